Background: an optimization exercise with open tools, aiming at small area, a short achievable clock period and few clock cycles. Do not read the settings as production practice.
Where RTL was checked, it was by simulation tests only, not by an equivalence proof against the original.
Order is by start time. A run may have started before the one above it ended, and the first run may already hold edits.
Some runs may be left out. An edit can pass the tests and still lose a function that they never use.
Function not checked in runs 2 to 4: the RTL went through the layout flow alone.

$ cat run.sh
#!/bin/bash
# synth_recipe.tcl (not shown) runs the flow's synth.tcl, then flattens the netlist and writes it again
# the make line also repeats each setting of config.mk as NAME=value (left out here)
make -C /OpenROAD-flow-scripts/flow DESIGN_CONFIG=/design/flow/config.mk WORK_HOME=/design/flow/orfs CLKGATE_MAP_FILE= SYNTH_SCRIPT=/design/flow/synth_recipe.tcl finish
$ cat config.mk
export PLATFORM = sky130hd
export DESIGN_NAME = conv_acc
export DESIGN_NICKNAME = conv_acc
export VERILOG_FILES = /design/flow/design.v
export SDC_FILE = /design/flow/constraint.sdc
export NUM_CORES = 4
export LEC_CHECK = 0
export CAP_MARGIN = 20
export CORE_MARGIN = 2
export CORE_UTILIZATION = 40
export SLEW_MARGIN = 20
$ cat constraint.sdc
create_clock -name core_clock -period 9.0 [get_ports {clk}]
set_input_delay 1.8000 -clock core_clock [delete_from_list [all_inputs] [get_ports {clk}]]
set_output_delay 1.8000 -clock core_clock [all_outputs]
set_load 0.01 [all_outputs]
$ cat design.v
`timescale 1ns / 1ns
module conv_acc(
    input         clk,
    input         rst_n,
    input         in_valid,
    input  [31:0] in_data,
    output        in_ready,
    output        out_valid,
    output [19:0] out_data
);
localparam W = 20;
localparam M_W = 2'd0, M_ING = 2'd1, M_FL = 2'd2;
reg [1:0] mode;
reg [1:0] widx;
reg [1:0] phase;
reg [4:0] col;
reg [4:0] row;
reg [4:0] rot;
reg       rdy;
wire at_start = (row == 5'd0) && (col == 5'd0);
wire can_adv  = (rot == 5'd0) || at_start;
wire adv_ing  = (mode == M_ING) && in_valid && can_adv;
wire adv      = adv_ing || (mode == M_FL);
wire last_col = (col == 5'd27);
reg [1:0] mode_n;
reg [1:0] widx_n;
reg [1:0] phase_n;
reg [4:0] col_n;
reg [4:0] row_n;
reg [4:0] rot_n;
always @(*) begin
    mode_n  = mode;
    widx_n  = widx;
    phase_n = phase;
    col_n   = col;
    row_n   = row;
    rot_n   = rot;
    if (adv) begin
        rot_n = 5'd0;
        col_n = last_col ? 5'd0 : col + 5'd1;
        row_n = last_col ? row + 5'd1 : row;
    end else if (rot != 5'd0 || (mode == M_ING && !at_start)) begin
        rot_n = (rot == 5'd27) ? 5'd0 : rot + 5'd1;
    end
    if (adv_ing)
        phase_n = phase + 2'd1;
    case (mode)
        M_W: if (in_valid) begin
            widx_n = (widx == 2'd2) ? 2'd0 : widx + 2'd1;
            if (widx == 2'd2) mode_n = M_ING;
        end
        M_ING: if (adv && row == 5'd27 && last_col) mode_n = M_FL;
        default: if (row == 5'd29) begin
            mode_n = M_W;
            row_n  = 5'd0;
            col_n  = 5'd0;
        end
    endcase
end
wire at_start_n = (row_n == 5'd0) && (col_n == 5'd0);
wire rdy_n = (mode_n == M_W) ||
             ((mode_n == M_ING) && (phase_n == 2'd3) && ((rot_n == 5'd0) || at_start_n));
always @(posedge clk or negedge rst_n) begin
    if (!rst_n) begin
        mode  <= M_W;
        widx  <= 2'd0;
        phase <= 2'd0;
        col   <= 5'd0;
        row   <= 5'd0;
        rot   <= 5'd0;
        rdy   <= 1'b0;
    end else begin
        mode  <= mode_n;
        widx  <= widx_n;
        phase <= phase_n;
        col   <= col_n;
        row   <= row_n;
        rot   <= rot_n;
        rdy   <= rdy_n;
    end
end
assign in_ready = rdy;
reg [7:0] k0, k1, k2, k3, k4, k5, k6, k7, k8;
always @(posedge clk) begin
    if (mode == M_W && in_valid) begin
        if (widx == 2'd0) {k0, k1, k2, k3} <= in_data;
        if (widx == 2'd1) {k4, k5, k6, k7} <= in_data;
        if (widx == 2'd2) k8 <= in_data[7:0];
    end
end
wire [7:0] byte_in = in_data[8*phase +: 8];
reg  [7:0] ry [0:27];
reg  [7:0] rx [0:27];
reg  [7:0] t1, t2;
integer q;
always @(posedge clk) begin
    ry[0] <= adv ? byte_in : ry[27];
    rx[0] <= adv ? ry[27]  : rx[27];
    for (q = 1; q < 28; q = q + 1) begin
        ry[q] <= ry[q-1];
        rx[q] <= rx[q-1];
    end
    t1 <= rx[27];
    t2 <= t1;
end
reg v1, top1, bot1, cm0_1, cm2_1, ov1;
always @(posedge clk or negedge rst_n) begin
    if (!rst_n) begin
        v1 <= 1'b0;
        ov1 <= 1'b0;
    end else begin
        v1  <= adv;
        ov1 <= adv && ((col != 5'd0) ? (row >= 5'd1 && row <= 5'd28)
                                     : (row >= 5'd2 && row <= 5'd29));
    end
end
always @(posedge clk) begin
    top1  <= (row <= 5'd1);
    bot1  <= (row >= 5'd28);
    cm0_1 <= last_col;
    cm2_1 <= (col == 5'd0);
end
reg [9:0] p3_0, p3_1, p3_2;      
reg v2, top2, bot2, cm0_2, cm2_2, ov2;
always @(posedge clk) begin
    p3_0 <= {2'b0, t1}    + {1'b0, t1, 1'b0};
    p3_1 <= {2'b0, rx[0]} + {1'b0, rx[0], 1'b0};
    p3_2 <= {2'b0, ry[0]} + {1'b0, ry[0], 1'b0};
    top2  <= top1;
    bot2  <= bot1;
    cm0_2 <= cm0_1;
    cm2_2 <= cm2_1;
end
always @(posedge clk or negedge rst_n) begin
    if (!rst_n) begin
        v2 <= 1'b0;
        ov2 <= 1'b0;
    end else begin
        v2  <= v1;
        ov2 <= ov1;
    end
end
wire [7:0] px0 = t2;        
wire [7:0] px1 = rx[1];     
wire [7:0] px2 = ry[1];     
wire [71:0] kk = {k0, k1, k2, k3, k4, k5, k6, k7, k8};
wire [2:0] rmask = {~bot2, 1'b1, ~top2};    
wire [2:0] cmask = {~cm2_2, 1'b1, ~cm0_2};  
function [39:0] pp;    
    input [7:0] k;
    input       en;
    input [7:0] p;
    input [9:0] p3;
    integer m;
    reg [1:0] d;
    begin
        for (m = 0; m < 4; m = m + 1) begin
            d = k[2*m +: 2] & {2{en}};
            pp[10*m +: 10] = ({10{d == 2'd1}} & {2'b0, p})
                           | ({10{d == 2'd2}} & {1'b0, p, 1'b0})
                           | ({10{d == 2'd3}} & p3);
        end
    end
endfunction
wire [39:0] pp_0_0 = pp(k0, rmask[0] & cmask[0], px0, p3_0);
wire [39:0] pp_0_1 = pp(k1, rmask[0] & cmask[1], px0, p3_0);
wire [39:0] pp_0_2 = pp(k2, rmask[0] & cmask[2], px0, p3_0);
wire [39:0] pp_1_0 = pp(k3, rmask[1] & cmask[0], px1, p3_1);
wire [39:0] pp_1_1 = pp(k4, rmask[1] & cmask[1], px1, p3_1);
wire [39:0] pp_1_2 = pp(k5, rmask[1] & cmask[2], px1, p3_1);
wire [39:0] pp_2_0 = pp(k6, rmask[2] & cmask[0], px2, p3_2);
wire [39:0] pp_2_1 = pp(k7, rmask[2] & cmask[1], px2, p3_2);
wire [39:0] pp_2_2 = pp(k8, rmask[2] & cmask[2], px2, p3_2);
reg [W-1:0] r1_s, r1_c, r2_s, r2_c, o_s, o_c;
always @(posedge clk) begin
    if (v2) begin
        r1_s <= n0_s; r1_c <= n0_c;
        r2_s <= n1_s; r2_c <= n1_c;
    end
    o_s <= n2_s; o_c <= n2_c;
end
reg        ov3, ov4;
reg [W-1:0] res;
always @(posedge clk or negedge rst_n) begin
    if (!rst_n) begin
        ov3 <= 1'b0;
        ov4 <= 1'b0;
    end else begin
        ov3 <= ov2;
        ov4 <= ov3;
    end
end
always @(posedge clk) res <= o_s + o_c;
assign out_valid = ov4;
assign out_data  = res;
wire t0_w1;
wire t0_w2;
wire t0_w3;
wire t0_w4;
wire t0_w5;
wire t0_w6;
wire t0_w7;
wire t0_w8;
wire t0_w9;
wire t0_w10;
wire t0_w11;
wire t0_w12;
wire t0_w13;
wire t0_w14;
wire t0_w15;
wire t0_w16;
wire t0_w17;
wire t0_w18;
wire t0_w19;
wire t0_w20;
wire t0_w21;
wire t0_w22;
wire t0_w23;
wire t0_w24;
wire t0_w25;
wire t0_w26;
wire t0_w27;
wire t0_w28;
wire t0_w29;
wire t0_w30;
wire t0_w31;
wire t0_w32;
wire t0_w33;
wire t0_w34;
wire t0_w35;
wire t0_w36;
wire t0_w37;
wire t0_w38;
wire t0_w39;
wire t0_w40;
wire t0_w41;
wire t0_w42;
wire t0_w43;
wire t0_w44;
wire t0_w45;
wire t0_w46;
wire t0_w47;
wire t0_w48;
wire t0_w49;
wire t0_w50;
wire t0_w51;
wire t0_w52;
wire t0_w53;
wire t0_w54;
wire t0_w55;
wire t0_w56;
wire t0_w57;
wire t0_w58;
wire t0_w59;
wire t0_w60;
wire t0_w61;
wire t0_w62;
wire t0_w63;
wire t0_w64;
wire t0_w65;
wire t0_w66;
wire t0_w67;
wire t0_w68;
wire t0_w69;
wire t0_w70;
wire t0_w71;
wire t0_w72;
wire t0_w73;
wire t0_w74;
wire t0_w75;
wire t0_w76;
wire t0_w77;
wire t0_w78;
wire t0_w79;
wire t0_w80;
wire t0_w81;
wire t0_w82;
wire t0_w83;
wire t0_w84;
wire t0_w85;
wire t0_w86;
wire t0_w87;
wire t0_w88;
wire t0_w89;
wire t0_w90;
wire t0_w91;
wire t0_w92;
wire t0_w93;
wire t0_w94;
wire t0_w95;
wire t0_w96;
wire t0_w97;
wire t0_w98;
wire t0_w99;
wire t0_w100;
wire t0_w101;
wire t0_w102;
wire t0_w103;
wire t0_w104;
wire t0_w105;
wire t0_w106;
wire t0_w107;
wire t0_w108;
wire t0_w109;
wire t0_w110;
wire t0_w111;
wire t0_w112;
wire t0_w113;
wire t0_w114;
wire t0_w115;
wire t0_w116;
wire t0_w117;
wire t0_w118;
wire t0_w119;
wire t0_w120;
wire t0_w121;
wire t0_w122;
wire t0_w123;
wire t0_w124;
wire t0_w125;
wire t0_w126;
wire t0_w127;
wire t0_w128;
wire t0_w129;
wire t0_w130;
wire t0_w131;
wire t0_w132;
wire t0_w133;
wire t0_w134;
wire t0_w135;
wire t0_w136;
wire t0_w137;
wire t0_w138;
wire t0_w139;
wire t0_w140;
wire t0_w141;
wire t0_w142;
wire t0_w143;
wire t0_w144;
wire t0_w145;
wire t0_w146;
wire t0_w147;
wire t0_w148;
wire t0_w149;
wire t0_w150;
wire t0_w151;
wire t0_w152;
wire t0_w153;
wire t0_w154;
wire t0_w155;
wire t0_w156;
wire t0_w157;
wire t0_w158;
wire t0_w159;
wire t0_w160;
wire t0_w161;
wire t0_w162;
wire t0_w163;
wire t0_w164;
wire t0_w165;
wire t0_w166;
wire t0_w167;
wire t0_w168;
wire t0_w169;
wire t0_w170;
wire t0_w171;
wire t0_w172;
wire t0_w173;
wire t0_w174;
wire t0_w175;
wire t0_w176;
wire t0_w177;
wire t0_w178;
wire t0_w179;
wire t0_w180;
wire t0_w181;
wire t0_w182;
wire t0_w183;
wire t0_w184;
wire t0_w185;
wire t0_w186;
wire t0_w187;
wire t0_w188;
wire [W-1:0] n0_s, n0_c;
assign t0_w1 = pp_0_0[6] ^ pp_0_0[14] ^ pp_0_0[22];
assign t0_w2 = (pp_0_0[6] & pp_0_0[14]) | (pp_0_0[6] & pp_0_0[22]) | (pp_0_0[14] & pp_0_0[22]);
assign t0_w3 = pp_0_0[30] ^ pp_1_0[6];
assign t0_w4 = pp_0_0[30] & pp_1_0[6];
assign t0_w5 = pp_0_0[7] ^ pp_0_0[15] ^ pp_0_0[23];
assign t0_w6 = (pp_0_0[7] & pp_0_0[15]) | (pp_0_0[7] & pp_0_0[23]) | (pp_0_0[15] & pp_0_0[23]);
assign t0_w7 = pp_0_0[31] ^ pp_1_0[7] ^ pp_1_0[15];
assign t0_w8 = (pp_0_0[31] & pp_1_0[7]) | (pp_0_0[31] & pp_1_0[15]) | (pp_1_0[7] & pp_1_0[15]);
assign t0_w9 = pp_1_0[23] ^ pp_1_0[31];
assign t0_w10 = pp_1_0[23] & pp_1_0[31];
assign t0_w11 = pp_0_0[8] ^ pp_0_0[16] ^ pp_0_0[24];
assign t0_w12 = (pp_0_0[8] & pp_0_0[16]) | (pp_0_0[8] & pp_0_0[24]) | (pp_0_0[16] & pp_0_0[24]);
assign t0_w13 = pp_0_0[32] ^ pp_1_0[8] ^ pp_1_0[16];
assign t0_w14 = (pp_0_0[32] & pp_1_0[8]) | (pp_0_0[32] & pp_1_0[16]) | (pp_1_0[8] & pp_1_0[16]);
assign t0_w15 = pp_1_0[24] ^ pp_1_0[32] ^ pp_2_0[8];
assign t0_w16 = (pp_1_0[24] & pp_1_0[32]) | (pp_1_0[24] & pp_2_0[8]) | (pp_1_0[32] & pp_2_0[8]);
assign t0_w17 = pp_0_0[9] ^ pp_0_0[17] ^ pp_0_0[25];
assign t0_w18 = (pp_0_0[9] & pp_0_0[17]) | (pp_0_0[9] & pp_0_0[25]) | (pp_0_0[17] & pp_0_0[25]);
assign t0_w19 = pp_0_0[33] ^ pp_1_0[9] ^ pp_1_0[17];
assign t0_w20 = (pp_0_0[33] & pp_1_0[9]) | (pp_0_0[33] & pp_1_0[17]) | (pp_1_0[9] & pp_1_0[17]);
assign t0_w21 = pp_1_0[25] ^ pp_1_0[33] ^ pp_2_0[9];
assign t0_w22 = (pp_1_0[25] & pp_1_0[33]) | (pp_1_0[25] & pp_2_0[9]) | (pp_1_0[33] & pp_2_0[9]);
assign t0_w23 = pp_0_0[18] ^ pp_0_0[26] ^ pp_0_0[34];
assign t0_w24 = (pp_0_0[18] & pp_0_0[26]) | (pp_0_0[18] & pp_0_0[34]) | (pp_0_0[26] & pp_0_0[34]);
assign t0_w25 = pp_1_0[18] ^ pp_1_0[26];
assign t0_w26 = pp_1_0[18] & pp_1_0[26];
assign t0_w27 = pp_0_0[19] ^ pp_0_0[27] ^ pp_0_0[35];
assign t0_w28 = (pp_0_0[19] & pp_0_0[27]) | (pp_0_0[19] & pp_0_0[35]) | (pp_0_0[27] & pp_0_0[35]);
assign t0_w29 = pp_0_0[4] ^ pp_0_0[12] ^ pp_0_0[20];
assign t0_w30 = (pp_0_0[4] & pp_0_0[12]) | (pp_0_0[4] & pp_0_0[20]) | (pp_0_0[12] & pp_0_0[20]);
assign t0_w31 = pp_1_0[4] ^ pp_1_0[12];
assign t0_w32 = pp_1_0[4] & pp_1_0[12];
assign t0_w33 = pp_0_0[5] ^ pp_0_0[13] ^ pp_0_0[21];
assign t0_w34 = (pp_0_0[5] & pp_0_0[13]) | (pp_0_0[5] & pp_0_0[21]) | (pp_0_0[13] & pp_0_0[21]);
assign t0_w35 = pp_1_0[5] ^ pp_1_0[13] ^ pp_1_0[21];
assign t0_w36 = (pp_1_0[5] & pp_1_0[13]) | (pp_1_0[5] & pp_1_0[21]) | (pp_1_0[13] & pp_1_0[21]);
assign t0_w37 = pp_2_0[5] ^ pp_2_0[13];
assign t0_w38 = pp_2_0[5] & pp_2_0[13];
assign t0_w39 = t0_w1 ^ t0_w3 ^ pp_1_0[14];
assign t0_w40 = (t0_w1 & t0_w3) | (t0_w1 & pp_1_0[14]) | (t0_w3 & pp_1_0[14]);
assign t0_w41 = pp_1_0[22] ^ pp_1_0[30] ^ pp_2_0[6];
assign t0_w42 = (pp_1_0[22] & pp_1_0[30]) | (pp_1_0[22] & pp_2_0[6]) | (pp_1_0[30] & pp_2_0[6]);
assign t0_w43 = pp_2_0[14] ^ pp_2_0[22] ^ pp_2_0[30];
assign t0_w44 = (pp_2_0[14] & pp_2_0[22]) | (pp_2_0[14] & pp_2_0[30]) | (pp_2_0[22] & pp_2_0[30]);
assign t0_w45 = t0_w2 ^ t0_w4 ^ t0_w5;
assign t0_w46 = (t0_w2 & t0_w4) | (t0_w2 & t0_w5) | (t0_w4 & t0_w5);
assign t0_w47 = t0_w7 ^ t0_w9 ^ pp_2_0[7];
assign t0_w48 = (t0_w7 & t0_w9) | (t0_w7 & pp_2_0[7]) | (t0_w9 & pp_2_0[7]);
assign t0_w49 = pp_2_0[15] ^ pp_2_0[23] ^ pp_2_0[31];
assign t0_w50 = (pp_2_0[15] & pp_2_0[23]) | (pp_2_0[15] & pp_2_0[31]) | (pp_2_0[23] & pp_2_0[31]);
assign t0_w51 = t0_w6 ^ t0_w8 ^ t0_w10;
assign t0_w52 = (t0_w6 & t0_w8) | (t0_w6 & t0_w10) | (t0_w8 & t0_w10);
assign t0_w53 = t0_w11 ^ t0_w13 ^ t0_w15;
assign t0_w54 = (t0_w11 & t0_w13) | (t0_w11 & t0_w15) | (t0_w13 & t0_w15);
assign t0_w55 = pp_2_0[16] ^ pp_2_0[24] ^ pp_2_0[32];
assign t0_w56 = (pp_2_0[16] & pp_2_0[24]) | (pp_2_0[16] & pp_2_0[32]) | (pp_2_0[24] & pp_2_0[32]);
assign t0_w57 = t0_w12 ^ t0_w14 ^ t0_w16;
assign t0_w58 = (t0_w12 & t0_w14) | (t0_w12 & t0_w16) | (t0_w14 & t0_w16);
assign t0_w59 = t0_w17 ^ t0_w19 ^ t0_w21;
assign t0_w60 = (t0_w17 & t0_w19) | (t0_w17 & t0_w21) | (t0_w19 & t0_w21);
assign t0_w61 = pp_2_0[17] ^ pp_2_0[25] ^ pp_2_0[33];
assign t0_w62 = (pp_2_0[17] & pp_2_0[25]) | (pp_2_0[17] & pp_2_0[33]) | (pp_2_0[25] & pp_2_0[33]);
assign t0_w63 = t0_w18 ^ t0_w20 ^ t0_w22;
assign t0_w64 = (t0_w18 & t0_w20) | (t0_w18 & t0_w22) | (t0_w20 & t0_w22);
assign t0_w65 = t0_w23 ^ t0_w25 ^ pp_1_0[34];
assign t0_w66 = (t0_w23 & t0_w25) | (t0_w23 & pp_1_0[34]) | (t0_w25 & pp_1_0[34]);
assign t0_w67 = pp_2_0[18] ^ pp_2_0[26] ^ pp_2_0[34];
assign t0_w68 = (pp_2_0[18] & pp_2_0[26]) | (pp_2_0[18] & pp_2_0[34]) | (pp_2_0[26] & pp_2_0[34]);
assign t0_w69 = t0_w24 ^ t0_w26 ^ t0_w27;
assign t0_w70 = (t0_w24 & t0_w26) | (t0_w24 & t0_w27) | (t0_w26 & t0_w27);
assign t0_w71 = pp_1_0[19] ^ pp_1_0[27] ^ pp_1_0[35];
assign t0_w72 = (pp_1_0[19] & pp_1_0[27]) | (pp_1_0[19] & pp_1_0[35]) | (pp_1_0[27] & pp_1_0[35]);
assign t0_w73 = pp_2_0[19] ^ pp_2_0[27] ^ pp_2_0[35];
assign t0_w74 = (pp_2_0[19] & pp_2_0[27]) | (pp_2_0[19] & pp_2_0[35]) | (pp_2_0[27] & pp_2_0[35]);
assign t0_w75 = t0_w28 ^ pp_0_0[28] ^ pp_0_0[36];
assign t0_w76 = (t0_w28 & pp_0_0[28]) | (t0_w28 & pp_0_0[36]) | (pp_0_0[28] & pp_0_0[36]);
assign t0_w77 = pp_1_0[28] ^ pp_1_0[36] ^ pp_2_0[28];
assign t0_w78 = (pp_1_0[28] & pp_1_0[36]) | (pp_1_0[28] & pp_2_0[28]) | (pp_1_0[36] & pp_2_0[28]);
assign t0_w79 = pp_0_0[29] ^ pp_0_0[37] ^ pp_1_0[29];
assign t0_w80 = (pp_0_0[29] & pp_0_0[37]) | (pp_0_0[29] & pp_1_0[29]) | (pp_0_0[37] & pp_1_0[29]);
assign t0_w81 = pp_0_0[2] ^ pp_0_0[10] ^ pp_1_0[2];
assign t0_w82 = (pp_0_0[2] & pp_0_0[10]) | (pp_0_0[2] & pp_1_0[2]) | (pp_0_0[10] & pp_1_0[2]);
assign t0_w83 = pp_0_0[3] ^ pp_0_0[11] ^ pp_1_0[3];
assign t0_w84 = (pp_0_0[3] & pp_0_0[11]) | (pp_0_0[3] & pp_1_0[3]) | (pp_0_0[11] & pp_1_0[3]);
assign t0_w85 = pp_1_0[11] ^ pp_2_0[3];
assign t0_w86 = pp_1_0[11] & pp_2_0[3];
assign t0_w87 = t0_w29 ^ t0_w31 ^ pp_1_0[20];
assign t0_w88 = (t0_w29 & t0_w31) | (t0_w29 & pp_1_0[20]) | (t0_w31 & pp_1_0[20]);
assign t0_w89 = pp_2_0[4] ^ pp_2_0[12] ^ pp_2_0[20];
assign t0_w90 = (pp_2_0[4] & pp_2_0[12]) | (pp_2_0[4] & pp_2_0[20]) | (pp_2_0[12] & pp_2_0[20]);
assign t0_w91 = t0_w30 ^ t0_w32 ^ t0_w33;
assign t0_w92 = (t0_w30 & t0_w32) | (t0_w30 & t0_w33) | (t0_w32 & t0_w33);
assign t0_w93 = t0_w35 ^ t0_w37 ^ pp_2_0[21];
assign t0_w94 = (t0_w35 & t0_w37) | (t0_w35 & pp_2_0[21]) | (t0_w37 & pp_2_0[21]);
assign t0_w95 = t0_w34 ^ t0_w36 ^ t0_w38;
assign t0_w96 = (t0_w34 & t0_w36) | (t0_w34 & t0_w38) | (t0_w36 & t0_w38);
assign t0_w97 = t0_w39 ^ t0_w41 ^ t0_w43;
assign t0_w98 = (t0_w39 & t0_w41) | (t0_w39 & t0_w43) | (t0_w41 & t0_w43);
assign t0_w99 = t0_w40 ^ t0_w42 ^ t0_w44;
assign t0_w100 = (t0_w40 & t0_w42) | (t0_w40 & t0_w44) | (t0_w42 & t0_w44);
assign t0_w101 = t0_w45 ^ t0_w47 ^ t0_w49;
assign t0_w102 = (t0_w45 & t0_w47) | (t0_w45 & t0_w49) | (t0_w47 & t0_w49);
assign t0_w103 = t0_w46 ^ t0_w48 ^ t0_w50;
assign t0_w104 = (t0_w46 & t0_w48) | (t0_w46 & t0_w50) | (t0_w48 & t0_w50);
assign t0_w105 = t0_w51 ^ t0_w53 ^ t0_w55;
assign t0_w106 = (t0_w51 & t0_w53) | (t0_w51 & t0_w55) | (t0_w53 & t0_w55);
assign t0_w107 = t0_w52 ^ t0_w54 ^ t0_w56;
assign t0_w108 = (t0_w52 & t0_w54) | (t0_w52 & t0_w56) | (t0_w54 & t0_w56);
assign t0_w109 = t0_w57 ^ t0_w59 ^ t0_w61;
assign t0_w110 = (t0_w57 & t0_w59) | (t0_w57 & t0_w61) | (t0_w59 & t0_w61);
assign t0_w111 = t0_w58 ^ t0_w60 ^ t0_w62;
assign t0_w112 = (t0_w58 & t0_w60) | (t0_w58 & t0_w62) | (t0_w60 & t0_w62);
assign t0_w113 = t0_w63 ^ t0_w65 ^ t0_w67;
assign t0_w114 = (t0_w63 & t0_w65) | (t0_w63 & t0_w67) | (t0_w65 & t0_w67);
assign t0_w115 = t0_w64 ^ t0_w66 ^ t0_w68;
assign t0_w116 = (t0_w64 & t0_w66) | (t0_w64 & t0_w68) | (t0_w66 & t0_w68);
assign t0_w117 = t0_w69 ^ t0_w71 ^ t0_w73;
assign t0_w118 = (t0_w69 & t0_w71) | (t0_w69 & t0_w73) | (t0_w71 & t0_w73);
assign t0_w119 = t0_w70 ^ t0_w72 ^ t0_w74;
assign t0_w120 = (t0_w70 & t0_w72) | (t0_w70 & t0_w74) | (t0_w72 & t0_w74);
assign t0_w121 = t0_w75 ^ t0_w77 ^ pp_2_0[36];
assign t0_w122 = (t0_w75 & t0_w77) | (t0_w75 & pp_2_0[36]) | (t0_w77 & pp_2_0[36]);
assign t0_w123 = t0_w76 ^ t0_w78 ^ t0_w79;
assign t0_w124 = (t0_w76 & t0_w78) | (t0_w76 & t0_w79) | (t0_w78 & t0_w79);
assign t0_w125 = pp_1_0[37] ^ pp_2_0[29] ^ pp_2_0[37];
assign t0_w126 = (pp_1_0[37] & pp_2_0[29]) | (pp_1_0[37] & pp_2_0[37]) | (pp_2_0[29] & pp_2_0[37]);
assign t0_w127 = t0_w80 ^ pp_0_0[38] ^ pp_1_0[38];
assign t0_w128 = (t0_w80 & pp_0_0[38]) | (t0_w80 & pp_1_0[38]) | (pp_0_0[38] & pp_1_0[38]);
assign t0_w129 = t0_w81 ^ pp_1_0[10];
assign t0_w130 = t0_w81 & pp_1_0[10];
assign t0_w131 = t0_w82 ^ t0_w83 ^ t0_w85;
assign t0_w132 = (t0_w82 & t0_w83) | (t0_w82 & t0_w85) | (t0_w83 & t0_w85);
assign t0_w133 = t0_w84 ^ t0_w86 ^ t0_w87;
assign t0_w134 = (t0_w84 & t0_w86) | (t0_w84 & t0_w87) | (t0_w86 & t0_w87);
assign t0_w135 = t0_w88 ^ t0_w90 ^ t0_w91;
assign t0_w136 = (t0_w88 & t0_w90) | (t0_w88 & t0_w91) | (t0_w90 & t0_w91);
assign t0_w137 = t0_w92 ^ t0_w94 ^ t0_w95;
assign t0_w138 = (t0_w92 & t0_w94) | (t0_w92 & t0_w95) | (t0_w94 & t0_w95);
assign t0_w139 = t0_w96 ^ t0_w98 ^ t0_w99;
assign t0_w140 = (t0_w96 & t0_w98) | (t0_w96 & t0_w99) | (t0_w98 & t0_w99);
assign t0_w141 = t0_w100 ^ t0_w102 ^ t0_w103;
assign t0_w142 = (t0_w100 & t0_w102) | (t0_w100 & t0_w103) | (t0_w102 & t0_w103);
assign t0_w143 = t0_w104 ^ t0_w106 ^ t0_w107;
assign t0_w144 = (t0_w104 & t0_w106) | (t0_w104 & t0_w107) | (t0_w106 & t0_w107);
assign t0_w145 = t0_w108 ^ t0_w110 ^ t0_w111;
assign t0_w146 = (t0_w108 & t0_w110) | (t0_w108 & t0_w111) | (t0_w110 & t0_w111);
assign t0_w147 = t0_w112 ^ t0_w114 ^ t0_w115;
assign t0_w148 = (t0_w112 & t0_w114) | (t0_w112 & t0_w115) | (t0_w114 & t0_w115);
assign t0_w149 = t0_w116 ^ t0_w118 ^ t0_w119;
assign t0_w150 = (t0_w116 & t0_w118) | (t0_w116 & t0_w119) | (t0_w118 & t0_w119);
assign t0_w151 = t0_w120 ^ t0_w122 ^ t0_w123;
assign t0_w152 = (t0_w120 & t0_w122) | (t0_w120 & t0_w123) | (t0_w122 & t0_w123);
assign t0_w153 = t0_w124 ^ t0_w126 ^ t0_w127;
assign t0_w154 = (t0_w124 & t0_w126) | (t0_w124 & t0_w127) | (t0_w126 & t0_w127);
assign t0_w155 = t0_w128 ^ pp_0_0[39] ^ pp_1_0[39];
assign t0_w156 = (t0_w128 & pp_0_0[39]) | (t0_w128 & pp_1_0[39]) | (pp_0_0[39] & pp_1_0[39]);
assign t0_w157 = pp_0_0[0] ^ pp_1_0[0];
assign t0_w158 = pp_0_0[0] & pp_1_0[0];
assign t0_w159 = pp_0_0[1] ^ pp_1_0[1] ^ pp_2_0[1];
assign t0_w160 = (pp_0_0[1] & pp_1_0[1]) | (pp_0_0[1] & pp_2_0[1]) | (pp_1_0[1] & pp_2_0[1]);
assign t0_w161 = t0_w129 ^ pp_2_0[2] ^ pp_2_0[10];
assign t0_w162 = (t0_w129 & pp_2_0[2]) | (t0_w129 & pp_2_0[10]) | (pp_2_0[2] & pp_2_0[10]);
assign t0_w163 = t0_w130 ^ t0_w131 ^ pp_2_0[11];
assign t0_w164 = (t0_w130 & t0_w131) | (t0_w130 & pp_2_0[11]) | (t0_w131 & pp_2_0[11]);
assign t0_w165 = t0_w132 ^ t0_w133 ^ t0_w89;
assign t0_w166 = (t0_w132 & t0_w133) | (t0_w132 & t0_w89) | (t0_w133 & t0_w89);
assign t0_w167 = t0_w134 ^ t0_w135 ^ t0_w93;
assign t0_w168 = (t0_w134 & t0_w135) | (t0_w134 & t0_w93) | (t0_w135 & t0_w93);
assign t0_w169 = t0_w136 ^ t0_w137 ^ t0_w97;
assign t0_w170 = (t0_w136 & t0_w137) | (t0_w136 & t0_w97) | (t0_w137 & t0_w97);
assign t0_w171 = t0_w138 ^ t0_w139 ^ t0_w101;
assign t0_w172 = (t0_w138 & t0_w139) | (t0_w138 & t0_w101) | (t0_w139 & t0_w101);
assign t0_w173 = t0_w140 ^ t0_w141 ^ t0_w105;
assign t0_w174 = (t0_w140 & t0_w141) | (t0_w140 & t0_w105) | (t0_w141 & t0_w105);
assign t0_w175 = t0_w142 ^ t0_w143 ^ t0_w109;
assign t0_w176 = (t0_w142 & t0_w143) | (t0_w142 & t0_w109) | (t0_w143 & t0_w109);
assign t0_w177 = t0_w144 ^ t0_w145 ^ t0_w113;
assign t0_w178 = (t0_w144 & t0_w145) | (t0_w144 & t0_w113) | (t0_w145 & t0_w113);
assign t0_w179 = t0_w146 ^ t0_w147 ^ t0_w117;
assign t0_w180 = (t0_w146 & t0_w147) | (t0_w146 & t0_w117) | (t0_w147 & t0_w117);
assign t0_w181 = t0_w148 ^ t0_w149 ^ t0_w121;
assign t0_w182 = (t0_w148 & t0_w149) | (t0_w148 & t0_w121) | (t0_w149 & t0_w121);
assign t0_w183 = t0_w150 ^ t0_w151 ^ t0_w125;
assign t0_w184 = (t0_w150 & t0_w151) | (t0_w150 & t0_w125) | (t0_w151 & t0_w125);
assign t0_w185 = t0_w152 ^ t0_w153 ^ pp_2_0[38];
assign t0_w186 = (t0_w152 & t0_w153) | (t0_w152 & pp_2_0[38]) | (t0_w153 & pp_2_0[38]);
assign t0_w187 = t0_w154 ^ t0_w155 ^ pp_2_0[39];
assign t0_w188 = (t0_w154 & t0_w155) | (t0_w154 & pp_2_0[39]) | (t0_w155 & pp_2_0[39]);
assign n0_s = {1'b0, 1'b0, 1'b0, t0_w188, t0_w186, t0_w184, t0_w182, t0_w180, t0_w178, t0_w176, t0_w174, t0_w172, t0_w170, t0_w168, t0_w166, t0_w164, t0_w162, t0_w160, t0_w158, t0_w157};
assign n0_c = {1'b0, 1'b0, 1'b0, t0_w156, t0_w187, t0_w185, t0_w183, t0_w181, t0_w179, t0_w177, t0_w175, t0_w173, t0_w171, t0_w169, t0_w167, t0_w165, t0_w163, t0_w161, t0_w159, pp_2_0[0]};
wire t1_w1;
wire t1_w2;
wire t1_w3;
wire t1_w4;
wire t1_w5;
wire t1_w6;
wire t1_w7;
wire t1_w8;
wire t1_w9;
wire t1_w10;
wire t1_w11;
wire t1_w12;
wire t1_w13;
wire t1_w14;
wire t1_w15;
wire t1_w16;
wire t1_w17;
wire t1_w18;
wire t1_w19;
wire t1_w20;
wire t1_w21;
wire t1_w22;
wire t1_w23;
wire t1_w24;
wire t1_w25;
wire t1_w26;
wire t1_w27;
wire t1_w28;
wire t1_w29;
wire t1_w30;
wire t1_w31;
wire t1_w32;
wire t1_w33;
wire t1_w34;
wire t1_w35;
wire t1_w36;
wire t1_w37;
wire t1_w38;
wire t1_w39;
wire t1_w40;
wire t1_w41;
wire t1_w42;
wire t1_w43;
wire t1_w44;
wire t1_w45;
wire t1_w46;
wire t1_w47;
wire t1_w48;
wire t1_w49;
wire t1_w50;
wire t1_w51;
wire t1_w52;
wire t1_w53;
wire t1_w54;
wire t1_w55;
wire t1_w56;
wire t1_w57;
wire t1_w58;
wire t1_w59;
wire t1_w60;
wire t1_w61;
wire t1_w62;
wire t1_w63;
wire t1_w64;
wire t1_w65;
wire t1_w66;
wire t1_w67;
wire t1_w68;
wire t1_w69;
wire t1_w70;
wire t1_w71;
wire t1_w72;
wire t1_w73;
wire t1_w74;
wire t1_w75;
wire t1_w76;
wire t1_w77;
wire t1_w78;
wire t1_w79;
wire t1_w80;
wire t1_w81;
wire t1_w82;
wire t1_w83;
wire t1_w84;
wire t1_w85;
wire t1_w86;
wire t1_w87;
wire t1_w88;
wire t1_w89;
wire t1_w90;
wire t1_w91;
wire t1_w92;
wire t1_w93;
wire t1_w94;
wire t1_w95;
wire t1_w96;
wire t1_w97;
wire t1_w98;
wire t1_w99;
wire t1_w100;
wire t1_w101;
wire t1_w102;
wire t1_w103;
wire t1_w104;
wire t1_w105;
wire t1_w106;
wire t1_w107;
wire t1_w108;
wire t1_w109;
wire t1_w110;
wire t1_w111;
wire t1_w112;
wire t1_w113;
wire t1_w114;
wire t1_w115;
wire t1_w116;
wire t1_w117;
wire t1_w118;
wire t1_w119;
wire t1_w120;
wire t1_w121;
wire t1_w122;
wire t1_w123;
wire t1_w124;
wire t1_w125;
wire t1_w126;
wire t1_w127;
wire t1_w128;
wire t1_w129;
wire t1_w130;
wire t1_w131;
wire t1_w132;
wire t1_w133;
wire t1_w134;
wire t1_w135;
wire t1_w136;
wire t1_w137;
wire t1_w138;
wire t1_w139;
wire t1_w140;
wire t1_w141;
wire t1_w142;
wire t1_w143;
wire t1_w144;
wire t1_w145;
wire t1_w146;
wire t1_w147;
wire t1_w148;
wire t1_w149;
wire t1_w150;
wire t1_w151;
wire t1_w152;
wire t1_w153;
wire t1_w154;
wire t1_w155;
wire t1_w156;
wire t1_w157;
wire t1_w158;
wire t1_w159;
wire t1_w160;
wire t1_w161;
wire t1_w162;
wire t1_w163;
wire t1_w164;
wire t1_w165;
wire t1_w166;
wire t1_w167;
wire t1_w168;
wire t1_w169;
wire t1_w170;
wire t1_w171;
wire t1_w172;
wire t1_w173;
wire t1_w174;
wire t1_w175;
wire t1_w176;
wire t1_w177;
wire t1_w178;
wire t1_w179;
wire t1_w180;
wire t1_w181;
wire t1_w182;
wire t1_w183;
wire t1_w184;
wire t1_w185;
wire t1_w186;
wire t1_w187;
wire t1_w188;
wire t1_w189;
wire t1_w190;
wire t1_w191;
wire t1_w192;
wire t1_w193;
wire t1_w194;
wire t1_w195;
wire t1_w196;
wire t1_w197;
wire t1_w198;
wire t1_w199;
wire t1_w200;
wire t1_w201;
wire t1_w202;
wire t1_w203;
wire t1_w204;
wire t1_w205;
wire t1_w206;
wire t1_w207;
wire t1_w208;
wire t1_w209;
wire t1_w210;
wire t1_w211;
wire t1_w212;
wire t1_w213;
wire t1_w214;
wire t1_w215;
wire t1_w216;
wire t1_w217;
wire t1_w218;
wire t1_w219;
wire t1_w220;
wire t1_w221;
wire t1_w222;
wire t1_w223;
wire t1_w224;
wire t1_w225;
wire t1_w226;
wire t1_w227;
wire t1_w228;
wire t1_w229;
wire t1_w230;
wire t1_w231;
wire t1_w232;
wire t1_w233;
wire t1_w234;
wire t1_w235;
wire t1_w236;
wire t1_w237;
wire t1_w238;
wire t1_w239;
wire t1_w240;
wire t1_w241;
wire t1_w242;
wire t1_w243;
wire t1_w244;
wire t1_w245;
wire t1_w246;
wire t1_w247;
wire t1_w248;
wire t1_w249;
wire t1_w250;
wire t1_w251;
wire t1_w252;
wire t1_w253;
wire t1_w254;
wire t1_w255;
wire t1_w256;
wire t1_w257;
wire t1_w258;
wire t1_w259;
wire t1_w260;
wire t1_w261;
wire t1_w262;
wire [W-1:0] n1_s, n1_c;
assign t1_w1 = r1_s[6] ^ r1_c[6];
assign t1_w2 = r1_s[6] & r1_c[6];
assign t1_w3 = r1_s[7] ^ r1_c[7] ^ pp_0_1[7];
assign t1_w4 = (r1_s[7] & r1_c[7]) | (r1_s[7] & pp_0_1[7]) | (r1_c[7] & pp_0_1[7]);
assign t1_w5 = r1_s[8] ^ r1_c[8] ^ pp_0_1[8];
assign t1_w6 = (r1_s[8] & r1_c[8]) | (r1_s[8] & pp_0_1[8]) | (r1_c[8] & pp_0_1[8]);
assign t1_w7 = r1_s[9] ^ r1_c[9] ^ pp_0_1[9];
assign t1_w8 = (r1_s[9] & r1_c[9]) | (r1_s[9] & pp_0_1[9]) | (r1_c[9] & pp_0_1[9]);
assign t1_w9 = r1_s[4] ^ r1_c[4] ^ pp_0_1[4];
assign t1_w10 = (r1_s[4] & r1_c[4]) | (r1_s[4] & pp_0_1[4]) | (r1_c[4] & pp_0_1[4]);
assign t1_w11 = r1_s[5] ^ r1_c[5] ^ pp_0_1[5];
assign t1_w12 = (r1_s[5] & r1_c[5]) | (r1_s[5] & pp_0_1[5]) | (r1_c[5] & pp_0_1[5]);
assign t1_w13 = pp_0_1[13] ^ pp_0_1[21];
assign t1_w14 = pp_0_1[13] & pp_0_1[21];
assign t1_w15 = t1_w1 ^ pp_0_1[6] ^ pp_0_1[14];
assign t1_w16 = (t1_w1 & pp_0_1[6]) | (t1_w1 & pp_0_1[14]) | (pp_0_1[6] & pp_0_1[14]);
assign t1_w17 = pp_0_1[22] ^ pp_0_1[30] ^ pp_1_1[6];
assign t1_w18 = (pp_0_1[22] & pp_0_1[30]) | (pp_0_1[22] & pp_1_1[6]) | (pp_0_1[30] & pp_1_1[6]);
assign t1_w19 = pp_1_1[14] ^ pp_1_1[22] ^ pp_1_1[30];
assign t1_w20 = (pp_1_1[14] & pp_1_1[22]) | (pp_1_1[14] & pp_1_1[30]) | (pp_1_1[22] & pp_1_1[30]);
assign t1_w21 = t1_w2 ^ t1_w3 ^ pp_0_1[15];
assign t1_w22 = (t1_w2 & t1_w3) | (t1_w2 & pp_0_1[15]) | (t1_w3 & pp_0_1[15]);
assign t1_w23 = pp_0_1[23] ^ pp_0_1[31] ^ pp_1_1[7];
assign t1_w24 = (pp_0_1[23] & pp_0_1[31]) | (pp_0_1[23] & pp_1_1[7]) | (pp_0_1[31] & pp_1_1[7]);
assign t1_w25 = pp_1_1[15] ^ pp_1_1[23] ^ pp_1_1[31];
assign t1_w26 = (pp_1_1[15] & pp_1_1[23]) | (pp_1_1[15] & pp_1_1[31]) | (pp_1_1[23] & pp_1_1[31]);
assign t1_w27 = pp_2_1[7] ^ pp_2_1[15];
assign t1_w28 = pp_2_1[7] & pp_2_1[15];
assign t1_w29 = t1_w4 ^ t1_w5 ^ pp_0_1[16];
assign t1_w30 = (t1_w4 & t1_w5) | (t1_w4 & pp_0_1[16]) | (t1_w5 & pp_0_1[16]);
assign t1_w31 = pp_0_1[24] ^ pp_0_1[32] ^ pp_1_1[8];
assign t1_w32 = (pp_0_1[24] & pp_0_1[32]) | (pp_0_1[24] & pp_1_1[8]) | (pp_0_1[32] & pp_1_1[8]);
assign t1_w33 = pp_1_1[16] ^ pp_1_1[24] ^ pp_1_1[32];
assign t1_w34 = (pp_1_1[16] & pp_1_1[24]) | (pp_1_1[16] & pp_1_1[32]) | (pp_1_1[24] & pp_1_1[32]);
assign t1_w35 = pp_2_1[8] ^ pp_2_1[16] ^ pp_2_1[24];
assign t1_w36 = (pp_2_1[8] & pp_2_1[16]) | (pp_2_1[8] & pp_2_1[24]) | (pp_2_1[16] & pp_2_1[24]);
assign t1_w37 = t1_w6 ^ t1_w7 ^ pp_0_1[17];
assign t1_w38 = (t1_w6 & t1_w7) | (t1_w6 & pp_0_1[17]) | (t1_w7 & pp_0_1[17]);
assign t1_w39 = pp_0_1[25] ^ pp_0_1[33] ^ pp_1_1[9];
assign t1_w40 = (pp_0_1[25] & pp_0_1[33]) | (pp_0_1[25] & pp_1_1[9]) | (pp_0_1[33] & pp_1_1[9]);
assign t1_w41 = pp_1_1[17] ^ pp_1_1[25] ^ pp_1_1[33];
assign t1_w42 = (pp_1_1[17] & pp_1_1[25]) | (pp_1_1[17] & pp_1_1[33]) | (pp_1_1[25] & pp_1_1[33]);
assign t1_w43 = pp_2_1[9] ^ pp_2_1[17] ^ pp_2_1[25];
assign t1_w44 = (pp_2_1[9] & pp_2_1[17]) | (pp_2_1[9] & pp_2_1[25]) | (pp_2_1[17] & pp_2_1[25]);
assign t1_w45 = t1_w8 ^ r1_s[10] ^ r1_c[10];
assign t1_w46 = (t1_w8 & r1_s[10]) | (t1_w8 & r1_c[10]) | (r1_s[10] & r1_c[10]);
assign t1_w47 = pp_0_1[18] ^ pp_0_1[26] ^ pp_0_1[34];
assign t1_w48 = (pp_0_1[18] & pp_0_1[26]) | (pp_0_1[18] & pp_0_1[34]) | (pp_0_1[26] & pp_0_1[34]);
assign t1_w49 = pp_1_1[18] ^ pp_1_1[26] ^ pp_1_1[34];
assign t1_w50 = (pp_1_1[18] & pp_1_1[26]) | (pp_1_1[18] & pp_1_1[34]) | (pp_1_1[26] & pp_1_1[34]);
assign t1_w51 = pp_2_1[18] ^ pp_2_1[26];
assign t1_w52 = pp_2_1[18] & pp_2_1[26];
assign t1_w53 = r1_s[11] ^ r1_c[11] ^ pp_0_1[19];
assign t1_w54 = (r1_s[11] & r1_c[11]) | (r1_s[11] & pp_0_1[19]) | (r1_c[11] & pp_0_1[19]);
assign t1_w55 = pp_0_1[27] ^ pp_0_1[35] ^ pp_1_1[19];
assign t1_w56 = (pp_0_1[27] & pp_0_1[35]) | (pp_0_1[27] & pp_1_1[19]) | (pp_0_1[35] & pp_1_1[19]);
assign t1_w57 = pp_1_1[27] ^ pp_1_1[35] ^ pp_2_1[19];
assign t1_w58 = (pp_1_1[27] & pp_1_1[35]) | (pp_1_1[27] & pp_2_1[19]) | (pp_1_1[35] & pp_2_1[19]);
assign t1_w59 = r1_s[12] ^ r1_c[12] ^ pp_0_1[28];
assign t1_w60 = (r1_s[12] & r1_c[12]) | (r1_s[12] & pp_0_1[28]) | (r1_c[12] & pp_0_1[28]);
assign t1_w61 = r1_s[2] ^ r1_c[2] ^ pp_0_1[2];
assign t1_w62 = (r1_s[2] & r1_c[2]) | (r1_s[2] & pp_0_1[2]) | (r1_c[2] & pp_0_1[2]);
assign t1_w63 = r1_s[3] ^ r1_c[3] ^ pp_0_1[3];
assign t1_w64 = (r1_s[3] & r1_c[3]) | (r1_s[3] & pp_0_1[3]) | (r1_c[3] & pp_0_1[3]);
assign t1_w65 = pp_0_1[11] ^ pp_1_1[3];
assign t1_w66 = pp_0_1[11] & pp_1_1[3];
assign t1_w67 = t1_w9 ^ pp_0_1[12] ^ pp_0_1[20];
assign t1_w68 = (t1_w9 & pp_0_1[12]) | (t1_w9 & pp_0_1[20]) | (pp_0_1[12] & pp_0_1[20]);
assign t1_w69 = pp_1_1[4] ^ pp_1_1[12] ^ pp_1_1[20];
assign t1_w70 = (pp_1_1[4] & pp_1_1[12]) | (pp_1_1[4] & pp_1_1[20]) | (pp_1_1[12] & pp_1_1[20]);
assign t1_w71 = pp_2_1[4] ^ pp_2_1[12];
assign t1_w72 = pp_2_1[4] & pp_2_1[12];
assign t1_w73 = t1_w10 ^ t1_w11 ^ t1_w13;
assign t1_w74 = (t1_w10 & t1_w11) | (t1_w10 & t1_w13) | (t1_w11 & t1_w13);
assign t1_w75 = pp_1_1[5] ^ pp_1_1[13] ^ pp_1_1[21];
assign t1_w76 = (pp_1_1[5] & pp_1_1[13]) | (pp_1_1[5] & pp_1_1[21]) | (pp_1_1[13] & pp_1_1[21]);
assign t1_w77 = pp_2_1[5] ^ pp_2_1[13] ^ pp_2_1[21];
assign t1_w78 = (pp_2_1[5] & pp_2_1[13]) | (pp_2_1[5] & pp_2_1[21]) | (pp_2_1[13] & pp_2_1[21]);
assign t1_w79 = t1_w12 ^ t1_w14 ^ t1_w15;
assign t1_w80 = (t1_w12 & t1_w14) | (t1_w12 & t1_w15) | (t1_w14 & t1_w15);
assign t1_w81 = t1_w17 ^ t1_w19 ^ pp_2_1[6];
assign t1_w82 = (t1_w17 & t1_w19) | (t1_w17 & pp_2_1[6]) | (t1_w19 & pp_2_1[6]);
assign t1_w83 = pp_2_1[14] ^ pp_2_1[22] ^ pp_2_1[30];
assign t1_w84 = (pp_2_1[14] & pp_2_1[22]) | (pp_2_1[14] & pp_2_1[30]) | (pp_2_1[22] & pp_2_1[30]);
assign t1_w85 = t1_w16 ^ t1_w18 ^ t1_w20;
assign t1_w86 = (t1_w16 & t1_w18) | (t1_w16 & t1_w20) | (t1_w18 & t1_w20);
assign t1_w87 = t1_w21 ^ t1_w23 ^ t1_w25;
assign t1_w88 = (t1_w21 & t1_w23) | (t1_w21 & t1_w25) | (t1_w23 & t1_w25);
assign t1_w89 = t1_w27 ^ pp_2_1[23] ^ pp_2_1[31];
assign t1_w90 = (t1_w27 & pp_2_1[23]) | (t1_w27 & pp_2_1[31]) | (pp_2_1[23] & pp_2_1[31]);
assign t1_w91 = t1_w22 ^ t1_w24 ^ t1_w26;
assign t1_w92 = (t1_w22 & t1_w24) | (t1_w22 & t1_w26) | (t1_w24 & t1_w26);
assign t1_w93 = t1_w28 ^ t1_w29 ^ t1_w31;
assign t1_w94 = (t1_w28 & t1_w29) | (t1_w28 & t1_w31) | (t1_w29 & t1_w31);
assign t1_w95 = t1_w33 ^ t1_w35 ^ pp_2_1[32];
assign t1_w96 = (t1_w33 & t1_w35) | (t1_w33 & pp_2_1[32]) | (t1_w35 & pp_2_1[32]);
assign t1_w97 = t1_w30 ^ t1_w32 ^ t1_w34;
assign t1_w98 = (t1_w30 & t1_w32) | (t1_w30 & t1_w34) | (t1_w32 & t1_w34);
assign t1_w99 = t1_w36 ^ t1_w37 ^ t1_w39;
assign t1_w100 = (t1_w36 & t1_w37) | (t1_w36 & t1_w39) | (t1_w37 & t1_w39);
assign t1_w101 = t1_w41 ^ t1_w43 ^ pp_2_1[33];
assign t1_w102 = (t1_w41 & t1_w43) | (t1_w41 & pp_2_1[33]) | (t1_w43 & pp_2_1[33]);
assign t1_w103 = t1_w38 ^ t1_w40 ^ t1_w42;
assign t1_w104 = (t1_w38 & t1_w40) | (t1_w38 & t1_w42) | (t1_w40 & t1_w42);
assign t1_w105 = t1_w44 ^ t1_w45 ^ t1_w47;
assign t1_w106 = (t1_w44 & t1_w45) | (t1_w44 & t1_w47) | (t1_w45 & t1_w47);
assign t1_w107 = t1_w49 ^ t1_w51 ^ pp_2_1[34];
assign t1_w108 = (t1_w49 & t1_w51) | (t1_w49 & pp_2_1[34]) | (t1_w51 & pp_2_1[34]);
assign t1_w109 = t1_w46 ^ t1_w48 ^ t1_w50;
assign t1_w110 = (t1_w46 & t1_w48) | (t1_w46 & t1_w50) | (t1_w48 & t1_w50);
assign t1_w111 = t1_w52 ^ t1_w53 ^ t1_w55;
assign t1_w112 = (t1_w52 & t1_w53) | (t1_w52 & t1_w55) | (t1_w53 & t1_w55);
assign t1_w113 = t1_w57 ^ pp_2_1[27] ^ pp_2_1[35];
assign t1_w114 = (t1_w57 & pp_2_1[27]) | (t1_w57 & pp_2_1[35]) | (pp_2_1[27] & pp_2_1[35]);
assign t1_w115 = t1_w54 ^ t1_w56 ^ t1_w58;
assign t1_w116 = (t1_w54 & t1_w56) | (t1_w54 & t1_w58) | (t1_w56 & t1_w58);
assign t1_w117 = t1_w59 ^ pp_0_1[36] ^ pp_1_1[28];
assign t1_w118 = (t1_w59 & pp_0_1[36]) | (t1_w59 & pp_1_1[28]) | (pp_0_1[36] & pp_1_1[28]);
assign t1_w119 = pp_1_1[36] ^ pp_2_1[28] ^ pp_2_1[36];
assign t1_w120 = (pp_1_1[36] & pp_2_1[28]) | (pp_1_1[36] & pp_2_1[36]) | (pp_2_1[28] & pp_2_1[36]);
assign t1_w121 = t1_w60 ^ r1_s[13] ^ r1_c[13];
assign t1_w122 = (t1_w60 & r1_s[13]) | (t1_w60 & r1_c[13]) | (r1_s[13] & r1_c[13]);
assign t1_w123 = pp_0_1[29] ^ pp_0_1[37] ^ pp_1_1[29];
assign t1_w124 = (pp_0_1[29] & pp_0_1[37]) | (pp_0_1[29] & pp_1_1[29]) | (pp_0_1[37] & pp_1_1[29]);
assign t1_w125 = pp_1_1[37] ^ pp_2_1[29] ^ pp_2_1[37];
assign t1_w126 = (pp_1_1[37] & pp_2_1[29]) | (pp_1_1[37] & pp_2_1[37]) | (pp_2_1[29] & pp_2_1[37]);
assign t1_w127 = r1_s[14] ^ r1_c[14] ^ pp_0_1[38];
assign t1_w128 = (r1_s[14] & r1_c[14]) | (r1_s[14] & pp_0_1[38]) | (r1_c[14] & pp_0_1[38]);
assign t1_w129 = r1_s[0] ^ r1_c[0];
assign t1_w130 = r1_s[0] & r1_c[0];
assign t1_w131 = r1_s[1] ^ r1_c[1] ^ pp_0_1[1];
assign t1_w132 = (r1_s[1] & r1_c[1]) | (r1_s[1] & pp_0_1[1]) | (r1_c[1] & pp_0_1[1]);
assign t1_w133 = t1_w61 ^ pp_0_1[10] ^ pp_1_1[2];
assign t1_w134 = (t1_w61 & pp_0_1[10]) | (t1_w61 & pp_1_1[2]) | (pp_0_1[10] & pp_1_1[2]);
assign t1_w135 = pp_1_1[10] ^ pp_2_1[2];
assign t1_w136 = pp_1_1[10] & pp_2_1[2];
assign t1_w137 = t1_w62 ^ t1_w63 ^ t1_w65;
assign t1_w138 = (t1_w62 & t1_w63) | (t1_w62 & t1_w65) | (t1_w63 & t1_w65);
assign t1_w139 = pp_1_1[11] ^ pp_2_1[3] ^ pp_2_1[11];
assign t1_w140 = (pp_1_1[11] & pp_2_1[3]) | (pp_1_1[11] & pp_2_1[11]) | (pp_2_1[3] & pp_2_1[11]);
assign t1_w141 = t1_w64 ^ t1_w66 ^ t1_w67;
assign t1_w142 = (t1_w64 & t1_w66) | (t1_w64 & t1_w67) | (t1_w66 & t1_w67);
assign t1_w143 = t1_w69 ^ t1_w71 ^ pp_2_1[20];
assign t1_w144 = (t1_w69 & t1_w71) | (t1_w69 & pp_2_1[20]) | (t1_w71 & pp_2_1[20]);
assign t1_w145 = t1_w68 ^ t1_w70 ^ t1_w72;
assign t1_w146 = (t1_w68 & t1_w70) | (t1_w68 & t1_w72) | (t1_w70 & t1_w72);
assign t1_w147 = t1_w73 ^ t1_w75 ^ t1_w77;
assign t1_w148 = (t1_w73 & t1_w75) | (t1_w73 & t1_w77) | (t1_w75 & t1_w77);
assign t1_w149 = t1_w74 ^ t1_w76 ^ t1_w78;
assign t1_w150 = (t1_w74 & t1_w76) | (t1_w74 & t1_w78) | (t1_w76 & t1_w78);
assign t1_w151 = t1_w79 ^ t1_w81 ^ t1_w83;
assign t1_w152 = (t1_w79 & t1_w81) | (t1_w79 & t1_w83) | (t1_w81 & t1_w83);
assign t1_w153 = t1_w80 ^ t1_w82 ^ t1_w84;
assign t1_w154 = (t1_w80 & t1_w82) | (t1_w80 & t1_w84) | (t1_w82 & t1_w84);
assign t1_w155 = t1_w85 ^ t1_w87 ^ t1_w89;
assign t1_w156 = (t1_w85 & t1_w87) | (t1_w85 & t1_w89) | (t1_w87 & t1_w89);
assign t1_w157 = t1_w86 ^ t1_w88 ^ t1_w90;
assign t1_w158 = (t1_w86 & t1_w88) | (t1_w86 & t1_w90) | (t1_w88 & t1_w90);
assign t1_w159 = t1_w91 ^ t1_w93 ^ t1_w95;
assign t1_w160 = (t1_w91 & t1_w93) | (t1_w91 & t1_w95) | (t1_w93 & t1_w95);
assign t1_w161 = t1_w92 ^ t1_w94 ^ t1_w96;
assign t1_w162 = (t1_w92 & t1_w94) | (t1_w92 & t1_w96) | (t1_w94 & t1_w96);
assign t1_w163 = t1_w97 ^ t1_w99 ^ t1_w101;
assign t1_w164 = (t1_w97 & t1_w99) | (t1_w97 & t1_w101) | (t1_w99 & t1_w101);
assign t1_w165 = t1_w98 ^ t1_w100 ^ t1_w102;
assign t1_w166 = (t1_w98 & t1_w100) | (t1_w98 & t1_w102) | (t1_w100 & t1_w102);
assign t1_w167 = t1_w103 ^ t1_w105 ^ t1_w107;
assign t1_w168 = (t1_w103 & t1_w105) | (t1_w103 & t1_w107) | (t1_w105 & t1_w107);
assign t1_w169 = t1_w104 ^ t1_w106 ^ t1_w108;
assign t1_w170 = (t1_w104 & t1_w106) | (t1_w104 & t1_w108) | (t1_w106 & t1_w108);
assign t1_w171 = t1_w109 ^ t1_w111 ^ t1_w113;
assign t1_w172 = (t1_w109 & t1_w111) | (t1_w109 & t1_w113) | (t1_w111 & t1_w113);
assign t1_w173 = t1_w110 ^ t1_w112 ^ t1_w114;
assign t1_w174 = (t1_w110 & t1_w112) | (t1_w110 & t1_w114) | (t1_w112 & t1_w114);
assign t1_w175 = t1_w115 ^ t1_w117 ^ t1_w119;
assign t1_w176 = (t1_w115 & t1_w117) | (t1_w115 & t1_w119) | (t1_w117 & t1_w119);
assign t1_w177 = t1_w116 ^ t1_w118 ^ t1_w120;
assign t1_w178 = (t1_w116 & t1_w118) | (t1_w116 & t1_w120) | (t1_w118 & t1_w120);
assign t1_w179 = t1_w121 ^ t1_w123 ^ t1_w125;
assign t1_w180 = (t1_w121 & t1_w123) | (t1_w121 & t1_w125) | (t1_w123 & t1_w125);
assign t1_w181 = t1_w122 ^ t1_w124 ^ t1_w126;
assign t1_w182 = (t1_w122 & t1_w124) | (t1_w122 & t1_w126) | (t1_w124 & t1_w126);
assign t1_w183 = t1_w127 ^ pp_1_1[38] ^ pp_2_1[38];
assign t1_w184 = (t1_w127 & pp_1_1[38]) | (t1_w127 & pp_2_1[38]) | (pp_1_1[38] & pp_2_1[38]);
assign t1_w185 = t1_w128 ^ r1_s[15] ^ r1_c[15];
assign t1_w186 = (t1_w128 & r1_s[15]) | (t1_w128 & r1_c[15]) | (r1_s[15] & r1_c[15]);
assign t1_w187 = pp_0_1[39] ^ pp_1_1[39] ^ pp_2_1[39];
assign t1_w188 = (pp_0_1[39] & pp_1_1[39]) | (pp_0_1[39] & pp_2_1[39]) | (pp_1_1[39] & pp_2_1[39]);
assign t1_w189 = t1_w129 ^ pp_0_1[0];
assign t1_w190 = t1_w129 & pp_0_1[0];
assign t1_w191 = t1_w130 ^ t1_w131 ^ pp_1_1[1];
assign t1_w192 = (t1_w130 & t1_w131) | (t1_w130 & pp_1_1[1]) | (t1_w131 & pp_1_1[1]);
assign t1_w193 = t1_w132 ^ t1_w133 ^ t1_w135;
assign t1_w194 = (t1_w132 & t1_w133) | (t1_w132 & t1_w135) | (t1_w133 & t1_w135);
assign t1_w195 = t1_w134 ^ t1_w136 ^ t1_w137;
assign t1_w196 = (t1_w134 & t1_w136) | (t1_w134 & t1_w137) | (t1_w136 & t1_w137);
assign t1_w197 = t1_w138 ^ t1_w140 ^ t1_w141;
assign t1_w198 = (t1_w138 & t1_w140) | (t1_w138 & t1_w141) | (t1_w140 & t1_w141);
assign t1_w199 = t1_w142 ^ t1_w144 ^ t1_w145;
assign t1_w200 = (t1_w142 & t1_w144) | (t1_w142 & t1_w145) | (t1_w144 & t1_w145);
assign t1_w201 = t1_w146 ^ t1_w148 ^ t1_w149;
assign t1_w202 = (t1_w146 & t1_w148) | (t1_w146 & t1_w149) | (t1_w148 & t1_w149);
assign t1_w203 = t1_w150 ^ t1_w152 ^ t1_w153;
assign t1_w204 = (t1_w150 & t1_w152) | (t1_w150 & t1_w153) | (t1_w152 & t1_w153);
assign t1_w205 = t1_w154 ^ t1_w156 ^ t1_w157;
assign t1_w206 = (t1_w154 & t1_w156) | (t1_w154 & t1_w157) | (t1_w156 & t1_w157);
assign t1_w207 = t1_w158 ^ t1_w160 ^ t1_w161;
assign t1_w208 = (t1_w158 & t1_w160) | (t1_w158 & t1_w161) | (t1_w160 & t1_w161);
assign t1_w209 = t1_w162 ^ t1_w164 ^ t1_w165;
assign t1_w210 = (t1_w162 & t1_w164) | (t1_w162 & t1_w165) | (t1_w164 & t1_w165);
assign t1_w211 = t1_w166 ^ t1_w168 ^ t1_w169;
assign t1_w212 = (t1_w166 & t1_w168) | (t1_w166 & t1_w169) | (t1_w168 & t1_w169);
assign t1_w213 = t1_w170 ^ t1_w172 ^ t1_w173;
assign t1_w214 = (t1_w170 & t1_w172) | (t1_w170 & t1_w173) | (t1_w172 & t1_w173);
assign t1_w215 = t1_w174 ^ t1_w176 ^ t1_w177;
assign t1_w216 = (t1_w174 & t1_w176) | (t1_w174 & t1_w177) | (t1_w176 & t1_w177);
assign t1_w217 = t1_w178 ^ t1_w180 ^ t1_w181;
assign t1_w218 = (t1_w178 & t1_w180) | (t1_w178 & t1_w181) | (t1_w180 & t1_w181);
assign t1_w219 = t1_w182 ^ t1_w184 ^ t1_w185;
assign t1_w220 = (t1_w182 & t1_w184) | (t1_w182 & t1_w185) | (t1_w184 & t1_w185);
assign t1_w221 = t1_w186 ^ t1_w188 ^ r1_s[16];
assign t1_w222 = (t1_w186 & t1_w188) | (t1_w186 & r1_s[16]) | (t1_w188 & r1_s[16]);
assign t1_w223 = t1_w189 ^ pp_1_1[0];
assign t1_w224 = t1_w189 & pp_1_1[0];
assign t1_w225 = t1_w190 ^ t1_w191 ^ pp_2_1[1];
assign t1_w226 = (t1_w190 & t1_w191) | (t1_w190 & pp_2_1[1]) | (t1_w191 & pp_2_1[1]);
assign t1_w227 = t1_w192 ^ t1_w193 ^ pp_2_1[10];
assign t1_w228 = (t1_w192 & t1_w193) | (t1_w192 & pp_2_1[10]) | (t1_w193 & pp_2_1[10]);
assign t1_w229 = t1_w194 ^ t1_w195 ^ t1_w139;
assign t1_w230 = (t1_w194 & t1_w195) | (t1_w194 & t1_w139) | (t1_w195 & t1_w139);
assign t1_w231 = t1_w196 ^ t1_w197 ^ t1_w143;
assign t1_w232 = (t1_w196 & t1_w197) | (t1_w196 & t1_w143) | (t1_w197 & t1_w143);
assign t1_w233 = t1_w198 ^ t1_w199 ^ t1_w147;
assign t1_w234 = (t1_w198 & t1_w199) | (t1_w198 & t1_w147) | (t1_w199 & t1_w147);
assign t1_w235 = t1_w200 ^ t1_w201 ^ t1_w151;
assign t1_w236 = (t1_w200 & t1_w201) | (t1_w200 & t1_w151) | (t1_w201 & t1_w151);
assign t1_w237 = t1_w202 ^ t1_w203 ^ t1_w155;
assign t1_w238 = (t1_w202 & t1_w203) | (t1_w202 & t1_w155) | (t1_w203 & t1_w155);
assign t1_w239 = t1_w204 ^ t1_w205 ^ t1_w159;
assign t1_w240 = (t1_w204 & t1_w205) | (t1_w204 & t1_w159) | (t1_w205 & t1_w159);
assign t1_w241 = t1_w206 ^ t1_w207 ^ t1_w163;
assign t1_w242 = (t1_w206 & t1_w207) | (t1_w206 & t1_w163) | (t1_w207 & t1_w163);
assign t1_w243 = t1_w208 ^ t1_w209 ^ t1_w167;
assign t1_w244 = (t1_w208 & t1_w209) | (t1_w208 & t1_w167) | (t1_w209 & t1_w167);
assign t1_w245 = t1_w210 ^ t1_w211 ^ t1_w171;
assign t1_w246 = (t1_w210 & t1_w211) | (t1_w210 & t1_w171) | (t1_w211 & t1_w171);
assign t1_w247 = t1_w212 ^ t1_w213 ^ t1_w175;
assign t1_w248 = (t1_w212 & t1_w213) | (t1_w212 & t1_w175) | (t1_w213 & t1_w175);
assign t1_w249 = t1_w214 ^ t1_w215 ^ t1_w179;
assign t1_w250 = (t1_w214 & t1_w215) | (t1_w214 & t1_w179) | (t1_w215 & t1_w179);
assign t1_w251 = t1_w216 ^ t1_w217 ^ t1_w183;
assign t1_w252 = (t1_w216 & t1_w217) | (t1_w216 & t1_w183) | (t1_w217 & t1_w183);
assign t1_w253 = t1_w218 ^ t1_w219 ^ t1_w187;
assign t1_w254 = (t1_w218 & t1_w219) | (t1_w218 & t1_w187) | (t1_w219 & t1_w187);
assign t1_w255 = t1_w220 ^ t1_w221 ^ r1_c[16];
assign t1_w256 = (t1_w220 & t1_w221) | (t1_w220 & r1_c[16]) | (t1_w221 & r1_c[16]);
assign t1_w257 = t1_w222 ^ r1_s[17] ^ r1_c[17];
assign t1_w258 = (t1_w222 & r1_s[17]) | (t1_w222 & r1_c[17]) | (r1_s[17] & r1_c[17]);
assign t1_w259 = r1_s[18] ^ r1_c[18];
assign t1_w260 = r1_s[18] & r1_c[18];
assign t1_w261 = r1_s[19] ^ r1_c[19];
assign t1_w262 = r1_s[19] & r1_c[19];
assign n1_s = {t1_w260, t1_w258, t1_w256, t1_w254, t1_w252, t1_w250, t1_w248, t1_w246, t1_w244, t1_w242, t1_w240, t1_w238, t1_w236, t1_w234, t1_w232, t1_w230, t1_w228, t1_w226, t1_w224, t1_w223};
assign n1_c = {t1_w261, t1_w259, t1_w257, t1_w255, t1_w253, t1_w251, t1_w249, t1_w247, t1_w245, t1_w243, t1_w241, t1_w239, t1_w237, t1_w235, t1_w233, t1_w231, t1_w229, t1_w227, t1_w225, pp_2_1[0]};
wire t2_w1;
wire t2_w2;
wire t2_w3;
wire t2_w4;
wire t2_w5;
wire t2_w6;
wire t2_w7;
wire t2_w8;
wire t2_w9;
wire t2_w10;
wire t2_w11;
wire t2_w12;
wire t2_w13;
wire t2_w14;
wire t2_w15;
wire t2_w16;
wire t2_w17;
wire t2_w18;
wire t2_w19;
wire t2_w20;
wire t2_w21;
wire t2_w22;
wire t2_w23;
wire t2_w24;
wire t2_w25;
wire t2_w26;
wire t2_w27;
wire t2_w28;
wire t2_w29;
wire t2_w30;
wire t2_w31;
wire t2_w32;
wire t2_w33;
wire t2_w34;
wire t2_w35;
wire t2_w36;
wire t2_w37;
wire t2_w38;
wire t2_w39;
wire t2_w40;
wire t2_w41;
wire t2_w42;
wire t2_w43;
wire t2_w44;
wire t2_w45;
wire t2_w46;
wire t2_w47;
wire t2_w48;
wire t2_w49;
wire t2_w50;
wire t2_w51;
wire t2_w52;
wire t2_w53;
wire t2_w54;
wire t2_w55;
wire t2_w56;
wire t2_w57;
wire t2_w58;
wire t2_w59;
wire t2_w60;
wire t2_w61;
wire t2_w62;
wire t2_w63;
wire t2_w64;
wire t2_w65;
wire t2_w66;
wire t2_w67;
wire t2_w68;
wire t2_w69;
wire t2_w70;
wire t2_w71;
wire t2_w72;
wire t2_w73;
wire t2_w74;
wire t2_w75;
wire t2_w76;
wire t2_w77;
wire t2_w78;
wire t2_w79;
wire t2_w80;
wire t2_w81;
wire t2_w82;
wire t2_w83;
wire t2_w84;
wire t2_w85;
wire t2_w86;
wire t2_w87;
wire t2_w88;
wire t2_w89;
wire t2_w90;
wire t2_w91;
wire t2_w92;
wire t2_w93;
wire t2_w94;
wire t2_w95;
wire t2_w96;
wire t2_w97;
wire t2_w98;
wire t2_w99;
wire t2_w100;
wire t2_w101;
wire t2_w102;
wire t2_w103;
wire t2_w104;
wire t2_w105;
wire t2_w106;
wire t2_w107;
wire t2_w108;
wire t2_w109;
wire t2_w110;
wire t2_w111;
wire t2_w112;
wire t2_w113;
wire t2_w114;
wire t2_w115;
wire t2_w116;
wire t2_w117;
wire t2_w118;
wire t2_w119;
wire t2_w120;
wire t2_w121;
wire t2_w122;
wire t2_w123;
wire t2_w124;
wire t2_w125;
wire t2_w126;
wire t2_w127;
wire t2_w128;
wire t2_w129;
wire t2_w130;
wire t2_w131;
wire t2_w132;
wire t2_w133;
wire t2_w134;
wire t2_w135;
wire t2_w136;
wire t2_w137;
wire t2_w138;
wire t2_w139;
wire t2_w140;
wire t2_w141;
wire t2_w142;
wire t2_w143;
wire t2_w144;
wire t2_w145;
wire t2_w146;
wire t2_w147;
wire t2_w148;
wire t2_w149;
wire t2_w150;
wire t2_w151;
wire t2_w152;
wire t2_w153;
wire t2_w154;
wire t2_w155;
wire t2_w156;
wire t2_w157;
wire t2_w158;
wire t2_w159;
wire t2_w160;
wire t2_w161;
wire t2_w162;
wire t2_w163;
wire t2_w164;
wire t2_w165;
wire t2_w166;
wire t2_w167;
wire t2_w168;
wire t2_w169;
wire t2_w170;
wire t2_w171;
wire t2_w172;
wire t2_w173;
wire t2_w174;
wire t2_w175;
wire t2_w176;
wire t2_w177;
wire t2_w178;
wire t2_w179;
wire t2_w180;
wire t2_w181;
wire t2_w182;
wire t2_w183;
wire t2_w184;
wire t2_w185;
wire t2_w186;
wire t2_w187;
wire t2_w188;
wire t2_w189;
wire t2_w190;
wire t2_w191;
wire t2_w192;
wire t2_w193;
wire t2_w194;
wire t2_w195;
wire t2_w196;
wire t2_w197;
wire t2_w198;
wire t2_w199;
wire t2_w200;
wire t2_w201;
wire t2_w202;
wire t2_w203;
wire t2_w204;
wire t2_w205;
wire t2_w206;
wire t2_w207;
wire t2_w208;
wire t2_w209;
wire t2_w210;
wire t2_w211;
wire t2_w212;
wire t2_w213;
wire t2_w214;
wire t2_w215;
wire t2_w216;
wire t2_w217;
wire t2_w218;
wire t2_w219;
wire t2_w220;
wire t2_w221;
wire t2_w222;
wire t2_w223;
wire t2_w224;
wire t2_w225;
wire t2_w226;
wire t2_w227;
wire t2_w228;
wire t2_w229;
wire t2_w230;
wire t2_w231;
wire t2_w232;
wire t2_w233;
wire t2_w234;
wire t2_w235;
wire t2_w236;
wire t2_w237;
wire t2_w238;
wire t2_w239;
wire t2_w240;
wire t2_w241;
wire t2_w242;
wire t2_w243;
wire t2_w244;
wire t2_w245;
wire t2_w246;
wire t2_w247;
wire t2_w248;
wire t2_w249;
wire t2_w250;
wire t2_w251;
wire t2_w252;
wire t2_w253;
wire t2_w254;
wire t2_w255;
wire t2_w256;
wire t2_w257;
wire t2_w258;
wire t2_w259;
wire t2_w260;
wire t2_w261;
wire t2_w262;
wire [W-1:0] n2_s, n2_c;
assign t2_w1 = r2_s[6] ^ r2_c[6];
assign t2_w2 = r2_s[6] & r2_c[6];
assign t2_w3 = r2_s[7] ^ r2_c[7] ^ pp_0_2[7];
assign t2_w4 = (r2_s[7] & r2_c[7]) | (r2_s[7] & pp_0_2[7]) | (r2_c[7] & pp_0_2[7]);
assign t2_w5 = r2_s[8] ^ r2_c[8] ^ pp_0_2[8];
assign t2_w6 = (r2_s[8] & r2_c[8]) | (r2_s[8] & pp_0_2[8]) | (r2_c[8] & pp_0_2[8]);
assign t2_w7 = r2_s[9] ^ r2_c[9] ^ pp_0_2[9];
assign t2_w8 = (r2_s[9] & r2_c[9]) | (r2_s[9] & pp_0_2[9]) | (r2_c[9] & pp_0_2[9]);
assign t2_w9 = r2_s[4] ^ r2_c[4] ^ pp_0_2[4];
assign t2_w10 = (r2_s[4] & r2_c[4]) | (r2_s[4] & pp_0_2[4]) | (r2_c[4] & pp_0_2[4]);
assign t2_w11 = r2_s[5] ^ r2_c[5] ^ pp_0_2[5];
assign t2_w12 = (r2_s[5] & r2_c[5]) | (r2_s[5] & pp_0_2[5]) | (r2_c[5] & pp_0_2[5]);
assign t2_w13 = pp_0_2[13] ^ pp_0_2[21];
assign t2_w14 = pp_0_2[13] & pp_0_2[21];
assign t2_w15 = t2_w1 ^ pp_0_2[6] ^ pp_0_2[14];
assign t2_w16 = (t2_w1 & pp_0_2[6]) | (t2_w1 & pp_0_2[14]) | (pp_0_2[6] & pp_0_2[14]);
assign t2_w17 = pp_0_2[22] ^ pp_0_2[30] ^ pp_1_2[6];
assign t2_w18 = (pp_0_2[22] & pp_0_2[30]) | (pp_0_2[22] & pp_1_2[6]) | (pp_0_2[30] & pp_1_2[6]);
assign t2_w19 = pp_1_2[14] ^ pp_1_2[22] ^ pp_1_2[30];
assign t2_w20 = (pp_1_2[14] & pp_1_2[22]) | (pp_1_2[14] & pp_1_2[30]) | (pp_1_2[22] & pp_1_2[30]);
assign t2_w21 = t2_w2 ^ t2_w3 ^ pp_0_2[15];
assign t2_w22 = (t2_w2 & t2_w3) | (t2_w2 & pp_0_2[15]) | (t2_w3 & pp_0_2[15]);
assign t2_w23 = pp_0_2[23] ^ pp_0_2[31] ^ pp_1_2[7];
assign t2_w24 = (pp_0_2[23] & pp_0_2[31]) | (pp_0_2[23] & pp_1_2[7]) | (pp_0_2[31] & pp_1_2[7]);
assign t2_w25 = pp_1_2[15] ^ pp_1_2[23] ^ pp_1_2[31];
assign t2_w26 = (pp_1_2[15] & pp_1_2[23]) | (pp_1_2[15] & pp_1_2[31]) | (pp_1_2[23] & pp_1_2[31]);
assign t2_w27 = pp_2_2[7] ^ pp_2_2[15];
assign t2_w28 = pp_2_2[7] & pp_2_2[15];
assign t2_w29 = t2_w4 ^ t2_w5 ^ pp_0_2[16];
assign t2_w30 = (t2_w4 & t2_w5) | (t2_w4 & pp_0_2[16]) | (t2_w5 & pp_0_2[16]);
assign t2_w31 = pp_0_2[24] ^ pp_0_2[32] ^ pp_1_2[8];
assign t2_w32 = (pp_0_2[24] & pp_0_2[32]) | (pp_0_2[24] & pp_1_2[8]) | (pp_0_2[32] & pp_1_2[8]);
assign t2_w33 = pp_1_2[16] ^ pp_1_2[24] ^ pp_1_2[32];
assign t2_w34 = (pp_1_2[16] & pp_1_2[24]) | (pp_1_2[16] & pp_1_2[32]) | (pp_1_2[24] & pp_1_2[32]);
assign t2_w35 = pp_2_2[8] ^ pp_2_2[16] ^ pp_2_2[24];
assign t2_w36 = (pp_2_2[8] & pp_2_2[16]) | (pp_2_2[8] & pp_2_2[24]) | (pp_2_2[16] & pp_2_2[24]);
assign t2_w37 = t2_w6 ^ t2_w7 ^ pp_0_2[17];
assign t2_w38 = (t2_w6 & t2_w7) | (t2_w6 & pp_0_2[17]) | (t2_w7 & pp_0_2[17]);
assign t2_w39 = pp_0_2[25] ^ pp_0_2[33] ^ pp_1_2[9];
assign t2_w40 = (pp_0_2[25] & pp_0_2[33]) | (pp_0_2[25] & pp_1_2[9]) | (pp_0_2[33] & pp_1_2[9]);
assign t2_w41 = pp_1_2[17] ^ pp_1_2[25] ^ pp_1_2[33];
assign t2_w42 = (pp_1_2[17] & pp_1_2[25]) | (pp_1_2[17] & pp_1_2[33]) | (pp_1_2[25] & pp_1_2[33]);
assign t2_w43 = pp_2_2[9] ^ pp_2_2[17] ^ pp_2_2[25];
assign t2_w44 = (pp_2_2[9] & pp_2_2[17]) | (pp_2_2[9] & pp_2_2[25]) | (pp_2_2[17] & pp_2_2[25]);
assign t2_w45 = t2_w8 ^ r2_s[10] ^ r2_c[10];
assign t2_w46 = (t2_w8 & r2_s[10]) | (t2_w8 & r2_c[10]) | (r2_s[10] & r2_c[10]);
assign t2_w47 = pp_0_2[18] ^ pp_0_2[26] ^ pp_0_2[34];
assign t2_w48 = (pp_0_2[18] & pp_0_2[26]) | (pp_0_2[18] & pp_0_2[34]) | (pp_0_2[26] & pp_0_2[34]);
assign t2_w49 = pp_1_2[18] ^ pp_1_2[26] ^ pp_1_2[34];
assign t2_w50 = (pp_1_2[18] & pp_1_2[26]) | (pp_1_2[18] & pp_1_2[34]) | (pp_1_2[26] & pp_1_2[34]);
assign t2_w51 = pp_2_2[18] ^ pp_2_2[26];
assign t2_w52 = pp_2_2[18] & pp_2_2[26];
assign t2_w53 = r2_s[11] ^ r2_c[11] ^ pp_0_2[19];
assign t2_w54 = (r2_s[11] & r2_c[11]) | (r2_s[11] & pp_0_2[19]) | (r2_c[11] & pp_0_2[19]);
assign t2_w55 = pp_0_2[27] ^ pp_0_2[35] ^ pp_1_2[19];
assign t2_w56 = (pp_0_2[27] & pp_0_2[35]) | (pp_0_2[27] & pp_1_2[19]) | (pp_0_2[35] & pp_1_2[19]);
assign t2_w57 = pp_1_2[27] ^ pp_1_2[35] ^ pp_2_2[19];
assign t2_w58 = (pp_1_2[27] & pp_1_2[35]) | (pp_1_2[27] & pp_2_2[19]) | (pp_1_2[35] & pp_2_2[19]);
assign t2_w59 = r2_s[12] ^ r2_c[12] ^ pp_0_2[28];
assign t2_w60 = (r2_s[12] & r2_c[12]) | (r2_s[12] & pp_0_2[28]) | (r2_c[12] & pp_0_2[28]);
assign t2_w61 = r2_s[2] ^ r2_c[2] ^ pp_0_2[2];
assign t2_w62 = (r2_s[2] & r2_c[2]) | (r2_s[2] & pp_0_2[2]) | (r2_c[2] & pp_0_2[2]);
assign t2_w63 = r2_s[3] ^ r2_c[3] ^ pp_0_2[3];
assign t2_w64 = (r2_s[3] & r2_c[3]) | (r2_s[3] & pp_0_2[3]) | (r2_c[3] & pp_0_2[3]);
assign t2_w65 = pp_0_2[11] ^ pp_1_2[3];
assign t2_w66 = pp_0_2[11] & pp_1_2[3];
assign t2_w67 = t2_w9 ^ pp_0_2[12] ^ pp_0_2[20];
assign t2_w68 = (t2_w9 & pp_0_2[12]) | (t2_w9 & pp_0_2[20]) | (pp_0_2[12] & pp_0_2[20]);
assign t2_w69 = pp_1_2[4] ^ pp_1_2[12] ^ pp_1_2[20];
assign t2_w70 = (pp_1_2[4] & pp_1_2[12]) | (pp_1_2[4] & pp_1_2[20]) | (pp_1_2[12] & pp_1_2[20]);
assign t2_w71 = pp_2_2[4] ^ pp_2_2[12];
assign t2_w72 = pp_2_2[4] & pp_2_2[12];
assign t2_w73 = t2_w10 ^ t2_w11 ^ t2_w13;
assign t2_w74 = (t2_w10 & t2_w11) | (t2_w10 & t2_w13) | (t2_w11 & t2_w13);
assign t2_w75 = pp_1_2[5] ^ pp_1_2[13] ^ pp_1_2[21];
assign t2_w76 = (pp_1_2[5] & pp_1_2[13]) | (pp_1_2[5] & pp_1_2[21]) | (pp_1_2[13] & pp_1_2[21]);
assign t2_w77 = pp_2_2[5] ^ pp_2_2[13] ^ pp_2_2[21];
assign t2_w78 = (pp_2_2[5] & pp_2_2[13]) | (pp_2_2[5] & pp_2_2[21]) | (pp_2_2[13] & pp_2_2[21]);
assign t2_w79 = t2_w12 ^ t2_w14 ^ t2_w15;
assign t2_w80 = (t2_w12 & t2_w14) | (t2_w12 & t2_w15) | (t2_w14 & t2_w15);
assign t2_w81 = t2_w17 ^ t2_w19 ^ pp_2_2[6];
assign t2_w82 = (t2_w17 & t2_w19) | (t2_w17 & pp_2_2[6]) | (t2_w19 & pp_2_2[6]);
assign t2_w83 = pp_2_2[14] ^ pp_2_2[22] ^ pp_2_2[30];
assign t2_w84 = (pp_2_2[14] & pp_2_2[22]) | (pp_2_2[14] & pp_2_2[30]) | (pp_2_2[22] & pp_2_2[30]);
assign t2_w85 = t2_w16 ^ t2_w18 ^ t2_w20;
assign t2_w86 = (t2_w16 & t2_w18) | (t2_w16 & t2_w20) | (t2_w18 & t2_w20);
assign t2_w87 = t2_w21 ^ t2_w23 ^ t2_w25;
assign t2_w88 = (t2_w21 & t2_w23) | (t2_w21 & t2_w25) | (t2_w23 & t2_w25);
assign t2_w89 = t2_w27 ^ pp_2_2[23] ^ pp_2_2[31];
assign t2_w90 = (t2_w27 & pp_2_2[23]) | (t2_w27 & pp_2_2[31]) | (pp_2_2[23] & pp_2_2[31]);
assign t2_w91 = t2_w22 ^ t2_w24 ^ t2_w26;
assign t2_w92 = (t2_w22 & t2_w24) | (t2_w22 & t2_w26) | (t2_w24 & t2_w26);
assign t2_w93 = t2_w28 ^ t2_w29 ^ t2_w31;
assign t2_w94 = (t2_w28 & t2_w29) | (t2_w28 & t2_w31) | (t2_w29 & t2_w31);
assign t2_w95 = t2_w33 ^ t2_w35 ^ pp_2_2[32];
assign t2_w96 = (t2_w33 & t2_w35) | (t2_w33 & pp_2_2[32]) | (t2_w35 & pp_2_2[32]);
assign t2_w97 = t2_w30 ^ t2_w32 ^ t2_w34;
assign t2_w98 = (t2_w30 & t2_w32) | (t2_w30 & t2_w34) | (t2_w32 & t2_w34);
assign t2_w99 = t2_w36 ^ t2_w37 ^ t2_w39;
assign t2_w100 = (t2_w36 & t2_w37) | (t2_w36 & t2_w39) | (t2_w37 & t2_w39);
assign t2_w101 = t2_w41 ^ t2_w43 ^ pp_2_2[33];
assign t2_w102 = (t2_w41 & t2_w43) | (t2_w41 & pp_2_2[33]) | (t2_w43 & pp_2_2[33]);
assign t2_w103 = t2_w38 ^ t2_w40 ^ t2_w42;
assign t2_w104 = (t2_w38 & t2_w40) | (t2_w38 & t2_w42) | (t2_w40 & t2_w42);
assign t2_w105 = t2_w44 ^ t2_w45 ^ t2_w47;
assign t2_w106 = (t2_w44 & t2_w45) | (t2_w44 & t2_w47) | (t2_w45 & t2_w47);
assign t2_w107 = t2_w49 ^ t2_w51 ^ pp_2_2[34];
assign t2_w108 = (t2_w49 & t2_w51) | (t2_w49 & pp_2_2[34]) | (t2_w51 & pp_2_2[34]);
assign t2_w109 = t2_w46 ^ t2_w48 ^ t2_w50;
assign t2_w110 = (t2_w46 & t2_w48) | (t2_w46 & t2_w50) | (t2_w48 & t2_w50);
assign t2_w111 = t2_w52 ^ t2_w53 ^ t2_w55;
assign t2_w112 = (t2_w52 & t2_w53) | (t2_w52 & t2_w55) | (t2_w53 & t2_w55);
assign t2_w113 = t2_w57 ^ pp_2_2[27] ^ pp_2_2[35];
assign t2_w114 = (t2_w57 & pp_2_2[27]) | (t2_w57 & pp_2_2[35]) | (pp_2_2[27] & pp_2_2[35]);
assign t2_w115 = t2_w54 ^ t2_w56 ^ t2_w58;
assign t2_w116 = (t2_w54 & t2_w56) | (t2_w54 & t2_w58) | (t2_w56 & t2_w58);
assign t2_w117 = t2_w59 ^ pp_0_2[36] ^ pp_1_2[28];
assign t2_w118 = (t2_w59 & pp_0_2[36]) | (t2_w59 & pp_1_2[28]) | (pp_0_2[36] & pp_1_2[28]);
assign t2_w119 = pp_1_2[36] ^ pp_2_2[28] ^ pp_2_2[36];
assign t2_w120 = (pp_1_2[36] & pp_2_2[28]) | (pp_1_2[36] & pp_2_2[36]) | (pp_2_2[28] & pp_2_2[36]);
assign t2_w121 = t2_w60 ^ r2_s[13] ^ r2_c[13];
assign t2_w122 = (t2_w60 & r2_s[13]) | (t2_w60 & r2_c[13]) | (r2_s[13] & r2_c[13]);
assign t2_w123 = pp_0_2[29] ^ pp_0_2[37] ^ pp_1_2[29];
assign t2_w124 = (pp_0_2[29] & pp_0_2[37]) | (pp_0_2[29] & pp_1_2[29]) | (pp_0_2[37] & pp_1_2[29]);
assign t2_w125 = pp_1_2[37] ^ pp_2_2[29] ^ pp_2_2[37];
assign t2_w126 = (pp_1_2[37] & pp_2_2[29]) | (pp_1_2[37] & pp_2_2[37]) | (pp_2_2[29] & pp_2_2[37]);
assign t2_w127 = r2_s[14] ^ r2_c[14] ^ pp_0_2[38];
assign t2_w128 = (r2_s[14] & r2_c[14]) | (r2_s[14] & pp_0_2[38]) | (r2_c[14] & pp_0_2[38]);
assign t2_w129 = r2_s[0] ^ r2_c[0];
assign t2_w130 = r2_s[0] & r2_c[0];
assign t2_w131 = r2_s[1] ^ r2_c[1] ^ pp_0_2[1];
assign t2_w132 = (r2_s[1] & r2_c[1]) | (r2_s[1] & pp_0_2[1]) | (r2_c[1] & pp_0_2[1]);
assign t2_w133 = t2_w61 ^ pp_0_2[10] ^ pp_1_2[2];
assign t2_w134 = (t2_w61 & pp_0_2[10]) | (t2_w61 & pp_1_2[2]) | (pp_0_2[10] & pp_1_2[2]);
assign t2_w135 = pp_1_2[10] ^ pp_2_2[2];
assign t2_w136 = pp_1_2[10] & pp_2_2[2];
assign t2_w137 = t2_w62 ^ t2_w63 ^ t2_w65;
assign t2_w138 = (t2_w62 & t2_w63) | (t2_w62 & t2_w65) | (t2_w63 & t2_w65);
assign t2_w139 = pp_1_2[11] ^ pp_2_2[3] ^ pp_2_2[11];
assign t2_w140 = (pp_1_2[11] & pp_2_2[3]) | (pp_1_2[11] & pp_2_2[11]) | (pp_2_2[3] & pp_2_2[11]);
assign t2_w141 = t2_w64 ^ t2_w66 ^ t2_w67;
assign t2_w142 = (t2_w64 & t2_w66) | (t2_w64 & t2_w67) | (t2_w66 & t2_w67);
assign t2_w143 = t2_w69 ^ t2_w71 ^ pp_2_2[20];
assign t2_w144 = (t2_w69 & t2_w71) | (t2_w69 & pp_2_2[20]) | (t2_w71 & pp_2_2[20]);
assign t2_w145 = t2_w68 ^ t2_w70 ^ t2_w72;
assign t2_w146 = (t2_w68 & t2_w70) | (t2_w68 & t2_w72) | (t2_w70 & t2_w72);
assign t2_w147 = t2_w73 ^ t2_w75 ^ t2_w77;
assign t2_w148 = (t2_w73 & t2_w75) | (t2_w73 & t2_w77) | (t2_w75 & t2_w77);
assign t2_w149 = t2_w74 ^ t2_w76 ^ t2_w78;
assign t2_w150 = (t2_w74 & t2_w76) | (t2_w74 & t2_w78) | (t2_w76 & t2_w78);
assign t2_w151 = t2_w79 ^ t2_w81 ^ t2_w83;
assign t2_w152 = (t2_w79 & t2_w81) | (t2_w79 & t2_w83) | (t2_w81 & t2_w83);
assign t2_w153 = t2_w80 ^ t2_w82 ^ t2_w84;
assign t2_w154 = (t2_w80 & t2_w82) | (t2_w80 & t2_w84) | (t2_w82 & t2_w84);
assign t2_w155 = t2_w85 ^ t2_w87 ^ t2_w89;
assign t2_w156 = (t2_w85 & t2_w87) | (t2_w85 & t2_w89) | (t2_w87 & t2_w89);
assign t2_w157 = t2_w86 ^ t2_w88 ^ t2_w90;
assign t2_w158 = (t2_w86 & t2_w88) | (t2_w86 & t2_w90) | (t2_w88 & t2_w90);
assign t2_w159 = t2_w91 ^ t2_w93 ^ t2_w95;
assign t2_w160 = (t2_w91 & t2_w93) | (t2_w91 & t2_w95) | (t2_w93 & t2_w95);
assign t2_w161 = t2_w92 ^ t2_w94 ^ t2_w96;
assign t2_w162 = (t2_w92 & t2_w94) | (t2_w92 & t2_w96) | (t2_w94 & t2_w96);
assign t2_w163 = t2_w97 ^ t2_w99 ^ t2_w101;
assign t2_w164 = (t2_w97 & t2_w99) | (t2_w97 & t2_w101) | (t2_w99 & t2_w101);
assign t2_w165 = t2_w98 ^ t2_w100 ^ t2_w102;
assign t2_w166 = (t2_w98 & t2_w100) | (t2_w98 & t2_w102) | (t2_w100 & t2_w102);
assign t2_w167 = t2_w103 ^ t2_w105 ^ t2_w107;
assign t2_w168 = (t2_w103 & t2_w105) | (t2_w103 & t2_w107) | (t2_w105 & t2_w107);
assign t2_w169 = t2_w104 ^ t2_w106 ^ t2_w108;
assign t2_w170 = (t2_w104 & t2_w106) | (t2_w104 & t2_w108) | (t2_w106 & t2_w108);
assign t2_w171 = t2_w109 ^ t2_w111 ^ t2_w113;
assign t2_w172 = (t2_w109 & t2_w111) | (t2_w109 & t2_w113) | (t2_w111 & t2_w113);
assign t2_w173 = t2_w110 ^ t2_w112 ^ t2_w114;
assign t2_w174 = (t2_w110 & t2_w112) | (t2_w110 & t2_w114) | (t2_w112 & t2_w114);
assign t2_w175 = t2_w115 ^ t2_w117 ^ t2_w119;
assign t2_w176 = (t2_w115 & t2_w117) | (t2_w115 & t2_w119) | (t2_w117 & t2_w119);
assign t2_w177 = t2_w116 ^ t2_w118 ^ t2_w120;
assign t2_w178 = (t2_w116 & t2_w118) | (t2_w116 & t2_w120) | (t2_w118 & t2_w120);
assign t2_w179 = t2_w121 ^ t2_w123 ^ t2_w125;
assign t2_w180 = (t2_w121 & t2_w123) | (t2_w121 & t2_w125) | (t2_w123 & t2_w125);
assign t2_w181 = t2_w122 ^ t2_w124 ^ t2_w126;
assign t2_w182 = (t2_w122 & t2_w124) | (t2_w122 & t2_w126) | (t2_w124 & t2_w126);
assign t2_w183 = t2_w127 ^ pp_1_2[38] ^ pp_2_2[38];
assign t2_w184 = (t2_w127 & pp_1_2[38]) | (t2_w127 & pp_2_2[38]) | (pp_1_2[38] & pp_2_2[38]);
assign t2_w185 = t2_w128 ^ r2_s[15] ^ r2_c[15];
assign t2_w186 = (t2_w128 & r2_s[15]) | (t2_w128 & r2_c[15]) | (r2_s[15] & r2_c[15]);
assign t2_w187 = pp_0_2[39] ^ pp_1_2[39] ^ pp_2_2[39];
assign t2_w188 = (pp_0_2[39] & pp_1_2[39]) | (pp_0_2[39] & pp_2_2[39]) | (pp_1_2[39] & pp_2_2[39]);
assign t2_w189 = t2_w129 ^ pp_0_2[0];
assign t2_w190 = t2_w129 & pp_0_2[0];
assign t2_w191 = t2_w130 ^ t2_w131 ^ pp_1_2[1];
assign t2_w192 = (t2_w130 & t2_w131) | (t2_w130 & pp_1_2[1]) | (t2_w131 & pp_1_2[1]);
assign t2_w193 = t2_w132 ^ t2_w133 ^ t2_w135;
assign t2_w194 = (t2_w132 & t2_w133) | (t2_w132 & t2_w135) | (t2_w133 & t2_w135);
assign t2_w195 = t2_w134 ^ t2_w136 ^ t2_w137;
assign t2_w196 = (t2_w134 & t2_w136) | (t2_w134 & t2_w137) | (t2_w136 & t2_w137);
assign t2_w197 = t2_w138 ^ t2_w140 ^ t2_w141;
assign t2_w198 = (t2_w138 & t2_w140) | (t2_w138 & t2_w141) | (t2_w140 & t2_w141);
assign t2_w199 = t2_w142 ^ t2_w144 ^ t2_w145;
assign t2_w200 = (t2_w142 & t2_w144) | (t2_w142 & t2_w145) | (t2_w144 & t2_w145);
assign t2_w201 = t2_w146 ^ t2_w148 ^ t2_w149;
assign t2_w202 = (t2_w146 & t2_w148) | (t2_w146 & t2_w149) | (t2_w148 & t2_w149);
assign t2_w203 = t2_w150 ^ t2_w152 ^ t2_w153;
assign t2_w204 = (t2_w150 & t2_w152) | (t2_w150 & t2_w153) | (t2_w152 & t2_w153);
assign t2_w205 = t2_w154 ^ t2_w156 ^ t2_w157;
assign t2_w206 = (t2_w154 & t2_w156) | (t2_w154 & t2_w157) | (t2_w156 & t2_w157);
assign t2_w207 = t2_w158 ^ t2_w160 ^ t2_w161;
assign t2_w208 = (t2_w158 & t2_w160) | (t2_w158 & t2_w161) | (t2_w160 & t2_w161);
assign t2_w209 = t2_w162 ^ t2_w164 ^ t2_w165;
assign t2_w210 = (t2_w162 & t2_w164) | (t2_w162 & t2_w165) | (t2_w164 & t2_w165);
assign t2_w211 = t2_w166 ^ t2_w168 ^ t2_w169;
assign t2_w212 = (t2_w166 & t2_w168) | (t2_w166 & t2_w169) | (t2_w168 & t2_w169);
assign t2_w213 = t2_w170 ^ t2_w172 ^ t2_w173;
assign t2_w214 = (t2_w170 & t2_w172) | (t2_w170 & t2_w173) | (t2_w172 & t2_w173);
assign t2_w215 = t2_w174 ^ t2_w176 ^ t2_w177;
assign t2_w216 = (t2_w174 & t2_w176) | (t2_w174 & t2_w177) | (t2_w176 & t2_w177);
assign t2_w217 = t2_w178 ^ t2_w180 ^ t2_w181;
assign t2_w218 = (t2_w178 & t2_w180) | (t2_w178 & t2_w181) | (t2_w180 & t2_w181);
assign t2_w219 = t2_w182 ^ t2_w184 ^ t2_w185;
assign t2_w220 = (t2_w182 & t2_w184) | (t2_w182 & t2_w185) | (t2_w184 & t2_w185);
assign t2_w221 = t2_w186 ^ t2_w188 ^ r2_s[16];
assign t2_w222 = (t2_w186 & t2_w188) | (t2_w186 & r2_s[16]) | (t2_w188 & r2_s[16]);
assign t2_w223 = t2_w189 ^ pp_1_2[0];
assign t2_w224 = t2_w189 & pp_1_2[0];
assign t2_w225 = t2_w190 ^ t2_w191 ^ pp_2_2[1];
assign t2_w226 = (t2_w190 & t2_w191) | (t2_w190 & pp_2_2[1]) | (t2_w191 & pp_2_2[1]);
assign t2_w227 = t2_w192 ^ t2_w193 ^ pp_2_2[10];
assign t2_w228 = (t2_w192 & t2_w193) | (t2_w192 & pp_2_2[10]) | (t2_w193 & pp_2_2[10]);
assign t2_w229 = t2_w194 ^ t2_w195 ^ t2_w139;
assign t2_w230 = (t2_w194 & t2_w195) | (t2_w194 & t2_w139) | (t2_w195 & t2_w139);
assign t2_w231 = t2_w196 ^ t2_w197 ^ t2_w143;
assign t2_w232 = (t2_w196 & t2_w197) | (t2_w196 & t2_w143) | (t2_w197 & t2_w143);
assign t2_w233 = t2_w198 ^ t2_w199 ^ t2_w147;
assign t2_w234 = (t2_w198 & t2_w199) | (t2_w198 & t2_w147) | (t2_w199 & t2_w147);
assign t2_w235 = t2_w200 ^ t2_w201 ^ t2_w151;
assign t2_w236 = (t2_w200 & t2_w201) | (t2_w200 & t2_w151) | (t2_w201 & t2_w151);
assign t2_w237 = t2_w202 ^ t2_w203 ^ t2_w155;
assign t2_w238 = (t2_w202 & t2_w203) | (t2_w202 & t2_w155) | (t2_w203 & t2_w155);
assign t2_w239 = t2_w204 ^ t2_w205 ^ t2_w159;
assign t2_w240 = (t2_w204 & t2_w205) | (t2_w204 & t2_w159) | (t2_w205 & t2_w159);
assign t2_w241 = t2_w206 ^ t2_w207 ^ t2_w163;
assign t2_w242 = (t2_w206 & t2_w207) | (t2_w206 & t2_w163) | (t2_w207 & t2_w163);
assign t2_w243 = t2_w208 ^ t2_w209 ^ t2_w167;
assign t2_w244 = (t2_w208 & t2_w209) | (t2_w208 & t2_w167) | (t2_w209 & t2_w167);
assign t2_w245 = t2_w210 ^ t2_w211 ^ t2_w171;
assign t2_w246 = (t2_w210 & t2_w211) | (t2_w210 & t2_w171) | (t2_w211 & t2_w171);
assign t2_w247 = t2_w212 ^ t2_w213 ^ t2_w175;
assign t2_w248 = (t2_w212 & t2_w213) | (t2_w212 & t2_w175) | (t2_w213 & t2_w175);
assign t2_w249 = t2_w214 ^ t2_w215 ^ t2_w179;
assign t2_w250 = (t2_w214 & t2_w215) | (t2_w214 & t2_w179) | (t2_w215 & t2_w179);
assign t2_w251 = t2_w216 ^ t2_w217 ^ t2_w183;
assign t2_w252 = (t2_w216 & t2_w217) | (t2_w216 & t2_w183) | (t2_w217 & t2_w183);
assign t2_w253 = t2_w218 ^ t2_w219 ^ t2_w187;
assign t2_w254 = (t2_w218 & t2_w219) | (t2_w218 & t2_w187) | (t2_w219 & t2_w187);
assign t2_w255 = t2_w220 ^ t2_w221 ^ r2_c[16];
assign t2_w256 = (t2_w220 & t2_w221) | (t2_w220 & r2_c[16]) | (t2_w221 & r2_c[16]);
assign t2_w257 = t2_w222 ^ r2_s[17] ^ r2_c[17];
assign t2_w258 = (t2_w222 & r2_s[17]) | (t2_w222 & r2_c[17]) | (r2_s[17] & r2_c[17]);
assign t2_w259 = r2_s[18] ^ r2_c[18];
assign t2_w260 = r2_s[18] & r2_c[18];
assign t2_w261 = r2_s[19] ^ r2_c[19];
assign t2_w262 = r2_s[19] & r2_c[19];
assign n2_s = {t2_w260, t2_w258, t2_w256, t2_w254, t2_w252, t2_w250, t2_w248, t2_w246, t2_w244, t2_w242, t2_w240, t2_w238, t2_w236, t2_w234, t2_w232, t2_w230, t2_w228, t2_w226, t2_w224, t2_w223};
assign n2_c = {t2_w261, t2_w259, t2_w257, t2_w255, t2_w253, t2_w251, t2_w249, t2_w247, t2_w245, t2_w243, t2_w241, t2_w239, t2_w237, t2_w235, t2_w233, t2_w231, t2_w229, t2_w227, t2_w225, pp_2_2[0]};
endmodule
==> out/metrics.csv, run 1 <==
metric,value,unit
coreArea,88100,µm²
place_area,36900,µm²
finalHoldViolations,0,
cp-end-kind,flop,
critPathMostFrequentCell,fa_1,
first_pass_iters,6,
crit_path_start_kind,flop,
cp_max_fo,24,
hold_path.class,flop to flop,
synth-seq-cells,726,
dieHeight,302,µm
clockBufferDepth,3,
drt-total-wl,95900,µm
syn2layout_area_growth,11.5,%
met2_length,40900,µm
num_rows,109,
crit_arrival,5.06,ns
synth-seq-area-share,0.455,
gp_congestion,0.932,
ys.flop_type,dfxtp_1,
fmax,213,MHz
synth-async-reset-ratio,0.0386,
die_w,302,µm
ant_nets,0,
drtIter0Drc,2184,
worstPathRequired,9.37,ns
fin_nets,3480,
cp_slowest_stage_delay,1.03,ns
post_cts_buffers,0,
grt_pass1_vias,22100,
grt.overflow.total,0,
wl_met1,40400,µm
clockRootBuffer,clkbuf_16,
synth_warnings,3,
grt_usage,0.215,
setup_viol,0,
crit_chain,mux2_2 > a21oi_1 > nor2_1 > fa_1 > fa_1 > fa_1 > inv_1 > fa_1 > fa_1 > inv_1 > fa_1,
cts.sink_count,726,
final_common_cell,dfxtp_1,
cts_hold_buf,0,
relSlewSlack,0.238,
initial_utilization,0.402,
numCtsBuffers,74,
finalCritPeriodShare,0.521,
top_layer_used,met5,
place_hpwl,68800,µm
final_cell_area,39500,µm²
critPathSlowestCell,dfxtp_1,
slew_violations,0,
path_clk_slew,0.06,ns
routed_via_density,5.23,
mappedNetlistArea,35400,µm²
boundaryPins,57,
synth_cell_types,70,
vias,22300,
antenna_found_initial,4,
drive_gt1_frac,0.161,
drc,0,
min_period,4.69,ns
cts-resized-gates,0,
critPathKind,flop to flop,
path_delay_family,adder cells,
tightest_slew,1.14,ns
grt_start_max_net_pins,49,
avgSynthCellArea,11.5,µm²
grt_pass1_wl,143000,µm
htreeDepth,3,
io_buffer_count,56,
cts_tree,done,
route.met3.wl,9790,µm
final.setup.tns,0,ns
syn_inst,3083,
outcome,timing/DRC/antenna clean,
rsz0062_at_grt,false,
clock_latency,0.65,ns
wl_per_cell,22.5,µm
fillers,8227,
synth-edff-count,142,
worst-path-buf-inv,2,
skew,0.0349,ns
die_area,90900,µm²
final_cell_mix,"dfxtp_1, inv_1, fa_1",
maxCapViolCount,0,
==> cell usage after synthesis (25+ instances only) <==
cell type    n  share of area
a22o_1      69          0.017
nor2_1     172          0.018
o21ai_0     40         0.0057
mux2_2     271          0.086
inv_1      376          0.040
or2_2       37         0.0065
nor2b_1     45         0.0080
edfxtp_1   142           0.12
nand2_1    217          0.023
dfxtp_1    556           0.31
a21oi_1     61         0.0086
dfrtp_1     28          0.020
fa_1       327           0.18
xnor2_1     25         0.0062
and3_1      29         0.0051
nand3_1     40         0.0057
a22oi_1    135          0.029
clkbuf_1   212          0.022
ha_1        81          0.029
==> logic make-up (layout without fill, tap and decap cells) <==
logic type,count (synthesis),in the layout,share of synthesized area
other cells,0,1,0
fa+ha+maj,408,408,0.213
buf+inv,604,615,0.0642
simple gates,640,640,0.0868
xor+xnor,35,35,0.00866
compound gates,369,369,0.0747
flops,726,726,0.455
mux,301,301,0.0975
==> sequential cells by signal, indices dropped and copies added, names as in the netlist, 9 cells and up <==
register	cells
rx	224
ry	224
res	20
o_s	19
o_c	18
r2_c	18
r2_s	18
r1_c	17
r1_s	17
p3_0	9
p3_1	9
p3_2	9
==> worst register-to-register path, stage by stage, from the launching register on <==
cell,delay (ns)
dfxtp_1,1.03
mux2_2,0.32
a21oi_1,0.06
nor2_1,0.15
fa_1,0.45
fa_1,0.48
fa_1,0.50
inv_1,0.05
fa_1,0.41
fa_1,0.51
inv_1,0.05
fa_1,0.43
==> through the flow <==
| step | cells | utilization | hold slack, ns | setup slack (ns) |
|---|---|---|---|---|
| after floorplan | 3083 | - | 0.310 | 4.10 |
| after detailed placement | 4126 | 0.419 | 0.312 | 4.34 |
| final | 4260 | 0.448 | 0.314 | 4.31 |
| after global routing | 4259 | 0.448 | 0.318 | 4.15 |
| after global placement | 4126 | 0.419 | 0.310 | 4.38 |
| after CTS | 4259 | 0.448 | 0.304 | 4.32 |
==> cell type report <==
cell class                      count  area [µm²]  share of cell area
Sequential cell                   726       16100               0.408
Clock buffer                       98        2040              0.0518
Inverter                          377        1420              0.0358
Timing Repair Buffer              105         928              0.0235
Multi-Input combinational cell   1753       17100               0.432
Tap cell                         1165        1460              0.0369
Clock inverter                     35         488              0.0124
Antenna cell                        1        2.50           0.0000634
==> metal layers <==
layer  global-route usage  up-vias
li1                     -     9969
met1                0.288    11100
met2                0.317      996
met3               0.0677      206
met4               0.0976        6
met5                    0        -
==> final timing paths <==
check | endpoint | cells past startpoint | slack (ns) | startpoint
max | r2_c[8] | 11 | 4.31 | t2[7]
min | ry[3][0] | 0 | 0.31 | ry[2][0]
max reg2reg | r2_c[8] | 11 | 4.31 | t2[7]
min reg2reg | ry[3][0] | 0 | 0.31 | ry[2][0]
max in group asynchronous | v2 | 2 | 7.16 | rst_n
min in group asynchronous | mode[0] | 2 | 1.55 | rst_n
Testbench counts, summed over its fixed seeds: cycles 19,616.
Power of run 1 is not shown: the default activity estimate is doubtful for this run.
==> run 2, diff against run 1 <==
--- a/design.v
+++ b/design.v
@@ -121,15 +121,21 @@
     cm2_1 <= (col == 5'd0);
 end
 reg [9:0] p3_0, p3_1, p3_2;      
-reg v2, top2, bot2, cm0_2, cm2_2, ov2;
+reg [8:0] en;                    
+reg v2, ov2;
 always @(posedge clk) begin
     p3_0 <= {2'b0, t1}    + {1'b0, t1, 1'b0};
     p3_1 <= {2'b0, rx[0]} + {1'b0, rx[0], 1'b0};
     p3_2 <= {2'b0, ry[0]} + {1'b0, ry[0], 1'b0};
-    top2  <= top1;
-    bot2  <= bot1;
-    cm0_2 <= cm0_1;
-    cm2_2 <= cm2_1;
+    en[0] <= ~top1 & ~cm0_1;
+    en[1] <= ~top1;
+    en[2] <= ~top1 & ~cm2_1;
+    en[3] <= ~cm0_1;
+    en[4] <= 1'b1;
+    en[5] <= ~cm2_1;
+    en[6] <= ~bot1 & ~cm0_1;
+    en[7] <= ~bot1;
+    en[8] <= ~bot1 & ~cm2_1;
 end
 always @(posedge clk or negedge rst_n) begin
     if (!rst_n) begin
@@ -143,9 +149,6 @@
 wire [7:0] px0 = t2;        
 wire [7:0] px1 = rx[1];     
 wire [7:0] px2 = ry[1];     
-wire [71:0] kk = {k0, k1, k2, k3, k4, k5, k6, k7, k8};
-wire [2:0] rmask = {~bot2, 1'b1, ~top2};    
-wire [2:0] cmask = {~cm2_2, 1'b1, ~cm0_2};  
 function [39:0] pp;    
     input [7:0] k;
     input       en;
@@ -162,15 +165,15 @@
         end
     end
 endfunction
-wire [39:0] pp_0_0 = pp(k0, rmask[0] & cmask[0], px0, p3_0);
-wire [39:0] pp_0_1 = pp(k1, rmask[0] & cmask[1], px0, p3_0);
-wire [39:0] pp_0_2 = pp(k2, rmask[0] & cmask[2], px0, p3_0);
-wire [39:0] pp_1_0 = pp(k3, rmask[1] & cmask[0], px1, p3_1);
-wire [39:0] pp_1_1 = pp(k4, rmask[1] & cmask[1], px1, p3_1);
-wire [39:0] pp_1_2 = pp(k5, rmask[1] & cmask[2], px1, p3_1);
-wire [39:0] pp_2_0 = pp(k6, rmask[2] & cmask[0], px2, p3_2);
-wire [39:0] pp_2_1 = pp(k7, rmask[2] & cmask[1], px2, p3_2);
-wire [39:0] pp_2_2 = pp(k8, rmask[2] & cmask[2], px2, p3_2);
+wire [39:0] pp_0_0 = pp(k0, en[0], px0, p3_0);
+wire [39:0] pp_0_1 = pp(k1, en[1], px0, p3_0);
+wire [39:0] pp_0_2 = pp(k2, en[2], px0, p3_0);
+wire [39:0] pp_1_0 = pp(k3, en[3], px1, p3_1);
+wire [39:0] pp_1_1 = pp(k4, en[4], px1, p3_1);
+wire [39:0] pp_1_2 = pp(k5, en[5], px1, p3_1);
+wire [39:0] pp_2_0 = pp(k6, en[6], px2, p3_2);
+wire [39:0] pp_2_1 = pp(k7, en[7], px2, p3_2);
+wire [39:0] pp_2_2 = pp(k8, en[8], px2, p3_2);
 reg [W-1:0] r1_s, r1_c, r2_s, r2_c, o_s, o_c;
 always @(posedge clk) begin
     if (v2) begin
--- a/config.mk
+++ b/config.mk
@@ -5,7 +5,9 @@
 export SDC_FILE = /design/flow/constraint.sdc
 export NUM_CORES = 4
 export LEC_CHECK = 0
+export ABC_CLOCK_PERIOD_IN_PS = 3000
 export CAP_MARGIN = 20
 export CORE_MARGIN = 2
 export CORE_UTILIZATION = 40
+export SETUP_SLACK_MARGIN = 5
 export SLEW_MARGIN = 20
==> run 2 against run 1 <==
Net effect:
- worst setup slack better by 0.45 ns
- synthesized cell count increased by 0.65%
- wire length is 2.7% higher
- die area rose by 0.86%
- critical endpoint unchanged
- highest routed layer unchanged
==> out/metrics.csv, run 2 <==
metric,value,unit
fillers,8102,
synth_most_common_cell,dfxtp_1,
synth_warnings,3,
clock_latency,0.68,ns
mappedNetlistArea,35700,µm²
grt_pass1_vias,22900,
synth-seq-cells,730,
relSlewSlack,0.287,
tightest_slew,1.07,ns
finalCritPeriodShare,0.472,
top_regs,"rx (224), ry (224), res (20)",
synthTopCellsByCount,"dfxtp_1, inv_1, fa_1",
routed_via_density,5.22,
yosysTopAreaCellShare,0.314,
worst-path-buf-inv,4,
cts_tree,done,
path_delay_family,adder cells,
grt.overflow.total,0,
final_cell_area,41500,µm²
regArea,16200,µm²
cp_max_fo,2,
syn2layout_area_growth,16.2,%
synth-async-reset-ratio,0.0384,
grt_start_max_net_pins,71,
slew_violations,0,
drc,0,
rsz0062_at_grt,true,
synth_cell_types,67,
initial_utilization,0.404,
setup_viol,0,
avgSynthCellArea,11.5,µm²
hold_path.class,flop to flop,
critPathKind,flop to flop,
drtIter0Drc,2118,
vias,23000,
path_clk_slew,0.06,ns
gp_congestion,0.907,
finalHoldViolations,0,
critPathSlowestCell,fa_1,
boundaryPins,57,
cts_hold_buf,0,
place_hpwl,69000,µm
fin_nets,3612,
crit_path_start_kind,flop,
dieHeight,303,µm
coreArea,88400,µm²
multi_input_area,17600,µm²
wl_per_cell,22.4,µm
die_area,91700,µm²
worstPathRequired,9.36,ns
htreeDepth,3,
crit_arrival,4.61,ns
grt_pass1_wl,147000,µm
ant_nets,0,
syn_inst,3103,
numCtsBuffers,76,
cp_slowest_stage_delay,0.56,ns
clockBufferDepth,3,
skew,0.0681,ns
die_w,303,µm
final_cell_mix,"dfxtp_1, inv_1, nand2_1",
cp-end-kind,flop,
crit_chain,mux2_4 > nand2_2 > o21ai_1 > and2_4 > fa_1 > inv_1 > fa_1 > inv_2 > fa_2 > inv_2 > fa_2 > fa_1 > inv_2 > fa_2,
drive_gt1_frac,0.233,
maxCapViolCount,0,
synth_area_leader_cell,dfxtp_1,
io_buffer_count,56,
grt_usage,0.217,
place_area,37200,µm²
cts.sink_count,730,
ys_top_cells_by_area,"dfxtp_1, fa_1, edfxtp_1",
final.setup.tns,0,ns
min_period,4.25,ns
synth-seq-area-share,0.453,
num_rows,109,
first_pass_iters,5,
ys.flop_type,dfxtp_1,
synth-edff-count,142,
clockRootBuffer,clkbuf_16,
final_common_cell,dfxtp_1,
antenna_found_initial,9,
fmax,236,MHz
outcome,timing/DRC/antenna clean,
drt-total-wl,98400,µm
## run 2: through the flow
step           setup WS (ns)  utilization  std cells  hold WS, ns
4_1_cts                 4.71        0.461       4344        0.298
3_3_place_gp            4.40        0.421       4133        0.310
2_1_floorplan           4.76            -       3103        0.310
3_5_place_dp            4.37        0.421       4133        0.312
6_report                4.75        0.470       4399        0.298
5_1_grt                 4.67        0.470       4398        0.302
## run 2: path summary, 6_finish.rpt
check / startpoint / endpoint / slack (ns) / depth (start not counted)
max: k1[1] / r2_c[8] / 4.75 / 14
max in group asynchronous: rst_n / col[0] / 7.19 / 2
min: rx[3][7] / rx[4][7] / 0.30 / 0
min in group asynchronous: rst_n / v2 / 1.51 / 2
min reg2reg: rx[3][7] / rx[4][7] / 0.30 / 0
max reg2reg: k1[1] / r2_c[8] / 4.75 / 14
## run 2: logic make-up after synthesis
group | after synthesis | share of synthesized area
compound gates | 376 | 0.0774
mux | 302 | 0.0970
simple gates | 644 | 0.0876
fa+ha+maj | 408 | 0.212
xor+xnor | 35 | 0.00858
buf+inv | 608 | 0.0649
flops | 730 | 0.453
## run 2: worst reg2reg max path, delay by kind of cell, from the launching register on
family | cells | cell delay [ns]
compound gates | 1 | 0.06
fa+ha+maj | 6 | 2.81
buf+inv | 4 | 0.19
flops | 1 | 0.42
mux | 1 | 0.32
simple gates | 2 | 0.20
## run 2: area by class of cell
cell class	instances	area share
Timing Repair Buffer	220	0.0507
Sequential cell	730	0.391
Inverter	376	0.0340
Clock buffer	97	0.0506
Clock inverter	44	0.0141
Tap cell	1165	0.0351
Multi-Input combinational cell	1765	0.424
Antenna cell	2	0.000121
## run 2: repair_timing
action                                  4_1_cts  5_1_grt
gates resized for setup                      81      149
cloned                                        4        1
setup buffers                                66       52
endpoints found under the setup margin       54       48
pin swaps                                    17       71
## run 2: per-layer routing
layer  global-route usage  part of all wire
met1                0.300              0.42
met5                    0           0.00021
met3               0.0436             0.092
met2                0.339              0.45
met4               0.0745             0.040
Power of run 2 is not shown: the default activity estimate is doubtful for this run.
==> run 3, diff against run 2 <==
==> design.v (replaced) <==
`timescale 1ns / 1ns
module conv_acc(
    input         clk,
    input         rst_n,
    input         in_valid,
    input  [31:0] in_data,
    output        in_ready,
    output        out_valid,
    output [19:0] out_data
);
localparam W = 20;
localparam M_W = 2'd0, M_ING = 2'd1, M_FL = 2'd2;
reg [1:0] mode;
reg [1:0] widx;
reg [1:0] phase;
reg [4:0] col;
reg [4:0] row;
reg [4:0] rot;
reg       rdy;       
reg       ingc;      
reg       fl;        
wire adv      = (in_valid & ingc) | fl;
wire last_col = (col == 5'd27);
function [23:0] nxt;
    input       v;
    input [1:0] mode;
    input [1:0] widx;
    input [1:0] phase;
    input [4:0] col;
    input [4:0] row;
    input [4:0] rot;
    input       ingc;
    input       fl;
    reg [1:0] mode_n, widx_n, phase_n;
    reg [4:0] col_n, row_n, rot_n;
    reg at_start, a, lc;
    begin
        at_start = (row == 5'd0) && (col == 5'd0);
        lc       = (col == 5'd27);
        a        = (v & ingc) | fl;
        mode_n  = mode;
        widx_n  = widx;
        phase_n = phase;
        col_n   = col;
        row_n   = row;
        rot_n   = rot;
        if (a) begin
            rot_n = 5'd0;
            col_n = lc ? 5'd0 : col + 5'd1;
            row_n = lc ? row + 5'd1 : row;
        end else if (rot != 5'd0 || (mode == M_ING && !at_start)) begin
            rot_n = (rot == 5'd27) ? 5'd0 : rot + 5'd1;
        end
        if (v & ingc)
            phase_n = phase + 2'd1;
        case (mode)
            M_W: if (v) begin
                widx_n = (widx == 2'd2) ? 2'd0 : widx + 2'd1;
                if (widx == 2'd2) mode_n = M_ING;
            end
            M_ING: if (a && row == 5'd27 && lc) mode_n = M_FL;
            default: if (row == 5'd29) begin
                mode_n = M_W;
                row_n  = 5'd0;
                col_n  = 5'd0;
            end
        endcase
        nxt = {mode_n, widx_n, phase_n, col_n, row_n, rot_n,
               (mode_n == M_W) || ((mode_n == M_ING) && (phase_n == 2'd3) &&
                                   ((rot_n == 5'd0) || (row_n == 5'd0 && col_n == 5'd0))),
               (mode_n == M_ING) && ((rot_n == 5'd0) || (row_n == 5'd0 && col_n == 5'd0)),
               (mode_n == M_FL)};
    end
endfunction
wire [23:0] nx1 = nxt(1'b1, mode, widx, phase, col, row, rot, ingc, fl);
wire [23:0] nx0 = nxt(1'b0, mode, widx, phase, col, row, rot, ingc, fl);
wire [23:0] nx  = in_valid ? nx1 : nx0;
always @(posedge clk or negedge rst_n) begin
    if (!rst_n) begin
        {mode, widx, phase, col, row, rot, rdy, ingc, fl} <= {M_W, 22'd0};
    end else begin
        {mode, widx, phase, col, row, rot, rdy, ingc, fl} <= nx;
    end
end
assign in_ready = rdy;
reg [7:0] k0, k1, k2, k3, k4, k5, k6, k7, k8;
always @(posedge clk) begin
    if (mode == M_W) begin       
        if (widx == 2'd0) {k0, k1, k2, k3} <= in_data;
        if (widx == 2'd1) {k4, k5, k6, k7} <= in_data;
        if (widx == 2'd2) k8 <= in_data[7:0];
    end
end
wire [7:0] byte_in = in_data[8*phase +: 8];
reg  [7:0] ry [0:27];
reg  [7:0] rx [0:27];
reg  [7:0] t1, t2;
integer q;
always @(posedge clk) begin
    ry[0] <= adv ? byte_in : ry[27];
    rx[0] <= adv ? ry[27]  : rx[27];
    for (q = 1; q < 28; q = q + 1) begin
        ry[q] <= ry[q-1];
        rx[q] <= rx[q-1];
    end
    t1 <= rx[27];
    t2 <= t1;
end
reg v1, top1, bot1, cm0_1, cm2_1, ov1;
always @(posedge clk or negedge rst_n) begin
    if (!rst_n) begin
        v1 <= 1'b0;
        ov1 <= 1'b0;
    end else begin
        v1  <= adv;
        ov1 <= adv && ((col != 5'd0) ? (row >= 5'd1 && row <= 5'd28)
                                     : (row >= 5'd2 && row <= 5'd29));
    end
end
always @(posedge clk) begin
    top1  <= (row <= 5'd1);
    bot1  <= (row >= 5'd28);
    cm0_1 <= last_col;
    cm2_1 <= (col == 5'd0);
end
reg [9:0] p3_0, p3_1, p3_2;      
reg [8:0] en;                    
reg v2, ov2;
always @(posedge clk) begin
    p3_0 <= {2'b0, t1}    + {1'b0, t1, 1'b0};
    p3_1 <= {2'b0, rx[0]} + {1'b0, rx[0], 1'b0};
    p3_2 <= {2'b0, ry[0]} + {1'b0, ry[0], 1'b0};
    en[0] <= ~top1 & ~cm0_1;
    en[1] <= ~top1;
    en[2] <= ~top1 & ~cm2_1;
    en[3] <= ~cm0_1;
    en[4] <= 1'b1;
    en[5] <= ~cm2_1;
    en[6] <= ~bot1 & ~cm0_1;
    en[7] <= ~bot1;
    en[8] <= ~bot1 & ~cm2_1;
end
always @(posedge clk or negedge rst_n) begin
    if (!rst_n) begin
        v2 <= 1'b0;
        ov2 <= 1'b0;
    end else begin
        v2  <= v1;
        ov2 <= ov1;
    end
end
wire [7:0] px0 = t2;        
wire [7:0] px1 = rx[1];     
wire [7:0] px2 = ry[1];     
function [39:0] pp;    
    input [7:0] k;
    input       en;
    input [7:0] p;
    input [9:0] p3;
    integer m;
    reg [1:0] d;
    begin
        for (m = 0; m < 4; m = m + 1) begin
            d = k[2*m +: 2] & {2{en}};
            pp[10*m +: 10] = ({10{d == 2'd1}} & {2'b0, p})
                           | ({10{d == 2'd2}} & {1'b0, p, 1'b0})
                           | ({10{d == 2'd3}} & p3);
        end
    end
endfunction
wire [39:0] pp_0_0 = pp(k0, en[0], px0, p3_0);
wire [39:0] pp_0_1 = pp(k1, en[1], px0, p3_0);
wire [39:0] pp_0_2 = pp(k2, en[2], px0, p3_0);
wire [39:0] pp_1_0 = pp(k3, en[3], px1, p3_1);
wire [39:0] pp_1_1 = pp(k4, en[4], px1, p3_1);
wire [39:0] pp_1_2 = pp(k5, en[5], px1, p3_1);
wire [39:0] pp_2_0 = pp(k6, en[6], px2, p3_2);
wire [39:0] pp_2_1 = pp(k7, en[7], px2, p3_2);
wire [39:0] pp_2_2 = pp(k8, en[8], px2, p3_2);
localparam NR = 4;             
reg [NR*W-1:0] r1, r2, o;
always @(posedge clk) begin
    if (v2) begin
        r1 <= n0;
        r2 <= n1;
    end
    o <= n2;
end
reg        ov3, ov4;
reg [W-1:0] res;
always @(posedge clk or negedge rst_n) begin
    if (!rst_n) begin
        ov3 <= 1'b0;
        ov4 <= 1'b0;
    end else begin
        ov3 <= ov2;
        ov4 <= ov3;
    end
end
always @(posedge clk) res <= fin[W-1:0] + fin[2*W-1:W];
assign out_valid = ov4;
assign out_data  = res;
wire [NR*W-1:0] n0;
wire t0_w1;
wire t0_w2;
wire t0_w3;
wire t0_w4;
wire t0_w5;
wire t0_w6;
wire t0_w7;
wire t0_w8;
wire t0_w9;
wire t0_w10;
wire t0_w11;
wire t0_w12;
wire t0_w13;
wire t0_w14;
wire t0_w15;
wire t0_w16;
wire t0_w17;
wire t0_w18;
wire t0_w19;
wire t0_w20;
wire t0_w21;
wire t0_w22;
wire t0_w23;
wire t0_w24;
wire t0_w25;
wire t0_w26;
wire t0_w27;
wire t0_w28;
wire t0_w29;
wire t0_w30;
wire t0_w31;
wire t0_w32;
wire t0_w33;
wire t0_w34;
wire t0_w35;
wire t0_w36;
wire t0_w37;
wire t0_w38;
wire t0_w39;
wire t0_w40;
wire t0_w41;
wire t0_w42;
wire t0_w43;
wire t0_w44;
wire t0_w45;
wire t0_w46;
wire t0_w47;
wire t0_w48;
wire t0_w49;
wire t0_w50;
wire t0_w51;
wire t0_w52;
wire t0_w53;
wire t0_w54;
wire t0_w55;
wire t0_w56;
wire t0_w57;
wire t0_w58;
wire t0_w59;
wire t0_w60;
wire t0_w61;
wire t0_w62;
wire t0_w63;
wire t0_w64;
wire t0_w65;
wire t0_w66;
wire t0_w67;
wire t0_w68;
wire t0_w69;
wire t0_w70;
wire t0_w71;
wire t0_w72;
wire t0_w73;
wire t0_w74;
wire t0_w75;
wire t0_w76;
wire t0_w77;
wire t0_w78;
wire t0_w79;
wire t0_w80;
wire t0_w81;
wire t0_w82;
wire t0_w83;
wire t0_w84;
wire t0_w85;
wire t0_w86;
wire t0_w87;
wire t0_w88;
wire t0_w89;
wire t0_w90;
wire t0_w91;
wire t0_w92;
wire t0_w93;
wire t0_w94;
wire t0_w95;
wire t0_w96;
wire t0_w97;
wire t0_w98;
wire t0_w99;
wire t0_w100;
wire t0_w101;
wire t0_w102;
wire t0_w103;
wire t0_w104;
wire t0_w105;
wire t0_w106;
wire t0_w107;
wire t0_w108;
wire t0_w109;
wire t0_w110;
wire t0_w111;
wire t0_w112;
wire t0_w113;
wire t0_w114;
wire t0_w115;
wire t0_w116;
wire t0_w117;
wire t0_w118;
wire t0_w119;
wire t0_w120;
wire t0_w121;
wire t0_w122;
wire t0_w123;
wire t0_w124;
wire t0_w125;
wire t0_w126;
wire t0_w127;
wire t0_w128;
assign t0_w1 = pp_0_0[6] ^ pp_0_0[14] ^ pp_0_0[22];
assign t0_w2 = (pp_0_0[6] & pp_0_0[14]) | (pp_0_0[6] & pp_0_0[22]) | (pp_0_0[14] & pp_0_0[22]);
assign t0_w3 = pp_0_0[30] ^ pp_1_0[6];
assign t0_w4 = pp_0_0[30] & pp_1_0[6];
assign t0_w5 = pp_0_0[7] ^ pp_0_0[15] ^ pp_0_0[23];
assign t0_w6 = (pp_0_0[7] & pp_0_0[15]) | (pp_0_0[7] & pp_0_0[23]) | (pp_0_0[15] & pp_0_0[23]);
assign t0_w7 = pp_0_0[31] ^ pp_1_0[7] ^ pp_1_0[15];
assign t0_w8 = (pp_0_0[31] & pp_1_0[7]) | (pp_0_0[31] & pp_1_0[15]) | (pp_1_0[7] & pp_1_0[15]);
assign t0_w9 = pp_1_0[23] ^ pp_1_0[31];
assign t0_w10 = pp_1_0[23] & pp_1_0[31];
assign t0_w11 = pp_0_0[8] ^ pp_0_0[16] ^ pp_0_0[24];
assign t0_w12 = (pp_0_0[8] & pp_0_0[16]) | (pp_0_0[8] & pp_0_0[24]) | (pp_0_0[16] & pp_0_0[24]);
assign t0_w13 = pp_0_0[32] ^ pp_1_0[8] ^ pp_1_0[16];
assign t0_w14 = (pp_0_0[32] & pp_1_0[8]) | (pp_0_0[32] & pp_1_0[16]) | (pp_1_0[8] & pp_1_0[16]);
assign t0_w15 = pp_1_0[24] ^ pp_1_0[32] ^ pp_2_0[8];
assign t0_w16 = (pp_1_0[24] & pp_1_0[32]) | (pp_1_0[24] & pp_2_0[8]) | (pp_1_0[32] & pp_2_0[8]);
assign t0_w17 = pp_0_0[9] ^ pp_0_0[17] ^ pp_0_0[25];
assign t0_w18 = (pp_0_0[9] & pp_0_0[17]) | (pp_0_0[9] & pp_0_0[25]) | (pp_0_0[17] & pp_0_0[25]);
assign t0_w19 = pp_0_0[33] ^ pp_1_0[9] ^ pp_1_0[17];
assign t0_w20 = (pp_0_0[33] & pp_1_0[9]) | (pp_0_0[33] & pp_1_0[17]) | (pp_1_0[9] & pp_1_0[17]);
assign t0_w21 = pp_1_0[25] ^ pp_1_0[33] ^ pp_2_0[9];
assign t0_w22 = (pp_1_0[25] & pp_1_0[33]) | (pp_1_0[25] & pp_2_0[9]) | (pp_1_0[33] & pp_2_0[9]);
assign t0_w23 = pp_0_0[18] ^ pp_0_0[26] ^ pp_0_0[34];
assign t0_w24 = (pp_0_0[18] & pp_0_0[26]) | (pp_0_0[18] & pp_0_0[34]) | (pp_0_0[26] & pp_0_0[34]);
assign t0_w25 = pp_1_0[18] ^ pp_1_0[26];
assign t0_w26 = pp_1_0[18] & pp_1_0[26];
assign t0_w27 = pp_0_0[19] ^ pp_0_0[27] ^ pp_0_0[35];
assign t0_w28 = (pp_0_0[19] & pp_0_0[27]) | (pp_0_0[19] & pp_0_0[35]) | (pp_0_0[27] & pp_0_0[35]);
assign t0_w29 = pp_0_0[4] ^ pp_0_0[12] ^ pp_0_0[20];
assign t0_w30 = (pp_0_0[4] & pp_0_0[12]) | (pp_0_0[4] & pp_0_0[20]) | (pp_0_0[12] & pp_0_0[20]);
assign t0_w31 = pp_1_0[4] ^ pp_1_0[12];
assign t0_w32 = pp_1_0[4] & pp_1_0[12];
assign t0_w33 = pp_0_0[5] ^ pp_0_0[13] ^ pp_0_0[21];
assign t0_w34 = (pp_0_0[5] & pp_0_0[13]) | (pp_0_0[5] & pp_0_0[21]) | (pp_0_0[13] & pp_0_0[21]);
assign t0_w35 = pp_1_0[5] ^ pp_1_0[13] ^ pp_1_0[21];
assign t0_w36 = (pp_1_0[5] & pp_1_0[13]) | (pp_1_0[5] & pp_1_0[21]) | (pp_1_0[13] & pp_1_0[21]);
assign t0_w37 = pp_2_0[5] ^ pp_2_0[13];
assign t0_w38 = pp_2_0[5] & pp_2_0[13];
assign t0_w39 = t0_w1 ^ t0_w3 ^ pp_1_0[14];
assign t0_w40 = (t0_w1 & t0_w3) | (t0_w1 & pp_1_0[14]) | (t0_w3 & pp_1_0[14]);
assign t0_w41 = pp_1_0[22] ^ pp_1_0[30] ^ pp_2_0[6];
assign t0_w42 = (pp_1_0[22] & pp_1_0[30]) | (pp_1_0[22] & pp_2_0[6]) | (pp_1_0[30] & pp_2_0[6]);
assign t0_w43 = pp_2_0[14] ^ pp_2_0[22] ^ pp_2_0[30];
assign t0_w44 = (pp_2_0[14] & pp_2_0[22]) | (pp_2_0[14] & pp_2_0[30]) | (pp_2_0[22] & pp_2_0[30]);
assign t0_w45 = t0_w2 ^ t0_w4 ^ t0_w5;
assign t0_w46 = (t0_w2 & t0_w4) | (t0_w2 & t0_w5) | (t0_w4 & t0_w5);
assign t0_w47 = t0_w7 ^ t0_w9 ^ pp_2_0[7];
assign t0_w48 = (t0_w7 & t0_w9) | (t0_w7 & pp_2_0[7]) | (t0_w9 & pp_2_0[7]);
assign t0_w49 = pp_2_0[15] ^ pp_2_0[23] ^ pp_2_0[31];
assign t0_w50 = (pp_2_0[15] & pp_2_0[23]) | (pp_2_0[15] & pp_2_0[31]) | (pp_2_0[23] & pp_2_0[31]);
assign t0_w51 = t0_w6 ^ t0_w8 ^ t0_w10;
assign t0_w52 = (t0_w6 & t0_w8) | (t0_w6 & t0_w10) | (t0_w8 & t0_w10);
assign t0_w53 = t0_w11 ^ t0_w13 ^ t0_w15;
assign t0_w54 = (t0_w11 & t0_w13) | (t0_w11 & t0_w15) | (t0_w13 & t0_w15);
assign t0_w55 = pp_2_0[16] ^ pp_2_0[24] ^ pp_2_0[32];
assign t0_w56 = (pp_2_0[16] & pp_2_0[24]) | (pp_2_0[16] & pp_2_0[32]) | (pp_2_0[24] & pp_2_0[32]);
assign t0_w57 = t0_w12 ^ t0_w14 ^ t0_w16;
assign t0_w58 = (t0_w12 & t0_w14) | (t0_w12 & t0_w16) | (t0_w14 & t0_w16);
assign t0_w59 = t0_w17 ^ t0_w19 ^ t0_w21;
assign t0_w60 = (t0_w17 & t0_w19) | (t0_w17 & t0_w21) | (t0_w19 & t0_w21);
assign t0_w61 = pp_2_0[17] ^ pp_2_0[25] ^ pp_2_0[33];
assign t0_w62 = (pp_2_0[17] & pp_2_0[25]) | (pp_2_0[17] & pp_2_0[33]) | (pp_2_0[25] & pp_2_0[33]);
assign t0_w63 = t0_w18 ^ t0_w20 ^ t0_w22;
assign t0_w64 = (t0_w18 & t0_w20) | (t0_w18 & t0_w22) | (t0_w20 & t0_w22);
assign t0_w65 = t0_w23 ^ t0_w25 ^ pp_1_0[34];
assign t0_w66 = (t0_w23 & t0_w25) | (t0_w23 & pp_1_0[34]) | (t0_w25 & pp_1_0[34]);
assign t0_w67 = pp_2_0[18] ^ pp_2_0[26] ^ pp_2_0[34];
assign t0_w68 = (pp_2_0[18] & pp_2_0[26]) | (pp_2_0[18] & pp_2_0[34]) | (pp_2_0[26] & pp_2_0[34]);
assign t0_w69 = t0_w24 ^ t0_w26 ^ t0_w27;
assign t0_w70 = (t0_w24 & t0_w26) | (t0_w24 & t0_w27) | (t0_w26 & t0_w27);
assign t0_w71 = pp_1_0[19] ^ pp_1_0[27] ^ pp_1_0[35];
assign t0_w72 = (pp_1_0[19] & pp_1_0[27]) | (pp_1_0[19] & pp_1_0[35]) | (pp_1_0[27] & pp_1_0[35]);
assign t0_w73 = pp_2_0[19] ^ pp_2_0[27] ^ pp_2_0[35];
assign t0_w74 = (pp_2_0[19] & pp_2_0[27]) | (pp_2_0[19] & pp_2_0[35]) | (pp_2_0[27] & pp_2_0[35]);
assign t0_w75 = t0_w28 ^ pp_0_0[28] ^ pp_0_0[36];
assign t0_w76 = (t0_w28 & pp_0_0[28]) | (t0_w28 & pp_0_0[36]) | (pp_0_0[28] & pp_0_0[36]);
assign t0_w77 = pp_1_0[28] ^ pp_1_0[36] ^ pp_2_0[28];
assign t0_w78 = (pp_1_0[28] & pp_1_0[36]) | (pp_1_0[28] & pp_2_0[28]) | (pp_1_0[36] & pp_2_0[28]);
assign t0_w79 = pp_0_0[29] ^ pp_0_0[37] ^ pp_1_0[29];
assign t0_w80 = (pp_0_0[29] & pp_0_0[37]) | (pp_0_0[29] & pp_1_0[29]) | (pp_0_0[37] & pp_1_0[29]);
assign t0_w81 = pp_0_0[2] ^ pp_0_0[10] ^ pp_1_0[2];
assign t0_w82 = (pp_0_0[2] & pp_0_0[10]) | (pp_0_0[2] & pp_1_0[2]) | (pp_0_0[10] & pp_1_0[2]);
assign t0_w83 = pp_0_0[3] ^ pp_0_0[11] ^ pp_1_0[3];
assign t0_w84 = (pp_0_0[3] & pp_0_0[11]) | (pp_0_0[3] & pp_1_0[3]) | (pp_0_0[11] & pp_1_0[3]);
assign t0_w85 = pp_1_0[11] ^ pp_2_0[3];
assign t0_w86 = pp_1_0[11] & pp_2_0[3];
assign t0_w87 = t0_w29 ^ t0_w31 ^ pp_1_0[20];
assign t0_w88 = (t0_w29 & t0_w31) | (t0_w29 & pp_1_0[20]) | (t0_w31 & pp_1_0[20]);
assign t0_w89 = pp_2_0[4] ^ pp_2_0[12] ^ pp_2_0[20];
assign t0_w90 = (pp_2_0[4] & pp_2_0[12]) | (pp_2_0[4] & pp_2_0[20]) | (pp_2_0[12] & pp_2_0[20]);
assign t0_w91 = t0_w30 ^ t0_w32 ^ t0_w33;
assign t0_w92 = (t0_w30 & t0_w32) | (t0_w30 & t0_w33) | (t0_w32 & t0_w33);
assign t0_w93 = t0_w35 ^ t0_w37 ^ pp_2_0[21];
assign t0_w94 = (t0_w35 & t0_w37) | (t0_w35 & pp_2_0[21]) | (t0_w37 & pp_2_0[21]);
assign t0_w95 = t0_w34 ^ t0_w36 ^ t0_w38;
assign t0_w96 = (t0_w34 & t0_w36) | (t0_w34 & t0_w38) | (t0_w36 & t0_w38);
assign t0_w97 = t0_w39 ^ t0_w41 ^ t0_w43;
assign t0_w98 = (t0_w39 & t0_w41) | (t0_w39 & t0_w43) | (t0_w41 & t0_w43);
assign t0_w99 = t0_w40 ^ t0_w42 ^ t0_w44;
assign t0_w100 = (t0_w40 & t0_w42) | (t0_w40 & t0_w44) | (t0_w42 & t0_w44);
assign t0_w101 = t0_w45 ^ t0_w47 ^ t0_w49;
assign t0_w102 = (t0_w45 & t0_w47) | (t0_w45 & t0_w49) | (t0_w47 & t0_w49);
assign t0_w103 = t0_w46 ^ t0_w48 ^ t0_w50;
assign t0_w104 = (t0_w46 & t0_w48) | (t0_w46 & t0_w50) | (t0_w48 & t0_w50);
assign t0_w105 = t0_w51 ^ t0_w53 ^ t0_w55;
assign t0_w106 = (t0_w51 & t0_w53) | (t0_w51 & t0_w55) | (t0_w53 & t0_w55);
assign t0_w107 = t0_w52 ^ t0_w54 ^ t0_w56;
assign t0_w108 = (t0_w52 & t0_w54) | (t0_w52 & t0_w56) | (t0_w54 & t0_w56);
assign t0_w109 = t0_w57 ^ t0_w59 ^ t0_w61;
assign t0_w110 = (t0_w57 & t0_w59) | (t0_w57 & t0_w61) | (t0_w59 & t0_w61);
assign t0_w111 = t0_w58 ^ t0_w60 ^ t0_w62;
assign t0_w112 = (t0_w58 & t0_w60) | (t0_w58 & t0_w62) | (t0_w60 & t0_w62);
assign t0_w113 = t0_w63 ^ t0_w65 ^ t0_w67;
assign t0_w114 = (t0_w63 & t0_w65) | (t0_w63 & t0_w67) | (t0_w65 & t0_w67);
assign t0_w115 = t0_w64 ^ t0_w66 ^ t0_w68;
assign t0_w116 = (t0_w64 & t0_w66) | (t0_w64 & t0_w68) | (t0_w66 & t0_w68);
assign t0_w117 = t0_w69 ^ t0_w71 ^ t0_w73;
assign t0_w118 = (t0_w69 & t0_w71) | (t0_w69 & t0_w73) | (t0_w71 & t0_w73);
assign t0_w119 = t0_w70 ^ t0_w72 ^ t0_w74;
assign t0_w120 = (t0_w70 & t0_w72) | (t0_w70 & t0_w74) | (t0_w72 & t0_w74);
assign t0_w121 = t0_w75 ^ t0_w77 ^ pp_2_0[36];
assign t0_w122 = (t0_w75 & t0_w77) | (t0_w75 & pp_2_0[36]) | (t0_w77 & pp_2_0[36]);
assign t0_w123 = t0_w76 ^ t0_w78 ^ t0_w79;
assign t0_w124 = (t0_w76 & t0_w78) | (t0_w76 & t0_w79) | (t0_w78 & t0_w79);
assign t0_w125 = pp_1_0[37] ^ pp_2_0[29] ^ pp_2_0[37];
assign t0_w126 = (pp_1_0[37] & pp_2_0[29]) | (pp_1_0[37] & pp_2_0[37]) | (pp_2_0[29] & pp_2_0[37]);
assign t0_w127 = t0_w80 ^ pp_0_0[38] ^ pp_1_0[38];
assign t0_w128 = (t0_w80 & pp_0_0[38]) | (t0_w80 & pp_1_0[38]) | (pp_0_0[38] & pp_1_0[38]);
assign n0 = {1'b0, 1'b0, 1'b0, 1'b0, pp_2_0[39], pp_2_0[38], t0_w125, t0_w121, t0_w117, t0_w113, t0_w109, t0_w105, t0_w101, t0_w97, t0_w93, t0_w89, pp_2_0[11], pp_2_0[10], 1'b0, 1'b0, 1'b0, 1'b0, 1'b0, 1'b0, pp_1_0[39], t0_w127, t0_w123, t0_w119, t0_w115, t0_w111, t0_w107, t0_w103, t0_w99, t0_w95, t0_w91, t0_w87, t0_w85, pp_2_0[2], pp_2_0[1], pp_2_0[0], 1'b0, 1'b0, 1'b0, 1'b0, pp_0_0[39], t0_w126, t0_w122, t0_w118, t0_w114, t0_w110, t0_w106, t0_w102, t0_w98, t0_w94, t0_w90, t0_w86, t0_w83, pp_1_0[10], pp_1_0[1], pp_1_0[0], 1'b0, 1'b0, 1'b0, 1'b0, t0_w128, t0_w124, t0_w120, t0_w116, t0_w112, t0_w108, t0_w104, t0_w100, t0_w96, t0_w92, t0_w88, t0_w84, t0_w82, t0_w81, pp_0_0[1], pp_0_0[0]};
wire [NR*W-1:0] n1;
wire t1_w1;
wire t1_w2;
wire t1_w3;
wire t1_w4;
wire t1_w5;
wire t1_w6;
wire t1_w7;
wire t1_w8;
wire t1_w9;
wire t1_w10;
wire t1_w11;
wire t1_w12;
wire t1_w13;
wire t1_w14;
wire t1_w15;
wire t1_w16;
wire t1_w17;
wire t1_w18;
wire t1_w19;
wire t1_w20;
wire t1_w21;
wire t1_w22;
wire t1_w23;
wire t1_w24;
wire t1_w25;
wire t1_w26;
wire t1_w27;
wire t1_w28;
wire t1_w29;
wire t1_w30;
wire t1_w31;
wire t1_w32;
wire t1_w33;
wire t1_w34;
wire t1_w35;
wire t1_w36;
wire t1_w37;
wire t1_w38;
wire t1_w39;
wire t1_w40;
wire t1_w41;
wire t1_w42;
wire t1_w43;
wire t1_w44;
wire t1_w45;
wire t1_w46;
wire t1_w47;
wire t1_w48;
wire t1_w49;
wire t1_w50;
wire t1_w51;
wire t1_w52;
wire t1_w53;
wire t1_w54;
wire t1_w55;
wire t1_w56;
wire t1_w57;
wire t1_w58;
wire t1_w59;
wire t1_w60;
wire t1_w61;
wire t1_w62;
wire t1_w63;
wire t1_w64;
wire t1_w65;
wire t1_w66;
wire t1_w67;
wire t1_w68;
wire t1_w69;
wire t1_w70;
wire t1_w71;
wire t1_w72;
wire t1_w73;
wire t1_w74;
wire t1_w75;
wire t1_w76;
wire t1_w77;
wire t1_w78;
wire t1_w79;
wire t1_w80;
wire t1_w81;
wire t1_w82;
wire t1_w83;
wire t1_w84;
wire t1_w85;
wire t1_w86;
wire t1_w87;
wire t1_w88;
wire t1_w89;
wire t1_w90;
wire t1_w91;
wire t1_w92;
wire t1_w93;
wire t1_w94;
wire t1_w95;
wire t1_w96;
wire t1_w97;
wire t1_w98;
wire t1_w99;
wire t1_w100;
wire t1_w101;
wire t1_w102;
wire t1_w103;
wire t1_w104;
wire t1_w105;
wire t1_w106;
wire t1_w107;
wire t1_w108;
wire t1_w109;
wire t1_w110;
wire t1_w111;
wire t1_w112;
wire t1_w113;
wire t1_w114;
wire t1_w115;
wire t1_w116;
wire t1_w117;
wire t1_w118;
wire t1_w119;
wire t1_w120;
wire t1_w121;
wire t1_w122;
wire t1_w123;
wire t1_w124;
wire t1_w125;
wire t1_w126;
wire t1_w127;
wire t1_w128;
wire t1_w129;
wire t1_w130;
wire t1_w131;
wire t1_w132;
wire t1_w133;
wire t1_w134;
wire t1_w135;
wire t1_w136;
wire t1_w137;
wire t1_w138;
wire t1_w139;
wire t1_w140;
wire t1_w141;
wire t1_w142;
wire t1_w143;
wire t1_w144;
wire t1_w145;
wire t1_w146;
wire t1_w147;
wire t1_w148;
wire t1_w149;
wire t1_w150;
wire t1_w151;
wire t1_w152;
wire t1_w153;
wire t1_w154;
wire t1_w155;
wire t1_w156;
wire t1_w157;
wire t1_w158;
wire t1_w159;
wire t1_w160;
wire t1_w161;
wire t1_w162;
wire t1_w163;
wire t1_w164;
wire t1_w165;
wire t1_w166;
wire t1_w167;
wire t1_w168;
wire t1_w169;
wire t1_w170;
wire t1_w171;
wire t1_w172;
wire t1_w173;
wire t1_w174;
wire t1_w175;
wire t1_w176;
wire t1_w177;
wire t1_w178;
wire t1_w179;
wire t1_w180;
wire t1_w181;
wire t1_w182;
wire t1_w183;
wire t1_w184;
wire t1_w185;
wire t1_w186;
wire t1_w187;
wire t1_w188;
wire t1_w189;
wire t1_w190;
wire t1_w191;
wire t1_w192;
wire t1_w193;
wire t1_w194;
wire t1_w195;
wire t1_w196;
wire t1_w197;
wire t1_w198;
wire t1_w199;
wire t1_w200;
wire t1_w201;
wire t1_w202;
wire t1_w203;
wire t1_w204;
wire t1_w205;
wire t1_w206;
wire t1_w207;
wire t1_w208;
wire t1_w209;
wire t1_w210;
wire t1_w211;
wire t1_w212;
wire t1_w213;
wire t1_w214;
wire t1_w215;
wire t1_w216;
wire t1_w217;
wire t1_w218;
wire t1_w219;
wire t1_w220;
wire t1_w221;
wire t1_w222;
wire t1_w223;
wire t1_w224;
wire t1_w225;
wire t1_w226;
wire t1_w227;
wire t1_w228;
wire t1_w229;
wire t1_w230;
wire t1_w231;
wire t1_w232;
wire t1_w233;
wire t1_w234;
wire t1_w235;
wire t1_w236;
wire t1_w237;
wire t1_w238;
wire t1_w239;
wire t1_w240;
wire t1_w241;
wire t1_w242;
wire t1_w243;
wire t1_w244;
wire t1_w245;
wire t1_w246;
wire t1_w247;
wire t1_w248;
wire t1_w249;
wire t1_w250;
wire t1_w251;
wire t1_w252;
wire t1_w253;
wire t1_w254;
wire t1_w255;
wire t1_w256;
wire t1_w257;
wire t1_w258;
wire t1_w259;
wire t1_w260;
assign t1_w1 = r1[6] ^ r1[26] ^ r1[46];
assign t1_w2 = (r1[6] & r1[26]) | (r1[6] & r1[46]) | (r1[26] & r1[46]);
assign t1_w3 = r1[66] ^ pp_0_1[6];
assign t1_w4 = r1[66] & pp_0_1[6];
assign t1_w5 = r1[7] ^ r1[27] ^ r1[47];
assign t1_w6 = (r1[7] & r1[27]) | (r1[7] & r1[47]) | (r1[27] & r1[47]);
assign t1_w7 = r1[67] ^ pp_0_1[7] ^ pp_0_1[15];
assign t1_w8 = (r1[67] & pp_0_1[7]) | (r1[67] & pp_0_1[15]) | (pp_0_1[7] & pp_0_1[15]);
assign t1_w9 = pp_0_1[23] ^ pp_0_1[31];
assign t1_w10 = pp_0_1[23] & pp_0_1[31];
assign t1_w11 = r1[8] ^ r1[28] ^ r1[48];
assign t1_w12 = (r1[8] & r1[28]) | (r1[8] & r1[48]) | (r1[28] & r1[48]);
assign t1_w13 = r1[68] ^ pp_0_1[8] ^ pp_0_1[16];
assign t1_w14 = (r1[68] & pp_0_1[8]) | (r1[68] & pp_0_1[16]) | (pp_0_1[8] & pp_0_1[16]);
assign t1_w15 = pp_0_1[24] ^ pp_0_1[32] ^ pp_1_1[8];
assign t1_w16 = (pp_0_1[24] & pp_0_1[32]) | (pp_0_1[24] & pp_1_1[8]) | (pp_0_1[32] & pp_1_1[8]);
assign t1_w17 = r1[9] ^ r1[29] ^ r1[49];
assign t1_w18 = (r1[9] & r1[29]) | (r1[9] & r1[49]) | (r1[29] & r1[49]);
assign t1_w19 = r1[69] ^ pp_0_1[9] ^ pp_0_1[17];
assign t1_w20 = (r1[69] & pp_0_1[9]) | (r1[69] & pp_0_1[17]) | (pp_0_1[9] & pp_0_1[17]);
assign t1_w21 = pp_0_1[25] ^ pp_0_1[33] ^ pp_1_1[9];
assign t1_w22 = (pp_0_1[25] & pp_0_1[33]) | (pp_0_1[25] & pp_1_1[9]) | (pp_0_1[33] & pp_1_1[9]);
assign t1_w23 = r1[10] ^ r1[30] ^ r1[50];
assign t1_w24 = (r1[10] & r1[30]) | (r1[10] & r1[50]) | (r1[30] & r1[50]);
assign t1_w25 = r1[70] ^ pp_0_1[18];
assign t1_w26 = r1[70] & pp_0_1[18];
assign t1_w27 = r1[11] ^ r1[31] ^ r1[51];
assign t1_w28 = (r1[11] & r1[31]) | (r1[11] & r1[51]) | (r1[31] & r1[51]);
assign t1_w29 = r1[2] ^ r1[22];
assign t1_w30 = r1[2] & r1[22];
assign t1_w31 = r1[3] ^ r1[23] ^ r1[43];
assign t1_w32 = (r1[3] & r1[23]) | (r1[3] & r1[43]) | (r1[23] & r1[43]);
assign t1_w33 = r1[4] ^ r1[24] ^ r1[44];
assign t1_w34 = (r1[4] & r1[24]) | (r1[4] & r1[44]) | (r1[24] & r1[44]);
assign t1_w35 = r1[64] ^ pp_0_1[4] ^ pp_0_1[12];
assign t1_w36 = (r1[64] & pp_0_1[4]) | (r1[64] & pp_0_1[12]) | (pp_0_1[4] & pp_0_1[12]);
assign t1_w37 = pp_0_1[20] ^ pp_1_1[4];
assign t1_w38 = pp_0_1[20] & pp_1_1[4];
assign t1_w39 = r1[5] ^ r1[25] ^ r1[45];
assign t1_w40 = (r1[5] & r1[25]) | (r1[5] & r1[45]) | (r1[25] & r1[45]);
assign t1_w41 = r1[65] ^ pp_0_1[5] ^ pp_0_1[13];
assign t1_w42 = (r1[65] & pp_0_1[5]) | (r1[65] & pp_0_1[13]) | (pp_0_1[5] & pp_0_1[13]);
assign t1_w43 = pp_0_1[21] ^ pp_1_1[5] ^ pp_1_1[13];
assign t1_w44 = (pp_0_1[21] & pp_1_1[5]) | (pp_0_1[21] & pp_1_1[13]) | (pp_1_1[5] & pp_1_1[13]);
assign t1_w45 = pp_1_1[21] ^ pp_2_1[5];
assign t1_w46 = pp_1_1[21] & pp_2_1[5];
assign t1_w47 = t1_w1 ^ t1_w3 ^ pp_0_1[14];
assign t1_w48 = (t1_w1 & t1_w3) | (t1_w1 & pp_0_1[14]) | (t1_w3 & pp_0_1[14]);
assign t1_w49 = pp_0_1[22] ^ pp_0_1[30] ^ pp_1_1[6];
assign t1_w50 = (pp_0_1[22] & pp_0_1[30]) | (pp_0_1[22] & pp_1_1[6]) | (pp_0_1[30] & pp_1_1[6]);
assign t1_w51 = pp_1_1[14] ^ pp_1_1[22] ^ pp_1_1[30];
assign t1_w52 = (pp_1_1[14] & pp_1_1[22]) | (pp_1_1[14] & pp_1_1[30]) | (pp_1_1[22] & pp_1_1[30]);
assign t1_w53 = pp_2_1[6] ^ pp_2_1[14] ^ pp_2_1[22];
assign t1_w54 = (pp_2_1[6] & pp_2_1[14]) | (pp_2_1[6] & pp_2_1[22]) | (pp_2_1[14] & pp_2_1[22]);
assign t1_w55 = t1_w2 ^ t1_w4 ^ t1_w5;
assign t1_w56 = (t1_w2 & t1_w4) | (t1_w2 & t1_w5) | (t1_w4 & t1_w5);
assign t1_w57 = t1_w7 ^ t1_w9 ^ pp_1_1[7];
assign t1_w58 = (t1_w7 & t1_w9) | (t1_w7 & pp_1_1[7]) | (t1_w9 & pp_1_1[7]);
assign t1_w59 = pp_1_1[15] ^ pp_1_1[23] ^ pp_1_1[31];
assign t1_w60 = (pp_1_1[15] & pp_1_1[23]) | (pp_1_1[15] & pp_1_1[31]) | (pp_1_1[23] & pp_1_1[31]);
assign t1_w61 = pp_2_1[7] ^ pp_2_1[15] ^ pp_2_1[23];
assign t1_w62 = (pp_2_1[7] & pp_2_1[15]) | (pp_2_1[7] & pp_2_1[23]) | (pp_2_1[15] & pp_2_1[23]);
assign t1_w63 = t1_w6 ^ t1_w8 ^ t1_w10;
assign t1_w64 = (t1_w6 & t1_w8) | (t1_w6 & t1_w10) | (t1_w8 & t1_w10);
assign t1_w65 = t1_w11 ^ t1_w13 ^ t1_w15;
assign t1_w66 = (t1_w11 & t1_w13) | (t1_w11 & t1_w15) | (t1_w13 & t1_w15);
assign t1_w67 = pp_1_1[16] ^ pp_1_1[24] ^ pp_1_1[32];
assign t1_w68 = (pp_1_1[16] & pp_1_1[24]) | (pp_1_1[16] & pp_1_1[32]) | (pp_1_1[24] & pp_1_1[32]);
assign t1_w69 = pp_2_1[8] ^ pp_2_1[16] ^ pp_2_1[24];
assign t1_w70 = (pp_2_1[8] & pp_2_1[16]) | (pp_2_1[8] & pp_2_1[24]) | (pp_2_1[16] & pp_2_1[24]);
assign t1_w71 = t1_w12 ^ t1_w14 ^ t1_w16;
assign t1_w72 = (t1_w12 & t1_w14) | (t1_w12 & t1_w16) | (t1_w14 & t1_w16);
assign t1_w73 = t1_w17 ^ t1_w19 ^ t1_w21;
assign t1_w74 = (t1_w17 & t1_w19) | (t1_w17 & t1_w21) | (t1_w19 & t1_w21);
assign t1_w75 = pp_1_1[17] ^ pp_1_1[25] ^ pp_1_1[33];
assign t1_w76 = (pp_1_1[17] & pp_1_1[25]) | (pp_1_1[17] & pp_1_1[33]) | (pp_1_1[25] & pp_1_1[33]);
assign t1_w77 = pp_2_1[9] ^ pp_2_1[17] ^ pp_2_1[25];
assign t1_w78 = (pp_2_1[9] & pp_2_1[17]) | (pp_2_1[9] & pp_2_1[25]) | (pp_2_1[17] & pp_2_1[25]);
assign t1_w79 = t1_w18 ^ t1_w20 ^ t1_w22;
assign t1_w80 = (t1_w18 & t1_w20) | (t1_w18 & t1_w22) | (t1_w20 & t1_w22);
assign t1_w81 = t1_w23 ^ t1_w25 ^ pp_0_1[26];
assign t1_w82 = (t1_w23 & t1_w25) | (t1_w23 & pp_0_1[26]) | (t1_w25 & pp_0_1[26]);
assign t1_w83 = pp_0_1[34] ^ pp_1_1[18] ^ pp_1_1[26];
assign t1_w84 = (pp_0_1[34] & pp_1_1[18]) | (pp_0_1[34] & pp_1_1[26]) | (pp_1_1[18] & pp_1_1[26]);
assign t1_w85 = pp_1_1[34] ^ pp_2_1[18] ^ pp_2_1[26];
assign t1_w86 = (pp_1_1[34] & pp_2_1[18]) | (pp_1_1[34] & pp_2_1[26]) | (pp_2_1[18] & pp_2_1[26]);
assign t1_w87 = t1_w24 ^ t1_w26 ^ t1_w27;
assign t1_w88 = (t1_w24 & t1_w26) | (t1_w24 & t1_w27) | (t1_w26 & t1_w27);
assign t1_w89 = r1[71] ^ pp_0_1[19] ^ pp_0_1[27];
assign t1_w90 = (r1[71] & pp_0_1[19]) | (r1[71] & pp_0_1[27]) | (pp_0_1[19] & pp_0_1[27]);
assign t1_w91 = pp_0_1[35] ^ pp_1_1[19] ^ pp_1_1[27];
assign t1_w92 = (pp_0_1[35] & pp_1_1[19]) | (pp_0_1[35] & pp_1_1[27]) | (pp_1_1[19] & pp_1_1[27]);
assign t1_w93 = pp_1_1[35] ^ pp_2_1[19] ^ pp_2_1[27];
assign t1_w94 = (pp_1_1[35] & pp_2_1[19]) | (pp_1_1[35] & pp_2_1[27]) | (pp_2_1[19] & pp_2_1[27]);
assign t1_w95 = t1_w28 ^ r1[12] ^ r1[32];
assign t1_w96 = (t1_w28 & r1[12]) | (t1_w28 & r1[32]) | (r1[12] & r1[32]);
assign t1_w97 = r1[52] ^ r1[72] ^ pp_0_1[28];
assign t1_w98 = (r1[52] & r1[72]) | (r1[52] & pp_0_1[28]) | (r1[72] & pp_0_1[28]);
assign t1_w99 = pp_0_1[36] ^ pp_1_1[28] ^ pp_1_1[36];
assign t1_w100 = (pp_0_1[36] & pp_1_1[28]) | (pp_0_1[36] & pp_1_1[36]) | (pp_1_1[28] & pp_1_1[36]);
assign t1_w101 = r1[13] ^ r1[33] ^ r1[53];
assign t1_w102 = (r1[13] & r1[33]) | (r1[13] & r1[53]) | (r1[33] & r1[53]);
assign t1_w103 = r1[73] ^ pp_0_1[29] ^ pp_0_1[37];
assign t1_w104 = (r1[73] & pp_0_1[29]) | (r1[73] & pp_0_1[37]) | (pp_0_1[29] & pp_0_1[37]);
assign t1_w105 = r1[0] ^ r1[20];
assign t1_w106 = r1[0] & r1[20];
assign t1_w107 = r1[1] ^ r1[21] ^ r1[41];
assign t1_w108 = (r1[1] & r1[21]) | (r1[1] & r1[41]) | (r1[21] & r1[41]);
assign t1_w109 = t1_w29 ^ r1[42] ^ r1[62];
assign t1_w110 = (t1_w29 & r1[42]) | (t1_w29 & r1[62]) | (r1[42] & r1[62]);
assign t1_w111 = pp_0_1[2] ^ pp_0_1[10] ^ pp_1_1[2];
assign t1_w112 = (pp_0_1[2] & pp_0_1[10]) | (pp_0_1[2] & pp_1_1[2]) | (pp_0_1[10] & pp_1_1[2]);
assign t1_w113 = t1_w30 ^ t1_w31 ^ r1[63];
assign t1_w114 = (t1_w30 & t1_w31) | (t1_w30 & r1[63]) | (t1_w31 & r1[63]);
assign t1_w115 = pp_0_1[3] ^ pp_0_1[11] ^ pp_1_1[3];
assign t1_w116 = (pp_0_1[3] & pp_0_1[11]) | (pp_0_1[3] & pp_1_1[3]) | (pp_0_1[11] & pp_1_1[3]);
assign t1_w117 = pp_1_1[11] ^ pp_2_1[3];
assign t1_w118 = pp_1_1[11] & pp_2_1[3];
assign t1_w119 = t1_w32 ^ t1_w33 ^ t1_w35;
assign t1_w120 = (t1_w32 & t1_w33) | (t1_w32 & t1_w35) | (t1_w33 & t1_w35);
assign t1_w121 = t1_w37 ^ pp_1_1[12] ^ pp_1_1[20];
assign t1_w122 = (t1_w37 & pp_1_1[12]) | (t1_w37 & pp_1_1[20]) | (pp_1_1[12] & pp_1_1[20]);
assign t1_w123 = pp_2_1[4] ^ pp_2_1[12] ^ pp_2_1[20];
assign t1_w124 = (pp_2_1[4] & pp_2_1[12]) | (pp_2_1[4] & pp_2_1[20]) | (pp_2_1[12] & pp_2_1[20]);
assign t1_w125 = t1_w34 ^ t1_w36 ^ t1_w38;
assign t1_w126 = (t1_w34 & t1_w36) | (t1_w34 & t1_w38) | (t1_w36 & t1_w38);
assign t1_w127 = t1_w39 ^ t1_w41 ^ t1_w43;
assign t1_w128 = (t1_w39 & t1_w41) | (t1_w39 & t1_w43) | (t1_w41 & t1_w43);
assign t1_w129 = t1_w45 ^ pp_2_1[13] ^ pp_2_1[21];
assign t1_w130 = (t1_w45 & pp_2_1[13]) | (t1_w45 & pp_2_1[21]) | (pp_2_1[13] & pp_2_1[21]);
assign t1_w131 = t1_w40 ^ t1_w42 ^ t1_w44;
assign t1_w132 = (t1_w40 & t1_w42) | (t1_w40 & t1_w44) | (t1_w42 & t1_w44);
assign t1_w133 = t1_w46 ^ t1_w47 ^ t1_w49;
assign t1_w134 = (t1_w46 & t1_w47) | (t1_w46 & t1_w49) | (t1_w47 & t1_w49);
assign t1_w135 = t1_w51 ^ t1_w53 ^ pp_2_1[30];
assign t1_w136 = (t1_w51 & t1_w53) | (t1_w51 & pp_2_1[30]) | (t1_w53 & pp_2_1[30]);
assign t1_w137 = t1_w48 ^ t1_w50 ^ t1_w52;
assign t1_w138 = (t1_w48 & t1_w50) | (t1_w48 & t1_w52) | (t1_w50 & t1_w52);
assign t1_w139 = t1_w54 ^ t1_w55 ^ t1_w57;
assign t1_w140 = (t1_w54 & t1_w55) | (t1_w54 & t1_w57) | (t1_w55 & t1_w57);
assign t1_w141 = t1_w59 ^ t1_w61 ^ pp_2_1[31];
assign t1_w142 = (t1_w59 & t1_w61) | (t1_w59 & pp_2_1[31]) | (t1_w61 & pp_2_1[31]);
assign t1_w143 = t1_w56 ^ t1_w58 ^ t1_w60;
assign t1_w144 = (t1_w56 & t1_w58) | (t1_w56 & t1_w60) | (t1_w58 & t1_w60);
assign t1_w145 = t1_w62 ^ t1_w63 ^ t1_w65;
assign t1_w146 = (t1_w62 & t1_w63) | (t1_w62 & t1_w65) | (t1_w63 & t1_w65);
assign t1_w147 = t1_w67 ^ t1_w69 ^ pp_2_1[32];
assign t1_w148 = (t1_w67 & t1_w69) | (t1_w67 & pp_2_1[32]) | (t1_w69 & pp_2_1[32]);
assign t1_w149 = t1_w64 ^ t1_w66 ^ t1_w68;
assign t1_w150 = (t1_w64 & t1_w66) | (t1_w64 & t1_w68) | (t1_w66 & t1_w68);
assign t1_w151 = t1_w70 ^ t1_w71 ^ t1_w73;
assign t1_w152 = (t1_w70 & t1_w71) | (t1_w70 & t1_w73) | (t1_w71 & t1_w73);
assign t1_w153 = t1_w75 ^ t1_w77 ^ pp_2_1[33];
assign t1_w154 = (t1_w75 & t1_w77) | (t1_w75 & pp_2_1[33]) | (t1_w77 & pp_2_1[33]);
assign t1_w155 = t1_w72 ^ t1_w74 ^ t1_w76;
assign t1_w156 = (t1_w72 & t1_w74) | (t1_w72 & t1_w76) | (t1_w74 & t1_w76);
assign t1_w157 = t1_w78 ^ t1_w79 ^ t1_w81;
assign t1_w158 = (t1_w78 & t1_w79) | (t1_w78 & t1_w81) | (t1_w79 & t1_w81);
assign t1_w159 = t1_w83 ^ t1_w85 ^ pp_2_1[34];
assign t1_w160 = (t1_w83 & t1_w85) | (t1_w83 & pp_2_1[34]) | (t1_w85 & pp_2_1[34]);
assign t1_w161 = t1_w80 ^ t1_w82 ^ t1_w84;
assign t1_w162 = (t1_w80 & t1_w82) | (t1_w80 & t1_w84) | (t1_w82 & t1_w84);
assign t1_w163 = t1_w86 ^ t1_w87 ^ t1_w89;
assign t1_w164 = (t1_w86 & t1_w87) | (t1_w86 & t1_w89) | (t1_w87 & t1_w89);
assign t1_w165 = t1_w91 ^ t1_w93 ^ pp_2_1[35];
assign t1_w166 = (t1_w91 & t1_w93) | (t1_w91 & pp_2_1[35]) | (t1_w93 & pp_2_1[35]);
assign t1_w167 = t1_w88 ^ t1_w90 ^ t1_w92;
assign t1_w168 = (t1_w88 & t1_w90) | (t1_w88 & t1_w92) | (t1_w90 & t1_w92);
assign t1_w169 = t1_w94 ^ t1_w95 ^ t1_w97;
assign t1_w170 = (t1_w94 & t1_w95) | (t1_w94 & t1_w97) | (t1_w95 & t1_w97);
assign t1_w171 = t1_w99 ^ pp_2_1[28] ^ pp_2_1[36];
assign t1_w172 = (t1_w99 & pp_2_1[28]) | (t1_w99 & pp_2_1[36]) | (pp_2_1[28] & pp_2_1[36]);
assign t1_w173 = t1_w96 ^ t1_w98 ^ t1_w100;
assign t1_w174 = (t1_w96 & t1_w98) | (t1_w96 & t1_w100) | (t1_w98 & t1_w100);
assign t1_w175 = t1_w101 ^ t1_w103 ^ pp_1_1[29];
assign t1_w176 = (t1_w101 & t1_w103) | (t1_w101 & pp_1_1[29]) | (t1_w103 & pp_1_1[29]);
assign t1_w177 = pp_1_1[37] ^ pp_2_1[29] ^ pp_2_1[37];
assign t1_w178 = (pp_1_1[37] & pp_2_1[29]) | (pp_1_1[37] & pp_2_1[37]) | (pp_2_1[29] & pp_2_1[37]);
assign t1_w179 = t1_w102 ^ t1_w104 ^ r1[14];
assign t1_w180 = (t1_w102 & t1_w104) | (t1_w102 & r1[14]) | (t1_w104 & r1[14]);
assign t1_w181 = r1[34] ^ r1[54] ^ r1[74];
assign t1_w182 = (r1[34] & r1[54]) | (r1[34] & r1[74]) | (r1[54] & r1[74]);
assign t1_w183 = pp_0_1[38] ^ pp_1_1[38] ^ pp_2_1[38];
assign t1_w184 = (pp_0_1[38] & pp_1_1[38]) | (pp_0_1[38] & pp_2_1[38]) | (pp_1_1[38] & pp_2_1[38]);
assign t1_w185 = r1[15] ^ r1[35] ^ r1[55];
assign t1_w186 = (r1[15] & r1[35]) | (r1[15] & r1[55]) | (r1[35] & r1[55]);
assign t1_w187 = r1[75] ^ pp_0_1[39] ^ pp_1_1[39];
assign t1_w188 = (r1[75] & pp_0_1[39]) | (r1[75] & pp_1_1[39]) | (pp_0_1[39] & pp_1_1[39]);
assign t1_w189 = t1_w105 ^ r1[40] ^ r1[60];
assign t1_w190 = (t1_w105 & r1[40]) | (t1_w105 & r1[60]) | (r1[40] & r1[60]);
assign t1_w191 = t1_w106 ^ t1_w107 ^ r1[61];
assign t1_w192 = (t1_w106 & t1_w107) | (t1_w106 & r1[61]) | (t1_w107 & r1[61]);
assign t1_w193 = pp_0_1[1] ^ pp_1_1[1];
assign t1_w194 = pp_0_1[1] & pp_1_1[1];
assign t1_w195 = t1_w108 ^ t1_w109 ^ t1_w111;
assign t1_w196 = (t1_w108 & t1_w109) | (t1_w108 & t1_w111) | (t1_w109 & t1_w111);
assign t1_w197 = pp_1_1[10] ^ pp_2_1[2] ^ pp_2_1[10];
assign t1_w198 = (pp_1_1[10] & pp_2_1[2]) | (pp_1_1[10] & pp_2_1[10]) | (pp_2_1[2] & pp_2_1[10]);
assign t1_w199 = t1_w110 ^ t1_w112 ^ t1_w113;
assign t1_w200 = (t1_w110 & t1_w112) | (t1_w110 & t1_w113) | (t1_w112 & t1_w113);
assign t1_w201 = t1_w115 ^ t1_w117 ^ pp_2_1[11];
assign t1_w202 = (t1_w115 & t1_w117) | (t1_w115 & pp_2_1[11]) | (t1_w117 & pp_2_1[11]);
assign t1_w203 = t1_w114 ^ t1_w116 ^ t1_w118;
assign t1_w204 = (t1_w114 & t1_w116) | (t1_w114 & t1_w118) | (t1_w116 & t1_w118);
assign t1_w205 = t1_w119 ^ t1_w121 ^ t1_w123;
assign t1_w206 = (t1_w119 & t1_w121) | (t1_w119 & t1_w123) | (t1_w121 & t1_w123);
assign t1_w207 = t1_w120 ^ t1_w122 ^ t1_w124;
assign t1_w208 = (t1_w120 & t1_w122) | (t1_w120 & t1_w124) | (t1_w122 & t1_w124);
assign t1_w209 = t1_w125 ^ t1_w127 ^ t1_w129;
assign t1_w210 = (t1_w125 & t1_w127) | (t1_w125 & t1_w129) | (t1_w127 & t1_w129);
assign t1_w211 = t1_w126 ^ t1_w128 ^ t1_w130;
assign t1_w212 = (t1_w126 & t1_w128) | (t1_w126 & t1_w130) | (t1_w128 & t1_w130);
assign t1_w213 = t1_w131 ^ t1_w133 ^ t1_w135;
assign t1_w214 = (t1_w131 & t1_w133) | (t1_w131 & t1_w135) | (t1_w133 & t1_w135);
assign t1_w215 = t1_w132 ^ t1_w134 ^ t1_w136;
assign t1_w216 = (t1_w132 & t1_w134) | (t1_w132 & t1_w136) | (t1_w134 & t1_w136);
assign t1_w217 = t1_w137 ^ t1_w139 ^ t1_w141;
assign t1_w218 = (t1_w137 & t1_w139) | (t1_w137 & t1_w141) | (t1_w139 & t1_w141);
assign t1_w219 = t1_w138 ^ t1_w140 ^ t1_w142;
assign t1_w220 = (t1_w138 & t1_w140) | (t1_w138 & t1_w142) | (t1_w140 & t1_w142);
assign t1_w221 = t1_w143 ^ t1_w145 ^ t1_w147;
assign t1_w222 = (t1_w143 & t1_w145) | (t1_w143 & t1_w147) | (t1_w145 & t1_w147);
assign t1_w223 = t1_w144 ^ t1_w146 ^ t1_w148;
assign t1_w224 = (t1_w144 & t1_w146) | (t1_w144 & t1_w148) | (t1_w146 & t1_w148);
assign t1_w225 = t1_w149 ^ t1_w151 ^ t1_w153;
assign t1_w226 = (t1_w149 & t1_w151) | (t1_w149 & t1_w153) | (t1_w151 & t1_w153);
assign t1_w227 = t1_w150 ^ t1_w152 ^ t1_w154;
assign t1_w228 = (t1_w150 & t1_w152) | (t1_w150 & t1_w154) | (t1_w152 & t1_w154);
assign t1_w229 = t1_w155 ^ t1_w157 ^ t1_w159;
assign t1_w230 = (t1_w155 & t1_w157) | (t1_w155 & t1_w159) | (t1_w157 & t1_w159);
assign t1_w231 = t1_w156 ^ t1_w158 ^ t1_w160;
assign t1_w232 = (t1_w156 & t1_w158) | (t1_w156 & t1_w160) | (t1_w158 & t1_w160);
assign t1_w233 = t1_w161 ^ t1_w163 ^ t1_w165;
assign t1_w234 = (t1_w161 & t1_w163) | (t1_w161 & t1_w165) | (t1_w163 & t1_w165);
assign t1_w235 = t1_w162 ^ t1_w164 ^ t1_w166;
assign t1_w236 = (t1_w162 & t1_w164) | (t1_w162 & t1_w166) | (t1_w164 & t1_w166);
assign t1_w237 = t1_w167 ^ t1_w169 ^ t1_w171;
assign t1_w238 = (t1_w167 & t1_w169) | (t1_w167 & t1_w171) | (t1_w169 & t1_w171);
assign t1_w239 = t1_w168 ^ t1_w170 ^ t1_w172;
assign t1_w240 = (t1_w168 & t1_w170) | (t1_w168 & t1_w172) | (t1_w170 & t1_w172);
assign t1_w241 = t1_w173 ^ t1_w175 ^ t1_w177;
assign t1_w242 = (t1_w173 & t1_w175) | (t1_w173 & t1_w177) | (t1_w175 & t1_w177);
assign t1_w243 = t1_w174 ^ t1_w176 ^ t1_w178;
assign t1_w244 = (t1_w174 & t1_w176) | (t1_w174 & t1_w178) | (t1_w176 & t1_w178);
assign t1_w245 = t1_w179 ^ t1_w181 ^ t1_w183;
assign t1_w246 = (t1_w179 & t1_w181) | (t1_w179 & t1_w183) | (t1_w181 & t1_w183);
assign t1_w247 = t1_w180 ^ t1_w182 ^ t1_w184;
assign t1_w248 = (t1_w180 & t1_w182) | (t1_w180 & t1_w184) | (t1_w182 & t1_w184);
assign t1_w249 = t1_w185 ^ t1_w187 ^ pp_2_1[39];
assign t1_w250 = (t1_w185 & t1_w187) | (t1_w185 & pp_2_1[39]) | (t1_w187 & pp_2_1[39]);
assign t1_w251 = t1_w186 ^ t1_w188 ^ r1[16];
assign t1_w252 = (t1_w186 & t1_w188) | (t1_w186 & r1[16]) | (t1_w188 & r1[16]);
assign t1_w253 = r1[36] ^ r1[56] ^ r1[76];
assign t1_w254 = (r1[36] & r1[56]) | (r1[36] & r1[76]) | (r1[56] & r1[76]);
assign t1_w255 = r1[17] ^ r1[37] ^ r1[57];
assign t1_w256 = (r1[17] & r1[37]) | (r1[17] & r1[57]) | (r1[37] & r1[57]);
assign t1_w257 = r1[18] ^ r1[38];
assign t1_w258 = r1[18] & r1[38];
assign t1_w259 = r1[19] ^ r1[39];
assign t1_w260 = r1[19] & r1[39];
assign n1 = {r1[79], r1[78], r1[77], t1_w253, t1_w249, t1_w245, t1_w241, t1_w237, t1_w233, t1_w229, t1_w225, t1_w221, t1_w217, t1_w213, t1_w209, t1_w205, t1_w201, t1_w197, pp_2_1[1], pp_2_1[0], r1[59], r1[58], t1_w255, t1_w251, t1_w247, t1_w243, t1_w239, t1_w235, t1_w231, t1_w227, t1_w223, t1_w219, t1_w215, t1_w211, t1_w207, t1_w203, t1_w199, t1_w195, t1_w193, pp_1_1[0], t1_w259, t1_w257, t1_w254, t1_w250, t1_w246, t1_w242, t1_w238, t1_w234, t1_w230, t1_w226, t1_w222, t1_w218, t1_w214, t1_w210, t1_w206, t1_w202, t1_w198, t1_w194, t1_w191, pp_0_1[0], t1_w258, t1_w256, t1_w252, t1_w248, t1_w244, t1_w240, t1_w236, t1_w232, t1_w228, t1_w224, t1_w220, t1_w216, t1_w212, t1_w208, t1_w204, t1_w200, t1_w196, t1_w192, t1_w190, t1_w189};
wire [NR*W-1:0] n2;
wire t2_w1;
wire t2_w2;
wire t2_w3;
wire t2_w4;
wire t2_w5;
wire t2_w6;
wire t2_w7;
wire t2_w8;
wire t2_w9;
wire t2_w10;
wire t2_w11;
wire t2_w12;
wire t2_w13;
wire t2_w14;
wire t2_w15;
wire t2_w16;
wire t2_w17;
wire t2_w18;
wire t2_w19;
wire t2_w20;
wire t2_w21;
wire t2_w22;
wire t2_w23;
wire t2_w24;
wire t2_w25;
wire t2_w26;
wire t2_w27;
wire t2_w28;
wire t2_w29;
wire t2_w30;
wire t2_w31;
wire t2_w32;
wire t2_w33;
wire t2_w34;
wire t2_w35;
wire t2_w36;
wire t2_w37;
wire t2_w38;
wire t2_w39;
wire t2_w40;
wire t2_w41;
wire t2_w42;
wire t2_w43;
wire t2_w44;
wire t2_w45;
wire t2_w46;
wire t2_w47;
wire t2_w48;
wire t2_w49;
wire t2_w50;
wire t2_w51;
wire t2_w52;
wire t2_w53;
wire t2_w54;
wire t2_w55;
wire t2_w56;
wire t2_w57;
wire t2_w58;
wire t2_w59;
wire t2_w60;
wire t2_w61;
wire t2_w62;
wire t2_w63;
wire t2_w64;
wire t2_w65;
wire t2_w66;
wire t2_w67;
wire t2_w68;
wire t2_w69;
wire t2_w70;
wire t2_w71;
wire t2_w72;
wire t2_w73;
wire t2_w74;
wire t2_w75;
wire t2_w76;
wire t2_w77;
wire t2_w78;
wire t2_w79;
wire t2_w80;
wire t2_w81;
wire t2_w82;
wire t2_w83;
wire t2_w84;
wire t2_w85;
wire t2_w86;
wire t2_w87;
wire t2_w88;
wire t2_w89;
wire t2_w90;
wire t2_w91;
wire t2_w92;
wire t2_w93;
wire t2_w94;
wire t2_w95;
wire t2_w96;
wire t2_w97;
wire t2_w98;
wire t2_w99;
wire t2_w100;
wire t2_w101;
wire t2_w102;
wire t2_w103;
wire t2_w104;
wire t2_w105;
wire t2_w106;
wire t2_w107;
wire t2_w108;
wire t2_w109;
wire t2_w110;
wire t2_w111;
wire t2_w112;
wire t2_w113;
wire t2_w114;
wire t2_w115;
wire t2_w116;
wire t2_w117;
wire t2_w118;
wire t2_w119;
wire t2_w120;
wire t2_w121;
wire t2_w122;
wire t2_w123;
wire t2_w124;
wire t2_w125;
wire t2_w126;
wire t2_w127;
wire t2_w128;
wire t2_w129;
wire t2_w130;
wire t2_w131;
wire t2_w132;
wire t2_w133;
wire t2_w134;
wire t2_w135;
wire t2_w136;
wire t2_w137;
wire t2_w138;
wire t2_w139;
wire t2_w140;
wire t2_w141;
wire t2_w142;
wire t2_w143;
wire t2_w144;
wire t2_w145;
wire t2_w146;
wire t2_w147;
wire t2_w148;
wire t2_w149;
wire t2_w150;
wire t2_w151;
wire t2_w152;
wire t2_w153;
wire t2_w154;
wire t2_w155;
wire t2_w156;
wire t2_w157;
wire t2_w158;
wire t2_w159;
wire t2_w160;
wire t2_w161;
wire t2_w162;
wire t2_w163;
wire t2_w164;
wire t2_w165;
wire t2_w166;
wire t2_w167;
wire t2_w168;
wire t2_w169;
wire t2_w170;
wire t2_w171;
wire t2_w172;
wire t2_w173;
wire t2_w174;
wire t2_w175;
wire t2_w176;
wire t2_w177;
wire t2_w178;
wire t2_w179;
wire t2_w180;
wire t2_w181;
wire t2_w182;
wire t2_w183;
wire t2_w184;
wire t2_w185;
wire t2_w186;
wire t2_w187;
wire t2_w188;
wire t2_w189;
wire t2_w190;
wire t2_w191;
wire t2_w192;
wire t2_w193;
wire t2_w194;
wire t2_w195;
wire t2_w196;
wire t2_w197;
wire t2_w198;
wire t2_w199;
wire t2_w200;
wire t2_w201;
wire t2_w202;
wire t2_w203;
wire t2_w204;
wire t2_w205;
wire t2_w206;
wire t2_w207;
wire t2_w208;
wire t2_w209;
wire t2_w210;
wire t2_w211;
wire t2_w212;
wire t2_w213;
wire t2_w214;
wire t2_w215;
wire t2_w216;
wire t2_w217;
wire t2_w218;
wire t2_w219;
wire t2_w220;
wire t2_w221;
wire t2_w222;
wire t2_w223;
wire t2_w224;
wire t2_w225;
wire t2_w226;
wire t2_w227;
wire t2_w228;
wire t2_w229;
wire t2_w230;
wire t2_w231;
wire t2_w232;
wire t2_w233;
wire t2_w234;
wire t2_w235;
wire t2_w236;
wire t2_w237;
wire t2_w238;
wire t2_w239;
wire t2_w240;
wire t2_w241;
wire t2_w242;
wire t2_w243;
wire t2_w244;
wire t2_w245;
wire t2_w246;
wire t2_w247;
wire t2_w248;
wire t2_w249;
wire t2_w250;
wire t2_w251;
wire t2_w252;
wire t2_w253;
wire t2_w254;
wire t2_w255;
wire t2_w256;
wire t2_w257;
wire t2_w258;
wire t2_w259;
wire t2_w260;
assign t2_w1 = r2[6] ^ r2[26] ^ r2[46];
assign t2_w2 = (r2[6] & r2[26]) | (r2[6] & r2[46]) | (r2[26] & r2[46]);
assign t2_w3 = r2[66] ^ pp_0_2[6];
assign t2_w4 = r2[66] & pp_0_2[6];
assign t2_w5 = r2[7] ^ r2[27] ^ r2[47];
assign t2_w6 = (r2[7] & r2[27]) | (r2[7] & r2[47]) | (r2[27] & r2[47]);
assign t2_w7 = r2[67] ^ pp_0_2[7] ^ pp_0_2[15];
assign t2_w8 = (r2[67] & pp_0_2[7]) | (r2[67] & pp_0_2[15]) | (pp_0_2[7] & pp_0_2[15]);
assign t2_w9 = pp_0_2[23] ^ pp_0_2[31];
assign t2_w10 = pp_0_2[23] & pp_0_2[31];
assign t2_w11 = r2[8] ^ r2[28] ^ r2[48];
assign t2_w12 = (r2[8] & r2[28]) | (r2[8] & r2[48]) | (r2[28] & r2[48]);
assign t2_w13 = r2[68] ^ pp_0_2[8] ^ pp_0_2[16];
assign t2_w14 = (r2[68] & pp_0_2[8]) | (r2[68] & pp_0_2[16]) | (pp_0_2[8] & pp_0_2[16]);
assign t2_w15 = pp_0_2[24] ^ pp_0_2[32] ^ pp_1_2[8];
assign t2_w16 = (pp_0_2[24] & pp_0_2[32]) | (pp_0_2[24] & pp_1_2[8]) | (pp_0_2[32] & pp_1_2[8]);
assign t2_w17 = r2[9] ^ r2[29] ^ r2[49];
assign t2_w18 = (r2[9] & r2[29]) | (r2[9] & r2[49]) | (r2[29] & r2[49]);
assign t2_w19 = r2[69] ^ pp_0_2[9] ^ pp_0_2[17];
assign t2_w20 = (r2[69] & pp_0_2[9]) | (r2[69] & pp_0_2[17]) | (pp_0_2[9] & pp_0_2[17]);
assign t2_w21 = pp_0_2[25] ^ pp_0_2[33] ^ pp_1_2[9];
assign t2_w22 = (pp_0_2[25] & pp_0_2[33]) | (pp_0_2[25] & pp_1_2[9]) | (pp_0_2[33] & pp_1_2[9]);
assign t2_w23 = r2[10] ^ r2[30] ^ r2[50];
assign t2_w24 = (r2[10] & r2[30]) | (r2[10] & r2[50]) | (r2[30] & r2[50]);
assign t2_w25 = r2[70] ^ pp_0_2[18];
assign t2_w26 = r2[70] & pp_0_2[18];
assign t2_w27 = r2[11] ^ r2[31] ^ r2[51];
assign t2_w28 = (r2[11] & r2[31]) | (r2[11] & r2[51]) | (r2[31] & r2[51]);
assign t2_w29 = r2[2] ^ r2[22];
assign t2_w30 = r2[2] & r2[22];
assign t2_w31 = r2[3] ^ r2[23] ^ r2[43];
assign t2_w32 = (r2[3] & r2[23]) | (r2[3] & r2[43]) | (r2[23] & r2[43]);
assign t2_w33 = r2[4] ^ r2[24] ^ r2[44];
assign t2_w34 = (r2[4] & r2[24]) | (r2[4] & r2[44]) | (r2[24] & r2[44]);
assign t2_w35 = r2[64] ^ pp_0_2[4] ^ pp_0_2[12];
assign t2_w36 = (r2[64] & pp_0_2[4]) | (r2[64] & pp_0_2[12]) | (pp_0_2[4] & pp_0_2[12]);
assign t2_w37 = pp_0_2[20] ^ pp_1_2[4];
assign t2_w38 = pp_0_2[20] & pp_1_2[4];
assign t2_w39 = r2[5] ^ r2[25] ^ r2[45];
assign t2_w40 = (r2[5] & r2[25]) | (r2[5] & r2[45]) | (r2[25] & r2[45]);
assign t2_w41 = r2[65] ^ pp_0_2[5] ^ pp_0_2[13];
assign t2_w42 = (r2[65] & pp_0_2[5]) | (r2[65] & pp_0_2[13]) | (pp_0_2[5] & pp_0_2[13]);
assign t2_w43 = pp_0_2[21] ^ pp_1_2[5] ^ pp_1_2[13];
assign t2_w44 = (pp_0_2[21] & pp_1_2[5]) | (pp_0_2[21] & pp_1_2[13]) | (pp_1_2[5] & pp_1_2[13]);
assign t2_w45 = pp_1_2[21] ^ pp_2_2[5];
assign t2_w46 = pp_1_2[21] & pp_2_2[5];
assign t2_w47 = t2_w1 ^ t2_w3 ^ pp_0_2[14];
assign t2_w48 = (t2_w1 & t2_w3) | (t2_w1 & pp_0_2[14]) | (t2_w3 & pp_0_2[14]);
assign t2_w49 = pp_0_2[22] ^ pp_0_2[30] ^ pp_1_2[6];
assign t2_w50 = (pp_0_2[22] & pp_0_2[30]) | (pp_0_2[22] & pp_1_2[6]) | (pp_0_2[30] & pp_1_2[6]);
assign t2_w51 = pp_1_2[14] ^ pp_1_2[22] ^ pp_1_2[30];
assign t2_w52 = (pp_1_2[14] & pp_1_2[22]) | (pp_1_2[14] & pp_1_2[30]) | (pp_1_2[22] & pp_1_2[30]);
assign t2_w53 = pp_2_2[6] ^ pp_2_2[14] ^ pp_2_2[22];
assign t2_w54 = (pp_2_2[6] & pp_2_2[14]) | (pp_2_2[6] & pp_2_2[22]) | (pp_2_2[14] & pp_2_2[22]);
assign t2_w55 = t2_w2 ^ t2_w4 ^ t2_w5;
assign t2_w56 = (t2_w2 & t2_w4) | (t2_w2 & t2_w5) | (t2_w4 & t2_w5);
assign t2_w57 = t2_w7 ^ t2_w9 ^ pp_1_2[7];
assign t2_w58 = (t2_w7 & t2_w9) | (t2_w7 & pp_1_2[7]) | (t2_w9 & pp_1_2[7]);
assign t2_w59 = pp_1_2[15] ^ pp_1_2[23] ^ pp_1_2[31];
assign t2_w60 = (pp_1_2[15] & pp_1_2[23]) | (pp_1_2[15] & pp_1_2[31]) | (pp_1_2[23] & pp_1_2[31]);
assign t2_w61 = pp_2_2[7] ^ pp_2_2[15] ^ pp_2_2[23];
assign t2_w62 = (pp_2_2[7] & pp_2_2[15]) | (pp_2_2[7] & pp_2_2[23]) | (pp_2_2[15] & pp_2_2[23]);
assign t2_w63 = t2_w6 ^ t2_w8 ^ t2_w10;
assign t2_w64 = (t2_w6 & t2_w8) | (t2_w6 & t2_w10) | (t2_w8 & t2_w10);
assign t2_w65 = t2_w11 ^ t2_w13 ^ t2_w15;
assign t2_w66 = (t2_w11 & t2_w13) | (t2_w11 & t2_w15) | (t2_w13 & t2_w15);
assign t2_w67 = pp_1_2[16] ^ pp_1_2[24] ^ pp_1_2[32];
assign t2_w68 = (pp_1_2[16] & pp_1_2[24]) | (pp_1_2[16] & pp_1_2[32]) | (pp_1_2[24] & pp_1_2[32]);
assign t2_w69 = pp_2_2[8] ^ pp_2_2[16] ^ pp_2_2[24];
assign t2_w70 = (pp_2_2[8] & pp_2_2[16]) | (pp_2_2[8] & pp_2_2[24]) | (pp_2_2[16] & pp_2_2[24]);
assign t2_w71 = t2_w12 ^ t2_w14 ^ t2_w16;
assign t2_w72 = (t2_w12 & t2_w14) | (t2_w12 & t2_w16) | (t2_w14 & t2_w16);
assign t2_w73 = t2_w17 ^ t2_w19 ^ t2_w21;
assign t2_w74 = (t2_w17 & t2_w19) | (t2_w17 & t2_w21) | (t2_w19 & t2_w21);
assign t2_w75 = pp_1_2[17] ^ pp_1_2[25] ^ pp_1_2[33];
assign t2_w76 = (pp_1_2[17] & pp_1_2[25]) | (pp_1_2[17] & pp_1_2[33]) | (pp_1_2[25] & pp_1_2[33]);
assign t2_w77 = pp_2_2[9] ^ pp_2_2[17] ^ pp_2_2[25];
assign t2_w78 = (pp_2_2[9] & pp_2_2[17]) | (pp_2_2[9] & pp_2_2[25]) | (pp_2_2[17] & pp_2_2[25]);
assign t2_w79 = t2_w18 ^ t2_w20 ^ t2_w22;
assign t2_w80 = (t2_w18 & t2_w20) | (t2_w18 & t2_w22) | (t2_w20 & t2_w22);
assign t2_w81 = t2_w23 ^ t2_w25 ^ pp_0_2[26];
assign t2_w82 = (t2_w23 & t2_w25) | (t2_w23 & pp_0_2[26]) | (t2_w25 & pp_0_2[26]);
assign t2_w83 = pp_0_2[34] ^ pp_1_2[18] ^ pp_1_2[26];
assign t2_w84 = (pp_0_2[34] & pp_1_2[18]) | (pp_0_2[34] & pp_1_2[26]) | (pp_1_2[18] & pp_1_2[26]);
assign t2_w85 = pp_1_2[34] ^ pp_2_2[18] ^ pp_2_2[26];
assign t2_w86 = (pp_1_2[34] & pp_2_2[18]) | (pp_1_2[34] & pp_2_2[26]) | (pp_2_2[18] & pp_2_2[26]);
assign t2_w87 = t2_w24 ^ t2_w26 ^ t2_w27;
assign t2_w88 = (t2_w24 & t2_w26) | (t2_w24 & t2_w27) | (t2_w26 & t2_w27);
assign t2_w89 = r2[71] ^ pp_0_2[19] ^ pp_0_2[27];
assign t2_w90 = (r2[71] & pp_0_2[19]) | (r2[71] & pp_0_2[27]) | (pp_0_2[19] & pp_0_2[27]);
assign t2_w91 = pp_0_2[35] ^ pp_1_2[19] ^ pp_1_2[27];
assign t2_w92 = (pp_0_2[35] & pp_1_2[19]) | (pp_0_2[35] & pp_1_2[27]) | (pp_1_2[19] & pp_1_2[27]);
assign t2_w93 = pp_1_2[35] ^ pp_2_2[19] ^ pp_2_2[27];
assign t2_w94 = (pp_1_2[35] & pp_2_2[19]) | (pp_1_2[35] & pp_2_2[27]) | (pp_2_2[19] & pp_2_2[27]);
assign t2_w95 = t2_w28 ^ r2[12] ^ r2[32];
assign t2_w96 = (t2_w28 & r2[12]) | (t2_w28 & r2[32]) | (r2[12] & r2[32]);
assign t2_w97 = r2[52] ^ r2[72] ^ pp_0_2[28];
assign t2_w98 = (r2[52] & r2[72]) | (r2[52] & pp_0_2[28]) | (r2[72] & pp_0_2[28]);
assign t2_w99 = pp_0_2[36] ^ pp_1_2[28] ^ pp_1_2[36];
assign t2_w100 = (pp_0_2[36] & pp_1_2[28]) | (pp_0_2[36] & pp_1_2[36]) | (pp_1_2[28] & pp_1_2[36]);
assign t2_w101 = r2[13] ^ r2[33] ^ r2[53];
assign t2_w102 = (r2[13] & r2[33]) | (r2[13] & r2[53]) | (r2[33] & r2[53]);
assign t2_w103 = r2[73] ^ pp_0_2[29] ^ pp_0_2[37];
assign t2_w104 = (r2[73] & pp_0_2[29]) | (r2[73] & pp_0_2[37]) | (pp_0_2[29] & pp_0_2[37]);
assign t2_w105 = r2[0] ^ r2[20];
assign t2_w106 = r2[0] & r2[20];
assign t2_w107 = r2[1] ^ r2[21] ^ r2[41];
assign t2_w108 = (r2[1] & r2[21]) | (r2[1] & r2[41]) | (r2[21] & r2[41]);
assign t2_w109 = t2_w29 ^ r2[42] ^ r2[62];
assign t2_w110 = (t2_w29 & r2[42]) | (t2_w29 & r2[62]) | (r2[42] & r2[62]);
assign t2_w111 = pp_0_2[2] ^ pp_0_2[10] ^ pp_1_2[2];
assign t2_w112 = (pp_0_2[2] & pp_0_2[10]) | (pp_0_2[2] & pp_1_2[2]) | (pp_0_2[10] & pp_1_2[2]);
assign t2_w113 = t2_w30 ^ t2_w31 ^ r2[63];
assign t2_w114 = (t2_w30 & t2_w31) | (t2_w30 & r2[63]) | (t2_w31 & r2[63]);
assign t2_w115 = pp_0_2[3] ^ pp_0_2[11] ^ pp_1_2[3];
assign t2_w116 = (pp_0_2[3] & pp_0_2[11]) | (pp_0_2[3] & pp_1_2[3]) | (pp_0_2[11] & pp_1_2[3]);
assign t2_w117 = pp_1_2[11] ^ pp_2_2[3];
assign t2_w118 = pp_1_2[11] & pp_2_2[3];
assign t2_w119 = t2_w32 ^ t2_w33 ^ t2_w35;
assign t2_w120 = (t2_w32 & t2_w33) | (t2_w32 & t2_w35) | (t2_w33 & t2_w35);
assign t2_w121 = t2_w37 ^ pp_1_2[12] ^ pp_1_2[20];
assign t2_w122 = (t2_w37 & pp_1_2[12]) | (t2_w37 & pp_1_2[20]) | (pp_1_2[12] & pp_1_2[20]);
assign t2_w123 = pp_2_2[4] ^ pp_2_2[12] ^ pp_2_2[20];
assign t2_w124 = (pp_2_2[4] & pp_2_2[12]) | (pp_2_2[4] & pp_2_2[20]) | (pp_2_2[12] & pp_2_2[20]);
assign t2_w125 = t2_w34 ^ t2_w36 ^ t2_w38;
assign t2_w126 = (t2_w34 & t2_w36) | (t2_w34 & t2_w38) | (t2_w36 & t2_w38);
assign t2_w127 = t2_w39 ^ t2_w41 ^ t2_w43;
assign t2_w128 = (t2_w39 & t2_w41) | (t2_w39 & t2_w43) | (t2_w41 & t2_w43);
assign t2_w129 = t2_w45 ^ pp_2_2[13] ^ pp_2_2[21];
assign t2_w130 = (t2_w45 & pp_2_2[13]) | (t2_w45 & pp_2_2[21]) | (pp_2_2[13] & pp_2_2[21]);
assign t2_w131 = t2_w40 ^ t2_w42 ^ t2_w44;
assign t2_w132 = (t2_w40 & t2_w42) | (t2_w40 & t2_w44) | (t2_w42 & t2_w44);
assign t2_w133 = t2_w46 ^ t2_w47 ^ t2_w49;
assign t2_w134 = (t2_w46 & t2_w47) | (t2_w46 & t2_w49) | (t2_w47 & t2_w49);
assign t2_w135 = t2_w51 ^ t2_w53 ^ pp_2_2[30];
assign t2_w136 = (t2_w51 & t2_w53) | (t2_w51 & pp_2_2[30]) | (t2_w53 & pp_2_2[30]);
assign t2_w137 = t2_w48 ^ t2_w50 ^ t2_w52;
assign t2_w138 = (t2_w48 & t2_w50) | (t2_w48 & t2_w52) | (t2_w50 & t2_w52);
assign t2_w139 = t2_w54 ^ t2_w55 ^ t2_w57;
assign t2_w140 = (t2_w54 & t2_w55) | (t2_w54 & t2_w57) | (t2_w55 & t2_w57);
assign t2_w141 = t2_w59 ^ t2_w61 ^ pp_2_2[31];
assign t2_w142 = (t2_w59 & t2_w61) | (t2_w59 & pp_2_2[31]) | (t2_w61 & pp_2_2[31]);
assign t2_w143 = t2_w56 ^ t2_w58 ^ t2_w60;
assign t2_w144 = (t2_w56 & t2_w58) | (t2_w56 & t2_w60) | (t2_w58 & t2_w60);
assign t2_w145 = t2_w62 ^ t2_w63 ^ t2_w65;
assign t2_w146 = (t2_w62 & t2_w63) | (t2_w62 & t2_w65) | (t2_w63 & t2_w65);
assign t2_w147 = t2_w67 ^ t2_w69 ^ pp_2_2[32];
assign t2_w148 = (t2_w67 & t2_w69) | (t2_w67 & pp_2_2[32]) | (t2_w69 & pp_2_2[32]);
assign t2_w149 = t2_w64 ^ t2_w66 ^ t2_w68;
assign t2_w150 = (t2_w64 & t2_w66) | (t2_w64 & t2_w68) | (t2_w66 & t2_w68);
assign t2_w151 = t2_w70 ^ t2_w71 ^ t2_w73;
assign t2_w152 = (t2_w70 & t2_w71) | (t2_w70 & t2_w73) | (t2_w71 & t2_w73);
assign t2_w153 = t2_w75 ^ t2_w77 ^ pp_2_2[33];
assign t2_w154 = (t2_w75 & t2_w77) | (t2_w75 & pp_2_2[33]) | (t2_w77 & pp_2_2[33]);
assign t2_w155 = t2_w72 ^ t2_w74 ^ t2_w76;
assign t2_w156 = (t2_w72 & t2_w74) | (t2_w72 & t2_w76) | (t2_w74 & t2_w76);
assign t2_w157 = t2_w78 ^ t2_w79 ^ t2_w81;
assign t2_w158 = (t2_w78 & t2_w79) | (t2_w78 & t2_w81) | (t2_w79 & t2_w81);
assign t2_w159 = t2_w83 ^ t2_w85 ^ pp_2_2[34];
assign t2_w160 = (t2_w83 & t2_w85) | (t2_w83 & pp_2_2[34]) | (t2_w85 & pp_2_2[34]);
assign t2_w161 = t2_w80 ^ t2_w82 ^ t2_w84;
assign t2_w162 = (t2_w80 & t2_w82) | (t2_w80 & t2_w84) | (t2_w82 & t2_w84);
assign t2_w163 = t2_w86 ^ t2_w87 ^ t2_w89;
assign t2_w164 = (t2_w86 & t2_w87) | (t2_w86 & t2_w89) | (t2_w87 & t2_w89);
assign t2_w165 = t2_w91 ^ t2_w93 ^ pp_2_2[35];
assign t2_w166 = (t2_w91 & t2_w93) | (t2_w91 & pp_2_2[35]) | (t2_w93 & pp_2_2[35]);
assign t2_w167 = t2_w88 ^ t2_w90 ^ t2_w92;
assign t2_w168 = (t2_w88 & t2_w90) | (t2_w88 & t2_w92) | (t2_w90 & t2_w92);
assign t2_w169 = t2_w94 ^ t2_w95 ^ t2_w97;
assign t2_w170 = (t2_w94 & t2_w95) | (t2_w94 & t2_w97) | (t2_w95 & t2_w97);
assign t2_w171 = t2_w99 ^ pp_2_2[28] ^ pp_2_2[36];
assign t2_w172 = (t2_w99 & pp_2_2[28]) | (t2_w99 & pp_2_2[36]) | (pp_2_2[28] & pp_2_2[36]);
assign t2_w173 = t2_w96 ^ t2_w98 ^ t2_w100;
assign t2_w174 = (t2_w96 & t2_w98) | (t2_w96 & t2_w100) | (t2_w98 & t2_w100);
assign t2_w175 = t2_w101 ^ t2_w103 ^ pp_1_2[29];
assign t2_w176 = (t2_w101 & t2_w103) | (t2_w101 & pp_1_2[29]) | (t2_w103 & pp_1_2[29]);
assign t2_w177 = pp_1_2[37] ^ pp_2_2[29] ^ pp_2_2[37];
assign t2_w178 = (pp_1_2[37] & pp_2_2[29]) | (pp_1_2[37] & pp_2_2[37]) | (pp_2_2[29] & pp_2_2[37]);
assign t2_w179 = t2_w102 ^ t2_w104 ^ r2[14];
assign t2_w180 = (t2_w102 & t2_w104) | (t2_w102 & r2[14]) | (t2_w104 & r2[14]);
assign t2_w181 = r2[34] ^ r2[54] ^ r2[74];
assign t2_w182 = (r2[34] & r2[54]) | (r2[34] & r2[74]) | (r2[54] & r2[74]);
assign t2_w183 = pp_0_2[38] ^ pp_1_2[38] ^ pp_2_2[38];
assign t2_w184 = (pp_0_2[38] & pp_1_2[38]) | (pp_0_2[38] & pp_2_2[38]) | (pp_1_2[38] & pp_2_2[38]);
assign t2_w185 = r2[15] ^ r2[35] ^ r2[55];
assign t2_w186 = (r2[15] & r2[35]) | (r2[15] & r2[55]) | (r2[35] & r2[55]);
assign t2_w187 = r2[75] ^ pp_0_2[39] ^ pp_1_2[39];
assign t2_w188 = (r2[75] & pp_0_2[39]) | (r2[75] & pp_1_2[39]) | (pp_0_2[39] & pp_1_2[39]);
assign t2_w189 = t2_w105 ^ r2[40] ^ r2[60];
assign t2_w190 = (t2_w105 & r2[40]) | (t2_w105 & r2[60]) | (r2[40] & r2[60]);
assign t2_w191 = t2_w106 ^ t2_w107 ^ r2[61];
assign t2_w192 = (t2_w106 & t2_w107) | (t2_w106 & r2[61]) | (t2_w107 & r2[61]);
assign t2_w193 = pp_0_2[1] ^ pp_1_2[1];
assign t2_w194 = pp_0_2[1] & pp_1_2[1];
assign t2_w195 = t2_w108 ^ t2_w109 ^ t2_w111;
assign t2_w196 = (t2_w108 & t2_w109) | (t2_w108 & t2_w111) | (t2_w109 & t2_w111);
assign t2_w197 = pp_1_2[10] ^ pp_2_2[2] ^ pp_2_2[10];
assign t2_w198 = (pp_1_2[10] & pp_2_2[2]) | (pp_1_2[10] & pp_2_2[10]) | (pp_2_2[2] & pp_2_2[10]);
assign t2_w199 = t2_w110 ^ t2_w112 ^ t2_w113;
assign t2_w200 = (t2_w110 & t2_w112) | (t2_w110 & t2_w113) | (t2_w112 & t2_w113);
assign t2_w201 = t2_w115 ^ t2_w117 ^ pp_2_2[11];
assign t2_w202 = (t2_w115 & t2_w117) | (t2_w115 & pp_2_2[11]) | (t2_w117 & pp_2_2[11]);
assign t2_w203 = t2_w114 ^ t2_w116 ^ t2_w118;
assign t2_w204 = (t2_w114 & t2_w116) | (t2_w114 & t2_w118) | (t2_w116 & t2_w118);
assign t2_w205 = t2_w119 ^ t2_w121 ^ t2_w123;
assign t2_w206 = (t2_w119 & t2_w121) | (t2_w119 & t2_w123) | (t2_w121 & t2_w123);
assign t2_w207 = t2_w120 ^ t2_w122 ^ t2_w124;
assign t2_w208 = (t2_w120 & t2_w122) | (t2_w120 & t2_w124) | (t2_w122 & t2_w124);
assign t2_w209 = t2_w125 ^ t2_w127 ^ t2_w129;
assign t2_w210 = (t2_w125 & t2_w127) | (t2_w125 & t2_w129) | (t2_w127 & t2_w129);
assign t2_w211 = t2_w126 ^ t2_w128 ^ t2_w130;
assign t2_w212 = (t2_w126 & t2_w128) | (t2_w126 & t2_w130) | (t2_w128 & t2_w130);
assign t2_w213 = t2_w131 ^ t2_w133 ^ t2_w135;
assign t2_w214 = (t2_w131 & t2_w133) | (t2_w131 & t2_w135) | (t2_w133 & t2_w135);
assign t2_w215 = t2_w132 ^ t2_w134 ^ t2_w136;
assign t2_w216 = (t2_w132 & t2_w134) | (t2_w132 & t2_w136) | (t2_w134 & t2_w136);
assign t2_w217 = t2_w137 ^ t2_w139 ^ t2_w141;
assign t2_w218 = (t2_w137 & t2_w139) | (t2_w137 & t2_w141) | (t2_w139 & t2_w141);
assign t2_w219 = t2_w138 ^ t2_w140 ^ t2_w142;
assign t2_w220 = (t2_w138 & t2_w140) | (t2_w138 & t2_w142) | (t2_w140 & t2_w142);
assign t2_w221 = t2_w143 ^ t2_w145 ^ t2_w147;
assign t2_w222 = (t2_w143 & t2_w145) | (t2_w143 & t2_w147) | (t2_w145 & t2_w147);
assign t2_w223 = t2_w144 ^ t2_w146 ^ t2_w148;
assign t2_w224 = (t2_w144 & t2_w146) | (t2_w144 & t2_w148) | (t2_w146 & t2_w148);
assign t2_w225 = t2_w149 ^ t2_w151 ^ t2_w153;
assign t2_w226 = (t2_w149 & t2_w151) | (t2_w149 & t2_w153) | (t2_w151 & t2_w153);
assign t2_w227 = t2_w150 ^ t2_w152 ^ t2_w154;
assign t2_w228 = (t2_w150 & t2_w152) | (t2_w150 & t2_w154) | (t2_w152 & t2_w154);
assign t2_w229 = t2_w155 ^ t2_w157 ^ t2_w159;
assign t2_w230 = (t2_w155 & t2_w157) | (t2_w155 & t2_w159) | (t2_w157 & t2_w159);
assign t2_w231 = t2_w156 ^ t2_w158 ^ t2_w160;
assign t2_w232 = (t2_w156 & t2_w158) | (t2_w156 & t2_w160) | (t2_w158 & t2_w160);
assign t2_w233 = t2_w161 ^ t2_w163 ^ t2_w165;
assign t2_w234 = (t2_w161 & t2_w163) | (t2_w161 & t2_w165) | (t2_w163 & t2_w165);
assign t2_w235 = t2_w162 ^ t2_w164 ^ t2_w166;
assign t2_w236 = (t2_w162 & t2_w164) | (t2_w162 & t2_w166) | (t2_w164 & t2_w166);
assign t2_w237 = t2_w167 ^ t2_w169 ^ t2_w171;
assign t2_w238 = (t2_w167 & t2_w169) | (t2_w167 & t2_w171) | (t2_w169 & t2_w171);
assign t2_w239 = t2_w168 ^ t2_w170 ^ t2_w172;
assign t2_w240 = (t2_w168 & t2_w170) | (t2_w168 & t2_w172) | (t2_w170 & t2_w172);
assign t2_w241 = t2_w173 ^ t2_w175 ^ t2_w177;
assign t2_w242 = (t2_w173 & t2_w175) | (t2_w173 & t2_w177) | (t2_w175 & t2_w177);
assign t2_w243 = t2_w174 ^ t2_w176 ^ t2_w178;
assign t2_w244 = (t2_w174 & t2_w176) | (t2_w174 & t2_w178) | (t2_w176 & t2_w178);
assign t2_w245 = t2_w179 ^ t2_w181 ^ t2_w183;
assign t2_w246 = (t2_w179 & t2_w181) | (t2_w179 & t2_w183) | (t2_w181 & t2_w183);
assign t2_w247 = t2_w180 ^ t2_w182 ^ t2_w184;
assign t2_w248 = (t2_w180 & t2_w182) | (t2_w180 & t2_w184) | (t2_w182 & t2_w184);
assign t2_w249 = t2_w185 ^ t2_w187 ^ pp_2_2[39];
assign t2_w250 = (t2_w185 & t2_w187) | (t2_w185 & pp_2_2[39]) | (t2_w187 & pp_2_2[39]);
assign t2_w251 = t2_w186 ^ t2_w188 ^ r2[16];
assign t2_w252 = (t2_w186 & t2_w188) | (t2_w186 & r2[16]) | (t2_w188 & r2[16]);
assign t2_w253 = r2[36] ^ r2[56] ^ r2[76];
assign t2_w254 = (r2[36] & r2[56]) | (r2[36] & r2[76]) | (r2[56] & r2[76]);
assign t2_w255 = r2[17] ^ r2[37] ^ r2[57];
assign t2_w256 = (r2[17] & r2[37]) | (r2[17] & r2[57]) | (r2[37] & r2[57]);
assign t2_w257 = r2[18] ^ r2[38];
assign t2_w258 = r2[18] & r2[38];
assign t2_w259 = r2[19] ^ r2[39];
assign t2_w260 = r2[19] & r2[39];
assign n2 = {r2[79], r2[78], r2[77], t2_w253, t2_w249, t2_w245, t2_w241, t2_w237, t2_w233, t2_w229, t2_w225, t2_w221, t2_w217, t2_w213, t2_w209, t2_w205, t2_w201, t2_w197, pp_2_2[1], pp_2_2[0], r2[59], r2[58], t2_w255, t2_w251, t2_w247, t2_w243, t2_w239, t2_w235, t2_w231, t2_w227, t2_w223, t2_w219, t2_w215, t2_w211, t2_w207, t2_w203, t2_w199, t2_w195, t2_w193, pp_1_2[0], t2_w259, t2_w257, t2_w254, t2_w250, t2_w246, t2_w242, t2_w238, t2_w234, t2_w230, t2_w226, t2_w222, t2_w218, t2_w214, t2_w210, t2_w206, t2_w202, t2_w198, t2_w194, t2_w191, pp_0_2[0], t2_w258, t2_w256, t2_w252, t2_w248, t2_w244, t2_w240, t2_w236, t2_w232, t2_w228, t2_w224, t2_w220, t2_w216, t2_w212, t2_w208, t2_w204, t2_w200, t2_w196, t2_w192, t2_w190, t2_w189};
wire [2*W-1:0] fin;
wire t3_w1;
wire t3_w2;
wire t3_w3;
wire t3_w4;
wire t3_w5;
wire t3_w6;
wire t3_w7;
wire t3_w8;
wire t3_w9;
wire t3_w10;
wire t3_w11;
wire t3_w12;
wire t3_w13;
wire t3_w14;
wire t3_w15;
wire t3_w16;
wire t3_w17;
wire t3_w18;
wire t3_w19;
wire t3_w20;
wire t3_w21;
wire t3_w22;
wire t3_w23;
wire t3_w24;
wire t3_w25;
wire t3_w26;
wire t3_w27;
wire t3_w28;
wire t3_w29;
wire t3_w30;
wire t3_w31;
wire t3_w32;
wire t3_w33;
wire t3_w34;
wire t3_w35;
wire t3_w36;
wire t3_w37;
wire t3_w38;
wire t3_w39;
wire t3_w40;
wire t3_w41;
wire t3_w42;
wire t3_w43;
wire t3_w44;
wire t3_w45;
wire t3_w46;
wire t3_w47;
wire t3_w48;
wire t3_w49;
wire t3_w50;
wire t3_w51;
wire t3_w52;
wire t3_w53;
wire t3_w54;
wire t3_w55;
wire t3_w56;
wire t3_w57;
wire t3_w58;
wire t3_w59;
wire t3_w60;
wire t3_w61;
wire t3_w62;
wire t3_w63;
wire t3_w64;
wire t3_w65;
wire t3_w66;
wire t3_w67;
wire t3_w68;
wire t3_w69;
wire t3_w70;
wire t3_w71;
wire t3_w72;
wire t3_w73;
wire t3_w74;
wire t3_w75;
wire t3_w76;
wire t3_w77;
wire t3_w78;
wire t3_w79;
wire t3_w80;
assign t3_w1 = o[0] ^ o[20];
assign t3_w2 = o[0] & o[20];
assign t3_w3 = o[1] ^ o[21] ^ o[41];
assign t3_w4 = (o[1] & o[21]) | (o[1] & o[41]) | (o[21] & o[41]);
assign t3_w5 = o[2] ^ o[22] ^ o[42];
assign t3_w6 = (o[2] & o[22]) | (o[2] & o[42]) | (o[22] & o[42]);
assign t3_w7 = o[3] ^ o[23] ^ o[43];
assign t3_w8 = (o[3] & o[23]) | (o[3] & o[43]) | (o[23] & o[43]);
assign t3_w9 = o[4] ^ o[24] ^ o[44];
assign t3_w10 = (o[4] & o[24]) | (o[4] & o[44]) | (o[24] & o[44]);
assign t3_w11 = o[5] ^ o[25] ^ o[45];
assign t3_w12 = (o[5] & o[25]) | (o[5] & o[45]) | (o[25] & o[45]);
assign t3_w13 = o[6] ^ o[26] ^ o[46];
assign t3_w14 = (o[6] & o[26]) | (o[6] & o[46]) | (o[26] & o[46]);
assign t3_w15 = o[7] ^ o[27] ^ o[47];
assign t3_w16 = (o[7] & o[27]) | (o[7] & o[47]) | (o[27] & o[47]);
assign t3_w17 = o[8] ^ o[28] ^ o[48];
assign t3_w18 = (o[8] & o[28]) | (o[8] & o[48]) | (o[28] & o[48]);
assign t3_w19 = o[9] ^ o[29] ^ o[49];
assign t3_w20 = (o[9] & o[29]) | (o[9] & o[49]) | (o[29] & o[49]);
assign t3_w21 = o[10] ^ o[30] ^ o[50];
assign t3_w22 = (o[10] & o[30]) | (o[10] & o[50]) | (o[30] & o[50]);
assign t3_w23 = o[11] ^ o[31] ^ o[51];
assign t3_w24 = (o[11] & o[31]) | (o[11] & o[51]) | (o[31] & o[51]);
assign t3_w25 = o[12] ^ o[32] ^ o[52];
assign t3_w26 = (o[12] & o[32]) | (o[12] & o[52]) | (o[32] & o[52]);
assign t3_w27 = o[13] ^ o[33] ^ o[53];
assign t3_w28 = (o[13] & o[33]) | (o[13] & o[53]) | (o[33] & o[53]);
assign t3_w29 = o[14] ^ o[34] ^ o[54];
assign t3_w30 = (o[14] & o[34]) | (o[14] & o[54]) | (o[34] & o[54]);
assign t3_w31 = o[15] ^ o[35] ^ o[55];
assign t3_w32 = (o[15] & o[35]) | (o[15] & o[55]) | (o[35] & o[55]);
assign t3_w33 = o[16] ^ o[36] ^ o[56];
assign t3_w34 = (o[16] & o[36]) | (o[16] & o[56]) | (o[36] & o[56]);
assign t3_w35 = o[17] ^ o[37] ^ o[57];
assign t3_w36 = (o[17] & o[37]) | (o[17] & o[57]) | (o[37] & o[57]);
assign t3_w37 = o[18] ^ o[38] ^ o[58];
assign t3_w38 = (o[18] & o[38]) | (o[18] & o[58]) | (o[38] & o[58]);
assign t3_w39 = o[19] ^ o[39] ^ o[59];
assign t3_w40 = (o[19] & o[39]) | (o[19] & o[59]) | (o[39] & o[59]);
assign t3_w41 = t3_w1 ^ o[40];
assign t3_w42 = t3_w1 & o[40];
assign t3_w43 = t3_w2 ^ t3_w3 ^ o[61];
assign t3_w44 = (t3_w2 & t3_w3) | (t3_w2 & o[61]) | (t3_w3 & o[61]);
assign t3_w45 = t3_w4 ^ t3_w5 ^ o[62];
assign t3_w46 = (t3_w4 & t3_w5) | (t3_w4 & o[62]) | (t3_w5 & o[62]);
assign t3_w47 = t3_w6 ^ t3_w7 ^ o[63];
assign t3_w48 = (t3_w6 & t3_w7) | (t3_w6 & o[63]) | (t3_w7 & o[63]);
assign t3_w49 = t3_w8 ^ t3_w9 ^ o[64];
assign t3_w50 = (t3_w8 & t3_w9) | (t3_w8 & o[64]) | (t3_w9 & o[64]);
assign t3_w51 = t3_w10 ^ t3_w11 ^ o[65];
assign t3_w52 = (t3_w10 & t3_w11) | (t3_w10 & o[65]) | (t3_w11 & o[65]);
assign t3_w53 = t3_w12 ^ t3_w13 ^ o[66];
assign t3_w54 = (t3_w12 & t3_w13) | (t3_w12 & o[66]) | (t3_w13 & o[66]);
assign t3_w55 = t3_w14 ^ t3_w15 ^ o[67];
assign t3_w56 = (t3_w14 & t3_w15) | (t3_w14 & o[67]) | (t3_w15 & o[67]);
assign t3_w57 = t3_w16 ^ t3_w17 ^ o[68];
assign t3_w58 = (t3_w16 & t3_w17) | (t3_w16 & o[68]) | (t3_w17 & o[68]);
assign t3_w59 = t3_w18 ^ t3_w19 ^ o[69];
assign t3_w60 = (t3_w18 & t3_w19) | (t3_w18 & o[69]) | (t3_w19 & o[69]);
assign t3_w61 = t3_w20 ^ t3_w21 ^ o[70];
assign t3_w62 = (t3_w20 & t3_w21) | (t3_w20 & o[70]) | (t3_w21 & o[70]);
assign t3_w63 = t3_w22 ^ t3_w23 ^ o[71];
assign t3_w64 = (t3_w22 & t3_w23) | (t3_w22 & o[71]) | (t3_w23 & o[71]);
assign t3_w65 = t3_w24 ^ t3_w25 ^ o[72];
assign t3_w66 = (t3_w24 & t3_w25) | (t3_w24 & o[72]) | (t3_w25 & o[72]);
assign t3_w67 = t3_w26 ^ t3_w27 ^ o[73];
assign t3_w68 = (t3_w26 & t3_w27) | (t3_w26 & o[73]) | (t3_w27 & o[73]);
assign t3_w69 = t3_w28 ^ t3_w29 ^ o[74];
assign t3_w70 = (t3_w28 & t3_w29) | (t3_w28 & o[74]) | (t3_w29 & o[74]);
assign t3_w71 = t3_w30 ^ t3_w31 ^ o[75];
assign t3_w72 = (t3_w30 & t3_w31) | (t3_w30 & o[75]) | (t3_w31 & o[75]);
assign t3_w73 = t3_w32 ^ t3_w33 ^ o[76];
assign t3_w74 = (t3_w32 & t3_w33) | (t3_w32 & o[76]) | (t3_w33 & o[76]);
assign t3_w75 = t3_w34 ^ t3_w35 ^ o[77];
assign t3_w76 = (t3_w34 & t3_w35) | (t3_w34 & o[77]) | (t3_w35 & o[77]);
assign t3_w77 = t3_w36 ^ t3_w37 ^ o[78];
assign t3_w78 = (t3_w36 & t3_w37) | (t3_w36 & o[78]) | (t3_w37 & o[78]);
assign t3_w79 = t3_w38 ^ t3_w39 ^ o[79];
assign t3_w80 = (t3_w38 & t3_w39) | (t3_w38 & o[79]) | (t3_w39 & o[79]);
assign fin = {t3_w79, t3_w77, t3_w75, t3_w73, t3_w71, t3_w69, t3_w67, t3_w65, t3_w63, t3_w61, t3_w59, t3_w57, t3_w55, t3_w53, t3_w51, t3_w49, t3_w47, t3_w45, t3_w43, o[60], t3_w78, t3_w76, t3_w74, t3_w72, t3_w70, t3_w68, t3_w66, t3_w64, t3_w62, t3_w60, t3_w58, t3_w56, t3_w54, t3_w52, t3_w50, t3_w48, t3_w46, t3_w44, t3_w42, t3_w41};
endmodule
--- a/config.mk
+++ b/config.mk
@@ -5,9 +5,9 @@
 export SDC_FILE = /design/flow/constraint.sdc
 export NUM_CORES = 4
 export LEC_CHECK = 0
-export ABC_CLOCK_PERIOD_IN_PS = 3000
 export CAP_MARGIN = 20
 export CORE_MARGIN = 2
-export CORE_UTILIZATION = 40
+export CORE_UTILIZATION = 65
+export PLACE_DENSITY = 0.72
 export SETUP_SLACK_MARGIN = 5
 export SLEW_MARGIN = 20
==> run 3 against run 2 <==
Net effect:
- count of clock-buffer cells in the layout rose by 6
- via count rose by 4.7%
- critical path type unchanged
- still clean on timing, DRC and antenna
- critical path depth fell by 6
==> out/metrics.csv, run 3 <==
metric,value,unit
routed_via_density,6.11,
avgSynthCellArea,12.1,µm²
io_buffer_count,56,
rsz0062_at_grt,false,
grt_usage,0.368,
maxCapViolCount,0,
min_period,3.81,ns
hold_path.class,flop to flop,
outcome,timing/DRC/antenna clean,
finalHoldViolations,0,
synth-async-reset-ratio,0.0363,
cp_max_fo,11,
r2r-start,k1[2],
cts_tree,done,
boundaryPins,57,
path_clk_slew,0.07,ns
post_cts_buffers,0,
initial_utilization,0.658,
ant_nets,0,
wl_per_cell,27.1,µm
synth-seq-area-share,0.493,
ys.flop_type,dfxtp_1,
first_pass_iters,6,
drt-total-wl,107000,µm
fmax,263,MHz
worstPathRequired,9.36,ns
mappedNetlistArea,38000,µm²
clockRootBuffer,clkbuf_16,
tightest_slew,1.20,ns
syn2layout_area_growth,10.1,%
final.setup.tns,0,ns
slew_violations,0,
crit_arrival,4.17,ns
ff2ff_setup_slack,5.19,ns
drtIter0Drc,2554,
critPathKind,flop to flop,
place_hpwl,75200,µm
grt_pass1_vias,25100,
setup_viol,0,
gp_congestion,0.988,
numCtsBuffers,80,
skew,0.0528,ns
final_cell_mix,"dfxtp_1, nand2_1, fa_1",
top_regs,"rx (224), ry (224), o (70)",
synth_most_common_cell,dfxtp_1,
antenna_found_initial,9,
fin_nets,3552,
finalCritPeriodShare,0.423,
synth_warnings,3,
die_area,60300,µm²
synth_cell_types,65,
worstHoldStart,ry[15][5],
cp-end-kind,flop,
drc,0,
grt_start_max_net_pins,72,
cts_hold_buf,0,
coreArea,57700,µm²
relSlewSlack,0.199,
critPathLaunch,k1[2],
synth-seq-cells,826,
clockBufferDepth,3,
cts.sink_count,826,
synth-edff-count,202,
num_rows,88,
htreeDepth,3,
dieHeight,246,µm
grt_pass1_wl,160000,µm
final_common_cell,dfxtp_1,
synthTopCellsByCount,"dfxtp_1, nand2_1, fa_1",
die_w,246,µm
grt.overflow.total,0,
yosysTopAreaCellShare,0.313,
clock_latency,0.67,ns
cts-resized-gates,0,
synth_area_leader_cell,dfxtp_1,
syn_inst,3141,
vias,24100,
drive_gt1_frac,0.152,
ys_top_cells_by_area,"dfxtp_1, fa_1, edfxtp_1",
crit_path_start_kind,flop,
## run 3: cell count changes in the layout (fill, tap and decap cells not counted), sizes merged, moves of 18 or more
cell,before,now
nand2,302,351
o21ai,58,83
inv,389,317
and2,24,42
edfxtp,142,202
dfxtp,560,594
buf,158,38
## run 3: area by class of cell
cell class / instances / area (µm²)
Clock buffer: 103 / 2290
Clock inverter: 46 / 480
Sequential cell: 826 / 18700
Fill cell: 3931 / 15900
Timing Repair Buffer: 94 / 846
Multi-Input combinational cell: 1798 / 17300
Antenna cell: 5 / 12.5
Tap cell: 765 / 957
Inverter: 305 / 1140
## run 3: path summary, 6_finish.rpt
kind / depth (start not counted) / to
hold / removal: 0 / ry[16][5]
min in group asynchronous: 2 / ov2
hold reg to reg: 0 / ry[16][5]
setup reg to reg: 8 / r2[50]
max in group asynchronous: 2 / v2
setup / recovery: 8 / r2[50]
## run 3: worst max-delay path, stage by stage, from the launching register on
cell      delay (ns)
edfxtp_1        0.62
nor2b_1         0.48
a22o_1          0.24
nand2_1         0.08
fa_1            0.51
fa_1            0.54
inv_1           0.07
fa_1            0.45
fa_1            0.50
## run 3: cell families (layout without fill, tap and decap cells)
logic type,count (synthesis),after routing,share of synthesized area
DFF,826,826,0.493
and+or+nand+nor,691,691,0.0881
buffers and inverters,517,548,0.0512
adders and majority gates,412,412,0.200
AOI/OAI and AO/OA,354,354,0.0671
muxes,301,301,0.0911
xor gates and xnor gates,40,40,0.00923
other,0,5,0
## run 3: through the flow
step	utilization	hold WS, ns	area (µm²)	setup WS, ns	cells
detailed placement	0.676	0.312	39000	5.13	3788
CTS	0.724	0.323	41800	5.09	3937
floorplan	-	0.310	38000	5.48	3141
global placement	0.676	0.309	39000	5.18	3788
finish	0.724	0.322	41800	5.19	3942
global route	0.724	0.325	41800	5.03	3937
## run 3: per-layer routing
| layer | vias up | track usage | part of all wire |
|---|---|---|---|
| li1 | 10300 | - | - |
| met5 | - | 0 | 0.000094 |
| met4 | 2 | 0.202 | 0.059 |
| met3 | 326 | 0.0982 | 0.11 |
| met2 | 1416 | 0.559 | 0.45 |
| met1 | 12000 | 0.484 | 0.38 |
Power of run 3 is not shown: the default activity estimate is doubtful for this run.
==> run 4, diff against run 3 <==
--- a/config.mk
+++ b/config.mk
@@ -7,7 +7,6 @@
 export LEC_CHECK = 0
 export CAP_MARGIN = 20
 export CORE_MARGIN = 2
-export CORE_UTILIZATION = 65
-export PLACE_DENSITY = 0.72
+export CORE_UTILIZATION = 40
 export SETUP_SLACK_MARGIN = 5
 export SLEW_MARGIN = 20
==> run 4 against run 3 <==
Net effect:
- largest cell class unchanged
- final cell count is 13% higher
- cell area grew 2.7%
- critical endpoint is now r2[68]
- count of clock-buffer cells in the layout increased by 12
- worst setup slack better by 0.058 ns
==> out/metrics.csv, run 4 <==
metric,value,unit
outcome,timing/DRC/antenna clean,
critPathKind,flop to flop,
syn2layout_area_growth,13.0,%
drtIter0Drc,2229,
fmax,267,MHz
top_regs,"rx (224), ry (224), o (70)",
hold_path.class,flop to flop,
synth_cell_types,65,
ant_nets,0,
initial_utilization,0.405,
crit_arrival,4.14,ns
grt_start_max_net_pins,68,
numCtsBuffers,86,
die_area,97400,µm²
vias,23400,
grt_pass1_vias,23100,
finalCritPeriodShare,0.416,
post_cts_buffers,0,
fillers,8514,
final.setup.tns,0,ns
grt_usage,0.217,
synth-seq-area-share,0.493,
coreArea,93700,µm²
gp_congestion,0.901,
synth-async-reset-ratio,0.0363,
critPathMostFrequentCell,fa_1,
first_pass_iters,6,
cp_slowest_stage_delay,0.61,ns
grt_pass1_wl,155000,µm
grt.overflow.total,0,
cp_max_fo,11,
synthTopCellsByCount,"dfxtp_1, nand2_1, fa_1",
relSlewSlack,0.162,
crit_path_start_kind,flop,
cts.sink_count,826,
num_rows,112,
ys.flop_type,dfxtp_1,
mappedNetlistArea,38000,µm²
multi_input_area,17300,µm²
ys_top_cells_by_area,"dfxtp_1, fa_1, edfxtp_1",
clockBufferDepth,3,
final_cell_mix,"dfxtp_1, nand2_1, fa_1",
drive_gt1_frac,0.158,
clockRootBuffer,clkbuf_16,
synth-edff-count,202,
skew,0.0606,ns
crit_chain,nor2b_1 > a22o_1 > nand2_1 > fa_1 > fa_1 > inv_1 > fa_1 > fa_1,
htreeDepth,3,
cts_hold_buf,0,
io_buffer_count,56,
boundaryPins,57,
dieHeight,312,µm
slew_violations,0,
rsz0062_at_grt,false,
synth_area_leader_cell,dfxtp_1,
final_common_cell,dfxtp_1,
worstPathRequired,9.39,ns
yosysTopAreaCellShare,0.313,
synth_warnings,3,
routed_via_density,5.25,
cts_tree,done,
antenna_found_initial,10,
maxCapViolCount,0,
synth-seq-cells,826,
place_hpwl,75000,µm
clock_latency,0.70,ns
setup_viol,0,
finalHoldViolations,0,
drc,0,
synth_most_common_cell,dfxtp_1,
die_w,312,µm
regArea,18700,µm²
cts-resized-gates,0,
drt-total-wl,106000,µm
cp-end-kind,flop,
wl_per_cell,23.7,µm
min_period,3.75,ns
critPathSlowestCell,edfxtp_1,
path_clk_slew,0.07,ns
tightest_slew,1.25,ns
avgSynthCellArea,12.1,µm²
syn_inst,3141,
fin_nets,3569,
run 4: critical path, delay by kind of cell (launching register included):
kind | cells | cell delay [ns]
adders and majority gates | 4 | 2.02
DFF | 1 | 0.61
and+or+nand+nor | 2 | 0.55
AOI/OAI and AO/OA | 1 | 0.22
buffers and inverters | 1 | 0.06
run 4: per-layer routing:
layer / track usage / vias to the layer above / wire [µm]
li1: - / 10400 / -
met1: 0.294 / 11700 / 44800
met2: 0.332 / 1043 / 46600
met4: 0.0948 / 4 / 4720
met5: 0 / - / 31
met3: 0.0525 / 264 / 9590
run 4: final cells by class:
cell class | count | area share
Clock buffer | 115 | 0.0600
Timing Repair Buffer | 105 | 0.0216
Multi-Input combinational cell | 1798 | 0.404
Sequential cell | 826 | 0.436
Tap cell | 1254 | 0.0366
Clock inverter | 44 | 0.0143
Antenna cell | 4 | 0.000233
Inverter | 305 | 0.0267
run 4: cells by family (layout without fill, tap and decap cells):
family          count (synthesis)  after routing  synth area share
simple gates                  691            691            0.0881
compound gates                354            354            0.0671
mux                           301            301            0.0911
other cells                     0              4                 0
xor+xnor                       40             40           0.00923
fa+ha+maj                     412            412             0.200
flops                         826            826             0.493
buf+inv                       517            569            0.0512
run 4: final timing paths:
kind                              to      start  cells past startpoint  slack [ns]
hold reg to reg            rx[26][2]  rx[25][2]                      0        0.31
min in group asynchronous   phase[1]      rst_n                      2        1.50
setup reg to reg              r2[68]      k1[6]                      8        5.25
setup / recovery              r2[68]      k1[6]                      8        5.25
max in group asynchronous         v2      rst_n                      2        7.18
hold / removal             rx[26][2]  rx[25][2]                      0        0.31
run 4: through the flow:
stage / hold WS (ns) / instances / setup slack (ns) / instance area [µm²] / util
floorplan: 0.310 / 3141 / 5.48 / 38000 / -
global placement: 0.310 / 4288 / 5.32 / 39700 / 0.423
detailed placement: 0.312 / 4288 / 5.30 / 39700 / 0.423
CTS: 0.303 / 4447 / 5.26 / 42900 / 0.457
global route: 0.317 / 4447 / 5.05 / 42900 / 0.457
finish: 0.313 / 4451 / 5.25 / 42900 / 0.458
Power of run 4 is not shown: the default activity estimate is doubtful for this run.
--- run 5: outline of the changes from run 4 ---
design.v: 1667 -> 1337 lines; modules unchanged: 0
  conv_acc: edited, 1666 -> 1332 lines, shown in part
  csa_fa: new, 4 lines
==> module conv_acc as of run 5, first 63 of 1332 lines <==
module conv_acc(
    input         clk,
    input         rst_n,
    input         in_valid,
    input  [31:0] in_data,
    output        in_ready,
    output        out_valid,
    output [19:0] out_data
);
localparam W = 20;
localparam M_W = 2'd0, M_ING = 2'd1, M_FL = 2'd2;
reg [1:0] mode;
reg [1:0] widx;
reg [1:0] phase;
reg [4:0] col;
reg [4:0] row;
reg [4:0] rot;
reg       rdy;       
reg       ingc;      
reg       fl;        
wire adv      = (in_valid & ingc) | fl;
wire last_col = (col == 5'd27);
function [23:0] nxt;
    input       v;
    input [1:0] mode;
    input [1:0] widx;
    input [1:0] phase;
    input [4:0] col;
    input [4:0] row;
    input [4:0] rot;
    input       ingc;
    input       fl;
    reg [1:0] mode_n, widx_n, phase_n;
    reg [4:0] col_n, row_n, rot_n;
    reg at_start, a, lc;
    begin
        at_start = (row == 5'd0) && (col == 5'd0);
        lc       = (col == 5'd27);
        a        = (v & ingc) | fl;
        mode_n  = mode;
        widx_n  = widx;
        phase_n = phase;
        col_n   = col;
        row_n   = row;
        rot_n   = rot;
        if (a) begin
            rot_n = 5'd0;
            col_n = lc ? 5'd0 : col + 5'd1;
            row_n = lc ? row + 5'd1 : row;
        end else if (rot != 5'd0 || (mode == M_ING && !at_start)) begin
            rot_n = (rot == 5'd27) ? 5'd0 : rot + 5'd1;
        end
        if (v & ingc)
            phase_n = phase + 2'd1;
        case (mode)
            M_W: if (v) begin
                widx_n = (widx == 2'd2) ? 2'd0 : widx + 2'd1;
                if (widx == 2'd2) mode_n = M_ING;
            end
            M_ING: if (a && row == 5'd27 && lc) mode_n = M_FL;
            default: if (row == 5'd29) begin
                mode_n = M_W;
                row_n  = 5'd0;
==> module csa_fa as of run 5 <==
module csa_fa(input a, input b, input c, output s, output co);
assign s = a ^ b ^ c;
assign co = (a & b) | (a & c) | (b & c);
endmodule
--- a/config.mk
+++ b/config.mk
@@ -5,8 +5,12 @@
 export SDC_FILE = /design/flow/constraint.sdc
 export NUM_CORES = 4
 export LEC_CHECK = 0
+export ABC_AREA = 1
 export CAP_MARGIN = 20
 export CORE_MARGIN = 2
-export CORE_UTILIZATION = 40
+export CORE_UTILIZATION = 65
+export PLACE_DENSITY = 0.72
 export SETUP_SLACK_MARGIN = 5
 export SLEW_MARGIN = 20
+export SYNTH_HIERARCHICAL = 1
+export SYNTH_MINIMUM_KEEP_SIZE = 0
==> run 5 against run 4 <==
Net effect:
- hold slack worse by 0.0041 ns
- count of clock-buffer cells in the layout is 6 lower
- final cell count is 8.7% lower
- maximum frequency is 0.50% higher
- register-to-register slack better by 0.02 ns
- critical path type unchanged
- critical endpoint is now o[69]
==> out/metrics.csv, run 5 <==
metric,value,unit
relSlewSlack,0.147,
final_util,0.737,
syn2layout_area_growth,12.4,%
fmax,268,MHz
die_area,56100,µm²
worst_hold_slack,0.308,ns
coreArea,53700,µm²
synthTopCellsByCount,"nand2_1, dfxtp_1, fa_1",
synth-seq-area-share,0.535,
top_regs,"rx (224), ry (224), o (72)",
min_period,3.73,ns
synth-edff-count,206,
synth_cell_types,45,
wl_per_cell,29.7,µm
cts.sink_count,832,
crit_arrival,4.26,ns
clockRootBuffer,clkbuf_16,
avgSynthCellArea,11.0,µm²
ant_nets,0,
hold_path.class,flop to flop,
synth-async-reset-ratio,0.0361,
tightest_slew,1.28,ns
cp-end-kind,flop,
antenna_found_initial,6,
ys.flop_type,dfxtp_1,
vias,26300,
worstPathRequired,9.53,ns
clock_latency,0.68,ns
routed_via_density,6.46,
yosysTopAreaCellShare,0.339,
drt-total-wl,120000,µm
grt_pass1_wl,175000,µm
die_w,237,µm
place_area,36700,µm²
final.setup.tns,0,ns
fin_nets,3748,
gp_congestion,1.04,
cts-resized-gates,0,
setup_viol,0,
drc,0,
initial_utilization,0.656,
critPathSlowestCell,dfxtp_1,
drive_gt1_frac,0.0625,
outcome,timing/DRC/antenna clean,
first_pass_iters,9,
finalCritPeriodShare,0.414,
grt_start_max_net_pins,81,
rsz0062_at_grt,false,
synth_warnings,9,
grt_usage,0.439,
io_buffer_count,56,
mappedNetlistArea,35200,µm²
critPathKind,flop to flop,
synth_most_common_cell,nand2_1,
grt_pass1_vias,28200,
synth-seq-cells,832,
post_cts_buffers,0,
fillers,3283,
syn_inst,3192,
rr_worst_depth,8,
skew,0.0497,ns
cp_slowest_stage_delay,0.52,ns
critPathMostFrequentCell,fa_1,
numCtsBuffers,81,
place_hpwl,78700,µm
cp_max_fo,8,
cts_hold_buf,0,
maxCapViolCount,0,
boundaryPins,57,
htreeDepth,3,
final_cell_area,39600,µm²
crit_path_start_kind,flop,
regArea,18900,µm²
finalHoldViolations,0,
multi_input_area,15400,µm²
dieHeight,237,µm
slew_violations,0,
path_clk_slew,0.06,ns
final_cell_mix,"nand2_1, dfxtp_1, fa_1",
crit_chain,nand2_1 > nor2_1 > inv_1 > o21ai_0 > fa_1 > fa_1 > fa_1 > fa_1,
final_common_cell,nand2_1,
grt.overflow.total,0,
ys_top_cells_by_area,"dfxtp_1, fa_1, edfxtp_1",
clockBufferDepth,3,
drtIter0Drc,3781,
synth_area_leader_cell,dfxtp_1,
holdPathStages,0,
cts_tree,done,
num_rows,85,
==> run 5: cell families after synthesis <==
group	Yosys count	share of synthesized area
AOI/OAI and AO/OA	263	0.0480
xor gates and xnor gates	37	0.00920
adders and majority gates	419	0.221
buffers and inverters	273	0.0294
DFF	832	0.535
muxes	3	0.000888
other	1	0.000106
and+or+nand+nor	1364	0.156
==> run 5: path summary, 6_finish.rpt <==
kind	start	end	slack, ns
setup / recovery	en[2]	o[69]	5.27
hold reg to reg	ry[14][6]	ry[15][6]	0.31
min in group asynchronous	rst_n	col[1]	1.53
max in group asynchronous	rst_n	v2	7.11
hold / removal	ry[14][6]	ry[15][6]	0.31
setup reg to reg	en[2]	o[69]	5.27
==> run 5: Yosys stat by module, one instance, submodules excluded <==
module / copies in the design / cell area, µm² / flip-flops and latches / cells
conv_acc: 1 / 28600 / 832 / 2858
csa_fa: 334 / 20.0 / 0 / 1
==> run 5: area by class of cell <==
cell class	instances	share of cell area
antenna	5	0.000316
timing repair buffer	103	0.0231
clock buffer	109	0.0595
multi-input combinational	2102	0.389
clock inverter	41	0.0133
sequential	832	0.477
tap	696	0.0220
inverter	174	0.0165
==> run 5: routing by layer <==
layer	part of all wire	GRT usage
met1	0.32	0.493
met2	0.47	0.704
met3	0.12	0.131
met4	0.090	0.343
met5	0.00053	0
==> run 5: per-stage QoR <==
step	worst slack, ns	cells
after floorplan	5.50	3207
after global placement	5.02	3907
after detailed placement	4.82	3907
after CTS	5.38	4057
after global routing	5.16	4057
final	5.27	4062
==> run 5: worst max-delay path, delay by kind of cell (launching register included) <==
kind            cells  cell delay [ns]
fa+ha+maj           4             1.95
simple gates        2             0.64
flops               1             0.52
compound gates      1             0.38
buf+inv             1             0.12
Testbench counts for the RTL of run 5, summed over its fixed seeds: cycles 19,616.
Power of run 5 is not shown: the default activity estimate is doubtful for this run.
==> run 6, diff against run 5 <==
--- a/design.v
+++ b/design.v
@@ -10,87 +10,90 @@
 );
 localparam W = 20;
 localparam M_W = 2'd0, M_ING = 2'd1, M_FL = 2'd2;
-reg [1:0] mode;
-reg [1:0] widx;
+reg       started;   
+reg       wph;       
 reg [1:0] phase;
 reg [4:0] col;
 reg [4:0] row;
 reg [4:0] rot;
-reg       rdy;       
-reg       ingc;      
 reg       fl;        
-wire adv      = (in_valid & ingc) | fl;
-wire last_col = (col == 5'd27);
-function [23:0] nxt;
+reg [4:0] fpos;
+reg       rdy;       
+reg       canr;      
+wire take = in_valid & canr;
+wire adv  = take | (fl & ~started);
+function [26:0] nxt;
     input       v;
-    input [1:0] mode;
-    input [1:0] widx;
+    input       started;
+    input       wph;
     input [1:0] phase;
     input [4:0] col;
     input [4:0] row;
     input [4:0] rot;
-    input       ingc;
     input       fl;
-    reg [1:0] mode_n, widx_n, phase_n;
-    reg [4:0] col_n, row_n, rot_n;
-    reg at_start, a, lc;
+    input [4:0] fpos;
+    input       canr;
+    reg st_n, wph_n, fl_n;
+    reg [1:0] phase_n;
+    reg [4:0] col_n, row_n, rot_n, fpos_n;
+    reg t, a;
     begin
-        at_start = (row == 5'd0) && (col == 5'd0);
-        lc       = (col == 5'd27);
-        a        = (v & ingc) | fl;
-        mode_n  = mode;
-        widx_n  = widx;
+        t = v & canr;
+        a = t | (fl & ~started);
+        st_n    = started;
+        wph_n   = wph;
         phase_n = phase;
         col_n   = col;
         row_n   = row;
         rot_n   = rot;
-        if (a) begin
+        fl_n    = fl;
+        fpos_n  = fpos;
+        if (a)
             rot_n = 5'd0;
-            col_n = lc ? 5'd0 : col + 5'd1;
-            row_n = lc ? row + 5'd1 : row;
-        end else if (rot != 5'd0 || (mode == M_ING && !at_start)) begin
+        else if (started)
             rot_n = (rot == 5'd27) ? 5'd0 : rot + 5'd1;
+        if (a && fl) begin
+            fpos_n = fpos + 5'd1;
+            if (fpos == 5'd28) fl_n = 1'b0;
         end
-        if (v & ingc)
+        if (t) begin
+            st_n    = 1'b1;
             phase_n = phase + 2'd1;
-        case (mode)
-            M_W: if (v) begin
-                widx_n = (widx == 2'd2) ? 2'd0 : widx + 2'd1;
-                if (widx == 2'd2) mode_n = M_ING;
-            end
-            M_ING: if (a && row == 5'd27 && lc) mode_n = M_FL;
-            default: if (row == 5'd29) begin
-                mode_n = M_W;
-                row_n  = 5'd0;
-                col_n  = 5'd0;
+            if (wph) begin
+                col_n = col + 5'd1;
+                if (col == 5'd8) begin
+                    wph_n   = 1'b0;
+                    phase_n = 2'd0;
+                    col_n   = 5'd0;
+                end
+            end else begin
+                col_n = (col == 5'd27) ? 5'd0 : col + 5'd1;
+                row_n = (col == 5'd27) ? row + 5'd1 : row;
+                if (row == 5'd27 && col == 5'd27) begin
+                    st_n   = 1'b0;
+                    wph_n  = 1'b1;
+                    row_n  = 5'd0;
+                    fl_n   = 1'b1;
+                    fpos_n = 5'd0;
+                end
             end
-        endcase
-        nxt = {mode_n, widx_n, phase_n, col_n, row_n, rot_n,
-               (mode_n == M_W) || ((mode_n == M_ING) && (phase_n == 2'd3) &&
-                                   ((rot_n == 5'd0) || (row_n == 5'd0 && col_n == 5'd0))),
-               (mode_n == M_ING) && ((rot_n == 5'd0) || (row_n == 5'd0 && col_n == 5'd0)),
-               (mode_n == M_FL)};
+        end
+        nxt = {st_n, wph_n, phase_n, col_n, row_n, rot_n, fl_n, fpos_n,
+               (~st_n | (rot_n == 5'd0)) & ((phase_n == 2'd3) | (wph_n & (col_n == 5'd8))),
+               ~st_n | (rot_n == 5'd0)};
     end
 endfunction
-wire [23:0] nx1 = nxt(1'b1, mode, widx, phase, col, row, rot, ingc, fl);
-wire [23:0] nx0 = nxt(1'b0, mode, widx, phase, col, row, rot, ingc, fl);
-wire [23:0] nx  = in_valid ? nx1 : nx0;
+wire [26:0] nx1 = nxt(1'b1, started, wph, phase, col, row, rot, fl, fpos, canr);
+wire [26:0] nx0 = nxt(1'b0, started, wph, phase, col, row, rot, fl, fpos, canr);
+wire [26:0] nx  = in_valid ? nx1 : nx0;
 always @(posedge clk or negedge rst_n) begin
     if (!rst_n) begin
-        {mode, widx, phase, col, row, rot, rdy, ingc, fl} <= {M_W, 22'd0};
+        {started, wph, phase, col, row, rot, fl, fpos, rdy, canr} <= {1'b0, 1'b1, 24'd0, 1'b1};
     end else begin
-        {mode, widx, phase, col, row, rot, rdy, ingc, fl} <= nx;
+        {started, wph, phase, col, row, rot, fl, fpos, rdy, canr} <= nx;
     end
 end
 assign in_ready = rdy;
-reg [7:0] k0, k1, k2, k3, k4, k5, k6, k7, k8;
-always @(posedge clk) begin
-    if (mode == M_W) begin       
-        if (widx == 2'd0) {k0, k1, k2, k3} <= in_data;
-        if (widx == 2'd1) {k4, k5, k6, k7} <= in_data;
-        if (widx == 2'd2) k8 <= in_data[7:0];
-    end
-end
 wire [7:0] byte_in = in_data[8*phase +: 8];
 reg  [7:0] ry [0:27];
 reg  [7:0] rx [0:27];
@@ -106,22 +109,38 @@
     t1 <= rx[27];
     t2 <= t1;
 end
-reg v1, top1, bot1, cm0_1, cm2_1, ov1;
+reg v1, top1, bot1, cm0_1, cm2_1, ov1, wl1;
+wire pix = take & ~wph;         
 always @(posedge clk or negedge rst_n) begin
     if (!rst_n) begin
-        v1 <= 1'b0;
+        v1  <= 1'b0;
         ov1 <= 1'b0;
+        wl1 <= 1'b0;
     end else begin
         v1  <= adv;
-        ov1 <= adv && ((col != 5'd0) ? (row >= 5'd1 && row <= 5'd28)
-                                     : (row >= 5'd2 && row <= 5'd29));
+        ov1 <= adv & (fl | (pix & ((col != 5'd0) ? (row >= 5'd1) : (row >= 5'd2))));
+        wl1 <= pix & (row == 5'd0) & (col == 5'd20);
     end
 end
 always @(posedge clk) begin
-    top1  <= (row <= 5'd1);
-    bot1  <= (row >= 5'd28);
-    cm0_1 <= last_col;
-    cm2_1 <= (col == 5'd0);
+    top1  <= ~fl & (row <= 5'd1);
+    bot1  <= fl;
+    cm0_1 <= fl ? (fpos == 5'd27) : (col == 5'd27);
+    cm2_1 <= fl ? (fpos == 5'd0 || fpos == 5'd28) : (col == 5'd0);
+end
+reg [7:0] k0, k1, k2, k3, k4, k5, k6, k7, k8;
+always @(posedge clk) begin
+    if (wl1) begin
+        k3 <= rx[1];
+        k2 <= rx[0];
+        k1 <= ry[27];
+        k0 <= ry[26];
+        k7 <= ry[25];
+        k6 <= ry[24];
+        k5 <= ry[23];
+        k4 <= ry[22];
+        k8 <= ry[21];
+    end
 end
 reg [9:0] p3_0, p3_1, p3_2;      
 reg [8:0] en;                    
==> run 6 against run 5 <==
Net effect:
- sequential share of layout area up 0.49 points
- still clean
- flip-flop and latch count rose by 4
- final cell count down 0.79%
- hold slack improved by 0.013 ns
- via count shrank 4.4%
- register-to-register slack better by 0.04 ns
- synthesized cell count is 0.81% lower
- die area is 0.11% lower
- area after synthesis decreased by 0.11%
- global-route usage down 2.7 points
- clock skew rose by 0.0060 ns
- first-iteration DRC count is 13% lower
==> out/metrics.csv, run 6 <==
metric,value,unit
outcome,timing/DRC/antenna clean,
synth_warnings,9,
final_common_cell,nand2_1,
synthXorXnorAreaFrac,0.00846,
io_buffer_count,56,
synth-seq-cells,836,
synth-edff-count,206,
grt_pass1_wl,166000,µm
fillers,3341,
synthMuxAreaShare,0.000284,
drc,0,
htreeDepth,3,
cp_max_fo,9,
drtIter0Drc,3300,
setup_viol,0,
numCtsBuffers,80,
vias,25100,
dieHeight,237,µm
coreArea,53700,µm²
synthTopCellsByCount,"nand2_1, dfxtp_1, fa_1",
yosysTopAreaCellShare,0.339,
synth_area_leader_cell,dfxtp_1,
cts-resized-gates,0,
grt_usage,0.412,
gp_congestion,1.04,
fin_nets,3719,
synth_top_family_by_area,adder cells,
r2r-start,en[1],
slew_violations,0,
die_area,56000,µm²
synth-seq-area-share,0.539,
worstPathRequired,9.39,ns
clockRootBuffer,clkbuf_16,
num_rows,85,
hold_path.class,flop to flop,
tightest_slew,1.11,ns
clock_latency,0.68,ns
crit_arrival,4.07,ns
boundaryPins,57,
first_pass_iters,8,
finalCritPeriodShare,0.410,
path_clk_slew,0.07,ns
avgSynthCellArea,11.1,µm²
routed_via_density,6.23,
cp-end-kind,flop,
die_w,237,µm
grt_pass1_vias,26300,
syn2layout_area_growth,12.0,%
ys_top_cells_by_area,"dfxtp_1, fa_1, edfxtp_1",
wl_per_cell,27.9,µm
top_regs,"rx (224), ry (224), o (72)",
critPathKind,flop to flop,
synth_compound_area_frac,0.0479,
skew,0.0557,ns
rr_worst_depth,8,
ff2ff_setup_slack,5.31,ns
post_cts_buffers,0,
cts_tree,done,
clockBufferDepth,3,
mappedNetlistArea,35200,µm²
drt-total-wl,113000,µm
crit_path_start_kind,flop,
ant_nets,0,
grt_start_max_net_pins,75,
synth_most_common_cell,nand2_1,
synthAdderAreaFrac,0.221,
syn_inst,3166,
synth-async-reset-ratio,0.0407,
final_cell_mix,"nand2_1, dfxtp_1, fa_1",
relSlewSlack,0.253,
critPathLaunch,en[1],
crit_end,r2[69],
grt.overflow.total,0,
min_period,3.69,ns
synth-simple-area-share,0.153,
rsz0062_at_grt,false,
fmax,271,MHz
worstReg2RegEnd,r2[69],
ys.flop_type,dfxtp_1,
final.setup.tns,0,ns
cts.sink_count,836,
cts_hold_buf,0,
synth_cell_types,47,
maxCapViolCount,0,
finalHoldViolations,0,
antenna_found_initial,3,
drive_gt1_frac,0.0576,
initial_utilization,0.655,
place_hpwl,76800,µm
==> run 6: changes by cell type after synthesis, sizes merged, moves of 3 or more <==
| cell | previous run | this run |
|---|---|---|
| nor2 | 233 | 238 |
| clkbuf | 90 | 75 |
| o21ai | 85 | 93 |
| inv | 166 | 172 |
| o211ai | 43 | 53 |
| buf | 9 | 18 |
| xnor2 | 12 | 7 |
| nand2 | 873 | 868 |
| o311ai | 0 | 3 |
| nand3 | 234 | 205 |
| o221ai | 50 | 35 |
==> run 6: cell families (layout without fill, tap and decap cells) <==
logic type / after synthesis / after routing
other: 1 / 19
multiplexers: 1 / 1
adder cells (fa/ha/maj): 420 / 420
flip-flops: 836 / 836
buffers and inverters: 273 / 423
AND/OR/NAND/NOR: 1334 / 1334
AO/OA/AOI/OAI: 267 / 267
XOR/XNOR: 34 / 34
==> run 6: metal layers <==
metal | up-vias | routed length, µm | track usage
li1 | 10500 | - | -
met1 | 12100 | 37500 | 0.475
met5 | - | 0 | 0
met4 | 0 | 11300 | 0.331
met2 | 1894 | 50900 | 0.644
met3 | 656 | 12900 | 0.122
==> run 6: final cells by class <==
class                           count  area, µm²  share of cell area
Sequential cell                   836      19000               0.481
Timing Repair Buffer               94        846              0.0215
Antenna cell                        3       7.51            0.000190
Multi-Input combinational cell   2072      15200               0.386
Inverter                          180        681              0.0173
Tap cell                          696        871              0.0221
Clock buffer                      109       2270              0.0576
Clock inverter                     40        536              0.0136
==> run 6: metrics by stage <==
step	setup WS [ns]	util	hold slack [ns]	instance area (µm²)	cells
final	5.31	0.734	0.321	39400	4030
after global routing	5.16	0.734	0.323	39400	4027
after CTS	5.33	0.734	0.320	39400	4027
after detailed placement	5.21	0.681	0.312	36600	3878
after global placement	5.30	0.681	0.310	36600	3878
after floorplan	5.50	-	0.310	35300	3181
==> run 6: worst min path at each step <==
| stage | start | end | slack [ns] | depth (start not counted) |
|---|---|---|---|---|
| after floorplan | rx[9][0] | rx[10][0] | 0.31 | 0 |
| after global placement | rx[5][2] | rx[6][2] | 0.31 | 0 |
| after detailed placement | rx[9][1] | rx[10][1] | 0.31 | 0 |
| after CTS | rx[22][6] | rx[23][6] | 0.32 | 0 |
| after global routing | rx[22][6] | rx[23][6] | 0.32 | 0 |
| final | ry[13][7] | ry[14][7] | 0.32 | 0 |
==> run 6: worst max-delay path: stages (launching register included) <==
cell and delay (ns):
dfxtp_1 0.49, nand2_1 0.15, nor2_1 0.45, inv_1 0.15, o21ai_0 0.25, fa_1 0.48, fa_1 0.46, fa_1 0.51
fa_1 0.49
==> run 6: modules after synthesis, one instance, submodules excluded <==
| module | times used | cells inside |
|---|---|---|
| conv_acc | 1 | 2832 |
| csa_fa | 334 | 1 |
Testbench counts for the RTL of run 6, summed over its fixed seeds: cycles 19,296.
Power of run 6 is not shown: the default activity estimate is doubtful for this run.
==> run 7, diff against run 6 <==
--- a/design.v
+++ b/design.v
@@ -196,8 +196,9 @@
 wire [39:0] pp_2_0 = pp(k6, en[6], px2, p3_2);
 wire [39:0] pp_2_1 = pp(k7, en[7], px2, p3_2);
 wire [39:0] pp_2_2 = pp(k8, en[8], px2, p3_2);
-localparam NR = 4;             
-reg [NR*W-1:0] r1, r2, o;
+reg [3*W-1:0] r1;
+reg [4*W-1:0] r2;
+reg [4*W-1:0] o;
 always @(posedge clk) begin
     if (v2) begin
         r1 <= n0;
@@ -219,7 +220,7 @@
 always @(posedge clk) res <= fin[W-1:0] + fin[2*W-1:W];
 assign out_valid = ov4;
 assign out_data  = res;
-wire [NR*W-1:0] n0;
+wire [3*W-1:0] n0;
 wire t0_w1;
 wire t0_w2;
 wire t0_w3;
@@ -348,6 +349,34 @@
 wire t0_w126;
 wire t0_w127;
 wire t0_w128;
+wire t0_w129;
+wire t0_w130;
+wire t0_w131;
+wire t0_w132;
+wire t0_w133;
+wire t0_w134;
+wire t0_w135;
+wire t0_w136;
+wire t0_w137;
+wire t0_w138;
+wire t0_w139;
+wire t0_w140;
+wire t0_w141;
+wire t0_w142;
+wire t0_w143;
+wire t0_w144;
+wire t0_w145;
+wire t0_w146;
+wire t0_w147;
+wire t0_w148;
+wire t0_w149;
+wire t0_w150;
+wire t0_w151;
+wire t0_w152;
+wire t0_w153;
+wire t0_w154;
+wire t0_w155;
+wire t0_w156;
 csa_fa u_t0_w1 (.a(pp_0_0[6]), .b(pp_0_0[14]), .c(pp_0_0[22]), .s(t0_w1), .co(t0_w2));
 assign t0_w3 = pp_0_0[30] ^ pp_1_0[6];
 assign t0_w4 = pp_0_0[30] & pp_1_0[6];
@@ -418,8 +447,23 @@
 csa_fa u_t0_w123 (.a(t0_w76), .b(t0_w78), .c(t0_w79), .s(t0_w123), .co(t0_w124));
 csa_fa u_t0_w125 (.a(pp_1_0[37]), .b(pp_2_0[29]), .c(pp_2_0[37]), .s(t0_w125), .co(t0_w126));
 csa_fa u_t0_w127 (.a(t0_w80), .b(pp_0_0[38]), .c(pp_1_0[38]), .s(t0_w127), .co(t0_w128));
-assign n0 = {1'b0, 1'b0, 1'b0, 1'b0, pp_2_0[39], pp_2_0[38], t0_w125, t0_w121, t0_w117, t0_w113, t0_w109, t0_w105, t0_w101, t0_w97, t0_w93, t0_w89, pp_2_0[11], pp_2_0[10], 1'b0, 1'b0, 1'b0, 1'b0, 1'b0, 1'b0, pp_1_0[39], t0_w127, t0_w123, t0_w119, t0_w115, t0_w111, t0_w107, t0_w103, t0_w99, t0_w95, t0_w91, t0_w87, t0_w85, pp_2_0[2], pp_2_0[1], pp_2_0[0], 1'b0, 1'b0, 1'b0, 1'b0, pp_0_0[39], t0_w126, t0_w122, t0_w118, t0_w114, t0_w110, t0_w106, t0_w102, t0_w98, t0_w94, t0_w90, t0_w86, t0_w83, pp_1_0[10], pp_1_0[1], pp_1_0[0], 1'b0, 1'b0, 1'b0, 1'b0, t0_w128, t0_w124, t0_w120, t0_w116, t0_w112, t0_w108, t0_w104, t0_w100, t0_w96, t0_w92, t0_w88, t0_w84, t0_w82, t0_w81, pp_0_0[1], pp_0_0[0]};
-wire [NR*W-1:0] n1;
+assign t0_w129 = t0_w81 ^ pp_1_0[10];
+assign t0_w130 = t0_w81 & pp_1_0[10];
+csa_fa u_t0_w131 (.a(t0_w82), .b(t0_w83), .c(t0_w85), .s(t0_w131), .co(t0_w132));
+csa_fa u_t0_w133 (.a(t0_w84), .b(t0_w86), .c(t0_w87), .s(t0_w133), .co(t0_w134));
+csa_fa u_t0_w135 (.a(t0_w88), .b(t0_w90), .c(t0_w91), .s(t0_w135), .co(t0_w136));
+csa_fa u_t0_w137 (.a(t0_w92), .b(t0_w94), .c(t0_w95), .s(t0_w137), .co(t0_w138));
+csa_fa u_t0_w139 (.a(t0_w96), .b(t0_w98), .c(t0_w99), .s(t0_w139), .co(t0_w140));
+csa_fa u_t0_w141 (.a(t0_w100), .b(t0_w102), .c(t0_w103), .s(t0_w141), .co(t0_w142));
+csa_fa u_t0_w143 (.a(t0_w104), .b(t0_w106), .c(t0_w107), .s(t0_w143), .co(t0_w144));
+csa_fa u_t0_w145 (.a(t0_w108), .b(t0_w110), .c(t0_w111), .s(t0_w145), .co(t0_w146));
+csa_fa u_t0_w147 (.a(t0_w112), .b(t0_w114), .c(t0_w115), .s(t0_w147), .co(t0_w148));
+csa_fa u_t0_w149 (.a(t0_w116), .b(t0_w118), .c(t0_w119), .s(t0_w149), .co(t0_w150));
+csa_fa u_t0_w151 (.a(t0_w120), .b(t0_w122), .c(t0_w123), .s(t0_w151), .co(t0_w152));
+csa_fa u_t0_w153 (.a(t0_w124), .b(t0_w126), .c(t0_w127), .s(t0_w153), .co(t0_w154));
+csa_fa u_t0_w155 (.a(t0_w128), .b(pp_0_0[39]), .c(pp_1_0[39]), .s(t0_w155), .co(t0_w156));
+assign n0 = {1'b0, 1'b0, 1'b0, 1'b0, pp_2_0[39], pp_2_0[38], t0_w125, t0_w121, t0_w117, t0_w113, t0_w109, t0_w105, t0_w101, t0_w97, t0_w93, t0_w89, pp_2_0[11], pp_2_0[10], pp_2_0[1], pp_2_0[0], 1'b0, 1'b0, 1'b0, 1'b0, t0_w155, t0_w153, t0_w151, t0_w149, t0_w147, t0_w145, t0_w143, t0_w141, t0_w139, t0_w137, t0_w135, t0_w133, t0_w131, pp_2_0[2], pp_1_0[1], pp_1_0[0], 1'b0, 1'b0, 1'b0, t0_w156, t0_w154, t0_w152, t0_w150, t0_w148, t0_w146, t0_w144, t0_w142, t0_w140, t0_w138, t0_w136, t0_w134, t0_w132, t0_w130, t0_w129, pp_0_0[1], pp_0_0[0]};
+wire [4*W-1:0] n1;
 wire t1_w1;
 wire t1_w2;
 wire t1_w3;
@@ -640,189 +684,126 @@
 wire t1_w218;
 wire t1_w219;
 wire t1_w220;
-wire t1_w221;
-wire t1_w222;
-wire t1_w223;
-wire t1_w224;
-wire t1_w225;
-wire t1_w226;
-wire t1_w227;
-wire t1_w228;
-wire t1_w229;
-wire t1_w230;
-wire t1_w231;
-wire t1_w232;
-wire t1_w233;
-wire t1_w234;
-wire t1_w235;
-wire t1_w236;
-wire t1_w237;
-wire t1_w238;
-wire t1_w239;
-wire t1_w240;
-wire t1_w241;
-wire t1_w242;
-wire t1_w243;
-wire t1_w244;
-wire t1_w245;
-wire t1_w246;
-wire t1_w247;
-wire t1_w248;
-wire t1_w249;
-wire t1_w250;
-wire t1_w251;
-wire t1_w252;
-wire t1_w253;
-wire t1_w254;
-wire t1_w255;
-wire t1_w256;
-wire t1_w257;
-wire t1_w258;
-wire t1_w259;
-wire t1_w260;
 csa_fa u_t1_w1 (.a(r1[6]), .b(r1[26]), .c(r1[46]), .s(t1_w1), .co(t1_w2));
-assign t1_w3 = r1[66] ^ pp_0_1[6];
-assign t1_w4 = r1[66] & pp_0_1[6];
-csa_fa u_t1_w5 (.a(r1[7]), .b(r1[27]), .c(r1[47]), .s(t1_w5), .co(t1_w6));
-csa_fa u_t1_w7 (.a(r1[67]), .b(pp_0_1[7]), .c(pp_0_1[15]), .s(t1_w7), .co(t1_w8));
-assign t1_w9 = pp_0_1[23] ^ pp_0_1[31];
-assign t1_w10 = pp_0_1[23] & pp_0_1[31];
-csa_fa u_t1_w11 (.a(r1[8]), .b(r1[28]), .c(r1[48]), .s(t1_w11), .co(t1_w12));
-csa_fa u_t1_w13 (.a(r1[68]), .b(pp_0_1[8]), .c(pp_0_1[16]), .s(t1_w13), .co(t1_w14));
-csa_fa u_t1_w15 (.a(pp_0_1[24]), .b(pp_0_1[32]), .c(pp_1_1[8]), .s(t1_w15), .co(t1_w16));
-csa_fa u_t1_w17 (.a(r1[9]), .b(r1[29]), .c(r1[49]), .s(t1_w17), .co(t1_w18));
-csa_fa u_t1_w19 (.a(r1[69]), .b(pp_0_1[9]), .c(pp_0_1[17]), .s(t1_w19), .co(t1_w20));
-csa_fa u_t1_w21 (.a(pp_0_1[25]), .b(pp_0_1[33]), .c(pp_1_1[9]), .s(t1_w21), .co(t1_w22));
-csa_fa u_t1_w23 (.a(r1[10]), .b(r1[30]), .c(r1[50]), .s(t1_w23), .co(t1_w24));
-assign t1_w25 = r1[70] ^ pp_0_1[18];
-assign t1_w26 = r1[70] & pp_0_1[18];
-csa_fa u_t1_w27 (.a(r1[11]), .b(r1[31]), .c(r1[51]), .s(t1_w27), .co(t1_w28));
-assign t1_w29 = r1[2] ^ r1[22];
-assign t1_w30 = r1[2] & r1[22];
-csa_fa u_t1_w31 (.a(r1[3]), .b(r1[23]), .c(r1[43]), .s(t1_w31), .co(t1_w32));
-csa_fa u_t1_w33 (.a(r1[4]), .b(r1[24]), .c(r1[44]), .s(t1_w33), .co(t1_w34));
-csa_fa u_t1_w35 (.a(r1[64]), .b(pp_0_1[4]), .c(pp_0_1[12]), .s(t1_w35), .co(t1_w36));
-assign t1_w37 = pp_0_1[20] ^ pp_1_1[4];
-assign t1_w38 = pp_0_1[20] & pp_1_1[4];
-csa_fa u_t1_w39 (.a(r1[5]), .b(r1[25]), .c(r1[45]), .s(t1_w39), .co(t1_w40));
-csa_fa u_t1_w41 (.a(r1[65]), .b(pp_0_1[5]), .c(pp_0_1[13]), .s(t1_w41), .co(t1_w42));
-csa_fa u_t1_w43 (.a(pp_0_1[21]), .b(pp_1_1[5]), .c(pp_1_1[13]), .s(t1_w43), .co(t1_w44));
-assign t1_w45 = pp_1_1[21] ^ pp_2_1[5];
-assign t1_w46 = pp_1_1[21] & pp_2_1[5];
-csa_fa u_t1_w47 (.a(t1_w1), .b(t1_w3), .c(pp_0_1[14]), .s(t1_w47), .co(t1_w48));
-csa_fa u_t1_w49 (.a(pp_0_1[22]), .b(pp_0_1[30]), .c(pp_1_1[6]), .s(t1_w49), .co(t1_w50));
-csa_fa u_t1_w51 (.a(pp_1_1[14]), .b(pp_1_1[22]), .c(pp_1_1[30]), .s(t1_w51), .co(t1_w52));
-csa_fa u_t1_w53 (.a(pp_2_1[6]), .b(pp_2_1[14]), .c(pp_2_1[22]), .s(t1_w53), .co(t1_w54));
-csa_fa u_t1_w55 (.a(t1_w2), .b(t1_w4), .c(t1_w5), .s(t1_w55), .co(t1_w56));
-csa_fa u_t1_w57 (.a(t1_w7), .b(t1_w9), .c(pp_1_1[7]), .s(t1_w57), .co(t1_w58));
-csa_fa u_t1_w59 (.a(pp_1_1[15]), .b(pp_1_1[23]), .c(pp_1_1[31]), .s(t1_w59), .co(t1_w60));
-csa_fa u_t1_w61 (.a(pp_2_1[7]), .b(pp_2_1[15]), .c(pp_2_1[23]), .s(t1_w61), .co(t1_w62));
-csa_fa u_t1_w63 (.a(t1_w6), .b(t1_w8), .c(t1_w10), .s(t1_w63), .co(t1_w64));
-csa_fa u_t1_w65 (.a(t1_w11), .b(t1_w13), .c(t1_w15), .s(t1_w65), .co(t1_w66));
-csa_fa u_t1_w67 (.a(pp_1_1[16]), .b(pp_1_1[24]), .c(pp_1_1[32]), .s(t1_w67), .co(t1_w68));
-csa_fa u_t1_w69 (.a(pp_2_1[8]), .b(pp_2_1[16]), .c(pp_2_1[24]), .s(t1_w69), .co(t1_w70));
-csa_fa u_t1_w71 (.a(t1_w12), .b(t1_w14), .c(t1_w16), .s(t1_w71), .co(t1_w72));
-csa_fa u_t1_w73 (.a(t1_w17), .b(t1_w19), .c(t1_w21), .s(t1_w73), .co(t1_w74));
-csa_fa u_t1_w75 (.a(pp_1_1[17]), .b(pp_1_1[25]), .c(pp_1_1[33]), .s(t1_w75), .co(t1_w76));
-csa_fa u_t1_w77 (.a(pp_2_1[9]), .b(pp_2_1[17]), .c(pp_2_1[25]), .s(t1_w77), .co(t1_w78));
-csa_fa u_t1_w79 (.a(t1_w18), .b(t1_w20), .c(t1_w22), .s(t1_w79), .co(t1_w80));
-csa_fa u_t1_w81 (.a(t1_w23), .b(t1_w25), .c(pp_0_1[26]), .s(t1_w81), .co(t1_w82));
-csa_fa u_t1_w83 (.a(pp_0_1[34]), .b(pp_1_1[18]), .c(pp_1_1[26]), .s(t1_w83), .co(t1_w84));
-csa_fa u_t1_w85 (.a(pp_1_1[34]), .b(pp_2_1[18]), .c(pp_2_1[26]), .s(t1_w85), .co(t1_w86));
-csa_fa u_t1_w87 (.a(t1_w24), .b(t1_w26), .c(t1_w27), .s(t1_w87), .co(t1_w88));
-csa_fa u_t1_w89 (.a(r1[71]), .b(pp_0_1[19]), .c(pp_0_1[27]), .s(t1_w89), .co(t1_w90));
-csa_fa u_t1_w91 (.a(pp_0_1[35]), .b(pp_1_1[19]), .c(pp_1_1[27]), .s(t1_w91), .co(t1_w92));
-csa_fa u_t1_w93 (.a(pp_1_1[35]), .b(pp_2_1[19]), .c(pp_2_1[27]), .s(t1_w93), .co(t1_w94));
-csa_fa u_t1_w95 (.a(t1_w28), .b(r1[12]), .c(r1[32]), .s(t1_w95), .co(t1_w96));
-csa_fa u_t1_w97 (.a(r1[52]), .b(r1[72]), .c(pp_0_1[28]), .s(t1_w97), .co(t1_w98));
-csa_fa u_t1_w99 (.a(pp_0_1[36]), .b(pp_1_1[28]), .c(pp_1_1[36]), .s(t1_w99), .co(t1_w100));
-csa_fa u_t1_w101 (.a(r1[13]), .b(r1[33]), .c(r1[53]), .s(t1_w101), .co(t1_w102));
-csa_fa u_t1_w103 (.a(r1[73]), .b(pp_0_1[29]), .c(pp_0_1[37]), .s(t1_w103), .co(t1_w104));
-assign t1_w105 = r1[0] ^ r1[20];
-assign t1_w106 = r1[0] & r1[20];
-csa_fa u_t1_w107 (.a(r1[1]), .b(r1[21]), .c(r1[41]), .s(t1_w107), .co(t1_w108));
-csa_fa u_t1_w109 (.a(t1_w29), .b(r1[42]), .c(r1[62]), .s(t1_w109), .co(t1_w110));
-csa_fa u_t1_w111 (.a(pp_0_1[2]), .b(pp_0_1[10]), .c(pp_1_1[2]), .s(t1_w111), .co(t1_w112));
-csa_fa u_t1_w113 (.a(t1_w30), .b(t1_w31), .c(r1[63]), .s(t1_w113), .co(t1_w114));
-csa_fa u_t1_w115 (.a(pp_0_1[3]), .b(pp_0_1[11]), .c(pp_1_1[3]), .s(t1_w115), .co(t1_w116));
-assign t1_w117 = pp_1_1[11] ^ pp_2_1[3];
-assign t1_w118 = pp_1_1[11] & pp_2_1[3];
-csa_fa u_t1_w119 (.a(t1_w32), .b(t1_w33), .c(t1_w35), .s(t1_w119), .co(t1_w120));
-csa_fa u_t1_w121 (.a(t1_w37), .b(pp_1_1[12]), .c(pp_1_1[20]), .s(t1_w121), .co(t1_w122));
-csa_fa u_t1_w123 (.a(pp_2_1[4]), .b(pp_2_1[12]), .c(pp_2_1[20]), .s(t1_w123), .co(t1_w124));
-csa_fa u_t1_w125 (.a(t1_w34), .b(t1_w36), .c(t1_w38), .s(t1_w125), .co(t1_w126));
-csa_fa u_t1_w127 (.a(t1_w39), .b(t1_w41), .c(t1_w43), .s(t1_w127), .co(t1_w128));
-csa_fa u_t1_w129 (.a(t1_w45), .b(pp_2_1[13]), .c(pp_2_1[21]), .s(t1_w129), .co(t1_w130));
-csa_fa u_t1_w131 (.a(t1_w40), .b(t1_w42), .c(t1_w44), .s(t1_w131), .co(t1_w132));
-csa_fa u_t1_w133 (.a(t1_w46), .b(t1_w47), .c(t1_w49), .s(t1_w133), .co(t1_w134));
-csa_fa u_t1_w135 (.a(t1_w51), .b(t1_w53), .c(pp_2_1[30]), .s(t1_w135), .co(t1_w136));
-csa_fa u_t1_w137 (.a(t1_w48), .b(t1_w50), .c(t1_w52), .s(t1_w137), .co(t1_w138));
-csa_fa u_t1_w139 (.a(t1_w54), .b(t1_w55), .c(t1_w57), .s(t1_w139), .co(t1_w140));
-csa_fa u_t1_w141 (.a(t1_w59), .b(t1_w61), .c(pp_2_1[31]), .s(t1_w141), .co(t1_w142));
-csa_fa u_t1_w143 (.a(t1_w56), .b(t1_w58), .c(t1_w60), .s(t1_w143), .co(t1_w144));
-csa_fa u_t1_w145 (.a(t1_w62), .b(t1_w63), .c(t1_w65), .s(t1_w145), .co(t1_w146));
-csa_fa u_t1_w147 (.a(t1_w67), .b(t1_w69), .c(pp_2_1[32]), .s(t1_w147), .co(t1_w148));
-csa_fa u_t1_w149 (.a(t1_w64), .b(t1_w66), .c(t1_w68), .s(t1_w149), .co(t1_w150));
-csa_fa u_t1_w151 (.a(t1_w70), .b(t1_w71), .c(t1_w73), .s(t1_w151), .co(t1_w152));
-csa_fa u_t1_w153 (.a(t1_w75), .b(t1_w77), .c(pp_2_1[33]), .s(t1_w153), .co(t1_w154));
-csa_fa u_t1_w155 (.a(t1_w72), .b(t1_w74), .c(t1_w76), .s(t1_w155), .co(t1_w156));
-csa_fa u_t1_w157 (.a(t1_w78), .b(t1_w79), .c(t1_w81), .s(t1_w157), .co(t1_w158));
-csa_fa u_t1_w159 (.a(t1_w83), .b(t1_w85), .c(pp_2_1[34]), .s(t1_w159), .co(t1_w160));
-csa_fa u_t1_w161 (.a(t1_w80), .b(t1_w82), .c(t1_w84), .s(t1_w161), .co(t1_w162));
-csa_fa u_t1_w163 (.a(t1_w86), .b(t1_w87), .c(t1_w89), .s(t1_w163), .co(t1_w164));
-csa_fa u_t1_w165 (.a(t1_w91), .b(t1_w93), .c(pp_2_1[35]), .s(t1_w165), .co(t1_w166));
-csa_fa u_t1_w167 (.a(t1_w88), .b(t1_w90), .c(t1_w92), .s(t1_w167), .co(t1_w168));
-csa_fa u_t1_w169 (.a(t1_w94), .b(t1_w95), .c(t1_w97), .s(t1_w169), .co(t1_w170));
-csa_fa u_t1_w171 (.a(t1_w99), .b(pp_2_1[28]), .c(pp_2_1[36]), .s(t1_w171), .co(t1_w172));
-csa_fa u_t1_w173 (.a(t1_w96), .b(t1_w98), .c(t1_w100), .s(t1_w173), .co(t1_w174));
-csa_fa u_t1_w175 (.a(t1_w101), .b(t1_w103), .c(pp_1_1[29]), .s(t1_w175), .co(t1_w176));
-csa_fa u_t1_w177 (.a(pp_1_1[37]), .b(pp_2_1[29]), .c(pp_2_1[37]), .s(t1_w177), .co(t1_w178));
-csa_fa u_t1_w179 (.a(t1_w102), .b(t1_w104), .c(r1[14]), .s(t1_w179), .co(t1_w180));
-csa_fa u_t1_w181 (.a(r1[34]), .b(r1[54]), .c(r1[74]), .s(t1_w181), .co(t1_w182));
-csa_fa u_t1_w183 (.a(pp_0_1[38]), .b(pp_1_1[38]), .c(pp_2_1[38]), .s(t1_w183), .co(t1_w184));
-csa_fa u_t1_w185 (.a(r1[15]), .b(r1[35]), .c(r1[55]), .s(t1_w185), .co(t1_w186));
-csa_fa u_t1_w187 (.a(r1[75]), .b(pp_0_1[39]), .c(pp_1_1[39]), .s(t1_w187), .co(t1_w188));
-csa_fa u_t1_w189 (.a(t1_w105), .b(r1[40]), .c(r1[60]), .s(t1_w189), .co(t1_w190));
-csa_fa u_t1_w191 (.a(t1_w106), .b(t1_w107), .c(r1[61]), .s(t1_w191), .co(t1_w192));
-assign t1_w193 = pp_0_1[1] ^ pp_1_1[1];
-assign t1_w194 = pp_0_1[1] & pp_1_1[1];
-csa_fa u_t1_w195 (.a(t1_w108), .b(t1_w109), .c(t1_w111), .s(t1_w195), .co(t1_w196));
-csa_fa u_t1_w197 (.a(pp_1_1[10]), .b(pp_2_1[2]), .c(pp_2_1[10]), .s(t1_w197), .co(t1_w198));
-csa_fa u_t1_w199 (.a(t1_w110), .b(t1_w112), .c(t1_w113), .s(t1_w199), .co(t1_w200));
-csa_fa u_t1_w201 (.a(t1_w115), .b(t1_w117), .c(pp_2_1[11]), .s(t1_w201), .co(t1_w202));
-csa_fa u_t1_w203 (.a(t1_w114), .b(t1_w116), .c(t1_w118), .s(t1_w203), .co(t1_w204));
-csa_fa u_t1_w205 (.a(t1_w119), .b(t1_w121), .c(t1_w123), .s(t1_w205), .co(t1_w206));
-csa_fa u_t1_w207 (.a(t1_w120), .b(t1_w122), .c(t1_w124), .s(t1_w207), .co(t1_w208));
-csa_fa u_t1_w209 (.a(t1_w125), .b(t1_w127), .c(t1_w129), .s(t1_w209), .co(t1_w210));
-csa_fa u_t1_w211 (.a(t1_w126), .b(t1_w128), .c(t1_w130), .s(t1_w211), .co(t1_w212));
-csa_fa u_t1_w213 (.a(t1_w131), .b(t1_w133), .c(t1_w135), .s(t1_w213), .co(t1_w214));
-csa_fa u_t1_w215 (.a(t1_w132), .b(t1_w134), .c(t1_w136), .s(t1_w215), .co(t1_w216));
-csa_fa u_t1_w217 (.a(t1_w137), .b(t1_w139), .c(t1_w141), .s(t1_w217), .co(t1_w218));
-csa_fa u_t1_w219 (.a(t1_w138), .b(t1_w140), .c(t1_w142), .s(t1_w219), .co(t1_w220));
-csa_fa u_t1_w221 (.a(t1_w143), .b(t1_w145), .c(t1_w147), .s(t1_w221), .co(t1_w222));
-csa_fa u_t1_w223 (.a(t1_w144), .b(t1_w146), .c(t1_w148), .s(t1_w223), .co(t1_w224));
-csa_fa u_t1_w225 (.a(t1_w149), .b(t1_w151), .c(t1_w153), .s(t1_w225), .co(t1_w226));
-csa_fa u_t1_w227 (.a(t1_w150), .b(t1_w152), .c(t1_w154), .s(t1_w227), .co(t1_w228));
-csa_fa u_t1_w229 (.a(t1_w155), .b(t1_w157), .c(t1_w159), .s(t1_w229), .co(t1_w230));
-csa_fa u_t1_w231 (.a(t1_w156), .b(t1_w158), .c(t1_w160), .s(t1_w231), .co(t1_w232));
-csa_fa u_t1_w233 (.a(t1_w161), .b(t1_w163), .c(t1_w165), .s(t1_w233), .co(t1_w234));
-csa_fa u_t1_w235 (.a(t1_w162), .b(t1_w164), .c(t1_w166), .s(t1_w235), .co(t1_w236));
-csa_fa u_t1_w237 (.a(t1_w167), .b(t1_w169), .c(t1_w171), .s(t1_w237), .co(t1_w238));
-csa_fa u_t1_w239 (.a(t1_w168), .b(t1_w170), .c(t1_w172), .s(t1_w239), .co(t1_w240));
-csa_fa u_t1_w241 (.a(t1_w173), .b(t1_w175), .c(t1_w177), .s(t1_w241), .co(t1_w242));
-csa_fa u_t1_w243 (.a(t1_w174), .b(t1_w176), .c(t1_w178), .s(t1_w243), .co(t1_w244));
-csa_fa u_t1_w245 (.a(t1_w179), .b(t1_w181), .c(t1_w183), .s(t1_w245), .co(t1_w246));
-csa_fa u_t1_w247 (.a(t1_w180), .b(t1_w182), .c(t1_w184), .s(t1_w247), .co(t1_w248));
-csa_fa u_t1_w249 (.a(t1_w185), .b(t1_w187), .c(pp_2_1[39]), .s(t1_w249), .co(t1_w250));
-csa_fa u_t1_w251 (.a(t1_w186), .b(t1_w188), .c(r1[16]), .s(t1_w251), .co(t1_w252));
-csa_fa u_t1_w253 (.a(r1[36]), .b(r1[56]), .c(r1[76]), .s(t1_w253), .co(t1_w254));
-csa_fa u_t1_w255 (.a(r1[17]), .b(r1[37]), .c(r1[57]), .s(t1_w255), .co(t1_w256));
-assign t1_w257 = r1[18] ^ r1[38];
-assign t1_w258 = r1[18] & r1[38];
-assign t1_w259 = r1[19] ^ r1[39];
-assign t1_w260 = r1[19] & r1[39];
-assign n1 = {r1[79], r1[78], r1[77], t1_w253, t1_w249, t1_w245, t1_w241, t1_w237, t1_w233, t1_w229, t1_w225, t1_w221, t1_w217, t1_w213, t1_w209, t1_w205, t1_w201, t1_w197, pp_2_1[1], pp_2_1[0], r1[59], r1[58], t1_w255, t1_w251, t1_w247, t1_w243, t1_w239, t1_w235, t1_w231, t1_w227, t1_w223, t1_w219, t1_w215, t1_w211, t1_w207, t1_w203, t1_w199, t1_w195, t1_w193, pp_1_1[0], t1_w259, t1_w257, t1_w254, t1_w250, t1_w246, t1_w242, t1_w238, t1_w234, t1_w230, t1_w226, t1_w222, t1_w218, t1_w214, t1_w210, t1_w206, t1_w202, t1_w198, t1_w194, t1_w191, pp_0_1[0], t1_w258, t1_w256, t1_w252, t1_w248, t1_w244, t1_w240, t1_w236, t1_w232, t1_w228, t1_w224, t1_w220, t1_w216, t1_w212, t1_w208, t1_w204, t1_w200, t1_w196, t1_w192, t1_w190, t1_w189};
-wire [NR*W-1:0] n2;
+csa_fa u_t1_w3 (.a(r1[7]), .b(r1[27]), .c(r1[47]), .s(t1_w3), .co(t1_w4));
+assign t1_w5 = pp_0_1[7] ^ pp_0_1[15];
+assign t1_w6 = pp_0_1[7] & pp_0_1[15];
+csa_fa u_t1_w7 (.a(r1[8]), .b(r1[28]), .c(r1[48]), .s(t1_w7), .co(t1_w8));
+csa_fa u_t1_w9 (.a(pp_0_1[8]), .b(pp_0_1[16]), .c(pp_0_1[24]), .s(t1_w9), .co(t1_w10));
+csa_fa u_t1_w11 (.a(r1[9]), .b(r1[29]), .c(r1[49]), .s(t1_w11), .co(t1_w12));
+csa_fa u_t1_w13 (.a(pp_0_1[9]), .b(pp_0_1[17]), .c(pp_0_1[25]), .s(t1_w13), .co(t1_w14));
+assign t1_w15 = r1[10] ^ r1[30];
+assign t1_w16 = r1[10] & r1[30];
+csa_fa u_t1_w17 (.a(r1[4]), .b(r1[24]), .c(r1[44]), .s(t1_w17), .co(t1_w18));
+assign t1_w19 = pp_0_1[4] ^ pp_0_1[12];
+assign t1_w20 = pp_0_1[4] & pp_0_1[12];
+csa_fa u_t1_w21 (.a(r1[5]), .b(r1[25]), .c(r1[45]), .s(t1_w21), .co(t1_w22));
+csa_fa u_t1_w23 (.a(pp_0_1[5]), .b(pp_0_1[13]), .c(pp_0_1[21]), .s(t1_w23), .co(t1_w24));
+assign t1_w25 = pp_1_1[5] ^ pp_1_1[13];
+assign t1_w26 = pp_1_1[5] & pp_1_1[13];
+csa_fa u_t1_w27 (.a(t1_w1), .b(pp_0_1[6]), .c(pp_0_1[14]), .s(t1_w27), .co(t1_w28));
+csa_fa u_t1_w29 (.a(pp_0_1[22]), .b(pp_0_1[30]), .c(pp_1_1[6]), .s(t1_w29), .co(t1_w30));
+csa_fa u_t1_w31 (.a(pp_1_1[14]), .b(pp_1_1[22]), .c(pp_1_1[30]), .s(t1_w31), .co(t1_w32));
+assign t1_w33 = pp_2_1[6] ^ pp_2_1[14];
+assign t1_w34 = pp_2_1[6] & pp_2_1[14];
+csa_fa u_t1_w35 (.a(t1_w2), .b(t1_w3), .c(t1_w5), .s(t1_w35), .co(t1_w36));
+csa_fa u_t1_w37 (.a(pp_0_1[23]), .b(pp_0_1[31]), .c(pp_1_1[7]), .s(t1_w37), .co(t1_w38));
+csa_fa u_t1_w39 (.a(pp_1_1[15]), .b(pp_1_1[23]), .c(pp_1_1[31]), .s(t1_w39), .co(t1_w40));
+csa_fa u_t1_w41 (.a(pp_2_1[7]), .b(pp_2_1[15]), .c(pp_2_1[23]), .s(t1_w41), .co(t1_w42));
+csa_fa u_t1_w43 (.a(t1_w4), .b(t1_w6), .c(t1_w7), .s(t1_w43), .co(t1_w44));
+csa_fa u_t1_w45 (.a(t1_w9), .b(pp_0_1[32]), .c(pp_1_1[8]), .s(t1_w45), .co(t1_w46));
+csa_fa u_t1_w47 (.a(pp_1_1[16]), .b(pp_1_1[24]), .c(pp_1_1[32]), .s(t1_w47), .co(t1_w48));
+csa_fa u_t1_w49 (.a(pp_2_1[8]), .b(pp_2_1[16]), .c(pp_2_1[24]), .s(t1_w49), .co(t1_w50));
+csa_fa u_t1_w51 (.a(t1_w8), .b(t1_w10), .c(t1_w11), .s(t1_w51), .co(t1_w52));
+csa_fa u_t1_w53 (.a(t1_w13), .b(pp_0_1[33]), .c(pp_1_1[9]), .s(t1_w53), .co(t1_w54));
+csa_fa u_t1_w55 (.a(pp_1_1[17]), .b(pp_1_1[25]), .c(pp_1_1[33]), .s(t1_w55), .co(t1_w56));
+csa_fa u_t1_w57 (.a(pp_2_1[9]), .b(pp_2_1[17]), .c(pp_2_1[25]), .s(t1_w57), .co(t1_w58));
+csa_fa u_t1_w59 (.a(t1_w12), .b(t1_w14), .c(t1_w15), .s(t1_w59), .co(t1_w60));
+csa_fa u_t1_w61 (.a(r1[50]), .b(pp_0_1[18]), .c(pp_0_1[26]), .s(t1_w61), .co(t1_w62));
+csa_fa u_t1_w63 (.a(pp_0_1[34]), .b(pp_1_1[18]), .c(pp_1_1[26]), .s(t1_w63), .co(t1_w64));
+csa_fa u_t1_w65 (.a(pp_1_1[34]), .b(pp_2_1[18]), .c(pp_2_1[26]), .s(t1_w65), .co(t1_w66));
+csa_fa u_t1_w67 (.a(t1_w16), .b(r1[11]), .c(r1[31]), .s(t1_w67), .co(t1_w68));
+csa_fa u_t1_w69 (.a(r1[51]), .b(pp_0_1[19]), .c(pp_0_1[27]), .s(t1_w69), .co(t1_w70));
+csa_fa u_t1_w71 (.a(pp_0_1[35]), .b(pp_1_1[19]), .c(pp_1_1[27]), .s(t1_w71), .co(t1_w72));
+csa_fa u_t1_w73 (.a(pp_1_1[35]), .b(pp_2_1[19]), .c(pp_2_1[27]), .s(t1_w73), .co(t1_w74));
+csa_fa u_t1_w75 (.a(r1[12]), .b(r1[32]), .c(r1[52]), .s(t1_w75), .co(t1_w76));
+csa_fa u_t1_w77 (.a(pp_0_1[28]), .b(pp_0_1[36]), .c(pp_1_1[28]), .s(t1_w77), .co(t1_w78));
+csa_fa u_t1_w79 (.a(r1[13]), .b(r1[33]), .c(r1[53]), .s(t1_w79), .co(t1_w80));
+csa_fa u_t1_w81 (.a(r1[2]), .b(r1[22]), .c(r1[42]), .s(t1_w81), .co(t1_w82));
+assign t1_w83 = pp_0_1[2] ^ pp_0_1[10];
+assign t1_w84 = pp_0_1[2] & pp_0_1[10];
+csa_fa u_t1_w85 (.a(r1[3]), .b(r1[23]), .c(r1[43]), .s(t1_w85), .co(t1_w86));
+csa_fa u_t1_w87 (.a(pp_0_1[3]), .b(pp_0_1[11]), .c(pp_1_1[3]), .s(t1_w87), .co(t1_w88));
+assign t1_w89 = pp_1_1[11] ^ pp_2_1[3];
+assign t1_w90 = pp_1_1[11] & pp_2_1[3];
+csa_fa u_t1_w91 (.a(t1_w17), .b(t1_w19), .c(pp_0_1[20]), .s(t1_w91), .co(t1_w92));
+csa_fa u_t1_w93 (.a(pp_1_1[4]), .b(pp_1_1[12]), .c(pp_1_1[20]), .s(t1_w93), .co(t1_w94));
+csa_fa u_t1_w95 (.a(pp_2_1[4]), .b(pp_2_1[12]), .c(pp_2_1[20]), .s(t1_w95), .co(t1_w96));
+csa_fa u_t1_w97 (.a(t1_w18), .b(t1_w20), .c(t1_w21), .s(t1_w97), .co(t1_w98));
+csa_fa u_t1_w99 (.a(t1_w23), .b(t1_w25), .c(pp_1_1[21]), .s(t1_w99), .co(t1_w100));
+csa_fa u_t1_w101 (.a(pp_2_1[5]), .b(pp_2_1[13]), .c(pp_2_1[21]), .s(t1_w101), .co(t1_w102));
+csa_fa u_t1_w103 (.a(t1_w22), .b(t1_w24), .c(t1_w26), .s(t1_w103), .co(t1_w104));
+csa_fa u_t1_w105 (.a(t1_w27), .b(t1_w29), .c(t1_w31), .s(t1_w105), .co(t1_w106));
+csa_fa u_t1_w107 (.a(t1_w33), .b(pp_2_1[22]), .c(pp_2_1[30]), .s(t1_w107), .co(t1_w108));
+csa_fa u_t1_w109 (.a(t1_w28), .b(t1_w30), .c(t1_w32), .s(t1_w109), .co(t1_w110));
+csa_fa u_t1_w111 (.a(t1_w34), .b(t1_w35), .c(t1_w37), .s(t1_w111), .co(t1_w112));
+csa_fa u_t1_w113 (.a(t1_w39), .b(t1_w41), .c(pp_2_1[31]), .s(t1_w113), .co(t1_w114));
+csa_fa u_t1_w115 (.a(t1_w36), .b(t1_w38), .c(t1_w40), .s(t1_w115), .co(t1_w116));
+csa_fa u_t1_w117 (.a(t1_w42), .b(t1_w43), .c(t1_w45), .s(t1_w117), .co(t1_w118));
+csa_fa u_t1_w119 (.a(t1_w47), .b(t1_w49), .c(pp_2_1[32]), .s(t1_w119), .co(t1_w120));
+csa_fa u_t1_w121 (.a(t1_w44), .b(t1_w46), .c(t1_w48), .s(t1_w121), .co(t1_w122));
+csa_fa u_t1_w123 (.a(t1_w50), .b(t1_w51), .c(t1_w53), .s(t1_w123), .co(t1_w124));
+csa_fa u_t1_w125 (.a(t1_w55), .b(t1_w57), .c(pp_2_1[33]), .s(t1_w125), .co(t1_w126));
+csa_fa u_t1_w127 (.a(t1_w52), .b(t1_w54), .c(t1_w56), .s(t1_w127), .co(t1_w128));
+csa_fa u_t1_w129 (.a(t1_w58), .b(t1_w59), .c(t1_w61), .s(t1_w129), .co(t1_w130));
+csa_fa u_t1_w131 (.a(t1_w63), .b(t1_w65), .c(pp_2_1[34]), .s(t1_w131), .co(t1_w132));
+csa_fa u_t1_w133 (.a(t1_w60), .b(t1_w62), .c(t1_w64), .s(t1_w133), .co(t1_w134));
+csa_fa u_t1_w135 (.a(t1_w66), .b(t1_w67), .c(t1_w69), .s(t1_w135), .co(t1_w136));
+csa_fa u_t1_w137 (.a(t1_w71), .b(t1_w73), .c(pp_2_1[35]), .s(t1_w137), .co(t1_w138));
+csa_fa u_t1_w139 (.a(t1_w68), .b(t1_w70), .c(t1_w72), .s(t1_w139), .co(t1_w140));
+csa_fa u_t1_w141 (.a(t1_w74), .b(t1_w75), .c(t1_w77), .s(t1_w141), .co(t1_w142));
+csa_fa u_t1_w143 (.a(pp_1_1[36]), .b(pp_2_1[28]), .c(pp_2_1[36]), .s(t1_w143), .co(t1_w144));
+csa_fa u_t1_w145 (.a(t1_w76), .b(t1_w78), .c(t1_w79), .s(t1_w145), .co(t1_w146));
+csa_fa u_t1_w147 (.a(pp_0_1[29]), .b(pp_0_1[37]), .c(pp_1_1[29]), .s(t1_w147), .co(t1_w148));
+csa_fa u_t1_w149 (.a(pp_1_1[37]), .b(pp_2_1[29]), .c(pp_2_1[37]), .s(t1_w149), .co(t1_w150));
+csa_fa u_t1_w151 (.a(t1_w80), .b(r1[14]), .c(r1[34]), .s(t1_w151), .co(t1_w152));
+csa_fa u_t1_w153 (.a(r1[54]), .b(pp_0_1[38]), .c(pp_1_1[38]), .s(t1_w153), .co(t1_w154));
+csa_fa u_t1_w155 (.a(r1[15]), .b(r1[35]), .c(r1[55]), .s(t1_w155), .co(t1_w156));
+csa_fa u_t1_w157 (.a(r1[0]), .b(r1[20]), .c(r1[40]), .s(t1_w157), .co(t1_w158));
+csa_fa u_t1_w159 (.a(r1[1]), .b(r1[21]), .c(r1[41]), .s(t1_w159), .co(t1_w160));
+assign t1_w161 = pp_0_1[1] ^ pp_1_1[1];
+assign t1_w162 = pp_0_1[1] & pp_1_1[1];
+csa_fa u_t1_w163 (.a(t1_w81), .b(t1_w83), .c(pp_1_1[2]), .s(t1_w163), .co(t1_w164));
+csa_fa u_t1_w165 (.a(pp_1_1[10]), .b(pp_2_1[2]), .c(pp_2_1[10]), .s(t1_w165), .co(t1_w166));
+csa_fa u_t1_w167 (.a(t1_w82), .b(t1_w84), .c(t1_w85), .s(t1_w167), .co(t1_w168));
+csa_fa u_t1_w169 (.a(t1_w87), .b(t1_w89), .c(pp_2_1[11]), .s(t1_w169), .co(t1_w170));
+csa_fa u_t1_w171 (.a(t1_w86), .b(t1_w88), .c(t1_w90), .s(t1_w171), .co(t1_w172));
+csa_fa u_t1_w173 (.a(t1_w91), .b(t1_w93), .c(t1_w95), .s(t1_w173), .co(t1_w174));
+csa_fa u_t1_w175 (.a(t1_w92), .b(t1_w94), .c(t1_w96), .s(t1_w175), .co(t1_w176));
+csa_fa u_t1_w177 (.a(t1_w97), .b(t1_w99), .c(t1_w101), .s(t1_w177), .co(t1_w178));
+csa_fa u_t1_w179 (.a(t1_w98), .b(t1_w100), .c(t1_w102), .s(t1_w179), .co(t1_w180));
+csa_fa u_t1_w181 (.a(t1_w103), .b(t1_w105), .c(t1_w107), .s(t1_w181), .co(t1_w182));
+csa_fa u_t1_w183 (.a(t1_w104), .b(t1_w106), .c(t1_w108), .s(t1_w183), .co(t1_w184));
+csa_fa u_t1_w185 (.a(t1_w109), .b(t1_w111), .c(t1_w113), .s(t1_w185), .co(t1_w186));
+csa_fa u_t1_w187 (.a(t1_w110), .b(t1_w112), .c(t1_w114), .s(t1_w187), .co(t1_w188));
+csa_fa u_t1_w189 (.a(t1_w115), .b(t1_w117), .c(t1_w119), .s(t1_w189), .co(t1_w190));
+csa_fa u_t1_w191 (.a(t1_w116), .b(t1_w118), .c(t1_w120), .s(t1_w191), .co(t1_w192));
+csa_fa u_t1_w193 (.a(t1_w121), .b(t1_w123), .c(t1_w125), .s(t1_w193), .co(t1_w194));
+csa_fa u_t1_w195 (.a(t1_w122), .b(t1_w124), .c(t1_w126), .s(t1_w195), .co(t1_w196));
+csa_fa u_t1_w197 (.a(t1_w127), .b(t1_w129), .c(t1_w131), .s(t1_w197), .co(t1_w198));
+csa_fa u_t1_w199 (.a(t1_w128), .b(t1_w130), .c(t1_w132), .s(t1_w199), .co(t1_w200));
+csa_fa u_t1_w201 (.a(t1_w133), .b(t1_w135), .c(t1_w137), .s(t1_w201), .co(t1_w202));
+csa_fa u_t1_w203 (.a(t1_w134), .b(t1_w136), .c(t1_w138), .s(t1_w203), .co(t1_w204));
+csa_fa u_t1_w205 (.a(t1_w139), .b(t1_w141), .c(t1_w143), .s(t1_w205), .co(t1_w206));
+csa_fa u_t1_w207 (.a(t1_w140), .b(t1_w142), .c(t1_w144), .s(t1_w207), .co(t1_w208));
+csa_fa u_t1_w209 (.a(t1_w145), .b(t1_w147), .c(t1_w149), .s(t1_w209), .co(t1_w210));
+csa_fa u_t1_w211 (.a(t1_w146), .b(t1_w148), .c(t1_w150), .s(t1_w211), .co(t1_w212));
+csa_fa u_t1_w213 (.a(t1_w151), .b(t1_w153), .c(pp_2_1[38]), .s(t1_w213), .co(t1_w214));
+csa_fa u_t1_w215 (.a(t1_w152), .b(t1_w154), .c(t1_w155), .s(t1_w215), .co(t1_w216));
+csa_fa u_t1_w217 (.a(pp_0_1[39]), .b(pp_1_1[39]), .c(pp_2_1[39]), .s(t1_w217), .co(t1_w218));
+csa_fa u_t1_w219 (.a(t1_w156), .b(r1[16]), .c(r1[36]), .s(t1_w219), .co(t1_w220));
+assign n1 = {1'b0, 1'b0, r1[57], r1[56], t1_w217, t1_w213, t1_w209, t1_w205, t1_w201, t1_w197, t1_w193, t1_w189, t1_w185, t1_w181, t1_w177, t1_w173, t1_w169, t1_w165, pp_2_1[1], pp_2_1[0], r1[59], r1[58], r1[37], t1_w219, t1_w215, t1_w211, t1_w207, t1_w203, t1_w199, t1_w195, t1_w191, t1_w187, t1_w183, t1_w179, t1_w175, t1_w171, t1_w167, t1_w163, t1_w161, pp_1_1[0], r1[39], r1[38], r1[17], t1_w218, t1_w214, t1_w210, t1_w206, t1_w202, t1_w198, t1_w194, t1_w190, t1_w186, t1_w182, t1_w178, t1_w174, t1_w170, t1_w166, t1_w162, t1_w159, pp_0_1[0], r1[19], r1[18], t1_w220, t1_w216, t1_w212, t1_w208, t1_w204, t1_w200, t1_w196, t1_w192, t1_w188, t1_w184, t1_w180, t1_w176, t1_w172, t1_w168, t1_w164, t1_w160, t1_w158, t1_w157};
+wire [4*W-1:0] n2;
 wire t2_w1;
 wire t2_w2;
 wire t2_w3;
==> flow/run.sh (new file) <==
#!/bin/bash
set -euo pipefail
export SETUP_SLACK_MARGIN=5.8
bash standard.sh > standard.log 2>&1
==> standard.sh (new file) <==
#!/bin/bash
# synth_recipe.tcl (not shown) runs the flow's synth.tcl, then flattens the netlist and writes it again
# the make line also repeats each setting of config.mk as NAME=value (left out here)
make -C /OpenROAD-flow-scripts/flow DESIGN_CONFIG=/design/flow/config.mk WORK_HOME=/design/flow/orfs CLKGATE_MAP_FILE= SYNTH_SCRIPT=/design/flow/synth_recipe.tcl "${@:-finish}"
--- a/config.mk
+++ b/config.mk
@@ -10,7 +10,6 @@
 export CORE_MARGIN = 2
 export CORE_UTILIZATION = 65
 export PLACE_DENSITY = 0.72
-export SETUP_SLACK_MARGIN = 5
 export SLEW_MARGIN = 20
 export SYNTH_HIERARCHICAL = 1
 export SYNTH_MINIMUM_KEEP_SIZE = 0
removed: run.sh
==> run 7 against run 6 <==
Net effect:
- synthesized cell count is 0.41% lower
- flip-flop and latch count decreased by 18
- area after synthesis fell by 1.7%
- critical path depth stayed put
- register-to-register slack better by 0.44 ns
- highest routed layer is now met5
- hold slack got worse by 0.016 ns
- wire length up 2.0%
==> out/metrics.csv, run 7 <==
metric,value,unit
syn2layout_area_growth,15.5,%
synth_cell_types,44,
initial_utilization,0.657,
die_area,55100,µm²
final_common_cell,nand2_1,
mappedNetlistArea,34600,µm²
regArea,18500,µm²
antenna_found_initial,12,
fillers,3182,
cp_slowest_stage_delay,0.56,ns
crit_chain,inv_1 > nor2_4 > inv_1 > o21ai_2 > fa_2 > fa_2 > fa_2 > fa_1,
holdPathStages,0,
fmax,308,MHz
outcome,timing/DRC/antenna clean,
wl_per_cell,28.2,µm
dieHeight,235,µm
setup_viol,0,
grt_pass1_wl,166000,µm
die_w,235,µm
worstPathRequired,9.41,ns
routed_via_density,6.24,
grt_busiest_layer,met2,
synth_area_leader_cell,dfxtp_1,
use_met1,0.482,
drc,0,
grt.overflow.total,0,
synth_warnings,9,
first_pass_iters,9,
fin_nets,3768,
skew,0.0490,ns
coreArea,52700,µm²
vias,25400,
clockRootBuffer,clkbuf_16,
synthTopCellsByCount,"nand2_1, dfxtp_1, fa_1",
syn_inst,3153,
clockBufferDepth,3,
drive_gt1_frac,0.127,
synth_most_common_cell,nand2_1,
ys.flop_type,dfxtp_1,
drt-total-wl,115000,µm
cts.sink_count,818,
rsz0062_at_grt,true,
met2_usage,0.650,
cp-end-kind,flop,
num_rows,84,
yosysTopAreaCellShare,0.344,
htreeDepth,3,
maxCapViolCount,0,
finalCritPeriodShare,0.361,
critPathSlowestCell,fa_2,
grt_start_max_net_pins,67,
slew_violations,0,
grtUsageMet3,0.133,
synth-async-reset-ratio,0.0416,
gp_congestion,1.04,
avgSynthCellArea,11.0,µm²
rr_worst_depth,8,
cts_hold_buf,0,
final_cell_mix,"nand2_1, dfxtp_1, fa_1",
io_buffer_count,56,
path_clk_slew,0.07,ns
top_regs,"rx (224), ry (224), o (71)",
ys_top_cells_by_area,"dfxtp_1, fa_1, edfxtp_1",
grt_pass1_vias,25800,
grt_usage,0.418,
ant_nets,0,
hold_path.class,flop to flop,
place_hpwl,76800,µm
relSlewSlack,0.116,
drtIter0Drc,3463,
synth-seq-cells,818,
cts_tree,done,
synth-seq-area-share,0.533,
critPathKind,flop to flop,
crit_path_start_kind,flop,
final.setup.tns,0,ns
crit_arrival,3.66,ns
tightest_slew,1.32,ns
synth-edff-count,189,
clock_latency,0.69,ns
finalHoldViolations,0,
critPathMostFrequentCell,fa_2,
numCtsBuffers,78,
multi_input_area,15800,µm²
boundaryPins,57,
cp_max_fo,7,
min_period,3.25,ns
==> run 7: cell count changes after synthesis, moves of 6 or more <==
cell and delta:
edfxtp_1 -17, o21ai_0 -7, o21ai_1 +9, nand2_1 +13, inv_2 +6
==> run 7: cell type report <==
type	count	share of cell area
Multi-Input combinational cell	2072	0.395
Antenna cell	6	0.000376
Inverter	181	0.0183
Clock buffer	99	0.0534
Timing Repair Buffer	166	0.0352
Tap cell	688	0.0215
Sequential cell	818	0.462
Clock inverter	45	0.0135
==> run 7: metrics by stage <==
stage | area (µm²) | utilization | worst slack [ns] | hold WS (ns) | std cells
after global routing | 40000 | 0.759 | 5.65 | 0.297 | 4070
final | 40000 | 0.759 | 5.75 | 0.306 | 4075
after detailed placement | 36000 | 0.683 | 5.25 | 0.312 | 3850
after CTS | 39200 | 0.744 | 5.71 | 0.290 | 4023
after floorplan | 34700 | - | 5.81 | 0.310 | 3164
after global placement | 36000 | 0.683 | 5.31 | 0.310 | 3850
==> run 7: metal layers <==
metal  routed length, µm  vias to the layer above
li1                    -                    10500
met1               37500                    12200
met2               51500                     1987
met3               13600                      734
met4               12000                        8
met5                  55                        -
==> run 7: cell families (layout without fill, tap and decap cells) <==
family                     after synthesis  after routing  synth area share
AOI/OAI and AO/OA                      265            265            0.0482
adders and majority gates              416            416             0.223
other                                    1             18          0.000108
DFF                                    818            818             0.533
and+or+nand+nor                       1343           1343             0.157
xor gates and xnor gates                35             35           0.00886
muxes                                    1              1          0.000289
buffers and inverters                  274            491            0.0304
==> run 7: critical path, delay by kind of cell, from the launching register on <==
| kind | cells | cell delay, ns |
|---|---|---|
| DFF | 1 | 0.45 |
| buffers and inverters | 2 | 0.22 |
| adders and majority gates | 4 | 1.92 |
| and+or+nand+nor | 1 | 0.22 |
| AOI/OAI and AO/OA | 1 | 0.19 |
==> run 7: Yosys stat by module (local to each module, per instance) <==
module	area (µm²)	copies in the design	flip-flops and latches
conv_acc	28000	1	818
csa_fa	20.0	330	0
==> run 7: path summary, 6_finish.rpt <==
kind                       startpoint        end  slack [ns]
hold reg to reg             rx[15][4]  rx[16][4]        0.31
hold / removal              rx[15][4]  rx[16][4]        0.31
setup / recovery                k0[2]     r1[31]        5.75
min in group asynchronous       rst_n     row[1]        1.57
setup reg to reg                k0[2]     r1[31]        5.75
max in group asynchronous       rst_n         v2        7.05
==> run 7: repair_timing <==
item,4_1_cts,5_1_grt
endpoints found under the setup margin,87,51
resized for setup,141,127
setup buffers,29,46
pin swaps,16,61
Testbench counts for the RTL of run 7, summed over its fixed seeds: cycles 19,296.
Power of run 7 is not shown: the default activity estimate is doubtful for this run.
==> run 8, diff against run 7 <==
--- a/config.mk
+++ b/config.mk
@@ -9,6 +9,8 @@
 export CAP_MARGIN = 20
 export CORE_MARGIN = 2
 export CORE_UTILIZATION = 65
+export CTS_CLUSTER_DIAMETER = 100
+export CTS_CLUSTER_SIZE = 30
 export PLACE_DENSITY = 0.72
 export SLEW_MARGIN = 20
 export SYNTH_HIERARCHICAL = 1
==> run 8 against run 7 <==
Net effect:
- non-clock buffer count down 3
- critical path depth unchanged
- sequential share of layout area up 1.9 points
- cell area down 4.1%
- flip-flop and latch count unchanged
- largest cell class unchanged
==> out/metrics.csv, run 8 <==
metric,value,unit
rr_worst_depth,8,
grt_start_max_net_pins,67,
synth_warnings,9,
die_w,235,µm
synth_most_common_cell,nand2_1,
relSlewSlack,0.166,
mappedNetlistArea,34600,µm²
worstReg2RegEnd,r1[28],
ys_top_cells_by_area,"dfxtp_1, fa_1, edfxtp_1",
drt-total-wl,109000,µm
syn2layout_area_growth,10.8,%
htreeDepth,2,
synth_cell_types,44,
synth-edff-count,189,
drtIter0Drc,3141,
syn_inst,3153,
min_to,ry[16][4],
drc,0,
final_cell_mix,"nand2_1, dfxtp_1, fa_1",
rsz0062_at_grt,true,
boundaryPins,57,
ff2ff_setup_slack,5.74,ns
ys.flop_type,dfxtp_1,
final_common_cell,nand2_1,
worst_hold_slack,0.326,ns
grt_pass1_vias,24600,
cts_tree,done,
outcome,timing/DRC/antenna clean,
first_pass_iters,8,
synthTopCellsByCount,"nand2_1, dfxtp_1, fa_1",
dieHeight,235,µm
synth_area_leader_cell,dfxtp_1,
min_period,3.26,ns
stdcell_count,3992,
critPathSlowestCell,edfxtp_1,
r2r-start,k3[0],
cts.sink_count,818,
coreArea,52700,µm²
cp_max_fo,4,
top_regs,"rx (224), ry (224), o (71)",
grt_usage,0.395,
hold_path.class,flop to flop,
drive_gt1_frac,0.100,
worstHoldStart,ry[15][4],
ant_nets,0,
antenna_found_initial,10,
place_hpwl,76800,µm
clockBufferDepth,3,
initial_utilization,0.657,
fin_nets,3723,
grt.overflow.total,0,
final_util,0.729,
finalCritPeriodShare,0.362,
synth-seq-area-share,0.533,
tightest_slew,1.25,ns
place_inst,3850,
avgSynthCellArea,11.0,µm²
setup_viol,0,
final.setup.tns,0,ns
routed_via_density,6.17,
cp-end-kind,flop,
holdPathStages,0,
clock_latency,0.63,ns
fillers,3515,
synth-async-reset-ratio,0.0416,
gp_congestion,1.04,
finalHoldViolations,0,
numCtsBuffers,36,
slew_violations,0,
maxCapViolCount,0,
skew,0.0404,ns
crit_arrival,3.64,ns
critPathMostFrequentCell,fa_1,
clockRootBuffer,clkbuf_16,
cp_slowest_stage_delay,0.53,ns
die_area,55100,µm²
vias,24600,
grt_pass1_wl,157000,µm
num_rows,84,
yosysTopAreaCellShare,0.344,
critPathKind,flop to flop,
io_buffer_count,56,
worstPathRequired,9.38,ns
crit_chain,nand2_2 > nor2_2 > clkinv_2 > o211ai_1 > fa_1 > fa_2 > fa_1 > fa_1,
wl_per_cell,27.2,µm
crit_path_start_kind,flop,
fmax,307,MHz
path_clk_slew,0.11,ns
synth-seq-cells,818,
[run 8: layer usage]
metal	wire length [µm]	global-route usage	vias up
met2	49400	0.624	1843
met5	55	0	-
li1	-	-	10400
met1	36100	0.464	11800
met4	10200	0.290	8
met3	12900	0.111	589
[run 8: metrics by stage]
stage	cell area [µm²]	setup slack [ns]
floorplan	34700	5.81
global placement	36000	5.31
detailed placement	36000	5.25
CTS	37500	5.75
global route	38300	5.71
finish	38400	5.74
[run 8: how the worst max path moves through the flow]
| stage | start | endpoint | slack [ns] | cells after the start |
|---|---|---|---|---|
| 6_report | k3[0] | r1[28] | 5.74 | 8 |
| 2_1_floorplan | en[0] | r1[29] | 5.81 | 9 |
| 4_1_cts | k0[3] | r1[31] | 5.75 | 8 |
| 5_1_grt | k3[0] | r1[28] | 5.71 | 8 |
| 3_3_place_gp | in_valid | fl | 5.31 | 6 |
| 3_5_place_dp | in_valid | fl | 5.25 | 6 |
[run 8: what timing repair did]
action                                  CTS  global route
pin swaps                                 9            56
cloned                                    0             0
gates resized for setup                 123           101
setup buffers                            12            60
hold buffers                              0             0
endpoints found under the setup margin   84            57
[run 8: layout make-up]
type                       instances  area (µm²)  share of cell area
clock inverter                    13         250             0.00652
sequential                       818       18500               0.482
tap                              688         861              0.0224
multi-input combinational       2072       15700               0.409
timing repair buffer             163        1400              0.0366
inverter                         181         728              0.0190
antenna                            8        20.0            0.000522
clock buffer                      49         950              0.0248
[run 8: modules after synthesis (local to each module, per instance)]
module	area (µm²)	times used	flip-flops and latches
csa_fa	20.0	330	0
conv_acc	28000	1	818
[run 8: critical path: cells and delay by family (launching register included)]
kind / cells / cell delay, ns
buf+inv: 1 / 0.10
fa+ha+maj: 4 / 1.83
compound gates: 1 / 0.27
simple gates: 2 / 0.28
flops: 1 / 0.53
[run 8: cells by family after synthesis]
group | count (synthesis) | synth area share
DFF | 818 | 0.533
buffers and inverters | 274 | 0.0304
AOI/OAI and AO/OA | 265 | 0.0482
and+or+nand+nor | 1343 | 0.157
other | 1 | 0.000108
muxes | 1 | 0.000289
xor gates and xnor gates | 35 | 0.00886
adders and majority gates | 416 | 0.223
Power of run 8 is not shown: the default activity estimate is doubtful for this run.
==> run 9, diff against run 8 <==
--- a/config.mk
+++ b/config.mk
@@ -9,7 +9,7 @@
 export CAP_MARGIN = 20
 export CORE_MARGIN = 2
 export CORE_UTILIZATION = 65
-export CTS_CLUSTER_DIAMETER = 100
+export CTS_CLUSTER_DIAMETER = 60
 export CTS_CLUSTER_SIZE = 30
 export PLACE_DENSITY = 0.72
 export SLEW_MARGIN = 20
==> run 9 against run 8 <==
Net effect:
- count of clock-buffer cells in the layout up 8
- clock skew up 0.0092 ns
- global-route usage up 0.41 points
==> out/metrics.csv, run 9 <==
metric,value,unit
cp-end-kind,flop,
cts.sink_count,818,
drive_gt1_frac,0.119,
fillers,3335,
gp_congestion,1.04,
clockBufferDepth,3,
final_common_cell,nand2_1,
synth-edff-count,189,
hold_path.class,flop to flop,
mappedNetlistArea,34600,µm²
cp_slowest_stage_delay,0.59,ns
crit_arrival,3.66,ns
coreArea,52700,µm²
synthMuxAreaShare,0.000289,
critPathMostFrequentCell,fa_2,
routed_via_density,6.16,
initial_utilization,0.657,
place_hpwl,76800,µm
grt_pass1_vias,24800,
maxCapViolCount,0,
synthAdderAreaFrac,0.223,
synth-seq-area-share,0.533,
ff2ff_setup_slack,5.72,ns
critPathSlowestCell,edfxtp_1,
fin_nets,3748,
grt_usage,0.399,
cts_tree,done,
drc,0,
synthTopCellsByCount,"nand2_1, dfxtp_1, fa_1",
finalCritPeriodShare,0.364,
num_rows,84,
synth-async-reset-ratio,0.0416,
synth_most_common_cell,nand2_1,
drt-total-wl,110000,µm
cts_hold_buf,0,
ant_nets,0,
crit_end,r1[27],
worstReg2RegEnd,r1[27],
cp_max_fo,6,
vias,24800,
ys.flop_type,dfxtp_1,
syn_inst,3153,
relSlewSlack,0.206,
setup_viol,0,
boundaryPins,57,
synth_compound_area_frac,0.0482,
critPathKind,flop to flop,
tightest_slew,1.19,ns
io_buffer_count,56,
top_regs,"rx (224), ry (224), o (71)",
die_area,55100,µm²
wl_per_cell,27.4,µm
synth_warnings,9,
synth_area_leader_cell,dfxtp_1,
numCtsBuffers,48,
worstPathRequired,9.38,ns
finalHoldViolations,0,
ys_top_cells_by_area,"dfxtp_1, fa_1, edfxtp_1",
skew,0.0496,ns
synthXorXnorAreaFrac,0.00886,
path_clk_slew,0.11,ns
slew_violations,0,
synth_cell_types,44,
r2r-start,k3[0],
synth_top_family_by_area,adder cells,
crit_chain,nand2_2 > nor2_2 > clkinv_2 > buf_4 > o211ai_1 > ha_1 > fa_2 > fa_2 > fa_1,
min_period,3.28,ns
die_w,235,µm
grt_start_max_net_pins,67,
syn2layout_area_growth,13.3,%
final.setup.tns,0,ns
crit_path_start_kind,flop,
clockRootBuffer,clkbuf_16,
avgSynthCellArea,11.0,µm²
grt_pass1_wl,159000,µm
critPathLaunch,k3[0],
synth-simple-area-share,0.157,
fmax,305,MHz
antenna_found_initial,11,
outcome,timing/DRC/antenna clean,
first_pass_iters,9,
synth-seq-cells,818,
dieHeight,235,µm
final_cell_mix,"nand2_1, dfxtp_1, fa_1",
rr_worst_depth,9,
clock_latency,0.66,ns
rsz0062_at_grt,true,
grt.overflow.total,0,
drtIter0Drc,3195,
htreeDepth,2,
yosysTopAreaCellShare,0.344,
run 9: cell types whose count changed in the layout (fill, tap and decap cells not counted), moves of 5 or more:
cell and change:
inv_16 +8, nor2_4 +8, nand2_1 -8, nand2_2 +9, nor2_1 -10, buf_4 +14
inv_2 +5, inv_1 -6, clkinv_16 +6, clkbuf_16 +12
run 9: critical path, delay by kind of cell (launching register included):
kind | cells | cell delay, ns
fa+ha+maj | 4 | 1.71
simple gates | 2 | 0.29
compound gates | 1 | 0.17
buf+inv | 2 | 0.26
flops | 1 | 0.59
run 9: stage by stage:
| step | cell area [µm²] | instances | util | hold WS [ns] | worst slack (ns) |
|---|---|---|---|---|---|
| finish | 39200 | 4028 | 0.745 | 0.312 | 5.72 |
| global route | 39200 | 4025 | 0.745 | 0.303 | 5.63 |
| CTS | 38300 | 3963 | 0.728 | 0.305 | 5.80 |
| detailed placement | 36000 | 3850 | 0.683 | 0.312 | 5.25 |
| global placement | 36000 | 3850 | 0.683 | 0.310 | 5.31 |
| floorplan | 34700 | 3164 | - | 0.310 | 5.81 |
run 9: cells by family after synthesis:
logic type / Yosys count
adders and majority gates: 416
AOI/OAI and AO/OA: 265
buffers and inverters: 274
muxes: 1
DFF: 818
and+or+nand+nor: 1343
other: 1
xor gates and xnor gates: 35
run 9: layout make-up:
class,count,area (µm²),area share
sequential,818,18500,0.471
inverter,181,731,0.0186
timing repair buffer,176,1500,0.0383
clock buffer,57,1230,0.0315
multi-input combinational,2072,15800,0.402
antenna,6,15.0,0.000383
clock inverter,30,624,0.0159
tap,688,861,0.0219
run 9: per-module statistics from Yosys, one instance, submodules excluded:
| module | flip-flops and latches | cells |
|---|---|---|
| conv_acc | 818 | 2823 |
| csa_fa | 0 | 1 |
run 9: routing by layer:
| metal | vias to the layer above | GRT usage | wire length (µm) |
|---|---|---|---|
| li1 | 10500 | - | - |
| met1 | 11900 | 0.471 | 36400 |
| met2 | 1822 | 0.624 | 49700 |
| met3 | 623 | 0.113 | 13100 |
| met4 | 8 | 0.301 | 10900 |
| met5 | - | 0 | 54 |
run 9: worst min path at each step:
stage / startpoint / endpoint / slack, ns / cells after the start
global placement: ry[19][0] / ry[20][0] / 0.31 / 0
finish: rx[12][4] / rx[13][4] / 0.31 / 0
CTS: rx[12][4] / rx[13][4] / 0.30 / 0
floorplan: rx[9][0] / rx[10][0] / 0.31 / 0
detailed placement: rx[20][1] / rx[21][1] / 0.31 / 0
global route: rx[12][4] / rx[13][4] / 0.30 / 0
run 9: timing repair:
action | 4_1_cts | 5_1_grt
resized for setup | 140 | 117
hold endpoints to repair | 0 | 0
endpoints found under the setup margin | 83 | 55
pin swaps | 14 | 70
setup buffers | 26 | 59
Power of run 9 is not shown: the default activity estimate is doubtful for this run.
==> run 10, diff against run 9 <==
==> flow/run.sh (replaced) <==
#!/bin/bash
set -euo pipefail
export SETUP_SLACK_MARGIN=6.1
bash standard.sh > standard.log 2>&1
--- a/config.mk
+++ b/config.mk
@@ -9,7 +9,7 @@
 export CAP_MARGIN = 20
 export CORE_MARGIN = 2
 export CORE_UTILIZATION = 65
-export CTS_CLUSTER_DIAMETER = 60
+export CTS_CLUSTER_DIAMETER = 100
 export CTS_CLUSTER_SIZE = 30
 export PLACE_DENSITY = 0.72
 export SLEW_MARGIN = 20
==> run 10 against run 9 <==
Net effect:
- flip-flop and latch count unchanged
- maximum frequency fell by 0.89%
- die area did not move
- critical path depth decreased by 1
- hold slack better by 0.013 ns
- area after synthesis unchanged
- global-route usage decreased by 0.23 points
- worst setup slack worse by 0.029 ns
- via count increased by 0.23%
==> out/metrics.csv, run 10 <==
metric,value,unit
outcome,timing/DRC/antenna clean,
cts_tree,done,
place_inst,3843,
synth_warnings,9,
yosysTopAreaCellShare,0.344,
ant_nets,0,
clockBufferDepth,3,
final_cell_area,39400,µm²
gp_congestion,1.02,
worstPathRequired,9.54,ns
grt_pass1_vias,25500,
place_hpwl,75900,µm
hold_path.class,flop to flop,
cp_max_fo,5,
syn_inst,3153,
cts.sink_count,818,
mappedNetlistArea,34600,µm²
critPathSlowestCell,fa_2,
holdPathStages,0,
skew,0.0439,ns
numCtsBuffers,34,
path_depth,8,
synth_area_leader_cell,dfxtp_1,
ys_top_cells_by_area,"dfxtp_1, fa_1, edfxtp_1",
critPathMostFrequentCell,fa_2,
synth-seq-cells,818,
grt_usage,0.396,
htreeDepth,2,
place_area,36300,µm²
path_clk_slew,0.11,ns
worst-path-buf-inv,1,
setup_viol,0,
synth-seq-area-share,0.533,
syn2layout_area_growth,13.9,%
critPathKind,flop to flop,
crit_arrival,3.85,ns
synth_cell_types,44,
vias,24900,
initial_utilization,0.657,
fin_nets,3758,
clock_latency,0.62,ns
maxCapViolCount,0,
clockRootBuffer,clkbuf_16,
routed_via_density,6.18,
dieHeight,235,µm
first_pass_iters,6,
relSlewSlack,0.257,
num_rows,84,
synth-async-reset-ratio,0.0416,
finalCritPeriodShare,0.367,
crit_chain,buf_6 > nor2_4 > nand2_2 > nand3_4 > fa_2 > fa_2 > fa_2 > fa_2,
fmax,302,MHz
tightest_slew,1.11,ns
drtIter0Drc,3023,
worst_hold_slack,0.325,ns
synth_most_common_cell,nand2_1,
synth-edff-count,189,
antenna_found_initial,3,
finalHoldViolations,0,
grt_pass1_wl,160000,µm
final_cell_mix,"nand2_1, dfxtp_1, fa_1",
grt_start_max_net_pins,82,
io_buffer_count,56,
crit_path_start_kind,flop,
grt.overflow.total,0,
die_area,55100,µm²
drt-total-wl,109000,µm
final_common_cell,nand2_1,
rsz0062_at_grt,true,
rr_worst_depth,8,
slew_violations,0,
drc,0,
coreArea,52700,µm²
path_delay_family,adder cells,
avgSynthCellArea,11.0,µm²
final.setup.tns,0,ns
stdcell_count,4019,
min_period,3.31,ns
drive_gt1_frac,0.177,
cts_hold_buf,0,
wl_per_cell,27.2,µm
ys.flop_type,dfxtp_1,
synthTopCellsByCount,"nand2_1, dfxtp_1, fa_1",
cp-end-kind,flop,
cp_slowest_stage_delay,0.61,ns
die_w,235,µm
boundaryPins,57,
ff2ff_setup_slack,5.69,ns
top_regs,"rx (224), ry (224), o (71)",
-- run 10: cell counts after synthesis --
No cell type changed its count.
-- run 10: per-layer routing --
metal	vias to the layer above	wire (µm)	track usage	share of wire
li1	10500	-	-	-
met1	12000	36900	0.469	0.34
met2	1796	50800	0.635	0.46
met3	530	11700	0.0959	0.11
met4	0	10100	0.292	0.093
met5	-	0	0	0
-- run 10: final cells by class --
| type | instances | area (µm²) |
|---|---|---|
| Fill cell | 3352 | 13200 |
| Sequential cell | 818 | 18500 |
| Multi-Input combinational cell | 2072 | 16600 |
| Clock inverter | 10 | 139 |
| Inverter | 181 | 762 |
| Tap cell | 688 | 861 |
| Timing Repair Buffer | 200 | 1680 |
| Antenna cell | 2 | 5.00 |
| Clock buffer | 48 | 903 |
-- run 10: cell families (layout without fill, tap and decap cells) --
| kind of cell | Yosys count | in the layout | synth area share |
|---|---|---|---|
| XOR/XNOR | 35 | 35 | 0.00886 |
| other | 1 | 14 | 0.000108 |
| adder cells (fa/ha/maj) | 416 | 416 | 0.223 |
| AO/OA/AOI/OAI | 265 | 265 | 0.0482 |
| buffers and inverters | 274 | 439 | 0.0304 |
| multiplexers | 1 | 1 | 0.000289 |
| flip-flops | 818 | 818 | 0.533 |
| AND/OR/NAND/NOR | 1343 | 1343 | 0.157 |
-- run 10: what timing repair did --
action / in CTS / in global routing
buffers inserted: 78 / 37
pin swaps: 92 / 113
endpoints found under the setup margin: 143 / 99
gates resized for setup: 297 / 165
gates cloned: 0 / 1
-- run 10: Yosys stat by module (local to each module, per instance) --
module / cell area, µm² / flops+latches
conv_acc: 28000 / 818
csa_fa: 20.0 / 0
-- run 10: worst paths after layout --
kind,startpoint,to
min reg2reg,ry[20][1],ry[21][1]
max in group asynchronous,rst_n,v2
max,k2[2],o[69]
min,ry[20][1],ry[21][1]
min in group asynchronous,rst_n,col[4]
max reg2reg,k2[2],o[69]
-- run 10: metrics by stage --
step	util	worst slack (ns)
after floorplan	-	5.97
after global placement	0.689	5.33
after detailed placement	0.689	5.26
after CTS	0.731	5.83
after global routing	0.748	5.69
final	0.748	5.69
Power of run 10 is not shown: the default activity estimate is doubtful for this run.
==> run 11, diff against run 10 <==
--- a/design.v
+++ b/design.v
@@ -97,7 +97,7 @@
 wire [7:0] byte_in = in_data[8*phase +: 8];
 reg  [7:0] ry [0:27];
 reg  [7:0] rx [0:27];
-reg  [7:0] t1, t2;
+reg  [7:0] t1;
 integer q;
 always @(posedge clk) begin
     ry[0] <= adv ? byte_in : ry[27];
@@ -107,9 +107,8 @@
         rx[q] <= rx[q-1];
     end
     t1 <= rx[27];
-    t2 <= t1;
 end
-reg v1, top1, bot1, cm0_1, cm2_1, ov1, wl1;
+reg v1, top1, bot1, cm2_1, ov1, wl1;
 wire pix = take & ~wph;         
 always @(posedge clk or negedge rst_n) begin
     if (!rst_n) begin
@@ -125,39 +124,45 @@
 always @(posedge clk) begin
     top1  <= ~fl & (row <= 5'd1);
     bot1  <= fl;
-    cm0_1 <= fl ? (fpos == 5'd27) : (col == 5'd27);
     cm2_1 <= fl ? (fpos == 5'd0 || fpos == 5'd28) : (col == 5'd0);
 end
-reg [7:0] k0, k1, k2, k3, k4, k5, k6, k7, k8;
+function [11:0] dig;
+    input [7:0] k;
+    integer m;
+    begin
+        for (m = 0; m < 4; m = m + 1) begin
+            dig[3*m]   = (k[2*m +: 2] == 2'd1);
+            dig[3*m+1] = (k[2*m +: 2] == 2'd2);
+            dig[3*m+2] = (k[2*m +: 2] == 2'd3);
+        end
+    end
+endfunction
+reg [11:0] k0, k1, k2, k3, k4, k5, k6, k7, k8;
 always @(posedge clk) begin
     if (wl1) begin
-        k3 <= rx[1];
-        k2 <= rx[0];
-        k1 <= ry[27];
-        k0 <= ry[26];
-        k7 <= ry[25];
-        k6 <= ry[24];
-        k5 <= ry[23];
-        k4 <= ry[22];
-        k8 <= ry[21];
+        k3 <= dig(rx[1]);
+        k2 <= dig(rx[0]);
+        k1 <= dig(ry[27]);
+        k0 <= dig(ry[26]);
+        k7 <= dig(ry[25]);
+        k6 <= dig(ry[24]);
+        k5 <= dig(ry[23]);
+        k4 <= dig(ry[22]);
+        k8 <= dig(ry[21]);
     end
 end
 reg [9:0] p3_0, p3_1, p3_2;      
-reg [8:0] en;                    
+reg [7:0] t2, b2;                
+reg en2, mr1;
 reg v2, ov2;
 always @(posedge clk) begin
-    p3_0 <= {2'b0, t1}    + {1'b0, t1, 1'b0};
+    p3_0 <= top1 ? 10'd0 : {2'b0, t1} + {1'b0, t1, 1'b0};
     p3_1 <= {2'b0, rx[0]} + {1'b0, rx[0], 1'b0};
-    p3_2 <= {2'b0, ry[0]} + {1'b0, ry[0], 1'b0};
-    en[0] <= ~top1 & ~cm0_1;
-    en[1] <= ~top1;
-    en[2] <= ~top1 & ~cm2_1;
-    en[3] <= ~cm0_1;
-    en[4] <= 1'b1;
-    en[5] <= ~cm2_1;
-    en[6] <= ~bot1 & ~cm0_1;
-    en[7] <= ~bot1;
-    en[8] <= ~bot1 & ~cm2_1;
+    p3_2 <= bot1 ? 10'd0 : {2'b0, ry[0]} + {1'b0, ry[0], 1'b0};
+    t2  <= top1 ? 8'd0 : t1;
+    b2  <= bot1 ? 8'd0 : ry[0];
+    en2 <= ~cm2_1;
+    mr1 <= cm2_1;
 end
 always @(posedge clk or negedge rst_n) begin
     if (!rst_n) begin
@@ -170,35 +175,33 @@
 end
 wire [7:0] px0 = t2;        
 wire [7:0] px1 = rx[1];     
-wire [7:0] px2 = ry[1];     
+wire [7:0] px2 = b2;        
 function [39:0] pp;    
-    input [7:0] k;
-    input       en;
-    input [7:0] p;
-    input [9:0] p3;
+    input [11:0] k;        
+    input        en;
+    input [7:0]  p;
+    input [9:0]  p3;
     integer m;
-    reg [1:0] d;
     begin
-        for (m = 0; m < 4; m = m + 1) begin
-            d = k[2*m +: 2] & {2{en}};
-            pp[10*m +: 10] = ({10{d == 2'd1}} & {2'b0, p})
-                           | ({10{d == 2'd2}} & {1'b0, p, 1'b0})
-                           | ({10{d == 2'd3}} & p3);
-        end
+        for (m = 0; m < 4; m = m + 1)
+            pp[10*m +: 10] = ({10{k[3*m]   & en}} & {2'b0, p})
+                           | ({10{k[3*m+1] & en}} & {1'b0, p, 1'b0})
+                           | ({10{k[3*m+2] & en}} & p3);
     end
 endfunction
-wire [39:0] pp_0_0 = pp(k0, en[0], px0, p3_0);
-wire [39:0] pp_0_1 = pp(k1, en[1], px0, p3_0);
-wire [39:0] pp_0_2 = pp(k2, en[2], px0, p3_0);
-wire [39:0] pp_1_0 = pp(k3, en[3], px1, p3_1);
-wire [39:0] pp_1_1 = pp(k4, en[4], px1, p3_1);
-wire [39:0] pp_1_2 = pp(k5, en[5], px1, p3_1);
-wire [39:0] pp_2_0 = pp(k6, en[6], px2, p3_2);
-wire [39:0] pp_2_1 = pp(k7, en[7], px2, p3_2);
-wire [39:0] pp_2_2 = pp(k8, en[8], px2, p3_2);
+wire [39:0] pp_0_0 = pp(k0, 1'b1, px0, p3_0);
+wire [39:0] pp_0_1 = pp(k1, 1'b1, px0, p3_0);
+wire [39:0] pp_0_2 = pp(k2, en2, px0, p3_0);
+wire [39:0] pp_1_0 = pp(k3, 1'b1, px1, p3_1);
+wire [39:0] pp_1_1 = pp(k4, 1'b1, px1, p3_1);
+wire [39:0] pp_1_2 = pp(k5, en2, px1, p3_1);
+wire [39:0] pp_2_0 = pp(k6, 1'b1, px2, p3_2);
+wire [39:0] pp_2_1 = pp(k7, 1'b1, px2, p3_2);
+wire [39:0] pp_2_2 = pp(k8, en2, px2, p3_2);
 reg [3*W-1:0] r1;
 reg [4*W-1:0] r2;
 reg [4*W-1:0] o;
+wire [3*W-1:0] r1m = mr1 ? {(3*W){1'b0}} : r1;
 always @(posedge clk) begin
     if (v2) begin
         r1 <= n0;
@@ -684,20 +687,20 @@
 wire t1_w218;
 wire t1_w219;
 wire t1_w220;
-csa_fa u_t1_w1 (.a(r1[6]), .b(r1[26]), .c(r1[46]), .s(t1_w1), .co(t1_w2));
-csa_fa u_t1_w3 (.a(r1[7]), .b(r1[27]), .c(r1[47]), .s(t1_w3), .co(t1_w4));
+csa_fa u_t1_w1 (.a(r1m[6]), .b(r1m[26]), .c(r1m[46]), .s(t1_w1), .co(t1_w2));
+csa_fa u_t1_w3 (.a(r1m[7]), .b(r1m[27]), .c(r1m[47]), .s(t1_w3), .co(t1_w4));
 assign t1_w5 = pp_0_1[7] ^ pp_0_1[15];
 assign t1_w6 = pp_0_1[7] & pp_0_1[15];
-csa_fa u_t1_w7 (.a(r1[8]), .b(r1[28]), .c(r1[48]), .s(t1_w7), .co(t1_w8));
+csa_fa u_t1_w7 (.a(r1m[8]), .b(r1m[28]), .c(r1m[48]), .s(t1_w7), .co(t1_w8));
 csa_fa u_t1_w9 (.a(pp_0_1[8]), .b(pp_0_1[16]), .c(pp_0_1[24]), .s(t1_w9), .co(t1_w10));
-csa_fa u_t1_w11 (.a(r1[9]), .b(r1[29]), .c(r1[49]), .s(t1_w11), .co(t1_w12));
+csa_fa u_t1_w11 (.a(r1m[9]), .b(r1m[29]), .c(r1m[49]), .s(t1_w11), .co(t1_w12));
 csa_fa u_t1_w13 (.a(pp_0_1[9]), .b(pp_0_1[17]), .c(pp_0_1[25]), .s(t1_w13), .co(t1_w14));
-assign t1_w15 = r1[10] ^ r1[30];
-assign t1_w16 = r1[10] & r1[30];
-csa_fa u_t1_w17 (.a(r1[4]), .b(r1[24]), .c(r1[44]), .s(t1_w17), .co(t1_w18));
+assign t1_w15 = r1m[10] ^ r1m[30];
+assign t1_w16 = r1m[10] & r1m[30];
+csa_fa u_t1_w17 (.a(r1m[4]), .b(r1m[24]), .c(r1m[44]), .s(t1_w17), .co(t1_w18));
 assign t1_w19 = pp_0_1[4] ^ pp_0_1[12];
 assign t1_w20 = pp_0_1[4] & pp_0_1[12];
-csa_fa u_t1_w21 (.a(r1[5]), .b(r1[25]), .c(r1[45]), .s(t1_w21), .co(t1_w22));
+csa_fa u_t1_w21 (.a(r1m[5]), .b(r1m[25]), .c(r1m[45]), .s(t1_w21), .co(t1_w22));
 csa_fa u_t1_w23 (.a(pp_0_1[5]), .b(pp_0_1[13]), .c(pp_0_1[21]), .s(t1_w23), .co(t1_w24));
 assign t1_w25 = pp_1_1[5] ^ pp_1_1[13];
 assign t1_w26 = pp_1_1[5] & pp_1_1[13];
@@ -719,20 +722,20 @@
 csa_fa u_t1_w55 (.a(pp_1_1[17]), .b(pp_1_1[25]), .c(pp_1_1[33]), .s(t1_w55), .co(t1_w56));
 csa_fa u_t1_w57 (.a(pp_2_1[9]), .b(pp_2_1[17]), .c(pp_2_1[25]), .s(t1_w57), .co(t1_w58));
 csa_fa u_t1_w59 (.a(t1_w12), .b(t1_w14), .c(t1_w15), .s(t1_w59), .co(t1_w60));
-csa_fa u_t1_w61 (.a(r1[50]), .b(pp_0_1[18]), .c(pp_0_1[26]), .s(t1_w61), .co(t1_w62));
+csa_fa u_t1_w61 (.a(r1m[50]), .b(pp_0_1[18]), .c(pp_0_1[26]), .s(t1_w61), .co(t1_w62));
 csa_fa u_t1_w63 (.a(pp_0_1[34]), .b(pp_1_1[18]), .c(pp_1_1[26]), .s(t1_w63), .co(t1_w64));
 csa_fa u_t1_w65 (.a(pp_1_1[34]), .b(pp_2_1[18]), .c(pp_2_1[26]), .s(t1_w65), .co(t1_w66));
-csa_fa u_t1_w67 (.a(t1_w16), .b(r1[11]), .c(r1[31]), .s(t1_w67), .co(t1_w68));
-csa_fa u_t1_w69 (.a(r1[51]), .b(pp_0_1[19]), .c(pp_0_1[27]), .s(t1_w69), .co(t1_w70));
+csa_fa u_t1_w67 (.a(t1_w16), .b(r1m[11]), .c(r1m[31]), .s(t1_w67), .co(t1_w68));
+csa_fa u_t1_w69 (.a(r1m[51]), .b(pp_0_1[19]), .c(pp_0_1[27]), .s(t1_w69), .co(t1_w70));
 csa_fa u_t1_w71 (.a(pp_0_1[35]), .b(pp_1_1[19]), .c(pp_1_1[27]), .s(t1_w71), .co(t1_w72));
 csa_fa u_t1_w73 (.a(pp_1_1[35]), .b(pp_2_1[19]), .c(pp_2_1[27]), .s(t1_w73), .co(t1_w74));
-csa_fa u_t1_w75 (.a(r1[12]), .b(r1[32]), .c(r1[52]), .s(t1_w75), .co(t1_w76));
+csa_fa u_t1_w75 (.a(r1m[12]), .b(r1m[32]), .c(r1m[52]), .s(t1_w75), .co(t1_w76));
 csa_fa u_t1_w77 (.a(pp_0_1[28]), .b(pp_0_1[36]), .c(pp_1_1[28]), .s(t1_w77), .co(t1_w78));
-csa_fa u_t1_w79 (.a(r1[13]), .b(r1[33]), .c(r1[53]), .s(t1_w79), .co(t1_w80));
-csa_fa u_t1_w81 (.a(r1[2]), .b(r1[22]), .c(r1[42]), .s(t1_w81), .co(t1_w82));
+csa_fa u_t1_w79 (.a(r1m[13]), .b(r1m[33]), .c(r1m[53]), .s(t1_w79), .co(t1_w80));
+csa_fa u_t1_w81 (.a(r1m[2]), .b(r1m[22]), .c(r1m[42]), .s(t1_w81), .co(t1_w82));
 assign t1_w83 = pp_0_1[2] ^ pp_0_1[10];
 assign t1_w84 = pp_0_1[2] & pp_0_1[10];
-csa_fa u_t1_w85 (.a(r1[3]), .b(r1[23]), .c(r1[43]), .s(t1_w85), .co(t1_w86));
+csa_fa u_t1_w85 (.a(r1m[3]), .b(r1m[23]), .c(r1m[43]), .s(t1_w85), .co(t1_w86));
 csa_fa u_t1_w87 (.a(pp_0_1[3]), .b(pp_0_1[11]), .c(pp_1_1[3]), .s(t1_w87), .co(t1_w88));
 assign t1_w89 = pp_1_1[11] ^ pp_2_1[3];
 assign t1_w90 = pp_1_1[11] & pp_2_1[3];
@@ -766,11 +769,11 @@
 csa_fa u_t1_w145 (.a(t1_w76), .b(t1_w78), .c(t1_w79), .s(t1_w145), .co(t1_w146));
 csa_fa u_t1_w147 (.a(pp_0_1[29]), .b(pp_0_1[37]), .c(pp_1_1[29]), .s(t1_w147), .co(t1_w148));
 csa_fa u_t1_w149 (.a(pp_1_1[37]), .b(pp_2_1[29]), .c(pp_2_1[37]), .s(t1_w149), .co(t1_w150));
-csa_fa u_t1_w151 (.a(t1_w80), .b(r1[14]), .c(r1[34]), .s(t1_w151), .co(t1_w152));
-csa_fa u_t1_w153 (.a(r1[54]), .b(pp_0_1[38]), .c(pp_1_1[38]), .s(t1_w153), .co(t1_w154));
-csa_fa u_t1_w155 (.a(r1[15]), .b(r1[35]), .c(r1[55]), .s(t1_w155), .co(t1_w156));
-csa_fa u_t1_w157 (.a(r1[0]), .b(r1[20]), .c(r1[40]), .s(t1_w157), .co(t1_w158));
-csa_fa u_t1_w159 (.a(r1[1]), .b(r1[21]), .c(r1[41]), .s(t1_w159), .co(t1_w160));
+csa_fa u_t1_w151 (.a(t1_w80), .b(r1m[14]), .c(r1m[34]), .s(t1_w151), .co(t1_w152));
+csa_fa u_t1_w153 (.a(r1m[54]), .b(pp_0_1[38]), .c(pp_1_1[38]), .s(t1_w153), .co(t1_w154));
+csa_fa u_t1_w155 (.a(r1m[15]), .b(r1m[35]), .c(r1m[55]), .s(t1_w155), .co(t1_w156));
+csa_fa u_t1_w157 (.a(r1m[0]), .b(r1m[20]), .c(r1m[40]), .s(t1_w157), .co(t1_w158));
+csa_fa u_t1_w159 (.a(r1m[1]), .b(r1m[21]), .c(r1m[41]), .s(t1_w159), .co(t1_w160));
 assign t1_w161 = pp_0_1[1] ^ pp_1_1[1];
 assign t1_w162 = pp_0_1[1] & pp_1_1[1];
 csa_fa u_t1_w163 (.a(t1_w81), .b(t1_w83), .c(pp_1_1[2]), .s(t1_w163), .co(t1_w164));
@@ -801,8 +804,8 @@
 csa_fa u_t1_w213 (.a(t1_w151), .b(t1_w153), .c(pp_2_1[38]), .s(t1_w213), .co(t1_w214));
 csa_fa u_t1_w215 (.a(t1_w152), .b(t1_w154), .c(t1_w155), .s(t1_w215), .co(t1_w216));
 csa_fa u_t1_w217 (.a(pp_0_1[39]), .b(pp_1_1[39]), .c(pp_2_1[39]), .s(t1_w217), .co(t1_w218));
-csa_fa u_t1_w219 (.a(t1_w156), .b(r1[16]), .c(r1[36]), .s(t1_w219), .co(t1_w220));
-assign n1 = {1'b0, 1'b0, r1[57], r1[56], t1_w217, t1_w213, t1_w209, t1_w205, t1_w201, t1_w197, t1_w193, t1_w189, t1_w185, t1_w181, t1_w177, t1_w173, t1_w169, t1_w165, pp_2_1[1], pp_2_1[0], r1[59], r1[58], r1[37], t1_w219, t1_w215, t1_w211, t1_w207, t1_w203, t1_w199, t1_w195, t1_w191, t1_w187, t1_w183, t1_w179, t1_w175, t1_w171, t1_w167, t1_w163, t1_w161, pp_1_1[0], r1[39], r1[38], r1[17], t1_w218, t1_w214, t1_w210, t1_w206, t1_w202, t1_w198, t1_w194, t1_w190, t1_w186, t1_w182, t1_w178, t1_w174, t1_w170, t1_w166, t1_w162, t1_w159, pp_0_1[0], r1[19], r1[18], t1_w220, t1_w216, t1_w212, t1_w208, t1_w204, t1_w200, t1_w196, t1_w192, t1_w188, t1_w184, t1_w180, t1_w176, t1_w172, t1_w168, t1_w164, t1_w160, t1_w158, t1_w157};
+csa_fa u_t1_w219 (.a(t1_w156), .b(r1m[16]), .c(r1m[36]), .s(t1_w219), .co(t1_w220));
+assign n1 = {1'b0, 1'b0, r1m[57], r1m[56], t1_w217, t1_w213, t1_w209, t1_w205, t1_w201, t1_w197, t1_w193, t1_w189, t1_w185, t1_w181, t1_w177, t1_w173, t1_w169, t1_w165, pp_2_1[1], pp_2_1[0], r1m[59], r1m[58], r1m[37], t1_w219, t1_w215, t1_w211, t1_w207, t1_w203, t1_w199, t1_w195, t1_w191, t1_w187, t1_w183, t1_w179, t1_w175, t1_w171, t1_w167, t1_w163, t1_w161, pp_1_1[0], r1m[39], r1m[38], r1m[17], t1_w218, t1_w214, t1_w210, t1_w206, t1_w202, t1_w198, t1_w194, t1_w190, t1_w186, t1_w182, t1_w178, t1_w174, t1_w170, t1_w166, t1_w162, t1_w159, pp_0_1[0], r1m[19], r1m[18], t1_w220, t1_w216, t1_w212, t1_w208, t1_w204, t1_w200, t1_w196, t1_w192, t1_w188, t1_w184, t1_w180, t1_w176, t1_w172, t1_w168, t1_w164, t1_w160, t1_w158, t1_w157};
 wire [4*W-1:0] n2;
 wire t2_w1;
 wire t2_w2;
==> flow/run.sh (replaced) <==
#!/bin/bash
set -euo pipefail
export SETUP_SLACK_MARGIN=5.8
bash standard.sh > standard.log 2>&1
==> run 11 against run 10 <==
Net effect:
- maximum frequency grew 1.1%
- count of clock-buffer cells in the layout grew 8
- sequential share of layout area grew 2.0 points
- utilization shrank 2.1 points
- flip-flop and latch count grew 37
- global-route usage grew 0.26 points
- worst setup slack gained 0.037 ns
- die area grew 4.1%
- area after synthesis grew 4.2%
- hold slack gained 0.0072 ns
- cell area grew 1.4%
- critical endpoint is now r1[27]
==> out/metrics.csv, run 11 <==
metric,value,unit
outcome,timing/DRC/antenna clean,
min_period,3.27,ns
path_clk_slew,0.12,ns
grt.overflow.total,0,
crit_arrival,3.65,ns
synth-async-reset-ratio,0.0398,
avgSynthCellArea,11.7,µm²
boundaryPins,57,
final_common_cell,dfxtp_1,
synthTopCellsByCount,"dfxtp_1, nand2_1, inv_1",
die_area,57400,µm²
coreArea,55000,µm²
clockBufferDepth,3,
die_w,240,µm
ff2ff_setup_slack,5.73,ns
rsz0062_at_grt,true,
final.setup.tns,0,ns
holdPathStages,0,
slew_violations,0,
final_util,0.727,
ys.flop_type,dfxtp_1,
cp_max_fo,13,
routed_via_density,6.34,
relSlewSlack,0.316,
yosysTopAreaCellShare,0.331,
final_cell_area,40000,µm²
worstPathRequired,9.38,ns
hold_path.class,flop to flop,
cts.sink_count,855,
grt_usage,0.399,
crit_chain,buf_4 > inv_1 > a21oi_1 > ha_1 > fa_2 > fa_1 > fa_1,
gp_congestion,1.02,
place_area,37400,µm²
drt-total-wl,114000,µm
tightest_slew,1.03,ns
drc,0,
fmax,306,MHz
skew,0.0287,ns
critPathKind,flop to flop,
mappedNetlistArea,36100,µm²
synth-edff-count,225,
finalHoldViolations,0,
grt_pass1_vias,25600,
vias,25200,
ys_top_cells_by_area,"dfxtp_1, edfxtp_1, fa_1",
clockRootBuffer,clkbuf_16,
synth_area_leader_cell,dfxtp_1,
dieHeight,240,µm
antenna_found_initial,7,
n_antenna_cell,0,
grt_pass1_wl,163000,µm
fin_nets,3663,
worstReg2RegEnd,r1[27],
synth-seq-cells,855,
initial_utilization,0.656,
htreeDepth,2,
wl_per_cell,28.5,µm
critPathSlowestCell,inv_1,
place_hpwl,80100,µm
synth_most_common_cell,dfxtp_1,
synth_warnings,9,
maxCapViolCount,0,
drtIter0Drc,3417,
first_pass_iters,8,
ant_nets,0,
numCtsBuffers,36,
r2r-start,p3_0[0],
cp-end-kind,flop,
syn_inst,3081,
synth-seq-area-share,0.542,
synth_cell_types,51,
setup_viol,0,
cts_hold_buf,0,
syn2layout_area_growth,10.9,%
crit_path_start_kind,flop,
rr_worst_depth,7,
drive_gt1_frac,0.0941,
cp_slowest_stage_delay,0.56,ns
clock_latency,0.63,ns
top_regs,"rx (224), ry (224), o (71)",
grt_start_max_net_pins,69,
num_rows,86,
critPathMostFrequentCell,fa_1,
finalCritPeriodShare,0.363,
min_to,ry[5][1],
cts_tree,done,
final_cell_mix,"dfxtp_1, nand2_1, fa_1",
worstHoldStart,ry[4][1],
io_buffer_count,56,
==> run 11: changes by cell type after synthesis, sizes merged, moves of 6 or more <==
cell and change:
nand2 -367, o221ai +217, inv +184, nand3 -165, o211ai -51, a21oi +43, edfxtp +36, clkinv +20
o22ai +13, clkbuf +12, o21ai -11, xor2 -10, ha +7, nor2 -6
==> run 11: worst max path at each step <==
stage / start / endpoint / cells past startpoint
4_1_cts: t2[4] / r1[27] / 7
5_1_grt: p3_0[0] / r1[27] / 7
2_1_floorplan: v2 / r1[0] / 0
3_3_place_gp: in_valid / ry[0][0] / 7
3_5_place_dp: in_valid / ry[0][4] / 7
6_report: p3_0[0] / r1[27] / 7
==> run 11: cell type report <==
class | instances | area, µm²
sequential | 855 | 19600
timing repair buffer | 177 | 1730
clock inverter | 9 | 164
fill | 3499 | 15000
clock buffer | 56 | 976
multi-input combinational | 1747 | 15000
timing repair inverter | 3 | 20.0
inverter | 385 | 1590
tap | 748 | 936
==> run 11: timing repair <==
action                     4_1_cts  5_1_grt
setup endpoints to repair      113       54
cloned                           3        2
setup buffers                   50       41
gates resized for setup        120       70
pin swaps                        6       23
==> run 11: worst max-delay path: cells and delay by family (launching register included) <==
family | cells | cell delay (ns)
fa+ha+maj | 4 | 1.77
flops | 1 | 0.32
compound gates | 1 | 0.16
buf+inv | 2 | 0.76
==> run 11: modules after synthesis, one instance, submodules excluded <==
| module | area, µm² | flip-flops and latches |
|---|---|---|
| conv_acc | 29500 | 855 |
| csa_fa | 20.0 | 0 |
==> run 11: cells by family (layout without fill, tap and decap cells) <==
family,count (synthesis),in the layout,share of synthesized area
AO/OA/AOI/OAI,476,476,0.0947
XOR/XNOR,22,22,0.00534
adder cells (fa/ha/maj),423,423,0.216
buffers and inverters,491,630,0.0519
flip-flops,855,855,0.542
multiplexers,1,1,0.000278
other,1,12,0.000104
AND/OR/NAND/NOR,812,813,0.0896
==> run 11: metrics by stage <==
stage | hold slack, ns | std cells | worst slack (ns)
after floorplan | 0.310 | 3092 | 5.86
after global placement | 0.310 | 3819 | 5.19
after detailed placement | 0.312 | 3819 | 5.09
after CTS | 0.331 | 3937 | 5.78
after global routing | 0.334 | 3980 | 5.70
final | 0.333 | 3980 | 5.73
==> run 11: routing by layer <==
layer	global-route usage	part of all wire
met1	0.480	0.34
met2	0.633	0.46
met3	0.104	0.12
met4	0.276	0.088
met5	0	0.00052
Testbench counts for the RTL of run 11, summed over its fixed seeds: cycles 19,296.
Power of run 11 is not shown: the default activity estimate is doubtful for this run.
==> run 12, diff against run 11 <==
==> design.v: back to that of run 7 <==
--- a/config.mk
+++ b/config.mk
@@ -10,7 +10,7 @@
 export CORE_MARGIN = 2
 export CORE_UTILIZATION = 65
 export CTS_CLUSTER_DIAMETER = 100
-export CTS_CLUSTER_SIZE = 30
+export CTS_CLUSTER_SIZE = 24
 export PLACE_DENSITY = 0.72
 export SLEW_MARGIN = 20
 export SYNTH_HIERARCHICAL = 1
==> run 12 against run 11 <==
Net effect:
- worst setup slack worse by 0.088 ns
- count of clock-buffer cells in the layout up 7
- wire length down 3.6%
- hold slack worse by 0.015 ns
- critical path type unchanged
- highest routed layer unchanged
- area after synthesis down 4.0%
- maximum frequency down 2.6%
==> out/metrics.csv, run 12 <==
metric,value,unit
ys_top_cells_by_area,"dfxtp_1, fa_1, edfxtp_1",
yosysTopAreaCellShare,0.344,
coreArea,52700,µm²
min_period,3.36,ns
synth_cell_types,44,
cp_max_fo,7,
antenna_found_initial,14,
synth_warnings,9,
crit_chain,nand2_2 > nor2_4 > buf_4 > nand2_1 > nand3_1 > fa_1 > fa_1 > fa_1 > fa_1,
cp-end-kind,flop,
synth_area_leader_cell,dfxtp_1,
synthTopCellsByCount,"nand2_1, dfxtp_1, fa_1",
die_area,55100,µm²
path_clk_slew,0.10,ns
avgSynthCellArea,11.0,µm²
stdcell_count,4018,
setup_viol,0,
first_pass_iters,9,
crit_arrival,3.75,ns
mappedNetlistArea,34600,µm²
synth-seq-cells,818,
ys.flop_type,dfxtp_1,
worstReg2RegEnd,r1[30],
crit_end,r1[30],
synth_most_common_cell,nand2_1,
initial_utilization,0.657,
cp_slowest_stage_delay,0.54,ns
critPathKind,flop to flop,
tightest_slew,1.16,ns
place_inst,3850,
grt_pass1_wl,159000,µm
grt_start_max_net_pins,67,
drive_gt1_frac,0.111,
worst_hold_slack,0.317,ns
crit_path_start_kind,flop,
clockRootBuffer,clkbuf_16,
final_cell_mix,"nand2_1, dfxtp_1, fa_1",
drt-total-wl,110000,µm
final_common_cell,nand2_1,
finalHoldViolations,0,
critPathSlowestCell,fa_1,
final_cell_area,38600,µm²
top_regs,"rx (224), ry (224), o (71)",
ff2ff_setup_slack,5.64,ns
drtIter0Drc,3143,
finalCritPeriodShare,0.373,
outcome,timing/DRC/antenna clean,
syn2layout_area_growth,11.7,%
r2r-start,k0[6],
final.setup.tns,0,ns
grt.overflow.total,0,
cts.sink_count,818,
place_hpwl,76800,µm
critPathLaunch,k0[6],
worstPathRequired,9.39,ns
die_w,235,µm
grt_usage,0.398,
clockBufferDepth,3,
dieHeight,235,µm
fin_nets,3746,
num_rows,84,
rsz0062_at_grt,true,
wl_per_cell,27.3,µm
clock_latency,0.64,ns
critPathMostFrequentCell,fa_1,
slew_violations,0,
synth-seq-area-share,0.533,
relSlewSlack,0.225,
boundaryPins,57,
vias,24900,
maxCapViolCount,0,
skew,0.0287,ns
fillers,3454,
fmax,298,MHz
ant_nets,0,
worstHoldStart,ry[14][0],
grt_pass1_vias,24900,
synth-edff-count,189,
drc,0,
cts_tree,done,
io_buffer_count,56,
routed_via_density,6.19,
rr_worst_depth,9,
syn_inst,3153,
numCtsBuffers,41,
synth-async-reset-ratio,0.0416,
place_area,36000,µm²
hold_path.class,flop to flop,
htreeDepth,2,
gp_congestion,1.04,
-- run 12: worst min-delay path by stage --
stage	endpoint	cells after the start	slack, ns
floorplan	rx[10][0]	0	0.31
global placement	ry[20][0]	0	0.31
detailed placement	rx[21][1]	0	0.31
CTS	rx[21][4]	0	0.33
global route	rx[26][3]	0	0.33
finish	ry[15][0]	0	0.32
-- run 12: cells by family (layout without fill, tap and decap cells) --
| group | Yosys count | after routing | share of synthesized area |
|---|---|---|---|
| xor+xnor | 35 | 35 | 0.00886 |
| simple gates | 1343 | 1343 | 0.157 |
| flops | 818 | 818 | 0.533 |
| fa+ha+maj | 416 | 416 | 0.223 |
| compound gates | 265 | 265 | 0.0482 |
| buf+inv | 274 | 433 | 0.0304 |
| mux | 1 | 1 | 0.000289 |
| other cells | 1 | 19 | 0.000108 |
-- run 12: area by class of cell --
cell class	count	area, µm²	share of cell area
inverters	181	732	0.0189
clock buffers	63	1110	0.0287
diodes	7	17.5	0.000453
multi-input cells	2072	15800	0.408
repair buffers	181	1560	0.0402
flip-flops and latches	818	18500	0.478
clock inverters	8	123	0.00317
well taps	688	861	0.0223
-- run 12: worst max-delay path, delay by kind of cell, from the launching register on --
family                     cells  cell delay, ns
and+or+nand+nor                4            0.55
adders and majority gates      4            1.98
buffers and inverters          1            0.14
DFF                            1            0.44
-- run 12: metrics by stage --
step                utilization  setup slack [ns]
floorplan                     -              5.81
global placement          0.683              5.31
detailed placement        0.683              5.25
CTS                       0.715              5.76
global route              0.734              5.59
finish                    0.734              5.64
-- run 12: Yosys stat by module, one instance, submodules excluded --
module	cells	cell area (µm²)	copies in the design	flip-flops and latches
conv_acc	2823	28000	1	818
csa_fa	1	20.0	330	0
-- run 12: timing repair --
item | in CTS | in global routing
buffers inserted | 21 | 69
hold buffers | 0 | 0
gates resized for setup | 131 | 125
setup endpoints to repair | 87 | 58
pin swaps | 11 | 69
-- run 12: layer usage --
layer / vias up / track usage / routed length [µm]
met3: 579 / 0.117 / 13500
met2: 1924 / 0.625 / 50000
met1: 11900 / 0.469 / 35900
li1: 10500 / - / -
met5: - / 0 / 93
met4: 10 / 0.292 / 10100
Testbench counts for the RTL of run 12, summed over its fixed seeds: cycles 19,296.
Power of run 12 is not shown: the default activity estimate is doubtful for this run.
==> run 13, diff against run 12 <==
--- a/design.v
+++ b/design.v
@@ -15,27 +15,28 @@
 reg [1:0] phase;
 reg [4:0] col;
 reg [4:0] row;
-reg [4:0] rot;
+reg [5:0] rot;       
 reg       fl;        
 reg [4:0] fpos;
 reg       rdy;       
 reg       canr;      
 wire take = in_valid & canr;
 wire adv  = take | (fl & ~started);
-function [26:0] nxt;
+function [27:0] nxt;
     input       v;
     input       started;
     input       wph;
     input [1:0] phase;
     input [4:0] col;
     input [4:0] row;
-    input [4:0] rot;
+    input [5:0] rot;
     input       fl;
     input [4:0] fpos;
     input       canr;
     reg st_n, wph_n, fl_n;
     reg [1:0] phase_n;
-    reg [4:0] col_n, row_n, rot_n, fpos_n;
+    reg [4:0] col_n, row_n, fpos_n;
+    reg [5:0] rot_n;
     reg t, a;
     begin
         t = v & canr;
@@ -49,9 +50,9 @@
         fl_n    = fl;
         fpos_n  = fpos;
         if (a)
-            rot_n = 5'd0;
+            rot_n = 6'd0;
         else if (started)
-            rot_n = (rot == 5'd27) ? 5'd0 : rot + 5'd1;
+            rot_n = (rot == 6'd57) ? 6'd0 : rot + 6'd1;
         if (a && fl) begin
             fpos_n = fpos + 5'd1;
             if (fpos == 5'd28) fl_n = 1'b0;
@@ -79,16 +80,16 @@
             end
         end
         nxt = {st_n, wph_n, phase_n, col_n, row_n, rot_n, fl_n, fpos_n,
-               (~st_n | (rot_n == 5'd0)) & ((phase_n == 2'd3) | (wph_n & (col_n == 5'd8))),
-               ~st_n | (rot_n == 5'd0)};
+               (~st_n | (rot_n == 6'd0)) & ((phase_n == 2'd3) | (wph_n & (col_n == 5'd8))),
+               ~st_n | (rot_n == 6'd0)};
     end
 endfunction
-wire [26:0] nx1 = nxt(1'b1, started, wph, phase, col, row, rot, fl, fpos, canr);
-wire [26:0] nx0 = nxt(1'b0, started, wph, phase, col, row, rot, fl, fpos, canr);
-wire [26:0] nx  = in_valid ? nx1 : nx0;
+wire [27:0] nx1 = nxt(1'b1, started, wph, phase, col, row, rot, fl, fpos, canr);
+wire [27:0] nx0 = nxt(1'b0, started, wph, phase, col, row, rot, fl, fpos, canr);
+wire [27:0] nx  = in_valid ? nx1 : nx0;
 always @(posedge clk or negedge rst_n) begin
     if (!rst_n) begin
-        {started, wph, phase, col, row, rot, fl, fpos, rdy, canr} <= {1'b0, 1'b1, 24'd0, 1'b1};
+        {started, wph, phase, col, row, rot, fl, fpos, rdy, canr} <= {1'b0, 1'b1, 25'd0, 1'b1};
     end else begin
         {started, wph, phase, col, row, rot, fl, fpos, rdy, canr} <= nx;
     end
@@ -100,8 +101,8 @@
 reg  [7:0] t1, t2;
 integer q;
 always @(posedge clk) begin
-    ry[0] <= adv ? byte_in : ry[27];
-    rx[0] <= adv ? ry[27]  : rx[27];
+    ry[0] <= adv ? byte_in : t2;
+    rx[0] <= ry[27];
     for (q = 1; q < 28; q = q + 1) begin
         ry[q] <= ry[q-1];
         rx[q] <= rx[q-1];
@@ -109,24 +110,27 @@
     t1 <= rx[27];
     t2 <= t1;
 end
-reg v1, top1, bot1, cm0_1, cm2_1, ov1, wl1;
+reg top1, bot1, cm0_1, cm2_1, ov1, wl1;
 wire pix = take & ~wph;         
 always @(posedge clk or negedge rst_n) begin
     if (!rst_n) begin
-        v1  <= 1'b0;
         ov1 <= 1'b0;
         wl1 <= 1'b0;
     end else begin
-        v1  <= adv;
         ov1 <= adv & (fl | (pix & ((col != 5'd0) ? (row >= 5'd1) : (row >= 5'd2))));
         wl1 <= pix & (row == 5'd0) & (col == 5'd20);
     end
 end
+wire [3:0] fl_now = {~fl & (row <= 5'd1), fl,
+                     fl ? (fpos == 5'd27) : (col == 5'd27),
+                     fl ? (fpos == 5'd0 || fpos == 5'd28) : (col == 5'd0)};
+reg  [3:0] h1, h2;
 always @(posedge clk) begin
-    top1  <= ~fl & (row <= 5'd1);
-    bot1  <= fl;
-    cm0_1 <= fl ? (fpos == 5'd27) : (col == 5'd27);
-    cm2_1 <= fl ? (fpos == 5'd0 || fpos == 5'd28) : (col == 5'd0);
+    if (adv) begin
+        h1 <= fl_now;
+        h2 <= h1;
+    end
+    {top1, bot1, cm0_1, cm2_1} <= adv ? fl_now : (rot == 6'd56) ? h2 : h1;
 end
 reg [7:0] k0, k1, k2, k3, k4, k5, k6, k7, k8;
 always @(posedge clk) begin
@@ -144,7 +148,7 @@
 end
 reg [9:0] p3_0, p3_1, p3_2;      
 reg [8:0] en;                    
-reg v2, ov2;
+reg ov2;
 always @(posedge clk) begin
     p3_0 <= {2'b0, t1}    + {1'b0, t1, 1'b0};
     p3_1 <= {2'b0, rx[0]} + {1'b0, rx[0], 1'b0};
@@ -160,13 +164,8 @@
     en[8] <= ~bot1 & ~cm2_1;
 end
 always @(posedge clk or negedge rst_n) begin
-    if (!rst_n) begin
-        v2 <= 1'b0;
-        ov2 <= 1'b0;
-    end else begin
-        v2  <= v1;
-        ov2 <= ov1;
-    end
+    if (!rst_n) ov2 <= 1'b0;
+    else        ov2 <= ov1;
 end
 wire [7:0] px0 = t2;        
 wire [7:0] px1 = rx[1];     
@@ -200,10 +199,8 @@
 reg [4*W-1:0] r2;
 reg [4*W-1:0] o;
 always @(posedge clk) begin
-    if (v2) begin
-        r1 <= n0;
-        r2 <= n1;
-    end
+    r1 <= n0;
+    r2 <= n1;
     o <= n2;
 end
 reg        ov3, ov4;
==> run 13 against run 12 <==
Net effect:
- sequential share of layout area down 0.098 points
- final cell count down 2.1%
- cell area down 5.0%
- global-route usage down 1.9 points
- clock skew up 0.00063 ns
- first-iteration DRC count down 18%
- area after synthesis down 2.6%
- critical path type unchanged
- utilization down 1.8 points
- non-clock buffer count down 63
- via count down 3.8%
- register-to-register slack better by 0.12 ns
- largest cell class unchanged
- die area down 2.6%
==> out/metrics.csv, run 13 <==
metric,value,unit
synth_most_common_cell,nand2_1,
drc,0,
layout_setup_ws,5.76,ns
final_common_cell,nand2_1,
synthMuxAreaShare,0,
worstPathRequired,9.48,ns
avgSynthCellArea,10.7,µm²
ys_top_cells_by_area,"dfxtp_1, fa_1, nand2_1",
yosysTopAreaCellShare,0.423,
tightest_slew,1.10,ns
dieHeight,232,µm
outcome,timing/DRC/antenna clean,
relSlewSlack,0.269,
slew_violations,0,
clockBufferDepth,3,
htreeDepth,2,
drt-total-wl,101000,µm
synth_top_family_by_area,adder cells,
synth_area_leader_cell,dfxtp_1,
boundaryPins,57,
ant_nets,0,
synthAdderAreaFrac,0.230,
min_period,3.24,ns
drtIter0Drc,2584,
routed_via_density,6.08,
met2_usage,0.595,
first_pass_iters,7,
grt_pass1_wl,149000,µm
io_buffer_count,56,
rsz0062_at_grt,true,
place_hpwl,72200,µm
path_clk_slew,0.10,ns
syn_inst,3156,
ys.flop_type,dfxtp_1,
grt_busiest_layer,met2,
synth-edff-count,80,
cp_slowest_stage_delay,0.62,ns
finalHoldViolations,0,
drive_gt1_frac,0.0658,
final.setup.tns,0,ns
crit_arrival,3.72,ns
synth_warnings,9,
cts_tree,done,
top_regs,"rx (224), ry (224), o (71)",
crit_chain,nand2_1 > nor2_1 > nand2_1 > o211ai_1 > fa_1 > fa_1 > fa_1,
critPathMostFrequentCell,fa_1,
fmax,309,MHz
num_rows,83,
clockRootBuffer,clkbuf_16,
cp_max_fo,7,
mappedNetlistArea,33700,µm²
antenna_found_initial,4,
hold_path.class,flop to flop,
synth-simple-area-share,0.159,
synthXorXnorAreaFrac,0.00858,
coreArea,51300,µm²
die_w,232,µm
grt_pass1_vias,24200,
vias,23900,
grt.overflow.total,0,
finalCritPeriodShare,0.360,
grt_start_max_net_pins,73,
initial_utilization,0.657,
n_antenna_cell,0,
use_met1,0.470,
setup_viol,0,
synth_compound_area_frac,0.0526,
numCtsBuffers,40,
synth-seq-cells,825,
crit_path_start_kind,flop,
synthTopCellsByCount,"nand2_1, dfxtp_1, fa_1",
critPathKind,flop to flop,
syn2layout_area_growth,8.92,%
gp_congestion,0.970,
synth_cell_types,47,
grtUsageMet3,0.0744,
final_cell_mix,"nand2_1, dfxtp_1, fa_1",
synth-async-reset-ratio,0.0400,
synth-seq-area-share,0.519,
fin_nets,3685,
cp-end-kind,flop,
clock_latency,0.61,ns
cts.sink_count,825,
critPathSlowestCell,nor2_1,
dp_slack,5.38,ns
die_area,53700,µm²
skew,0.0293,ns
wl_per_cell,25.6,µm
grt_usage,0.379,
maxCapViolCount,0,
==> run 13: changes by cell type in the layout (fill, tap and decap cells not counted), moves of 12 or more <==
cell / before / now
buf_4: 113 / 57
dfxtp_1: 582 / 699
edfxtp_1: 189 / 80
fa_1: 306 / 330
fa_2: 28 / 4
nand2_1: 852 / 834
nand2_2: 25 / 7
nand3_2: 14 / 2
nor2_1: 171 / 198
nor2_4: 41 / 25
o211ai_1: 52 / 65
==> run 13: final cells by class <==
cell class	count	area, µm²
multi-input combinational	2065	15500
inverter	182	728
fill	3535	14600
clock buffer	59	1070
timing repair buffer	118	1040
clock inverter	4	42.5
sequential	825	17500
tap	680	851
==> run 13: logic make-up (layout without fill, tap and decap cells) <==
group                    Yosys count  after routing
flip-flops                       825            825
AND/OR/NAND/NOR                 1323           1323
buffers and inverters            277            363
adder cells (fa/ha/maj)          418            418
XOR/XNOR                          33             33
other                              1             12
AO/OA/AOI/OAI                    279            279
==> run 13: what timing repair did <==
item,CTS,global route
buffers inserted,4,24
pin swaps,5,14
resized for setup,70,81
endpoints found under the setup margin,75,46
hold buffers,0,0
==> run 13: critical path, delay by kind of cell (launching register included) <==
| family | cells | cell delay [ns] |
|---|---|---|
| AO/OA/AOI/OAI | 1 | 0.19 |
| adder cells (fa/ha/maj) | 3 | 1.58 |
| flip-flops | 1 | 0.49 |
| AND/OR/NAND/NOR | 3 | 0.86 |
==> run 13: modules after synthesis (local to each module, per instance) <==
module / cells inside / cell area (µm²) / times used / flops+latches
csa_fa: 1 / 20.0 / 330 / 0
conv_acc: 2826 / 27100 / 1 / 825
==> run 13: per-stage QoR <==
stage                     instances  instance area (µm²)  hold WS, ns   util
after floorplan                3167                33700        0.310      -
after global placement         3842                35000        0.309  0.683
after detailed placement       3842                35000        0.312  0.683
after CTS                      3909                36300        0.329  0.707
after global routing           3933                36700        0.334  0.716
final                          3933                36700        0.321  0.716
==> run 13: per-layer routing <==
layer,wire (µm),share of wire
met5,31,0.00031
met4,9220,0.092
met3,9870,0.098
met2,45800,0.46
met1,35800,0.36
==> run 13: final timing paths <==
check,startpoint,endpoint,slack [ns],depth (start not counted)
worst min register to register,rx[15][4],rx[16][4],0.32,0
worst max register to register,k5[0],o[66],5.76,7
min in group asynchronous,rst_n,col[2],1.60,2
worst min-delay path,rx[15][4],rx[16][4],0.32,0
max in group asynchronous,rst_n,wph,7.07,2
worst max-delay path,k5[0],o[66],5.76,7
Testbench counts for the RTL of run 13, summed over its fixed seeds: cycles 19,296.
Power of run 13 is not shown: the default activity estimate is doubtful for this run.
==> run 14, diff against run 13 <==
--- a/design.v
+++ b/design.v
@@ -110,7 +110,7 @@
     t1 <= rx[27];
     t2 <= t1;
 end
-reg top1, bot1, cm0_1, cm2_1, ov1, wl1;
+reg top1, bot1, cm2_1, ov1, wl1;
 wire pix = take & ~wph;         
 always @(posedge clk or negedge rst_n) begin
     if (!rst_n) begin
@@ -121,83 +121,87 @@
         wl1 <= pix & (row == 5'd0) & (col == 5'd20);
     end
 end
-wire [3:0] fl_now = {~fl & (row <= 5'd1), fl,
-                     fl ? (fpos == 5'd27) : (col == 5'd27),
+wire [2:0] fl_now = {~fl & (row <= 5'd1), fl,
                      fl ? (fpos == 5'd0 || fpos == 5'd28) : (col == 5'd0)};
-reg  [3:0] h1, h2;
+reg  [2:0] h1, h2;
 always @(posedge clk) begin
     if (adv) begin
         h1 <= fl_now;
         h2 <= h1;
     end
-    {top1, bot1, cm0_1, cm2_1} <= adv ? fl_now : (rot == 6'd56) ? h2 : h1;
+    {top1, bot1, cm2_1} <= adv ? fl_now : (rot == 6'd56) ? h2 : h1;
 end
-reg [7:0] k0, k1, k2, k3, k4, k5, k6, k7, k8;
+function [11:0] dig;
+    input [7:0] k;
+    integer m;
+    begin
+        for (m = 0; m < 4; m = m + 1) begin
+            dig[3*m]   = (k[2*m +: 2] == 2'd1);
+            dig[3*m+1] = (k[2*m +: 2] == 2'd2);
+            dig[3*m+2] = (k[2*m +: 2] == 2'd3);
+        end
+    end
+endfunction
+reg [11:0] k0, k1, k2, k3, k4, k5, k6, k7, k8;
 always @(posedge clk) begin
     if (wl1) begin
-        k3 <= rx[1];
-        k2 <= rx[0];
-        k1 <= ry[27];
-        k0 <= ry[26];
-        k7 <= ry[25];
-        k6 <= ry[24];
-        k5 <= ry[23];
-        k4 <= ry[22];
-        k8 <= ry[21];
+        k3 <= dig(rx[1]);
+        k2 <= dig(rx[0]);
+        k1 <= dig(ry[27]);
+        k0 <= dig(ry[26]);
+        k7 <= dig(ry[25]);
+        k6 <= dig(ry[24]);
+        k5 <= dig(ry[23]);
+        k4 <= dig(ry[22]);
+        k8 <= dig(ry[21]);
     end
 end
 reg [9:0] p3_0, p3_1, p3_2;      
-reg [8:0] en;                    
+reg [7:0] tm, bm;                
+reg en2, mr1;
 reg ov2;
 always @(posedge clk) begin
-    p3_0 <= {2'b0, t1}    + {1'b0, t1, 1'b0};
+    p3_0 <= top1 ? 10'd0 : {2'b0, t1} + {1'b0, t1, 1'b0};
     p3_1 <= {2'b0, rx[0]} + {1'b0, rx[0], 1'b0};
-    p3_2 <= {2'b0, ry[0]} + {1'b0, ry[0], 1'b0};
-    en[0] <= ~top1 & ~cm0_1;
-    en[1] <= ~top1;
-    en[2] <= ~top1 & ~cm2_1;
-    en[3] <= ~cm0_1;
-    en[4] <= 1'b1;
-    en[5] <= ~cm2_1;
-    en[6] <= ~bot1 & ~cm0_1;
-    en[7] <= ~bot1;
-    en[8] <= ~bot1 & ~cm2_1;
+    p3_2 <= bot1 ? 10'd0 : {2'b0, ry[0]} + {1'b0, ry[0], 1'b0};
+    tm  <= top1 ? 8'd0 : t1;
+    bm  <= bot1 ? 8'd0 : ry[0];
+    en2 <= ~cm2_1;
+    mr1 <= cm2_1;
 end
 always @(posedge clk or negedge rst_n) begin
     if (!rst_n) ov2 <= 1'b0;
     else        ov2 <= ov1;
 end
-wire [7:0] px0 = t2;        
+wire [7:0] px0 = tm;        
 wire [7:0] px1 = rx[1];     
-wire [7:0] px2 = ry[1];     
+wire [7:0] px2 = bm;        
 function [39:0] pp;    
-    input [7:0] k;
-    input       en;
-    input [7:0] p;
-    input [9:0] p3;
+    input [11:0] k;        
+    input        en;
+    input [7:0]  p;
+    input [9:0]  p3;
     integer m;
-    reg [1:0] d;
     begin
-        for (m = 0; m < 4; m = m + 1) begin
-            d = k[2*m +: 2] & {2{en}};
-            pp[10*m +: 10] = ({10{d == 2'd1}} & {2'b0, p})
-                           | ({10{d == 2'd2}} & {1'b0, p, 1'b0})
-                           | ({10{d == 2'd3}} & p3);
-        end
+        for (m = 0; m < 4; m = m + 1)
+            pp[10*m +: 10] = ({10{k[3*m]   & en}} & {2'b0, p})
+                           | ({10{k[3*m+1] & en}} & {1'b0, p, 1'b0})
+                           | ({10{k[3*m+2] & en}} & p3);
     end
 endfunction
-wire [39:0] pp_0_0 = pp(k0, en[0], px0, p3_0);
-wire [39:0] pp_0_1 = pp(k1, en[1], px0, p3_0);
-wire [39:0] pp_0_2 = pp(k2, en[2], px0, p3_0);
-wire [39:0] pp_1_0 = pp(k3, en[3], px1, p3_1);
-wire [39:0] pp_1_1 = pp(k4, en[4], px1, p3_1);
-wire [39:0] pp_1_2 = pp(k5, en[5], px1, p3_1);
-wire [39:0] pp_2_0 = pp(k6, en[6], px2, p3_2);
-wire [39:0] pp_2_1 = pp(k7, en[7], px2, p3_2);
-wire [39:0] pp_2_2 = pp(k8, en[8], px2, p3_2);
+wire [39:0] pp_0_0 = pp(k0, 1'b1, px0, p3_0);
+wire [39:0] pp_0_1 = pp(k1, 1'b1, px0, p3_0);
+wire [39:0] pp_0_2 = pp(k2, en2, px0, p3_0);
+wire [39:0] pp_1_0 = pp(k3, 1'b1, px1, p3_1);
+wire [39:0] pp_1_1 = pp(k4, 1'b1, px1, p3_1);
+wire [39:0] pp_1_2 = pp(k5, en2, px1, p3_1);
+wire [39:0] pp_2_0 = pp(k6, 1'b1, px2, p3_2);
+wire [39:0] pp_2_1 = pp(k7, 1'b1, px2, p3_2);
+wire [39:0] pp_2_2 = pp(k8, en2, px2, p3_2);
 reg [3*W-1:0] r1;
 reg [4*W-1:0] r2;
 reg [4*W-1:0] o;
+wire [3*W-1:0] r1m = mr1 ? {(3*W){1'b0}} : r1;
 always @(posedge clk) begin
     r1 <= n0;
     r2 <= n1;
@@ -681,20 +685,20 @@
 wire t1_w218;
 wire t1_w219;
 wire t1_w220;
-csa_fa u_t1_w1 (.a(r1[6]), .b(r1[26]), .c(r1[46]), .s(t1_w1), .co(t1_w2));
-csa_fa u_t1_w3 (.a(r1[7]), .b(r1[27]), .c(r1[47]), .s(t1_w3), .co(t1_w4));
+csa_fa u_t1_w1 (.a(r1m[6]), .b(r1m[26]), .c(r1m[46]), .s(t1_w1), .co(t1_w2));
+csa_fa u_t1_w3 (.a(r1m[7]), .b(r1m[27]), .c(r1m[47]), .s(t1_w3), .co(t1_w4));
 assign t1_w5 = pp_0_1[7] ^ pp_0_1[15];
 assign t1_w6 = pp_0_1[7] & pp_0_1[15];
-csa_fa u_t1_w7 (.a(r1[8]), .b(r1[28]), .c(r1[48]), .s(t1_w7), .co(t1_w8));
+csa_fa u_t1_w7 (.a(r1m[8]), .b(r1m[28]), .c(r1m[48]), .s(t1_w7), .co(t1_w8));
 csa_fa u_t1_w9 (.a(pp_0_1[8]), .b(pp_0_1[16]), .c(pp_0_1[24]), .s(t1_w9), .co(t1_w10));
-csa_fa u_t1_w11 (.a(r1[9]), .b(r1[29]), .c(r1[49]), .s(t1_w11), .co(t1_w12));
+csa_fa u_t1_w11 (.a(r1m[9]), .b(r1m[29]), .c(r1m[49]), .s(t1_w11), .co(t1_w12));
 csa_fa u_t1_w13 (.a(pp_0_1[9]), .b(pp_0_1[17]), .c(pp_0_1[25]), .s(t1_w13), .co(t1_w14));
-assign t1_w15 = r1[10] ^ r1[30];
-assign t1_w16 = r1[10] & r1[30];
-csa_fa u_t1_w17 (.a(r1[4]), .b(r1[24]), .c(r1[44]), .s(t1_w17), .co(t1_w18));
+assign t1_w15 = r1m[10] ^ r1m[30];
+assign t1_w16 = r1m[10] & r1m[30];
+csa_fa u_t1_w17 (.a(r1m[4]), .b(r1m[24]), .c(r1m[44]), .s(t1_w17), .co(t1_w18));
 assign t1_w19 = pp_0_1[4] ^ pp_0_1[12];
 assign t1_w20 = pp_0_1[4] & pp_0_1[12];
-csa_fa u_t1_w21 (.a(r1[5]), .b(r1[25]), .c(r1[45]), .s(t1_w21), .co(t1_w22));
+csa_fa u_t1_w21 (.a(r1m[5]), .b(r1m[25]), .c(r1m[45]), .s(t1_w21), .co(t1_w22));
 csa_fa u_t1_w23 (.a(pp_0_1[5]), .b(pp_0_1[13]), .c(pp_0_1[21]), .s(t1_w23), .co(t1_w24));
 assign t1_w25 = pp_1_1[5] ^ pp_1_1[13];
 assign t1_w26 = pp_1_1[5] & pp_1_1[13];
@@ -716,20 +720,20 @@
 csa_fa u_t1_w55 (.a(pp_1_1[17]), .b(pp_1_1[25]), .c(pp_1_1[33]), .s(t1_w55), .co(t1_w56));
 csa_fa u_t1_w57 (.a(pp_2_1[9]), .b(pp_2_1[17]), .c(pp_2_1[25]), .s(t1_w57), .co(t1_w58));
 csa_fa u_t1_w59 (.a(t1_w12), .b(t1_w14), .c(t1_w15), .s(t1_w59), .co(t1_w60));
-csa_fa u_t1_w61 (.a(r1[50]), .b(pp_0_1[18]), .c(pp_0_1[26]), .s(t1_w61), .co(t1_w62));
+csa_fa u_t1_w61 (.a(r1m[50]), .b(pp_0_1[18]), .c(pp_0_1[26]), .s(t1_w61), .co(t1_w62));
 csa_fa u_t1_w63 (.a(pp_0_1[34]), .b(pp_1_1[18]), .c(pp_1_1[26]), .s(t1_w63), .co(t1_w64));
 csa_fa u_t1_w65 (.a(pp_1_1[34]), .b(pp_2_1[18]), .c(pp_2_1[26]), .s(t1_w65), .co(t1_w66));
-csa_fa u_t1_w67 (.a(t1_w16), .b(r1[11]), .c(r1[31]), .s(t1_w67), .co(t1_w68));
-csa_fa u_t1_w69 (.a(r1[51]), .b(pp_0_1[19]), .c(pp_0_1[27]), .s(t1_w69), .co(t1_w70));
+csa_fa u_t1_w67 (.a(t1_w16), .b(r1m[11]), .c(r1m[31]), .s(t1_w67), .co(t1_w68));
+csa_fa u_t1_w69 (.a(r1m[51]), .b(pp_0_1[19]), .c(pp_0_1[27]), .s(t1_w69), .co(t1_w70));
 csa_fa u_t1_w71 (.a(pp_0_1[35]), .b(pp_1_1[19]), .c(pp_1_1[27]), .s(t1_w71), .co(t1_w72));
 csa_fa u_t1_w73 (.a(pp_1_1[35]), .b(pp_2_1[19]), .c(pp_2_1[27]), .s(t1_w73), .co(t1_w74));
-csa_fa u_t1_w75 (.a(r1[12]), .b(r1[32]), .c(r1[52]), .s(t1_w75), .co(t1_w76));
+csa_fa u_t1_w75 (.a(r1m[12]), .b(r1m[32]), .c(r1m[52]), .s(t1_w75), .co(t1_w76));
 csa_fa u_t1_w77 (.a(pp_0_1[28]), .b(pp_0_1[36]), .c(pp_1_1[28]), .s(t1_w77), .co(t1_w78));
-csa_fa u_t1_w79 (.a(r1[13]), .b(r1[33]), .c(r1[53]), .s(t1_w79), .co(t1_w80));
-csa_fa u_t1_w81 (.a(r1[2]), .b(r1[22]), .c(r1[42]), .s(t1_w81), .co(t1_w82));
+csa_fa u_t1_w79 (.a(r1m[13]), .b(r1m[33]), .c(r1m[53]), .s(t1_w79), .co(t1_w80));
+csa_fa u_t1_w81 (.a(r1m[2]), .b(r1m[22]), .c(r1m[42]), .s(t1_w81), .co(t1_w82));
 assign t1_w83 = pp_0_1[2] ^ pp_0_1[10];
 assign t1_w84 = pp_0_1[2] & pp_0_1[10];
-csa_fa u_t1_w85 (.a(r1[3]), .b(r1[23]), .c(r1[43]), .s(t1_w85), .co(t1_w86));
+csa_fa u_t1_w85 (.a(r1m[3]), .b(r1m[23]), .c(r1m[43]), .s(t1_w85), .co(t1_w86));
 csa_fa u_t1_w87 (.a(pp_0_1[3]), .b(pp_0_1[11]), .c(pp_1_1[3]), .s(t1_w87), .co(t1_w88));
 assign t1_w89 = pp_1_1[11] ^ pp_2_1[3];
 assign t1_w90 = pp_1_1[11] & pp_2_1[3];
@@ -763,11 +767,11 @@
 csa_fa u_t1_w145 (.a(t1_w76), .b(t1_w78), .c(t1_w79), .s(t1_w145), .co(t1_w146));
 csa_fa u_t1_w147 (.a(pp_0_1[29]), .b(pp_0_1[37]), .c(pp_1_1[29]), .s(t1_w147), .co(t1_w148));
 csa_fa u_t1_w149 (.a(pp_1_1[37]), .b(pp_2_1[29]), .c(pp_2_1[37]), .s(t1_w149), .co(t1_w150));
-csa_fa u_t1_w151 (.a(t1_w80), .b(r1[14]), .c(r1[34]), .s(t1_w151), .co(t1_w152));
-csa_fa u_t1_w153 (.a(r1[54]), .b(pp_0_1[38]), .c(pp_1_1[38]), .s(t1_w153), .co(t1_w154));
-csa_fa u_t1_w155 (.a(r1[15]), .b(r1[35]), .c(r1[55]), .s(t1_w155), .co(t1_w156));
-csa_fa u_t1_w157 (.a(r1[0]), .b(r1[20]), .c(r1[40]), .s(t1_w157), .co(t1_w158));
-csa_fa u_t1_w159 (.a(r1[1]), .b(r1[21]), .c(r1[41]), .s(t1_w159), .co(t1_w160));
+csa_fa u_t1_w151 (.a(t1_w80), .b(r1m[14]), .c(r1m[34]), .s(t1_w151), .co(t1_w152));
+csa_fa u_t1_w153 (.a(r1m[54]), .b(pp_0_1[38]), .c(pp_1_1[38]), .s(t1_w153), .co(t1_w154));
+csa_fa u_t1_w155 (.a(r1m[15]), .b(r1m[35]), .c(r1m[55]), .s(t1_w155), .co(t1_w156));
+csa_fa u_t1_w157 (.a(r1m[0]), .b(r1m[20]), .c(r1m[40]), .s(t1_w157), .co(t1_w158));
+csa_fa u_t1_w159 (.a(r1m[1]), .b(r1m[21]), .c(r1m[41]), .s(t1_w159), .co(t1_w160));
 assign t1_w161 = pp_0_1[1] ^ pp_1_1[1];
 assign t1_w162 = pp_0_1[1] & pp_1_1[1];
 csa_fa u_t1_w163 (.a(t1_w81), .b(t1_w83), .c(pp_1_1[2]), .s(t1_w163), .co(t1_w164));
@@ -798,8 +802,8 @@
 csa_fa u_t1_w213 (.a(t1_w151), .b(t1_w153), .c(pp_2_1[38]), .s(t1_w213), .co(t1_w214));
 csa_fa u_t1_w215 (.a(t1_w152), .b(t1_w154), .c(t1_w155), .s(t1_w215), .co(t1_w216));
 csa_fa u_t1_w217 (.a(pp_0_1[39]), .b(pp_1_1[39]), .c(pp_2_1[39]), .s(t1_w217), .co(t1_w218));
-csa_fa u_t1_w219 (.a(t1_w156), .b(r1[16]), .c(r1[36]), .s(t1_w219), .co(t1_w220));
-assign n1 = {1'b0, 1'b0, r1[57], r1[56], t1_w217, t1_w213, t1_w209, t1_w205, t1_w201, t1_w197, t1_w193, t1_w189, t1_w185, t1_w181, t1_w177, t1_w173, t1_w169, t1_w165, pp_2_1[1], pp_2_1[0], r1[59], r1[58], r1[37], t1_w219, t1_w215, t1_w211, t1_w207, t1_w203, t1_w199, t1_w195, t1_w191, t1_w187, t1_w183, t1_w179, t1_w175, t1_w171, t1_w167, t1_w163, t1_w161, pp_1_1[0], r1[39], r1[38], r1[17], t1_w218, t1_w214, t1_w210, t1_w206, t1_w202, t1_w198, t1_w194, t1_w190, t1_w186, t1_w182, t1_w178, t1_w174, t1_w170, t1_w166, t1_w162, t1_w159, pp_0_1[0], r1[19], r1[18], t1_w220, t1_w216, t1_w212, t1_w208, t1_w204, t1_w200, t1_w196, t1_w192, t1_w188, t1_w184, t1_w180, t1_w176, t1_w172, t1_w168, t1_w164, t1_w160, t1_w158, t1_w157};
+csa_fa u_t1_w219 (.a(t1_w156), .b(r1m[16]), .c(r1m[36]), .s(t1_w219), .co(t1_w220));
+assign n1 = {1'b0, 1'b0, r1m[57], r1m[56], t1_w217, t1_w213, t1_w209, t1_w205, t1_w201, t1_w197, t1_w193, t1_w189, t1_w185, t1_w181, t1_w177, t1_w173, t1_w169, t1_w165, pp_2_1[1], pp_2_1[0], r1m[59], r1m[58], r1m[37], t1_w219, t1_w215, t1_w211, t1_w207, t1_w203, t1_w199, t1_w195, t1_w191, t1_w187, t1_w183, t1_w179, t1_w175, t1_w171, t1_w167, t1_w163, t1_w161, pp_1_1[0], r1m[39], r1m[38], r1m[17], t1_w218, t1_w214, t1_w210, t1_w206, t1_w202, t1_w198, t1_w194, t1_w190, t1_w186, t1_w182, t1_w178, t1_w174, t1_w170, t1_w166, t1_w162, t1_w159, pp_0_1[0], r1m[19], r1m[18], t1_w220, t1_w216, t1_w212, t1_w208, t1_w204, t1_w200, t1_w196, t1_w192, t1_w188, t1_w184, t1_w180, t1_w176, t1_w172, t1_w168, t1_w164, t1_w160, t1_w158, t1_w157};
 wire [4*W-1:0] n2;
 wire t2_w1;
 wire t2_w2;
==> run 14 against run 13 <==
Net effect:
- still clean on timing, DRC and antenna
- cell area rose by 6.0%
- area after synthesis rose by 4.8%
- maximum frequency fell by 0.13%
- count of clock-buffer cells in the layout rose by 10
- first-iteration DRC count rose by 30%
- worst setup slack got worse by 0.0043 ns
- die area rose by 4.7%
- hold slack improved by 0.0065 ns
==> out/metrics.csv, run 14 <==
metric,value,unit
wl_per_cell,28.7,µm
synthTopCellsByCount,"dfxtp_1, nand2_1, inv_1",
antenna_found_initial,5,
coreArea,53800,µm²
die_w,237,µm
drtIter0Drc,3358,
final_common_cell,dfxtp_1,
worstPathRequired,9.50,ns
routed_via_density,6.36,
layout_setup_ws,5.76,ns
ys_top_cells_by_area,"dfxtp_1, fa_1, edfxtp_1",
drive_gt1_frac,0.0824,
drt-total-wl,114000,µm
path_clk_slew,0.09,ns
rsz0062_at_grt,true,
final_cell_area,38900,µm²
clock_latency,0.63,ns
synth-async-reset-ratio,0.0380,
cts_hold_buf,0,
gp_congestion,0.993,
grt_pass1_vias,26100,
cp_max_fo,13,
synth_cell_types,45,
ys.flop_type,dfxtp_1,
synth-edff-count,114,
final_cell_mix,"dfxtp_1, nand2_1, inv_1",
die_area,56200,µm²
avgSynthCellArea,11.3,µm²
clockBufferDepth,3,
finalHoldViolations,0,
mappedNetlistArea,35300,µm²
hold_path.class,flop to flop,
yosysTopAreaCellShare,0.409,
worstReg2RegEnd,r1[28],
stdcell_count,3963,
cts_tree,done,
cp_slowest_stage_delay,0.53,ns
numCtsBuffers,44,
vias,25200,
synth-seq-cells,868,
first_pass_iters,7,
setup_viol,0,
synth_warnings,9,
grt_start_max_net_pins,61,
min_to,ry[7][3],
final.setup.tns,0,ns
crit_path_start_kind,flop,
cts.sink_count,868,
maxCapViolCount,0,
path_delay_family,adder cells,
place_hpwl,80000,µm
grt.overflow.total,0,
crit_chain,buf_6 > clkinvlp_4 > buf_6 > o221ai_2 > fa_1 > fa_1 > fa_1 > fa_1,
worst-path-buf-inv,3,
tightest_slew,1.00,ns
io_buffer_count,56,
num_rows,85,
r2r-start,tm[1],
critPathSlowestCell,fa_1,
crit_arrival,3.74,ns
dp_slack,4.78,ns
fin_nets,3692,
holdPathStages,0,
grt_usage,0.409,
finalCritPeriodShare,0.360,
synth_area_leader_cell,dfxtp_1,
place_area,36500,µm²
syn2layout_area_growth,10.2,%
critPathMostFrequentCell,fa_1,
htreeDepth,2,
clockRootBuffer,clkbuf_16,
drc,0,
ant_nets,0,
dieHeight,237,µm
skew,0.0325,ns
synth-seq-area-share,0.529,
min_period,3.24,ns
fmax,308,MHz
boundaryPins,57,
relSlewSlack,0.332,
place_inst,3802,
slew_violations,0,
synth_most_common_cell,dfxtp_1,
outcome,timing/DRC/antenna clean,
grt_pass1_wl,164000,µm
top_regs,"rx (224), ry (224), o (71)",
syn_inst,3122,
cp-end-kind,flop,
initial_utilization,0.656,
worstHoldStart,ry[6][3],
rr_worst_depth,8,
ff2ff_setup_slack,5.76,ns
critPathKind,flop to flop,
==> run 14: metrics by stage <==
stage	hold WS [ns]	utilization
final	0.328	0.723
after global routing	0.331	0.723
after CTS	0.328	0.715
after detailed placement	0.312	0.679
after global placement	0.310	0.679
after floorplan	0.310	-
==> run 14: how the worst max path moves through the flow <==
stage               startpoint  endpoint  slack (ns)  cells past startpoint
finish                   tm[1]    r1[28]        5.76                      8
detailed placement    in_valid      top1        4.78                      6
global route             tm[1]    r1[28]        5.74                      8
CTS                    p3_0[3]     o[69]        5.77                      6
global placement      in_valid      bot1        4.89                      6
floorplan             rx[1][7]    r1[28]        5.90                      8
==> run 14: layout make-up <==
type	instances	area, µm²
Antenna cell	2	5.00
Clock buffer	69	1190
Clock inverter	9	126
Fill cell	3480	14900
Inverter	400	1610
Multi-Input combinational cell	1757	14900
Sequential cell	868	18700
Tap cell	696	871
Timing Repair Buffer	162	1510
==> run 14: modules after synthesis, one instance, submodules excluded <==
module,area [µm²],cells
conv_acc,28700,2792
csa_fa,20.0,1
==> run 14: cell families (layout without fill, tap and decap cells) <==
group	count (synthesis)	in the layout	share of synthesized area
DFF	868	868	0.529
other	1	14	0.000106
AOI/OAI and AO/OA	467	467	0.0953
buffers and inverters	508	640	0.0555
adders and majority gates	424	424	0.221
and+or+nand+nor	833	833	0.0938
xor gates and xnor gates	21	21	0.00521
==> run 14: timing repair <==
item                                   4_1_cts  5_1_grt
pin swaps                                    3        9
endpoints found under the hold margin        0        0
setup buffers                               48       32
gates resized for setup                     89       39
cloned                                       1        0
setup endpoints to repair                  109       55
==> run 14: layer usage <==
layer  track usage  wire [µm]
met1         0.474      38000
met4         0.274       9010
met5             0         13
met3         0.102      12900
met2         0.677      54000
==> run 14: worst reg2reg max path, cell delays in order, from the launching register on <==
cell	delay [ns]
dfxtp_1	0.34
buf_6	0.23
clkinvlp_4	0.22
buf_6	0.22
o221ai_2	0.19
fa_1	0.52
fa_1	0.53
fa_1	0.43
fa_1	0.47
Testbench counts for the RTL of run 14, summed over its fixed seeds: cycles 19,296.
Power of run 14 is not shown: the default activity estimate is doubtful for this run.
==> run 15, diff against run 14 <==
==> flow/run.sh (replaced) <==
#!/bin/bash
set -euo pipefail
export SETUP_SLACK_MARGIN=6.0
bash standard.sh > standard.log 2>&1
==> run 15 against run 14 <==
Net effect:
- die area unchanged
- synthesized cell count did not move
- worst setup slack better by 0.080 ns
- clock skew rose by 0.0028 ns
- maximum frequency up 2.5%
- sequential share of layout area shrank 1.4 points
- flip-flop and latch count did not move
==> out/metrics.csv, run 15 <==
metric,value,unit
outcome,timing/DRC/antenna clean,
critPathSlowestCell,fa_1,
slew_violations,0,
cts_tree,done,
cts_hold_buf,0,
place_hpwl,82900,µm
routed_via_density,6.58,
synth-seq-cells,868,
avgSynthCellArea,11.3,µm²
die_w,237,µm
cp-end-kind,flop,
synth-async-reset-ratio,0.0380,
ys_top_cells_by_area,"dfxtp_1, fa_1, edfxtp_1",
io_buffer_count,56,
synth-seq-area-share,0.529,
finalCritPeriodShare,0.352,
clockRootBuffer,clkbuf_16,
die_area,56200,µm²
rsz0062_at_grt,true,
synth_area_leader_cell,dfxtp_1,
stdcell_count,4011,
drc,0,
clockBufferDepth,3,
relSlewSlack,0.131,
synth_warnings,9,
clock_latency,0.65,ns
ff2ff_setup_slack,5.84,ns
initial_utilization,0.656,
grt_start_max_net_pins,59,
layout_setup_ws,5.84,ns
first_pass_iters,8,
final.setup.tns,0,ns
critPathKind,flop to flop,
gp_congestion,1.02,
fin_nets,3740,
antenna_found_initial,7,
hold_path.class,flop to flop,
cts.sink_count,868,
grt_usage,0.439,
path_clk_slew,0.11,ns
dp_slack,4.74,ns
min_period,3.16,ns
yosysTopAreaCellShare,0.409,
drive_gt1_frac,0.140,
setup_viol,0,
boundaryPins,57,
final_util,0.746,
mappedNetlistArea,35300,µm²
maxCapViolCount,0,
place_inst,3811,
grt.overflow.total,0,
syn_inst,3122,
num_rows,85,
htreeDepth,2,
worstPathRequired,9.54,ns
grt_pass1_wl,177000,µm
cp_slowest_stage_delay,0.85,ns
ant_nets,0,
synth-edff-count,114,
grt_pass1_vias,27100,
synth_most_common_cell,dfxtp_1,
top_regs,"rx (224), ry (224), o (71)",
crit_arrival,3.70,ns
crit_path_start_kind,flop,
fmax,316,MHz
wl_per_cell,31.0,µm
synth_cell_types,45,
dieHeight,237,µm
cp_max_fo,5,
skew,0.0352,ns
finalHoldViolations,0,
vias,26400,
final_cell_mix,"dfxtp_1, nand2_1, inv_1",
ys.flop_type,dfxtp_1,
coreArea,53800,µm²
crit_chain,fa_1 > fa_1 > ha_2 > a21oi_2 > o21ai_1 > nor2_2 > o21ai_2 > nand2_1 > nand2_1 > nand2_1 > nand2_1,
final_common_cell,dfxtp_1,
synthTopCellsByCount,"dfxtp_1, nand2_1, inv_1",
tightest_slew,1.29,ns
syn2layout_area_growth,13.6,%
critPathMostFrequentCell,nand2_1,
numCtsBuffers,42,
drt-total-wl,124000,µm
drtIter0Drc,3496,
[run 15: worst max-delay path, delay by kind of cell (launching register included)]
kind,cells,cell delay [ns]
AOI/OAI and AO/OA,3,0.42
adders and majority gates,3,1.76
DFF,1,0.34
and+or+nand+nor,5,0.54
[run 15: area by class of cell]
class	count	area [µm²]
Clock buffer	70	1200
Multi-Input combinational cell	1757	15500
Sequential cell	868	18700
Antenna cell	4	10.0
Timing Repair Buffer	212	2050
Clock inverter	4	67.6
Tap cell	696	871
Fill cell	3242	13700
Inverter	400	1680
[run 15: cells by family (layout without fill, tap and decap cells)]
logic type / Yosys count / in the layout / share of synthesized area
flops: 868 / 868 / 0.529
buf+inv: 508 / 686 / 0.0555
compound gates: 467 / 467 / 0.0953
fa+ha+maj: 424 / 424 / 0.221
other cells: 1 / 16 / 0.000106
xor+xnor: 21 / 21 / 0.00521
simple gates: 833 / 833 / 0.0938
[run 15: worst paths after layout]
check | endpoint | cells after the start | startpoint
worst max-delay path | res[15] | 11 | o[3]
worst min-delay path | rx[27][1] | 0 | rx[26][1]
worst max register to register | res[15] | 11 | o[3]
worst min register to register | rx[27][1] | 0 | rx[26][1]
max in group asynchronous | wl1 | 2 | rst_n
min in group asynchronous | col[0] | 2 | rst_n
[run 15: routing by layer]
layer / vias to the layer above / global-route usage / wire (µm)
met1: 12700 / 0.506 / 40200
li1: 10500 / - / -
met3: 815 / 0.142 / 16700
met4: 4 / 0.318 / 11500
met5: - / 0 / 62
met2: 2353 / 0.695 / 55900
[run 15: Yosys stat by module, one instance, submodules excluded]
module    flops+latches  copies in the design
conv_acc            868                     1
csa_fa                0                   330
[run 15: stage by stage]
step | instance area, µm² | hold WS, ns
final | 40100 | 0.320
after global routing | 40100 | 0.311
after CTS | 39300 | 0.311
after detailed placement | 36600 | 0.312
after global placement | 36600 | 0.309
after floorplan | 35400 | 0.310
[run 15: repair_timing]
| item | CTS | global route |
|---|---|---|
| gates cloned | 4 | 2 |
| endpoints found under the hold margin | 0 | 0 |
| buffers inserted | 81 | 35 |
| gates resized for setup | 233 | 133 |
| pin swaps | 24 | 37 |
| setup endpoints to repair | 152 | 98 |
Power of run 15 is not shown: the default activity estimate is doubtful for this run.
==> run 16, diff against run 15 <==
==> design.v: back to that of run 13 <==
==> run 16 against run 15 <==
Net effect:
- hold slack gained 0.0018 ns
- cell area shrank 5.5%
- non-clock buffer count shrank 30
- final cell count shrank 0.20%
- first-iteration DRC count shrank 8.8%
- worst setup slack lost 0.022 ns
- die area shrank 4.5%
- clock skew grew 0.0014 ns
- synthesized cell count grew 1.1%
- count of clock-buffer cells in the layout shrank 9
- critical path depth shrank 2
- sequential share of layout area shrank 0.44 points
==> out/metrics.csv, run 16 <==
metric,value,unit
crit_chain,buf_6 > nand2_2 > nor2_4 > nand2_1 > nand3_2 > fa_1 > fa_1 > fa_2 > fa_2,
clockRootBuffer,clkbuf_16,
maxCapViolCount,0,
synth-seq-cells,825,
synth-async-reset-ratio,0.0400,
critPathKind,flop to flop,
htreeDepth,2,
io_buffer_count,56,
wl_per_cell,26.1,µm
dp_slack,5.39,ns
clockBufferDepth,3,
mappedNetlistArea,33700,µm²
synth_warnings,9,
gp_congestion,0.995,
finalHoldViolations,0,
final_cell_mix,"nand2_1, dfxtp_1, fa_1",
relSlewSlack,0.286,
stdcell_count,4003,
drc,0,
hold_path.class,flop to flop,
cp_max_fo,7,
fin_nets,3750,
synth-edff-count,80,
multi_input_area,16000,µm²
routed_via_density,6.12,
synth-seq-area-share,0.519,
boundaryPins,57,
ant_nets,0,
cp_slowest_stage_delay,0.56,ns
clock_latency,0.62,ns
final.setup.tns,0,ns
cts_tree,done,
syn2layout_area_growth,12.5,%
drtIter0Drc,3190,
crit_arrival,3.68,ns
min_period,3.19,ns
num_rows,83,
critPathSlowestCell,fa_2,
regArea,17500,µm²
layout_setup_ws,5.81,ns
avgSynthCellArea,10.7,µm²
dieHeight,232,µm
ys_top_cells_by_area,"dfxtp_1, fa_1, nand2_1",
grt_pass1_vias,24600,
path_clk_slew,0.10,ns
grt_start_max_net_pins,73,
ff2ff_setup_slack,5.81,ns
first_pass_iters,8,
initial_utilization,0.657,
crit_path_start_kind,flop,
grt_pass1_wl,152000,µm
numCtsBuffers,41,
die_area,53700,µm²
die_w,232,µm
worst_hold_slack,0.321,ns
antenna_found_initial,7,
final_common_cell,nand2_1,
finalCritPeriodShare,0.354,
ys.flop_type,dfxtp_1,
synth_area_leader_cell,dfxtp_1,
drt-total-wl,104000,µm
synth_most_common_cell,nand2_1,
grt.overflow.total,0,
synth_cell_types,47,
worstPathRequired,9.50,ns
place_inst,3843,
coreArea,51300,µm²
place_hpwl,71900,µm
drive_gt1_frac,0.131,
outcome,timing/DRC/antenna clean,
fmax,314,MHz
cts.sink_count,825,
setup_viol,0,
grt_usage,0.388,
top_regs,"rx (224), ry (224), o (71)",
slew_violations,0,
skew,0.0366,ns
vias,24500,
cp-end-kind,flop,
synthTopCellsByCount,"nand2_1, dfxtp_1, fa_1",
tightest_slew,1.06,ns
syn_inst,3156,
fillers,3308,
yosysTopAreaCellShare,0.423,
rsz0062_at_grt,true,
==> run 16: changes by cell type after synthesis, moves of 17 or more <==
cell	delta
nand2_1	+318
o221ai_1	-217
inv_1	-195
nand3_1	+155
o211ai_1	+64
a21oi_1	-40
edfxtp_1	-34
clkinv_1	-21
nor2_1	+17
==> run 16: stage by stage <==
step	instance area [µm²]	utilization
after floorplan	33800	-
after global placement	35100	0.683
after detailed placement	35100	0.683
after CTS	37300	0.726
after global routing	37900	0.739
final	37900	0.739
==> run 16: path summary, 6_finish.rpt <==
kind | start | end | cells past startpoint
worst max-delay path | en[2] | o[69] | 9
worst max register to register | en[2] | o[69] | 9
worst min register to register | rx[10][7] | rx[11][7] | 0
min in group asynchronous | rst_n | col[4] | 2
max in group asynchronous | rst_n | wl1 | 2
worst min-delay path | rx[10][7] | rx[11][7] | 0
==> run 16: layer usage <==
| layer | up-vias | track usage | share of wire |
|---|---|---|---|
| li1 | 10400 | - | - |
| met1 | 11700 | 0.472 | 0.34 |
| met2 | 1802 | 0.605 | 0.45 |
| met3 | 584 | 0.0966 | 0.12 |
| met4 | 8 | 0.280 | 0.095 |
| met5 | - | 0 | 0.00050 |
==> run 16: worst max-delay path, delay by kind of cell (launching register included) <==
kind          cells  cell delay, ns
flops             1            0.48
fa+ha+maj         4            1.95
simple gates      4            0.50
buf+inv           1            0.15
==> run 16: final cells by class <==
cell class | count | area share
Inverter | 182 | 0.0196
Clock inverter | 6 | 0.00178
Timing Repair Buffer | 182 | 0.0429
Clock buffer | 61 | 0.0290
Sequential cell | 825 | 0.462
Antenna cell | 2 | 0.000132
Tap cell | 680 | 0.0224
Multi-Input combinational cell | 2065 | 0.422
==> run 16: cell families after synthesis <==
group	count (synthesis)	share of synthesized area
and+or+nand+nor	1323	0.159
DFF	825	0.519
adders and majority gates	418	0.230
AOI/OAI and AO/OA	279	0.0526
buffers and inverters	277	0.0318
xor gates and xnor gates	33	0.00858
other	1	0.000111
==> run 16: what timing repair did <==
item | CTS | global route
resized for setup | 234 | 141
hold buffers | 0 | 0
pin swaps | 56 | 69
setup endpoints to repair | 100 | 85
cloned | 1 | 1
setup buffers | 60 | 28
==> run 16: modules after synthesis, one instance, submodules excluded <==
module | cell area [µm²] | times used
conv_acc | 27100 | 1
csa_fa | 20.0 | 330
Testbench counts for the RTL of run 16, summed over its fixed seeds: cycles 19,296.
Power of run 16 is not shown: the default activity estimate is doubtful for this run.
==> run 17, diff against run 16 <==
==> flow/run.sh (replaced) <==
#!/bin/bash
set -euo pipefail
export SETUP_SLACK_MARGIN=5.8
export BUFFER_PORTS_ARGS="-buffer_cell sky130_fd_sc_hd__buf_2"
bash standard.sh > standard.log 2>&1
==> run 17 against run 16 <==
Net effect:
- flip-flop and latch count stayed put
- hold slack worse by 0.0043 ns
- wire length down 5.9%
- sequential share of layout area grew 1.8 points
- cell area shrank 3.8%
- synthesized cell count stayed put
- area after synthesis unchanged
- die area unchanged
- via count decreased by 3.9%
- non-clock buffer count fell by 73
==> out/metrics.csv, run 17 <==
metric,value,unit
final_common_cell,nand2_1,
synthTopCellsByCount,"nand2_1, dfxtp_1, fa_1",
route.met3.wl,10000,µm
clockBufferDepth,3,
drt-total-wl,98100,µm
clockRootBuffer,clkbuf_16,
grt.overflow.total,0,
wl_met1,35100,µm
cts.sink_count,825,
drc,0,
die_area,53700,µm²
boundaryPins,57,
synth-edff-count,80,
drtIter0Drc,2676,
numCtsBuffers,40,
critPathLaunch,k2[1],
synth_most_common_cell,nand2_1,
grt_usage,0.371,
place_hpwl,73000,µm
path_delay_family,adder cells,
fmax,313,MHz
ys.flop_type,dfxtp_1,
setup_viol,0,
gp_congestion,0.995,
top_regs,"rx (224), ry (224), o (71)",
antenna_found_initial,3,
ff2ff_setup_slack,5.81,ns
initial_utilization,0.657,
crit_chain,nand2_1 > nor2_4 > inv_1 > o21ai_0 > fa_1 > fa_1 > fa_1 > fa_1,
ant_nets,0,
grt_pass1_wl,145000,µm
crit_end,o[68],
cp_max_fo,3,
cts_tree,done,
grt_start_max_net_pins,73,
vias,23500,
r2r-start,k2[1],
synth_cell_types,47,
n_antenna_cell,0,
synth_warnings,9,
tightest_slew,1.10,ns
io_buffer_count,56,
routed_via_density,6.00,
critPathMostFrequentCell,fa_1,
crit_arrival,3.67,ns
final_util,0.710,
first_pass_iters,8,
min_period,3.19,ns
stdcell_count,3925,
skew,0.0294,ns
cp_slowest_stage_delay,0.54,ns
rsz0062_at_grt,true,
path_clk_slew,0.11,ns
finalHoldViolations,0,
crit_path_start_kind,flop,
dieHeight,232,µm
synth-seq-cells,825,
mappedNetlistArea,33700,µm²
avgSynthCellArea,10.7,µm²
clock_latency,0.62,ns
die_w,232,µm
outcome,timing/DRC/antenna clean,
synth_area_leader_cell,dfxtp_1,
grt_pass1_vias,23500,
top_layer_used,met5,
fin_nets,3676,
ys_top_cells_by_area,"dfxtp_1, fa_1, nand2_1",
final.setup.tns,0,ns
slew_violations,0,
met2_length,45700,µm
relSlewSlack,0.266,
coreArea,51300,µm²
syn_inst,3156,
num_rows,83,
cp-end-kind,flop,
drive_gt1_frac,0.0795,
synth-seq-area-share,0.519,
yosysTopAreaCellShare,0.423,
critPathSlowestCell,fa_1,
hold_path.class,flop to flop,
final_cell_mix,"nand2_1, dfxtp_1, fa_1",
critPathKind,flop to flop,
wl_per_cell,25.0,µm
finalCritPeriodShare,0.355,
worst-path-buf-inv,1,
path_depth,8,
place_inst,3836,
maxCapViolCount,0,
worstReg2RegEnd,o[68],
synth-async-reset-ratio,0.0400,
syn2layout_area_growth,8.14,%
htreeDepth,2,
rr_worst_depth,8,
worstPathRequired,9.48,ns
==> run 17: cell types whose count changed in the layout (fill, tap and decap cells not counted), moves of 13 or more <==
cell	previous run	this run
buf_2	2	56
buf_4	106	47
clkdlybuf4s50_1	33	0
fa_1	295	333
fa_2	39	1
inv_1	146	163
nand2_1	806	833
nand2_2	28	8
nand3_1	177	197
nand3_2	21	1
nor2_1	169	198
nor2_2	32	19
nor2_4	49	33
==> run 17: how the worst min path moves through the flow <==
stage / start / end / slack [ns] / cells after the start
floorplan: rx[9][0] / rx[10][0] / 0.31 / 0
global placement: ry[19][1] / ry[20][1] / 0.31 / 0
detailed placement: rx[21][6] / rx[22][6] / 0.31 / 0
CTS: ry[18][0] / ry[19][0] / 0.33 / 0
global route: rx[14][7] / rx[15][7] / 0.33 / 0
finish: ry[20][7] / ry[21][7] / 0.32 / 0
==> run 17: layer usage <==
metal	track usage	up-vias
li1	-	10200
met1	0.464	11400
met2	0.603	1526
met3	0.0713	369
met4	0.224	4
met5	0	-
==> run 17: cell families (layout without fill, tap and decap cells) <==
| family | count (synthesis) | in the layout | share of synthesized area |
|---|---|---|---|
| simple gates | 1323 | 1323 | 0.159 |
| xor+xnor | 33 | 33 | 0.00858 |
| fa+ha+maj | 418 | 418 | 0.230 |
| flops | 825 | 825 | 0.519 |
| buf+inv | 277 | 355 | 0.0318 |
| compound gates | 279 | 279 | 0.0526 |
| other cells | 1 | 12 | 0.000111 |
==> run 17: repair_timing <==
action / CTS / global route
pin swaps: 3 / 26
buffers inserted: 0 / 25
endpoints found under the setup margin: 52 / 40
hold buffers: 0 / 0
gates resized for setup: 48 / 82
hold endpoints to repair: 0 / 0
==> run 17: layout make-up <==
type / count / area (µm²)
timing repair buffer: 109 / 717
clock inverter: 5 / 58.8
sequential: 825 / 17500
multi-input combinational: 2065 / 15500
fill: 3584 / 14900
tap: 680 / 851
inverter: 182 / 712
clock buffer: 59 / 1090
==> run 17: per-module statistics from Yosys, one instance, submodules excluded <==
module / copies in the design / flops+latches / area [µm²] / cells
conv_acc: 1 / 825 / 27100 / 2826
csa_fa: 330 / 0 / 20.0 / 1
==> run 17: through the flow <==
stage / hold slack, ns / setup slack, ns / area, µm²
final: 0.317 / 5.81 / 36400
after global routing: 0.331 / 5.75 / 36400
after CTS: 0.326 / 5.79 / 36000
after detailed placement: 0.312 / 5.39 / 34700
after global placement: 0.309 / 5.46 / 34700
after floorplan: 0.310 / 5.88 / 33700
==> run 17: worst register-to-register path, cell delays in order, from the launching register on <==
cell and delay (ns):
edfxtp_1 0.43, nand2_1 0.18, nor2_4 0.17, inv_1 0.07, o21ai_0 0.22, fa_1 0.50
fa_1 0.54, fa_1 0.46, fa_1 0.49
Power of run 17 is not shown: the default activity estimate is doubtful for this run.
--- run 18: outline of the changes from run 17 ---
design.v: 1334 -> 1367 lines; modules unchanged: 1
  conv_acc: edited, 1329 -> 1362 lines, shown in part
==> module conv_acc, changes in run 18, first 80 of 860 lines <==
@@ -194,29 +194,35 @@
 wire [39:0] pp_2_0 = pp(k6, en[6], px2, p3_2);
 wire [39:0] pp_2_1 = pp(k7, en[7], px2, p3_2);
 wire [39:0] pp_2_2 = pp(k8, en[8], px2, p3_2);
-reg [3*W-1:0] r1;
-reg [4*W-1:0] r2;
-reg [4*W-1:0] o;
+reg [4*W-1:0] r1;
+reg [6*W-1:0] r2;
+reg [6*W-1:0] o;
 always @(posedge clk) begin
     r1 <= n0;
     r2 <= n1;
     o <= n2;
 end
-reg        ov3, ov4;
+reg        ov3, ov4, ov5;
+reg [2*W-1:0] o2;                
 reg [W-1:0] res;
 always @(posedge clk or negedge rst_n) begin
     if (!rst_n) begin
         ov3 <= 1'b0;
         ov4 <= 1'b0;
+        ov5 <= 1'b0;
     end else begin
         ov3 <= ov2;
         ov4 <= ov3;
+        ov5 <= ov4;
     end
 end
-always @(posedge clk) res <= fin[W-1:0] + fin[2*W-1:W];
-assign out_valid = ov4;
+always @(posedge clk) begin
+    o2  <= fin;
+    res <= o2[W-1:0] + o2[2*W-1:W];
+end
+assign out_valid = ov5;
 assign out_data  = res;
-wire [3*W-1:0] n0;
+wire [4*W-1:0] n0;
 wire t0_w1;
 wire t0_w2;
 wire t0_w3;
@@ -345,34 +351,6 @@
 wire t0_w126;
 wire t0_w127;
 wire t0_w128;
-wire t0_w129;
-wire t0_w130;
-wire t0_w131;
-wire t0_w132;
-wire t0_w133;
-wire t0_w134;
-wire t0_w135;
-wire t0_w136;
-wire t0_w137;
-wire t0_w138;
-wire t0_w139;
-wire t0_w140;
-wire t0_w141;
-wire t0_w142;
-wire t0_w143;
-wire t0_w144;
-wire t0_w145;
-wire t0_w146;
-wire t0_w147;
-wire t0_w148;
-wire t0_w149;
-wire t0_w150;
-wire t0_w151;
-wire t0_w152;
-wire t0_w153;
-wire t0_w154;
-wire t0_w155;
-wire t0_w156;
 csa_fa u_t0_w1 (.a(pp_0_0[6]), .b(pp_0_0[14]), .c(pp_0_0[22]), .s(t0_w1), .co(t0_w2));
 assign t0_w3 = pp_0_0[30] ^ pp_1_0[6];
 assign t0_w4 = pp_0_0[30] & pp_1_0[6];
@@ -443,23 +421,8 @@
 csa_fa u_t0_w123 (.a(t0_w76), .b(t0_w78), .c(t0_w79), .s(t0_w123), .co(t0_w124));
==> flow/run.sh (replaced) <==
#!/bin/bash
set -euo pipefail
export SETUP_SLACK_MARGIN=6.2
export BUFFER_PORTS_ARGS="-buffer_cell sky130_fd_sc_hd__buf_2"
bash standard.sh > standard.log 2>&1
==> run 18 against run 17 <==
Net effect:
- register-to-register slack better by 0.36 ns
- cell area up 8.1%
- non-clock buffer count up 19
==> out/metrics.csv, run 18 <==
metric,value,unit
crit_chain,buf_2,
final_cell_area,39400,µm²
critPathKind,flop to primary output,
critPathSlowestCell,dfrtp_1,
coreArea,55100,µm²
synth_most_common_cell,nand2_1,
cts.sink_count,940,
fmax,342,MHz
top_regs,"rx (224), ry (224), o (104)",
clockRootBuffer,clkbuf_16,
boundaryPins,57,
syn_inst,3265,
cp-end-kind,primary output,
min_period,2.92,ns
cp_slowest_stage_delay,0.37,ns
relSlewSlack,0.258,
slew_violations,0,
drtIter0Drc,2841,
final_common_cell,nand2_1,
htreeDepth,2,
final.setup.tns,0,ns
clock_latency,0.63,ns
worst-path-buf-inv,1,
avgSynthCellArea,11.1,µm²
synth-async-reset-ratio,0.0362,
hold_path.class,flop to flop,
crit_path_start_kind,flop,
setup_viol,0,
die_w,240,µm
yosysTopAreaCellShare,0.457,
final_cell_mix,"nand2_1, dfxtp_1, fa_1",
antenna_found_initial,4,
io_buffer_count,56,
holdPathStages,0,
fin_nets,3830,
place_inst,4024,
syn2layout_area_growth,9.01,%
ys.flop_type,dfxtp_1,
synth_area_leader_cell,dfxtp_1,
worst_hold_slack,0.319,ns
regArea,19800,µm²
worstReg2RegEnd,r1[68],
synthTopCellsByCount,"nand2_1, dfxtp_1, fa_1",
dieHeight,240,µm
path_delay_family,flip-flops,
routed_via_density,5.98,
first_pass_iters,7,
tightest_slew,1.11,ns
numCtsBuffers,45,
grt_usage,0.378,
multi_input_area,15700,µm²
drc,0,
ys_top_cells_by_area,"dfxtp_1, fa_1, nand2_1",
fillers,3814,
crit_arrival,1.12,ns
finalHoldViolations,0,
mappedNetlistArea,36200,µm²
grt.overflow.total,0,
finalCritPeriodShare,0.325,
synth-seq-cells,940,
initial_utilization,0.656,
worstPathRequired,7.20,ns
synth-seq-area-share,0.547,
stdcell_count,4137,
rr_worst_depth,5,
skew,0.0422,ns
grt_start_max_net_pins,50,
path_depth,1,
maxCapViolCount,0,
path_clk_slew,0.11,ns
ant_nets,0,
ff2ff_setup_slack,6.17,ns
clockBufferDepth,3,
drt-total-wl,107000,µm
cts_hold_buf,0,
outcome,timing/DRC/antenna clean,
min_to,rx[3][2],
num_rows,86,
drive_gt1_frac,0.0924,
worstHoldStart,rx[2][2],
synth_warnings,9,
cp_max_fo,1,
grt_pass1_wl,156000,µm
cts_tree,done,
place_area,37300,µm²
r2r-start,p3_1[4],
wl_per_cell,25.8,µm
synth-edff-count,80,
grt_pass1_vias,25100,
vias,24700,
critPathLaunch,rdy,
place_hpwl,76600,µm
gp_congestion,1.02,
synth_cell_types,44,
rsz0062_at_grt,true,
die_area,57500,µm²
-- run 18: changes by cell type after synthesis, sizes merged, moves of 5 or more --
cell    before  now
dfxtp      712  826
o221ai      35   42
inv        173  168
fa         334  343
o211ai      65   56
nor2       251  244
nor3        16    7
nand2      842  850
-- run 18: layer usage --
metal / part of all wire / vias up / global-route usage
li1: - / 10600 / -
met1: 0.36 / 12000 / 0.475
met2: 0.45 / 1663 / 0.598
met3: 0.11 / 462 / 0.0823
met4: 0.078 / 2 / 0.242
met5: 0.00012 / - / 0
-- run 18: per-stage QoR --
step	setup WS (ns)	utilization
global route	6.04	0.715
detailed placement	5.67	0.677
CTS	6.06	0.704
global placement	5.76	0.677
floorplan	6.26	-
finish	6.08	0.715
-- run 18: layout make-up --
class / count / area share
clock buffers: 63 / 0.0311
flip-flops and latches: 940 / 0.503
repair buffers: 128 / 0.0237
inverters: 180 / 0.0183
clock inverters: 4 / 0.00162
well taps: 748 / 0.0237
diodes: 1 / 0.0000635
multi-input cells: 2073 / 0.398
-- run 18: how the worst max path moves through the flow --
stage	endpoint
finish	in_ready
global route	in_ready
CTS	in_ready
detailed placement	top1
global placement	cm2_1
floorplan	h1[0]
-- run 18: timing repair --
item                       4_1_cts  5_1_grt
setup endpoints to repair       90       83
gates resized for setup         63       89
setup buffers                    9       36
pin swaps                       10       17
-- run 18: Yosys stat by module, one instance, submodules excluded --
module	flip-flops and latches	times used	area, µm²
csa_fa	0	339	20.0
conv_acc	940	1	29400
-- run 18: logic make-up (layout without fill, tap and decap cells) --
group | after synthesis | count (layout) | synth area share
simple gates | 1313 | 1313 | 0.147
flops | 940 | 940 | 0.547
other cells | 1 | 24 | 0.000104
compound gates | 272 | 272 | 0.0485
buf+inv | 274 | 375 | 0.0292
fa+ha+maj | 427 | 427 | 0.219
xor+xnor | 38 | 38 | 0.00921
Testbench counts for the RTL of run 18, summed over its fixed seeds: cycles 19,304.
Power of run 18 is not shown: the default activity estimate is doubtful for this run.
==> run 19, diff against run 18 <==
==> design.v: back to that of run 13 <==
==> flow/run.sh (replaced) <==
#!/bin/bash
set -euo pipefail
export SETUP_SLACK_MARGIN=6.1
export BUFFER_PORTS_ARGS="-buffer_cell sky130_fd_sc_hd__buf_2"
bash standard.sh > standard.log 2>&1
==> run 19 against run 18 <==
Net effect:
- wire length is 2.6% higher
- count of clock-buffer cells in the layout is 3 lower
- area after synthesis is 6.8% lower
- hold slack better by 0.0034 ns
- synthesized cell count is 3.3% lower
- clock skew is 0.0079 ns lower
- via count is 1.0% higher
- global-route usage is 2.3 points higher
- largest cell class unchanged
==> out/metrics.csv, run 19 <==
metric,value,unit
die_area,53700,µm²
synth_most_common_cell,nand2_1,
syn2layout_area_growth,13.8,%
grt.overflow.total,0,
fin_nets,3780,
drc,0,
ys.flop_type,dfxtp_1,
initial_utilization,0.657,
worst_hold_slack,0.322,ns
r2r-start,en[2],
worstPathRequired,9.50,ns
grt_start_max_net_pins,73,
setup_viol,0,
holdPathStages,0,
finalHoldViolations,0,
crit_arrival,3.69,ns
boundaryPins,57,
synth-seq-cells,825,
grt_usage,0.402,
num_rows,83,
clock_latency,0.63,ns
path_clk_slew,0.11,ns
io_buffer_count,56,
min_period,3.18,ns
yosysTopAreaCellShare,0.423,
wl_per_cell,27.1,µm
cp_slowest_stage_delay,0.56,ns
fmax,314,MHz
cts_tree,done,
cp-end-kind,flop,
clockBufferDepth,3,
outcome,timing/DRC/antenna clean,
synth-edff-count,80,
antenna_found_initial,3,
cts.sink_count,825,
htreeDepth,2,
cp_max_fo,6,
worstHoldStart,rx[3][1],
synthTopCellsByCount,"nand2_1, dfxtp_1, fa_1",
drive_gt1_frac,0.169,
critPathKind,flop to flop,
grt_pass1_wl,156000,µm
ff2ff_setup_slack,5.82,ns
synth-async-reset-ratio,0.0400,
coreArea,51300,µm²
final_cell_mix,"nand2_1, dfxtp_1, fa_1",
hold_path.class,flop to flop,
final.setup.tns,0,ns
tightest_slew,1.11,ns
ant_nets,0,
synth_area_leader_cell,dfxtp_1,
die_w,232,µm
finalCritPeriodShare,0.354,
routed_via_density,6.20,
crit_path_start_kind,flop,
synth_warnings,9,
dieHeight,232,µm
path_delay_family,adder cells,
clockRootBuffer,clkbuf_16,
numCtsBuffers,40,
synth-seq-area-share,0.519,
drtIter0Drc,3099,
rsz0062_at_grt,true,
first_pass_iters,10,
vias,25000,
maxCapViolCount,0,
min_to,rx[4][1],
avgSynthCellArea,10.7,µm²
drt-total-wl,109000,µm
top_regs,"rx (224), ry (224), o (71)",
syn_inst,3156,
skew,0.0343,ns
slew_violations,0,
worst-path-buf-inv,1,
worstReg2RegEnd,o[68],
relSlewSlack,0.258,
synth_cell_types,47,
ys_top_cells_by_area,"dfxtp_1, fa_1, nand2_1",
gp_congestion,1.00,
rr_worst_depth,9,
place_hpwl,75600,µm
fillers,3219,
crit_chain,buf_12 > nand2_4 > nor2_4 > nand2_2 > nand3_2 > fa_1 > fa_1 > fa_2 > fa_2,
final_common_cell,nand2_1,
mappedNetlistArea,33700,µm²
critPathSlowestCell,fa_2,
grt_pass1_vias,25100,
[run 19: metal layers]
layer / vias to the layer above / share of wire / global-route usage
met2: 1910 / 0.45 / 0.643
met3: 579 / 0.11 / 0.0896
li1: 10500 / - / -
met4: 0 / 0.091 / 0.274
met5: - / 0 / 0
met1: 12000 / 0.35 / 0.488
[run 19: modules after synthesis (local to each module, per instance)]
module | copies in the design | cells | flops+latches | area (µm²)
csa_fa | 330 | 1 | 0 | 20.0
conv_acc | 1 | 2826 | 825 | 27100
[run 19: how the worst max path moves through the flow]
stage	from	end	slack [ns]	cells after the start
floorplan	en[2]	o[68]	6.09	9
global placement	t2[4]	o[67]	5.29	6
detailed placement	t2[4]	o[67]	5.19	6
CTS	p3_1[8]	o[68]	5.99	6
global route	en[2]	o[68]	5.77	9
finish	en[2]	o[68]	5.82	9
[run 19: layout make-up]
class / count / area, µm² / area share
inverter: 182 / 773 / 0.0202
clock buffer: 60 / 1110 / 0.0289
clock inverter: 4 / 62.6 / 0.00163
multi-input combinational: 2065 / 16300 / 0.426
tap: 680 / 851 / 0.0222
antenna: 1 / 2.50 / 0.0000652
timing repair buffer: 213 / 1690 / 0.0440
sequential: 825 / 17500 / 0.457
[run 19: kinds of logic (layout without fill, tap and decap cells)]
family | Yosys count | in the layout | synth area share
compound gates | 279 | 279 | 0.0526
xor+xnor | 33 | 33 | 0.00858
fa+ha+maj | 418 | 418 | 0.230
buf+inv | 277 | 459 | 0.0318
flops | 825 | 825 | 0.519
other cells | 1 | 13 | 0.000111
simple gates | 1323 | 1323 | 0.159
[run 19: repair_timing]
| item | in CTS | in global routing |
|---|---|---|
| gates resized for setup | 207 | 159 |
| endpoints found under the setup margin | 93 | 93 |
| pin swaps | 71 | 83 |
| hold buffers | 0 | 0 |
| setup buffers | 82 | 44 |
| gates cloned | 2 | 1 |
[run 19: metrics by stage]
| step | cells | instance area (µm²) | util | setup slack (ns) |
|---|---|---|---|---|
| finish | 4030 | 38400 | 0.748 | 5.82 |
| global route | 4029 | 38400 | 0.748 | 5.77 |
| CTS | 3984 | 37300 | 0.728 | 5.99 |
| detailed placement | 3836 | 34800 | 0.678 | 5.19 |
| global placement | 3836 | 34800 | 0.678 | 5.29 |
| floorplan | 3167 | 33900 | - | 6.09 |
Testbench counts for the RTL of run 19, summed over its fixed seeds: cycles 19,296.
Power of run 19 is not shown: the default activity estimate is doubtful for this run.
==> run 20, diff against run 19 <==
==> design.v: back to that of run 18 <==
==> flow/run.sh (replaced) <==
#!/bin/bash
set -euo pipefail
export SETUP_SLACK_MARGIN=6.2
export BUFFER_PORTS_ARGS="-buffer_cell sky130_fd_sc_hd__buf_2"
bash standard.sh > standard.log 2>&1
--- a/config.mk
+++ b/config.mk
@@ -8,10 +8,10 @@
 export ABC_AREA = 1
 export CAP_MARGIN = 20
 export CORE_MARGIN = 2
-export CORE_UTILIZATION = 65
+export CORE_UTILIZATION = 55
 export CTS_CLUSTER_DIAMETER = 100
 export CTS_CLUSTER_SIZE = 24
-export PLACE_DENSITY = 0.72
+export PLACE_DENSITY = 0.65
 export SLEW_MARGIN = 20
 export SYNTH_HIERARCHICAL = 1
 export SYNTH_MINIMUM_KEEP_SIZE = 0
==> run 20 against run 19 <==
Net effect:
- first-iteration DRC count fell by 15%
- critical path depth fell by 8
- flip-flop and latch count rose by 115
- sequential share of layout area rose by 4.1 points
- worst setup slack improved by 0.25 ns
- clock skew fell by 0.0066 ns
- largest cell class unchanged
- still clean
==> out/metrics.csv, run 20 <==
metric,value,unit
outcome,timing/DRC/antenna clean,
multi_input_area,15800,µm²
skew,0.0277,ns
worst-path-buf-inv,1,
rr_worst_depth,5,
clockBufferDepth,3,
avgSynthCellArea,11.1,µm²
crit_chain,buf_2,
synth_top_family_by_area,adder cells,
critPathKind,flop to primary output,
num_rows,93,
holdPathStages,0,
fillers,5210,
setup_viol,0,
synth_most_common_cell,nand2_1,
dieHeight,260,µm
synthMuxAreaShare,0,
hold_path.class,flop to flop,
place_hpwl,78400,µm
path_delay_family,flip-flops,
synth_warnings,9,
io_buffer_count,56,
antenna_found_initial,5,
worstPathRequired,7.20,ns
min_period,2.93,ns
synth-seq-cells,940,
cts_tree,done,
relSlewSlack,0.268,
drt-total-wl,106000,µm
synthXorXnorAreaFrac,0.00921,
final_cell_mix,"nand2_1, dfxtp_1, fa_1",
drtIter0Drc,2632,
synth_compound_area_frac,0.0485,
cp-end-kind,primary output,
min_to,rx[18][6],
worstReg2RegEnd,o[108],
crit_path_start_kind,flop,
final_common_cell,nand2_1,
maxCapViolCount,0,
drc,0,
wl_per_cell,24.9,µm
first_pass_iters,9,
grt.overflow.total,0,
grt_usage,0.316,
ant_nets,0,
synthAdderAreaFrac,0.219,
final.setup.tns,0,ns
finalCritPeriodShare,0.326,
fin_nets,3830,
clock_latency,0.64,ns
critPathSlowestCell,dfrtp_1,
cts_hold_buf,0,
grt_pass1_vias,23900,
synth_area_leader_cell,dfxtp_1,
cts.sink_count,940,
syn_inst,3265,
worstHoldStart,rx[17][6],
path_clk_slew,0.09,ns
finalHoldViolations,0,
clockRootBuffer,clkbuf_16,
synth_cell_types,44,
synth-edff-count,80,
grt_pass1_wl,155000,µm
regArea,19800,µm²
routed_via_density,5.60,
r2r-start,p3_1[6],
ff2ff_setup_slack,6.17,ns
cp_max_fo,1,
fmax,341,MHz
ys.flop_type,dfxtp_1,
syn2layout_area_growth,10.0,%
slew_violations,0,
numCtsBuffers,48,
yosysTopAreaCellShare,0.457,
grt_start_max_net_pins,73,
rsz0062_at_grt,true,
vias,23800,
tightest_slew,1.10,ns
synthTopCellsByCount,"nand2_1, dfxtp_1, fa_1",
synth-async-reset-ratio,0.0362,
ys_top_cells_by_area,"dfxtp_1, fa_1, nand2_1",
coreArea,64700,µm²
cp_slowest_stage_delay,0.36,ns
crit_arrival,1.13,ns
top_regs,"rx (224), ry (224), o (104)",
synth-simple-area-share,0.147,
die_area,67800,µm²
die_w,260,µm
initial_utilization,0.559,
drive_gt1_frac,0.0970,
htreeDepth,2,
boundaryPins,57,
synth-seq-area-share,0.547,
mappedNetlistArea,36200,µm²
gp_congestion,0.994,
-- run 20: metrics by stage --
stage | utilization | cells | area, µm² | worst slack, ns | hold slack (ns)
final | 0.615 | 4249 | 39800 | 6.07 | 0.324
after global routing | 0.615 | 4248 | 39800 | 6.02 | 0.335
after CTS | 0.606 | 4220 | 39200 | 6.03 | 0.326
after detailed placement | 0.578 | 4133 | 37400 | 5.59 | 0.312
after global placement | 0.578 | 4133 | 37400 | 5.63 | 0.310
after floorplan | - | 3287 | 36200 | 6.26 | 0.310
-- run 20: kinds of logic after synthesis --
logic type / count (synthesis)
other: 1
DFF: 940
adders and majority gates: 427
and+or+nand+nor: 1313
buffers and inverters: 274
xor gates and xnor gates: 38
AOI/OAI and AO/OA: 272
-- run 20: cell type report --
class	instances	share of cell area
antenna	1	0.0000629
clock buffer	63	0.0324
clock inverter	12	0.00393
inverter	180	0.0186
multi-input combinational	2074	0.396
sequential	940	0.499
tap	855	0.0269
timing repair buffer	124	0.0235
-- run 20: worst max-delay path by stage --
stage | start | endpoint | cells after the start
after CTS | rdy | in_ready | 1
after global routing | ov5 | out_valid | 1
after detailed placement | in_valid | cm2_1 | 6
after floorplan | in_valid | h1[0] | 4
final | rdy | in_ready | 1
after global placement | in_valid | cm2_1 | 6
-- run 20: Yosys stat by module (local to each module, per instance) --
module | flip-flops and latches | cell area, µm² | cells inside
csa_fa | 0 | 20.0 | 1
conv_acc | 940 | 29400 | 2926
-- run 20: timing repair --
| action | 4_1_cts | 5_1_grt |
|---|---|---|
| pin swaps | 4 | 27 |
| gates cloned | 0 | 1 |
| gates resized for setup | 83 | 93 |
| setup endpoints to repair | 103 | 86 |
| buffers inserted | 12 | 27 |
-- run 20: layer usage --
| layer | track usage | share of wire | vias to the layer above |
|---|---|---|---|
| li1 | - | - | 10600 |
| met1 | 0.416 | 0.40 | 11700 |
| met2 | 0.503 | 0.46 | 1133 |
| met3 | 0.0591 | 0.086 | 276 |
| met4 | 0.163 | 0.061 | 0 |
| met5 | 0 | 0 | - |
Testbench counts for the RTL of run 20, summed over its fixed seeds: cycles 19,304.
Power of run 20 is not shown: the default activity estimate is doubtful for this run.
==> run 21, diff against run 20 <==
==> flow/run.sh (replaced) <==
#!/bin/bash
set -euo pipefail
export SETUP_SLACK_MARGIN=6.0
export BUFFER_PORTS_ARGS="-buffer_cell sky130_fd_sc_hd__buf_2"
bash standard.sh > standard.log 2>&1
--- a/config.mk
+++ b/config.mk
@@ -8,10 +8,10 @@
 export ABC_AREA = 1
 export CAP_MARGIN = 20
 export CORE_MARGIN = 2
-export CORE_UTILIZATION = 55
+export CORE_UTILIZATION = 65
 export CTS_CLUSTER_DIAMETER = 100
 export CTS_CLUSTER_SIZE = 24
-export PLACE_DENSITY = 0.65
+export PLACE_DENSITY = 0.72
 export SLEW_MARGIN = 20
 export SYNTH_HIERARCHICAL = 1
 export SYNTH_MINIMUM_KEEP_SIZE = 0
==> run 21 against run 20 <==
Net effect:
- register-to-register slack got worse by 0.18 ns
- still clean
- maximum frequency decreased by 2.6%
- global-route usage increased by 6.1 points
- count of clock-buffer cells in the layout unchanged
- area after synthesis unchanged
- synthesized cell count unchanged
- non-clock buffer count decreased by 41
- critical endpoint is now o[90]
- highest routed layer is now met5
==> out/metrics.csv, run 21 <==
metric,value,unit
numCtsBuffers,45,
synth_compound_area_frac,0.0485,
fin_nets,3785,
top_regs,"rx (224), ry (224), o (104)",
drive_gt1_frac,0.0595,
cts_tree,done,
synthMuxAreaShare,0,
antenna_found_initial,7,
hold_path.class,flop to flop,
io_buffer_count,56,
yosysTopAreaCellShare,0.457,
grt.overflow.total,0,
cp_max_fo,12,
boundaryPins,57,
holdPathStages,0,
crit_arrival,3.48,ns
finalHoldViolations,0,
critPathMostFrequentCell,fa_1,
crit_chain,inv_1 > o221ai_1 > fa_1 > fa_1 > fa_1,
met2_usage,0.596,
avgSynthCellArea,11.1,µm²
synth-seq-cells,940,
vias,24400,
synth-simple-area-share,0.147,
dieHeight,240,µm
grt_pass1_vias,25100,
ys_top_cells_by_area,"dfxtp_1, fa_1, nand2_1",
coreArea,55100,µm²
synthXorXnorAreaFrac,0.00921,
final.setup.tns,0,ns
drtIter0Drc,2707,
drt-total-wl,106000,µm
ys.flop_type,dfxtp_1,
synth_area_leader_cell,dfxtp_1,
final_cell_mix,"nand2_1, dfxtp_1, fa_1",
ant_nets,0,
rsz0062_at_grt,true,
synth-async-reset-ratio,0.0362,
die_area,57500,µm²
gp_congestion,1.02,
synth-edff-count,80,
routed_via_density,5.95,
initial_utilization,0.656,
crit_path_start_kind,flop,
grtUsageMet3,0.0893,
grt_start_max_net_pins,50,
rr_worst_depth,5,
num_rows,86,
syn_inst,3265,
setup_viol,0,
clock_latency,0.63,ns
htreeDepth,2,
min_period,3.01,ns
cp-end-kind,flop,
synth_cell_types,44,
place_hpwl,76600,µm
maxCapViolCount,0,
synth_warnings,9,
relSlewSlack,0.218,
synthAdderAreaFrac,0.219,
clockRootBuffer,clkbuf_16,
cp_slowest_stage_delay,0.68,ns
critPathSlowestCell,inv_1,
path_clk_slew,0.11,ns
finalCritPeriodShare,0.334,
clockBufferDepth,3,
synth_top_family_by_area,adder cells,
post_cts_buffers,0,
die_w,240,µm
grt_pass1_wl,155000,µm
synthTopCellsByCount,"nand2_1, dfxtp_1, fa_1",
critPathKind,flop to flop,
final_common_cell,nand2_1,
grt_usage,0.377,
use_met1,0.468,
cts.sink_count,940,
skew,0.0354,ns
synth_most_common_cell,nand2_1,
tightest_slew,1.17,ns
mappedNetlistArea,36200,µm²
drc,0,
worstPathRequired,9.47,ns
first_pass_iters,8,
synth-seq-area-share,0.547,
slew_violations,0,
syn2layout_area_growth,6.98,%
fmax,332,MHz
wl_per_cell,25.8,µm
grt_busiest_layer,met2,
outcome,timing/DRC/antenna clean,
run 21: path summary, 6_finish.rpt:
kind,from,endpoint,slack [ns]
setup reg to reg,p3_1[7],o[90],5.99
min in group asynchronous,rst_n,col[3],1.23
max in group asynchronous,rst_n,wl1,7.24
hold / removal,rx[2][2],rx[3][2],0.32
setup / recovery,p3_1[7],o[90],5.99
hold reg to reg,rx[2][2],rx[3][2],0.32
run 21: cell type report:
| type | instances | area [µm²] |
|---|---|---|
| antenna | 3 | 7.51 |
| clock buffer | 63 | 1220 |
| clock inverter | 4 | 63.8 |
| fill | 3890 | 16400 |
| inverter | 180 | 676 |
| multi-input combinational | 2073 | 15500 |
| sequential | 940 | 19800 |
| tap | 748 | 936 |
| timing repair buffer | 83 | 483 |
run 21: repair_timing:
| action | 4_1_cts | 5_1_grt |
|---|---|---|
| endpoints found under the hold margin | 0 | 0 |
| gates resized for setup | 9 | 36 |
| setup endpoints to repair | 11 | 45 |
| hold buffers | 0 | 0 |
| pin swaps | 0 | 2 |
run 21: logic make-up after synthesis:
family,Yosys count
XOR/XNOR,38
other,1
buffers and inverters,274
AO/OA/AOI/OAI,272
AND/OR/NAND/NOR,1313
flip-flops,940
adder cells (fa/ha/maj),427
run 21: stage by stage:
step           hold WS (ns)  instances  setup WS (ns)  area [µm²]   util
4_1_cts               0.320       4091           6.01       38600  0.700
6_report              0.317       4094           5.99       38700  0.702
5_1_grt               0.330       4091           5.92       38700  0.702
3_3_place_gp          0.309       4024           5.76       37300  0.677
2_1_floorplan         0.310       3287           6.26       36200      -
3_5_place_dp          0.312       4024           5.67       37300  0.677
run 21: critical path, delay by kind of cell, from the launching register on:
family / cells / cell delay, ns
buffers and inverters: 1 / 0.68
AO/OA/AOI/OAI: 1 / 0.34
adder cells (fa/ha/maj): 3 / 1.51
flip-flops: 1 / 0.31
run 21: per-layer routing:
metal  part of all wire  vias to the layer above  wire (µm)
met5            0.00026                        -         27
met4              0.078                        4       8230
met1               0.36                    11800      38500
met2               0.45                     1585      47900
li1                   -                    10500          -
met3               0.10                      448      11000
run 21: modules after synthesis (local to each module, per instance):
module    cells  flip-flops and latches  times used  area, µm²
conv_acc   2926                     940           1      29400
csa_fa        1                       0         339       20.0
Power of run 21 is not shown: the default activity estimate is doubtful for this run.
==> run 22, diff against run 21 <==
--- a/design.v
+++ b/design.v
@@ -86,7 +86,8 @@
 endfunction
 wire [27:0] nx1 = nxt(1'b1, started, wph, phase, col, row, rot, fl, fpos, canr);
 wire [27:0] nx0 = nxt(1'b0, started, wph, phase, col, row, rot, fl, fpos, canr);
-wire [27:0] nx  = in_valid ? nx1 : nx0;
+wire [27:0] nx;
+state_mux u_state_mux (.s(in_valid), .a(nx1), .b(nx0), .y(nx));    
 always @(posedge clk or negedge rst_n) begin
     if (!rst_n) begin
         {started, wph, phase, col, row, rot, fl, fpos, rdy, canr} <= {1'b0, 1'b1, 25'd0, 1'b1};
@@ -1361,6 +1362,9 @@
 csa_fa u_t3_w157 (.a(t3_w116), .b(t3_w117), .c(t3_w77), .s(t3_w157), .co(t3_w158));
 assign fin = {t3_w157, t3_w155, t3_w153, t3_w151, t3_w149, t3_w147, t3_w145, t3_w143, t3_w141, t3_w139, t3_w137, t3_w135, t3_w133, t3_w131, t3_w129, t3_w127, t3_w125, t3_w123, t3_w121, o[100], t3_w156, t3_w154, t3_w152, t3_w150, t3_w148, t3_w146, t3_w144, t3_w142, t3_w140, t3_w138, t3_w136, t3_w134, t3_w132, t3_w130, t3_w128, t3_w126, t3_w124, t3_w122, t3_w120, t3_w119};
 endmodule
+module state_mux(input s, input [27:0] a, input [27:0] b, output [27:0] y);
+assign y = s ? a : b;
+endmodule
 module csa_fa(input a, input b, input c, output s, output co);
 assign s = a ^ b ^ c;
 assign co = (a & b) | (a & c) | (b & c);
==> flow/run.sh (replaced) <==
#!/bin/bash
set -euo pipefail
export SETUP_SLACK_MARGIN=6.2
export BUFFER_PORTS_ARGS="-buffer_cell sky130_fd_sc_hd__buf_2"
bash standard.sh > standard.log 2>&1
==> run 22 against run 21 <==
Net effect:
- first-iteration DRC count grew 16%
- sequential share of layout area fell by 1.9 points
- critical path depth decreased by 4
- synthesized cell count increased by 4.3%
- register-to-register slack better by 0.12 ns
- via count is 4.7% higher
- maximum frequency rose by 2.4%
- global-route usage fell by 1.3 points
- hold slack gained 0.0067 ns
==> out/metrics.csv, run 22 <==
metric,value,unit
outcome,timing/DRC/antenna clean,
synth_most_common_cell,nand2_1,
initial_utilization,0.654,
min_period,2.94,ns
finalCritPeriodShare,0.326,
relSlewSlack,0.191,
coreArea,56100,µm²
path_delay_family,flip-flops,
cts.sink_count,940,
vias,25500,
place_hpwl,75400,µm
die_w,242,µm
drt-total-wl,106000,µm
avgSynthCellArea,10.8,µm²
setup_viol,0,
die_area,58400,µm²
syn_inst,3404,
drtIter0Drc,3142,
gp_congestion,1.01,
grt_usage,0.364,
clockRootBuffer,clkbuf_16,
fmax,340,MHz
synth-async-reset-ratio,0.0362,
synth-seq-cells,940,
mappedNetlistArea,36700,µm²
stdcell_count,4301,
place_inst,4158,
io_buffer_count,56,
antenna_found_initial,3,
grt.overflow.total,0,
synth-seq-area-share,0.540,
grt_start_max_net_pins,73,
synth_warnings,9,
path_clk_slew,0.09,ns
first_pass_iters,21,
fin_nets,3981,
final_cell_mix,"nand2_1, dfxtp_1, fa_1",
rr_worst_depth,5,
num_rows,87,
numCtsBuffers,46,
clock_latency,0.65,ns
cp_slowest_stage_delay,0.36,ns
ant_nets,0,
synth_area_leader_cell,dfxtp_1,
final_common_cell,nand2_1,
rsz0062_at_grt,true,
path_depth,1,
cp-end-kind,primary output,
top_regs,"rx (224), ry (224), o (104)",
syn2layout_area_growth,9.58,%
fillers,3836,
drc,0,
ys_top_cells_by_area,"dfxtp_1, fa_1, nand2_1",
synth-edff-count,80,
cts_tree,done,
clockBufferDepth,3,
slew_violations,0,
hold_path.class,flop to flop,
holdPathStages,0,
crit_path_start_kind,flop,
routed_via_density,5.93,
wl_per_cell,24.7,µm
grt_pass1_wl,157000,µm
ys.flop_type,dfxtp_1,
dieHeight,242,µm
worst-path-buf-inv,1,
synth_cell_types,44,
grt_pass1_vias,25700,
final.setup.tns,0,ns
htreeDepth,2,
worstPathRequired,7.20,ns
boundaryPins,57,
crit_arrival,1.14,ns
drive_gt1_frac,0.0999,
tightest_slew,1.21,ns
critPathKind,flop to primary output,
critPathSlowestCell,dfrtp_1,
worst_hold_slack,0.323,ns
finalHoldViolations,0,
crit_chain,buf_2,
skew,0.0292,ns
cp_max_fo,1,
synthTopCellsByCount,"nand2_1, dfxtp_1, fa_1",
maxCapViolCount,0,
yosysTopAreaCellShare,0.451,
## run 22: kinds of logic (layout without fill, tap and decap cells)
| family | count (synthesis) | in the layout | synth area share |
|---|---|---|---|
| AND/OR/NAND/NOR | 1437 | 1437 | 0.157 |
| flip-flops | 940 | 940 | 0.540 |
| AO/OA/AOI/OAI | 257 | 257 | 0.0449 |
| XOR/XNOR | 41 | 41 | 0.00979 |
| other | 1 | 25 | 0.000102 |
| buffers and inverters | 301 | 418 | 0.0330 |
| adder cells (fa/ha/maj) | 427 | 427 | 0.216 |
## run 22: worst paths after layout
check                          start         to  slack (ns)
max                              rdy   in_ready        6.06
min                        ry[20][5]  ry[21][5]        0.32
max reg2reg                  p3_0[1]     o[107]        6.11
min reg2reg                ry[20][5]  ry[21][5]        0.32
max in group asynchronous      rst_n        wl1        7.24
min in group asynchronous      rst_n     row[2]        1.23
## run 22: stage by stage
step / setup WS (ns) / instance area, µm² / util
after floorplan: 6.34 / 36800 / -
after global placement: 5.34 / 37700 / 0.673
after detailed placement: 5.27 / 37700 / 0.673
after CTS: 6.06 / 39400 / 0.702
after global routing: 6.01 / 40200 / 0.717
final: 6.06 / 40200 / 0.717
## run 22: worst reg2reg max path, cell delays in order, from the launching register on
cell	delay, ns
dfxtp_1	0.91
nand2_1	0.18
nand3_1	0.24
fa_1	0.46
fa_1	0.51
fa_1	0.48
## run 22: final cells by class
| class | count | area, µm² | share of cell area |
|---|---|---|---|
| Sequential cell | 940 | 19800 | 0.493 |
| Inverter | 196 | 791 | 0.0197 |
| Clock buffer | 64 | 1220 | 0.0303 |
| Clock inverter | 8 | 114 | 0.00283 |
| Timing Repair Buffer | 150 | 1130 | 0.0282 |
| Multi-Input combinational cell | 2185 | 16200 | 0.402 |
| Tap cell | 756 | 946 | 0.0235 |
| Antenna cell | 2 | 5.00 | 0.000125 |
## run 22: timing repair
action / 4_1_cts / 5_1_grt
resized for setup: 74 / 108
endpoints found under the setup margin: 120 / 96
pin swaps: 5 / 28
setup buffers: 15 / 54
hold buffers: 0 / 0
## run 22: routing by layer
layer | up-vias | track usage | wire length, µm
met1 | 12300 | 0.457 | 38200
li1 | 11000 | - | -
met4 | 2 | 0.200 | 7580
met5 | - | 0 | 13
met2 | 1722 | 0.581 | 48600
met3 | 511 | 0.0951 | 11900
## run 22: Yosys stat by module, one instance, submodules excluded
module / area (µm²) / times used / flip-flops and latches
state_mux: 375 / 1 / 0
csa_fa: 20.0 / 339 / 0
conv_acc: 29500 / 1 / 940
Testbench counts for the RTL of run 22, summed over its fixed seeds: cycles 19,304.
Power of run 22 is not shown: the default activity estimate is doubtful for this run.
==> run 23, diff against run 22 <==
--- a/design.v
+++ b/design.v
@@ -86,8 +86,7 @@
 endfunction
 wire [27:0] nx1 = nxt(1'b1, started, wph, phase, col, row, rot, fl, fpos, canr);
 wire [27:0] nx0 = nxt(1'b0, started, wph, phase, col, row, rot, fl, fpos, canr);
-wire [27:0] nx;
-state_mux u_state_mux (.s(in_valid), .a(nx1), .b(nx0), .y(nx));    
+wire [27:0] nx  = in_valid ? nx1 : nx0;
 always @(posedge clk or negedge rst_n) begin
     if (!rst_n) begin
         {started, wph, phase, col, row, rot, fl, fpos, rdy, canr} <= {1'b0, 1'b1, 25'd0, 1'b1};
@@ -1362,9 +1361,6 @@
 csa_fa u_t3_w157 (.a(t3_w116), .b(t3_w117), .c(t3_w77), .s(t3_w157), .co(t3_w158));
 assign fin = {t3_w157, t3_w155, t3_w153, t3_w151, t3_w149, t3_w147, t3_w145, t3_w143, t3_w141, t3_w139, t3_w137, t3_w135, t3_w133, t3_w131, t3_w129, t3_w127, t3_w125, t3_w123, t3_w121, o[100], t3_w156, t3_w154, t3_w152, t3_w150, t3_w148, t3_w146, t3_w144, t3_w142, t3_w140, t3_w138, t3_w136, t3_w134, t3_w132, t3_w130, t3_w128, t3_w126, t3_w124, t3_w122, t3_w120, t3_w119};
 endmodule
-module state_mux(input s, input [27:0] a, input [27:0] b, output [27:0] y);
-assign y = s ? a : b;
-endmodule
 module csa_fa(input a, input b, input c, output s, output co);
 assign s = a ^ b ^ c;
 assign co = (a & b) | (a & c) | (b & c);
==> flow/run.sh (replaced) <==
#!/bin/bash
set -euo pipefail
export SETUP_SLACK_MARGIN=6.4
export BUFFER_PORTS_ARGS="-buffer_cell sky130_fd_sc_hd__buf_2"
bash standard.sh > standard.log 2>&1
==> run 23 against run 22 <==
Net effect:
- still clean on timing, DRC and antenna
- utilization is 3.4 points higher
- synthesized cell count is 4.1% lower
- via count is 5.2% higher
- non-clock buffer count is 102 higher
- critical endpoint unchanged
- highest routed layer unchanged
==> out/metrics.csv, run 23 <==
metric,value,unit
synthMuxAreaShare,0,
grt.overflow.total,0,
cp_slowest_stage_delay,0.37,ns
grt_usage,0.422,
synth-seq-area-share,0.547,
mappedNetlistArea,36200,µm²
synth_cell_types,44,
synth-simple-area-share,0.147,
cts_hold_buf,0,
ys.flop_type,dfxtp_1,
coreArea,55100,µm²
path_clk_slew,0.10,ns
crit_arrival,1.13,ns
setup_viol,0,
synth_warnings,9,
r2r-start,k2[6],
fin_nets,3956,
dieHeight,240,µm
drive_gt1_frac,0.170,
wl_per_cell,29.1,µm
vias,26800,
final.setup.tns,0,ns
routed_via_density,6.28,
tightest_slew,1.12,ns
antenna_found_initial,7,
synthTopCellsByCount,"nand2_1, dfxtp_1, fa_1",
finalCritPeriodShare,0.326,
final_common_cell,dfxtp_1,
place_hpwl,79700,µm
io_buffer_count,56,
path_delay_family,flip-flops,
drtIter0Drc,3794,
first_pass_iters,9,
die_area,57500,µm²
synth_compound_area_frac,0.0485,
worstHoldStart,rx[13][7],
syn_inst,3265,
critPathSlowestCell,dfrtp_1,
relSlewSlack,0.254,
clockBufferDepth,3,
drt-total-wl,124000,µm
clock_latency,0.64,ns
grt_pass1_wl,171000,µm
boundaryPins,57,
crit_chain,buf_2,
critPathKind,flop to primary output,
worstPathRequired,7.20,ns
min_period,2.93,ns
cts.sink_count,940,
initial_utilization,0.656,
htreeDepth,2,
gp_congestion,0.987,
fmax,341,MHz
die_w,240,µm
outcome,timing/DRC/antenna clean,
slew_violations,0,
synthAdderAreaFrac,0.219,
ys_top_cells_by_area,"dfxtp_1, fa_1, nand2_1",
ant_nets,0,
synth_most_common_cell,nand2_1,
critPathLaunch,rdy,
finalHoldViolations,0,
cp-end-kind,primary output,
synthXorXnorAreaFrac,0.00921,
synth_area_leader_cell,dfxtp_1,
synth-async-reset-ratio,0.0362,
cp_max_fo,1,
avgSynthCellArea,11.1,µm²
rsz0062_at_grt,true,
synth-seq-cells,940,
maxCapViolCount,0,
synth-edff-count,80,
worst-path-buf-inv,1,
crit_path_start_kind,flop,
top_regs,"rx (224), ry (224), o (104)",
grt_start_max_net_pins,73,
cts_tree,done,
hold_path.class,flop to flop,
numCtsBuffers,46,
synth_top_family_by_area,adder cells,
grt_pass1_vias,26500,
skew,0.0291,ns
final_cell_mix,"dfxtp_1, nand2_1, fa_1",
num_rows,86,
yosysTopAreaCellShare,0.457,
drc,0,
syn2layout_area_growth,14.5,%
ff2ff_setup_slack,6.22,ns
clockRootBuffer,clkbuf_16,
run 23: logic make-up (layout without fill, tap and decap cells):
logic type                 count (synthesis)  in the layout
buffers and inverters                    274            502
DFF                                      940            940
and+or+nand+nor                         1313           1313
AOI/OAI and AO/OA                        272            273
adders and majority gates                427            427
xor gates and xnor gates                  38             38
other                                      1             30
run 23: cell type report:
cell class | instances | area, µm²
Multi-Input combinational cell | 2074 | 16400
Fill cell | 3478 | 13700
Sequential cell | 940 | 19900
Clock inverter | 9 | 123
Clock buffer | 61 | 1210
Timing Repair Buffer | 252 | 2070
Tap cell | 748 | 936
Antenna cell | 7 | 17.5
Inverter | 180 | 764
run 23: path summary, 6_finish.rpt:
path,endpoint,cells after the start
max,in_ready,1
max reg2reg,o[111],8
max in group asynchronous,wl1,1
min reg2reg,rx[14][7],0
min,rx[14][7],0
min in group asynchronous,col[1],1
run 23: worst reg2reg max path, stage by stage (launching register included):
cell      delay, ns
edfxtp_1       0.49
nand2_2        0.13
nor2_4         0.25
buf_6          0.14
nand2_2        0.06
nand3_2        0.08
fa_2           0.51
fa_2           0.61
fa_2           0.42
run 23: metrics by stage:
step / cell area [µm²] / std cells / hold WS, ns / utilization / worst slack (ns)
5_1_grt: 41400 / 4265 / 0.328 / 0.751 / 6.01
3_3_place_gp: 37300 / 4028 / 0.310 / 0.678 / 5.73
4_1_cts: 40200 / 4186 / 0.327 / 0.729 / 6.05
2_1_floorplan: 36300 / 3287 / 0.310 / - / 6.37
3_5_place_dp: 37300 / 4028 / 0.312 / 0.678 / 5.64
6_report: 41400 / 4271 / 0.323 / 0.751 / 6.07
run 23: repair_timing:
action                                  in CTS  in global routing
gates cloned                                 3                  2
setup buffers                               85                 76
gates resized for setup                    232                161
endpoints found under the setup margin     128                112
pin swaps                                   64                110
run 23: metal layers:
metal,global-route usage,share of wire,up-vias
li1,-,-,10900
met1,0.505,0.33,12800
met2,0.638,0.43,2350
met3,0.145,0.13,798
met4,0.303,0.10,8
met5,0.00779,0.0011,-
run 23: modules after synthesis (local to each module, per instance):
module	cells	flops+latches
conv_acc	2926	940
csa_fa	1	0
Testbench counts for the RTL of run 23, summed over its fixed seeds: cycles 19,304.
Power of run 23 is not shown: the default activity estimate is doubtful for this run.

==> afterwards: timing with drivers on the ports <==
The results above use ideal ports. As a check the final layouts listed here were re-extracted and re-timed, cells and wires unchanged.
Step 1 sets driving cells, clkbuf_16 on the clock port and buf_2 on the other inputs (assumed; they add their load-dependent delay and slew).
Step 2 times the ports against the registers' clock, not the clock port: input delays grow and output delays shrink by t, the midpoint of the rising clock arrivals with the driver on.
Slacks: ideal ports / drivers / drivers and shift; pairs: ideal ports / drivers.
| run | t (ns) | setup WS [ns] | worst setup path after step 2 |
|---|---|---|---|
| run 1 | 0.699 | 4.308 / 4.308 / 4.308 | register to register |
| run 2 | 0.712 | 4.754 / 4.754 / 4.732 | input to register |
| run 3 | 0.718 | 5.194 / 5.194 / 5.194 | register to register |
| run 4 | 0.736 | 5.252 / 5.252 / 5.252 | register to register |
| run 5 | 0.717 | 5.271 / 5.271 / 4.627 | input to register |
| run 6 | 0.716 | 5.314 / 5.314 / 5.170 | input to register |
| run 7 | 0.726 | 5.750 / 5.750 / 5.319 | input to register |
| run 8 | 0.671 | 5.742 / 5.742 / 5.369 | input to register |
| run 9 | 0.700 | 5.723 / 5.723 / 5.383 | input to register |
| run 10 | 0.669 | 5.693 / 5.693 / 5.606 | input to register |
| run 11 | 0.681 | 5.730 / 5.730 / 5.638 | input to register |
| run 12 | 0.696 | 5.642 / 5.642 / 5.386 | input to register |
| run 13 | 0.654 | 5.760 / 5.760 / 5.378 | input to register |
| run 14 | 0.673 | 5.756 / 5.756 / 5.335 | input to register |
| run 15 | 0.697 | 5.836 / 5.836 / 5.691 | input to register |
| run 16 | 0.664 | 5.814 / 5.814 / 5.766 | input to register |
| run 17 | 0.658 | 5.809 / 5.809 / 5.809 | register to register |
| run 18 | 0.668 | 6.076 / 6.017 / 5.719 | input to register |
| run 19 | 0.677 | 5.816 / 5.816 / 5.715 | input to register |
| run 20 | 0.695 | 6.070 / 6.003 / 5.799 | input to register |
| run 21 | 0.674 | 5.992 / 5.992 / 5.676 | input to register |
| run 22 | 0.700 | 6.063 / 6.000 / 5.724 | input to register |
| run 23 | 0.690 | 6.069 / 6.007 / 5.836 | input to register |
After both steps every run listed still meets setup and hold. For run 5, which loses most, drivers alone change the setup slack by 0.000 ns; drivers and shift together by -0.644 ns.
